Context: an optimization exercise on an open-source flow, tuned for small area, a short achievable clock period and few clock cycles per item. The choices shown serve that exercise and are no tape-out recipe.
Where RTL was checked, it was by simulation tests only, not by an equivalence proof against the original.
Order is by start time. A run may have started before the one above it ended, and the first run may already hold edits.
Not every run is shown, and edits may drop behaviour that the tests do not exercise.
The RTL of runs 3 to 11, 16, 17, 25 and 28 was laid out without a check of its function.
The flow treats the clock pin as an ideal source, which a real chip does not have.
Power figures rest on the tool's default switching activity, not on a simulated workload.

==> flow/design.v <==
`timescale 1ns / 1ps
`timescale 1ns / 1ps
`timescale 1ns / 1ps
`timescale 1ns / 1ps
module systolic_array_controller (
	input clk,
	input rst_n,
	input [3:0] a11, a12, a21, a22,
	input [3:0] b11, b12, b21, b22,
	input in_valid,
	output logic [8:0] c11, c12, c21, c22,
	output logic out_valid
);
always_ff @(posedge clk or negedge rst_n) begin
	if (~rst_n) out_valid <= 1'b0;
	else        out_valid <= in_valid;
end
always_ff @(posedge clk) begin
	c11 <= 9'(a11 * b11) + 9'(a12 * b21);
	c12 <= 9'(a11 * b12) + 9'(a12 * b22);
	c21 <= 9'(a21 * b11) + 9'(a22 * b21);
	c22 <= 9'(a21 * b12) + 9'(a22 * b22);
end
endmodule
==> flow/run.sh <==
#!/bin/bash
# synth_recipe.tcl (not shown) runs the flow's synth.tcl, then flattens the netlist and writes it again
# the make line also repeats each setting of config.mk as NAME=value (left out here)
make -C /OpenROAD-flow-scripts/flow DESIGN_CONFIG=/design/flow/config.mk WORK_HOME=/design/flow/orfs CLKGATE_MAP_FILE= SYNTH_SCRIPT=/design/flow/synth_recipe.tcl finish
==> flow/config.mk <==
export PLATFORM = sky130hd
export DESIGN_NAME = systolic_array_controller
export DESIGN_NICKNAME = systolic_array_controller
export VERILOG_FILES = /design/flow/design.v
export SDC_FILE = /design/flow/constraint.sdc
export NUM_CORES = 4
export LEC_CHECK = 0
export CAP_MARGIN = 20
export CORE_MARGIN = 2
export CORE_UTILIZATION = 40
export SLEW_MARGIN = 20
==> flow/constraint.sdc <==
create_clock -name core_clock -period 5.0 [get_ports {clk}]
set_input_delay 1.0000 -clock core_clock [delete_from_list [all_inputs] [get_ports {clk}]]
set_output_delay 1.0000 -clock core_clock [all_outputs]
set_load 0.01 [all_outputs]
==> results of run 1 <==
-- layer usage --
layer / track usage / up-vias
li1: - / 1950
met1: 0.228 / 1908
met2: 0.272 / 82
met3: 0.0237 / 15
met4: 0.0494 / 0
met5: 0 / -
-- state kept, by name, summed over array words and instances, names as in the netlist --
name and count:
out_valid 1, c12 9, c22 9, c21 9
c11 9
-- worst max-delay path: stages --
cell and delay (ns):
sky130_fd_sc_hd__clkdlybuf4s50_1 0.60, sky130_fd_sc_hd__nand2_1 0.12, sky130_fd_sc_hd__fa_1 0.50, sky130_fd_sc_hd__fa_1 0.54
sky130_fd_sc_hd__inv_1 0.06, sky130_fd_sc_hd__fa_1 0.53, sky130_fd_sc_hd__inv_1 0.06, sky130_fd_sc_hd__fa_1 0.49
sky130_fd_sc_hd__buf_4 0.16, sky130_fd_sc_hd__fa_1 0.44, sky130_fd_sc_hd__nor2b_1 0.21, sky130_fd_sc_hd__o31a_1 0.18
sky130_fd_sc_hd__o311ai_1 0.11
-- power breakdown --
group          total, W  switching [W]  internal (W)
registers      0.000449      0.0000263      0.000423
logic           0.00142       0.000683      0.000734
clock network  0.000306       0.000120      0.000185
-- cells by family (layout without fill, tap and decap cells) --
| logic type | after synthesis | count (layout) | synth area share |
|---|---|---|---|
| xor+xnor | 9 | 9 | 0.0154 |
| compound gates | 55 | 55 | 0.0741 |
| fa+ha+maj | 156 | 156 | 0.485 |
| simple gates | 162 | 162 | 0.185 |
| flops | 37 | 37 | 0.145 |
| buf+inv | 130 | 242 | 0.0951 |
-- final cells by class --
type,count,area (um^2),share of cell area
multi-input cells,382,3910,0.605
repair buffers,104,968,0.150
flip-flops and latches,37,746,0.115
inverters,130,488,0.0756
well taps,172,215,0.0333
clock buffers,8,136,0.0211
-- timing repair --
action                                  CTS  global route
endpoints found under the setup margin    0             6
hold endpoints to repair                  0             0
resized for setup                         0             5
setup buffers                             0             0
-- stage by stage --
step / setup WS, ns / std cells
final: 0.163 / 833
after global routing: 0.0266 / 833
after CTS: 0.00814 / 833
after detailed placement: -0.274 / 825
after global placement: -0.174 / 825
after floorplan: 0.547 / 549
-- worst paths after layout --
| check | depth (start not counted) | startpoint | slack, ns | end |
|---|---|---|---|---|
| max | 13 | a12[1] | 0.16 | c11[8]$_DFF_P_ |
| min | 1 | rst_n | 0.85 | out_valid$_DFF_PN0_ |
| max in group asynchronous | 1 | rst_n | 4.05 | out_valid$_DFF_PN0_ |
| min in group core_clock | 1 | in_valid | 1.16 | out_valid$_DFF_PN0_ |
-- cells in the final DEF, fill, tap and decap left out, drive strengths merged --
cell | synthesis | layout
and3b | 2 | 2
nand2b | 2 | 2
dfxtp | 36 | 36
dlymetal6s2s | 0 | 4
clkdlybuf4s50 | 0 | 67
or4 | 1 | 1
a21o | 5 | 5
o21ai | 11 | 11
inv | 130 | 130
buf | 0 | 33
nor2 | 5 | 5
ha | 84 | 84
fa | 72 | 72
xor2 | 1 | 1
a211oi | 5 | 5
a21oi | 9 | 9
dfrtp | 1 | 1
nor3b | 9 | 9
or4b | 4 | 4
and2 | 96 | 96
o311ai | 6 | 6
clkbuf | 0 | 8
nand4 | 1 | 1
nor2b | 8 | 8
nand2 | 34 | 34
a31oi | 4 | 4
a311oi | 2 | 2
xnor2 | 8 | 8
o2111ai | 5 | 5
o211ai | 1 | 1
o21a | 3 | 3
o31a | 3 | 3
a221oi | 1 | 1
==> run notes, run 1 <==
The fraction of layout cells with a size suffix above 1 came out at 0.0605. The remaining global-route overflow was 0. The post-route worst hold slack is 0.855 ns, and the proportion of synthesized chip area in sequential cells is 0.145. The dominant register cell in the synthesized netlist was sky130_fd_sc_hd__dfxtp_1. The logs give 207 MHz for the highest clock frequency the design can meet and 1201 for the filler cell count in the final layout.

The path class of the tightest hold or removal check is input port to async pin. The area growth from synthesis to layout is 25.8%. The tools report the post-synthesis cell area as 0.00513 mm^2. The cell sitting at the root of the clock tree is a sky130_fd_sc_hd__clkbuf_16. The vertical die dimension was 117 um.

Critical path endpoint category: a flop. The slew of the pin with the lowest slew margin was 0.370 ns; the yosys synthesis warning count was 1. In this run, post-CTS hold repair placed 0 buffers. The total met3 wirelength after detailed routing came out at 447 um. The final route contains 3955 vias. In this run, distinct cell masters in the synthesized netlist total 32. The average via count per standard cell works out to 4.75.

For the number of top-level pins, the log shows 72. Sum of negative setup slack: 0 ns. The net count of the finished layout is 851.

Sorting the synthesized cells by how often they occur yields sky130_fd_sc_hd__inv_1 (130), sky130_fd_sc_hd__and2_1 (96), sky130_fd_sc_hd__ha_1 (84). For the sum of met2 wire segment lengths after detailed routing, the log shows 4.90 mm. Setup violations remaining at the end of the flow were counted as 0. The number of hold violations in the final report came out at 0.

The data required time of the critical path is 5.15 ns. The run finished with no timing, DRC or antenna violations. The leading cell type by number of instances after synthesis is sky130_fd_sc_hd__inv_1.

Starting density of the core: 0.408. The logs give 0 for the max-slew violation total from the final report and 0 for the DRC violation count after routing. The run gives 4 as the number of search-and-repair iterations in the first detailed-routing pass.

Clock-pin slew was measured on the worst setup and hold paths at 0.05 ns. The final weighted congestion of routability-driven global placement came out at 0.789. The number of enable-type register cells in the synthesized netlist came out at 0. In this run the worst path has a maximum fanout of 4. The total track usage was 0.166; the number of buffers between clock root and the deepest sink was 2. The placeable core area is 0.0126 mm^2. Element type at the critical path start: an input port. The H-tree was split into 2 levels. The portion of synthesized cell area occupied by the leading cell type was 0.281.

The critical path in this run is classified as input port to flop. The highest layer touched by signal routing is met4. The residual antenna-violating net count after detailed routing was 0; the routed wirelength normalized by instance count was 12.6 um.

The tools report the worst slew margin relative to its limit as 0.752. The fraction of the cycle the final worst path needs came out at 0.967. The tools report the final cell utilization of the core as 0.514.

The first global-routing pass estimated 17.8 mm of wire. Post-synthesis cell count: 549. The tools report the largest net degree at the start of global routing as 11. The reported leakage power was 3.26 nW; the number of storage elements in the synthesis netlist was 37. After routing the design area is 0.00646 mm^2. TritonCTS built the clock tree. The repair_antennas step left the layout with diodes totalling 0.

For the total power draw, the log shows 0.00217 W. The fraction of registers with async set or reset after synthesis is 0.0270. Across the VDD grid, the largest voltage drop is 162 uV.

The placement row count was 41. The die area came out at 0.0138 mm^2. The tool flagged a number of max-cap violations equal to 0. The run gives 9.02 mm as the detailed placer's ending HPWL. The detailed router put a total of 4.97 mm of wire on met1. The synthesized design spends more area on one cell type than any other, namely sky130_fd_sc_hd__fa_1. Input and output buffers added on the ports amount to 71. The average cell area after synthesis is 9.35 um^2, and the chip width is 117 um. The smallest clock period supported by the final layout is computed as 4.84 ns. The initial DRC count was 142.

Setup repair after global routing left no endpoint under its margin. The run gives 4.98 ns as the arrival time reported for the critical path endpoint. The logs give 37 for the clock sink count and 3954 for the via count of the first global-routing pass. In the post-synthesis netlist, the biggest area contributors are sky130_fd_sc_hd__fa_1 (28%), sky130_fd_sc_hd__ha_1 (20%), sky130_fd_sc_hd__dfxtp_1 (14%).

For the post-placement cell area, the log shows 0.00631 mm^2. The total power per unit cell area was 336 mW/mm^2; the CTS buffer count was 5. The logs give 10.5 mm for the total wire length and 0 for the initial antenna violation count.
Testbench counts, summed over its fixed seeds: cycles 1,208, items 1,200.
==> run 2: changes to the inputs <==
==> flow/design.v (replaced) <==
`timescale 1ns / 1ps
`timescale 1ns / 1ps
`timescale 1ns / 1ps
`timescale 1ns / 1ps
module systolic_array_controller (
	input clk,
	input rst_n,
	input [3:0] a11, a12, a21, a22,
	input [3:0] b11, b12, b21, b22,
	input in_valid,
	output logic [8:0] c11, c12, c21, c22,
	output logic out_valid
);
logic        v_q;
logic [3:0]  x11, x12, x21, x22, y11, y12, y21, y22;
always_ff @(posedge clk or negedge rst_n) begin
	if (~rst_n) {out_valid, v_q} <= 2'b00;
	else        {out_valid, v_q} <= {v_q, in_valid};
end
always_ff @(posedge clk) begin
	{x11, x12, x21, x22, y11, y12, y21, y22} <= {a11, a12, a21, a22, b11, b12, b21, b22};
	c11 <= 9'(x11 * y11) + 9'(x12 * y21);
	c12 <= 9'(x11 * y12) + 9'(x12 * y22);
	c21 <= 9'(x21 * y11) + 9'(x22 * y21);
	c22 <= 9'(x21 * y12) + 9'(x22 * y22);
end
endmodule
==> run 2 against run 1 <==
Against the previous run: still clean on timing, DRC and antenna; global-route usage about the same; non-clock buffer count is 33 lower; wire length is 12% higher; die area is 13% higher; critical endpoint is now c11[7]$_DFF_P_; largest power group unchanged; highest routed layer unchanged.
==> run notes, run 2 <==
The count of inserted antenna diode cells is 0 (unchanged), and the starting density of the core is 0.404 (-0.00468). Worst min-delay path startpoint: v_q$_DFF_PN0_. Fraction of layout cells with a size suffix above 1: 0.0269 (-0.0336). The worst reg2reg path startpoint is x12[1]$_DFF_P_. Die area: 0.0155 mm^2 (+13%). After synthesis, the cell types taking the most area are sky130_fd_sc_hd__fa_1 (25%), sky130_fd_sc_hd__dfxtp_1 (23%), sky130_fd_sc_hd__ha_1 (18%). The sum of negative setup slack was 0 ns (unchanged). The final non-filler cell total came out at 853 (+2.4%). The number of search-and-repair iterations in the first detailed-routing pass is 4 (unchanged), and the setup slack of the worst register-to-register path is 0.97 ns.

Number of buffers between clock root and the deepest sink: 2 (unchanged). The library cell used most frequently in the layout, excluding fill and tap cells, is sky130_fd_sc_hd__inv_1. The fraction of the cycle the final worst path needs came out at 0.807 (-0.161). The number of enable-type register cells in the synthesized netlist is 0 (unchanged). The routed wirelength normalized by instance count was 13.7 um (+9.0%); the residual antenna-violating net count after detailed routing was 0 (unchanged). The switching power is 0.000978 W (+18%). The tools report the DRC violation count after routing as 0 (unchanged). The fraction of registers with async set or reset after synthesis works out to 0.0286 (+0.00154).

The area of combinational cells with multiple inputs was 0.00390 mm^2 (about the same); the detailed placer's ending HPWL was 9.56 mm (+6.1%). The number of instances in the placed design was 837 (+1.5%). The critical path goes through nand2_1 -> fa_1 -> fa_1 -> inv_1 -> fa_1 -> inv_1 -> fa_1 -> inv_1 -> ha_1 -> a211oi_1 -> or4b_1 -> o2111ai_1. The count of buffers inserted at the top-level ports is 71 (unchanged), and the clock share of power is 0.230 (+0.089). The yosys synthesis warning count was 1 (unchanged).

Cell with the biggest individual delay on the critical path: sky130_fd_sc_hd__fa_1. The placement row count was 44 (+7.3%); the initial antenna violation count was 0 (unchanged). The critical path's largest stage delay is 0.59 ns (about the same), and the arrival time reported for the critical path endpoint is 4.30 ns (-0.68 ns). The shortest clock period the worst path allows after layout came out at 4.03 ns (-0.804 ns). The number of hold violations in the final report is 0 (unchanged), and the total non-filler cell area in the finished layout is 0.00703 mm^2 (+8.8%). The total power per unit cell area came out at 384 mW/mm^2 (+14%). The tools report the combinational share of power as 0.490 (-0.163). The slew of the pin with the lowest slew margin came out at 0.369 ns (-0.000680 ns).

Post-placement cell area: 0.00674 mm^2 (+6.9%). For the max-capacitance violation count, the log shows 0 (unchanged). The number of gates resized after CTS was 0 (unchanged). The path depth of the worst reg2reg path is 12, and the average via count per standard cell is 4.74 (-0.12%). The tools report the number of distinct library cells after synthesis as 31 (-3.1%). The critical path in this run is classified as flop to flop. Type of the most critical hold path: flop to flop. For the via count of the first global-routing pass, the log shows 4367 (+10%). The count of nets after finishing was 855 (+0.47%). The global routing usage on met3 was 0.0395 (+0.0158); the proportion of synthesized chip area in sequential cells was 0.243 (+0.0980). For the fraction of met2 tracks used by global routing, the log shows 0.280 (+0.00756). The CTS buffer count is 9 (+4), and the placeable core area is 0.0144 mm^2 (+14%). The total wire length was 11.7 mm (+12%); the number of top-level pins was 72 (unchanged). The run gives 20.5 mm (+15%) as the global-route wire length before repair. Largest fanout on the critical path: 8 (+4). The path with the worst hold slack has its endpoint at out_valid$_DFF_PN0_. The initial DRC count came out at 152 (+7.0%). The filler cell count in the final layout is 1382 (+15%). The tools report the largest net degree at the start of global routing as 14 (+3). For the power share of the sequential group, the log shows 0.281 (+0.074).

In this design, the critical path's most frequently occurring cell is sky130_fd_sc_hd__fa_1. The run gives 0.751 (-0.00118) as the worst slew margin relative to its limit. The area used by sequential logic in the layout was 0.00141 mm^2 (+89%); the switching portion of total power was 0.362 (-0.0197).

The element type at the critical path start was a flop. The max-slew violation total from the final report was 0 (unchanged); the number of storage elements in the synthesis netlist was 70 (+89%). Final-report setup violation count: 0 (unchanged). The run finished with no timing, DRC or antenna violations. The total vias in the final route was 4045 (+2.3%). Counting instances in the post-synthesis netlist gives the leading cell types as sky130_fd_sc_hd__inv_1 (130), sky130_fd_sc_hd__and2_1 (96), sky130_fd_sc_hd__ha_1 (84). The final weighted congestion of routability-driven global placement was 0.862 (+9.3%); the clock slew at the register clock pins of the worst setup and hold paths was 0.06 ns (about the same). The vertical die dimension works out to 124 um (+6.1%).

In the layout the commonest cells are sky130_fd_sc_hd__inv_1 (130), sky130_fd_sc_hd__and2_1 (96), sky130_fd_sc_hd__ha_1 (84). The synthesis-to-finish area growth was 21.1%; the total track usage was 0.166 (about the same). met2 is the most crowded layer. The remaining global-route overflow was 0 (unchanged). Leading cell type by number of instances after synthesis: sky130_fd_sc_hd__inv_1. For the clock sink count, the log shows 70 (+89%). The critical path endpoint category was a flop. The chip width came out at 124 um (+6.1%).

The worst hold path passes through 0 cells. The reported leakage power was 3.41 nW (+4.7%). Clock latency on the worst-skew pair, taken at its later pin, is 0.35 ns. In this run the critical register-to-register path is captured at c11[7]$_DFF_P_. The highest clock frequency the design can meet is 248 MHz (+20%), and the average cell area after synthesis is 9.97 um^2 (+6.6%).

The data required time of the critical path was 5.27 ns (+0.12 ns); the total power draw was 0.00270 W (+24%). The clock arrives with 0.00889 ns of skew. The portion of synthesized cell area occupied by the leading cell type was 0.248 (-0.0323); the global routing usage on met1 was 0.204 (-0.0236). Post-synthesis cell type with the largest combined area: sky130_fd_sc_hd__fa_1. In this run the worst setup path begins at x12[1]$_DFF_P_. Dominant register cell in the synthesized netlist: sky130_fd_sc_hd__dfxtp_1. The depth of the CTS H-tree came out at 3 (+1). The cell internal power dissipation is 0.00172 W (+28%).

Buffer cell driving the clock tree root: sky130_fd_sc_hd__clkbuf_16. For the number of buffers inserted by hold repair at cts, the log shows 0 (unchanged). Setup repair after global routing left no endpoint under its margin.

TritonCTS built the clock tree. The post-synthesis cell count is 582 (+6.0%), and the worst supply voltage drop on vdd is 242 uV (+49%). The tools report the post-synthesis cell area as 0.00580 mm^2 (+13%). The buffer count from post-CTS setup fixing was 0 (unchanged).
==> run 2: worst max path at each step <==
stage | end | slack, ns | cells past startpoint
after floorplan | c12[8]$_DFF_P_ | 1.19 | 13
after global placement | c12[8]$_DFF_P_ | 1.04 | 12
after detailed placement | c12[8]$_DFF_P_ | 0.95 | 12
after CTS | c12[8]$_DFF_P_ | 0.95 | 12
after global routing | c11[7]$_DFF_P_ | 0.75 | 12
final | c11[7]$_DFF_P_ | 0.97 | 12
==> run 2: per-layer routing <==
layer	vias up	part of all wire
li1	2003	-
met1	1956	0.45
met2	68	0.49
met3	18	0.036
met4	0	0.021
met5	-	0
==> run 2: metrics by stage <==
step	util	worst slack, ns	hold slack [ns]
6_report	0.489	0.967	0.355
5_1_grt	0.489	0.746	0.375
4_1_cts	0.489	0.947	0.363
3_5_place_dp	0.469	0.952	0.336
3_3_place_gp	0.469	1.04	0.343
2_1_floorplan	-	1.19	0.331
==> run 2: layout make-up <==
cell class,instances,share of cell area
inverter,130,0.0694
clock buffer,10,0.0340
tap,184,0.0328
multi-input combinational,382,0.555
timing repair buffer,71,0.101
sequential,70,0.201
clock inverter,6,0.00659
==> run 2: cells by family after synthesis <==
family / synth area share
compound gates: 0.0675
xor+xnor: 0.0136
fa+ha+maj: 0.430
buf+inv: 0.0841
flops: 0.243
simple gates: 0.162
==> run 2: power by group through the flow <==
stage	clock network, W	registers (W)	logic, W
floorplan	0	0.000819	0.000825
global placement	0	0.000768	0.00131
detailed placement	0	0.000772	0.00133
CTS	0.000650	0.000761	0.00135
global route	0.000663	0.000775	0.00152
finish	0.000620	0.000758	0.00132
==> run 2: critical path, delay by kind of cell, from the launching register on <==
family,cells,cell delay [ns]
flip-flops,1,0.46
AO/OA/AOI/OAI,2,0.18
AND/OR/NAND/NOR,2,0.63
adder cells (fa/ha/maj),5,2.51
buffers and inverters,3,0.18
Testbench counts for the RTL of run 2, summed over its fixed seeds: cycles 1,216, items 1,200.
==> run 3: changes to the inputs <==
--- a/flow/design.v
+++ b/flow/design.v
@@ -1,2 +1,44 @@
 `timescale 1ns / 1ps
+module fa3 (input a, b, c, output s, co);
+assign s  = a ^ b ^ c;
+assign co = (a & b) | (a & c) | (b & c);
+endmodule
+module ha2 (input a, b, output s, co);
+assign s  = a ^ b;
+assign co = a & b;
+endmodule
+module mac2 (
+	input  [3:0] x1, y1, x2, y2,
+	output [8:0] c
+);
+wire k0, s1, k1, k2, s3, k3, s4, k4, s5, k5, k6, s7, k7, s8, k8, s9, k9, s10, k10, s11, k11, k12, s13, k13, s14, k14, s15, k15, s16, k16, s17, k17, k18, s19, k19, s20, k20, s21, k21, s22, k22, k23, s24, k24, s25, k25, k26;
+ha2 u0 (.a((x1[0] & y1[0])), .b((x2[0] & y2[0])), .s(c[0]), .co(k0));
+fa3 u1 (.a((x1[0] & y1[1])), .b((x1[1] & y1[0])), .c((x2[0] & y2[1])), .s(s1), .co(k1));
+fa3 u2 (.a((x2[1] & y2[0])), .b(k0), .c(s1), .s(c[1]), .co(k2));
+fa3 u3 (.a((x1[0] & y1[2])), .b((x1[1] & y1[1])), .c((x1[2] & y1[0])), .s(s3), .co(k3));
+fa3 u4 (.a((x2[0] & y2[2])), .b((x2[1] & y2[1])), .c((x2[2] & y2[0])), .s(s4), .co(k4));
+fa3 u5 (.a(k1), .b(s3), .c(s4), .s(s5), .co(k5));
+ha2 u6 (.a(k2), .b(s5), .s(c[2]), .co(k6));
+fa3 u7 (.a((x1[0] & y1[3])), .b((x1[1] & y1[2])), .c((x1[2] & y1[1])), .s(s7), .co(k7));
+fa3 u8 (.a((x1[3] & y1[0])), .b((x2[0] & y2[3])), .c((x2[1] & y2[2])), .s(s8), .co(k8));
+fa3 u9 (.a((x2[2] & y2[1])), .b((x2[3] & y2[0])), .c(k3), .s(s9), .co(k9));
+fa3 u10 (.a(k4), .b(s7), .c(s8), .s(s10), .co(k10));
+fa3 u11 (.a(k5), .b(s9), .c(s10), .s(s11), .co(k11));
+ha2 u12 (.a(k6), .b(s11), .s(c[3]), .co(k12));
+fa3 u13 (.a((x1[1] & y1[3])), .b((x1[2] & y1[2])), .c((x1[3] & y1[1])), .s(s13), .co(k13));
+fa3 u14 (.a((x2[1] & y2[3])), .b((x2[2] & y2[2])), .c((x2[3] & y2[1])), .s(s14), .co(k14));
+fa3 u15 (.a(k7), .b(k8), .c(s13), .s(s15), .co(k15));
+fa3 u16 (.a(s14), .b(k9), .c(k10), .s(s16), .co(k16));
+fa3 u17 (.a(s15), .b(k11), .c(s16), .s(s17), .co(k17));
+ha2 u18 (.a(k12), .b(s17), .s(c[4]), .co(k18));
+fa3 u19 (.a((x1[2] & y1[3])), .b((x1[3] & y1[2])), .c((x2[2] & y2[3])), .s(s19), .co(k19));
+fa3 u20 (.a((x2[3] & y2[2])), .b(k13), .c(k14), .s(s20), .co(k20));
+fa3 u21 (.a(s19), .b(k15), .c(s20), .s(s21), .co(k21));
+fa3 u22 (.a(k16), .b(s21), .c(k17), .s(s22), .co(k22));
+ha2 u23 (.a(k18), .b(s22), .s(c[5]), .co(k23));
+fa3 u24 (.a((x1[3] & y1[3])), .b((x2[3] & y2[3])), .c(k19), .s(s24), .co(k24));
+fa3 u25 (.a(k20), .b(s24), .c(k21), .s(s25), .co(k25));
+fa3 u26 (.a(s25), .b(k22), .c(k23), .s(c[6]), .co(k26));
+fa3 u27 (.a(k24), .b(k25), .c(k26), .s(c[7]), .co(c[8]));
+endmodule
 `timescale 1ns / 1ps
@@ -15,2 +57,3 @@
 logic [3:0]  x11, x12, x21, x22, y11, y12, y21, y22;
+logic [8:0]  p11, p12, p21, p22;
 always_ff @(posedge clk or negedge rst_n) begin
@@ -19,8 +62,9 @@
 end
+mac2 i_mac11 (.x1(x11), .y1(y11), .x2(x12), .y2(y21), .c(p11));
+mac2 i_mac12 (.x1(x11), .y1(y12), .x2(x12), .y2(y22), .c(p12));
+mac2 i_mac21 (.x1(x21), .y1(y11), .x2(x22), .y2(y21), .c(p21));
+mac2 i_mac22 (.x1(x21), .y1(y12), .x2(x22), .y2(y22), .c(p22));
 always_ff @(posedge clk) begin
 	{x11, x12, x21, x22, y11, y12, y21, y22} <= {a11, a12, a21, a22, b11, b12, b21, b22};
-	c11 <= 9'(x11 * y11) + 9'(x12 * y21);
-	c12 <= 9'(x11 * y12) + 9'(x12 * y22);
-	c21 <= 9'(x21 * y11) + 9'(x22 * y21);
-	c22 <= 9'(x21 * y12) + 9'(x22 * y22);
+	{c11, c12, c21, c22} <= {p11, p12, p21, p22};
 end
--- a/flow/config.mk
+++ b/flow/config.mk
@@ -11 +11,3 @@
 export SLEW_MARGIN = 20
+export SYNTH_HIERARCHICAL = 1
+export SYNTH_MINIMUM_KEEP_SIZE = 0
==> run 3 against run 2 <==
Against the previous run: still clean; sequential power down 0.9%; wire length decreased by 30%; core utilization increased by 2.7 points; die area fell by 25%; synthesized area down 26%; non-clock buffer count unchanged; synthesized cell count fell by 47%; first-iteration DRC count shrank 60%; critical path depth shrank 3; worst setup slack got worse by 0.0056 ns; design area shrank 24%; critical endpoint unchanged; largest cell class unchanged.
==> run notes, run 3 <==
The flow ran to the end and the layout has no timing, DRC or antenna violations. The tools report the setup slack at placement as 0.941 ns (-0.0106 ns). The number of search-and-repair iterations in the first detailed-routing pass came out at 4 (unchanged).

For the yosys synthesis warning count, the log shows 7 (+6). The number of buffers between clock root and the deepest sink is 2 (unchanged), and the die area is 0.0116 mm^2 (-25%). The tools report the critical path endpoint category as a flop. Initial DRC count: 61 (-60%). Signal routing reaches up to met4.

The CTS buffer count is 9 (unchanged). The fraction of registers with async set or reset after synthesis is 0.0286 (unchanged). The reported leakage power was 2.32 nW (-32%); the average via count per standard cell was 4.69 (-1.1%).

sky130_fd_sc_hd__and2_1 is the most common cell in the netlist. The total track usage came out at 0.158 (-0.00787). The tools report the max-capacitance violation count as 0 (unchanged). The tools report the clock insertion delay at the later pin of the skew report as 0.35 ns (about the same). The area growth from synthesis to layout is 24.4%. The fraction of layout cells with a size suffix above 1 is 0.0353 (+0.00836), and the residual antenna-violating net count after detailed routing is 0 (unchanged). Max-slew violation total from the final report: 0 (unchanged). The remaining global-route overflow is 0 (unchanged), and the number of gates resized after CTS is 0 (unchanged).

The run gives 0.00766 ns (-0.00123 ns) as the final worst clock skew. The tools report the via count of the first global-routing pass as 2830 (-35%). The shortest clock period the worst path allows after layout came out at 4.04 ns (+0.00556 ns). The clock sink count came out at 70 (unchanged). Number of enable-type register cells in the synthesized netlist: 0 (unchanged). The average cell area after synthesis is 13.9 um^2 (+39%), and the initial antenna violation count is 0 (unchanged). The largest fanout on the critical path is 8 (unchanged), and the final-report setup violation count is 0 (unchanged). Setup repair after global routing left no endpoint under its margin. For the highest clock frequency the design can meet, the log shows 248 MHz (-0.14%). After synthesis, the cell types taking the most area are sky130_fd_sc_hd__fa_1 (43%), sky130_fd_sc_hd__dfxtp_1 (32%), sky130_fd_sc_hd__and2_1 (19%).

The fraction of the cycle the final worst path needs came out at 0.808 (+0.00111). Among the stages of the critical path, the cell type that occurs most often is sky130_fd_sc_hd__fa_1. The final non-filler cell total was 533 (-38%). The run gives 0.777 (-9.9%) as the final weighted congestion of routability-driven global placement.

The total met3 wirelength after detailed routing was 412 um (-2.4%). The total non-filler cell area in the finished layout was 0.00535 mm^2 (-24%); the routed wirelength normalized by instance count was 15.3 um (+12%). The largest delay contributor family on the critical path is adder cells. The area of combinational cells with multiple inputs was 0.00289 mm^2 (-26%); the worst slew margin relative to its limit was 0.777 (+0.0264).

Sorting the synthesized cells by how often they occur yields sky130_fd_sc_hd__and2_1 (128), sky130_fd_sc_hd__fa_1 (92), sky130_fd_sc_hd__dfxtp_1 (68). The number of instances in the placed design was 517 (-38%). The final setup slack of the worst path is 0.961 ns (-0.00556 ns). The DRC violation count after routing is 0 (unchanged).

On the critical path, the stage with the largest delay is an instance of sky130_fd_sc_hd__dfxtp_1. The count of inserted antenna diode cells is 0 (unchanged). The critical path goes through and2_1 -> fa_1 -> fa_1 -> fa_1 -> fa_1 -> fa_1 -> ha_1 -> fa_1 -> fa_1. The filler cell count in the final layout is 927 (-33%).

The number of hold violations in the final report was 0 (unchanged). Total vias in the final route: 2499 (-38%). The portion of synthesized cell area occupied by the leading cell type is 0.428 (+0.179), and the critical path's largest stage delay is 0.50 ns (-0.09 ns). The dominant register cell in the synthesized netlist is sky130_fd_sc_hd__dfxtp_1.

For the largest net degree at the start of global routing, the log shows 12 (-2). Routed length on met1: 3.46 mm (-34%). For the post-synthesis cell count, the log shows 310 (-47%). The count of buffers inserted at the top-level ports came out at 71 (unchanged). The tools report the placement row count as 37 (-16%). Detailed placer's ending HPWL: 6.36 mm (-33%).

The number of storage elements in the synthesis netlist was 70 (unchanged); the chip width was 108 um (-13%). The total power draw is 0.00189 W (-30%), and the count of buffer and inverter cells on the critical path is 0 (-3). The vertical die dimension works out to 108 um (-13%). The number of buffers inserted by hold repair at cts is 0 (unchanged).

For the starting density of the core, the log shows 0.415 (+0.0113). The placeable core area came out at 0.0104 mm^2 (-28%). The kind of critical path was flop to flop. The buffer count from post-CTS setup fixing came out at 0 (unchanged).

The number of top-level pins was 72 (unchanged). The run gives 4.19 mm (-27%) as the sum of met2 wire segment lengths after detailed routing. The type of the most critical hold path was flop to flop. The worst setup path is launched from a flop. TritonCTS built the clock tree. For the number of distinct library cells after synthesis, the log shows 5 (-84%). The clock slew at the register clock pins of the worst setup and hold paths works out to 0.07 ns (about the same). For the global-route wire length before repair, the log shows 13.8 mm (-33%).

The data required time of the critical path is 5.22 ns (-0.05 ns). The total wire length was 8.17 mm (-30%). The tools report the worst supply voltage drop on vdd as 140 uV (-42%). The tools report the post-placement cell area as 0.00518 mm^2 (-23%). The tools report the count of nets after finishing as 539 (-37%). The arrival time reported for the critical path endpoint is 4.26 ns (-0.04 ns). The logs give 0 ns (unchanged) for the sum of negative setup slack and 0.00430 mm^2 (-26%) for the post-synthesis cell area. In the layout the commonest cells are sky130_fd_sc_hd__and2_1 (128), sky130_fd_sc_hd__fa_1 (92), sky130_fd_sc_hd__clkdlybuf4s50_1 (71).

The run gives 3 (unchanged) as the depth of the CTS H-tree. Of all cell types, the one taking the most synthesized area is sky130_fd_sc_hd__fa_1. The run gives 0.328 (+0.0846) as the proportion of synthesized chip area in sequential cells.

The tools report the area used by sequential logic in the layout as 0.00141 mm^2 (unchanged). The slew of the pin with the lowest slew margin is 0.334 ns (-0.0354 ns). The total power per unit cell area came out at 353 mW/mm^2 (-8.2%). Most frequent standard cell in the layout excluding fill and tap cells: sky130_fd_sc_hd__and2_1. The root buffer cell chosen for the clock tree is sky130_fd_sc_hd__clkbuf_8.
## run 3: cell families (layout without fill, tap and decap cells)
| group | Yosys count | count (layout) | share of synthesized area |
|---|---|---|---|
| flip-flops | 70 | 70 | 0.328 |
| adder cells (fa/ha/maj) | 112 | 112 | 0.486 |
| buffers and inverters | 0 | 87 | 0 |
| AND/OR/NAND/NOR | 128 | 128 | 0.186 |
## run 3: report_power, final
part           total (W)  internal (W)  switching, W
combinational   0.000734      0.000421      0.000313
clock           0.000401      0.000191      0.000210
sequential      0.000751      0.000694     0.0000576
total            0.00189       0.00131      0.000580
## run 3: per-module statistics from Yosys, one instance, submodules excluded
module                     flip-flops and latches  area, um^2
fa3                                             0        20.0
ha2                                             0        12.5
systolic_array_controller                      70        1410
mac2                                            0         200
## run 3: layout make-up
cell class	count	share of cell area
Sequential cell	70	0.264
Clock buffer	12	0.0271
Tap cell	136	0.0318
Timing Repair Buffer	71	0.133
Multi-Input combinational cell	240	0.540
Clock inverter	4	0.00421
## run 3: per-layer routing
| metal | track usage | vias to the layer above |
|---|---|---|
| li1 | - | 1122 |
| met1 | 0.202 | 1300 |
| met2 | 0.263 | 65 |
| met3 | 0.0369 | 12 |
| met4 | 0.0559 | 0 |
| met5 | 0 | - |
## run 3: path summary, 6_finish.rpt
kind / start / to / slack (ns) / cells past startpoint
hold / removal: v_q$_DFF_PN0_ / out_valid$_DFF_PN0_ / 0.36 / 0
hold reg to reg: v_q$_DFF_PN0_ / out_valid$_DFF_PN0_ / 0.36 / 0
min in group asynchronous: rst_n / out_valid$_DFF_PN0_ / 0.81 / 1
setup reg to reg: x11[0]$_DFF_P_ / c11[7]$_DFF_P_ / 0.96 / 9
setup / recovery: x11[0]$_DFF_P_ / c11[7]$_DFF_P_ / 0.96 / 9
max in group asynchronous: rst_n / v_q$_DFF_PN0_ / 4.08 / 1
## run 3: through the flow
step,utilization,hold WS (ns)
final,0.516,0.364
after global routing,0.516,0.371
after CTS,0.516,0.366
after detailed placement,0.500,0.348
after global placement,0.500,0.343
after floorplan,-,0.331
## run 3: worst register-to-register path, delay by kind of cell (launching register included)
family | cells | cell delay (ns)
and+or+nand+nor | 1 | 0.21
DFF | 1 | 0.50
adders and majority gates | 8 | 3.21
==> run 4: changes to the inputs <==
--- a/flow/design.v
+++ b/flow/design.v
@@ -55,15 +55,12 @@
 );
-logic        v_q;
-logic [3:0]  x11, x12, x21, x22, y11, y12, y21, y22;
 logic [8:0]  p11, p12, p21, p22;
 always_ff @(posedge clk or negedge rst_n) begin
-	if (~rst_n) {out_valid, v_q} <= 2'b00;
-	else        {out_valid, v_q} <= {v_q, in_valid};
+	if (~rst_n) out_valid <= 1'b0;
+	else        out_valid <= in_valid;
 end
-mac2 i_mac11 (.x1(x11), .y1(y11), .x2(x12), .y2(y21), .c(p11));
-mac2 i_mac12 (.x1(x11), .y1(y12), .x2(x12), .y2(y22), .c(p12));
-mac2 i_mac21 (.x1(x21), .y1(y11), .x2(x22), .y2(y21), .c(p21));
-mac2 i_mac22 (.x1(x21), .y1(y12), .x2(x22), .y2(y22), .c(p22));
+mac2 i_mac11 (.x1(a11), .y1(b11), .x2(a12), .y2(b21), .c(p11));
+mac2 i_mac12 (.x1(a11), .y1(b12), .x2(a12), .y2(b22), .c(p12));
+mac2 i_mac21 (.x1(a21), .y1(b11), .x2(a22), .y2(b21), .c(p21));
+mac2 i_mac22 (.x1(a21), .y1(b12), .x2(a22), .y2(b22), .c(p22));
 always_ff @(posedge clk) begin
-	{x11, x12, x21, x22, y11, y12, y21, y22} <= {a11, a12, a21, a22, b11, b12, b21, b22};
 	{c11, c12, c21, c22} <= {p11, p12, p21, p22};
==> run 4 against run 3 <==
Against the previous run: still clean on timing, DRC and antenna; final cell count down 11%; synthesized cell count down 11%; first-iteration DRC count down 25%; global-route usage down 0.081 points; non-clock buffer count up 9; combinational power up 4.0%; sequential share of layout area down 10 points; core utilization up 1.5 points; largest power group is now combinational cells.
==> run notes, run 4 <==
STA classifies the critical path endpoint as a flop. The placement row count came out at 34 (-8.1%). The post-synthesis cell type with the largest combined area was sky130_fd_sc_hd__fa_1.

The number of distinct library cells after synthesis is 5 (unchanged). Most common cell type on the critical path: sky130_fd_sc_hd__fa_1. The clock sink count came out at 37 (-47%). The tools report the post-synthesis cell area as 0.00364 mm^2 (-15%). The reported leakage power came out at 2.12 nW (-8.7%).

The run gives 0 (unchanged) as the remaining global-route overflow. The placeable core area is 0.00876 mm^2 (-15%), and the final cell utilization of the core is 0.531 (+0.0150). The starting density of the core came out at 0.415 (about the same). The tree is rooted in a sky130_fd_sc_hd__clkbuf_8. The total track usage came out at 0.157 (-0.000813). The final weighted congestion of routability-driven global placement came out at 0.777 (about the same).

The run gives 12.1 mm (-12%) as the global-route wire length before repair. The depth of the CTS H-tree was 2 (-1). The signal on the critical path passes through clkdlybuf4s50_1 -> and2_1 -> fa_1 -> fa_1 -> fa_1 -> fa_1 -> fa_1 -> ha_1 -> fa_1 -> fa_1. The power share of the sequential group was 0.313 (-0.085). The count of buffers inserted at the top-level ports was 71 (unchanged). The total vias in the final route is 2262 (-9.5%). Counting instances in the post-synthesis netlist gives the leading cell types as sky130_fd_sc_hd__and2_1 (128), sky130_fd_sc_hd__fa_1 (92), sky130_fd_sc_hd__dfxtp_1 (36). The switching power is 0.000469 W (-19%), and the largest net degree at the start of global routing is 11 (-1). The run gives 781 (-16%) as the filler cell count in the final layout. TritonCTS built the clock tree. Setup repair after global routing left no endpoint under its margin. The data required time of the critical path was 5.17 ns (-0.05 ns). The initial DRC count is 46 (-25%). The combinational family with the most area after synthesis was adder cells. The CTS buffer count was 5 (-4). Total wire length: 6.88 mm (-16%).

The worst hold path belongs to the class input port to async pin. The run gives 0.849 ns (+0.484 ns) as the post-route worst hold slack. Proportion of synthesized chip area in sequential cells: 0.205 (-0.123).

Cell with the biggest individual delay on the critical path: sky130_fd_sc_hd__fa_1. The dominant register cell in the synthesized netlist is sky130_fd_sc_hd__dfxtp_1. For the total power draw, the log shows 0.00141 W (-25%).

The number of hold violations in the final report is 0 (unchanged). Post-synthesis cell count: 277 (-11%). The clock slew at the register clock pins of the worst setup and hold paths came out at 0.07 ns (about the same). The number of enable-type register cells in the synthesized netlist works out to 0 (unchanged). By startpoint and endpoint, the worst setup path is classified as input port to flop.

Via count of the first global-routing pass: 2603 (-8.0%). Sum of negative setup slack: 0 ns (unchanged). The count of inserted antenna diode cells is 0 (unchanged), and the adder-cell share of the synthesized area is 0.575 (+0.0889). Number of buffers inserted by hold repair at cts: 0 (unchanged). Switching portion of total power: 0.332 (+0.0246).

The logs give 0.146 (-0.067) for the clock share of power and 0.00289 mm^2 (unchanged) for the area of combinational cells with multiple inputs. The simple-gate share of the synthesized area is 0.220 (+0.0340), and the post-synthesis mux area share is 0 (unchanged). The count of nets after finishing is 511 (-5.2%).

Chip width: 99.4 um (-7.8%). The number of search-and-repair iterations in the first detailed-routing pass came out at 4 (unchanged). The run finished with no timing, DRC or antenna violations. The tools report the max-slew violation total from the final report as 0 (unchanged). The critical path's largest stage delay is 0.56 ns (+0.06 ns), and the fraction of layout cells with a size suffix above 1 is 0.0384 (+0.00309). Buffer count from post-CTS setup fixing: 0 (unchanged).

After synthesis, the cell types taking the most area are sky130_fd_sc_hd__fa_1 (51%), sky130_fd_sc_hd__and2_1 (22%), sky130_fd_sc_hd__dfxtp_1 (20%). The library cell used most frequently in the layout, excluding fill and tap cells, is sky130_fd_sc_hd__and2_1. Among all cell types in the netlist, the one instantiated most often is sky130_fd_sc_hd__and2_1. The worst supply voltage drop on vdd was 149 uV (+6.5%); the number of buffers between clock root and the deepest sink was 2 (unchanged).

The tools report the max-capacitance violation count as 0 (unchanged). The fraction of the cycle the final worst path needs was 0.975 (+0.167); the cell internal power dissipation was 0.000942 W (-28%). The tools report the yosys synthesis warning count as 7 (unchanged). The post-synthesis xor/xnor area fraction works out to 0 (unchanged).

The vertical die dimension came out at 99.4 um (-7.8%). In the layout the commonest cells are sky130_fd_sc_hd__and2_1 (128), sky130_fd_sc_hd__fa_1 (92), sky130_fd_sc_hd__clkdlybuf4s50_1 (62). For the area used by sequential logic in the layout, the log shows 746 um^2 (-47%). Average via count per standard cell: 4.78 (+2.0%). The element type at the critical path start is an input port. The run gives 0 (unchanged) as the initial antenna violation count. The shortest clock period the worst path allows after layout is 4.88 ns (+0.837 ns), and the detailed placer's ending HPWL is 5.80 mm (-8.8%). The DRC violation count after routing was 0 (unchanged); the complex-gate fraction of the synthesized area was 0 (unchanged).

The number of top-level pins is 72 (unchanged), and the number of storage elements in the synthesis netlist is 37 (-47%). The combinational share of power was 0.541 (+0.152). The fraction of registers with async set or reset after synthesis was 0.0270 (-0.00154); the portion of synthesized cell area occupied by the leading cell type was 0.506 (+0.0783). The area growth from synthesis to layout is 27.9%.

The slew of the pin with the lowest slew margin is 0.318 ns (-0.0155 ns). The die area is 0.00988 mm^2 (-15%), and the final-report setup violation count is 0 (unchanged). The residual antenna-violating net count after detailed routing came out at 0 (unchanged).

The arrival time reported for the critical path endpoint is 5.05 ns (+0.79 ns). The total power per unit cell area is 303 mW/mm^2 (-14%), and the worst slew margin relative to its limit is 0.787 (+0.00999). The routed wirelength normalized by instance count is 14.5 um (-5.1%).

The highest clock frequency the design can meet is 205 MHz (-17%). The largest fanout on the critical path was 8 (unchanged). The average cell area after synthesis works out to 13.1 um^2 (-5.4%).
## run 4: per-stage QoR
step	setup slack, ns	instances	instance area (um^2)
CTS	0.0735	473	4630
detailed placement	-0.233	465	4550
floorplan	0.516	277	3640
global route	0.000564	473	4650
finish	0.124	473	4650
global placement	-0.202	465	4550
## run 4: cells by family (layout without fill, tap and decap cells)
logic type               Yosys count  in the layout
AND/OR/NAND/NOR                  128            128
adder cells (fa/ha/maj)          112            112
flip-flops                        37             37
buffers and inverters              0             88
## run 4: per-module statistics from Yosys, one instance, submodules excluded
| module | copies in the design | cells | flip-flops and latches | area [um^2] |
|---|---|---|---|---|
| systolic_array_controller | 1 | 37 | 37 | 746 |
| mac2 | 4 | 32 | 0 | 200 |
| fa3 | 92 | 1 | 0 | 20.0 |
| ha2 | 20 | 1 | 0 | 12.5 |
## run 4: what timing repair did
| item | 4_1_cts | 5_1_grt |
|---|---|---|
| resized for setup | 0 | 9 |
| endpoints found under the hold margin | 0 | 0 |
| setup endpoints to repair | 0 | 4 |
## run 4: worst max-delay path by stage
stage | startpoint | end | cells past startpoint
finish | b11[3] | c11[7]$_DFF_P_ | 10
global route | b11[0] | c11[7]$_DFF_P_ | 10
CTS | b12[3] | c22[7]$_DFF_P_ | 10
detailed placement | b12[3] | c22[7]$_DFF_P_ | 10
global placement | a21[0] | c22[7]$_DFF_P_ | 10
floorplan | b11[3] | c11[7]$_DFF_P_ | 9
## run 4: power by group through the flow
stage	combinational (W)	clock [W]	sequential [W]
2_1_floorplan	0.000356	0	0.000512
3_3_place_gp	0.000777	0	0.000449
3_5_place_dp	0.000790	0	0.000450
4_1_cts	0.000794	0.000219	0.000443
5_1_grt	0.000890	0.000229	0.000454
6_report	0.000763	0.000206	0.000441
## run 4: worst max-delay path, delay by kind of cell
kind	cells	cell delay, ns
simple gates	1	0.24
buf+inv	1	0.53
fa+ha+maj	8	3.27
## run 4: final cells by class
class | count | area share
clock buffers | 8 | 0.0172
multi-input cells | 240 | 0.622
flip-flops and latches | 37 | 0.160
well taps | 108 | 0.0290
repair buffers | 80 | 0.172
## run 4: layer usage
metal,track usage,part of all wire
met1,0.214,0.44
met2,0.268,0.50
met3,0.0274,0.056
met4,0.0316,0.0084
met5,0,0
==> run 5: changes to the inputs <==
==> flow/design.v (replaced) <==
`timescale 1ns / 1ps
module fa3 (input a, b, c, output s, co);
assign s  = a ^ b ^ c;
assign co = (a & b) | (a & c) | (b & c);
endmodule
module ha2 (input a, b, output s, co);
assign s  = a ^ b;
assign co = a & b;
endmodule
`timescale 1ns / 1ps
`timescale 1ns / 1ps
`timescale 1ns / 1ps
module systolic_array_controller (
	input clk,
	input rst_n,
	input [3:0] a11, a12, a21, a22,
	input [3:0] b11, b12, b21, b22,
	input in_valid,
	output logic [8:0] c11, c12, c21, c22,
	output logic out_valid
);
logic v_q;
always_ff @(posedge clk or negedge rst_n) begin
	if (~rst_n) {out_valid, v_q} <= 2'b00;
	else        {out_valid, v_q} <= {v_q, in_valid};
end
wire [17:0] c11_m; logic [17:0] c11_q;
assign c11_m[0] = (a11[0] & b11[0]);
assign c11_m[1] = (a12[0] & b21[0]);
assign c11_m[2] = (a12[1] & b21[0]);
wire c11_k0, c11_s1, c11_k1, c11_s2, c11_k2, c11_s4, c11_k4, c11_s5, c11_k5, c11_s8, c11_k8, c11_k9, c11_k11;
fa3 c11_u0 (.a((a11[0] & b11[1])), .b((a11[1] & b11[0])), .c((a12[0] & b21[1])), .s(c11_m[3]), .co(c11_k0));
fa3 c11_u1 (.a((a11[0] & b11[2])), .b((a11[1] & b11[1])), .c((a11[2] & b11[0])), .s(c11_s1), .co(c11_k1));
fa3 c11_u2 (.a((a12[0] & b21[2])), .b((a12[1] & b21[1])), .c((a12[2] & b21[0])), .s(c11_s2), .co(c11_k2));
fa3 c11_u3 (.a(c11_k0), .b(c11_s1), .c(c11_s2), .s(c11_m[4]), .co(c11_m[5]));
fa3 c11_u4 (.a((a11[0] & b11[3])), .b((a11[1] & b11[2])), .c((a11[2] & b11[1])), .s(c11_s4), .co(c11_k4));
fa3 c11_u5 (.a((a11[3] & b11[0])), .b((a12[0] & b21[3])), .c((a12[1] & b21[2])), .s(c11_s5), .co(c11_k5));
fa3 c11_u6 (.a((a12[2] & b21[1])), .b((a12[3] & b21[0])), .c(c11_k1), .s(c11_m[6]), .co(c11_m[9]));
fa3 c11_u7 (.a(c11_k2), .b(c11_s4), .c(c11_s5), .s(c11_m[7]), .co(c11_m[10]));
fa3 c11_u8 (.a((a11[1] & b11[3])), .b((a11[2] & b11[2])), .c((a11[3] & b11[1])), .s(c11_s8), .co(c11_k8));
fa3 c11_u9 (.a((a12[1] & b21[3])), .b((a12[2] & b21[2])), .c((a12[3] & b21[1])), .s(c11_m[8]), .co(c11_k9));
fa3 c11_u10 (.a(c11_k4), .b(c11_k5), .c(c11_s8), .s(c11_m[11]), .co(c11_m[13]));
fa3 c11_u11 (.a((a11[2] & b11[3])), .b((a11[3] & b11[2])), .c((a12[2] & b21[3])), .s(c11_m[12]), .co(c11_k11));
fa3 c11_u12 (.a((a12[3] & b21[2])), .b(c11_k8), .c(c11_k9), .s(c11_m[14]), .co(c11_m[15]));
fa3 c11_u13 (.a((a11[3] & b11[3])), .b((a12[3] & b21[3])), .c(c11_k11), .s(c11_m[16]), .co(c11_m[17]));
wire c11_d0, c11_d1, c11_d2, c11_d3, c11_d4, c11_d5, c11_d6, c11_d7, c11_d8;
wire c11_2k0, c11_2k1, c11_2k2, c11_2s3, c11_2k3, c11_2k4, c11_2s5, c11_2k5, c11_2s6, c11_2k6, c11_2k7, c11_2s8, c11_2k8, c11_2s9, c11_2k9, c11_2k10, c11_2s11, c11_2k11, c11_2k12;
ha2 c11_2u0 (.a(c11_q[0]), .b(c11_q[1]), .s(c11_d0), .co(c11_2k0));
fa3 c11_2u1 (.a(c11_q[2]), .b(c11_q[3]), .c(c11_2k0), .s(c11_d1), .co(c11_2k1));
ha2 c11_2u2 (.a(c11_q[4]), .b(c11_2k1), .s(c11_d2), .co(c11_2k2));
fa3 c11_2u3 (.a(c11_q[5]), .b(c11_q[6]), .c(c11_q[7]), .s(c11_2s3), .co(c11_2k3));
ha2 c11_2u4 (.a(c11_2s3), .b(c11_2k2), .s(c11_d3), .co(c11_2k4));
fa3 c11_2u5 (.a(c11_q[8]), .b(c11_q[9]), .c(c11_q[10]), .s(c11_2s5), .co(c11_2k5));
fa3 c11_2u6 (.a(c11_q[11]), .b(c11_2k3), .c(c11_2s5), .s(c11_2s6), .co(c11_2k6));
ha2 c11_2u7 (.a(c11_2s6), .b(c11_2k4), .s(c11_d4), .co(c11_2k7));
fa3 c11_2u8 (.a(c11_q[12]), .b(c11_q[13]), .c(c11_q[14]), .s(c11_2s8), .co(c11_2k8));
fa3 c11_2u9 (.a(c11_2k5), .b(c11_2s8), .c(c11_2k6), .s(c11_2s9), .co(c11_2k9));
ha2 c11_2u10 (.a(c11_2k7), .b(c11_2s9), .s(c11_d5), .co(c11_2k10));
fa3 c11_2u11 (.a(c11_q[15]), .b(c11_q[16]), .c(c11_2k8), .s(c11_2s11), .co(c11_2k11));
fa3 c11_2u12 (.a(c11_2s11), .b(c11_2k9), .c(c11_2k10), .s(c11_d6), .co(c11_2k12));
fa3 c11_2u13 (.a(c11_q[17]), .b(c11_2k11), .c(c11_2k12), .s(c11_d7), .co(c11_d8));
wire [17:0] c12_m; logic [17:0] c12_q;
assign c12_m[0] = (a11[0] & b12[0]);
assign c12_m[1] = (a12[0] & b22[0]);
assign c12_m[2] = (a12[1] & b22[0]);
wire c12_k0, c12_s1, c12_k1, c12_s2, c12_k2, c12_s4, c12_k4, c12_s5, c12_k5, c12_s8, c12_k8, c12_k9, c12_k11;
fa3 c12_u0 (.a((a11[0] & b12[1])), .b((a11[1] & b12[0])), .c((a12[0] & b22[1])), .s(c12_m[3]), .co(c12_k0));
fa3 c12_u1 (.a((a11[0] & b12[2])), .b((a11[1] & b12[1])), .c((a11[2] & b12[0])), .s(c12_s1), .co(c12_k1));
fa3 c12_u2 (.a((a12[0] & b22[2])), .b((a12[1] & b22[1])), .c((a12[2] & b22[0])), .s(c12_s2), .co(c12_k2));
fa3 c12_u3 (.a(c12_k0), .b(c12_s1), .c(c12_s2), .s(c12_m[4]), .co(c12_m[5]));
fa3 c12_u4 (.a((a11[0] & b12[3])), .b((a11[1] & b12[2])), .c((a11[2] & b12[1])), .s(c12_s4), .co(c12_k4));
fa3 c12_u5 (.a((a11[3] & b12[0])), .b((a12[0] & b22[3])), .c((a12[1] & b22[2])), .s(c12_s5), .co(c12_k5));
fa3 c12_u6 (.a((a12[2] & b22[1])), .b((a12[3] & b22[0])), .c(c12_k1), .s(c12_m[6]), .co(c12_m[9]));
fa3 c12_u7 (.a(c12_k2), .b(c12_s4), .c(c12_s5), .s(c12_m[7]), .co(c12_m[10]));
fa3 c12_u8 (.a((a11[1] & b12[3])), .b((a11[2] & b12[2])), .c((a11[3] & b12[1])), .s(c12_s8), .co(c12_k8));
fa3 c12_u9 (.a((a12[1] & b22[3])), .b((a12[2] & b22[2])), .c((a12[3] & b22[1])), .s(c12_m[8]), .co(c12_k9));
fa3 c12_u10 (.a(c12_k4), .b(c12_k5), .c(c12_s8), .s(c12_m[11]), .co(c12_m[13]));
fa3 c12_u11 (.a((a11[2] & b12[3])), .b((a11[3] & b12[2])), .c((a12[2] & b22[3])), .s(c12_m[12]), .co(c12_k11));
fa3 c12_u12 (.a((a12[3] & b22[2])), .b(c12_k8), .c(c12_k9), .s(c12_m[14]), .co(c12_m[15]));
fa3 c12_u13 (.a((a11[3] & b12[3])), .b((a12[3] & b22[3])), .c(c12_k11), .s(c12_m[16]), .co(c12_m[17]));
wire c12_d0, c12_d1, c12_d2, c12_d3, c12_d4, c12_d5, c12_d6, c12_d7, c12_d8;
wire c12_2k0, c12_2k1, c12_2k2, c12_2s3, c12_2k3, c12_2k4, c12_2s5, c12_2k5, c12_2s6, c12_2k6, c12_2k7, c12_2s8, c12_2k8, c12_2s9, c12_2k9, c12_2k10, c12_2s11, c12_2k11, c12_2k12;
ha2 c12_2u0 (.a(c12_q[0]), .b(c12_q[1]), .s(c12_d0), .co(c12_2k0));
fa3 c12_2u1 (.a(c12_q[2]), .b(c12_q[3]), .c(c12_2k0), .s(c12_d1), .co(c12_2k1));
ha2 c12_2u2 (.a(c12_q[4]), .b(c12_2k1), .s(c12_d2), .co(c12_2k2));
fa3 c12_2u3 (.a(c12_q[5]), .b(c12_q[6]), .c(c12_q[7]), .s(c12_2s3), .co(c12_2k3));
ha2 c12_2u4 (.a(c12_2s3), .b(c12_2k2), .s(c12_d3), .co(c12_2k4));
fa3 c12_2u5 (.a(c12_q[8]), .b(c12_q[9]), .c(c12_q[10]), .s(c12_2s5), .co(c12_2k5));
fa3 c12_2u6 (.a(c12_q[11]), .b(c12_2k3), .c(c12_2s5), .s(c12_2s6), .co(c12_2k6));
ha2 c12_2u7 (.a(c12_2s6), .b(c12_2k4), .s(c12_d4), .co(c12_2k7));
fa3 c12_2u8 (.a(c12_q[12]), .b(c12_q[13]), .c(c12_q[14]), .s(c12_2s8), .co(c12_2k8));
fa3 c12_2u9 (.a(c12_2k5), .b(c12_2s8), .c(c12_2k6), .s(c12_2s9), .co(c12_2k9));
ha2 c12_2u10 (.a(c12_2k7), .b(c12_2s9), .s(c12_d5), .co(c12_2k10));
fa3 c12_2u11 (.a(c12_q[15]), .b(c12_q[16]), .c(c12_2k8), .s(c12_2s11), .co(c12_2k11));
fa3 c12_2u12 (.a(c12_2s11), .b(c12_2k9), .c(c12_2k10), .s(c12_d6), .co(c12_2k12));
fa3 c12_2u13 (.a(c12_q[17]), .b(c12_2k11), .c(c12_2k12), .s(c12_d7), .co(c12_d8));
wire [17:0] c21_m; logic [17:0] c21_q;
assign c21_m[0] = (a21[0] & b11[0]);
assign c21_m[1] = (a22[0] & b21[0]);
assign c21_m[2] = (a22[1] & b21[0]);
wire c21_k0, c21_s1, c21_k1, c21_s2, c21_k2, c21_s4, c21_k4, c21_s5, c21_k5, c21_s8, c21_k8, c21_k9, c21_k11;
fa3 c21_u0 (.a((a21[0] & b11[1])), .b((a21[1] & b11[0])), .c((a22[0] & b21[1])), .s(c21_m[3]), .co(c21_k0));
fa3 c21_u1 (.a((a21[0] & b11[2])), .b((a21[1] & b11[1])), .c((a21[2] & b11[0])), .s(c21_s1), .co(c21_k1));
fa3 c21_u2 (.a((a22[0] & b21[2])), .b((a22[1] & b21[1])), .c((a22[2] & b21[0])), .s(c21_s2), .co(c21_k2));
fa3 c21_u3 (.a(c21_k0), .b(c21_s1), .c(c21_s2), .s(c21_m[4]), .co(c21_m[5]));
fa3 c21_u4 (.a((a21[0] & b11[3])), .b((a21[1] & b11[2])), .c((a21[2] & b11[1])), .s(c21_s4), .co(c21_k4));
fa3 c21_u5 (.a((a21[3] & b11[0])), .b((a22[0] & b21[3])), .c((a22[1] & b21[2])), .s(c21_s5), .co(c21_k5));
fa3 c21_u6 (.a((a22[2] & b21[1])), .b((a22[3] & b21[0])), .c(c21_k1), .s(c21_m[6]), .co(c21_m[9]));
fa3 c21_u7 (.a(c21_k2), .b(c21_s4), .c(c21_s5), .s(c21_m[7]), .co(c21_m[10]));
fa3 c21_u8 (.a((a21[1] & b11[3])), .b((a21[2] & b11[2])), .c((a21[3] & b11[1])), .s(c21_s8), .co(c21_k8));
fa3 c21_u9 (.a((a22[1] & b21[3])), .b((a22[2] & b21[2])), .c((a22[3] & b21[1])), .s(c21_m[8]), .co(c21_k9));
fa3 c21_u10 (.a(c21_k4), .b(c21_k5), .c(c21_s8), .s(c21_m[11]), .co(c21_m[13]));
fa3 c21_u11 (.a((a21[2] & b11[3])), .b((a21[3] & b11[2])), .c((a22[2] & b21[3])), .s(c21_m[12]), .co(c21_k11));
fa3 c21_u12 (.a((a22[3] & b21[2])), .b(c21_k8), .c(c21_k9), .s(c21_m[14]), .co(c21_m[15]));
fa3 c21_u13 (.a((a21[3] & b11[3])), .b((a22[3] & b21[3])), .c(c21_k11), .s(c21_m[16]), .co(c21_m[17]));
wire c21_d0, c21_d1, c21_d2, c21_d3, c21_d4, c21_d5, c21_d6, c21_d7, c21_d8;
wire c21_2k0, c21_2k1, c21_2k2, c21_2s3, c21_2k3, c21_2k4, c21_2s5, c21_2k5, c21_2s6, c21_2k6, c21_2k7, c21_2s8, c21_2k8, c21_2s9, c21_2k9, c21_2k10, c21_2s11, c21_2k11, c21_2k12;
ha2 c21_2u0 (.a(c21_q[0]), .b(c21_q[1]), .s(c21_d0), .co(c21_2k0));
fa3 c21_2u1 (.a(c21_q[2]), .b(c21_q[3]), .c(c21_2k0), .s(c21_d1), .co(c21_2k1));
ha2 c21_2u2 (.a(c21_q[4]), .b(c21_2k1), .s(c21_d2), .co(c21_2k2));
fa3 c21_2u3 (.a(c21_q[5]), .b(c21_q[6]), .c(c21_q[7]), .s(c21_2s3), .co(c21_2k3));
ha2 c21_2u4 (.a(c21_2s3), .b(c21_2k2), .s(c21_d3), .co(c21_2k4));
fa3 c21_2u5 (.a(c21_q[8]), .b(c21_q[9]), .c(c21_q[10]), .s(c21_2s5), .co(c21_2k5));
fa3 c21_2u6 (.a(c21_q[11]), .b(c21_2k3), .c(c21_2s5), .s(c21_2s6), .co(c21_2k6));
ha2 c21_2u7 (.a(c21_2s6), .b(c21_2k4), .s(c21_d4), .co(c21_2k7));
fa3 c21_2u8 (.a(c21_q[12]), .b(c21_q[13]), .c(c21_q[14]), .s(c21_2s8), .co(c21_2k8));
fa3 c21_2u9 (.a(c21_2k5), .b(c21_2s8), .c(c21_2k6), .s(c21_2s9), .co(c21_2k9));
ha2 c21_2u10 (.a(c21_2k7), .b(c21_2s9), .s(c21_d5), .co(c21_2k10));
fa3 c21_2u11 (.a(c21_q[15]), .b(c21_q[16]), .c(c21_2k8), .s(c21_2s11), .co(c21_2k11));
fa3 c21_2u12 (.a(c21_2s11), .b(c21_2k9), .c(c21_2k10), .s(c21_d6), .co(c21_2k12));
fa3 c21_2u13 (.a(c21_q[17]), .b(c21_2k11), .c(c21_2k12), .s(c21_d7), .co(c21_d8));
wire [17:0] c22_m; logic [17:0] c22_q;
assign c22_m[0] = (a21[0] & b12[0]);
assign c22_m[1] = (a22[0] & b22[0]);
assign c22_m[2] = (a22[1] & b22[0]);
wire c22_k0, c22_s1, c22_k1, c22_s2, c22_k2, c22_s4, c22_k4, c22_s5, c22_k5, c22_s8, c22_k8, c22_k9, c22_k11;
fa3 c22_u0 (.a((a21[0] & b12[1])), .b((a21[1] & b12[0])), .c((a22[0] & b22[1])), .s(c22_m[3]), .co(c22_k0));
fa3 c22_u1 (.a((a21[0] & b12[2])), .b((a21[1] & b12[1])), .c((a21[2] & b12[0])), .s(c22_s1), .co(c22_k1));
fa3 c22_u2 (.a((a22[0] & b22[2])), .b((a22[1] & b22[1])), .c((a22[2] & b22[0])), .s(c22_s2), .co(c22_k2));
fa3 c22_u3 (.a(c22_k0), .b(c22_s1), .c(c22_s2), .s(c22_m[4]), .co(c22_m[5]));
fa3 c22_u4 (.a((a21[0] & b12[3])), .b((a21[1] & b12[2])), .c((a21[2] & b12[1])), .s(c22_s4), .co(c22_k4));
fa3 c22_u5 (.a((a21[3] & b12[0])), .b((a22[0] & b22[3])), .c((a22[1] & b22[2])), .s(c22_s5), .co(c22_k5));
fa3 c22_u6 (.a((a22[2] & b22[1])), .b((a22[3] & b22[0])), .c(c22_k1), .s(c22_m[6]), .co(c22_m[9]));
fa3 c22_u7 (.a(c22_k2), .b(c22_s4), .c(c22_s5), .s(c22_m[7]), .co(c22_m[10]));
fa3 c22_u8 (.a((a21[1] & b12[3])), .b((a21[2] & b12[2])), .c((a21[3] & b12[1])), .s(c22_s8), .co(c22_k8));
fa3 c22_u9 (.a((a22[1] & b22[3])), .b((a22[2] & b22[2])), .c((a22[3] & b22[1])), .s(c22_m[8]), .co(c22_k9));
fa3 c22_u10 (.a(c22_k4), .b(c22_k5), .c(c22_s8), .s(c22_m[11]), .co(c22_m[13]));
fa3 c22_u11 (.a((a21[2] & b12[3])), .b((a21[3] & b12[2])), .c((a22[2] & b22[3])), .s(c22_m[12]), .co(c22_k11));
fa3 c22_u12 (.a((a22[3] & b22[2])), .b(c22_k8), .c(c22_k9), .s(c22_m[14]), .co(c22_m[15]));
fa3 c22_u13 (.a((a21[3] & b12[3])), .b((a22[3] & b22[3])), .c(c22_k11), .s(c22_m[16]), .co(c22_m[17]));
wire c22_d0, c22_d1, c22_d2, c22_d3, c22_d4, c22_d5, c22_d6, c22_d7, c22_d8;
wire c22_2k0, c22_2k1, c22_2k2, c22_2s3, c22_2k3, c22_2k4, c22_2s5, c22_2k5, c22_2s6, c22_2k6, c22_2k7, c22_2s8, c22_2k8, c22_2s9, c22_2k9, c22_2k10, c22_2s11, c22_2k11, c22_2k12;
ha2 c22_2u0 (.a(c22_q[0]), .b(c22_q[1]), .s(c22_d0), .co(c22_2k0));
fa3 c22_2u1 (.a(c22_q[2]), .b(c22_q[3]), .c(c22_2k0), .s(c22_d1), .co(c22_2k1));
ha2 c22_2u2 (.a(c22_q[4]), .b(c22_2k1), .s(c22_d2), .co(c22_2k2));
fa3 c22_2u3 (.a(c22_q[5]), .b(c22_q[6]), .c(c22_q[7]), .s(c22_2s3), .co(c22_2k3));
ha2 c22_2u4 (.a(c22_2s3), .b(c22_2k2), .s(c22_d3), .co(c22_2k4));
fa3 c22_2u5 (.a(c22_q[8]), .b(c22_q[9]), .c(c22_q[10]), .s(c22_2s5), .co(c22_2k5));
fa3 c22_2u6 (.a(c22_q[11]), .b(c22_2k3), .c(c22_2s5), .s(c22_2s6), .co(c22_2k6));
ha2 c22_2u7 (.a(c22_2s6), .b(c22_2k4), .s(c22_d4), .co(c22_2k7));
fa3 c22_2u8 (.a(c22_q[12]), .b(c22_q[13]), .c(c22_q[14]), .s(c22_2s8), .co(c22_2k8));
fa3 c22_2u9 (.a(c22_2k5), .b(c22_2s8), .c(c22_2k6), .s(c22_2s9), .co(c22_2k9));
ha2 c22_2u10 (.a(c22_2k7), .b(c22_2s9), .s(c22_d5), .co(c22_2k10));
fa3 c22_2u11 (.a(c22_q[15]), .b(c22_q[16]), .c(c22_2k8), .s(c22_2s11), .co(c22_2k11));
fa3 c22_2u12 (.a(c22_2s11), .b(c22_2k9), .c(c22_2k10), .s(c22_d6), .co(c22_2k12));
fa3 c22_2u13 (.a(c22_q[17]), .b(c22_2k11), .c(c22_2k12), .s(c22_d7), .co(c22_d8));
always_ff @(posedge clk) begin
	c11_q <= c11_m;
	c11 <= {c11_d8, c11_d7, c11_d6, c11_d5, c11_d4, c11_d3, c11_d2, c11_d1, c11_d0};
	c12_q <= c12_m;
	c12 <= {c12_d8, c12_d7, c12_d6, c12_d5, c12_d4, c12_d3, c12_d2, c12_d1, c12_d0};
	c21_q <= c21_m;
	c21 <= {c21_d8, c21_d7, c21_d6, c21_d5, c21_d4, c21_d3, c21_d2, c21_d1, c21_d0};
	c22_q <= c22_m;
	c22 <= {c22_d8, c22_d7, c22_d6, c22_d5, c22_d4, c22_d3, c22_d2, c22_d1, c22_d0};
end
endmodule
==> run 5 against run 4 <==
Against the previous run: via count rose by 19%; sequential power rose to 2.6 times the previous value; core utilization is 2.7 points lower; largest cell class unchanged; largest power group is now sequential cells; highest routed layer unchanged.
==> run notes, run 5 <==
Average via count per standard cell: 4.43 (-7.4%). The number of buffers between clock root and the deepest sink was 2 (unchanged). For the depth of the CTS H-tree, the log shows 3 (+1). For the filler cell count in the final layout, the log shows 1139 (+46%). The most frequent standard cell in the layout excluding fill and tap cells was sky130_fd_sc_hd__and2_1.

The critical path's largest stage delay was 0.49 ns (-0.07 ns). TritonCTS built the clock tree. Cell with the biggest individual delay on the critical path: sky130_fd_sc_hd__fa_1. The total power per unit cell area was 403 mW/mm^2 (+33%).

Worst min-delay path endpoint: out_valid$_DFF_PN0_. The initial DRC count is 57 (+24%). For the highest clock frequency the design can meet, the log shows 357 MHz (+74%). The post-synthesis mux area share is 0 (unchanged), and the starting density of the core is 0.408 (-0.00735).

The final-report setup violation count was 0 (unchanged); the fraction of registers with async set or reset after synthesis was 0.0182 (-0.00885). The data required time of the critical path was 5.22 ns (+0.05 ns). Simple-gate share of the synthesized area: 0.157 (-0.0632). The average cell area after synthesis came out at 14.6 um^2 (+11%). Setup repair after global routing left no endpoint under its margin.

sky130_fd_sc_hd__dfxtp_1 takes more of the synthesized area than any other cell. The number of enable-type register cells in the synthesized netlist came out at 0 (unchanged). The total vias in the final route is 2693 (+19%).

The placement row count came out at 41 (+21%). Type of the most critical hold path: flop to flop. The number of cells on the worst hold path was 0. The adder-cell share of the synthesized area came out at 0.410 (-0.165).

The number of gates resized after CTS was 0 (unchanged). The complex-gate fraction of the synthesized area is 0 (unchanged). Walking the worst path, the cells encountered are fa_1 -> fa_1 -> fa_1 -> ha_1 -> fa_1 -> fa_1.

The cell that appears most often on the critical path is sky130_fd_sc_hd__fa_1. For the number of buffers inserted by hold repair at cts, the log shows 0 (unchanged). The portion of synthesized cell area occupied by the leading cell type was 0.424 (-0.0827). The worst supply voltage drop on vdd was 225 uV (+51%).

Worst slew margin relative to its limit: 0.783 (-0.00352). The tools report the number of search-and-repair iterations in the first detailed-routing pass as 4 (unchanged). The run gives 2.71 nW (+28%) as the reported leakage power. The chip width was 117 um (+18%).

The placeable core area is 0.0125 mm^2 (+43%), and the post-synthesis xor/xnor area fraction is 0 (unchanged). The residual antenna-violating net count after detailed routing is 0 (unchanged), and the post-synthesis cell count is 350 (+26%). After synthesis, the largest family of logic cells by area is adder cells.

The run gives 8.55 mm (+24%) as the total wire length. The endpoint identified for the worst register-to-register timing path is c21[7]$_DFF_P_. The tools report the die area as 0.0137 mm^2 (+39%). The final worst clock skew is 0.00691 ns.

Number of top-level pins: 72 (unchanged). Remaining global-route overflow: 0 (unchanged). The top cell types in the final layout, fill and taps aside, are sky130_fd_sc_hd__and2_1 (128), sky130_fd_sc_hd__dfxtp_1 (108), sky130_fd_sc_hd__fa_1 (92). The tools report the critical path endpoint category as a flop. The max-capacitance violation count was 0 (unchanged); the DRC violation count after routing was 0 (unchanged). The logs give 0 (unchanged) for the number of hold violations in the final report and 7.03 mm (+21%) for the detailed placer's ending HPWL. Total track usage: 0.146 (-0.0112). Routed wirelength normalized by instance count: 14.1 um (-3.3%). The tools report the clock insertion delay at the later pin of the skew report as 0.34 ns. Leading cell type by number of instances after synthesis: sky130_fd_sc_hd__and2_1. Proportion of synthesized chip area in sequential cells: 0.433 (+0.228). The setup path with the least slack is of type flop to flop. The yosys synthesis warning count is 7 (unchanged).

The CTS buffer count is 9 (+4). The flow ran to the end and the layout has no timing, DRC or antenna violations. The post-synthesis cell area is 0.00510 mm^2 (+40%). Sorting the synthesized cells by how often they occur yields sky130_fd_sc_hd__and2_1 (128), sky130_fd_sc_hd__dfxtp_1 (108), sky130_fd_sc_hd__fa_1 (92). The fraction of layout cells with a size suffix above 1 is 0.0298 (-0.00854), and the setup slack of the worst register-to-register path is 2.20 ns.

Path depth of the worst reg2reg path: 6. The sum of negative setup slack was 0 ns (unchanged); the count of inserted antenna diode cells was 0 (unchanged). For the final weighted congestion of routability-driven global placement, the log shows 0.756 (-2.7%). Sorting the synthesized cells by area gives the leading types as sky130_fd_sc_hd__dfxtp_1 (42%), sky130_fd_sc_hd__fa_1 (36%), sky130_fd_sc_hd__and2_1 (16%).

The fraction of the cycle the final worst path needs was 0.561 (-0.414). Largest fanout on the critical path: 1 (-7). The tools report the worst reg2reg path startpoint as c21_q[8]$_DFF_P_.

For the max-slew violation total from the final report, the log shows 0 (unchanged). The worst hold path begins at v_q$_DFF_PN0_. The count of buffers inserted at the top-level ports is 71 (unchanged), and the shortest clock period the worst path allows after layout is 2.80 ns (-2.07 ns).

The global-route wire length before repair came out at 14.8 mm (+22%). The buffer count from post-CTS setup fixing is 0 (unchanged), and the count of nets after finishing is 579 (+13%). The clock sink count was 110 (+200%). For this run, the leading register cell type out of synthesis is sky130_fd_sc_hd__dfxtp_1.

For the number of distinct library cells after synthesis, the log shows 5 (unchanged). The largest net degree at the start of global routing is 17 (+6), and the initial antenna violation count is 0 (unchanged). For the arrival time reported for the critical path endpoint, the log shows 3.02 ns (-2.03 ns). For the total power draw, the log shows 0.00254 W (+80%). The number of storage elements in the synthesis netlist came out at 110 (+200%). The clock slew at the register clock pins of the worst setup and hold paths is 0.06 ns (about the same), and the slew of the pin with the lowest slew margin is 0.324 ns (+0.00526 ns). The tools report the buffer cell driving the clock tree root as sky130_fd_sc_hd__clkbuf_16. The via count of the first global-routing pass was 3137 (+21%).

Vertical die dimension: 117 um (+18%). The element type at the critical path start was a flop. Compared with the post-synthesis result, the final layout area differs by 23.6%.
## run 5: cell count changes after synthesis
cell,delta
sky130_fd_sc_hd__dfxtp_1,+72
sky130_fd_sc_hd__dfrtp_1,+1
## run 5: layer usage
metal	wire, um	up-vias	track usage
li1	-	1240	-
met1	3640	1384	0.178
met2	4320	59	0.254
met3	487	10	0.0433
met4	93	0	0.0400
met5	0	-	0
## run 5: Yosys stat by module (local to each module, per instance)
module | cells inside | area, um^2
ha2 | 1 | 12.5
systolic_array_controller | 238 | 3010
fa3 | 1 | 20.0
## run 5: report_power, final
group	switching [W]	total, W	internal (W)	leakage [nW]
registers	0.0000732	0.00116	0.00109	0.927
clock network	0.000285	0.000660	0.000375	0.139
logic	0.000313	0.000718	0.000406	1.64
total	0.000671	0.00254	0.00187	2.71
## run 5: logic make-up after synthesis
group                      count (synthesis)
DFF                                      110
adders and majority gates                112
and+or+nand+nor                          128
## run 5: worst max-delay path by stage
| stage | start | end | slack (ns) | depth (start not counted) |
|---|---|---|---|---|
| after floorplan | c11_q[8]$_DFF_P_ | c11[7]$_DFF_P_ | 2.30 | 6 |
| after global placement | b22[2] | c22_q[4]$_DFF_P_ | 2.06 | 4 |
| after detailed placement | a12[0] | c12_q[4]$_DFF_P_ | 2.05 | 4 |
| after CTS | c21_q[8]$_DFF_P_ | c21[7]$_DFF_P_ | 2.16 | 6 |
| after global routing | c21_q[8]$_DFF_P_ | c21[7]$_DFF_P_ | 2.08 | 6 |
| final | c21_q[8]$_DFF_P_ | c21[7]$_DFF_P_ | 2.20 | 6 |
## run 5: worst max-delay path: cells and delay by family, from the launching register on
kind,cells,cell delay [ns]
flip-flops,1,0.32
adder cells (fa/ha/maj),6,2.36
## run 5: cell type report
cell class	count	area (um^2)	share of cell area
repair buffers	71	711	0.113
clock buffers	14	274	0.0434
flip-flops and latches	110	2210	0.351
well taps	172	215	0.0341
multi-input cells	240	2890	0.458
clock inverters	1	5.00	0.000793
## run 5: through the flow
| step | utilization | area, um^2 | worst slack [ns] | hold slack (ns) | std cells |
|---|---|---|---|---|---|
| 2_1_floorplan | - | 5100 | 2.30 | 0.331 | 350 |
| 3_3_place_gp | 0.482 | 6030 | 2.06 | 0.344 | 593 |
| 3_5_place_dp | 0.482 | 6030 | 2.05 | 0.350 | 593 |
| 4_1_cts | 0.504 | 6310 | 2.16 | 0.374 | 608 |
| 5_1_grt | 0.504 | 6310 | 2.08 | 0.375 | 608 |
| 6_report | 0.504 | 6310 | 2.20 | 0.364 | 608 |
==> run 6: changes to the inputs <==
==> flow/design.v: back to that of run 3 <==
--- a/flow/config.mk
+++ b/flow/config.mk
@@ -10,2 +10,3 @@
 export CORE_UTILIZATION = 40
+export SETUP_SLACK_MARGIN = 1.5
 export SLEW_MARGIN = 20
==> run 6 against run 5 <==
Against the previous run: register-to-register slack worse by 1.0 ns; hold slack worse by 0.0032 ns; non-clock buffer count is 9 higher; sequential cell count is 40 lower; maximum frequency is 27% lower; synthesized cell count is 11% lower; via count is 5.9% lower; critical path type unchanged.
==> run notes, run 6 <==
The flow ran to the end and the layout has no timing, DRC or antenna violations. The count of nets after finishing was 548 (-5.4%). The tools report the buffer cell driving the clock tree root as sky130_fd_sc_hd__clkbuf_8. The die area came out at 0.0116 mm^2 (-15%).

The number of enable-type register cells in the synthesized netlist came out at 0 (unchanged). The commonest cells after synthesis are sky130_fd_sc_hd__and2_1 (128), sky130_fd_sc_hd__fa_1 (92), sky130_fd_sc_hd__dfxtp_1 (68). The clock share of power was 0.261 (about the same); the switching power was 0.000603 W (-10%). For the count of inserted antenna diode cells, the log shows 0 (unchanged). The fraction of the cycle the final worst path needs was 0.766 (+0.205). The worst setup path is captured at a flop. The worst supply voltage drop on vdd was 215 uV (-4.3%). The total power per unit cell area was 367 mW/mm^2 (-8.9%); the starting density of the core was 0.415 (+0.00722).

For the reported leakage power, the log shows 2.38 nW (-12%). The cell internal power dissipation is 0.00147 W (-21%). Initial DRC count: 36 (-37%). The area growth from synthesis to layout is 31.4%. The post-synthesis cell count was 310 (-11%). Summed over all instances, the cell type with the most area after synthesis is sky130_fd_sc_hd__fa_1.

Element type at the critical path start: a flop. The final worst clock skew was 0.0113 ns (+0.00437 ns). The area of combinational cells with multiple inputs is 0.00299 mm^2 (+3.2%). The tools report the placement row count as 37 (-9.8%).

The depth of the CTS H-tree is 3 (unchanged), and the max-capacitance violation count is 0 (unchanged). The largest fanout on the critical path was 8 (+7). The final-report setup violation count was 0 (unchanged). By area the synthesized netlist is led by sky130_fd_sc_hd__fa_1 (43%), sky130_fd_sc_hd__dfxtp_1 (32%), sky130_fd_sc_hd__and2_1 (19%). TritonCTS built the clock tree. For the total wire length, the log shows 8.46 mm (-1.0%). The max-slew violation total from the final report was 0 (unchanged); the fraction of layout cells with a size suffix above 1 was 0.227 (+0.197). For the total track usage, the log shows 0.166 (+0.0200). The average cell area after synthesis was 13.9 um^2 (-4.8%); the post-route worst hold slack was 0.361 ns (-0.00323 ns).

The via count of the first global-routing pass was 2975 (-5.2%); the shortest clock period the worst path allows after layout was 3.83 ns (+1.03 ns). The final weighted congestion of routability-driven global placement is 0.828 (+9.6%), and the fraction of registers with async set or reset after synthesis is 0.0286 (+0.0104). The number of instances in the placed design came out at 517 (-13%). The routed wirelength normalized by instance count was 15.6 um (+11%); the largest net degree at the start of global routing was 13 (-4). The tools report the worst min-delay path startpoint as v_q$_DFF_PN0_. The run gives 1.17 ns (-1.03 ns) as the setup slack of the worst register-to-register path. The dominant register cell in the synthesized netlist is sky130_fd_sc_hd__dfxtp_1. The type of the most critical hold path is flop to flop. Portion of synthesized cell area occupied by the leading cell type: 0.428 (+0.00438). The total vias in the final route came out at 2534 (-5.9%).

The clock sink count is 70 (-36%), and the number of distinct library cells after synthesis is 5 (unchanged). The initial antenna violation count came out at 0 (unchanged). The library cell used most frequently in the layout, excluding fill and tap cells, is sky130_fd_sc_hd__and2_1.

The number of storage elements in the synthesis netlist was 70 (-36%); the combinational share of power was 0.378 (+0.095). The power share of the sequential group is 0.361 (-0.097), and the count of buffers inserted at the top-level ports is 71 (unchanged). For the detailed placer's ending HPWL, the log shows 6.60 mm (-6.1%). In this run the critical register-to-register path is captured at c21[7]$_DFF_P_. The tools report the number of search-and-repair iterations in the first detailed-routing pass as 4 (unchanged). Clock slew at the register clock pins of the worst setup and hold paths: 0.07 ns (about the same).

The logs give 72 (unchanged) for the number of top-level pins and 0 (unchanged) for the residual antenna-violating net count after detailed routing. For the clock insertion delay at the later pin of the skew report, the log shows 0.36 ns (+0.02 ns). In this run the critical register-to-register path is launched from x21[0]$_DFF_P_. The total power draw was 0.00208 W (-18%); the placeable core area was 0.0104 mm^2 (-17%). The chip width works out to 108 um (-7.9%). The final cell utilization of the core was 0.545 (+0.0414). The data required time of the critical path is 5.30 ns (+0.08 ns). The leading cell type by number of instances after synthesis is sky130_fd_sc_hd__and2_1. The tools report the post-synthesis cell area as 0.00430 mm^2 (-16%). The arrival time reported for the critical path endpoint is 4.13 ns (+1.11 ns), and the fraction of met2 tracks used by global routing is 0.280 (+0.0268).

The path depth of the worst reg2reg path was 9 (+3); the slew of the pin with the lowest slew margin was 0.296 ns (-0.0274 ns). The sum of negative setup slack is 0 ns (unchanged), and the global routing usage on met1 is 0.211 (+0.0321). Proportion of synthesized chip area in sequential cells: 0.328 (-0.105). For the yosys synthesis warning count, the log shows 7 (unchanged). The highest clock frequency the design can meet was 261 MHz (-27%). The number of hold violations in the final report came out at 0 (unchanged). The run gives 2 (unchanged) as the number of buffers between clock root and the deepest sink. For the area used by sequential logic in the layout, the log shows 0.00149 mm^2 (-33%). Kind of critical path: flop to flop. The average via count per standard cell works out to 4.68 (+5.6%). The tools report the worst slew margin relative to its limit as 0.802 (+0.0187). The final non-filler cell total was 542 (-11%); the number of cells on the worst hold path was 0 (unchanged). For hold timing, the worst endpoint is out_valid$_DFF_PN0_. The switching portion of total power was 0.290 (+0.0264). The DRC violation count after routing was 0 (unchanged); the CTS buffer count was 9 (unchanged).

The run gives 0.0412 (-0.00209) as the global routing usage on met3. Leaving out fill and tap cells, the most frequent cells in the layout are sky130_fd_sc_hd__and2_1 (119), sky130_fd_sc_hd__clkdlybuf4s50_1 (71), sky130_fd_sc_hd__fa_1 (68). The remaining global-route overflow is 0 (unchanged), and the global-route wire length before repair is 14.4 mm (-2.9%). Setup repair after global routing could not meet its margin everywhere. met2 is the most crowded layer. The vertical die dimension was 108 um (-7.9%); the filler cell count in the final layout was 914 (-20%).
[run 6: final cells by class]
| class | count | area share |
|---|---|---|
| clock inverters | 7 | 0.0199 |
| clock buffers | 9 | 0.0219 |
| flip-flops and latches | 70 | 0.263 |
| well taps | 136 | 0.0301 |
| multi-input cells | 240 | 0.528 |
| repair buffers | 80 | 0.138 |
[run 6: metrics by stage]
| stage | setup slack (ns) | area (um^2) |
|---|---|---|
| after CTS | 1.15 | 5620 |
| after global placement | 1.05 | 5240 |
| after global routing | 1.05 | 5660 |
| final | 1.17 | 5660 |
| after detailed placement | 1.01 | 5240 |
| after floorplan | 1.31 | 4360 |
[run 6: per-layer routing]
| layer | vias to the layer above | routed length [um] |
|---|---|---|
| met3 | 15 | 385 |
| met1 | 1321 | 3560 |
| met4 | 0 | 150 |
| li1 | 1141 | - |
| met5 | - | 0 |
| met2 | 57 | 4370 |
[run 6: repair_timing]
action                     4_1_cts  5_1_grt
hold buffers                     0        0
buffers inserted                 6        3
pin swaps                       17        3
setup endpoints to repair       12       12
hold endpoints to repair         0        0
gates resized for setup         51        7
[run 6: worst max-delay path, cell delays in order, from the launching register on]
cell	delay [ns]
sky130_fd_sc_hd__dfxtp_4	0.38
sky130_fd_sc_hd__and2_4	0.15
sky130_fd_sc_hd__fa_1	0.58
sky130_fd_sc_hd__fa_2	0.45
sky130_fd_sc_hd__fa_2	0.36
sky130_fd_sc_hd__fa_2	0.36
sky130_fd_sc_hd__fa_1	0.45
sky130_fd_sc_hd__ha_2	0.19
sky130_fd_sc_hd__fa_2	0.34
sky130_fd_sc_hd__fa_2	0.52
[run 6: power by group through the flow]
stage | logic (W) | clock network [W] | registers, W
floorplan | 0.000380 | 0 | 0.000809
global placement | 0.000789 | 0 | 0.000765
detailed placement | 0.000801 | 0 | 0.000766
CTS | 0.000813 | 0.000564 | 0.000752
global route | 0.000906 | 0.000587 | 0.000762
finish | 0.000785 | 0.000542 | 0.000749
[run 6: how the worst max path moves through the flow]
stage / cells after the start / to / slack [ns] / from
finish: 9 / c21[7]$_DFF_P_ / 1.17 / x21[0]$_DFF_P_
global route: 9 / c12[7]$_DFF_P_ / 1.05 / x11[2]$_DFF_P_
CTS: 9 / c21[7]$_DFF_P_ / 1.15 / x21[0]$_DFF_P_
detailed placement: 9 / c11[7]$_DFF_P_ / 1.01 / x12[0]$_DFF_P_
global placement: 9 / c12[7]$_DFF_P_ / 1.05 / x12[0]$_DFF_P_
floorplan: 9 / c11[7]$_DFF_P_ / 1.31 / y21[2]$_DFF_P_
[run 6: logic make-up (layout without fill, tap and decap cells)]
| family | Yosys count | after routing | synth area share |
|---|---|---|---|
| and+or+nand+nor | 128 | 128 | 0.186 |
| adders and majority gates | 112 | 112 | 0.486 |
| DFF | 70 | 70 | 0.328 |
| buffers and inverters | 0 | 96 | 0 |
[run 6: per-module statistics from Yosys (local to each module, per instance)]
module | copies in the design | flops+latches
mac2 | 4 | 0
systolic_array_controller | 1 | 70
fa3 | 92 | 0
ha2 | 20 | 0
==> run 7: changes to the inputs <==
==> flow/design.v (replaced) <==
`timescale 1ns / 1ps
module fa3 (input a, b, c, output s, co);
assign s  = a ^ b ^ c;
assign co = (a & b) | (a & c) | (b & c);
endmodule
module ha2 (input a, b, output s, co);
assign s  = a ^ b;
assign co = a & b;
endmodule
`timescale 1ns / 1ps
`timescale 1ns / 1ps
`timescale 1ns / 1ps
module systolic_array_controller (
	input clk,
	input rst_n,
	input [3:0] a11, a12, a21, a22,
	input [3:0] b11, b12, b21, b22,
	input in_valid,
	output logic [8:0] c11, c12, c21, c22,
	output logic out_valid
);
logic v_q;
always_ff @(posedge clk or negedge rst_n) begin
	if (~rst_n) {out_valid, v_q} <= 2'b00;
	else        {out_valid, v_q} <= {v_q, in_valid};
end
wire [17:0] c11_m; logic [17:0] c11_q;
assign c11_m[0] = (a11[0] & b11[0]);
assign c11_m[1] = (a12[0] & b21[0]);
assign c11_m[2] = (a12[1] & b21[0]);
wire c11_k0, c11_s1, c11_k1, c11_s2, c11_k2, c11_s4, c11_k4, c11_s5, c11_k5, c11_s8, c11_k8, c11_k9, c11_k11;
fa3 c11_u0 (.a((a11[0] & b11[1])), .b((a11[1] & b11[0])), .c((a12[0] & b21[1])), .s(c11_m[3]), .co(c11_k0));
fa3 c11_u1 (.a((a11[0] & b11[2])), .b((a11[1] & b11[1])), .c((a11[2] & b11[0])), .s(c11_s1), .co(c11_k1));
fa3 c11_u2 (.a((a12[0] & b21[2])), .b((a12[1] & b21[1])), .c((a12[2] & b21[0])), .s(c11_s2), .co(c11_k2));
fa3 c11_u3 (.a(c11_k0), .b(c11_s1), .c(c11_s2), .s(c11_m[4]), .co(c11_m[5]));
fa3 c11_u4 (.a((a11[0] & b11[3])), .b((a11[1] & b11[2])), .c((a11[2] & b11[1])), .s(c11_s4), .co(c11_k4));
fa3 c11_u5 (.a((a11[3] & b11[0])), .b((a12[0] & b21[3])), .c((a12[1] & b21[2])), .s(c11_s5), .co(c11_k5));
fa3 c11_u6 (.a((a12[2] & b21[1])), .b((a12[3] & b21[0])), .c(c11_k1), .s(c11_m[6]), .co(c11_m[9]));
fa3 c11_u7 (.a(c11_k2), .b(c11_s4), .c(c11_s5), .s(c11_m[7]), .co(c11_m[10]));
fa3 c11_u8 (.a((a11[1] & b11[3])), .b((a11[2] & b11[2])), .c((a11[3] & b11[1])), .s(c11_s8), .co(c11_k8));
fa3 c11_u9 (.a((a12[1] & b21[3])), .b((a12[2] & b21[2])), .c((a12[3] & b21[1])), .s(c11_m[8]), .co(c11_k9));
fa3 c11_u10 (.a(c11_k4), .b(c11_k5), .c(c11_s8), .s(c11_m[11]), .co(c11_m[13]));
fa3 c11_u11 (.a((a11[2] & b11[3])), .b((a11[3] & b11[2])), .c((a12[2] & b21[3])), .s(c11_m[12]), .co(c11_k11));
fa3 c11_u12 (.a((a12[3] & b21[2])), .b(c11_k8), .c(c11_k9), .s(c11_m[14]), .co(c11_m[15]));
fa3 c11_u13 (.a((a11[3] & b11[3])), .b((a12[3] & b21[3])), .c(c11_k11), .s(c11_m[16]), .co(c11_m[17]));
wire c11_2s0, c11_2k0, c11_2s1, c11_2k1, c11_2s2, c11_2k2, c11_2s3, c11_2k3, c11_2s4, c11_2k4, c11_2s5, c11_2k5;
fa3 c11_2u0 (.a(c11_q[5]), .b(c11_q[6]), .c(c11_q[7]), .s(c11_2s0), .co(c11_2k0));
fa3 c11_2u1 (.a(c11_q[8]), .b(c11_q[9]), .c(c11_q[10]), .s(c11_2s1), .co(c11_2k1));
fa3 c11_2u2 (.a(c11_q[11]), .b(c11_2k0), .c(c11_2s1), .s(c11_2s2), .co(c11_2k2));
fa3 c11_2u3 (.a(c11_q[12]), .b(c11_q[13]), .c(c11_q[14]), .s(c11_2s3), .co(c11_2k3));
fa3 c11_2u4 (.a(c11_2k1), .b(c11_2s3), .c(c11_2k2), .s(c11_2s4), .co(c11_2k4));
fa3 c11_2u5 (.a(c11_q[15]), .b(c11_q[16]), .c(c11_2k3), .s(c11_2s5), .co(c11_2k5));
wire [17:0] c12_m; logic [17:0] c12_q;
assign c12_m[0] = (a11[0] & b12[0]);
assign c12_m[1] = (a12[0] & b22[0]);
assign c12_m[2] = (a12[1] & b22[0]);
wire c12_k0, c12_s1, c12_k1, c12_s2, c12_k2, c12_s4, c12_k4, c12_s5, c12_k5, c12_s8, c12_k8, c12_k9, c12_k11;
fa3 c12_u0 (.a((a11[0] & b12[1])), .b((a11[1] & b12[0])), .c((a12[0] & b22[1])), .s(c12_m[3]), .co(c12_k0));
fa3 c12_u1 (.a((a11[0] & b12[2])), .b((a11[1] & b12[1])), .c((a11[2] & b12[0])), .s(c12_s1), .co(c12_k1));
fa3 c12_u2 (.a((a12[0] & b22[2])), .b((a12[1] & b22[1])), .c((a12[2] & b22[0])), .s(c12_s2), .co(c12_k2));
fa3 c12_u3 (.a(c12_k0), .b(c12_s1), .c(c12_s2), .s(c12_m[4]), .co(c12_m[5]));
fa3 c12_u4 (.a((a11[0] & b12[3])), .b((a11[1] & b12[2])), .c((a11[2] & b12[1])), .s(c12_s4), .co(c12_k4));
fa3 c12_u5 (.a((a11[3] & b12[0])), .b((a12[0] & b22[3])), .c((a12[1] & b22[2])), .s(c12_s5), .co(c12_k5));
fa3 c12_u6 (.a((a12[2] & b22[1])), .b((a12[3] & b22[0])), .c(c12_k1), .s(c12_m[6]), .co(c12_m[9]));
fa3 c12_u7 (.a(c12_k2), .b(c12_s4), .c(c12_s5), .s(c12_m[7]), .co(c12_m[10]));
fa3 c12_u8 (.a((a11[1] & b12[3])), .b((a11[2] & b12[2])), .c((a11[3] & b12[1])), .s(c12_s8), .co(c12_k8));
fa3 c12_u9 (.a((a12[1] & b22[3])), .b((a12[2] & b22[2])), .c((a12[3] & b22[1])), .s(c12_m[8]), .co(c12_k9));
fa3 c12_u10 (.a(c12_k4), .b(c12_k5), .c(c12_s8), .s(c12_m[11]), .co(c12_m[13]));
fa3 c12_u11 (.a((a11[2] & b12[3])), .b((a11[3] & b12[2])), .c((a12[2] & b22[3])), .s(c12_m[12]), .co(c12_k11));
fa3 c12_u12 (.a((a12[3] & b22[2])), .b(c12_k8), .c(c12_k9), .s(c12_m[14]), .co(c12_m[15]));
fa3 c12_u13 (.a((a11[3] & b12[3])), .b((a12[3] & b22[3])), .c(c12_k11), .s(c12_m[16]), .co(c12_m[17]));
wire c12_2s0, c12_2k0, c12_2s1, c12_2k1, c12_2s2, c12_2k2, c12_2s3, c12_2k3, c12_2s4, c12_2k4, c12_2s5, c12_2k5;
fa3 c12_2u0 (.a(c12_q[5]), .b(c12_q[6]), .c(c12_q[7]), .s(c12_2s0), .co(c12_2k0));
fa3 c12_2u1 (.a(c12_q[8]), .b(c12_q[9]), .c(c12_q[10]), .s(c12_2s1), .co(c12_2k1));
fa3 c12_2u2 (.a(c12_q[11]), .b(c12_2k0), .c(c12_2s1), .s(c12_2s2), .co(c12_2k2));
fa3 c12_2u3 (.a(c12_q[12]), .b(c12_q[13]), .c(c12_q[14]), .s(c12_2s3), .co(c12_2k3));
fa3 c12_2u4 (.a(c12_2k1), .b(c12_2s3), .c(c12_2k2), .s(c12_2s4), .co(c12_2k4));
fa3 c12_2u5 (.a(c12_q[15]), .b(c12_q[16]), .c(c12_2k3), .s(c12_2s5), .co(c12_2k5));
wire [17:0] c21_m; logic [17:0] c21_q;
assign c21_m[0] = (a21[0] & b11[0]);
assign c21_m[1] = (a22[0] & b21[0]);
assign c21_m[2] = (a22[1] & b21[0]);
wire c21_k0, c21_s1, c21_k1, c21_s2, c21_k2, c21_s4, c21_k4, c21_s5, c21_k5, c21_s8, c21_k8, c21_k9, c21_k11;
fa3 c21_u0 (.a((a21[0] & b11[1])), .b((a21[1] & b11[0])), .c((a22[0] & b21[1])), .s(c21_m[3]), .co(c21_k0));
fa3 c21_u1 (.a((a21[0] & b11[2])), .b((a21[1] & b11[1])), .c((a21[2] & b11[0])), .s(c21_s1), .co(c21_k1));
fa3 c21_u2 (.a((a22[0] & b21[2])), .b((a22[1] & b21[1])), .c((a22[2] & b21[0])), .s(c21_s2), .co(c21_k2));
fa3 c21_u3 (.a(c21_k0), .b(c21_s1), .c(c21_s2), .s(c21_m[4]), .co(c21_m[5]));
fa3 c21_u4 (.a((a21[0] & b11[3])), .b((a21[1] & b11[2])), .c((a21[2] & b11[1])), .s(c21_s4), .co(c21_k4));
fa3 c21_u5 (.a((a21[3] & b11[0])), .b((a22[0] & b21[3])), .c((a22[1] & b21[2])), .s(c21_s5), .co(c21_k5));
fa3 c21_u6 (.a((a22[2] & b21[1])), .b((a22[3] & b21[0])), .c(c21_k1), .s(c21_m[6]), .co(c21_m[9]));
fa3 c21_u7 (.a(c21_k2), .b(c21_s4), .c(c21_s5), .s(c21_m[7]), .co(c21_m[10]));
fa3 c21_u8 (.a((a21[1] & b11[3])), .b((a21[2] & b11[2])), .c((a21[3] & b11[1])), .s(c21_s8), .co(c21_k8));
fa3 c21_u9 (.a((a22[1] & b21[3])), .b((a22[2] & b21[2])), .c((a22[3] & b21[1])), .s(c21_m[8]), .co(c21_k9));
fa3 c21_u10 (.a(c21_k4), .b(c21_k5), .c(c21_s8), .s(c21_m[11]), .co(c21_m[13]));
fa3 c21_u11 (.a((a21[2] & b11[3])), .b((a21[3] & b11[2])), .c((a22[2] & b21[3])), .s(c21_m[12]), .co(c21_k11));
fa3 c21_u12 (.a((a22[3] & b21[2])), .b(c21_k8), .c(c21_k9), .s(c21_m[14]), .co(c21_m[15]));
fa3 c21_u13 (.a((a21[3] & b11[3])), .b((a22[3] & b21[3])), .c(c21_k11), .s(c21_m[16]), .co(c21_m[17]));
wire c21_2s0, c21_2k0, c21_2s1, c21_2k1, c21_2s2, c21_2k2, c21_2s3, c21_2k3, c21_2s4, c21_2k4, c21_2s5, c21_2k5;
fa3 c21_2u0 (.a(c21_q[5]), .b(c21_q[6]), .c(c21_q[7]), .s(c21_2s0), .co(c21_2k0));
fa3 c21_2u1 (.a(c21_q[8]), .b(c21_q[9]), .c(c21_q[10]), .s(c21_2s1), .co(c21_2k1));
fa3 c21_2u2 (.a(c21_q[11]), .b(c21_2k0), .c(c21_2s1), .s(c21_2s2), .co(c21_2k2));
fa3 c21_2u3 (.a(c21_q[12]), .b(c21_q[13]), .c(c21_q[14]), .s(c21_2s3), .co(c21_2k3));
fa3 c21_2u4 (.a(c21_2k1), .b(c21_2s3), .c(c21_2k2), .s(c21_2s4), .co(c21_2k4));
fa3 c21_2u5 (.a(c21_q[15]), .b(c21_q[16]), .c(c21_2k3), .s(c21_2s5), .co(c21_2k5));
wire [17:0] c22_m; logic [17:0] c22_q;
assign c22_m[0] = (a21[0] & b12[0]);
assign c22_m[1] = (a22[0] & b22[0]);
assign c22_m[2] = (a22[1] & b22[0]);
wire c22_k0, c22_s1, c22_k1, c22_s2, c22_k2, c22_s4, c22_k4, c22_s5, c22_k5, c22_s8, c22_k8, c22_k9, c22_k11;
fa3 c22_u0 (.a((a21[0] & b12[1])), .b((a21[1] & b12[0])), .c((a22[0] & b22[1])), .s(c22_m[3]), .co(c22_k0));
fa3 c22_u1 (.a((a21[0] & b12[2])), .b((a21[1] & b12[1])), .c((a21[2] & b12[0])), .s(c22_s1), .co(c22_k1));
fa3 c22_u2 (.a((a22[0] & b22[2])), .b((a22[1] & b22[1])), .c((a22[2] & b22[0])), .s(c22_s2), .co(c22_k2));
fa3 c22_u3 (.a(c22_k0), .b(c22_s1), .c(c22_s2), .s(c22_m[4]), .co(c22_m[5]));
fa3 c22_u4 (.a((a21[0] & b12[3])), .b((a21[1] & b12[2])), .c((a21[2] & b12[1])), .s(c22_s4), .co(c22_k4));
fa3 c22_u5 (.a((a21[3] & b12[0])), .b((a22[0] & b22[3])), .c((a22[1] & b22[2])), .s(c22_s5), .co(c22_k5));
fa3 c22_u6 (.a((a22[2] & b22[1])), .b((a22[3] & b22[0])), .c(c22_k1), .s(c22_m[6]), .co(c22_m[9]));
fa3 c22_u7 (.a(c22_k2), .b(c22_s4), .c(c22_s5), .s(c22_m[7]), .co(c22_m[10]));
fa3 c22_u8 (.a((a21[1] & b12[3])), .b((a21[2] & b12[2])), .c((a21[3] & b12[1])), .s(c22_s8), .co(c22_k8));
fa3 c22_u9 (.a((a22[1] & b22[3])), .b((a22[2] & b22[2])), .c((a22[3] & b22[1])), .s(c22_m[8]), .co(c22_k9));
fa3 c22_u10 (.a(c22_k4), .b(c22_k5), .c(c22_s8), .s(c22_m[11]), .co(c22_m[13]));
fa3 c22_u11 (.a((a21[2] & b12[3])), .b((a21[3] & b12[2])), .c((a22[2] & b22[3])), .s(c22_m[12]), .co(c22_k11));
fa3 c22_u12 (.a((a22[3] & b22[2])), .b(c22_k8), .c(c22_k9), .s(c22_m[14]), .co(c22_m[15]));
fa3 c22_u13 (.a((a21[3] & b12[3])), .b((a22[3] & b22[3])), .c(c22_k11), .s(c22_m[16]), .co(c22_m[17]));
wire c22_2s0, c22_2k0, c22_2s1, c22_2k1, c22_2s2, c22_2k2, c22_2s3, c22_2k3, c22_2s4, c22_2k4, c22_2s5, c22_2k5;
fa3 c22_2u0 (.a(c22_q[5]), .b(c22_q[6]), .c(c22_q[7]), .s(c22_2s0), .co(c22_2k0));
fa3 c22_2u1 (.a(c22_q[8]), .b(c22_q[9]), .c(c22_q[10]), .s(c22_2s1), .co(c22_2k1));
fa3 c22_2u2 (.a(c22_q[11]), .b(c22_2k0), .c(c22_2s1), .s(c22_2s2), .co(c22_2k2));
fa3 c22_2u3 (.a(c22_q[12]), .b(c22_q[13]), .c(c22_q[14]), .s(c22_2s3), .co(c22_2k3));
fa3 c22_2u4 (.a(c22_2k1), .b(c22_2s3), .c(c22_2k2), .s(c22_2s4), .co(c22_2k4));
fa3 c22_2u5 (.a(c22_q[15]), .b(c22_q[16]), .c(c22_2k3), .s(c22_2s5), .co(c22_2k5));
always_ff @(posedge clk) begin
	c11_q <= c11_m;
	c11 <= {1'b0, c11_q[17], c11_2s5, c11_2s4, c11_2s2, c11_2s0, c11_q[4], c11_q[2], c11_q[0]} + {1'b0, c11_2k5, c11_2k4, 1'b0, 1'b0, 1'b0, 1'b0, c11_q[3], c11_q[1]};
	c12_q <= c12_m;
	c12 <= {1'b0, c12_q[17], c12_2s5, c12_2s4, c12_2s2, c12_2s0, c12_q[4], c12_q[2], c12_q[0]} + {1'b0, c12_2k5, c12_2k4, 1'b0, 1'b0, 1'b0, 1'b0, c12_q[3], c12_q[1]};
	c21_q <= c21_m;
	c21 <= {1'b0, c21_q[17], c21_2s5, c21_2s4, c21_2s2, c21_2s0, c21_q[4], c21_q[2], c21_q[0]} + {1'b0, c21_2k5, c21_2k4, 1'b0, 1'b0, 1'b0, 1'b0, c21_q[3], c21_q[1]};
	c22_q <= c22_m;
	c22 <= {1'b0, c22_q[17], c22_2s5, c22_2s4, c22_2s2, c22_2s0, c22_q[4], c22_q[2], c22_q[0]} + {1'b0, c22_2k5, c22_2k4, 1'b0, 1'b0, 1'b0, 1'b0, c22_q[3], c22_q[1]};
end
endmodule
--- a/flow/config.mk
+++ b/flow/config.mk
@@ -10,3 +10,2 @@
 export CORE_UTILIZATION = 40
-export SETUP_SLACK_MARGIN = 1.5
 export SLEW_MARGIN = 20
==> run 7 against run 6 <==
Against the previous run: power grew 43%; synthesized cell count up 35%; largest cell class unchanged; core utilization shrank 3.9 points; via count up 26%; highest routed layer unchanged; worst setup slack improved by 1.2 ns; sequential power up 58%; critical endpoint is now c21_q[7]$_DFF_P_; sequential share of layout area grew 6.6 points; final cell count up 26%; non-clock buffer count down 9; hold slack lost 0.0087 ns; combinational power increased by 31%; sequential cell count up 40.
==> run notes, run 7 <==
Buffer cell driving the clock tree root: sky130_fd_sc_hd__clkbuf_16. The total wire length is 10.7 mm (+27%), and the max-slew violation total from the final report is 0 (unchanged). The number of gates resized after CTS is 0 (-100%), and the starting density of the core is 0.412 (-0.00296). Type of the most critical hold path: flop to flop. The highest clock frequency the design can meet came out at 378 MHz (+45%). The clock slew at the register clock pins of the worst setup and hold paths is 0.07 ns (about the same), and the placement row count is 42 (+14%). The tools report the yosys synthesis warning count as 7 (unchanged). The global routing's busiest layer is met2. The sum of negative setup slack is 0 ns (unchanged), and the synthesis-to-finish area growth is 22.9%.

The number of storage elements in the synthesis netlist was 110 (+57%); the DRC violation count after routing was 0 (unchanged). The data required time of the critical path was 5.23 ns (-0.07 ns). The library cells used most frequently in the layout, excluding fill and tap cells, are sky130_fd_sc_hd__and2_1 (128), sky130_fd_sc_hd__dfxtp_1 (108), sky130_fd_sc_hd__fa_1 (84).

For the depth of the CTS H-tree, the log shows 3 (unchanged). The startpoint identified for the worst hold timing path is v_q$_DFF_PN0_. The post-synthesis cell area is 0.00548 mm^2 (+27%), and the final weighted congestion of routability-driven global placement is 0.806 (-2.7%).

The number of search-and-repair iterations in the first detailed-routing pass is 4 (unchanged). The run gives 0.223 (+0.0123) as the global routing usage on met1. The final worst clock skew was 0.00641 ns (-0.00487 ns). The portion of synthesized cell area occupied by the leading cell type came out at 0.395 (-0.0333). The flow ran to the end and the layout has no timing, DRC or antenna violations.

The CTS buffer count is 9 (unchanged), and the post-route worst hold slack is 0.352 ns (-0.00870 ns). For the post-synthesis cell count, the log shows 419 (+35%). The vertical die dimension is 121 um (+12%), and the worst slew margin relative to its limit is 0.723 (-0.0794).

Fraction of the cycle the final worst path needs: 0.529 (-0.237). Number of distinct library cells after synthesis: 19 (+14). The number of buffers between clock root and the deepest sink is 2 (unchanged), and the total power per unit cell area is 442 mW/mm^2 (+21%). The startpoint identified for the worst register-to-register timing path is c22_q[8]$_DFF_P_. The routed wirelength normalized by instance count was 15.7 um (+0.85%); the total track usage was 0.163 (-0.00265). The run gives 2.87 ns (-1.26 ns) as the arrival time reported for the critical path endpoint. The number of enable-type register cells in the synthesized netlist is 0 (unchanged), and the placeable core area is 0.0133 mm^2 (+28%). Number of buffers inserted by hold repair at cts: 0 (unchanged).

The die area was 0.0146 mm^2 (+26%). The run gives 0 (-6) as the buffer count from post-CTS setup fixing. The logs give 0 (unchanged) for the max-capacitance violation count and 666 (+29%) for the number of instances in the placed design. The count of nets after finishing is 636 (+16%), and the global routing usage on met3 is 0.0376 (-0.00357).

The tools report the detailed placer's ending HPWL as 8.41 mm (+27%). The critical path is of the input port to flop type. The final-report setup violation count came out at 0 (unchanged). The total vias in the final route was 3187 (+26%); the final cell utilization of the core was 0.506 (-0.0390). The fraction of registers with async set or reset after synthesis was 0.0182 (-0.0104). Global-route wire length before repair: 17.7 mm (+23%). In the post-synthesis netlist, the biggest area contributors are sky130_fd_sc_hd__dfxtp_1 (39%), sky130_fd_sc_hd__fa_1 (31%), sky130_fd_sc_hd__and2_1 (15%).

The tools report the fraction of met2 tracks used by global routing as 0.253 (-0.0275). The run gives 0 (unchanged) as the remaining global-route overflow. The residual antenna-violating net count after detailed routing came out at 0 (unchanged). The average via count per standard cell is 4.68 (about the same), and the final non-filler cell total is 681 (+26%). The dominant register cell in the synthesized netlist was sky130_fd_sc_hd__dfxtp_1. The library cell used most frequently in the layout, excluding fill and tap cells, is sky130_fd_sc_hd__and2_1.

STA classifies the critical path endpoint as a flop. The clock insertion delay at the later pin of the skew report is 0.35 ns (about the same). The startpoint of the most critical setup path is b11[0]. The count of buffers inserted at the top-level ports is 71 (unchanged), and the chip width is 121 um (+12%). The shortest clock period the worst path allows after layout was 2.64 ns (-1.19 ns); the largest net degree at the start of global routing was 17 (+4). The filler cell count in the final layout is 1176 (+29%), and the largest fanout on the critical path is 8 (unchanged). The reported leakage power was 2.85 nW (+20%); the initial antenna violation count was 0 (unchanged). The initial DRC count was 111 (+210%). Slew of the pin with the lowest slew margin: 0.415 ns (+0.118 ns).

Setup repair after global routing left no endpoint under its margin. The tools report the number of hold violations in the final report as 0 (unchanged). TritonCTS built the clock tree. The post-synthesis cell type with the largest combined area was sky130_fd_sc_hd__dfxtp_1. The average cell area after synthesis is 13.1 um^2 (-5.8%), and the number of top-level pins is 72 (unchanged).

The count of inserted antenna diode cells came out at 0 (unchanged). sky130_fd_sc_hd__and2_1 is the most common cell in the netlist. By count the netlist is led by sky130_fd_sc_hd__and2_1 (128), sky130_fd_sc_hd__dfxtp_1 (108), sky130_fd_sc_hd__fa_1 (84). The tools report the element type at the critical path start as an input port.

The clock sink count was 110 (+57%). The total power draw was 0.00298 W (+43%); the proportion of synthesized chip area in sequential cells was 0.404 (+0.0758). The via count of the first global-routing pass was 3507 (+18%); the fraction of layout cells with a size suffix above 1 was 0.0455 (-0.181).

Worst supply voltage drop on vdd: 184 uV (-14%).
run 7: worst max-delay path, cell delays in order:
cell	delay [ns]
sky130_fd_sc_hd__clkdlybuf4s50_1	0.61
sky130_fd_sc_hd__and2_1	0.29
sky130_fd_sc_hd__fa_1	0.55
sky130_fd_sc_hd__fa_1	0.41
run 7: final timing paths:
| check | endpoint | slack (ns) | cells after the start |
|---|---|---|---|
| max in group asynchronous | v_q$_DFF_PN0_ | 4.06 | 1 |
| worst min register to register | out_valid$_DFF_PN0_ | 0.35 | 0 |
| min in group asynchronous | out_valid$_DFF_PN0_ | 0.81 | 1 |
| worst min-delay path | out_valid$_DFF_PN0_ | 0.35 | 0 |
| worst max-delay path | c21_q[7]$_DFF_P_ | 2.36 | 4 |
| worst max register to register | c22[7]$_DFF_P_ | 2.42 | 7 |
run 7: layout make-up:
class                      instances  area [um^2]  share of cell area
sequential                       110         2210               0.329
clock buffer                      12          256              0.0381
clock inverter                     3         67.6              0.0100
timing repair buffer              71          711               0.106
tap                              176          220              0.0327
inverter                          17         63.8             0.00948
multi-input combinational        292         3200               0.476
run 7: metal layers:
metal	wire length [um]	up-vias
met5	0	-
met4	206	0
met3	498	11
met2	4950	73
met1	5070	1631
li1	-	1472
run 7: modules after synthesis (local to each module, per instance):
module	cells	times used	cell area, um^2
systolic_array_controller	339	1	3880
fa3	1	80	20.0
run 7: logic make-up (layout without fill, tap and decap cells):
family                     Yosys count  after routing  synth area share
DFF                                110            110             0.404
buffers and inverters               17            103            0.0116
adders and majority gates          100            100             0.343
xor gates and xnor gates            24             24            0.0384
and+or+nand+nor                    152            152             0.176
AOI/OAI and AO/OA                   16             16            0.0267
run 7: stage by stage:
stage	cell area, um^2	setup WS, ns
after floorplan	5480	2.58
after global placement	6410	1.98
after detailed placement	6410	1.99
after CTS	6730	2.37
after global routing	6730	2.32
final	6730	2.36
run 7: power breakdown:
| part | switching, W | leakage (nW) | total (W) | internal [W] |
|---|---|---|---|---|
| Clock | 0.000306 | 0.155 | 0.000770 | 0.000464 |
| Combinational | 0.000455 | 1.77 | 0.00103 | 0.000572 |
| Sequential | 0.0000912 | 0.927 | 0.00118 | 0.00109 |
| Total | 0.000852 | 2.85 | 0.00298 | 0.00213 |
==> run 8: changes to the inputs <==
==> flow/flow/run.sh (new file) <==
#!/bin/bash
# Own layout flow: the standard layout (standard.sh), with the port buffers
# made from sky130_fd_sc_hd__buf_1 instead of the resizer's default choice.
# make's full output (yosys, openroad, ...) goes to make_finish.log here; ORFS
# keeps each step's own log under orfs/logs/.
set -euo pipefail
export BUFFER_PORTS_ARGS="-buffer_cell sky130_fd_sc_hd__buf_1"
bash standard.sh finish > make_finish.log 2>&1
==> flow/standard.sh (new file) <==
#!/bin/bash
# synth_recipe.tcl (not shown) runs the flow's synth.tcl, then flattens the netlist and writes it again
# the make line also repeats each setting of config.mk as NAME=value (left out here)
make -C /OpenROAD-flow-scripts/flow DESIGN_CONFIG=/design/flow/config.mk WORK_HOME=/design/flow/orfs CLKGATE_MAP_FILE= SYNTH_SCRIPT=/design/flow/synth_recipe.tcl "${@:-finish}"
removed: flow/run.sh
==> run 8 against run 7 <==
Against the previous run: combinational power decreased by 15%; maximum frequency increased by 3.7%; via count decreased by 1.4%; critical path depth increased by 3; worst setup slack improved by 0.095 ns; final cell count unchanged; sequential share of layout area increased by 2.6 points; clock skew decreased by 0.0014 ns.
==> run notes, run 8 <==
The slew of the pin with the lowest slew margin works out to 0.475 ns (+0.0602 ns). Clock insertion delay at the later pin of the skew report: 0.35 ns (about the same). STA classifies the critical path startpoint as a flop.

CTS placed an instance of sky130_fd_sc_hd__clkbuf_16 at the clock tree root. The run gives 0 (unchanged) as the residual antenna-violating net count after detailed routing. The total power per unit cell area works out to 435 mW/mm^2 (-1.8%).

The logs give 17 (unchanged) for the largest net degree at the start of global routing and 0 (unchanged) for the final-report setup violation count. The setup slack of the worst register-to-register path came out at 2.45 ns (+0.03 ns). The number of search-and-repair iterations in the first detailed-routing pass was 4 (unchanged); the final cell utilization of the core was 0.469 (-0.0376). Sorting the synthesized cells by how often they occur yields sky130_fd_sc_hd__and2_1 (128), sky130_fd_sc_hd__dfxtp_1 (108), sky130_fd_sc_hd__fa_1 (84).

The run gives 0 (unchanged) as the max-capacitance violation count. Leaving out fill and tap cells, the most frequent cell in the layout is sky130_fd_sc_hd__and2_1. The number of enable-type register cells in the synthesized netlist was 0 (unchanged). The post-synthesis cell type with the largest combined area is sky130_fd_sc_hd__dfxtp_1. Most common cell type on the critical path: sky130_fd_sc_hd__fa_1. For the total wire length, the log shows 10.4 mm (-3.0%). The tools report the yosys synthesis warning count as 7 (unchanged). The clock slew at the register clock pins of the worst setup and hold paths was 0.07 ns (about the same); the total vias in the final route was 3142 (-1.4%). The fraction of layout cells with a size suffix above 1 is 0.0436 (-0.00198). The tools report the worst supply voltage drop on vdd as 247 uV (+34%).

In the layout the commonest cells are sky130_fd_sc_hd__and2_1 (128), sky130_fd_sc_hd__dfxtp_1 (108), sky130_fd_sc_hd__fa_1 (84). DRC violation count after routing: 0 (unchanged). Sum of negative setup slack: 0 ns (unchanged). The global-route wire length before repair came out at 17.5 mm (-1.1%).

The final weighted congestion of routability-driven global placement came out at 0.839 (+4.2%). The critical path is of the flop to flop type. The critical path's largest stage delay is 0.49 ns (-0.12 ns).

For the post-synthesis cell count, the log shows 419 (unchanged). TritonCTS built the clock tree. The tools report the depth of the CTS H-tree as 3 (unchanged).

The min-delay analysis places its worst path in the category flop to flop. The number of top-level pins is 72 (unchanged). The logs give 0 (unchanged) for the max-slew violation total from the final report and 0 (unchanged) for the number of gates resized after CTS. The portion of synthesized cell area occupied by the leading cell type came out at 0.395 (unchanged). The total track usage is 0.159 (-0.00480). The number of distinct library cells after synthesis came out at 19 (unchanged). The number of buffers inserted by hold repair at cts was 0 (unchanged). The run gives 0 (unchanged) as the number of hold violations in the final report. The tools report the critical path endpoint category as a flop. The largest individual stage delay along the critical path comes from the cell sky130_fd_sc_hd__fa_1. The run gives 2 (unchanged) as the number of buffers between clock root and the deepest sink.

The largest fanout on the critical path is 2 (-6). Worst reg2reg path startpoint: c22_q[8]$_DFF_P_. The average cell area after synthesis came out at 13.1 um^2 (unchanged). The count of inserted antenna diode cells is 0 (unchanged), and the routed wirelength normalized by instance count is 15.3 um (-3.0%). The placeable core area was 0.0133 mm^2 (unchanged); the remaining global-route overflow was 0 (unchanged).

The tools report the worst slew margin relative to its limit as 0.683 (-0.0393). The run gives 9 (unchanged) as the CTS buffer count. The proportion of synthesized chip area in sequential cells came out at 0.404 (unchanged).

The flow ran to the end and the layout has no timing, DRC or antenna violations. The count of buffers inserted at the top-level ports was 71 (unchanged). Reported leakage power: 2.63 nW (-7.6%). The fraction of the cycle the final worst path needs was 0.510 (-0.0190).

The placement row count came out at 42 (unchanged). The shortest clock period the worst path allows after layout came out at 2.55 ns (-0.0951 ns). The fraction of registers with async set or reset after synthesis came out at 0.0182 (unchanged). For the data required time of the critical path, the log shows 5.28 ns (+0.05 ns). The average via count per standard cell was 4.61 (-1.4%). The vertical die dimension came out at 121 um (unchanged).

Setup repair after global routing left no endpoint under its margin. The synthesis-to-finish area growth was 13.8%; the via count of the first global-routing pass was 3460 (-1.3%). The worst min-delay path startpoint is v_q$_DFF_PN0_. The post-synthesis cell area came out at 0.00548 mm^2 (unchanged). The die area came out at 0.0146 mm^2 (unchanged). The clock sink count is 110 (unchanged), and the buffer count from post-CTS setup fixing is 0 (unchanged).

The chip width works out to 121 um (unchanged). The detailed placer's ending HPWL came out at 8.46 mm (+0.63%). The run gives 0.00500 ns (-0.00141 ns) as the final worst clock skew.

The logs give 392 MHz (+3.7%) for the highest clock frequency the design can meet and 0 (unchanged) for the initial antenna violation count. Dominant register cell in the synthesized netlist: sky130_fd_sc_hd__dfxtp_1. The starting density of the core is 0.412 (unchanged). Walking the worst path, the cells encountered are fa_1 -> fa_1 -> fa_1 -> ha_1 -> and4_1 -> a31oi_1 -> xnor2_1. Yosys attributes the largest share of cell area to sky130_fd_sc_hd__dfxtp_1 (39%), sky130_fd_sc_hd__fa_1 (31%), sky130_fd_sc_hd__and2_1 (15%). The run gives 127 (+14%) as the initial DRC count. The arrival time reported for the critical path endpoint came out at 2.83 ns (-0.04 ns).

The tools report the count of nets after finishing as 636 (unchanged). The most critical setup path has its startpoint at c22_q[8]$_DFF_P_. The number of storage elements in the synthesis netlist works out to 110 (unchanged).

Yosys instantiated no cell more often than sky130_fd_sc_hd__and2_1.
run 8: per-module statistics from Yosys, one instance, submodules excluded:
module	copies in the design	area (um^2)	flip-flops and latches
systolic_array_controller	1	3880	110
fa3	80	20.0	0
run 8: power by group:
| group | switching (W) | internal, W |
|---|---|---|
| Sequential | 0.0000892 | 0.00109 |
| Combinational | 0.000455 | 0.000419 |
| Clock | 0.000306 | 0.000349 |
run 8: worst max-delay path: cells and delay by family, from the launching register on:
family          cells  cell delay, ns
fa+ha+maj           4            1.58
compound gates      1            0.23
flops               1            0.32
xor+xnor            1            0.14
simple gates        1            0.22
run 8: final timing paths:
path | end | cells past startpoint
min reg2reg | out_valid$_DFF_PN0_ | 0
min | out_valid$_DFF_PN0_ | 0
min in group asynchronous | out_valid$_DFF_PN0_ | 1
max in group asynchronous | v_q$_DFF_PN0_ | 1
max reg2reg | c22[7]$_DFF_P_ | 7
max | c22[7]$_DFF_P_ | 7
run 8: area by class of cell:
cell class                      count  area, um^2
Clock inverter                      3        21.3
Clock buffer                       12         246
Inverter                           17        63.8
Tap cell                          176         220
Timing Repair Buffer               71         267
Sequential cell                   110        2210
Fill cell                        1222        7060
Multi-Input combinational cell    292        3200
run 8: logic make-up (layout without fill, tap and decap cells):
logic type / count (synthesis) / after routing / share of synthesized area
AO/OA/AOI/OAI: 16 / 16 / 0.0267
XOR/XNOR: 24 / 24 / 0.0384
adder cells (fa/ha/maj): 100 / 100 / 0.343
buffers and inverters: 17 / 103 / 0.0116
flip-flops: 110 / 110 / 0.404
AND/OR/NAND/NOR: 152 / 152 / 0.176
run 8: through the flow:
step                hold slack, ns  power [W]  instance area [um^2]  instances  worst slack [ns]
floorplan                    0.331    0.00183                  5480        419              2.58
global placement             0.343    0.00207                  5970        666              2.38
global route                 0.377    0.00291                  6230        681              2.29
finish                       0.361    0.00271                  6230        681              2.45
CTS                          0.367    0.00276                  6230        681              2.42
detailed placement           0.342    0.00210                  5970        666              2.37
run 8: per-layer routing:
layer  GRT usage  wire, um  share of wire  vias to the layer above
li1            -         -              -                     1469
met3      0.0357       541          0.052                       13
met5           0         0              0                        -
met1       0.220      4820           0.46                     1575
met2       0.248      4880           0.47                       85
met4      0.0509       153          0.015                        0
==> run 9: changes to the inputs <==
==> flow/design.v (replaced) <==
`timescale 1ns / 1ps
module fa3 (input a, b, c, output s, co);
assign s  = a ^ b ^ c;
assign co = (a & b) | (a & c) | (b & c);
endmodule
module ha2 (input a, b, output s, co);
assign s  = a ^ b;
assign co = a & b;
endmodule
`timescale 1ns / 1ps
`timescale 1ns / 1ps
`timescale 1ns / 1ps
module systolic_array_controller (
	input clk,
	input rst_n,
	input [3:0] a11, a12, a21, a22,
	input [3:0] b11, b12, b21, b22,
	input in_valid,
	output logic [8:0] c11, c12, c21, c22,
	output logic out_valid
);
logic v_q;
always_ff @(posedge clk or negedge rst_n) begin
	if (~rst_n) {out_valid, v_q} <= 2'b00;
	else        {out_valid, v_q} <= {v_q, in_valid};
end
wire [17:0] c11_m; logic [17:0] c11_q;
assign c11_m[0] = ~(a11[0] & b11[0]);
assign c11_m[1] = ~(a12[0] & b21[0]);
assign c11_m[2] = ~(a12[1] & b21[0]);
wire c11_k0, c11_s1, c11_k1, c11_s2, c11_k2, c11_s4, c11_k4, c11_s5, c11_k5, c11_s8, c11_k8, c11_k9, c11_k11;
fa3 c11_u0 (.a(~(a11[0] & b11[1])), .b(~(a11[1] & b11[0])), .c(~(a12[0] & b21[1])), .s(c11_m[3]), .co(c11_k0));
fa3 c11_u1 (.a(~(a11[0] & b11[2])), .b(~(a11[1] & b11[1])), .c(~(a11[2] & b11[0])), .s(c11_s1), .co(c11_k1));
fa3 c11_u2 (.a(~(a12[0] & b21[2])), .b(~(a12[1] & b21[1])), .c(~(a12[2] & b21[0])), .s(c11_s2), .co(c11_k2));
fa3 c11_u3 (.a(c11_k0), .b(c11_s1), .c(c11_s2), .s(c11_m[4]), .co(c11_m[5]));
fa3 c11_u4 (.a(~(a11[0] & b11[3])), .b(~(a11[1] & b11[2])), .c(~(a11[2] & b11[1])), .s(c11_s4), .co(c11_k4));
fa3 c11_u5 (.a(~(a11[3] & b11[0])), .b(~(a12[0] & b21[3])), .c(~(a12[1] & b21[2])), .s(c11_s5), .co(c11_k5));
fa3 c11_u6 (.a(~(a12[2] & b21[1])), .b(~(a12[3] & b21[0])), .c(c11_k1), .s(c11_m[6]), .co(c11_m[9]));
fa3 c11_u7 (.a(c11_k2), .b(c11_s4), .c(c11_s5), .s(c11_m[7]), .co(c11_m[10]));
fa3 c11_u8 (.a(~(a11[1] & b11[3])), .b(~(a11[2] & b11[2])), .c(~(a11[3] & b11[1])), .s(c11_s8), .co(c11_k8));
fa3 c11_u9 (.a(~(a12[1] & b21[3])), .b(~(a12[2] & b21[2])), .c(~(a12[3] & b21[1])), .s(c11_m[8]), .co(c11_k9));
fa3 c11_u10 (.a(c11_k4), .b(c11_k5), .c(c11_s8), .s(c11_m[11]), .co(c11_m[13]));
fa3 c11_u11 (.a(~(a11[2] & b11[3])), .b(~(a11[3] & b11[2])), .c(~(a12[2] & b21[3])), .s(c11_m[12]), .co(c11_k11));
fa3 c11_u12 (.a(~(a12[3] & b21[2])), .b(c11_k8), .c(c11_k9), .s(c11_m[14]), .co(c11_m[15]));
fa3 c11_u13 (.a(~(a11[3] & b11[3])), .b(~(a12[3] & b21[3])), .c(c11_k11), .s(c11_m[16]), .co(c11_m[17]));
wire c11_2s0, c11_2k0, c11_2s1, c11_2k1, c11_2s2, c11_2k2, c11_2s3, c11_2k3, c11_2s4, c11_2k4, c11_2s5, c11_2k5;
fa3 c11_2u0 (.a(c11_q[5]), .b(c11_q[6]), .c(c11_q[7]), .s(c11_2s0), .co(c11_2k0));
fa3 c11_2u1 (.a(c11_q[8]), .b(c11_q[9]), .c(c11_q[10]), .s(c11_2s1), .co(c11_2k1));
fa3 c11_2u2 (.a(c11_q[11]), .b(c11_2k0), .c(c11_2s1), .s(c11_2s2), .co(c11_2k2));
fa3 c11_2u3 (.a(c11_q[12]), .b(c11_q[13]), .c(c11_q[14]), .s(c11_2s3), .co(c11_2k3));
fa3 c11_2u4 (.a(c11_2k1), .b(c11_2s3), .c(c11_2k2), .s(c11_2s4), .co(c11_2k4));
fa3 c11_2u5 (.a(c11_q[15]), .b(c11_q[16]), .c(c11_2k3), .s(c11_2s5), .co(c11_2k5));
wire [8:0] c11_d;
wire c11_ak0, c11_ap0, c11_ak1, c11_ap1, c11_ak6, c11_ap6, c11_ak7, c11_ap7, c11_aK0_1, c11_aP0_1, c11_aK0_3, c11_aP0_3, c11_aK0_5, c11_aP0_5, c11_aK0_7, c11_aP0_7, c11_aK0_9, c11_aP0_9, c11_aK1_2, c11_aP1_2, c11_aK1_3, c11_aP1_3, c11_aK1_6, c11_aP1_6, c11_aK1_7, c11_aP1_7, c11_aK2_4, c11_aP2_4, c11_aK2_5, c11_aP2_5, c11_aK2_6, c11_aP2_6, c11_aK2_7, c11_aP2_7, c11_aK3_8, c11_aP3_8, c11_aK3_9, c11_aP3_9;
assign c11_ak0 = c11_q[0] & c11_q[1];
assign c11_ap0 = c11_q[0] ^ c11_q[1];
assign c11_ak1 = c11_q[2] & c11_q[3];
assign c11_ap1 = c11_q[2] ^ c11_q[3];
assign c11_ak6 = c11_2s5 & c11_2k4;
assign c11_ap6 = c11_2s5 ^ c11_2k4;
assign c11_ak7 = c11_q[17] & c11_2k5;
assign c11_ap7 = c11_q[17] ^ c11_2k5;
assign c11_aK0_1 = c11_ak0 | (c11_ap0 & 1'b1);
assign c11_aP0_1 = c11_ap0 & 1'b0;
assign c11_aK0_3 = c11_q[4] | (~c11_q[4] & c11_ak1);
assign c11_aP0_3 = ~c11_q[4] & c11_ap1;
assign c11_aK0_5 = c11_2s2 | (~c11_2s2 & c11_2s0);
assign c11_aP0_5 = ~c11_2s2 & ~c11_2s0;
assign c11_aK0_7 = c11_ak6 | (c11_ap6 & c11_2s4);
assign c11_aP0_7 = c11_ap6 & ~c11_2s4;
assign c11_aK0_9 = 1'b1 | (1'b0 & c11_ak7);
assign c11_aP0_9 = 1'b0 & c11_ap7;
assign c11_aK1_2 = c11_ak1 | (c11_ap1 & c11_aK0_1);
assign c11_aP1_2 = c11_ap1 & c11_aP0_1;
assign c11_aK1_3 = c11_aK0_3 | (c11_aP0_3 & c11_aK0_1);
assign c11_aP1_3 = c11_aP0_3 & c11_aP0_1;
assign c11_aK1_6 = c11_2s4 | (~c11_2s4 & c11_aK0_5);
assign c11_aP1_6 = ~c11_2s4 & c11_aP0_5;
assign c11_aK1_7 = c11_aK0_7 | (c11_aP0_7 & c11_aK0_5);
assign c11_aP1_7 = c11_aP0_7 & c11_aP0_5;
assign c11_aK2_4 = c11_2s0 | (~c11_2s0 & c11_aK1_3);
assign c11_aP2_4 = ~c11_2s0 & c11_aP1_3;
assign c11_aK2_5 = c11_aK0_5 | (c11_aP0_5 & c11_aK1_3);
assign c11_aP2_5 = c11_aP0_5 & c11_aP1_3;
assign c11_aK2_6 = c11_aK1_6 | (c11_aP1_6 & c11_aK1_3);
assign c11_aP2_6 = c11_aP1_6 & c11_aP1_3;
assign c11_aK2_7 = c11_aK1_7 | (c11_aP1_7 & c11_aK1_3);
assign c11_aP2_7 = c11_aP1_7 & c11_aP1_3;
assign c11_aK3_8 = c11_ak7 | (c11_ap7 & c11_aK2_7);
assign c11_aP3_8 = c11_ap7 & c11_aP2_7;
assign c11_aK3_9 = c11_aK0_9 | (c11_aP0_9 & c11_aK2_7);
assign c11_aP3_9 = c11_aP0_9 & c11_aP2_7;
assign c11_d[0] = ~(c11_ap0 ^ 1'b1);
assign c11_d[1] = ~(c11_ap1 ^ c11_aK0_1);
assign c11_d[2] = ~(~c11_q[4] ^ c11_aK1_2);
assign c11_d[3] = ~(~c11_2s0 ^ c11_aK1_3);
assign c11_d[4] = ~(~c11_2s2 ^ c11_aK2_4);
assign c11_d[5] = ~(~c11_2s4 ^ c11_aK2_5);
assign c11_d[6] = ~(c11_ap6 ^ c11_aK2_6);
assign c11_d[7] = ~(c11_ap7 ^ c11_aK2_7);
assign c11_d[8] = ~(1'b0 ^ c11_aK3_8);
wire [17:0] c12_m; logic [17:0] c12_q;
assign c12_m[0] = ~(a11[0] & b12[0]);
assign c12_m[1] = ~(a12[0] & b22[0]);
assign c12_m[2] = ~(a12[1] & b22[0]);
wire c12_k0, c12_s1, c12_k1, c12_s2, c12_k2, c12_s4, c12_k4, c12_s5, c12_k5, c12_s8, c12_k8, c12_k9, c12_k11;
fa3 c12_u0 (.a(~(a11[0] & b12[1])), .b(~(a11[1] & b12[0])), .c(~(a12[0] & b22[1])), .s(c12_m[3]), .co(c12_k0));
fa3 c12_u1 (.a(~(a11[0] & b12[2])), .b(~(a11[1] & b12[1])), .c(~(a11[2] & b12[0])), .s(c12_s1), .co(c12_k1));
fa3 c12_u2 (.a(~(a12[0] & b22[2])), .b(~(a12[1] & b22[1])), .c(~(a12[2] & b22[0])), .s(c12_s2), .co(c12_k2));
fa3 c12_u3 (.a(c12_k0), .b(c12_s1), .c(c12_s2), .s(c12_m[4]), .co(c12_m[5]));
fa3 c12_u4 (.a(~(a11[0] & b12[3])), .b(~(a11[1] & b12[2])), .c(~(a11[2] & b12[1])), .s(c12_s4), .co(c12_k4));
fa3 c12_u5 (.a(~(a11[3] & b12[0])), .b(~(a12[0] & b22[3])), .c(~(a12[1] & b22[2])), .s(c12_s5), .co(c12_k5));
fa3 c12_u6 (.a(~(a12[2] & b22[1])), .b(~(a12[3] & b22[0])), .c(c12_k1), .s(c12_m[6]), .co(c12_m[9]));
fa3 c12_u7 (.a(c12_k2), .b(c12_s4), .c(c12_s5), .s(c12_m[7]), .co(c12_m[10]));
fa3 c12_u8 (.a(~(a11[1] & b12[3])), .b(~(a11[2] & b12[2])), .c(~(a11[3] & b12[1])), .s(c12_s8), .co(c12_k8));
fa3 c12_u9 (.a(~(a12[1] & b22[3])), .b(~(a12[2] & b22[2])), .c(~(a12[3] & b22[1])), .s(c12_m[8]), .co(c12_k9));
fa3 c12_u10 (.a(c12_k4), .b(c12_k5), .c(c12_s8), .s(c12_m[11]), .co(c12_m[13]));
fa3 c12_u11 (.a(~(a11[2] & b12[3])), .b(~(a11[3] & b12[2])), .c(~(a12[2] & b22[3])), .s(c12_m[12]), .co(c12_k11));
fa3 c12_u12 (.a(~(a12[3] & b22[2])), .b(c12_k8), .c(c12_k9), .s(c12_m[14]), .co(c12_m[15]));
fa3 c12_u13 (.a(~(a11[3] & b12[3])), .b(~(a12[3] & b22[3])), .c(c12_k11), .s(c12_m[16]), .co(c12_m[17]));
wire c12_2s0, c12_2k0, c12_2s1, c12_2k1, c12_2s2, c12_2k2, c12_2s3, c12_2k3, c12_2s4, c12_2k4, c12_2s5, c12_2k5;
fa3 c12_2u0 (.a(c12_q[5]), .b(c12_q[6]), .c(c12_q[7]), .s(c12_2s0), .co(c12_2k0));
fa3 c12_2u1 (.a(c12_q[8]), .b(c12_q[9]), .c(c12_q[10]), .s(c12_2s1), .co(c12_2k1));
fa3 c12_2u2 (.a(c12_q[11]), .b(c12_2k0), .c(c12_2s1), .s(c12_2s2), .co(c12_2k2));
fa3 c12_2u3 (.a(c12_q[12]), .b(c12_q[13]), .c(c12_q[14]), .s(c12_2s3), .co(c12_2k3));
fa3 c12_2u4 (.a(c12_2k1), .b(c12_2s3), .c(c12_2k2), .s(c12_2s4), .co(c12_2k4));
fa3 c12_2u5 (.a(c12_q[15]), .b(c12_q[16]), .c(c12_2k3), .s(c12_2s5), .co(c12_2k5));
wire [8:0] c12_d;
wire c12_ak0, c12_ap0, c12_ak1, c12_ap1, c12_ak6, c12_ap6, c12_ak7, c12_ap7, c12_aK0_1, c12_aP0_1, c12_aK0_3, c12_aP0_3, c12_aK0_5, c12_aP0_5, c12_aK0_7, c12_aP0_7, c12_aK0_9, c12_aP0_9, c12_aK1_2, c12_aP1_2, c12_aK1_3, c12_aP1_3, c12_aK1_6, c12_aP1_6, c12_aK1_7, c12_aP1_7, c12_aK2_4, c12_aP2_4, c12_aK2_5, c12_aP2_5, c12_aK2_6, c12_aP2_6, c12_aK2_7, c12_aP2_7, c12_aK3_8, c12_aP3_8, c12_aK3_9, c12_aP3_9;
assign c12_ak0 = c12_q[0] & c12_q[1];
assign c12_ap0 = c12_q[0] ^ c12_q[1];
assign c12_ak1 = c12_q[2] & c12_q[3];
assign c12_ap1 = c12_q[2] ^ c12_q[3];
assign c12_ak6 = c12_2s5 & c12_2k4;
assign c12_ap6 = c12_2s5 ^ c12_2k4;
assign c12_ak7 = c12_q[17] & c12_2k5;
assign c12_ap7 = c12_q[17] ^ c12_2k5;
assign c12_aK0_1 = c12_ak0 | (c12_ap0 & 1'b1);
assign c12_aP0_1 = c12_ap0 & 1'b0;
assign c12_aK0_3 = c12_q[4] | (~c12_q[4] & c12_ak1);
assign c12_aP0_3 = ~c12_q[4] & c12_ap1;
assign c12_aK0_5 = c12_2s2 | (~c12_2s2 & c12_2s0);
assign c12_aP0_5 = ~c12_2s2 & ~c12_2s0;
assign c12_aK0_7 = c12_ak6 | (c12_ap6 & c12_2s4);
assign c12_aP0_7 = c12_ap6 & ~c12_2s4;
assign c12_aK0_9 = 1'b1 | (1'b0 & c12_ak7);
assign c12_aP0_9 = 1'b0 & c12_ap7;
assign c12_aK1_2 = c12_ak1 | (c12_ap1 & c12_aK0_1);
assign c12_aP1_2 = c12_ap1 & c12_aP0_1;
assign c12_aK1_3 = c12_aK0_3 | (c12_aP0_3 & c12_aK0_1);
assign c12_aP1_3 = c12_aP0_3 & c12_aP0_1;
assign c12_aK1_6 = c12_2s4 | (~c12_2s4 & c12_aK0_5);
assign c12_aP1_6 = ~c12_2s4 & c12_aP0_5;
assign c12_aK1_7 = c12_aK0_7 | (c12_aP0_7 & c12_aK0_5);
assign c12_aP1_7 = c12_aP0_7 & c12_aP0_5;
assign c12_aK2_4 = c12_2s0 | (~c12_2s0 & c12_aK1_3);
assign c12_aP2_4 = ~c12_2s0 & c12_aP1_3;
assign c12_aK2_5 = c12_aK0_5 | (c12_aP0_5 & c12_aK1_3);
assign c12_aP2_5 = c12_aP0_5 & c12_aP1_3;
assign c12_aK2_6 = c12_aK1_6 | (c12_aP1_6 & c12_aK1_3);
assign c12_aP2_6 = c12_aP1_6 & c12_aP1_3;
assign c12_aK2_7 = c12_aK1_7 | (c12_aP1_7 & c12_aK1_3);
assign c12_aP2_7 = c12_aP1_7 & c12_aP1_3;
assign c12_aK3_8 = c12_ak7 | (c12_ap7 & c12_aK2_7);
assign c12_aP3_8 = c12_ap7 & c12_aP2_7;
assign c12_aK3_9 = c12_aK0_9 | (c12_aP0_9 & c12_aK2_7);
assign c12_aP3_9 = c12_aP0_9 & c12_aP2_7;
assign c12_d[0] = ~(c12_ap0 ^ 1'b1);
assign c12_d[1] = ~(c12_ap1 ^ c12_aK0_1);
assign c12_d[2] = ~(~c12_q[4] ^ c12_aK1_2);
assign c12_d[3] = ~(~c12_2s0 ^ c12_aK1_3);
assign c12_d[4] = ~(~c12_2s2 ^ c12_aK2_4);
assign c12_d[5] = ~(~c12_2s4 ^ c12_aK2_5);
assign c12_d[6] = ~(c12_ap6 ^ c12_aK2_6);
assign c12_d[7] = ~(c12_ap7 ^ c12_aK2_7);
assign c12_d[8] = ~(1'b0 ^ c12_aK3_8);
wire [17:0] c21_m; logic [17:0] c21_q;
assign c21_m[0] = ~(a21[0] & b11[0]);
assign c21_m[1] = ~(a22[0] & b21[0]);
assign c21_m[2] = ~(a22[1] & b21[0]);
wire c21_k0, c21_s1, c21_k1, c21_s2, c21_k2, c21_s4, c21_k4, c21_s5, c21_k5, c21_s8, c21_k8, c21_k9, c21_k11;
fa3 c21_u0 (.a(~(a21[0] & b11[1])), .b(~(a21[1] & b11[0])), .c(~(a22[0] & b21[1])), .s(c21_m[3]), .co(c21_k0));
fa3 c21_u1 (.a(~(a21[0] & b11[2])), .b(~(a21[1] & b11[1])), .c(~(a21[2] & b11[0])), .s(c21_s1), .co(c21_k1));
fa3 c21_u2 (.a(~(a22[0] & b21[2])), .b(~(a22[1] & b21[1])), .c(~(a22[2] & b21[0])), .s(c21_s2), .co(c21_k2));
fa3 c21_u3 (.a(c21_k0), .b(c21_s1), .c(c21_s2), .s(c21_m[4]), .co(c21_m[5]));
fa3 c21_u4 (.a(~(a21[0] & b11[3])), .b(~(a21[1] & b11[2])), .c(~(a21[2] & b11[1])), .s(c21_s4), .co(c21_k4));
fa3 c21_u5 (.a(~(a21[3] & b11[0])), .b(~(a22[0] & b21[3])), .c(~(a22[1] & b21[2])), .s(c21_s5), .co(c21_k5));
fa3 c21_u6 (.a(~(a22[2] & b21[1])), .b(~(a22[3] & b21[0])), .c(c21_k1), .s(c21_m[6]), .co(c21_m[9]));
fa3 c21_u7 (.a(c21_k2), .b(c21_s4), .c(c21_s5), .s(c21_m[7]), .co(c21_m[10]));
fa3 c21_u8 (.a(~(a21[1] & b11[3])), .b(~(a21[2] & b11[2])), .c(~(a21[3] & b11[1])), .s(c21_s8), .co(c21_k8));
fa3 c21_u9 (.a(~(a22[1] & b21[3])), .b(~(a22[2] & b21[2])), .c(~(a22[3] & b21[1])), .s(c21_m[8]), .co(c21_k9));
fa3 c21_u10 (.a(c21_k4), .b(c21_k5), .c(c21_s8), .s(c21_m[11]), .co(c21_m[13]));
fa3 c21_u11 (.a(~(a21[2] & b11[3])), .b(~(a21[3] & b11[2])), .c(~(a22[2] & b21[3])), .s(c21_m[12]), .co(c21_k11));
fa3 c21_u12 (.a(~(a22[3] & b21[2])), .b(c21_k8), .c(c21_k9), .s(c21_m[14]), .co(c21_m[15]));
fa3 c21_u13 (.a(~(a21[3] & b11[3])), .b(~(a22[3] & b21[3])), .c(c21_k11), .s(c21_m[16]), .co(c21_m[17]));
wire c21_2s0, c21_2k0, c21_2s1, c21_2k1, c21_2s2, c21_2k2, c21_2s3, c21_2k3, c21_2s4, c21_2k4, c21_2s5, c21_2k5;
fa3 c21_2u0 (.a(c21_q[5]), .b(c21_q[6]), .c(c21_q[7]), .s(c21_2s0), .co(c21_2k0));
fa3 c21_2u1 (.a(c21_q[8]), .b(c21_q[9]), .c(c21_q[10]), .s(c21_2s1), .co(c21_2k1));
fa3 c21_2u2 (.a(c21_q[11]), .b(c21_2k0), .c(c21_2s1), .s(c21_2s2), .co(c21_2k2));
fa3 c21_2u3 (.a(c21_q[12]), .b(c21_q[13]), .c(c21_q[14]), .s(c21_2s3), .co(c21_2k3));
fa3 c21_2u4 (.a(c21_2k1), .b(c21_2s3), .c(c21_2k2), .s(c21_2s4), .co(c21_2k4));
fa3 c21_2u5 (.a(c21_q[15]), .b(c21_q[16]), .c(c21_2k3), .s(c21_2s5), .co(c21_2k5));
wire [8:0] c21_d;
wire c21_ak0, c21_ap0, c21_ak1, c21_ap1, c21_ak6, c21_ap6, c21_ak7, c21_ap7, c21_aK0_1, c21_aP0_1, c21_aK0_3, c21_aP0_3, c21_aK0_5, c21_aP0_5, c21_aK0_7, c21_aP0_7, c21_aK0_9, c21_aP0_9, c21_aK1_2, c21_aP1_2, c21_aK1_3, c21_aP1_3, c21_aK1_6, c21_aP1_6, c21_aK1_7, c21_aP1_7, c21_aK2_4, c21_aP2_4, c21_aK2_5, c21_aP2_5, c21_aK2_6, c21_aP2_6, c21_aK2_7, c21_aP2_7, c21_aK3_8, c21_aP3_8, c21_aK3_9, c21_aP3_9;
assign c21_ak0 = c21_q[0] & c21_q[1];
assign c21_ap0 = c21_q[0] ^ c21_q[1];
assign c21_ak1 = c21_q[2] & c21_q[3];
assign c21_ap1 = c21_q[2] ^ c21_q[3];
assign c21_ak6 = c21_2s5 & c21_2k4;
assign c21_ap6 = c21_2s5 ^ c21_2k4;
assign c21_ak7 = c21_q[17] & c21_2k5;
assign c21_ap7 = c21_q[17] ^ c21_2k5;
assign c21_aK0_1 = c21_ak0 | (c21_ap0 & 1'b1);
assign c21_aP0_1 = c21_ap0 & 1'b0;
assign c21_aK0_3 = c21_q[4] | (~c21_q[4] & c21_ak1);
assign c21_aP0_3 = ~c21_q[4] & c21_ap1;
assign c21_aK0_5 = c21_2s2 | (~c21_2s2 & c21_2s0);
assign c21_aP0_5 = ~c21_2s2 & ~c21_2s0;
assign c21_aK0_7 = c21_ak6 | (c21_ap6 & c21_2s4);
assign c21_aP0_7 = c21_ap6 & ~c21_2s4;
assign c21_aK0_9 = 1'b1 | (1'b0 & c21_ak7);
assign c21_aP0_9 = 1'b0 & c21_ap7;
assign c21_aK1_2 = c21_ak1 | (c21_ap1 & c21_aK0_1);
assign c21_aP1_2 = c21_ap1 & c21_aP0_1;
assign c21_aK1_3 = c21_aK0_3 | (c21_aP0_3 & c21_aK0_1);
assign c21_aP1_3 = c21_aP0_3 & c21_aP0_1;
assign c21_aK1_6 = c21_2s4 | (~c21_2s4 & c21_aK0_5);
assign c21_aP1_6 = ~c21_2s4 & c21_aP0_5;
assign c21_aK1_7 = c21_aK0_7 | (c21_aP0_7 & c21_aK0_5);
assign c21_aP1_7 = c21_aP0_7 & c21_aP0_5;
assign c21_aK2_4 = c21_2s0 | (~c21_2s0 & c21_aK1_3);
assign c21_aP2_4 = ~c21_2s0 & c21_aP1_3;
assign c21_aK2_5 = c21_aK0_5 | (c21_aP0_5 & c21_aK1_3);
assign c21_aP2_5 = c21_aP0_5 & c21_aP1_3;
assign c21_aK2_6 = c21_aK1_6 | (c21_aP1_6 & c21_aK1_3);
assign c21_aP2_6 = c21_aP1_6 & c21_aP1_3;
assign c21_aK2_7 = c21_aK1_7 | (c21_aP1_7 & c21_aK1_3);
assign c21_aP2_7 = c21_aP1_7 & c21_aP1_3;
assign c21_aK3_8 = c21_ak7 | (c21_ap7 & c21_aK2_7);
assign c21_aP3_8 = c21_ap7 & c21_aP2_7;
assign c21_aK3_9 = c21_aK0_9 | (c21_aP0_9 & c21_aK2_7);
assign c21_aP3_9 = c21_aP0_9 & c21_aP2_7;
assign c21_d[0] = ~(c21_ap0 ^ 1'b1);
assign c21_d[1] = ~(c21_ap1 ^ c21_aK0_1);
assign c21_d[2] = ~(~c21_q[4] ^ c21_aK1_2);
assign c21_d[3] = ~(~c21_2s0 ^ c21_aK1_3);
assign c21_d[4] = ~(~c21_2s2 ^ c21_aK2_4);
assign c21_d[5] = ~(~c21_2s4 ^ c21_aK2_5);
assign c21_d[6] = ~(c21_ap6 ^ c21_aK2_6);
assign c21_d[7] = ~(c21_ap7 ^ c21_aK2_7);
assign c21_d[8] = ~(1'b0 ^ c21_aK3_8);
wire [17:0] c22_m; logic [17:0] c22_q;
assign c22_m[0] = ~(a21[0] & b12[0]);
assign c22_m[1] = ~(a22[0] & b22[0]);
assign c22_m[2] = ~(a22[1] & b22[0]);
wire c22_k0, c22_s1, c22_k1, c22_s2, c22_k2, c22_s4, c22_k4, c22_s5, c22_k5, c22_s8, c22_k8, c22_k9, c22_k11;
fa3 c22_u0 (.a(~(a21[0] & b12[1])), .b(~(a21[1] & b12[0])), .c(~(a22[0] & b22[1])), .s(c22_m[3]), .co(c22_k0));
fa3 c22_u1 (.a(~(a21[0] & b12[2])), .b(~(a21[1] & b12[1])), .c(~(a21[2] & b12[0])), .s(c22_s1), .co(c22_k1));
fa3 c22_u2 (.a(~(a22[0] & b22[2])), .b(~(a22[1] & b22[1])), .c(~(a22[2] & b22[0])), .s(c22_s2), .co(c22_k2));
fa3 c22_u3 (.a(c22_k0), .b(c22_s1), .c(c22_s2), .s(c22_m[4]), .co(c22_m[5]));
fa3 c22_u4 (.a(~(a21[0] & b12[3])), .b(~(a21[1] & b12[2])), .c(~(a21[2] & b12[1])), .s(c22_s4), .co(c22_k4));
fa3 c22_u5 (.a(~(a21[3] & b12[0])), .b(~(a22[0] & b22[3])), .c(~(a22[1] & b22[2])), .s(c22_s5), .co(c22_k5));
fa3 c22_u6 (.a(~(a22[2] & b22[1])), .b(~(a22[3] & b22[0])), .c(c22_k1), .s(c22_m[6]), .co(c22_m[9]));
fa3 c22_u7 (.a(c22_k2), .b(c22_s4), .c(c22_s5), .s(c22_m[7]), .co(c22_m[10]));
fa3 c22_u8 (.a(~(a21[1] & b12[3])), .b(~(a21[2] & b12[2])), .c(~(a21[3] & b12[1])), .s(c22_s8), .co(c22_k8));
fa3 c22_u9 (.a(~(a22[1] & b22[3])), .b(~(a22[2] & b22[2])), .c(~(a22[3] & b22[1])), .s(c22_m[8]), .co(c22_k9));
fa3 c22_u10 (.a(c22_k4), .b(c22_k5), .c(c22_s8), .s(c22_m[11]), .co(c22_m[13]));
fa3 c22_u11 (.a(~(a21[2] & b12[3])), .b(~(a21[3] & b12[2])), .c(~(a22[2] & b22[3])), .s(c22_m[12]), .co(c22_k11));
fa3 c22_u12 (.a(~(a22[3] & b22[2])), .b(c22_k8), .c(c22_k9), .s(c22_m[14]), .co(c22_m[15]));
fa3 c22_u13 (.a(~(a21[3] & b12[3])), .b(~(a22[3] & b22[3])), .c(c22_k11), .s(c22_m[16]), .co(c22_m[17]));
wire c22_2s0, c22_2k0, c22_2s1, c22_2k1, c22_2s2, c22_2k2, c22_2s3, c22_2k3, c22_2s4, c22_2k4, c22_2s5, c22_2k5;
fa3 c22_2u0 (.a(c22_q[5]), .b(c22_q[6]), .c(c22_q[7]), .s(c22_2s0), .co(c22_2k0));
fa3 c22_2u1 (.a(c22_q[8]), .b(c22_q[9]), .c(c22_q[10]), .s(c22_2s1), .co(c22_2k1));
fa3 c22_2u2 (.a(c22_q[11]), .b(c22_2k0), .c(c22_2s1), .s(c22_2s2), .co(c22_2k2));
fa3 c22_2u3 (.a(c22_q[12]), .b(c22_q[13]), .c(c22_q[14]), .s(c22_2s3), .co(c22_2k3));
fa3 c22_2u4 (.a(c22_2k1), .b(c22_2s3), .c(c22_2k2), .s(c22_2s4), .co(c22_2k4));
fa3 c22_2u5 (.a(c22_q[15]), .b(c22_q[16]), .c(c22_2k3), .s(c22_2s5), .co(c22_2k5));
wire [8:0] c22_d;
wire c22_ak0, c22_ap0, c22_ak1, c22_ap1, c22_ak6, c22_ap6, c22_ak7, c22_ap7, c22_aK0_1, c22_aP0_1, c22_aK0_3, c22_aP0_3, c22_aK0_5, c22_aP0_5, c22_aK0_7, c22_aP0_7, c22_aK0_9, c22_aP0_9, c22_aK1_2, c22_aP1_2, c22_aK1_3, c22_aP1_3, c22_aK1_6, c22_aP1_6, c22_aK1_7, c22_aP1_7, c22_aK2_4, c22_aP2_4, c22_aK2_5, c22_aP2_5, c22_aK2_6, c22_aP2_6, c22_aK2_7, c22_aP2_7, c22_aK3_8, c22_aP3_8, c22_aK3_9, c22_aP3_9;
assign c22_ak0 = c22_q[0] & c22_q[1];
assign c22_ap0 = c22_q[0] ^ c22_q[1];
assign c22_ak1 = c22_q[2] & c22_q[3];
assign c22_ap1 = c22_q[2] ^ c22_q[3];
assign c22_ak6 = c22_2s5 & c22_2k4;
assign c22_ap6 = c22_2s5 ^ c22_2k4;
assign c22_ak7 = c22_q[17] & c22_2k5;
assign c22_ap7 = c22_q[17] ^ c22_2k5;
assign c22_aK0_1 = c22_ak0 | (c22_ap0 & 1'b1);
assign c22_aP0_1 = c22_ap0 & 1'b0;
assign c22_aK0_3 = c22_q[4] | (~c22_q[4] & c22_ak1);
assign c22_aP0_3 = ~c22_q[4] & c22_ap1;
assign c22_aK0_5 = c22_2s2 | (~c22_2s2 & c22_2s0);
assign c22_aP0_5 = ~c22_2s2 & ~c22_2s0;
assign c22_aK0_7 = c22_ak6 | (c22_ap6 & c22_2s4);
assign c22_aP0_7 = c22_ap6 & ~c22_2s4;
assign c22_aK0_9 = 1'b1 | (1'b0 & c22_ak7);
assign c22_aP0_9 = 1'b0 & c22_ap7;
assign c22_aK1_2 = c22_ak1 | (c22_ap1 & c22_aK0_1);
assign c22_aP1_2 = c22_ap1 & c22_aP0_1;
assign c22_aK1_3 = c22_aK0_3 | (c22_aP0_3 & c22_aK0_1);
assign c22_aP1_3 = c22_aP0_3 & c22_aP0_1;
assign c22_aK1_6 = c22_2s4 | (~c22_2s4 & c22_aK0_5);
assign c22_aP1_6 = ~c22_2s4 & c22_aP0_5;
assign c22_aK1_7 = c22_aK0_7 | (c22_aP0_7 & c22_aK0_5);
assign c22_aP1_7 = c22_aP0_7 & c22_aP0_5;
assign c22_aK2_4 = c22_2s0 | (~c22_2s0 & c22_aK1_3);
assign c22_aP2_4 = ~c22_2s0 & c22_aP1_3;
assign c22_aK2_5 = c22_aK0_5 | (c22_aP0_5 & c22_aK1_3);
assign c22_aP2_5 = c22_aP0_5 & c22_aP1_3;
assign c22_aK2_6 = c22_aK1_6 | (c22_aP1_6 & c22_aK1_3);
assign c22_aP2_6 = c22_aP1_6 & c22_aP1_3;
assign c22_aK2_7 = c22_aK1_7 | (c22_aP1_7 & c22_aK1_3);
assign c22_aP2_7 = c22_aP1_7 & c22_aP1_3;
assign c22_aK3_8 = c22_ak7 | (c22_ap7 & c22_aK2_7);
assign c22_aP3_8 = c22_ap7 & c22_aP2_7;
assign c22_aK3_9 = c22_aK0_9 | (c22_aP0_9 & c22_aK2_7);
assign c22_aP3_9 = c22_aP0_9 & c22_aP2_7;
assign c22_d[0] = ~(c22_ap0 ^ 1'b1);
assign c22_d[1] = ~(c22_ap1 ^ c22_aK0_1);
assign c22_d[2] = ~(~c22_q[4] ^ c22_aK1_2);
assign c22_d[3] = ~(~c22_2s0 ^ c22_aK1_3);
assign c22_d[4] = ~(~c22_2s2 ^ c22_aK2_4);
assign c22_d[5] = ~(~c22_2s4 ^ c22_aK2_5);
assign c22_d[6] = ~(c22_ap6 ^ c22_aK2_6);
assign c22_d[7] = ~(c22_ap7 ^ c22_aK2_7);
assign c22_d[8] = ~(1'b0 ^ c22_aK3_8);
always_ff @(posedge clk) begin
	c11_q <= c11_m;
	c11 <= c11_d;
	c12_q <= c12_m;
	c12 <= c12_d;
	c21_q <= c21_m;
	c21 <= c21_d;
	c22_q <= c22_m;
	c22 <= c22_d;
end
endmodule
==> run 9 against run 8 <==
Against the previous run: design area is 5.3% lower; first-iteration DRC count is 6.3% higher; synthesized cell count is 6.4% higher; maximum frequency is 4.1% lower; critical endpoint is now c11[7]$_DFF_P_; largest power group unchanged; highest routed layer unchanged.
==> run notes, run 9 <==
The run finished with no timing, DRC or antenna violations. Max-capacitance violation count: 0 (unchanged). The arrival time reported for the critical path endpoint was 2.89 ns (+0.06 ns); the detailed placer's ending HPWL was 7.59 mm (-10%). The tools report the global routing usage on met1 as 0.182 (-0.0373).

The capturing element of the worst setup path is c11[7]$_DFF_P_. For the area of combinational cells with multiple inputs, the log shows 0.00281 mm^2 (-12%). The number of buffers inserted by hold repair at cts was 0 (unchanged); the number of storage elements in the synthesis netlist was 110 (unchanged). For the starting density of the core, the log shows 0.412 (about the same).

Post-synthesis xor/xnor area fraction: 0.0267 (-0.0116). The number of gates resized after CTS is 0 (unchanged). The number of instances in the placed design was 657 (-1.4%). The shortest clock period the worst path allows after layout is 2.66 ns (+0.110 ns), and the placement row count is 41 (-2.4%).

The logs give 446 (+6.4%) for the post-synthesis cell count and 0.00221 mm^2 (unchanged) for the area used by sequential logic in the layout. Number of search-and-repair iterations in the first detailed-routing pass: 4 (unchanged). Setup repair after global routing left no endpoint under its margin.

The placeable core area is 0.0127 mm^2 (-4.3%), and the post-synthesis mux area share is 0 (unchanged). The most critical setup path has its startpoint at c11_q[8]$_DFF_P_. Largest fanout on the critical path: 2 (unchanged). The portion of synthesized cell area occupied by the leading cell type works out to 0.412 (+0.0177).

The CTS buffer count is 9 (unchanged). The number of enable-type register cells in the synthesized netlist is 0 (unchanged), and the setup slack of the worst register-to-register path is 2.34 ns (-0.11 ns). The global routing usage on met3 was 0.0487 (+0.0130); the global-route wire length before repair was 16.5 mm (-5.2%). Buffer cell driving the clock tree root: sky130_fd_sc_hd__clkbuf_16. The run gives 376 MHz (-4.1%) as the highest clock frequency the design can meet.

For the number of top-level pins, the log shows 72 (unchanged). The run gives 1202 (-1.6%) as the filler cell count in the final layout. The most frequent standard cell in the layout excluding fill and tap cells is sky130_fd_sc_hd__nand2_1.

The reported leakage power is 2.37 nW (-9.8%). Max-slew violation total from the final report: 0 (unchanged). After synthesis, the largest family of logic cells by area is adder cells. The slew of the pin with the lowest slew margin works out to 0.502 ns (+0.0270 ns).

The logs give 0 (unchanged) for the residual antenna-violating net count after detailed routing and 2.33 ns (-0.0453 ns) for the setup slack at placement. The post-synthesis cell area was 0.00524 mm^2 (-4.3%); the largest net degree at the start of global routing was 18 (+1). For the proportion of synthesized chip area in sequential cells, the log shows 0.422 (+0.0181).

Adder-cell share of the synthesized area: 0.374 (+0.0307). The total power per unit cell area was 456 mW/mm^2 (+4.9%); the average via count per standard cell was 4.60 (-0.23%). The run gives 0 (unchanged) as the count of inserted antenna diode cells.

For the final non-filler cell total, the log shows 673 (-1.2%). The tools report the worst reg2reg path startpoint as c11_q[8]$_DFF_P_. The DRC violation count after routing was 0 (unchanged). The chip width works out to 118 um (-2.1%).

Fraction of met2 tracks used by global routing: 0.259 (+0.0108). The tools report the depth of the CTS H-tree as 3 (unchanged). The tools report the post-placement cell area as 0.00561 mm^2 (-6.0%).

The run gives 2.34 ns (-0.110 ns) as the final setup slack of the worst path. The tools report the clock sink count as 110 (unchanged). The average cell area after synthesis is 11.8 um^2 (-10%).

The number of distinct library cells after synthesis is 17 (-2), and the fraction of registers with async set or reset after synthesis is 0.0182 (unchanged). For the worst supply voltage drop on vdd, the log shows 169 uV (-31%). The count of buffers inserted at the top-level ports came out at 71 (unchanged). The initial DRC count was 135 (+6.3%).

Yosys attributes the largest share of cell area to sky130_fd_sc_hd__dfxtp_1 (41%), sky130_fd_sc_hd__fa_1 (34%), sky130_fd_sc_hd__nand2_1 (9.2%). The routed wirelength normalized by instance count was 14.0 um (-8.0%). TritonCTS built the clock tree. The run gives 0.665 (-0.0180) as the worst slew margin relative to its limit. The clock slew at the register clock pins of the worst setup and hold paths is 0.07 ns (about the same), and the data required time of the critical path is 5.23 ns (-0.05 ns).

The commonest cells after synthesis are sky130_fd_sc_hd__nand2_1 (128), sky130_fd_sc_hd__dfxtp_1 (108), sky130_fd_sc_hd__fa_1 (88). Clock insertion delay at the later pin of the skew report: 0.35 ns (about the same). The leading cell type by number of instances after synthesis was sky130_fd_sc_hd__nand2_1. The endpoint of the lowest-slack register-to-register path was c11[7]$_DFF_P_.

The total non-filler cell area in the finished layout came out at 0.00590 mm^2 (-5.3%). The post-synthesis cell type with the largest combined area was sky130_fd_sc_hd__dfxtp_1. The worst setup path is of the flop to flop kind. The dominant register cell in the synthesized netlist is sky130_fd_sc_hd__dfxtp_1.

The tools report the critical path endpoint category as a flop. The initial antenna violation count was 0 (unchanged). The area growth from synthesis to layout is 12.5%.

The total wire length was 9.45 mm (-9.1%); the path depth of the worst reg2reg path was 6 (-1). The yosys synthesis warning count is 7 (unchanged), and the final-report setup violation count is 0 (unchanged). The simple-gate share of the synthesized area was 0.131 (-0.0455). For the remaining global-route overflow, the log shows 0 (unchanged). In the layout the commonest cells are sky130_fd_sc_hd__nand2_1 (128), sky130_fd_sc_hd__dfxtp_1 (108), sky130_fd_sc_hd__fa_1 (88).

The number of buffers between clock root and the deepest sink came out at 2 (unchanged). The total vias in the final route was 3098 (-1.4%). The die area is 0.0140 mm^2 (-4.2%). The sum of negative setup slack is 0 ns (unchanged), and the vertical die dimension is 118 um (-2.1%). The run gives 0.00558 ns (+0.000578 ns) as the final worst clock skew.

The worst hold path belongs to the class flop to flop. Total track usage: 0.153 (-0.00593). The number of hold violations in the final report is 0 (unchanged), and the fraction of layout cells with a size suffix above 1 is 0.0639 (+0.0203).

The buffer count from post-CTS setup fixing came out at 0 (unchanged). For the final weighted congestion of routability-driven global placement, the log shows 0.767 (-8.6%). STA classifies the critical path startpoint as a flop. The count of nets after finishing was 635 (-0.16%); the fraction of the cycle the final worst path needs was 0.532 (+0.0219). After global routing, the most crowded layer is met2. The via count of the first global-routing pass was 3432 (-0.81%); the complex-gate fraction of the synthesized area was 0.00382 (-0.0229).
[run 9: changes by cell type after synthesis, moves of 5 or more]
cell                       change
sky130_fd_sc_hd__xor2_1        +7
sky130_fd_sc_hd__and2_1      -125
sky130_fd_sc_hd__a21o_1        -7
sky130_fd_sc_hd__nand4_1       -5
sky130_fd_sc_hd__nor2_2        +8
sky130_fd_sc_hd__nand2_1     +117
sky130_fd_sc_hd__xnor2_1      -15
sky130_fd_sc_hd__clkbuf_1     +32
sky130_fd_sc_hd__inv_1        +11
[run 9: kinds of logic (layout without fill, tap and decap cells)]
kind of cell	count (synthesis)	count (layout)
AND/OR/NAND/NOR	152	152
flip-flops	110	110
adder cells (fa/ha/maj)	104	104
buffers and inverters	60	115
XOR/XNOR	16	16
AO/OA/AOI/OAI	4	4
[run 9: cell type report]
type,count,share of cell area
multi-input combinational,276,0.476
sequential,110,0.375
clock buffer,12,0.0452
timing repair buffer,71,0.0452
tap,172,0.0365
inverter,28,0.0178
clock inverter,4,0.00488
[run 9: metrics by stage]
stage                     hold WS (ns)  power, W   util
final                            0.364   0.00269  0.464
after detailed placement         0.351   0.00206  0.441
after CTS                        0.366   0.00275  0.464
after global placement           0.344   0.00203  0.441
after floorplan                  0.331   0.00182      -
after global routing             0.376   0.00292  0.464
[run 9: worst min path at each step]
stage	startpoint	to	slack (ns)	cells after the start
2_1_floorplan	v_q$_DFF_PN0_	out_valid$_DFF_PN0_	0.33	0
6_report	v_q$_DFF_PN0_	out_valid$_DFF_PN0_	0.36	0
3_5_place_dp	v_q$_DFF_PN0_	out_valid$_DFF_PN0_	0.35	0
4_1_cts	v_q$_DFF_PN0_	out_valid$_DFF_PN0_	0.37	0
3_3_place_gp	v_q$_DFF_PN0_	out_valid$_DFF_PN0_	0.34	0
5_1_grt	v_q$_DFF_PN0_	out_valid$_DFF_PN0_	0.38	0
[run 9: Yosys stat by module (local to each module, per instance)]
module	cells inside	flops+latches
systolic_array_controller	366	110
fa3	1	0
[run 9: report_power, final]
group          internal, W  switching (W)  leakage, nW
clock             0.000379       0.000307        0.141
sequential         0.00110      0.0000821        0.929
combinational     0.000374       0.000446         1.30
[run 9: critical path, stage by stage (launching register included)]
cell	delay (ns)
sky130_fd_sc_hd__dfxtp_1	0.31
sky130_fd_sc_hd__fa_1	0.49
sky130_fd_sc_hd__fa_1	0.39
sky130_fd_sc_hd__fa_1	0.48
sky130_fd_sc_hd__nand4b_2	0.24
sky130_fd_sc_hd__a21oi_1	0.21
sky130_fd_sc_hd__fa_1	0.42
[run 9: per-layer routing]
| layer | part of all wire | wire length [um] |
|---|---|---|
| met3 | 0.059 | 557 |
| met1 | 0.40 | 3760 |
| met5 | 0 | 0 |
| met4 | 0.022 | 204 |
| met2 | 0.52 | 4930 |
==> run 10: changes to the inputs <==
--- a/flow/config.mk
+++ b/flow/config.mk
@@ -9,3 +9,4 @@
 export CORE_MARGIN = 2
-export CORE_UTILIZATION = 40
+export CORE_UTILIZATION = 65
+export CTS_BUF_LIST = sky130_fd_sc_hd__clkbuf_8
 export SLEW_MARGIN = 20
==> run 10 against run 9 <==
Against the previous run: critical path depth is the same; final cell count down 10%; power fell by 7.4%; combinational power increased by 0.6%; worst setup slack lost 0.018 ns; die area shrank 37%; critical endpoint is now c12[7]$_DFF_P_; largest power group unchanged; highest routed layer unchanged.
==> run notes, run 10 <==
The count of nets after finishing was 635 (unchanged); the switching portion of total power was 0.335 (+0.0242). The post-placement cell area came out at 0.00552 mm^2 (-1.6%). The portion of synthesized cell area occupied by the leading cell type is 0.412 (unchanged), and the clock sink count is 110 (unchanged).

The buffer count from post-CTS setup fixing is 0 (unchanged), and the total power per unit cell area is 438 mW/mm^2 (-3.9%). Data required time of the critical path: 5.26 ns (+0.03 ns). The number of enable-type register cells in the synthesized netlist works out to 0 (unchanged).

Sorting the synthesized cells by how often they occur yields sky130_fd_sc_hd__nand2_1 (128), sky130_fd_sc_hd__dfxtp_1 (108), sky130_fd_sc_hd__fa_1 (88). The run gives 3 (unchanged) as the depth of the CTS H-tree. TritonCTS built the clock tree. The worst supply voltage drop on vdd is 257 uV (+52%), and the vertical die dimension is 93.8 um (-21%). The clock share of power came out at 0.195 (-0.060). Kind of critical path: flop to flop. Post-synthesis cell area: 0.00524 mm^2 (unchanged). The average via count per standard cell is 5.14 (+12%). The routed wirelength normalized by instance count works out to 14.9 um (+5.9%). sky130_fd_sc_hd__nand2_1 is the most common cell in the netlist.

The run gives 0.00569 mm^2 (-3.6%) as the total non-filler cell area in the finished layout. The average cell area after synthesis was 11.8 um^2 (unchanged); the total wire length was 8.97 mm (-5.1%). Yosys synthesis warning count: 7 (unchanged). In this design, the critical path's most frequently occurring cell is sky130_fd_sc_hd__fa_1. The tools report the number of gates resized after CTS as 0 (unchanged). For the highest clock frequency the design can meet, the log shows 374 MHz (-0.66%). The fraction of registers with async set or reset after synthesis was 0.0182 (unchanged). The slowest stage of the critical path belongs to the cell sky130_fd_sc_hd__fa_1. The tools report the final worst clock skew as 0.00830 ns (+0.00273 ns). The placeable core area came out at 0.00777 mm^2 (-39%). From synthesis to final layout, the design area changed by 8.52%.

Number of buffers between clock root and the deepest sink: 2 (unchanged). The switching power is 0.000834 W (-0.16%), and the critical path's largest stage delay is 0.50 ns (about the same). The post-synthesis mux area share was 0 (unchanged). For the clock insertion delay at the later pin of the skew report, the log shows 0.38 ns (+0.03 ns). The clock slew at the register clock pins of the worst setup and hold paths was 0.10 ns (+0.03 ns). The dominant register cell in the synthesized netlist was sky130_fd_sc_hd__dfxtp_1. The tools report the buffer cell driving the clock tree root as sky130_fd_sc_hd__clkbuf_8. For the remaining global-route overflow, the log shows 0 (unchanged).

The starting density of the core is 0.675 (+0.263), and the fraction of the cycle the final worst path needs is 0.535 (+0.00355). The total vias in the final route was 3099 (+0.032%). Fraction of layout cells with a size suffix above 1: 0.0639 (unchanged).

The tools report the post-synthesis cell count as 446 (unchanged). The count of buffers inserted at the top-level ports works out to 71 (unchanged). Chip width: 93.8 um (-21%). The path depth of the worst reg2reg path is 6 (unchanged).

For the number of buffers inserted by hold repair at cts, the log shows 0 (unchanged). The tools report the detailed placer's ending HPWL as 7.05 mm (-7.2%). The flow ran to the end and the layout has no timing, DRC or antenna violations. Die area: 0.00880 mm^2 (-37%).

Post-synthesis xor/xnor area fraction: 0.0267 (unchanged). Setup repair after global routing left no endpoint under its margin. Sum of negative setup slack: 0 ns (unchanged).

Total track usage: 0.234 (+0.0811). The logs give 0 (unchanged) for the number of hold violations in the final report and 0.00166 W (-11%) for the cell internal power dissipation. STA classifies the critical path endpoint as a flop. The post-route worst hold slack was 0.365 ns (+0.00122 ns); the worst slew margin relative to its limit was 0.695 (+0.0290). The number of distinct library cells after synthesis is 17 (unchanged), and the power share of the sequential group is 0.474 (+0.034). The area used by sequential logic in the layout is 0.00221 mm^2 (unchanged).

The arrival time reported for the critical path endpoint was 2.94 ns (+0.05 ns); the initial DRC count was 147 (+8.9%). The max-slew violation total from the final report was 0 (unchanged). Final cell utilization of the core: 0.733 (+0.269). The number of cells on the worst hold path is 0 (unchanged). The shortest clock period the worst path allows after layout works out to 2.68 ns (+0.0177 ns).

The combinational family with the most area after synthesis was adder cells. The run gives 0 (unchanged) as the final-report setup violation count. The largest net degree at the start of global routing was 19 (+1). The complex-gate fraction of the synthesized area is 0.00382 (unchanged), and the area of combinational cells with multiple inputs is 0.00281 mm^2 (unchanged). The adder-cell share of the synthesized area is 0.374 (unchanged), and the initial antenna violation count is 0 (unchanged). The run gives 0.754 (-1.7%) as the final weighted congestion of routability-driven global placement.

The element type at the critical path start was a flop. The library cells used most frequently in the layout, excluding fill and tap cells, are sky130_fd_sc_hd__nand2_1 (128), sky130_fd_sc_hd__dfxtp_1 (108), sky130_fd_sc_hd__fa_1 (88). The tools report the placement row count as 32 (-22%). Traced cell by cell, the critical path runs through fa_1 -> fa_1 -> fa_1 -> nand4b_2 -> a21oi_1 -> fa_1. The number of storage elements in the synthesis netlist works out to 110 (unchanged). The largest fanout on the critical path came out at 2 (unchanged). The run gives 0 (unchanged) as the max-capacitance violation count. The number of search-and-repair iterations in the first detailed-routing pass is 5 (+1). The count of inserted antenna diode cells is 0 (unchanged), and the simple-gate share of the synthesized area is 0.131 (unchanged). The run gives 15.3 mm (-7.5%) as the global-route wire length before repair. The run gives 563 (-53%) as the filler cell count in the final layout. The reported leakage power was 2.32 nW (-2.2%). DRC violation count after routing: 0 (unchanged). The slew of the pin with the lowest slew margin is 0.458 ns (-0.0436 ns). The tools report the proportion of synthesized chip area in sequential cells as 0.422 (unchanged). The tightest min-delay check is of the flop to flop type. The number of top-level pins came out at 72 (unchanged). The logs give 3263 (-4.9%) for the via count of the first global-routing pass and 9 (unchanged) for the CTS buffer count. The combinational share of power is 0.331 (+0.026). Yosys attributes the largest share of cell area to sky130_fd_sc_hd__dfxtp_1 (41%), sky130_fd_sc_hd__fa_1 (34%), sky130_fd_sc_hd__nand2_1 (9.2%). The most frequent standard cell in the layout excluding fill and tap cells was sky130_fd_sc_hd__nand2_1.

The residual antenna-violating net count after detailed routing is 0 (unchanged). The post-synthesis cell type with the largest combined area was sky130_fd_sc_hd__dfxtp_1.
[run 10: power groups by stage]
stage	Sequential, W	Combinational, W	Clock, W
3_3_place_gp	0.00120	0.000812	0
4_1_cts	0.00119	0.000850	0.000494
6_report	0.00118	0.000825	0.000485
3_5_place_dp	0.00121	0.000848	0
2_1_floorplan	0.00126	0.000563	0
5_1_grt	0.00121	0.000961	0.000532
[run 10: layout make-up]
type | instances | area share
multi-input combinational | 276 | 0.493
sequential | 110 | 0.389
timing repair buffer | 71 | 0.0468
tap | 102 | 0.0224
clock buffer | 9 | 0.0218
inverter | 28 | 0.0185
clock inverter | 7 | 0.00858
[run 10: Yosys stat by module, one instance, submodules excluded]
module	cells	times used
fa3	1	80
systolic_array_controller	366	1
[run 10: critical path: cells and delay by family (launching register included)]
kind                       cells  cell delay, ns
DFF                            1            0.33
and+or+nand+nor                1            0.24
adders and majority gates      4            1.81
AOI/OAI and AO/OA              1            0.19
[run 10: cells by family after synthesis]
family / Yosys count
simple gates: 152
compound gates: 4
flops: 110
fa+ha+maj: 104
buf+inv: 60
xor+xnor: 16
[run 10: stage by stage]
| step | worst slack, ns | std cells | power [W] |
|---|---|---|---|
| 6_report | 2.32 | 603 | 0.00249 |
| 5_1_grt | 2.22 | 603 | 0.00270 |
| 4_1_cts | 2.31 | 603 | 0.00253 |
| 3_5_place_dp | 2.32 | 587 | 0.00205 |
| 3_3_place_gp | 2.38 | 587 | 0.00201 |
| 2_1_floorplan | 2.44 | 446 | 0.00182 |
[run 10: final timing paths]
kind / startpoint / end / slack [ns]
worst max register to register: c12_q[8]$_DFF_P_ / c12[7]$_DFF_P_ / 2.32
min in group asynchronous: rst_n / out_valid$_DFF_PN0_ / 0.39
max in group asynchronous: rst_n / v_q$_DFF_PN0_ / 4.48
worst min-delay path: v_q$_DFF_PN0_ / out_valid$_DFF_PN0_ / 0.37
worst max-delay path: c12_q[8]$_DFF_P_ / c12[7]$_DFF_P_ / 2.32
worst min register to register: v_q$_DFF_PN0_ / out_valid$_DFF_PN0_ / 0.37
[run 10: per-layer routing]
metal	vias up	part of all wire	GRT usage
met1	1579	0.39	0.293
met5	-	0	0
met3	17	0.056	0.0554
li1	1419	-	-
met4	0	0.024	0.0773
met2	84	0.53	0.402
==> run 11: changes to the inputs <==
--- a/flow/config.mk
+++ b/flow/config.mk
@@ -9,4 +9,3 @@
 export CORE_MARGIN = 2
-export CORE_UTILIZATION = 65
-export CTS_BUF_LIST = sky130_fd_sc_hd__clkbuf_8
+export CORE_UTILIZATION = 80
 export SLEW_MARGIN = 20
==> run 11 against run 10 <==
Against the previous run: still clean; critical path depth unchanged; first-iteration DRC count grew 69%; clock power up 3%; global-route usage grew 11 points; maximum frequency is 4.0% lower; via count grew 8.3%; sequential share of layout area rose by 0.13 points; register-to-register slack got worse by 0.11 ns; highest routed layer unchanged.
==> run notes, run 11 <==
For the via count of the first global-routing pass, the log shows 3847 (+18%). The run gives 0.422 (unchanged) as the proportion of synthesized chip area in sequential cells. Data required time of the critical path: 5.25 ns (about the same). The total vias in the final route is 3357 (+8.3%). The worst hold path belongs to the class flop to flop. Cell with the biggest individual delay on the critical path: sky130_fd_sc_hd__fa_1. The total track usage was 0.339 (+0.105).

Clock insertion delay at the later pin of the skew report: 0.38 ns (about the same). By area the synthesized netlist is led by sky130_fd_sc_hd__dfxtp_1 (41%), sky130_fd_sc_hd__fa_1 (34%), sky130_fd_sc_hd__nand2_1 (9.2%). The tools report the max-slew violation total from the final report as 0 (unchanged). The count of buffer and inverter cells on the critical path is 0 (unchanged). The worst slew margin relative to its limit was 0.674 (-0.0206); the starting density of the core was 0.826 (+0.151). The area growth from synthesis to layout is 8.16%.

The number of instances in the placed design came out at 562 (-4.3%). Leaving out fill and tap cells, the most frequent cell in the layout is sky130_fd_sc_hd__nand2_1. The count of inserted antenna diode cells came out at 0 (unchanged). Walking the worst path, the cells encountered are fa_1 -> fa_1 -> fa_1 -> nand4b_2 -> a21oi_1 -> fa_1. Setup repair after global routing left no endpoint under its margin. The portion of synthesized cell area occupied by the leading cell type works out to 0.412 (unchanged). CTS placed an instance of sky130_fd_sc_hd__clkbuf_8 at the clock tree root. The number of top-level pins came out at 72 (unchanged). The shortest clock period the worst path allows after layout is 2.79 ns (+0.111 ns).

TritonCTS built the clock tree. The final cell utilization of the core came out at 0.893 (+0.161). For the buffer count from post-CTS setup fixing, the log shows 0 (unchanged).

The run gives 3.04 ns (+0.10 ns) as the arrival time reported for the critical path endpoint. The run gives 0 (unchanged) as the number of gates resized after CTS. The global routing's busiest layer was met2. Sorting the synthesized cells by how often they occur yields sky130_fd_sc_hd__nand2_1 (128), sky130_fd_sc_hd__dfxtp_1 (108), sky130_fd_sc_hd__fa_1 (88). The run gives 17 (unchanged) as the number of distinct library cells after synthesis. The run finished with no timing, DRC or antenna violations. The global-route wire length before repair was 17.9 mm (+17%). The reported leakage power is 2.32 nW (about the same), and the average cell area after synthesis is 11.8 um^2 (unchanged). The tools report the setup slack at placement as 2.31 ns (-0.0116 ns). The critical path's largest stage delay is 0.49 ns (about the same). The run gives 0.885 (+17%) as the final weighted congestion of routability-driven global placement. The cell family contributing the most delay on the critical path is adder cells. The CTS buffer count is 9 (unchanged), and the post-placement cell area is 0.00549 mm^2 (-0.57%). The path depth of the worst reg2reg path was 6 (unchanged); the final-report setup violation count was 0 (unchanged). The clock sink count was 110 (unchanged). The count of buffers inserted at the top-level ports is 71 (unchanged), and the worst supply voltage drop on vdd is 435 uV (+69%). Count of nets after finishing: 635 (unchanged).

The number of storage elements in the synthesis netlist is 110 (unchanged). The kind of critical path is flop to flop. The setup slack of the worst register-to-register path is 2.21 ns (-0.11 ns).

The chip width is 85.0 um (-9.4%). The critical path endpoint category is a flop. The number of enable-type register cells in the synthesized netlist was 0 (unchanged); the remaining global-route overflow was 0 (unchanged). The total power per unit cell area was 456 mW/mm^2 (+4.2%); the die area was 0.00722 mm^2 (-18%).

The slew of the pin with the lowest slew margin came out at 0.489 ns (+0.0309 ns). The synthesized design spends more area on one cell type than any other, namely sky130_fd_sc_hd__dfxtp_1. The fraction of registers with async set or reset after synthesis was 0.0182 (unchanged).

The initial antenna violation count came out at 0 (unchanged). The max-capacitance violation count is 0 (unchanged), and the fraction of layout cells with a size suffix above 1 is 0.0639 (unchanged). The tools report the final worst clock skew as 0.00924 ns (+0.000935 ns). The fraction of the cycle the final worst path needs was 0.557 (+0.0223). The vertical die dimension came out at 85.0 um (-9.4%). For the post-synthesis cell area, the log shows 0.00524 mm^2 (unchanged). The worst register-to-register path ends at c22[7]$_DFF_P_.

The yosys synthesis warning count was 7 (unchanged); the final setup slack of the worst path was 2.21 ns (-0.111 ns). The number of search-and-repair iterations in the first detailed-routing pass was 5 (unchanged); the largest fanout on the critical path was 2 (unchanged). Leaving out fill and tap cells, the most frequent cells in the layout are sky130_fd_sc_hd__nand2_1 (128), sky130_fd_sc_hd__dfxtp_1 (108), sky130_fd_sc_hd__fa_1 (88). The run gives 0.00635 mm^2 (-18%) as the placeable core area. Total non-filler cell area in the finished layout: 0.00567 mm^2 (-0.33%). The final non-filler cell total is 578 (-4.1%). The detailed placer's ending HPWL was 7.86 mm (+12%).

DRC violation count after routing: 0 (unchanged). The routed wirelength normalized by instance count works out to 19.2 um (+29%). For the depth of the CTS H-tree, the log shows 3 (unchanged). In the synthesized netlist the dominant register cell turns out to be sky130_fd_sc_hd__dfxtp_1.

The largest net degree at the start of global routing was 18 (-1). The clock slew at the register clock pins of the worst setup and hold paths works out to 0.10 ns (about the same). The run gives 0 (unchanged) as the residual antenna-violating net count after detailed routing. The element type at the critical path start is a flop. The number of cells on the worst hold path was 0 (unchanged). The run gives 0.619 (+0.217) as the fraction of met2 tracks used by global routing.

The highest clock frequency the design can meet was 359 MHz (-4.0%); the global routing usage on met3 was 0.0506 (-0.00479). The filler cell count in the final layout came out at 270 (-52%). The most common cell in the synthesized netlist is sky130_fd_sc_hd__nand2_1.

The average via count per standard cell works out to 5.81 (+13%). The run gives 29 (-9.4%) as the placement row count. Total wire length: 11.1 mm (+24%). The run gives 0 (unchanged) as the number of hold violations in the final report.

In this run the most critical hold path is launched from v_q$_DFF_PN0_. The worst min-delay path endpoint was out_valid$_DFF_PN0_. The worst register-to-register path begins at c22_q[8]$_DFF_P_. The post-synthesis cell count was 446 (unchanged); the number of buffers inserted by hold repair at cts was 0 (unchanged).

The most common cell type on the critical path was sky130_fd_sc_hd__fa_1. The run gives 0.354 (+0.0611) as the global routing usage on met1. The number of buffers between clock root and the deepest sink is 2 (unchanged), and the initial DRC count is 249 (+69%).

The sum of negative setup slack came out at 0 ns (unchanged).
[run 11: worst max path at each step]
| stage | startpoint | cells after the start | endpoint |
|---|---|---|---|
| 3_3_place_gp | c22_q[8]$_DFF_P_ | 6 | c22[7]$_DFF_P_ |
| 5_1_grt | c22_q[8]$_DFF_P_ | 6 | c22[7]$_DFF_P_ |
| 3_5_place_dp | c12_q[8]$_DFF_P_ | 6 | c12[7]$_DFF_P_ |
| 2_1_floorplan | c11_q[8]$_DFF_P_ | 6 | c11[7]$_DFF_P_ |
| 4_1_cts | c22_q[8]$_DFF_P_ | 6 | c22[7]$_DFF_P_ |
| 6_report | c22_q[8]$_DFF_P_ | 6 | c22[7]$_DFF_P_ |
[run 11: logic make-up after synthesis]
logic type,count (synthesis),share of synthesized area
simple gates,152,0.131
compound gates,4,0.00382
buf+inv,60,0.0429
flops,110,0.422
xor+xnor,16,0.0267
fa+ha+maj,104,0.374
[run 11: metrics by stage]
| stage | power [W] | hold WS, ns |
|---|---|---|
| detailed placement | 0.00208 | 0.347 |
| finish | 0.00259 | 0.367 |
| CTS | 0.00260 | 0.369 |
| global placement | 0.00200 | 0.337 |
| floorplan | 0.00182 | 0.331 |
| global route | 0.00273 | 0.376 |
[run 11: layout make-up]
type,instances,area (um^2),share of cell area
Sequential cell,110,2210,0.390
Timing Repair Buffer,71,267,0.0470
Tap cell,77,96.3,0.0170
Clock buffer,11,151,0.0267
Inverter,28,105,0.0185
Clock inverter,5,33.8,0.00596
Multi-Input combinational cell,276,2810,0.495
[run 11: per-layer routing]
metal / up-vias / part of all wire
li1: 1422 / -
met5: - / 0
met1: 1677 / 0.31
met3: 62 / 0.068
met4: 0 / 0.060
met2: 196 / 0.56
[run 11: modules after synthesis, one instance, submodules excluded]
module,flip-flops and latches,copies in the design,area [um^2],cells
fa3,0,80,20.0,1
systolic_array_controller,110,1,3640,366
[run 11: power breakdown]
part	internal, W	total [W]	switching [W]
Sequential	0.00110	0.00119	0.0000899
Clock	0.000208	0.000500	0.000293
Combinational	0.000392	0.000898	0.000506
Total	0.00170	0.00259	0.000888
==> run 12: changes to the inputs <==
--- a/flow/design.v
+++ b/flow/design.v
@@ -46,18 +46,17 @@
 wire c11_2s0, c11_2k0, c11_2s1, c11_2k1, c11_2s2, c11_2k2, c11_2s3, c11_2k3, c11_2s4, c11_2k4, c11_2s5, c11_2k5;
-fa3 c11_2u0 (.a(c11_q[5]), .b(c11_q[6]), .c(c11_q[7]), .s(c11_2s0), .co(c11_2k0));
-fa3 c11_2u1 (.a(c11_q[8]), .b(c11_q[9]), .c(c11_q[10]), .s(c11_2s1), .co(c11_2k1));
-fa3 c11_2u2 (.a(c11_q[11]), .b(c11_2k0), .c(c11_2s1), .s(c11_2s2), .co(c11_2k2));
-fa3 c11_2u3 (.a(c11_q[12]), .b(c11_q[13]), .c(c11_q[14]), .s(c11_2s3), .co(c11_2k3));
-fa3 c11_2u4 (.a(c11_2k1), .b(c11_2s3), .c(c11_2k2), .s(c11_2s4), .co(c11_2k4));
-fa3 c11_2u5 (.a(c11_q[15]), .b(c11_q[16]), .c(c11_2k3), .s(c11_2s5), .co(c11_2k5));
+fa3 c11_2u0 (.a(c11_q[8]), .b(c11_q[9]), .c(1'b1), .s(c11_2s0), .co(c11_2k0));
+fa3 c11_2u1 (.a(c11_q[12]), .b(c11_q[13]), .c(1'b1), .s(c11_2s1), .co(c11_2k1));
+fa3 c11_2u2 (.a(c11_q[5]), .b(c11_q[6]), .c(1'b1), .s(c11_2s2), .co(c11_2k2));
+fa3 c11_2u3 (.a(c11_q[10]), .b(c11_q[11]), .c(c11_2s0), .s(c11_2s3), .co(c11_2k3));
+fa3 c11_2u4 (.a(c11_q[14]), .b(c11_2k0), .c(c11_2s1), .s(c11_2s4), .co(c11_2k4));
+fa3 c11_2u5 (.a(c11_q[15]), .b(c11_q[16]), .c(c11_2k1), .s(c11_2s5), .co(c11_2k5));
 wire [8:0] c11_d;
-wire c11_ak0, c11_ap0, c11_ak1, c11_ap1, c11_ak6, c11_ap6, c11_ak7, c11_ap7, c11_aK0_1, c11_aP0_1, c11_aK0_3, c11_aP0_3, c11_aK0_5, c11_aP0_5, c11_aK0_7, c11_aP0_7, c11_aK0_9, c11_aP0_9, c11_aK1_2, c11_aP1_2, c11_aK1_3, c11_aP1_3, c11_aK1_6, c11_aP1_6, c11_aK1_7, c11_aP1_7, c11_aK2_4, c11_aP2_4, c11_aK2_5, c11_aP2_5, c11_aK2_6, c11_aP2_6, c11_aK2_7, c11_aP2_7, c11_aK3_8, c11_aP3_8, c11_aK3_9, c11_aP3_9;
-assign c11_ak0 = c11_q[0] & c11_q[1];
-assign c11_ap0 = c11_q[0] ^ c11_q[1];
-assign c11_ak1 = c11_q[2] & c11_q[3];
-assign c11_ap1 = c11_q[2] ^ c11_q[3];
-assign c11_ak6 = c11_2s5 & c11_2k4;
-assign c11_ap6 = c11_2s5 ^ c11_2k4;
-assign c11_ak7 = c11_q[17] & c11_2k5;
-assign c11_ap7 = c11_q[17] ^ c11_2k5;
+wire c11_ak0, c11_ap0, c11_ak1, c11_ap1, c11_ak3, c11_ap3, c11_ak4, c11_ap4, c11_ak5, c11_ap5, c11_ak6, c11_ap6, c11_ak7, c11_ap7, c11_aK0_1, c11_aP0_1, c11_aK0_3, c11_aP0_3, c11_aK0_5, c11_aP0_5, c11_aK0_7, c11_aP0_7, c11_aK0_9, c11_aP0_9, c11_aK1_2, c11_aP1_2, c11_aK1_3, c11_aP1_3, c11_aK1_6, c11_aP1_6, c11_aK1_7, c11_aP1_7, c11_aK2_4, c11_aP2_4, c11_aK2_5, c11_aP2_5, c11_aK2_6, c11_aP2_6, c11_aK2_7, c11_aP2_7, c11_aK3_8, c11_aP3_8, c11_aK3_9, c11_aP3_9;
+ha2 c11_ah0 (.a(c11_q[0]), .b(c11_q[1]), .s(c11_ap0), .co(c11_ak0));
+ha2 c11_ah1 (.a(c11_q[2]), .b(c11_q[3]), .s(c11_ap1), .co(c11_ak1));
+ha2 c11_ah3 (.a(c11_2s2), .b(c11_q[7]), .s(c11_ap3), .co(c11_ak3));
+ha2 c11_ah4 (.a(c11_2s3), .b(c11_2k2), .s(c11_ap4), .co(c11_ak4));
+ha2 c11_ah5 (.a(c11_2s4), .b(c11_2k3), .s(c11_ap5), .co(c11_ak5));
+ha2 c11_ah6 (.a(c11_2s5), .b(c11_2k4), .s(c11_ap6), .co(c11_ak6));
+ha2 c11_ah7 (.a(c11_q[17]), .b(c11_2k5), .s(c11_ap7), .co(c11_ak7));
 assign c11_aK0_1 = c11_ak0 | (c11_ap0 & 1'b1);
@@ -66,6 +65,6 @@
 assign c11_aP0_3 = ~c11_q[4] & c11_ap1;
-assign c11_aK0_5 = c11_2s2 | (~c11_2s2 & c11_2s0);
-assign c11_aP0_5 = ~c11_2s2 & ~c11_2s0;
-assign c11_aK0_7 = c11_ak6 | (c11_ap6 & c11_2s4);
-assign c11_aP0_7 = c11_ap6 & ~c11_2s4;
+assign c11_aK0_5 = c11_ak4 | (c11_ap4 & c11_ak3);
+assign c11_aP0_5 = c11_ap4 & c11_ap3;
+assign c11_aK0_7 = c11_ak6 | (c11_ap6 & c11_ak5);
+assign c11_aP0_7 = c11_ap6 & c11_ap5;
 assign c11_aK0_9 = 1'b1 | (1'b0 & c11_ak7);
@@ -76,8 +75,8 @@
 assign c11_aP1_3 = c11_aP0_3 & c11_aP0_1;
-assign c11_aK1_6 = c11_2s4 | (~c11_2s4 & c11_aK0_5);
-assign c11_aP1_6 = ~c11_2s4 & c11_aP0_5;
+assign c11_aK1_6 = c11_ak5 | (c11_ap5 & c11_aK0_5);
+assign c11_aP1_6 = c11_ap5 & c11_aP0_5;
 assign c11_aK1_7 = c11_aK0_7 | (c11_aP0_7 & c11_aK0_5);
 assign c11_aP1_7 = c11_aP0_7 & c11_aP0_5;
-assign c11_aK2_4 = c11_2s0 | (~c11_2s0 & c11_aK1_3);
-assign c11_aP2_4 = ~c11_2s0 & c11_aP1_3;
+assign c11_aK2_4 = c11_ak3 | (c11_ap3 & c11_aK1_3);
+assign c11_aP2_4 = c11_ap3 & c11_aP1_3;
 assign c11_aK2_5 = c11_aK0_5 | (c11_aP0_5 & c11_aK1_3);
@@ -95,5 +94,5 @@
 assign c11_d[2] = ~(~c11_q[4] ^ c11_aK1_2);
-assign c11_d[3] = ~(~c11_2s0 ^ c11_aK1_3);
-assign c11_d[4] = ~(~c11_2s2 ^ c11_aK2_4);
-assign c11_d[5] = ~(~c11_2s4 ^ c11_aK2_5);
+assign c11_d[3] = ~(c11_ap3 ^ c11_aK1_3);
+assign c11_d[4] = ~(c11_ap4 ^ c11_aK2_4);
+assign c11_d[5] = ~(c11_ap5 ^ c11_aK2_5);
 assign c11_d[6] = ~(c11_ap6 ^ c11_aK2_6);
@@ -121,18 +120,17 @@
 wire c12_2s0, c12_2k0, c12_2s1, c12_2k1, c12_2s2, c12_2k2, c12_2s3, c12_2k3, c12_2s4, c12_2k4, c12_2s5, c12_2k5;
-fa3 c12_2u0 (.a(c12_q[5]), .b(c12_q[6]), .c(c12_q[7]), .s(c12_2s0), .co(c12_2k0));
-fa3 c12_2u1 (.a(c12_q[8]), .b(c12_q[9]), .c(c12_q[10]), .s(c12_2s1), .co(c12_2k1));
-fa3 c12_2u2 (.a(c12_q[11]), .b(c12_2k0), .c(c12_2s1), .s(c12_2s2), .co(c12_2k2));
-fa3 c12_2u3 (.a(c12_q[12]), .b(c12_q[13]), .c(c12_q[14]), .s(c12_2s3), .co(c12_2k3));
-fa3 c12_2u4 (.a(c12_2k1), .b(c12_2s3), .c(c12_2k2), .s(c12_2s4), .co(c12_2k4));
-fa3 c12_2u5 (.a(c12_q[15]), .b(c12_q[16]), .c(c12_2k3), .s(c12_2s5), .co(c12_2k5));
+fa3 c12_2u0 (.a(c12_q[8]), .b(c12_q[9]), .c(1'b1), .s(c12_2s0), .co(c12_2k0));
+fa3 c12_2u1 (.a(c12_q[12]), .b(c12_q[13]), .c(1'b1), .s(c12_2s1), .co(c12_2k1));
+fa3 c12_2u2 (.a(c12_q[5]), .b(c12_q[6]), .c(1'b1), .s(c12_2s2), .co(c12_2k2));
+fa3 c12_2u3 (.a(c12_q[10]), .b(c12_q[11]), .c(c12_2s0), .s(c12_2s3), .co(c12_2k3));
+fa3 c12_2u4 (.a(c12_q[14]), .b(c12_2k0), .c(c12_2s1), .s(c12_2s4), .co(c12_2k4));
+fa3 c12_2u5 (.a(c12_q[15]), .b(c12_q[16]), .c(c12_2k1), .s(c12_2s5), .co(c12_2k5));
 wire [8:0] c12_d;
-wire c12_ak0, c12_ap0, c12_ak1, c12_ap1, c12_ak6, c12_ap6, c12_ak7, c12_ap7, c12_aK0_1, c12_aP0_1, c12_aK0_3, c12_aP0_3, c12_aK0_5, c12_aP0_5, c12_aK0_7, c12_aP0_7, c12_aK0_9, c12_aP0_9, c12_aK1_2, c12_aP1_2, c12_aK1_3, c12_aP1_3, c12_aK1_6, c12_aP1_6, c12_aK1_7, c12_aP1_7, c12_aK2_4, c12_aP2_4, c12_aK2_5, c12_aP2_5, c12_aK2_6, c12_aP2_6, c12_aK2_7, c12_aP2_7, c12_aK3_8, c12_aP3_8, c12_aK3_9, c12_aP3_9;
-assign c12_ak0 = c12_q[0] & c12_q[1];
-assign c12_ap0 = c12_q[0] ^ c12_q[1];
-assign c12_ak1 = c12_q[2] & c12_q[3];
-assign c12_ap1 = c12_q[2] ^ c12_q[3];
-assign c12_ak6 = c12_2s5 & c12_2k4;
-assign c12_ap6 = c12_2s5 ^ c12_2k4;
-assign c12_ak7 = c12_q[17] & c12_2k5;
-assign c12_ap7 = c12_q[17] ^ c12_2k5;
+wire c12_ak0, c12_ap0, c12_ak1, c12_ap1, c12_ak3, c12_ap3, c12_ak4, c12_ap4, c12_ak5, c12_ap5, c12_ak6, c12_ap6, c12_ak7, c12_ap7, c12_aK0_1, c12_aP0_1, c12_aK0_3, c12_aP0_3, c12_aK0_5, c12_aP0_5, c12_aK0_7, c12_aP0_7, c12_aK0_9, c12_aP0_9, c12_aK1_2, c12_aP1_2, c12_aK1_3, c12_aP1_3, c12_aK1_6, c12_aP1_6, c12_aK1_7, c12_aP1_7, c12_aK2_4, c12_aP2_4, c12_aK2_5, c12_aP2_5, c12_aK2_6, c12_aP2_6, c12_aK2_7, c12_aP2_7, c12_aK3_8, c12_aP3_8, c12_aK3_9, c12_aP3_9;
+ha2 c12_ah0 (.a(c12_q[0]), .b(c12_q[1]), .s(c12_ap0), .co(c12_ak0));
+ha2 c12_ah1 (.a(c12_q[2]), .b(c12_q[3]), .s(c12_ap1), .co(c12_ak1));
+ha2 c12_ah3 (.a(c12_2s2), .b(c12_q[7]), .s(c12_ap3), .co(c12_ak3));
+ha2 c12_ah4 (.a(c12_2s3), .b(c12_2k2), .s(c12_ap4), .co(c12_ak4));
+ha2 c12_ah5 (.a(c12_2s4), .b(c12_2k3), .s(c12_ap5), .co(c12_ak5));
+ha2 c12_ah6 (.a(c12_2s5), .b(c12_2k4), .s(c12_ap6), .co(c12_ak6));
+ha2 c12_ah7 (.a(c12_q[17]), .b(c12_2k5), .s(c12_ap7), .co(c12_ak7));
 assign c12_aK0_1 = c12_ak0 | (c12_ap0 & 1'b1);
@@ -141,6 +139,6 @@
 assign c12_aP0_3 = ~c12_q[4] & c12_ap1;
-assign c12_aK0_5 = c12_2s2 | (~c12_2s2 & c12_2s0);
-assign c12_aP0_5 = ~c12_2s2 & ~c12_2s0;
-assign c12_aK0_7 = c12_ak6 | (c12_ap6 & c12_2s4);
-assign c12_aP0_7 = c12_ap6 & ~c12_2s4;
+assign c12_aK0_5 = c12_ak4 | (c12_ap4 & c12_ak3);
+assign c12_aP0_5 = c12_ap4 & c12_ap3;
+assign c12_aK0_7 = c12_ak6 | (c12_ap6 & c12_ak5);
+assign c12_aP0_7 = c12_ap6 & c12_ap5;
 assign c12_aK0_9 = 1'b1 | (1'b0 & c12_ak7);
@@ -151,8 +149,8 @@
 assign c12_aP1_3 = c12_aP0_3 & c12_aP0_1;
-assign c12_aK1_6 = c12_2s4 | (~c12_2s4 & c12_aK0_5);
-assign c12_aP1_6 = ~c12_2s4 & c12_aP0_5;
+assign c12_aK1_6 = c12_ak5 | (c12_ap5 & c12_aK0_5);
+assign c12_aP1_6 = c12_ap5 & c12_aP0_5;
 assign c12_aK1_7 = c12_aK0_7 | (c12_aP0_7 & c12_aK0_5);
 assign c12_aP1_7 = c12_aP0_7 & c12_aP0_5;
-assign c12_aK2_4 = c12_2s0 | (~c12_2s0 & c12_aK1_3);
-assign c12_aP2_4 = ~c12_2s0 & c12_aP1_3;
+assign c12_aK2_4 = c12_ak3 | (c12_ap3 & c12_aK1_3);
+assign c12_aP2_4 = c12_ap3 & c12_aP1_3;
 assign c12_aK2_5 = c12_aK0_5 | (c12_aP0_5 & c12_aK1_3);
@@ -170,5 +168,5 @@
 assign c12_d[2] = ~(~c12_q[4] ^ c12_aK1_2);
-assign c12_d[3] = ~(~c12_2s0 ^ c12_aK1_3);
-assign c12_d[4] = ~(~c12_2s2 ^ c12_aK2_4);
-assign c12_d[5] = ~(~c12_2s4 ^ c12_aK2_5);
+assign c12_d[3] = ~(c12_ap3 ^ c12_aK1_3);
+assign c12_d[4] = ~(c12_ap4 ^ c12_aK2_4);
+assign c12_d[5] = ~(c12_ap5 ^ c12_aK2_5);
 assign c12_d[6] = ~(c12_ap6 ^ c12_aK2_6);
@@ -196,18 +194,17 @@
 wire c21_2s0, c21_2k0, c21_2s1, c21_2k1, c21_2s2, c21_2k2, c21_2s3, c21_2k3, c21_2s4, c21_2k4, c21_2s5, c21_2k5;
-fa3 c21_2u0 (.a(c21_q[5]), .b(c21_q[6]), .c(c21_q[7]), .s(c21_2s0), .co(c21_2k0));
-fa3 c21_2u1 (.a(c21_q[8]), .b(c21_q[9]), .c(c21_q[10]), .s(c21_2s1), .co(c21_2k1));
-fa3 c21_2u2 (.a(c21_q[11]), .b(c21_2k0), .c(c21_2s1), .s(c21_2s2), .co(c21_2k2));
-fa3 c21_2u3 (.a(c21_q[12]), .b(c21_q[13]), .c(c21_q[14]), .s(c21_2s3), .co(c21_2k3));
-fa3 c21_2u4 (.a(c21_2k1), .b(c21_2s3), .c(c21_2k2), .s(c21_2s4), .co(c21_2k4));
-fa3 c21_2u5 (.a(c21_q[15]), .b(c21_q[16]), .c(c21_2k3), .s(c21_2s5), .co(c21_2k5));
+fa3 c21_2u0 (.a(c21_q[8]), .b(c21_q[9]), .c(1'b1), .s(c21_2s0), .co(c21_2k0));
+fa3 c21_2u1 (.a(c21_q[12]), .b(c21_q[13]), .c(1'b1), .s(c21_2s1), .co(c21_2k1));
+fa3 c21_2u2 (.a(c21_q[5]), .b(c21_q[6]), .c(1'b1), .s(c21_2s2), .co(c21_2k2));
+fa3 c21_2u3 (.a(c21_q[10]), .b(c21_q[11]), .c(c21_2s0), .s(c21_2s3), .co(c21_2k3));
+fa3 c21_2u4 (.a(c21_q[14]), .b(c21_2k0), .c(c21_2s1), .s(c21_2s4), .co(c21_2k4));
+fa3 c21_2u5 (.a(c21_q[15]), .b(c21_q[16]), .c(c21_2k1), .s(c21_2s5), .co(c21_2k5));
 wire [8:0] c21_d;
-wire c21_ak0, c21_ap0, c21_ak1, c21_ap1, c21_ak6, c21_ap6, c21_ak7, c21_ap7, c21_aK0_1, c21_aP0_1, c21_aK0_3, c21_aP0_3, c21_aK0_5, c21_aP0_5, c21_aK0_7, c21_aP0_7, c21_aK0_9, c21_aP0_9, c21_aK1_2, c21_aP1_2, c21_aK1_3, c21_aP1_3, c21_aK1_6, c21_aP1_6, c21_aK1_7, c21_aP1_7, c21_aK2_4, c21_aP2_4, c21_aK2_5, c21_aP2_5, c21_aK2_6, c21_aP2_6, c21_aK2_7, c21_aP2_7, c21_aK3_8, c21_aP3_8, c21_aK3_9, c21_aP3_9;
-assign c21_ak0 = c21_q[0] & c21_q[1];
-assign c21_ap0 = c21_q[0] ^ c21_q[1];
-assign c21_ak1 = c21_q[2] & c21_q[3];
-assign c21_ap1 = c21_q[2] ^ c21_q[3];
-assign c21_ak6 = c21_2s5 & c21_2k4;
-assign c21_ap6 = c21_2s5 ^ c21_2k4;
-assign c21_ak7 = c21_q[17] & c21_2k5;
-assign c21_ap7 = c21_q[17] ^ c21_2k5;
+wire c21_ak0, c21_ap0, c21_ak1, c21_ap1, c21_ak3, c21_ap3, c21_ak4, c21_ap4, c21_ak5, c21_ap5, c21_ak6, c21_ap6, c21_ak7, c21_ap7, c21_aK0_1, c21_aP0_1, c21_aK0_3, c21_aP0_3, c21_aK0_5, c21_aP0_5, c21_aK0_7, c21_aP0_7, c21_aK0_9, c21_aP0_9, c21_aK1_2, c21_aP1_2, c21_aK1_3, c21_aP1_3, c21_aK1_6, c21_aP1_6, c21_aK1_7, c21_aP1_7, c21_aK2_4, c21_aP2_4, c21_aK2_5, c21_aP2_5, c21_aK2_6, c21_aP2_6, c21_aK2_7, c21_aP2_7, c21_aK3_8, c21_aP3_8, c21_aK3_9, c21_aP3_9;
+ha2 c21_ah0 (.a(c21_q[0]), .b(c21_q[1]), .s(c21_ap0), .co(c21_ak0));
+ha2 c21_ah1 (.a(c21_q[2]), .b(c21_q[3]), .s(c21_ap1), .co(c21_ak1));
+ha2 c21_ah3 (.a(c21_2s2), .b(c21_q[7]), .s(c21_ap3), .co(c21_ak3));
+ha2 c21_ah4 (.a(c21_2s3), .b(c21_2k2), .s(c21_ap4), .co(c21_ak4));
+ha2 c21_ah5 (.a(c21_2s4), .b(c21_2k3), .s(c21_ap5), .co(c21_ak5));
+ha2 c21_ah6 (.a(c21_2s5), .b(c21_2k4), .s(c21_ap6), .co(c21_ak6));
+ha2 c21_ah7 (.a(c21_q[17]), .b(c21_2k5), .s(c21_ap7), .co(c21_ak7));
 assign c21_aK0_1 = c21_ak0 | (c21_ap0 & 1'b1);
@@ -216,6 +213,6 @@
 assign c21_aP0_3 = ~c21_q[4] & c21_ap1;
-assign c21_aK0_5 = c21_2s2 | (~c21_2s2 & c21_2s0);
-assign c21_aP0_5 = ~c21_2s2 & ~c21_2s0;
-assign c21_aK0_7 = c21_ak6 | (c21_ap6 & c21_2s4);
-assign c21_aP0_7 = c21_ap6 & ~c21_2s4;
+assign c21_aK0_5 = c21_ak4 | (c21_ap4 & c21_ak3);
+assign c21_aP0_5 = c21_ap4 & c21_ap3;
+assign c21_aK0_7 = c21_ak6 | (c21_ap6 & c21_ak5);
+assign c21_aP0_7 = c21_ap6 & c21_ap5;
 assign c21_aK0_9 = 1'b1 | (1'b0 & c21_ak7);
@@ -226,8 +223,8 @@
 assign c21_aP1_3 = c21_aP0_3 & c21_aP0_1;
-assign c21_aK1_6 = c21_2s4 | (~c21_2s4 & c21_aK0_5);
-assign c21_aP1_6 = ~c21_2s4 & c21_aP0_5;
+assign c21_aK1_6 = c21_ak5 | (c21_ap5 & c21_aK0_5);
+assign c21_aP1_6 = c21_ap5 & c21_aP0_5;
 assign c21_aK1_7 = c21_aK0_7 | (c21_aP0_7 & c21_aK0_5);
 assign c21_aP1_7 = c21_aP0_7 & c21_aP0_5;
-assign c21_aK2_4 = c21_2s0 | (~c21_2s0 & c21_aK1_3);
-assign c21_aP2_4 = ~c21_2s0 & c21_aP1_3;
+assign c21_aK2_4 = c21_ak3 | (c21_ap3 & c21_aK1_3);
+assign c21_aP2_4 = c21_ap3 & c21_aP1_3;
 assign c21_aK2_5 = c21_aK0_5 | (c21_aP0_5 & c21_aK1_3);
@@ -245,5 +242,5 @@
 assign c21_d[2] = ~(~c21_q[4] ^ c21_aK1_2);
-assign c21_d[3] = ~(~c21_2s0 ^ c21_aK1_3);
-assign c21_d[4] = ~(~c21_2s2 ^ c21_aK2_4);
-assign c21_d[5] = ~(~c21_2s4 ^ c21_aK2_5);
+assign c21_d[3] = ~(c21_ap3 ^ c21_aK1_3);
+assign c21_d[4] = ~(c21_ap4 ^ c21_aK2_4);
+assign c21_d[5] = ~(c21_ap5 ^ c21_aK2_5);
 assign c21_d[6] = ~(c21_ap6 ^ c21_aK2_6);
@@ -271,18 +268,17 @@
 wire c22_2s0, c22_2k0, c22_2s1, c22_2k1, c22_2s2, c22_2k2, c22_2s3, c22_2k3, c22_2s4, c22_2k4, c22_2s5, c22_2k5;
-fa3 c22_2u0 (.a(c22_q[5]), .b(c22_q[6]), .c(c22_q[7]), .s(c22_2s0), .co(c22_2k0));
-fa3 c22_2u1 (.a(c22_q[8]), .b(c22_q[9]), .c(c22_q[10]), .s(c22_2s1), .co(c22_2k1));
-fa3 c22_2u2 (.a(c22_q[11]), .b(c22_2k0), .c(c22_2s1), .s(c22_2s2), .co(c22_2k2));
-fa3 c22_2u3 (.a(c22_q[12]), .b(c22_q[13]), .c(c22_q[14]), .s(c22_2s3), .co(c22_2k3));
-fa3 c22_2u4 (.a(c22_2k1), .b(c22_2s3), .c(c22_2k2), .s(c22_2s4), .co(c22_2k4));
-fa3 c22_2u5 (.a(c22_q[15]), .b(c22_q[16]), .c(c22_2k3), .s(c22_2s5), .co(c22_2k5));
+fa3 c22_2u0 (.a(c22_q[8]), .b(c22_q[9]), .c(1'b1), .s(c22_2s0), .co(c22_2k0));
+fa3 c22_2u1 (.a(c22_q[12]), .b(c22_q[13]), .c(1'b1), .s(c22_2s1), .co(c22_2k1));
+fa3 c22_2u2 (.a(c22_q[5]), .b(c22_q[6]), .c(1'b1), .s(c22_2s2), .co(c22_2k2));
+fa3 c22_2u3 (.a(c22_q[10]), .b(c22_q[11]), .c(c22_2s0), .s(c22_2s3), .co(c22_2k3));
+fa3 c22_2u4 (.a(c22_q[14]), .b(c22_2k0), .c(c22_2s1), .s(c22_2s4), .co(c22_2k4));
+fa3 c22_2u5 (.a(c22_q[15]), .b(c22_q[16]), .c(c22_2k1), .s(c22_2s5), .co(c22_2k5));
 wire [8:0] c22_d;
-wire c22_ak0, c22_ap0, c22_ak1, c22_ap1, c22_ak6, c22_ap6, c22_ak7, c22_ap7, c22_aK0_1, c22_aP0_1, c22_aK0_3, c22_aP0_3, c22_aK0_5, c22_aP0_5, c22_aK0_7, c22_aP0_7, c22_aK0_9, c22_aP0_9, c22_aK1_2, c22_aP1_2, c22_aK1_3, c22_aP1_3, c22_aK1_6, c22_aP1_6, c22_aK1_7, c22_aP1_7, c22_aK2_4, c22_aP2_4, c22_aK2_5, c22_aP2_5, c22_aK2_6, c22_aP2_6, c22_aK2_7, c22_aP2_7, c22_aK3_8, c22_aP3_8, c22_aK3_9, c22_aP3_9;
-assign c22_ak0 = c22_q[0] & c22_q[1];
-assign c22_ap0 = c22_q[0] ^ c22_q[1];
-assign c22_ak1 = c22_q[2] & c22_q[3];
-assign c22_ap1 = c22_q[2] ^ c22_q[3];
-assign c22_ak6 = c22_2s5 & c22_2k4;
-assign c22_ap6 = c22_2s5 ^ c22_2k4;
-assign c22_ak7 = c22_q[17] & c22_2k5;
-assign c22_ap7 = c22_q[17] ^ c22_2k5;
+wire c22_ak0, c22_ap0, c22_ak1, c22_ap1, c22_ak3, c22_ap3, c22_ak4, c22_ap4, c22_ak5, c22_ap5, c22_ak6, c22_ap6, c22_ak7, c22_ap7, c22_aK0_1, c22_aP0_1, c22_aK0_3, c22_aP0_3, c22_aK0_5, c22_aP0_5, c22_aK0_7, c22_aP0_7, c22_aK0_9, c22_aP0_9, c22_aK1_2, c22_aP1_2, c22_aK1_3, c22_aP1_3, c22_aK1_6, c22_aP1_6, c22_aK1_7, c22_aP1_7, c22_aK2_4, c22_aP2_4, c22_aK2_5, c22_aP2_5, c22_aK2_6, c22_aP2_6, c22_aK2_7, c22_aP2_7, c22_aK3_8, c22_aP3_8, c22_aK3_9, c22_aP3_9;
+ha2 c22_ah0 (.a(c22_q[0]), .b(c22_q[1]), .s(c22_ap0), .co(c22_ak0));
+ha2 c22_ah1 (.a(c22_q[2]), .b(c22_q[3]), .s(c22_ap1), .co(c22_ak1));
+ha2 c22_ah3 (.a(c22_2s2), .b(c22_q[7]), .s(c22_ap3), .co(c22_ak3));
+ha2 c22_ah4 (.a(c22_2s3), .b(c22_2k2), .s(c22_ap4), .co(c22_ak4));
+ha2 c22_ah5 (.a(c22_2s4), .b(c22_2k3), .s(c22_ap5), .co(c22_ak5));
+ha2 c22_ah6 (.a(c22_2s5), .b(c22_2k4), .s(c22_ap6), .co(c22_ak6));
+ha2 c22_ah7 (.a(c22_q[17]), .b(c22_2k5), .s(c22_ap7), .co(c22_ak7));
 assign c22_aK0_1 = c22_ak0 | (c22_ap0 & 1'b1);
@@ -291,6 +287,6 @@
 assign c22_aP0_3 = ~c22_q[4] & c22_ap1;
-assign c22_aK0_5 = c22_2s2 | (~c22_2s2 & c22_2s0);
-assign c22_aP0_5 = ~c22_2s2 & ~c22_2s0;
-assign c22_aK0_7 = c22_ak6 | (c22_ap6 & c22_2s4);
-assign c22_aP0_7 = c22_ap6 & ~c22_2s4;
+assign c22_aK0_5 = c22_ak4 | (c22_ap4 & c22_ak3);
+assign c22_aP0_5 = c22_ap4 & c22_ap3;
+assign c22_aK0_7 = c22_ak6 | (c22_ap6 & c22_ak5);
+assign c22_aP0_7 = c22_ap6 & c22_ap5;
 assign c22_aK0_9 = 1'b1 | (1'b0 & c22_ak7);
@@ -301,8 +297,8 @@
 assign c22_aP1_3 = c22_aP0_3 & c22_aP0_1;
-assign c22_aK1_6 = c22_2s4 | (~c22_2s4 & c22_aK0_5);
-assign c22_aP1_6 = ~c22_2s4 & c22_aP0_5;
+assign c22_aK1_6 = c22_ak5 | (c22_ap5 & c22_aK0_5);
+assign c22_aP1_6 = c22_ap5 & c22_aP0_5;
 assign c22_aK1_7 = c22_aK0_7 | (c22_aP0_7 & c22_aK0_5);
 assign c22_aP1_7 = c22_aP0_7 & c22_aP0_5;
-assign c22_aK2_4 = c22_2s0 | (~c22_2s0 & c22_aK1_3);
-assign c22_aP2_4 = ~c22_2s0 & c22_aP1_3;
+assign c22_aK2_4 = c22_ak3 | (c22_ap3 & c22_aK1_3);
+assign c22_aP2_4 = c22_ap3 & c22_aP1_3;
 assign c22_aK2_5 = c22_aK0_5 | (c22_aP0_5 & c22_aK1_3);
@@ -320,5 +316,5 @@
 assign c22_d[2] = ~(~c22_q[4] ^ c22_aK1_2);
-assign c22_d[3] = ~(~c22_2s0 ^ c22_aK1_3);
-assign c22_d[4] = ~(~c22_2s2 ^ c22_aK2_4);
-assign c22_d[5] = ~(~c22_2s4 ^ c22_aK2_5);
+assign c22_d[3] = ~(c22_ap3 ^ c22_aK1_3);
+assign c22_d[4] = ~(c22_ap4 ^ c22_aK2_4);
+assign c22_d[5] = ~(c22_ap5 ^ c22_aK2_5);
 assign c22_d[6] = ~(c22_ap6 ^ c22_aK2_6);
==> flow/flow/run.sh (replaced) <==
#!/bin/bash
# Own layout flow: the standard layout (standard.sh), with the port buffers
# made from sky130_fd_sc_hd__buf_2 instead of the resizer's default choice.
# make's full output (yosys, openroad, ...) goes to make_finish.log here; ORFS
# keeps each step's own log under orfs/logs/.
set -euo pipefail
export BUFFER_PORTS_ARGS="-buffer_cell sky130_fd_sc_hd__buf_2"
bash standard.sh finish > make_finish.log 2>&1
--- a/flow/config.mk
+++ b/flow/config.mk
@@ -9,3 +9,4 @@
 export CORE_MARGIN = 2
-export CORE_UTILIZATION = 80
+export CORE_UTILIZATION = 65
+export CTS_BUF_LIST = sky130_fd_sc_hd__clkbuf_8
 export SLEW_MARGIN = 20
==> run 12 against run 11 <==
Against the previous run: sequential power hardly changed; sequential cell count did not move; highest routed layer unchanged; via count rose by 0.98%; largest cell class unchanged; clock power shrank 4.2%; core utilization shrank 16 points; clock-buffer cell count is 1 lower.
==> run notes, run 12 <==
For the total vias in the final route, the log shows 3390 (+0.98%). Worst min-delay path startpoint: v_q$_DFF_PN0_. The worst hold path belongs to the class flop to flop.

The area growth from synthesis to layout is 10.7%. The max-capacitance violation count is 0 (unchanged), and the final worst clock skew is 0.0115 ns (+0.00226 ns). The DRC violation count after routing was 0 (unchanged).

The worst setup path is launched from a flop. The critical path's largest stage delay was 0.56 ns (+0.07 ns); the number of search-and-repair iterations in the first detailed-routing pass was 4 (-1). The clock slew at the register clock pins of the worst setup and hold paths came out at 0.10 ns (about the same). The logs give 0.00585 mm^2 (+6.6%) for the post-placement cell area and 649 (+12%) for the final non-filler cell total. The clock insertion delay at the later pin of the skew report came out at 0.37 ns (about the same). The worst supply voltage drop on vdd was 321 uV (-26%); the number of buffers inserted by hold repair at cts was 0 (unchanged). The largest fanout on the critical path works out to 3 (+1). Yosys instantiated no cell more often than sky130_fd_sc_hd__nand2_1.

The placement row count is 33 (+14%), and the max-slew violation total from the final report is 0 (unchanged). The number of enable-type register cells in the synthesized netlist is 0 (unchanged). The fraction of registers with async set or reset after synthesis works out to 0.0182 (unchanged). Total non-filler cell area in the finished layout: 0.00603 mm^2 (+6.3%). The run gives 0.666 (-0.160) as the starting density of the core. The startpoint identified for the worst register-to-register timing path is c22_q[8]$_DFF_P_. The worst setup path is of the flop to flop kind. The proportion of synthesized chip area in sequential cells came out at 0.406 (-0.0154). The logs give 110 (unchanged) for the clock sink count and 18 (unchanged) for the largest net degree at the start of global routing. The worst min-delay path endpoint was out_valid$_DFF_PN0_. For the total wire length, the log shows 9.48 mm (-15%).

The number of buffers between clock root and the deepest sink came out at 2 (unchanged). The portion of synthesized cell area occupied by the leading cell type was 0.397 (-0.0151). The fraction of layout cells with a size suffix above 1 was 0.182 (+0.118). The tree is rooted in a sky130_fd_sc_hd__clkbuf_8. The placeable core area was 0.00818 mm^2 (+29%); the routed wirelength normalized by instance count was 14.6 um (-24%). The buffer count from post-CTS setup fixing is 0 (unchanged). For the setup slack of the worst register-to-register path, the log shows 2.44 ns (+0.23 ns).

The cell with the biggest individual delay on the critical path was sky130_fd_sc_hd__fa_1. The path depth of the worst reg2reg path was 8 (+2); the data required time of the critical path was 5.28 ns (+0.03 ns). The post-synthesis cell area is 0.00544 mm^2 (+3.8%).

The total power per unit cell area is 462 mW/mm^2 (+1.4%), and the initial antenna violation count is 0 (unchanged). The chip width is 95.5 um (+12%), and the die area is 0.00912 mm^2 (+26%). The count of buffers inserted at the top-level ports came out at 71 (unchanged). Final weighted congestion of routability-driven global placement: 0.779 (-12%). The final-report setup violation count was 0 (unchanged); the arrival time reported for the critical path endpoint was 2.84 ns (-0.20 ns).

The dominant register cell in the synthesized netlist is sky130_fd_sc_hd__dfxtp_1. For the via count of the first global-routing pass, the log shows 3625 (-5.8%). The CTS buffer count was 9 (unchanged); the depth of the CTS H-tree was 3 (unchanged). The average via count per standard cell came out at 5.22 (-10%).

The post-synthesis cell count is 478 (+7.2%). The fraction of the cycle the final worst path needs is 0.512 (-0.0458), and the reported leakage power is 2.57 nW (+11%). The initial DRC count was 123 (-51%); the residual antenna-violating net count after detailed routing was 0 (unchanged). In the layout the commonest cells are sky130_fd_sc_hd__nand2_1 (134), sky130_fd_sc_hd__dfxtp_1 (108), sky130_fd_sc_hd__fa_1 (80). The remaining global-route overflow was 0 (unchanged); the shortest clock period the worst path allows after layout was 2.56 ns (-0.229 ns). The number of gates resized after CTS was 0 (unchanged); the count of inserted antenna diode cells was 0 (unchanged). The critical path endpoint category was a flop. The global-route wire length before repair was 16.2 mm (-9.4%). Setup repair after global routing left no endpoint under its margin. The detailed placer's ending HPWL is 7.68 mm (-2.4%).

The number of storage elements in the synthesis netlist was 110 (unchanged); the post-route worst hold slack was 0.375 ns (+0.00878 ns). The tools report the total track usage as 0.241 (-0.0984). The number of distinct library cells after synthesis was 25 (+8). The endpoint identified for the worst register-to-register timing path is c22[7]$_DFF_P_. Ranked by instance count, the synthesized netlist is headed by sky130_fd_sc_hd__nand2_1 (134), sky130_fd_sc_hd__dfxtp_1 (108), sky130_fd_sc_hd__fa_1 (80). The most frequent standard cell in the layout excluding fill and tap cells is sky130_fd_sc_hd__nand2_1. The count of nets after finishing came out at 694 (+9.3%).

The run finished with no timing, DRC or antenna violations. The number of cells on the worst hold path was 0 (unchanged). The logs give 72 (unchanged) for the number of top-level pins and 391 MHz (+8.9%) for the highest clock frequency the design can meet.

Post-synthesis cell type with the largest combined area: sky130_fd_sc_hd__dfxtp_1. Walking the worst path, the cells encountered are fa_1 -> fa_1 -> ha_1 -> o21a_1 -> a21oi_1 -> o21bai_1 -> ha_1 -> inv_1. The number of instances in the placed design came out at 633 (+13%). The average cell area after synthesis works out to 11.4 um^2 (-3.2%). Yosys attributes the largest share of cell area to sky130_fd_sc_hd__dfxtp_1 (40%), sky130_fd_sc_hd__fa_1 (29%), sky130_fd_sc_hd__nand2_1 (9.2%). Vertical die dimension: 95.5 um (+12%). TritonCTS built the clock tree. The number of hold violations in the final report is 0 (unchanged). The logs give 0 ns (unchanged) for the sum of negative setup slack and 7 (unchanged) for the yosys synthesis warning count.
-- run 12: cell types whose count changed after synthesis, moves of 4 or more --
| cell | before | now |
|---|---|---|
| sky130_fd_sc_hd__ha_1 | 16 | 40 |
| sky130_fd_sc_hd__nor2_1 | 0 | 19 |
| sky130_fd_sc_hd__inv_1 | 28 | 13 |
| sky130_fd_sc_hd__fa_1 | 88 | 80 |
| sky130_fd_sc_hd__nor2_2 | 8 | 0 |
| sky130_fd_sc_hd__nand2_1 | 128 | 134 |
| sky130_fd_sc_hd__nand4b_2 | 4 | 0 |
| sky130_fd_sc_hd__or2_2 | 0 | 4 |
-- run 12: power breakdown --
part           leakage (nW)  total, W  internal [W]  switching [W]
clock network        0.0875  0.000479      0.000193       0.000286
logic                  1.56   0.00112      0.000518       0.000602
registers             0.929   0.00119       0.00111      0.0000784
total                  2.57   0.00279       0.00182       0.000966
-- run 12: per-module statistics from Yosys (local to each module, per instance) --
module	area, um^2	flip-flops and latches
ha2	12.5	0
systolic_array_controller	3490	110
fa3	20.0	0
-- run 12: kinds of logic (layout without fill, tap and decap cells) --
| group | count (synthesis) | in the layout | share of synthesized area |
|---|---|---|---|
| fa+ha+maj | 120 | 120 | 0.386 |
| xor+xnor | 16 | 16 | 0.0257 |
| flops | 110 | 110 | 0.406 |
| buf+inv | 45 | 100 | 0.0310 |
| compound gates | 19 | 19 | 0.0264 |
| simple gates | 167 | 167 | 0.123 |
| other cells | 1 | 12 | 0.000689 |
-- run 12: through the flow --
step	power (W)	worst slack (ns)	util
6_report	0.00279	2.44	0.737
5_1_grt	0.00306	2.28	0.737
4_1_cts	0.00283	2.43	0.737
3_5_place_dp	0.00235	2.43	0.716
3_3_place_gp	0.00230	2.52	0.716
2_1_floorplan	0.00204	2.57	-
-- run 12: how the worst max path moves through the flow --
stage | cells past startpoint | slack, ns | endpoint | from
3_5_place_dp | 8 | 2.43 | c22[7]$_DFF_P_ | c22_q[8]$_DFF_P_
3_3_place_gp | 8 | 2.52 | c22[7]$_DFF_P_ | c22_q[8]$_DFF_P_
5_1_grt | 8 | 2.28 | c22[7]$_DFF_P_ | c22_q[8]$_DFF_P_
6_report | 8 | 2.44 | c22[7]$_DFF_P_ | c22_q[8]$_DFF_P_
4_1_cts | 8 | 2.43 | c22[7]$_DFF_P_ | c22_q[8]$_DFF_P_
2_1_floorplan | 8 | 2.57 | c22[7]$_DFF_P_ | c22_q[8]$_DFF_P_
-- run 12: area by class of cell --
cell class,instances,area (um^2)
multi-input combinational,334,3100
sequential,110,2210
fill,596,2150
timing repair buffer,71,355
clock buffer,10,138
tap,105,131
inverter,13,48.8
clock inverter,6,38.8
-- run 12: per-layer routing --
layer  global-route usage  wire length [um]  vias to the layer above
met5                    0                 0                        -
met4               0.0714               204                        0
met3               0.0530               498                       15
met2                0.436              5150                       97
met1                0.287              3620                     1693
li1                     -                 -                     1585
-- run 12: worst max-delay path, delay by kind of cell, from the launching register on --
family                     cells  cell delay, ns
DFF                            1            0.33
adders and majority gates      4            1.60
buffers and inverters          1            0.03
AOI/OAI and AO/OA              3            0.50
Testbench counts for the RTL of run 12, summed over its fixed seeds: cycles 1,216, items 1,200.
==> run 13: changes to the inputs <==
==> flow/flow/run.sh (replaced) <==
#!/bin/bash
# Own layout flow: the standard layout (standard.sh), with the port buffers
# made from sky130_fd_sc_hd__buf_1 instead of the resizer's default choice.
# make's full output (yosys, openroad, ...) goes to make_finish.log here; ORFS
# keeps each step's own log under orfs/logs/.
set -euo pipefail
export BUFFER_PORTS_ARGS="-buffer_cell sky130_fd_sc_hd__buf_1"
bash standard.sh finish > make_finish.log 2>&1
==> run 13 against run 12 <==
Against the previous run: sequential power hardly changed; clock skew grew 0.0017 ns; non-clock buffer count did not move; first-iteration DRC count rose by 19%; synthesized cell count is the same; maximum frequency up 1.2%; critical path depth is the same; register-to-register slack improved by 0.03 ns; critical path type unchanged; largest cell class unchanged; largest power group unchanged; highest routed layer unchanged.
==> run notes, run 13 <==
The max-slew violation total from the final report is 0 (unchanged). The tools report the number of top-level pins as 72 (unchanged). The tools report the final worst clock skew as 0.0132 ns (+0.00169 ns). The yosys synthesis warning count was 7 (unchanged). The arrival time reported for the critical path endpoint is 2.80 ns (-0.04 ns). The post-synthesis cell type with the largest combined area was sky130_fd_sc_hd__dfxtp_1. The worst slew margin relative to its limit is 0.646. The average via count per standard cell is 5.15 (-1.3%), and the final non-filler cell total is 649 (unchanged).

The buffer count from post-CTS setup fixing is 0 (unchanged). The commonest cells after synthesis are sky130_fd_sc_hd__nand2_1 (134), sky130_fd_sc_hd__dfxtp_1 (108), sky130_fd_sc_hd__fa_1 (80). The number of storage elements in the synthesis netlist was 110 (unchanged); the clock slew at the register clock pins of the worst setup and hold paths was 0.10 ns (about the same).

Leaving out fill and tap cells, the most frequent cell in the layout is sky130_fd_sc_hd__nand2_1. The logs give 7.68 mm (about the same) for the detailed placer's ending HPWL and 0.37 ns (about the same) for the clock insertion delay at the later pin of the skew report. For the count of inserted antenna diode cells, the log shows 0 (unchanged). The proportion of synthesized chip area in sequential cells is 0.406 (unchanged). The portion of synthesized cell area occupied by the leading cell type was 0.397 (unchanged).

STA classifies the critical path endpoint as a flop. The synthesis-to-finish area growth is 9.29%, and the data required time of the critical path is 5.28 ns (about the same). The type of the most critical hold path is flop to flop.

The total power per unit cell area works out to 466 mW/mm^2 (+0.77%). The run gives 18 (unchanged) as the largest net degree at the start of global routing. Setup repair after global routing left no endpoint under its margin.

The residual antenna-violating net count after detailed routing was 0 (unchanged). The reported leakage power was 2.38 nW (-7.8%); the highest clock frequency the design can meet was 396 MHz (+1.2%). For the total vias in the final route, the log shows 3345 (-1.3%). The tools report the depth of the CTS H-tree as 3 (unchanged). In the layout the commonest cells are sky130_fd_sc_hd__nand2_1 (134), sky130_fd_sc_hd__dfxtp_1 (108), sky130_fd_sc_hd__fa_1 (80). The fraction of the cycle the final worst path needs was 0.505 (-0.00618).

After synthesis, the cell types taking the most area are sky130_fd_sc_hd__dfxtp_1 (40%), sky130_fd_sc_hd__fa_1 (29%), sky130_fd_sc_hd__nand2_1 (9.2%). The placeable core area was 0.00818 mm^2 (unchanged). The die area came out at 0.00912 mm^2 (unchanged).

For the sum of negative setup slack, the log shows 0 ns (unchanged). The number of buffers between clock root and the deepest sink came out at 2 (unchanged). For this run, the leading register cell type out of synthesis is sky130_fd_sc_hd__dfxtp_1. For the global-route wire length before repair, the log shows 16.2 mm (-0.30%).

The final weighted congestion of routability-driven global placement is 0.831 (+6.7%). Largest fanout on the critical path: 3 (unchanged). The number of gates resized after CTS was 0 (unchanged); the max-capacitance violation count was 0 (unchanged). The total track usage is 0.240 (-0.000568). Starting density of the core: 0.666 (unchanged).

The chip width was 95.5 um (unchanged); the number of search-and-repair iterations in the first detailed-routing pass was 4 (unchanged). For the count of nets after finishing, the log shows 694 (unchanged). The fraction of registers with async set or reset after synthesis works out to 0.0182 (unchanged). At the pin with the least slew margin, the transition time is 0.531 ns. The number of hold violations in the final report was 0 (unchanged); the remaining global-route overflow was 0 (unchanged). The CTS buffer count was 9 (unchanged). For the post-synthesis cell count, the log shows 478 (unchanged). The worst supply voltage drop on vdd is 326 uV (+1.4%). TritonCTS built the clock tree. CTS placed an instance of sky130_fd_sc_hd__clkbuf_8 at the clock tree root. Total wire length: 9.44 mm (-0.36%). The routed wirelength normalized by instance count is 14.6 um (-0.36%), and the placement row count is 33 (unchanged). For the DRC violation count after routing, the log shows 0 (unchanged).

For the final-report setup violation count, the log shows 0 (unchanged). The clock sink count is 110 (unchanged). The run finished with no timing, DRC or antenna violations. The leading cell type by number of instances after synthesis was sky130_fd_sc_hd__nand2_1. The number of instances in the placed design was 633 (unchanged); the shortest clock period the worst path allows after layout was 2.53 ns (-0.0309 ns). The average cell area after synthesis came out at 11.4 um^2 (unchanged). The number of enable-type register cells in the synthesized netlist was 0 (unchanged); the number of buffers inserted by hold repair at cts was 0 (unchanged). The fraction of layout cells with a size suffix above 1 is 0.0533 (-0.129). The final cell utilization of the core is 0.728 (-0.00964). The critical path in this run is classified as flop to flop. The logs give 3553 (-2.0%) for the via count of the first global-routing pass and 0.00544 mm^2 (unchanged) for the post-synthesis cell area.

The run gives 0.00576 mm^2 (-1.5%) as the post-placement cell area. The vertical die dimension is 95.5 um (unchanged). The total non-filler cell area in the finished layout is 0.00595 mm^2 (-1.3%), and the number of distinct library cells after synthesis is 25 (unchanged). The total power draw was 0.00277 W (-0.54%); the count of buffers inserted at the top-level ports was 71 (unchanged). The initial DRC count came out at 146 (+19%).

Initial antenna violation count: 0 (unchanged). STA classifies the critical path startpoint as a flop.
-- run 13: path summary, 6_finish.rpt --
| path | start | to | slack [ns] | cells after the start |
|---|---|---|---|---|
| max reg2reg | c22_q[8]$_DFF_P_ | c22[7]$_DFF_P_ | 2.47 | 8 |
| min | v_q$_DFF_PN0_ | out_valid$_DFF_PN0_ | 0.38 | 0 |
| min reg2reg | v_q$_DFF_PN0_ | out_valid$_DFF_PN0_ | 0.38 | 0 |
| max in group asynchronous | rst_n | v_q$_DFF_PN0_ | 4.46 | 1 |
| max | c22_q[8]$_DFF_P_ | c22[7]$_DFF_P_ | 2.47 | 8 |
| min in group asynchronous | rst_n | out_valid$_DFF_PN0_ | 0.41 | 1 |
-- run 13: final cells by class --
cell class	instances	area (um^2)
Multi-Input combinational cell	334	3100
Clock buffer	11	151
Inverter	13	48.8
Clock inverter	5	35.0
Sequential cell	110	2210
Fill cell	627	2230
Tap cell	105	131
Timing Repair Buffer	71	267
-- run 13: cell families after synthesis --
kind of cell | share of synthesized area
AND/OR/NAND/NOR | 0.123
buffers and inverters | 0.0310
XOR/XNOR | 0.0257
AO/OA/AOI/OAI | 0.0264
other | 0.000689
flip-flops | 0.406
adder cells (fa/ha/maj) | 0.386
-- run 13: through the flow --
step	worst slack, ns	hold WS (ns)
after floorplan	2.57	0.331
after detailed placement	2.39	0.365
after global routing	2.33	0.398
after CTS	2.44	0.389
after global placement	2.45	0.342
final	2.47	0.381
-- run 13: Yosys stat by module, one instance, submodules excluded --
module,cells inside,area [um^2],copies in the design
systolic_array_controller,370,3490,1
ha2,1,12.5,28
fa3,1,20.0,80
-- run 13: worst max-delay path, cell delays in order (launching register included) --
cell	delay [ns]
sky130_fd_sc_hd__dfxtp_1	0.33
sky130_fd_sc_hd__fa_1	0.56
sky130_fd_sc_hd__fa_1	0.41
sky130_fd_sc_hd__ha_1	0.34
sky130_fd_sc_hd__o21a_1	0.19
sky130_fd_sc_hd__a21oi_1	0.21
sky130_fd_sc_hd__o21bai_1	0.09
sky130_fd_sc_hd__ha_1	0.27
sky130_fd_sc_hd__inv_1	0.03
-- run 13: power by group --
part	total [W]	leakage, nW	switching, W	internal, W
logic	0.00107	1.36	0.000594	0.000478
clock network	0.000504	0.0890	0.000296	0.000208
registers	0.00120	0.929	0.0000844	0.00111
total	0.00277	2.38	0.000975	0.00180
-- run 13: metal layers --
metal | part of all wire | vias up | wire, um | GRT usage
li1 | - | 1582 | - | -
met1 | 0.40 | 1654 | 3790 | 0.299
met2 | 0.52 | 89 | 4890 | 0.426
met3 | 0.057 | 20 | 537 | 0.0387
met4 | 0.023 | 0 | 218 | 0.0833
met5 | 0 | - | 0 | 0
==> run 14: changes to the inputs <==
--- a/flow/design.v
+++ b/flow/design.v
@@ -9,2 +9,5 @@
 endmodule
+module xn2 (input a, b, output y);
+assign y = ~(a ^ b);
+endmodule
 `timescale 1ns / 1ps
@@ -46,5 +49,5 @@
 wire c11_2s0, c11_2k0, c11_2s1, c11_2k1, c11_2s2, c11_2k2, c11_2s3, c11_2k3, c11_2s4, c11_2k4, c11_2s5, c11_2k5;
-fa3 c11_2u0 (.a(c11_q[8]), .b(c11_q[9]), .c(1'b1), .s(c11_2s0), .co(c11_2k0));
-fa3 c11_2u1 (.a(c11_q[12]), .b(c11_q[13]), .c(1'b1), .s(c11_2s1), .co(c11_2k1));
-fa3 c11_2u2 (.a(c11_q[5]), .b(c11_q[6]), .c(1'b1), .s(c11_2s2), .co(c11_2k2));
+fa3 c11_2u0 (.a(1'b1), .b(c11_q[8]), .c(c11_q[9]), .s(c11_2s0), .co(c11_2k0));
+fa3 c11_2u1 (.a(1'b1), .b(c11_q[12]), .c(c11_q[13]), .s(c11_2s1), .co(c11_2k1));
+fa3 c11_2u2 (.a(1'b1), .b(c11_q[5]), .c(c11_q[6]), .s(c11_2s2), .co(c11_2k2));
 fa3 c11_2u3 (.a(c11_q[10]), .b(c11_q[11]), .c(c11_2s0), .s(c11_2s3), .co(c11_2k3));
@@ -120,5 +123,5 @@
 wire c12_2s0, c12_2k0, c12_2s1, c12_2k1, c12_2s2, c12_2k2, c12_2s3, c12_2k3, c12_2s4, c12_2k4, c12_2s5, c12_2k5;
-fa3 c12_2u0 (.a(c12_q[8]), .b(c12_q[9]), .c(1'b1), .s(c12_2s0), .co(c12_2k0));
-fa3 c12_2u1 (.a(c12_q[12]), .b(c12_q[13]), .c(1'b1), .s(c12_2s1), .co(c12_2k1));
-fa3 c12_2u2 (.a(c12_q[5]), .b(c12_q[6]), .c(1'b1), .s(c12_2s2), .co(c12_2k2));
+fa3 c12_2u0 (.a(1'b1), .b(c12_q[8]), .c(c12_q[9]), .s(c12_2s0), .co(c12_2k0));
+fa3 c12_2u1 (.a(1'b1), .b(c12_q[12]), .c(c12_q[13]), .s(c12_2s1), .co(c12_2k1));
+fa3 c12_2u2 (.a(1'b1), .b(c12_q[5]), .c(c12_q[6]), .s(c12_2s2), .co(c12_2k2));
 fa3 c12_2u3 (.a(c12_q[10]), .b(c12_q[11]), .c(c12_2s0), .s(c12_2s3), .co(c12_2k3));
@@ -194,5 +197,5 @@
 wire c21_2s0, c21_2k0, c21_2s1, c21_2k1, c21_2s2, c21_2k2, c21_2s3, c21_2k3, c21_2s4, c21_2k4, c21_2s5, c21_2k5;
-fa3 c21_2u0 (.a(c21_q[8]), .b(c21_q[9]), .c(1'b1), .s(c21_2s0), .co(c21_2k0));
-fa3 c21_2u1 (.a(c21_q[12]), .b(c21_q[13]), .c(1'b1), .s(c21_2s1), .co(c21_2k1));
-fa3 c21_2u2 (.a(c21_q[5]), .b(c21_q[6]), .c(1'b1), .s(c21_2s2), .co(c21_2k2));
+fa3 c21_2u0 (.a(1'b1), .b(c21_q[8]), .c(c21_q[9]), .s(c21_2s0), .co(c21_2k0));
+fa3 c21_2u1 (.a(1'b1), .b(c21_q[12]), .c(c21_q[13]), .s(c21_2s1), .co(c21_2k1));
+fa3 c21_2u2 (.a(1'b1), .b(c21_q[5]), .c(c21_q[6]), .s(c21_2s2), .co(c21_2k2));
 fa3 c21_2u3 (.a(c21_q[10]), .b(c21_q[11]), .c(c21_2s0), .s(c21_2s3), .co(c21_2k3));
@@ -268,5 +271,5 @@
 wire c22_2s0, c22_2k0, c22_2s1, c22_2k1, c22_2s2, c22_2k2, c22_2s3, c22_2k3, c22_2s4, c22_2k4, c22_2s5, c22_2k5;
-fa3 c22_2u0 (.a(c22_q[8]), .b(c22_q[9]), .c(1'b1), .s(c22_2s0), .co(c22_2k0));
-fa3 c22_2u1 (.a(c22_q[12]), .b(c22_q[13]), .c(1'b1), .s(c22_2s1), .co(c22_2k1));
-fa3 c22_2u2 (.a(c22_q[5]), .b(c22_q[6]), .c(1'b1), .s(c22_2s2), .co(c22_2k2));
+fa3 c22_2u0 (.a(1'b1), .b(c22_q[8]), .c(c22_q[9]), .s(c22_2s0), .co(c22_2k0));
+fa3 c22_2u1 (.a(1'b1), .b(c22_q[12]), .c(c22_q[13]), .s(c22_2s1), .co(c22_2k1));
+fa3 c22_2u2 (.a(1'b1), .b(c22_q[5]), .c(c22_q[6]), .s(c22_2s2), .co(c22_2k2));
 fa3 c22_2u3 (.a(c22_q[10]), .b(c22_q[11]), .c(c22_2s0), .s(c22_2s3), .co(c22_2k3));
==> flow/flow/run.sh (replaced) <==
#!/bin/bash
# Own layout flow: the standard layout (standard.sh) with two changes:
# - the port buffers are sky130_fd_sc_hd__buf_1 instead of the resizer's default;
# - before CTS, flow/skew.tcl gives the output registers their own clock buffer,
#   so that their clock arrives later (useful skew for the stage-2 paths).
# make's full output (yosys, openroad, ...) goes to make_finish.log here; ORFS
# keeps each step's own log under orfs/logs/.
set -euo pipefail
export BUFFER_PORTS_ARGS="-buffer_cell sky130_fd_sc_hd__buf_1"
export PRE_CTS_TCL="$PWD/flow/skew.tcl"
bash standard.sh finish > make_finish.log 2>&1
==> flow/flow/skew.tcl (new file) <==
# Runs just before clock tree synthesis (PRE_CTS_TCL).  The output registers
# (c11..c22 and out_valid) get their clock through one extra clock buffer, so
# their clock arrives later than that of the stage-1 registers (useful skew
# for the register-to-register paths of stage 2).  CTS then builds the clock
# tree for both nets.
set block [ord::get_db_block]
set db [ord::get_db]
set master [$db findMaster sky130_fd_sc_hd__clkbuf_2]
set clk [$block findNet clk]
set regs {}
set sx 0
set sy 0
foreach inst [$block getInsts] {
  if {[regexp {^(c(11|12|21|22)\[[0-9]+\]|out_valid)\$_DFF} [$inst getName]]} {
    lappend regs $inst
    set b [$inst getBBox]
    set sx [expr {$sx + ([$b xMin] + [$b xMax]) / 2}]
    set sy [expr {$sy + ([$b yMin] + [$b yMax]) / 2}]
  }
}
set n [llength $regs]
puts "skew.tcl: $n output registers"
set buf [odb::dbInst_create $block $master clkskew_buf]
set net [odb::dbNet_create $block clk_out_regs]
$net setSigType CLOCK
[$buf findITerm A] connect $clk
[$buf findITerm X] connect $net
foreach inst $regs {
  set it [$inst findITerm CLK]
  $it disconnect
  $it connect $net
}
$buf setLocation [expr {$sx / $n}] [expr {$sy / $n}]
$buf setPlacementStatus PLACED
==> run 14 against run 13 <==
Against the previous run: synthesized area is 0.11% higher; critical endpoint unchanged; critical path depth rose by 1; still clean; clock power rose by 48%; largest cell class unchanged.
==> run notes, run 14 <==
The run gives 7.87 mm (+2.4%) as the detailed placer's ending HPWL. The largest fanout on the critical path is 3 (unchanged), and the die area is 0.00913 mm^2 (+0.12%). The proportion of synthesized chip area in sequential cells was 0.406 (-0.000467); the buffer count from post-CTS setup fixing was 0 (unchanged). The fraction of the cycle the final worst path needs was 0.493 (-0.0119); the synthesis-to-finish area growth was 11.5%. The largest delay contributor family on the critical path is adder cells.

Initial antenna violation count: 0 (unchanged). The number of hold violations in the final report was 0 (unchanged). The number of instances in the placed design came out at 634 (+0.16%). The initial DRC count was 138 (-5.5%). Post-synthesis cell count: 479 (+0.21%). The tools report the data required time of the critical path as 5.45 ns (+0.17 ns). The run finished with no timing, DRC or antenna violations. The placement row count was 33 (unchanged); the via count of the first global-routing pass was 3581 (+0.79%). The routed wirelength normalized by instance count works out to 15.3 um (+4.9%).

The total vias in the final route is 3420 (+2.2%), and the number of buffers inserted by hold repair at cts is 0 (unchanged). The complex-gate fraction of the synthesized area was 0.0230 (-0.00347); the remaining global-route overflow was 0 (unchanged). The critical path's largest stage delay works out to 0.52 ns (-0.04 ns). The chip width is 95.6 um (about the same). The final non-filler cell total was 655 (+0.92%); the count of buffers inserted at the top-level ports was 71 (unchanged). The total wire length was 10.0 mm (+5.9%). For the count of inserted antenna diode cells, the log shows 0 (unchanged). The clock slew at the register clock pins of the worst setup and hold paths is 0.11 ns (about the same), and the number of distinct library cells after synthesis is 19 (-24%).

The fraction of layout cells with a size suffix above 1 is 0.0582 (+0.00487). The cell with the biggest individual delay on the critical path is sky130_fd_sc_hd__fa_1. The run gives 2.91 ns (+0.11 ns) as the arrival time reported for the critical path endpoint.

The yosys synthesis warning count is 7 (unchanged), and the shortest clock period the worst path allows after layout is 2.47 ns (-0.0597 ns). The DRC violation count after routing was 0 (unchanged); the number of enable-type register cells in the synthesized netlist was 0 (unchanged). The run gives 405 MHz (+2.4%) as the highest clock frequency the design can meet. The count of buffer and inverter cells on the critical path works out to 1 (unchanged).

The average cell area after synthesis works out to 11.4 um^2 (about the same). In the synthesized netlist, the cells that appear most often are sky130_fd_sc_hd__nand2_1 (136), sky130_fd_sc_hd__dfxtp_1 (108), sky130_fd_sc_hd__fa_1 (80). The fraction of registers with async set or reset after synthesis was 0.0182 (unchanged). The run gives 304 uV (-6.8%) as the worst supply voltage drop on vdd. The filler cell count in the final layout is 597 (-4.8%), and the vertical die dimension is 95.6 um (about the same).

Post-synthesis cell area: 0.00545 mm^2 (+0.11%). The reported leakage power was 2.44 nW (+2.8%). The residual antenna-violating net count after detailed routing was 0 (unchanged); the average via count per standard cell was 5.22 (+1.3%).

The count of nets after finishing was 700 (+0.86%). The global-route wire length before repair came out at 16.6 mm (+2.6%). TritonCTS built the clock tree.

The simple-gate share of the synthesized area is 0.129 (+0.00514). The adder-cell share of the synthesized area was 0.386 (-0.000443). The post-synthesis xor/xnor area fraction is 0.0257 (-0.0000296), and the sum of negative setup slack is 0 ns (unchanged).

The logs give 0 (unchanged) for the final-report setup violation count and 0 (unchanged) for the max-slew violation total from the final report. Number of storage elements in the synthesis netlist: 110 (unchanged). The critical path in this run is classified as flop to flop. Leaving out fill and tap cells, the most frequent cell in the layout is sky130_fd_sc_hd__nand2_1. Among all flip-flop cells after synthesis, the most frequent one is sky130_fd_sc_hd__dfxtp_1. The library cells used most frequently in the layout, excluding fill and tap cells, are sky130_fd_sc_hd__nand2_1 (136), sky130_fd_sc_hd__dfxtp_1 (108), sky130_fd_sc_hd__fa_1 (80).

Post-synthesis cell type with the largest combined area: sky130_fd_sc_hd__dfxtp_1. Among all cell types in the netlist, the one instantiated most often is sky130_fd_sc_hd__nand2_1. The tools report the final weighted congestion of routability-driven global placement as 0.847 (+1.9%). Setup repair after global routing left no endpoint under its margin. The starting density of the core was 0.667 (+0.000765); the number of gates resized after CTS was 0 (unchanged). Element type at the critical path start: a flop. The post-synthesis mux area share was 0 (unchanged). After synthesis, the largest family of logic cells by area is adder cells. The max-capacitance violation count was 0 (unchanged). The critical path endpoint category is a flop. The number of search-and-repair iterations in the first detailed-routing pass came out at 4 (unchanged). For the clock insertion delay at the later pin of the skew report, the log shows 0.49 ns (+0.12 ns). The total power per unit cell area is 501 mW/mm^2 (+7.4%), and the number of top-level pins is 72 (unchanged). The signal on the critical path passes through fa_1 -> fa_1 -> ha_1 -> nor2_1 -> a211oi_2 -> nand3_1 -> nand2_1 -> ha_1 -> inv_1. The portion of synthesized cell area occupied by the leading cell type is 0.397 (-0.000456).

In the post-synthesis netlist, the biggest area contributors are sky130_fd_sc_hd__dfxtp_1 (40%), sky130_fd_sc_hd__fa_1 (29%), sky130_fd_sc_hd__nand2_1 (9.4%). The placeable core area is 0.00818 mm^2 (unchanged), and the total track usage is 0.250 (+0.00998). Largest net degree at the start of global routing: 19 (+1). The final worst clock skew came out at 0.0846 ns (+0.0714 ns).

Type of the most critical hold path: input port to async pin.
-- run 14: final cells by class, without the clock buffers --
class / count / area (um^2) / area share
Multi-Input combinational cell: 336 / 3110 / 0.512
Inverter: 12 / 45.0 / 0.00741
Tap cell: 105 / 131 / 0.0216
Timing Repair Buffer: 71 / 267 / 0.0439
Clock inverter: 6 / 111 / 0.0183
Buffer: 1 / 5.00 / 0.000824
Sequential cell: 110 / 2210 / 0.364
-- run 14: logic make-up (layout without fill, tap and decap cells) --
group | after synthesis | after routing
AND/OR/NAND/NOR | 172 | 172
adder cells (fa/ha/maj) | 120 | 120
flip-flops | 110 | 110
buffers and inverters | 44 | 104
AO/OA/AOI/OAI | 16 | 16
XOR/XNOR | 16 | 16
other | 1 | 12
-- run 14: power by group --
| group | internal (W) | total [W] | switching (W) | leakage (nW) |
|---|---|---|---|---|
| logic | 0.000486 | 0.00110 | 0.000619 | 1.35 |
| registers | 0.00111 | 0.00119 | 0.0000837 | 0.929 |
| clock network | 0.000421 | 0.000744 | 0.000323 | 0.161 |
-- run 14: metrics by stage --
stage	total power (W)	hold slack, ns	cell area [um^2]	util	setup slack [ns]
floorplan	0.00205	0.331	5490	-	2.59
global placement	0.00227	0.341	5770	0.706	2.42
detailed placement	0.00234	0.352	5770	0.706	2.34
CTS	0.00308	0.269	6080	0.743	2.51
global route	0.00328	0.269	6080	0.743	2.40
finish	0.00304	0.272	6080	0.743	2.53
-- run 14: worst register-to-register path, cell delays in order, from the launching register on --
cell                       delay (ns)
sky130_fd_sc_hd__dfxtp_1         0.34
sky130_fd_sc_hd__fa_1            0.52
sky130_fd_sc_hd__fa_1            0.42
sky130_fd_sc_hd__ha_1            0.33
sky130_fd_sc_hd__nor2_1          0.06
sky130_fd_sc_hd__a211oi_2        0.30
sky130_fd_sc_hd__nand3_1         0.12
sky130_fd_sc_hd__nand2_1         0.08
sky130_fd_sc_hd__ha_1            0.22
sky130_fd_sc_hd__inv_1           0.05
-- run 14: Yosys stat by module, one instance, submodules excluded --
module / times used / cells inside / flip-flops and latches
ha2: 28 / 1 / 0
fa3: 80 / 1 / 0
systolic_array_controller: 1 / 371 / 110
-- run 14: final timing paths --
kind,endpoint,slack [ns],startpoint,depth (start not counted)
max,c22[7]$_DFF_P_,2.53,c22_q[8]$_DFF_P_,9
min,v_q$_DFF_PN0_,0.27,rst_n,1
max reg2reg,c22[7]$_DFF_P_,2.53,c22_q[8]$_DFF_P_,9
min reg2reg,out_valid$_DFF_PN0_,0.47,v_q$_DFF_PN0_,0
max in group asynchronous,out_valid$_DFF_PN0_,4.49,rst_n,1
min in group core_clock,out_valid$_DFF_PN0_,0.47,v_q$_DFF_PN0_,0
-- run 14: metal layers --
metal | vias up | track usage | part of all wire
met5 | - | 0 | 0
met4 | 0 | 0.108 | 0.021
met3 | 18 | 0.0498 | 0.068
met2 | 109 | 0.426 | 0.52
met1 | 1695 | 0.310 | 0.39
li1 | 1598 | - | -
Testbench counts for the RTL of run 14, summed over its fixed seeds: cycles 1,216, items 1,200.
==> run 15: changes to the inputs <==
--- a/flow/flow/skew.tcl
+++ b/flow/flow/skew.tcl
@@ -13,3 +13,3 @@
 foreach inst [$block getInsts] {
-  if {[regexp {^(c(11|12|21|22)\[[0-9]+\]|out_valid)\$_DFF} [$inst getName]]} {
+  if {[regexp {^(c(11|12|21|22)\\?\[[0-9]+\\?\]|out_valid)\$_DFF} [$inst getName]]} {
     lappend regs $inst
==> run 15 against run 14 <==
Against the previous run: sequential power hardly changed; worst setup slack better by 0.035 ns; design area increased by 0.66%; core utilization up 0.49 points; critical path type unchanged; sequential share of layout area down 0.24 points; sequential cell count unchanged; register-to-register slack improved by 0.04 ns; power is 1.4% higher; maximum frequency up 1.5%; clock power is 5.5% higher; synthesized area stayed put; largest power group unchanged.
==> run notes, run 15 <==
Chip width: 95.6 um (unchanged). The run gives 0.406 (unchanged) as the proportion of synthesized chip area in sequential cells. The total vias in the final route is 3478 (+1.7%), and the number of gates resized after CTS is 0 (unchanged). The die area is 0.00913 mm^2 (unchanged).

The run gives 0 ns (unchanged) as the sum of negative setup slack. The final cell utilization of the core was 0.748 (+0.00490). The portion of synthesized cell area occupied by the leading cell type came out at 0.397 (unchanged). The most frequent standard cell in the layout excluding fill and tap cells was sky130_fd_sc_hd__nand2_1.

The max-slew violation total from the final report is 0 (unchanged). The largest net degree at the start of global routing is 13 (-6), and the total power per unit cell area is 504 mW/mm^2 (+0.72%). The highest clock frequency the design can meet was 411 MHz (+1.5%). The number of top-level pins was 72 (unchanged). Yosys attributes the largest share of cell area to sky130_fd_sc_hd__dfxtp_1 (40%), sky130_fd_sc_hd__fa_1 (29%), sky130_fd_sc_hd__nand2_1 (9.4%). The arrival time reported for the critical path endpoint was 2.99 ns (+0.08 ns). For this run, the leading register cell type out of synthesis is sky130_fd_sc_hd__dfxtp_1.

For the reported leakage power, the log shows 2.48 nW (+1.5%). The DRC violation count after routing is 0 (unchanged). The run gives 3688 (+3.0%) as the via count of the first global-routing pass. The number of buffers inserted by hold repair at cts is 0 (unchanged), and the number of distinct library cells after synthesis is 19 (unchanged). The average via count per standard cell came out at 5.25 (+0.47%). The fraction of registers with async set or reset after synthesis was 0.0182 (unchanged).

The buffer count from post-CTS setup fixing was 0 (unchanged); the synthesis-to-finish area growth was 12.3%. The placement row count is 33 (unchanged). Clock slew at the register clock pins of the worst setup and hold paths: 0.08 ns (-0.03 ns). TritonCTS built the clock tree. The critical path in this run is classified as flop to flop.

The run gives 0 (unchanged) as the number of hold violations in the final report. The tools report the clock insertion delay at the later pin of the skew report as 0.62 ns (+0.13 ns). Setup repair after global routing left no endpoint under its margin. The number of storage elements in the synthesis netlist came out at 110 (unchanged). The post-synthesis cell area was 0.00545 mm^2 (unchanged); the total wire length was 10.1 mm (+1.2%).

Fraction of the cycle the final worst path needs: 0.486 (-0.00709). The worst setup path is launched from a flop. Sorting the synthesized cells by how often they occur yields sky130_fd_sc_hd__nand2_1 (136), sky130_fd_sc_hd__dfxtp_1 (108), sky130_fd_sc_hd__fa_1 (80). The tools report the post-placement cell area as 0.00577 mm^2 (unchanged). The initial antenna violation count was 0 (unchanged). The logs give 7 (unchanged) for the yosys synthesis warning count and 0 (unchanged) for the final-report setup violation count.

In the layout the commonest cells are sky130_fd_sc_hd__nand2_1 (136), sky130_fd_sc_hd__dfxtp_1 (108), sky130_fd_sc_hd__fa_1 (80). The max-capacitance violation count is 0 (unchanged), and the data required time of the critical path is 5.56 ns (+0.11 ns). The fraction of layout cells with a size suffix above 1 works out to 0.0663 (+0.00813). The count of inserted antenna diode cells was 0 (unchanged); the average cell area after synthesis was 11.4 um^2 (unchanged). The flow ran to the end and the layout has no timing, DRC or antenna violations. Global-route wire length before repair: 17.0 mm (+2.0%). The detailed placer's ending HPWL was 7.87 mm (unchanged). The critical path endpoint category is a flop. The placeable core area was 0.00818 mm^2 (unchanged); the worst supply voltage drop on vdd was 311 uV (+2.3%).

The number of search-and-repair iterations in the first detailed-routing pass came out at 4 (unchanged). The run gives 2.34 ns (unchanged) as the setup slack at placement. Starting density of the core: 0.667 (unchanged). The run gives 0.259 (+0.00855) as the total track usage. The remaining global-route overflow was 0 (unchanged); the largest fanout on the critical path was 3 (unchanged). Total non-filler cell area in the finished layout: 0.00612 mm^2 (+0.66%).

Post-route worst hold slack: 0.152 ns (-0.121 ns). The worst hold path belongs to the class input port to async pin. The count of buffers inserted at the top-level ports came out at 71 (unchanged). Post-synthesis cell type with the largest combined area: sky130_fd_sc_hd__dfxtp_1.

The initial DRC count is 183 (+33%). The count of nets after finishing is 705 (+0.71%), and the shortest clock period the worst path allows after layout is 2.43 ns (-0.0354 ns). The tools report the final worst clock skew as 0.0471 ns (-0.0375 ns).

The final setup slack of the worst path is 2.57 ns (+0.0354 ns). The number of enable-type register cells in the synthesized netlist came out at 0 (unchanged). sky130_fd_sc_hd__nand2_1 is the most common cell in the netlist. The run gives 0.847 (unchanged) as the final weighted congestion of routability-driven global placement. The vertical die dimension is 95.6 um (unchanged), and the routed wirelength normalized by instance count is 15.3 um (about the same).

The post-synthesis cell count is 479 (unchanged). The run gives 0 (unchanged) as the residual antenna-violating net count after detailed routing.
[run 15: cell count changes in the layout (fill, tap and decap cells not counted), sizes merged]
cell,previous run,this run
inv,14,16
clkinv,1,2
bufinv,3,1
clkbuf,15,22
[run 15: per-stage QoR]
step	cells	power (W)
finish	663	0.00309
global route	663	0.00333
CTS	663	0.00312
detailed placement	634	0.00234
global placement	634	0.00227
floorplan	490	0.00205
[run 15: per-module statistics from Yosys, one instance, submodules excluded]
module                     flops+latches  cell area (um^2)  copies in the design  cells inside
fa3                                    0              20.0                    80             1
ha2                                    0              12.5                    28             1
systolic_array_controller            110              3500                     1           371
[run 15: metal layers]
metal  track usage  share of wire  wire [um]
met4         0.146          0.044        445
met3        0.0680          0.064        646
met2         0.424           0.50       5080
met5             0              0          0
met1         0.310           0.39       3950
[run 15: report_power, final]
part	internal [W]	total [W]	leakage, nW	switching (W)
combinational	0.000486	0.00110	1.35	0.000618
clock	0.000435	0.000785	0.198	0.000351
sequential	0.00111	0.00120	0.929	0.0000835
total	0.00203	0.00309	2.48	0.00105
[run 15: kinds of logic after synthesis]
group,Yosys count,synth area share
XOR/XNOR,16,0.0257
AND/OR/NAND/NOR,172,0.129
buffers and inverters,44,0.0303
flip-flops,110,0.406
adder cells (fa/ha/maj),120,0.386
other,1,0.000688
AO/OA/AOI/OAI,16,0.0230
[run 15: worst paths after layout]
path / start / slack (ns) / depth (start not counted) / endpoint
min: rst_n / 0.15 / 1 / out_valid$_DFF_PN0_
max in group asynchronous: rst_n / 4.68 / 1 / v_q$_DFF_PN0_
max reg2reg: c22_q[8]$_DFF_P_ / 2.57 / 9 / c22[7]$_DFF_P_
min reg2reg: v_q$_DFF_PN0_ / 0.33 / 0 / out_valid$_DFF_PN0_
max: c22_q[8]$_DFF_P_ / 2.57 / 9 / c22[7]$_DFF_P_
min in group core_clock: v_q$_DFF_PN0_ / 0.33 / 0 / out_valid$_DFF_PN0_
[run 15: worst max-delay path, cell delays in order, from the launching register on]
cell and delay [ns]:
sky130_fd_sc_hd__dfxtp_1 0.33, sky130_fd_sc_hd__fa_1 0.52, sky130_fd_sc_hd__fa_1 0.42, sky130_fd_sc_hd__ha_1 0.33
sky130_fd_sc_hd__nor2_1 0.06, sky130_fd_sc_hd__a211oi_2 0.29, sky130_fd_sc_hd__nand3_1 0.12, sky130_fd_sc_hd__nand2_1 0.08
sky130_fd_sc_hd__ha_1 0.22, sky130_fd_sc_hd__inv_1 0.05
[run 15: area by class of cell, without the clock buffers]
cell class                      instances  area, um^2
Multi-Input combinational cell        336        3110
Sequential cell                       110        2210
Fill cell                             597        2060
Timing Repair Buffer                   71         267
Tap cell                              105         131
Clock inverter                          7        55.1
Inverter                               12        45.0
Buffer                                  1        5.00
==> run 16: changes to the inputs <==
--- a/flow/design.v
+++ b/flow/design.v
@@ -49,13 +49,12 @@
 wire c11_2s0, c11_2k0, c11_2s1, c11_2k1, c11_2s2, c11_2k2, c11_2s3, c11_2k3, c11_2s4, c11_2k4, c11_2s5, c11_2k5;
-fa3 c11_2u0 (.a(1'b1), .b(c11_q[8]), .c(c11_q[9]), .s(c11_2s0), .co(c11_2k0));
-fa3 c11_2u1 (.a(1'b1), .b(c11_q[12]), .c(c11_q[13]), .s(c11_2s1), .co(c11_2k1));
-fa3 c11_2u2 (.a(1'b1), .b(c11_q[5]), .c(c11_q[6]), .s(c11_2s2), .co(c11_2k2));
-fa3 c11_2u3 (.a(c11_q[10]), .b(c11_q[11]), .c(c11_2s0), .s(c11_2s3), .co(c11_2k3));
-fa3 c11_2u4 (.a(c11_q[14]), .b(c11_2k0), .c(c11_2s1), .s(c11_2s4), .co(c11_2k4));
+fa3 c11_2u0 (.a(c11_q[8]), .b(c11_q[9]), .c(c11_q[10]), .s(c11_2s0), .co(c11_2k0));
+fa3 c11_2u1 (.a(c11_q[12]), .b(c11_q[13]), .c(c11_q[14]), .s(c11_2s1), .co(c11_2k1));
+fa3 c11_2u2 (.a(c11_q[5]), .b(c11_q[6]), .c(c11_q[7]), .s(c11_2s2), .co(c11_2k2));
+fa3 c11_2u3 (.a(1'b1), .b(c11_q[11]), .c(c11_2s0), .s(c11_2s3), .co(c11_2k3));
+fa3 c11_2u4 (.a(1'b1), .b(c11_2k0), .c(c11_2s1), .s(c11_2s4), .co(c11_2k4));
 fa3 c11_2u5 (.a(c11_q[15]), .b(c11_q[16]), .c(c11_2k1), .s(c11_2s5), .co(c11_2k5));
 wire [8:0] c11_d;
-wire c11_ak0, c11_ap0, c11_ak1, c11_ap1, c11_ak3, c11_ap3, c11_ak4, c11_ap4, c11_ak5, c11_ap5, c11_ak6, c11_ap6, c11_ak7, c11_ap7, c11_aK0_1, c11_aP0_1, c11_aK0_3, c11_aP0_3, c11_aK0_5, c11_aP0_5, c11_aK0_7, c11_aP0_7, c11_aK0_9, c11_aP0_9, c11_aK1_2, c11_aP1_2, c11_aK1_3, c11_aP1_3, c11_aK1_6, c11_aP1_6, c11_aK1_7, c11_aP1_7, c11_aK2_4, c11_aP2_4, c11_aK2_5, c11_aP2_5, c11_aK2_6, c11_aP2_6, c11_aK2_7, c11_aP2_7, c11_aK3_8, c11_aP3_8, c11_aK3_9, c11_aP3_9;
+wire c11_ak0, c11_ap0, c11_ak1, c11_ap1, c11_ak4, c11_ap4, c11_ak5, c11_ap5, c11_ak6, c11_ap6, c11_ak7, c11_ap7, c11_aK0_1, c11_aP0_1, c11_aK0_3, c11_aP0_3, c11_aK0_5, c11_aP0_5, c11_aK0_7, c11_aP0_7, c11_aK0_9, c11_aP0_9, c11_aK1_2, c11_aP1_2, c11_aK1_3, c11_aP1_3, c11_aK1_6, c11_aP1_6, c11_aK1_7, c11_aP1_7, c11_aK2_4, c11_aP2_4, c11_aK2_5, c11_aP2_5, c11_aK2_6, c11_aP2_6, c11_aK2_7, c11_aP2_7, c11_aK3_8, c11_aP3_8, c11_aK3_9, c11_aP3_9;
 ha2 c11_ah0 (.a(c11_q[0]), .b(c11_q[1]), .s(c11_ap0), .co(c11_ak0));
 ha2 c11_ah1 (.a(c11_q[2]), .b(c11_q[3]), .s(c11_ap1), .co(c11_ak1));
-ha2 c11_ah3 (.a(c11_2s2), .b(c11_q[7]), .s(c11_ap3), .co(c11_ak3));
 ha2 c11_ah4 (.a(c11_2s3), .b(c11_2k2), .s(c11_ap4), .co(c11_ak4));
@@ -68,4 +67,4 @@
 assign c11_aP0_3 = ~c11_q[4] & c11_ap1;
-assign c11_aK0_5 = c11_ak4 | (c11_ap4 & c11_ak3);
-assign c11_aP0_5 = c11_ap4 & c11_ap3;
+assign c11_aK0_5 = c11_ak4 | (c11_ap4 & c11_2s2);
+assign c11_aP0_5 = c11_ap4 & ~c11_2s2;
 assign c11_aK0_7 = c11_ak6 | (c11_ap6 & c11_ak5);
@@ -82,4 +81,4 @@
 assign c11_aP1_7 = c11_aP0_7 & c11_aP0_5;
-assign c11_aK2_4 = c11_ak3 | (c11_ap3 & c11_aK1_3);
-assign c11_aP2_4 = c11_ap3 & c11_aP1_3;
+assign c11_aK2_4 = c11_2s2 | (~c11_2s2 & c11_aK1_3);
+assign c11_aP2_4 = ~c11_2s2 & c11_aP1_3;
 assign c11_aK2_5 = c11_aK0_5 | (c11_aP0_5 & c11_aK1_3);
@@ -97,3 +96,3 @@
 assign c11_d[2] = ~(~c11_q[4] ^ c11_aK1_2);
-assign c11_d[3] = ~(c11_ap3 ^ c11_aK1_3);
+assign c11_d[3] = ~(~c11_2s2 ^ c11_aK1_3);
 assign c11_d[4] = ~(c11_ap4 ^ c11_aK2_4);
@@ -123,13 +122,12 @@
 wire c12_2s0, c12_2k0, c12_2s1, c12_2k1, c12_2s2, c12_2k2, c12_2s3, c12_2k3, c12_2s4, c12_2k4, c12_2s5, c12_2k5;
-fa3 c12_2u0 (.a(1'b1), .b(c12_q[8]), .c(c12_q[9]), .s(c12_2s0), .co(c12_2k0));
-fa3 c12_2u1 (.a(1'b1), .b(c12_q[12]), .c(c12_q[13]), .s(c12_2s1), .co(c12_2k1));
-fa3 c12_2u2 (.a(1'b1), .b(c12_q[5]), .c(c12_q[6]), .s(c12_2s2), .co(c12_2k2));
-fa3 c12_2u3 (.a(c12_q[10]), .b(c12_q[11]), .c(c12_2s0), .s(c12_2s3), .co(c12_2k3));
-fa3 c12_2u4 (.a(c12_q[14]), .b(c12_2k0), .c(c12_2s1), .s(c12_2s4), .co(c12_2k4));
+fa3 c12_2u0 (.a(c12_q[8]), .b(c12_q[9]), .c(c12_q[10]), .s(c12_2s0), .co(c12_2k0));
+fa3 c12_2u1 (.a(c12_q[12]), .b(c12_q[13]), .c(c12_q[14]), .s(c12_2s1), .co(c12_2k1));
+fa3 c12_2u2 (.a(c12_q[5]), .b(c12_q[6]), .c(c12_q[7]), .s(c12_2s2), .co(c12_2k2));
+fa3 c12_2u3 (.a(1'b1), .b(c12_q[11]), .c(c12_2s0), .s(c12_2s3), .co(c12_2k3));
+fa3 c12_2u4 (.a(1'b1), .b(c12_2k0), .c(c12_2s1), .s(c12_2s4), .co(c12_2k4));
 fa3 c12_2u5 (.a(c12_q[15]), .b(c12_q[16]), .c(c12_2k1), .s(c12_2s5), .co(c12_2k5));
 wire [8:0] c12_d;
-wire c12_ak0, c12_ap0, c12_ak1, c12_ap1, c12_ak3, c12_ap3, c12_ak4, c12_ap4, c12_ak5, c12_ap5, c12_ak6, c12_ap6, c12_ak7, c12_ap7, c12_aK0_1, c12_aP0_1, c12_aK0_3, c12_aP0_3, c12_aK0_5, c12_aP0_5, c12_aK0_7, c12_aP0_7, c12_aK0_9, c12_aP0_9, c12_aK1_2, c12_aP1_2, c12_aK1_3, c12_aP1_3, c12_aK1_6, c12_aP1_6, c12_aK1_7, c12_aP1_7, c12_aK2_4, c12_aP2_4, c12_aK2_5, c12_aP2_5, c12_aK2_6, c12_aP2_6, c12_aK2_7, c12_aP2_7, c12_aK3_8, c12_aP3_8, c12_aK3_9, c12_aP3_9;
+wire c12_ak0, c12_ap0, c12_ak1, c12_ap1, c12_ak4, c12_ap4, c12_ak5, c12_ap5, c12_ak6, c12_ap6, c12_ak7, c12_ap7, c12_aK0_1, c12_aP0_1, c12_aK0_3, c12_aP0_3, c12_aK0_5, c12_aP0_5, c12_aK0_7, c12_aP0_7, c12_aK0_9, c12_aP0_9, c12_aK1_2, c12_aP1_2, c12_aK1_3, c12_aP1_3, c12_aK1_6, c12_aP1_6, c12_aK1_7, c12_aP1_7, c12_aK2_4, c12_aP2_4, c12_aK2_5, c12_aP2_5, c12_aK2_6, c12_aP2_6, c12_aK2_7, c12_aP2_7, c12_aK3_8, c12_aP3_8, c12_aK3_9, c12_aP3_9;
 ha2 c12_ah0 (.a(c12_q[0]), .b(c12_q[1]), .s(c12_ap0), .co(c12_ak0));
 ha2 c12_ah1 (.a(c12_q[2]), .b(c12_q[3]), .s(c12_ap1), .co(c12_ak1));
-ha2 c12_ah3 (.a(c12_2s2), .b(c12_q[7]), .s(c12_ap3), .co(c12_ak3));
 ha2 c12_ah4 (.a(c12_2s3), .b(c12_2k2), .s(c12_ap4), .co(c12_ak4));
@@ -142,4 +140,4 @@
 assign c12_aP0_3 = ~c12_q[4] & c12_ap1;
-assign c12_aK0_5 = c12_ak4 | (c12_ap4 & c12_ak3);
-assign c12_aP0_5 = c12_ap4 & c12_ap3;
+assign c12_aK0_5 = c12_ak4 | (c12_ap4 & c12_2s2);
+assign c12_aP0_5 = c12_ap4 & ~c12_2s2;
 assign c12_aK0_7 = c12_ak6 | (c12_ap6 & c12_ak5);
@@ -156,4 +154,4 @@
 assign c12_aP1_7 = c12_aP0_7 & c12_aP0_5;
-assign c12_aK2_4 = c12_ak3 | (c12_ap3 & c12_aK1_3);
-assign c12_aP2_4 = c12_ap3 & c12_aP1_3;
+assign c12_aK2_4 = c12_2s2 | (~c12_2s2 & c12_aK1_3);
+assign c12_aP2_4 = ~c12_2s2 & c12_aP1_3;
 assign c12_aK2_5 = c12_aK0_5 | (c12_aP0_5 & c12_aK1_3);
@@ -171,3 +169,3 @@
 assign c12_d[2] = ~(~c12_q[4] ^ c12_aK1_2);
-assign c12_d[3] = ~(c12_ap3 ^ c12_aK1_3);
+assign c12_d[3] = ~(~c12_2s2 ^ c12_aK1_3);
 assign c12_d[4] = ~(c12_ap4 ^ c12_aK2_4);
@@ -197,13 +195,12 @@
 wire c21_2s0, c21_2k0, c21_2s1, c21_2k1, c21_2s2, c21_2k2, c21_2s3, c21_2k3, c21_2s4, c21_2k4, c21_2s5, c21_2k5;
-fa3 c21_2u0 (.a(1'b1), .b(c21_q[8]), .c(c21_q[9]), .s(c21_2s0), .co(c21_2k0));
-fa3 c21_2u1 (.a(1'b1), .b(c21_q[12]), .c(c21_q[13]), .s(c21_2s1), .co(c21_2k1));
-fa3 c21_2u2 (.a(1'b1), .b(c21_q[5]), .c(c21_q[6]), .s(c21_2s2), .co(c21_2k2));
-fa3 c21_2u3 (.a(c21_q[10]), .b(c21_q[11]), .c(c21_2s0), .s(c21_2s3), .co(c21_2k3));
-fa3 c21_2u4 (.a(c21_q[14]), .b(c21_2k0), .c(c21_2s1), .s(c21_2s4), .co(c21_2k4));
+fa3 c21_2u0 (.a(c21_q[8]), .b(c21_q[9]), .c(c21_q[10]), .s(c21_2s0), .co(c21_2k0));
+fa3 c21_2u1 (.a(c21_q[12]), .b(c21_q[13]), .c(c21_q[14]), .s(c21_2s1), .co(c21_2k1));
+fa3 c21_2u2 (.a(c21_q[5]), .b(c21_q[6]), .c(c21_q[7]), .s(c21_2s2), .co(c21_2k2));
+fa3 c21_2u3 (.a(1'b1), .b(c21_q[11]), .c(c21_2s0), .s(c21_2s3), .co(c21_2k3));
+fa3 c21_2u4 (.a(1'b1), .b(c21_2k0), .c(c21_2s1), .s(c21_2s4), .co(c21_2k4));
 fa3 c21_2u5 (.a(c21_q[15]), .b(c21_q[16]), .c(c21_2k1), .s(c21_2s5), .co(c21_2k5));
 wire [8:0] c21_d;
-wire c21_ak0, c21_ap0, c21_ak1, c21_ap1, c21_ak3, c21_ap3, c21_ak4, c21_ap4, c21_ak5, c21_ap5, c21_ak6, c21_ap6, c21_ak7, c21_ap7, c21_aK0_1, c21_aP0_1, c21_aK0_3, c21_aP0_3, c21_aK0_5, c21_aP0_5, c21_aK0_7, c21_aP0_7, c21_aK0_9, c21_aP0_9, c21_aK1_2, c21_aP1_2, c21_aK1_3, c21_aP1_3, c21_aK1_6, c21_aP1_6, c21_aK1_7, c21_aP1_7, c21_aK2_4, c21_aP2_4, c21_aK2_5, c21_aP2_5, c21_aK2_6, c21_aP2_6, c21_aK2_7, c21_aP2_7, c21_aK3_8, c21_aP3_8, c21_aK3_9, c21_aP3_9;
+wire c21_ak0, c21_ap0, c21_ak1, c21_ap1, c21_ak4, c21_ap4, c21_ak5, c21_ap5, c21_ak6, c21_ap6, c21_ak7, c21_ap7, c21_aK0_1, c21_aP0_1, c21_aK0_3, c21_aP0_3, c21_aK0_5, c21_aP0_5, c21_aK0_7, c21_aP0_7, c21_aK0_9, c21_aP0_9, c21_aK1_2, c21_aP1_2, c21_aK1_3, c21_aP1_3, c21_aK1_6, c21_aP1_6, c21_aK1_7, c21_aP1_7, c21_aK2_4, c21_aP2_4, c21_aK2_5, c21_aP2_5, c21_aK2_6, c21_aP2_6, c21_aK2_7, c21_aP2_7, c21_aK3_8, c21_aP3_8, c21_aK3_9, c21_aP3_9;
 ha2 c21_ah0 (.a(c21_q[0]), .b(c21_q[1]), .s(c21_ap0), .co(c21_ak0));
 ha2 c21_ah1 (.a(c21_q[2]), .b(c21_q[3]), .s(c21_ap1), .co(c21_ak1));
-ha2 c21_ah3 (.a(c21_2s2), .b(c21_q[7]), .s(c21_ap3), .co(c21_ak3));
 ha2 c21_ah4 (.a(c21_2s3), .b(c21_2k2), .s(c21_ap4), .co(c21_ak4));
@@ -216,4 +213,4 @@
 assign c21_aP0_3 = ~c21_q[4] & c21_ap1;
-assign c21_aK0_5 = c21_ak4 | (c21_ap4 & c21_ak3);
-assign c21_aP0_5 = c21_ap4 & c21_ap3;
+assign c21_aK0_5 = c21_ak4 | (c21_ap4 & c21_2s2);
+assign c21_aP0_5 = c21_ap4 & ~c21_2s2;
 assign c21_aK0_7 = c21_ak6 | (c21_ap6 & c21_ak5);
@@ -230,4 +227,4 @@
 assign c21_aP1_7 = c21_aP0_7 & c21_aP0_5;
-assign c21_aK2_4 = c21_ak3 | (c21_ap3 & c21_aK1_3);
-assign c21_aP2_4 = c21_ap3 & c21_aP1_3;
+assign c21_aK2_4 = c21_2s2 | (~c21_2s2 & c21_aK1_3);
+assign c21_aP2_4 = ~c21_2s2 & c21_aP1_3;
 assign c21_aK2_5 = c21_aK0_5 | (c21_aP0_5 & c21_aK1_3);
@@ -245,3 +242,3 @@
 assign c21_d[2] = ~(~c21_q[4] ^ c21_aK1_2);
-assign c21_d[3] = ~(c21_ap3 ^ c21_aK1_3);
+assign c21_d[3] = ~(~c21_2s2 ^ c21_aK1_3);
 assign c21_d[4] = ~(c21_ap4 ^ c21_aK2_4);
@@ -271,13 +268,12 @@
 wire c22_2s0, c22_2k0, c22_2s1, c22_2k1, c22_2s2, c22_2k2, c22_2s3, c22_2k3, c22_2s4, c22_2k4, c22_2s5, c22_2k5;
-fa3 c22_2u0 (.a(1'b1), .b(c22_q[8]), .c(c22_q[9]), .s(c22_2s0), .co(c22_2k0));
-fa3 c22_2u1 (.a(1'b1), .b(c22_q[12]), .c(c22_q[13]), .s(c22_2s1), .co(c22_2k1));
-fa3 c22_2u2 (.a(1'b1), .b(c22_q[5]), .c(c22_q[6]), .s(c22_2s2), .co(c22_2k2));
-fa3 c22_2u3 (.a(c22_q[10]), .b(c22_q[11]), .c(c22_2s0), .s(c22_2s3), .co(c22_2k3));
-fa3 c22_2u4 (.a(c22_q[14]), .b(c22_2k0), .c(c22_2s1), .s(c22_2s4), .co(c22_2k4));
+fa3 c22_2u0 (.a(c22_q[8]), .b(c22_q[9]), .c(c22_q[10]), .s(c22_2s0), .co(c22_2k0));
+fa3 c22_2u1 (.a(c22_q[12]), .b(c22_q[13]), .c(c22_q[14]), .s(c22_2s1), .co(c22_2k1));
+fa3 c22_2u2 (.a(c22_q[5]), .b(c22_q[6]), .c(c22_q[7]), .s(c22_2s2), .co(c22_2k2));
+fa3 c22_2u3 (.a(1'b1), .b(c22_q[11]), .c(c22_2s0), .s(c22_2s3), .co(c22_2k3));
+fa3 c22_2u4 (.a(1'b1), .b(c22_2k0), .c(c22_2s1), .s(c22_2s4), .co(c22_2k4));
 fa3 c22_2u5 (.a(c22_q[15]), .b(c22_q[16]), .c(c22_2k1), .s(c22_2s5), .co(c22_2k5));
 wire [8:0] c22_d;
-wire c22_ak0, c22_ap0, c22_ak1, c22_ap1, c22_ak3, c22_ap3, c22_ak4, c22_ap4, c22_ak5, c22_ap5, c22_ak6, c22_ap6, c22_ak7, c22_ap7, c22_aK0_1, c22_aP0_1, c22_aK0_3, c22_aP0_3, c22_aK0_5, c22_aP0_5, c22_aK0_7, c22_aP0_7, c22_aK0_9, c22_aP0_9, c22_aK1_2, c22_aP1_2, c22_aK1_3, c22_aP1_3, c22_aK1_6, c22_aP1_6, c22_aK1_7, c22_aP1_7, c22_aK2_4, c22_aP2_4, c22_aK2_5, c22_aP2_5, c22_aK2_6, c22_aP2_6, c22_aK2_7, c22_aP2_7, c22_aK3_8, c22_aP3_8, c22_aK3_9, c22_aP3_9;
+wire c22_ak0, c22_ap0, c22_ak1, c22_ap1, c22_ak4, c22_ap4, c22_ak5, c22_ap5, c22_ak6, c22_ap6, c22_ak7, c22_ap7, c22_aK0_1, c22_aP0_1, c22_aK0_3, c22_aP0_3, c22_aK0_5, c22_aP0_5, c22_aK0_7, c22_aP0_7, c22_aK0_9, c22_aP0_9, c22_aK1_2, c22_aP1_2, c22_aK1_3, c22_aP1_3, c22_aK1_6, c22_aP1_6, c22_aK1_7, c22_aP1_7, c22_aK2_4, c22_aP2_4, c22_aK2_5, c22_aP2_5, c22_aK2_6, c22_aP2_6, c22_aK2_7, c22_aP2_7, c22_aK3_8, c22_aP3_8, c22_aK3_9, c22_aP3_9;
 ha2 c22_ah0 (.a(c22_q[0]), .b(c22_q[1]), .s(c22_ap0), .co(c22_ak0));
 ha2 c22_ah1 (.a(c22_q[2]), .b(c22_q[3]), .s(c22_ap1), .co(c22_ak1));
-ha2 c22_ah3 (.a(c22_2s2), .b(c22_q[7]), .s(c22_ap3), .co(c22_ak3));
 ha2 c22_ah4 (.a(c22_2s3), .b(c22_2k2), .s(c22_ap4), .co(c22_ak4));
@@ -290,4 +286,4 @@
 assign c22_aP0_3 = ~c22_q[4] & c22_ap1;
-assign c22_aK0_5 = c22_ak4 | (c22_ap4 & c22_ak3);
-assign c22_aP0_5 = c22_ap4 & c22_ap3;
+assign c22_aK0_5 = c22_ak4 | (c22_ap4 & c22_2s2);
+assign c22_aP0_5 = c22_ap4 & ~c22_2s2;
 assign c22_aK0_7 = c22_ak6 | (c22_ap6 & c22_ak5);
@@ -304,4 +300,4 @@
 assign c22_aP1_7 = c22_aP0_7 & c22_aP0_5;
-assign c22_aK2_4 = c22_ak3 | (c22_ap3 & c22_aK1_3);
-assign c22_aP2_4 = c22_ap3 & c22_aP1_3;
+assign c22_aK2_4 = c22_2s2 | (~c22_2s2 & c22_aK1_3);
+assign c22_aP2_4 = ~c22_2s2 & c22_aP1_3;
 assign c22_aK2_5 = c22_aK0_5 | (c22_aP0_5 & c22_aK1_3);
@@ -319,3 +315,3 @@
 assign c22_d[2] = ~(~c22_q[4] ^ c22_aK1_2);
-assign c22_d[3] = ~(c22_ap3 ^ c22_aK1_3);
+assign c22_d[3] = ~(~c22_2s2 ^ c22_aK1_3);
 assign c22_d[4] = ~(c22_ap4 ^ c22_aK2_4);
==> flow/flow/run.sh (replaced) <==
#!/bin/bash
# Own layout flow: the standard layout (standard.sh), with the port buffers
# made from sky130_fd_sc_hd__buf_1 instead of the resizer's default choice.
# make's full output (yosys, openroad, ...) goes to make_finish.log here; ORFS
# keeps each step's own log under orfs/logs/.
set -euo pipefail
export BUFFER_PORTS_ARGS="-buffer_cell sky130_fd_sc_hd__buf_1"
bash standard.sh finish > make_finish.log 2>&1
removed: flow/flow/skew.tcl
==> run 16 against run 15 <==
Against the previous run: still clean; wire length down 2.5%; via count decreased by 1.1%; critical path depth is 1 lower; sequential share of layout area rose by 0.79 points; register-to-register slack worse by 0.05 ns; die area is essentially flat; design area down 2.1%; sequential cell count stayed put; synthesized area is essentially flat; power shrank 5.3%.
==> run notes, run 16 <==
The run finished with no timing, DRC or antenna violations. The fraction of registers with async set or reset after synthesis came out at 0.0182 (unchanged). In this run the worst hold path is classified as flop to flop.

The residual antenna-violating net count after detailed routing was 0 (unchanged); the switching portion of total power was 0.342 (+0.00136). TritonCTS created 9 clock buffers. sky130_fd_sc_hd__dfxtp_1 takes more of the synthesized area than any other cell.

The worst register-to-register path ends at c11[7]$_DFF_P_. The tools report the clock share of power as 0.207 (-0.048). TritonCTS built the clock tree. The run gives 0.36 ns (-0.26 ns) as the clock insertion delay at the later pin of the skew report. By area the synthesized netlist is led by sky130_fd_sc_hd__dfxtp_1 (40%), sky130_fd_sc_hd__fa_1 (29%), sky130_fd_sc_hd__nand2_1 (9.2%). By count the netlist is led by sky130_fd_sc_hd__nand2_1 (133), sky130_fd_sc_hd__dfxtp_1 (108), sky130_fd_sc_hd__fa_1 (80). The routed wirelength normalized by instance count came out at 15.2 um (-0.72%). The placeable core area was 0.00818 mm^2 (unchanged); the final weighted congestion of routability-driven global placement was 0.867 (+2.3%).

The count of inserted antenna diode cells was 0 (unchanged); the number of buffers between clock root and the deepest sink was 2. The initial antenna violation count is 0 (unchanged), and the die area is 0.00914 mm^2 (about the same). The largest fanout on the critical path works out to 4 (+1).

The tools report the max-slew violation total from the final report as 0 (unchanged). The logs give 635 (+0.16%) for the number of instances in the placed design and 2.52 ns (-0.0467 ns) for the final setup slack of the worst path. The arrival time reported for the critical path endpoint is 2.75 ns (-0.24 ns). The post-route worst hold slack was 0.385 ns (+0.234 ns); the path depth of the worst reg2reg path was 8 (-1). The number of cells on the worst hold path is 0. The tools report the setup slack of the worst register-to-register path as 2.52 ns (-0.05 ns).

The fraction of the cycle the final worst path needs was 0.496 (+0.00933). The worst hold path begins at v_q$_DFF_PN0_. The tools report the worst supply voltage drop on vdd as 305 uV (-1.9%).

The placement row count was 33 (unchanged). The tools report the critical path endpoint category as a flop. The number of enable-type register cells in the synthesized netlist came out at 0 (unchanged).

Largest net degree at the start of global routing: 19 (+6). The logs give 0.248 (-0.0110) for the total track usage and 0.408 (+0.021) for the power share of the sequential group. The logs give 0 (unchanged) for the max-capacitance violation count and 72 (unchanged) for the number of top-level pins. The global-route wire length before repair was 17.1 mm (+0.97%); the setup slack at placement was 2.37 ns (+0.0301 ns).

In the layout the commonest cells are sky130_fd_sc_hd__nand2_1 (133), sky130_fd_sc_hd__dfxtp_1 (108), sky130_fd_sc_hd__fa_1 (80). The starting density of the core is 0.667 (about the same). The tools report the highest clock frequency the design can meet as 403 MHz (-1.9%). The final worst clock skew is 0.0101 ns (-0.0369 ns), and the clock sink count is 110.

The number of search-and-repair iterations in the first detailed-routing pass was 4 (unchanged); the clock slew at the register clock pins of the worst setup and hold paths was 0.10 ns (+0.02 ns). Fraction of layout cells with a size suffix above 1: 0.0568 (-0.00953). The run gives 0.00100 W (-5.0%) as the switching power. Average cell area after synthesis: 11.3 um^2 (-0.96%). The cell internal power dissipation came out at 0.00192 W (-5.5%). Leaving out fill and tap cells, the most frequent cell in the layout is sky130_fd_sc_hd__nand2_1. The setup path with the least slack is of type flop to flop. The via count of the first global-routing pass was 3728 (+1.1%). Count of nets after finishing: 691 (-2.0%). Depth of the CTS H-tree: 3.

Clock tree synthesis selected as its root buffer the cell sky130_fd_sc_hd__clkbuf_8. By instance count, the leading cell after synthesis is sky130_fd_sc_hd__nand2_1. Vertical die dimension: 95.6 um (about the same). Total power per unit cell area: 488 mW/mm^2 (-3.3%). The chip width is 95.6 um (about the same), and the proportion of synthesized chip area in sequential cells is 0.406 (about the same). The tools report the number of hold violations in the final report as 0 (unchanged).

Element type at the critical path start: a flop. The tools report the final-report setup violation count as 0 (unchanged). Setup repair after global routing left no endpoint under its margin.

The DRC violation count after routing was 0 (unchanged); the total vias in the final route was 3439 (-1.1%). The portion of synthesized cell area occupied by the leading cell type was 0.397 (about the same); the post-synthesis cell area was 0.00545 mm^2 (about the same). The run gives 0 (unchanged) as the number of gates resized after CTS. The detailed placer's ending HPWL was 7.77 mm (-1.2%).

The tools report the worst reg2reg path startpoint as c11_q[12]$_DFF_P_. The tools report the final non-filler cell total as 651 (-1.8%). The combinational share of power is 0.385 (+0.027). The dominant register cell in the synthesized netlist is sky130_fd_sc_hd__dfxtp_1.

The tools report the number of buffers inserted by hold repair at cts as 0 (unchanged). The number of storage elements in the synthesis netlist came out at 110 (unchanged). The average via count per standard cell came out at 5.28 (+0.70%). The synthesis-to-finish area growth came out at 9.80%.

The tools report the number of distinct library cells after synthesis as 28 (+9). The worst hold path terminates at out_valid$_DFF_PN0_. For the reported leakage power, the log shows 2.38 nW (-3.9%). The logs give 5.27 ns (-0.29 ns) for the data required time of the critical path and 9.87 mm (-2.5%) for the total wire length.

The count of buffers inserted at the top-level ports was 71 (unchanged); the sum of negative setup slack was 0 ns (unchanged). The post-synthesis cell count was 484 (+1.0%); the total power draw was 0.00292 W (-5.3%). The yosys synthesis warning count is 7 (unchanged), and the remaining global-route overflow is 0 (unchanged).

The initial DRC count was 142 (-22%); the shortest clock period the worst path allows after layout was 2.48 ns (+0.0467 ns). Buffer count from post-CTS setup fixing: 0 (unchanged). The filler cell count in the final layout is 590 (-1.2%).
[run 16: through the flow]
step                utilization  area (um^2)
global placement          0.704         5760
floorplan                     -         5480
detailed placement        0.704         5760
global route              0.732         5990
CTS                       0.732         5990
finish                    0.732         5990
[run 16: layout make-up]
cell class                      count  area, um^2  area share
Clock inverter                      6        92.6      0.0155
Sequential cell                   110        2210       0.369
Clock buffer                       10         138      0.0230
Tap cell                          105         131      0.0219
Timing Repair Buffer               71         267      0.0445
Multi-Input combinational cell    338        3110       0.519
Inverter                           11        41.3     0.00690
[run 16: how the worst max path moves through the flow]
stage,cells past startpoint,to,startpoint
3_5_place_dp,4,c12_q[4]$_DFF_P_,b12[2]
4_1_cts,8,c11[7]$_DFF_P_,c11_q[12]$_DFF_P_
3_3_place_gp,4,c12_q[4]$_DFF_P_,b12[2]
2_1_floorplan,4,c21_q[7]$_DFF_P_,b11[3]
6_report,8,c11[7]$_DFF_P_,c11_q[12]$_DFF_P_
5_1_grt,8,c11[7]$_DFF_P_,c11_q[12]$_DFF_P_
[run 16: cells by family (layout without fill, tap and decap cells)]
group,Yosys count,after routing,share of synthesized area
XOR/XNOR,12,12,0.0193
AND/OR/NAND/NOR,171,171,0.129
adder cells (fa/ha/maj),115,115,0.374
other,1,8,0.000688
AO/OA/AOI/OAI,32,32,0.0418
buffers and inverters,43,98,0.0296
flip-flops,110,110,0.406
[run 16: per-module statistics from Yosys (local to each module, per instance)]
| module | times used | cells inside |
|---|---|---|
| fa3 | 80 | 1 |
| ha2 | 24 | 1 |
| systolic_array_controller | 1 | 380 |
[run 16: per-layer routing]
metal  share of wire  global-route usage
met5               0                   0
met3           0.059              0.0474
met2            0.52               0.431
met4           0.018              0.0857
met1            0.41               0.310
[run 16: power groups by stage]
stage	logic, W	registers, W	clock network [W]
5_1_grt	0.00132	0.00122	0.000650
3_3_place_gp	0.00109	0.00121	0
2_1_floorplan	0.000795	0.00127	0
3_5_place_dp	0.00114	0.00122	0
4_1_cts	0.00115	0.00119	0.000618
6_report	0.00113	0.00119	0.000603
[run 16: worst max-delay path, stage by stage, from the launching register on]
cell and delay [ns]:
sky130_fd_sc_hd__dfxtp_1 0.33, sky130_fd_sc_hd__fa_1 0.56, sky130_fd_sc_hd__fa_1 0.43, sky130_fd_sc_hd__ha_1 0.35, sky130_fd_sc_hd__and3_1 0.16, sky130_fd_sc_hd__a21oi_1 0.16
sky130_fd_sc_hd__nand3b_1 0.11, sky130_fd_sc_hd__ha_1 0.27, sky130_fd_sc_hd__inv_1 0.03
==> run 17: changes to the inputs <==
--- a/flow/config.mk
+++ b/flow/config.mk
@@ -11,2 +11,3 @@
 export CTS_BUF_LIST = sky130_fd_sc_hd__clkbuf_8
+export SETUP_SLACK_MARGIN = 2.8
 export SLEW_MARGIN = 20
==> run 17 against run 16 <==
Against the previous run: still clean on timing, DRC and antenna; synthesized cell count stayed put; core utilization is 5.9 points higher; design area is 8.1% higher; global-route usage is 1.6 points higher; wire length is 7.3% higher; clock skew is 0.0027 ns lower; maximum frequency is 2.5% higher; non-clock buffer count is 12 higher; sequential power hardly changed; hold slack worse by 0.022 ns; critical path type unchanged.
==> run notes, run 17 <==
The run gives 0.00818 mm^2 (unchanged) as the placeable core area. The number of hold violations in the final report came out at 0 (unchanged). The largest fanout on the critical path is 4 (unchanged), and the routed wirelength normalized by instance count is 16.0 um (+5.4%). The buffer cell driving the clock tree root is sky130_fd_sc_hd__clkbuf_8.

Post-placement cell area: 0.00596 mm^2 (+3.6%). The sum of negative setup slack was 0 ns (unchanged). The starting density of the core was 0.667 (unchanged).

The run gives 17.8 mm (+4.1%) as the global-route wire length before repair. The worst slew margin relative to its limit came out at 0.659. The largest net degree at the start of global routing came out at 19 (unchanged). The depth of the CTS H-tree is 3 (unchanged), and the fraction of the cycle the final worst path needs is 0.484 (-0.0122). The count of inserted antenna diode cells is 0 (unchanged). The cell that appears most often on the critical path is sky130_fd_sc_hd__fa_2.

The library cells used most frequently in the layout, excluding fill and tap cells, are sky130_fd_sc_hd__nand2_1 (112), sky130_fd_sc_hd__dfxtp_1 (97), sky130_fd_sc_hd__fa_1 (73). The area growth from synthesis to layout is 18.7%. The highest clock frequency the design can meet is 414 MHz (+2.5%), and the data required time of the critical path is 5.27 ns (about the same).

The number of cells on the worst hold path was 0 (unchanged). The worst setup path is captured at a flop. The residual antenna-violating net count after detailed routing was 0 (unchanged). On the critical path, the stage with the largest delay is an instance of sky130_fd_sc_hd__fa_2. The cell depth of the worst setup path was 8 (unchanged); the setup slack of the worst register-to-register path was 2.58 ns (+0.06 ns).

The total power per unit cell area was 527 mW/mm^2 (+8.1%). The clock sink count was 110 (unchanged). sky130_fd_sc_hd__dfxtp_1 takes more of the synthesized area than any other cell. The run gives 3596 (+4.6%) as the total vias in the final route. The fraction of registers with async set or reset after synthesis came out at 0.0182 (unchanged). Walking the worst path, the cells encountered are fa_2 -> fa_2 -> ha_4 -> and3_4 -> a21oi_4 -> nand3b_1 -> ha_1 -> inv_1. STA classifies the critical path startpoint as a flop. The run finished with no timing, DRC or antenna violations.

For the yosys synthesis warning count, the log shows 7 (unchanged). TritonCTS built the clock tree. The average via count per standard cell works out to 5.42 (+2.7%). The min-delay analysis places its worst path in the category flop to flop.

The number of storage elements in the synthesis netlist was 110 (unchanged). The tools report the number of top-level pins as 72 (unchanged). Number of buffers inserted by hold repair at cts: 0 (unchanged). The initial antenna violation count is 0 (unchanged), and the reported leakage power is 2.58 nW (+8.4%). Leaving out fill and tap cells, the most frequent cell in the layout is sky130_fd_sc_hd__nand2_1.

The remaining global-route overflow is 0 (unchanged), and the CTS buffer count is 9 (unchanged). The filler cell count in the final layout is 506 (-14%), and the total non-filler cell area in the finished layout is 0.00647 mm^2 (+8.1%). The chip width was 95.6 um (unchanged). Critical path's largest stage delay: 0.60 ns (+0.04 ns). The most used flip-flop cell after synthesis is sky130_fd_sc_hd__dfxtp_1. The initial DRC count was 184 (+30%). In this design, the largest share of critical-path delay is due to adder cells.

For the final-report setup violation count, the log shows 0 (unchanged). The proportion of synthesized chip area in sequential cells was 0.406 (unchanged); the final worst clock skew was 0.00749 ns (-0.00265 ns). The run gives 2 (unchanged) as the number of buffers between clock root and the deepest sink. The max-capacitance violation count was 0 (unchanged); the arrival time reported for the critical path endpoint was 2.69 ns (-0.06 ns).

Final cell utilization of the core: 0.792 (+0.0592). Setup repair after global routing could not meet its margin everywhere. The number of enable-type register cells in the synthesized netlist is 0 (unchanged). The run gives 3786 (+1.6%) as the via count of the first global-routing pass. The run gives 33 (unchanged) as the placement row count. The total power draw is 0.00341 W (+17%). The die area was 0.00914 mm^2 (unchanged); the clock slew at the register clock pins of the worst setup and hold paths was 0.10 ns (about the same). The portion of synthesized cell area occupied by the leading cell type is 0.397 (unchanged), and the path depth of the worst reg2reg path is 8 (unchanged).

The number of search-and-repair iterations in the first detailed-routing pass is 6 (+2). The count of nets after finishing was 703 (+1.7%). Kind of critical path: flop to flop.

The count of buffer and inverter cells on the critical path was 1 (unchanged); the post-synthesis cell count was 484 (unchanged). The shortest clock period the worst path allows after layout is 2.42 ns (-0.0609 ns), and the total wire length is 10.6 mm (+7.3%). The clock insertion delay at the later pin of the skew report was 0.36 ns (about the same); the detailed placer's ending HPWL was 8.34 mm (+7.2%).

For the final weighted congestion of routability-driven global placement, the log shows 0.900 (+3.8%). The worst supply voltage drop on vdd is 380 uV (+25%). The tools report the number of distinct library cells after synthesis as 28 (unchanged). Vertical die dimension: 95.6 um (unchanged). The commonest cells after synthesis are sky130_fd_sc_hd__nand2_1 (133), sky130_fd_sc_hd__dfxtp_1 (108), sky130_fd_sc_hd__fa_1 (80).

The slew of the pin with the lowest slew margin is 0.512 ns. The DRC violation count after routing was 0 (unchanged); the total track usage was 0.264 (+0.0164). For the post-synthesis cell area, the log shows 0.00545 mm^2 (unchanged). The count of buffers inserted at the top-level ports works out to 71 (unchanged). The average cell area after synthesis works out to 11.3 um^2 (unchanged).

The most common cell in the synthesized netlist is sky130_fd_sc_hd__nand2_1. The max-slew violation total from the final report came out at 0 (unchanged). The fraction of layout cells with a size suffix above 1 was 0.233 (+0.176). By area the synthesized netlist is led by sky130_fd_sc_hd__dfxtp_1 (40%), sky130_fd_sc_hd__fa_1 (29%), sky130_fd_sc_hd__nand2_1 (9.2%).
## run 17: kinds of logic (layout without fill, tap and decap cells)
group | count (synthesis) | in the layout | share of synthesized area
DFF | 110 | 110 | 0.406
adders and majority gates | 115 | 115 | 0.374
other | 1 | 8 | 0.000688
buffers and inverters | 43 | 110 | 0.0296
and+or+nand+nor | 171 | 171 | 0.129
AOI/OAI and AO/OA | 32 | 32 | 0.0418
xor gates and xnor gates | 12 | 12 | 0.0193
## run 17: metal layers
metal	vias up	part of all wire	GRT usage
li1	1649	-	-
met1	1783	0.39	0.340
met2	149	0.51	0.450
met3	15	0.080	0.0569
met4	0	0.014	0.0786
met5	-	0	0
## run 17: timing repair
action	4_1_cts	5_1_grt
endpoints found under the setup margin	37	42
setup buffers	12	0
pin swaps	21	11
gates cloned	0	0
resized for setup	30	34
## run 17: per-module statistics from Yosys, one instance, submodules excluded
module,area (um^2),times used,cells inside
systolic_array_controller,3550,1,380
ha2,12.5,24,1
fa3,20.0,80,1
## run 17: layout make-up
cell class / count / area, um^2 / share of cell area
clock buffers: 9 / 124 / 0.0191
clock inverters: 7 / 120 / 0.0186
inverters: 11 / 41.3 / 0.00638
multi-input cells: 338 / 3400 / 0.526
flip-flops and latches: 110 / 2230 / 0.344
well taps: 105 / 131 / 0.0203
repair buffers: 83 / 428 / 0.0661
## run 17: worst paths after layout
check,from,endpoint
max,c11_q[14]$_DFF_P_,c11[7]$_DFF_P_
min,v_q$_DFF_PN0_,out_valid$_DFF_PN0_
max reg2reg,c11_q[14]$_DFF_P_,c11[7]$_DFF_P_
min reg2reg,v_q$_DFF_PN0_,out_valid$_DFF_PN0_
max in group asynchronous,rst_n,v_q$_DFF_PN0_
min in group asynchronous,rst_n,out_valid$_DFF_PN0_
## run 17: where the power goes
| group | switching, W | internal (W) |
|---|---|---|
| registers | 0.0000858 | 0.00111 |
| clock network | 0.000300 | 0.000334 |
| logic | 0.000767 | 0.000812 |
## run 17: worst reg2reg max path: stages, from the launching register on
cell                       delay [ns]
sky130_fd_sc_hd__dfxtp_2         0.34
sky130_fd_sc_hd__fa_2            0.48
sky130_fd_sc_hd__fa_2            0.60
sky130_fd_sc_hd__ha_4            0.21
sky130_fd_sc_hd__and3_4          0.16
sky130_fd_sc_hd__a21oi_4         0.13
sky130_fd_sc_hd__nand3b_1        0.11
sky130_fd_sc_hd__ha_1            0.28
sky130_fd_sc_hd__inv_1           0.03
## run 17: stage by stage
stage | worst slack (ns) | cells | hold WS [ns]
floorplan | 2.75 | 491 | 0.331
detailed placement | 2.26 | 635 | 0.357
finish | 2.58 | 663 | 0.364
global route | 2.51 | 663 | 0.373
global placement | 2.33 | 635 | 0.340
CTS | 2.63 | 663 | 0.372
==> run 18: changes to the inputs <==
==> flow/design.v: back to that of run 14 <==
--- a/flow/config.mk
+++ b/flow/config.mk
@@ -11,3 +11,2 @@
 export CTS_BUF_LIST = sky130_fd_sc_hd__clkbuf_8
-export SETUP_SLACK_MARGIN = 2.8
 export SLEW_MARGIN = 20
==> run 18 against run 17 <==
Against the previous run: clock power shrank 23%; wire length shrank 8.2%; power shrank 18%; sequential share of layout area grew 2.8 points; synthesized area is essentially flat; global-route usage shrank 2.2 points.
==> run notes, run 18 <==
The fraction of registers with async set or reset after synthesis works out to 0.0182 (unchanged). The fraction of layout cells with a size suffix above 1 is 0.0495 (-0.183), and the number of buffers inserted by hold repair at cts is 0 (unchanged). The die area is 0.00913 mm^2 (about the same). The remaining global-route overflow is 0 (unchanged), and the max-capacitance violation count is 0 (unchanged). For the initial antenna violation count, the log shows 0 (unchanged). The data required time of the critical path is 5.33 ns (+0.06 ns), and the yosys synthesis warning count is 7 (unchanged). The buffer count from post-CTS setup fixing is 0 (-12), and the shortest clock period the worst path allows after layout is 2.47 ns (+0.0480 ns). Number of enable-type register cells in the synthesized netlist: 0 (unchanged).

The average via count per standard cell came out at 5.23 (-3.6%). The top cell types in the final layout, fill and taps aside, are sky130_fd_sc_hd__nand2_1 (136), sky130_fd_sc_hd__dfxtp_1 (108), sky130_fd_sc_hd__fa_1 (80). The largest delay contributor family on the critical path is adder cells.

The global-route wire length before repair was 16.2 mm (-9.2%); the synthesis-to-finish area growth was 9.02%. The highest clock frequency the design can meet is 406 MHz (-1.9%). Setup repair after global routing left no endpoint under its margin.

The post-synthesis cell area is 0.00545 mm^2 (about the same), and the post-synthesis cell count is 479 (-1.0%). After synthesis, the most frequently instantiated cells are sky130_fd_sc_hd__nand2_1 (136), sky130_fd_sc_hd__dfxtp_1 (108), sky130_fd_sc_hd__fa_1 (80). The vertical die dimension is 95.6 um (about the same), and the clock slew at the register clock pins of the worst setup and hold paths is 0.10 ns (about the same). The final worst clock skew was 0.0119 ns (+0.00439 ns). The reported leakage power was 2.36 nW (-8.4%). Element type at the critical path start: a flop. The largest fanout on the critical path works out to 3 (-1). The number of storage elements in the synthesis netlist is 110 (unchanged). The tools report the buffer cell driving the clock tree root as sky130_fd_sc_hd__clkbuf_8. The worst supply voltage drop on vdd came out at 304 uV (-20%). The average cell area after synthesis is 11.4 um^2 (+0.97%), and the residual antenna-violating net count after detailed routing is 0 (unchanged). The critical path is of the flop to flop type. The total wire length was 9.72 mm (-8.2%); the number of search-and-repair iterations in the first detailed-routing pass was 4 (-2). For the arrival time reported for the critical path endpoint, the log shows 2.80 ns (+0.11 ns). The via count of the first global-routing pass was 3513 (-7.2%). The logs give 0 (-100%) for the number of gates resized after CTS and 110 (unchanged) for the clock sink count. The count of nets after finishing was 695 (-1.1%). The flow ran to the end and the layout has no timing, DRC or antenna violations. The CTS buffer count was 9 (unchanged).

Leaving out fill and tap cells, the most frequent cell in the layout is sky130_fd_sc_hd__nand2_1. The number of top-level pins is 72 (unchanged), and the number of buffers between clock root and the deepest sink is 2 (unchanged). The setup slack of the worst register-to-register path is 2.53 ns (-0.05 ns), and the depth of the CTS H-tree is 3 (unchanged). The run gives 0.38 ns (+0.02 ns) as the clock insertion delay at the later pin of the skew report. The post-synthesis cell type with the largest combined area was sky130_fd_sc_hd__dfxtp_1. STA classifies the critical path endpoint as a flop.

Type of the most critical hold path: flop to flop. The placement row count is 33 (unchanged), and the final cell utilization of the core is 0.727 (-0.0649). Traced cell by cell, the critical path runs through fa_1 -> fa_1 -> ha_1 -> nor2_1 -> a211oi_2 -> nand3_1 -> nand2_1 -> ha_1 -> inv_1. The logs give 0.242 (-0.0217) for the total track usage and 3399 (-5.5%) for the total vias in the final route. The tools report the final weighted congestion of routability-driven global placement as 0.847 (-5.9%).

TritonCTS built the clock tree. The logs give 0.00818 mm^2 (unchanged) for the placeable core area and 0 (unchanged) for the count of inserted antenna diode cells. The routed wirelength normalized by instance count was 14.9 um (-6.4%). DRC violation count after routing: 0 (unchanged). The tools report the max-slew violation total from the final report as 0 (unchanged).

The fraction of the cycle the final worst path needs was 0.493 (+0.00959). For the starting density of the core, the log shows 0.667 (about the same). In the synthesized netlist the dominant register cell turns out to be sky130_fd_sc_hd__dfxtp_1.

The initial DRC count was 119 (-35%). The detailed placer's ending HPWL was 7.87 mm (-5.6%). Sorting the synthesized cells by area gives the leading types as sky130_fd_sc_hd__dfxtp_1 (40%), sky130_fd_sc_hd__fa_1 (29%), sky130_fd_sc_hd__nand2_1 (9.4%).

The number of hold violations in the final report was 0 (unchanged). The chip width was 95.6 um (about the same); the portion of synthesized cell area occupied by the leading cell type was 0.397 (about the same). The total power per unit cell area came out at 469 mW/mm^2 (-11%). Cell with the biggest individual delay on the critical path: sky130_fd_sc_hd__fa_1.

The proportion of synthesized chip area in sequential cells is 0.406 (about the same). The count of buffer and inverter cells on the critical path was 1 (unchanged); the largest net degree at the start of global routing was 19 (unchanged). The tools report the total power draw as 0.00279 W (-18%).

The final-report setup violation count is 0 (unchanged). The leading cell type by number of instances after synthesis was sky130_fd_sc_hd__nand2_1. The number of distinct library cells after synthesis was 19 (-32%). The count of buffers inserted at the top-level ports is 71 (unchanged). Critical path's largest stage delay: 0.52 ns (-0.08 ns).

The tools report the sum of negative setup slack as 0 ns (unchanged).
## run 18: cell count changes in the layout (fill, tap and decap cells not counted), moves of 13 or more
| cell | before | now |
|---|---|---|
| sky130_fd_sc_hd__buf_1 | 42 | 71 |
| sky130_fd_sc_hd__buf_2 | 13 | 0 |
| sky130_fd_sc_hd__clkbuf_2 | 16 | 0 |
| sky130_fd_sc_hd__ha_1 | 24 | 40 |
| sky130_fd_sc_hd__nand2_1 | 112 | 136 |
| sky130_fd_sc_hd__nand2_2 | 13 | 0 |
## run 18: layout make-up
cell class | count | area (um^2)
Clock buffer | 9 | 124
Sequential cell | 110 | 2210
Timing Repair Buffer | 71 | 267
Tap cell | 105 | 131
Inverter | 12 | 45.0
Fill cell | 618 | 2230
Clock inverter | 7 | 48.8
Multi-Input combinational cell | 336 | 3110
## run 18: power by group
| group | leakage, nW | internal [W] | switching [W] | total, W |
|---|---|---|---|---|
| sequential | 0.929 | 0.00111 | 0.0000828 | 0.00119 |
| combinational | 1.35 | 0.000485 | 0.000617 | 0.00110 |
| clock | 0.0834 | 0.000182 | 0.000308 | 0.000490 |
## run 18: routing by layer
metal | vias to the layer above | track usage | share of wire
li1 | 1589 | - | -
met1 | 1686 | 0.306 | 0.40
met2 | 99 | 0.403 | 0.51
met3 | 25 | 0.0466 | 0.050
met4 | 0 | 0.115 | 0.033
met5 | - | 0 | 0
## run 18: modules after synthesis (local to each module, per instance)
module,area (um^2),times used,flops+latches
fa3,20.0,80,0
systolic_array_controller,3500,1,110
ha2,12.5,28,0
## run 18: final timing paths
kind                                  start                  end  cells after the start
max in group asynchronous             rst_n        v_q$_DFF_PN0_                      1
setup reg to reg           c22_q[8]$_DFF_P_       c22[7]$_DFF_P_                      9
setup / recovery           c22_q[8]$_DFF_P_       c22[7]$_DFF_P_                      9
min in group asynchronous             rst_n  out_valid$_DFF_PN0_                      1
hold reg to reg               v_q$_DFF_PN0_  out_valid$_DFF_PN0_                      0
hold / removal                v_q$_DFF_PN0_  out_valid$_DFF_PN0_                      0
## run 18: through the flow
stage | setup slack [ns] | hold WS, ns | cell area, um^2 | instances
floorplan | 2.59 | 0.331 | 5490 | 490
global placement | 2.42 | 0.341 | 5770 | 634
detailed placement | 2.34 | 0.352 | 5770 | 634
CTS | 2.51 | 0.376 | 5940 | 650
global route | 2.40 | 0.371 | 5940 | 650
finish | 2.53 | 0.374 | 5940 | 650
## run 18: cell families (layout without fill, tap and decap cells)
logic type               Yosys count  after routing  synth area share
adder cells (fa/ha/maj)          120            120             0.386
buffers and inverters             44             99            0.0303
AO/OA/AOI/OAI                     16             16            0.0230
XOR/XNOR                          16             16            0.0257
other                              1             12          0.000688
flip-flops                       110            110             0.406
AND/OR/NAND/NOR                  172            172             0.129
Testbench counts for the RTL of run 18, summed over its fixed seeds: cycles 1,216, items 1,200.
==> run 19: changes to the inputs <==
==> flow/design.v (replaced) <==
`timescale 1ns / 1ps
module fa3 (input a, b, c, output s, co);
assign s  = a ^ b ^ c;
assign co = (a & b) | (a & c) | (b & c);
endmodule
module ha2 (input a, b, output s, co);
assign s  = a ^ b;
assign co = a & b;
endmodule
module xn2 (input a, b, output y);
assign y = ~(a ^ b);
endmodule
`timescale 1ns / 1ps
`timescale 1ns / 1ps
`timescale 1ns / 1ps
module systolic_array_controller (
	input clk,
	input rst_n,
	input [3:0] a11, a12, a21, a22,
	input [3:0] b11, b12, b21, b22,
	input in_valid,
	output logic [8:0] c11, c12, c21, c22,
	output logic out_valid
);
logic v_q;
always_ff @(posedge clk or negedge rst_n) begin
	if (~rst_n) {out_valid, v_q} <= 2'b00;
	else        {out_valid, v_q} <= {v_q, in_valid};
end
wire [14:0] c11_m; logic [14:0] c11_q;
assign c11_m[0] = ~(a11[0] & b11[0]);
assign c11_m[1] = ~(a12[0] & b21[0]);
assign c11_m[2] = ~(a12[1] & b21[0]);
wire c11_k0, c11_s1, c11_k1, c11_s2, c11_k2, c11_k3, c11_s4, c11_k4, c11_s5, c11_k5, c11_s6, c11_k6, c11_s7, c11_k7, c11_s9, c11_k9, c11_s10, c11_k10, c11_k11, c11_s13, c11_k13, c11_s14;
fa3 c11_u0 (.a(~(a11[0] & b11[1])), .b(~(a11[1] & b11[0])), .c(~(a12[0] & b21[1])), .s(c11_m[3]), .co(c11_k0));
fa3 c11_u1 (.a(~(a11[0] & b11[2])), .b(~(a11[1] & b11[1])), .c(~(a11[2] & b11[0])), .s(c11_s1), .co(c11_k1));
fa3 c11_u2 (.a(~(a12[0] & b21[2])), .b(~(a12[1] & b21[1])), .c(~(a12[2] & b21[0])), .s(c11_s2), .co(c11_k2));
fa3 c11_u3 (.a(c11_k0), .b(c11_s1), .c(c11_s2), .s(c11_m[4]), .co(c11_k3));
fa3 c11_u4 (.a(~(a11[0] & b11[3])), .b(~(a11[1] & b11[2])), .c(~(a11[2] & b11[1])), .s(c11_s4), .co(c11_k4));
fa3 c11_u5 (.a(~(a11[3] & b11[0])), .b(~(a12[0] & b21[3])), .c(~(a12[1] & b21[2])), .s(c11_s5), .co(c11_k5));
fa3 c11_u6 (.a(~(a12[2] & b21[1])), .b(~(a12[3] & b21[0])), .c(c11_k1), .s(c11_s6), .co(c11_k6));
fa3 c11_u7 (.a(c11_k2), .b(c11_s4), .c(c11_s5), .s(c11_s7), .co(c11_k7));
fa3 c11_u8 (.a(c11_k3), .b(c11_s6), .c(c11_s7), .s(c11_m[5]), .co(c11_m[7]));
fa3 c11_u9 (.a(~(a11[1] & b11[3])), .b(~(a11[2] & b11[2])), .c(~(a11[3] & b11[1])), .s(c11_s9), .co(c11_k9));
fa3 c11_u10 (.a(~(a12[1] & b21[3])), .b(~(a12[2] & b21[2])), .c(~(a12[3] & b21[1])), .s(c11_s10), .co(c11_k10));
fa3 c11_u11 (.a(c11_k4), .b(c11_k5), .c(c11_s9), .s(c11_m[6]), .co(c11_k11));
fa3 c11_u12 (.a(c11_s10), .b(c11_k6), .c(c11_k7), .s(c11_m[8]), .co(c11_m[9]));
fa3 c11_u13 (.a(~(a11[2] & b11[3])), .b(~(a11[3] & b11[2])), .c(~(a12[2] & b21[3])), .s(c11_s13), .co(c11_k13));
fa3 c11_u14 (.a(~(a12[3] & b21[2])), .b(c11_k9), .c(c11_k10), .s(c11_s14), .co(c11_m[11]));
fa3 c11_u15 (.a(c11_s13), .b(c11_k11), .c(c11_s14), .s(c11_m[10]), .co(c11_m[13]));
fa3 c11_u16 (.a(~(a11[3] & b11[3])), .b(~(a12[3] & b21[3])), .c(c11_k13), .s(c11_m[12]), .co(c11_m[14]));
wire c11_2s0, c11_2k0, c11_2s1, c11_2k1, c11_2s2, c11_2k2;
fa3 c11_2u0 (.a(c11_q[6]), .b(c11_q[7]), .c(c11_q[8]), .s(c11_2s0), .co(c11_2k0));
fa3 c11_2u1 (.a(1'b1), .b(c11_q[9]), .c(c11_q[10]), .s(c11_2s1), .co(c11_2k1));
fa3 c11_2u2 (.a(c11_q[11]), .b(c11_q[12]), .c(c11_q[13]), .s(c11_2s2), .co(c11_2k2));
wire [8:0] c11_d;
wire c11_ak0, c11_ap0, c11_ak1, c11_ap1, c11_ak5, c11_ap5, c11_ak6, c11_ap6, c11_ak7, c11_ap7, c11_aK0_1, c11_aP0_1, c11_aK0_3, c11_aP0_3, c11_aK0_5, c11_aP0_5, c11_aK0_7, c11_aP0_7, c11_aK0_9, c11_aP0_9, c11_aK1_2, c11_aP1_2, c11_aK1_3, c11_aP1_3, c11_aK1_6, c11_aP1_6, c11_aK1_7, c11_aP1_7, c11_aK2_4, c11_aP2_4, c11_aK2_5, c11_aP2_5, c11_aK2_6, c11_aP2_6, c11_aK2_7, c11_aP2_7, c11_aK3_8, c11_aP3_8, c11_aK3_9, c11_aP3_9;
ha2 c11_ah0 (.a(c11_q[0]), .b(c11_q[1]), .s(c11_ap0), .co(c11_ak0));
ha2 c11_ah1 (.a(c11_q[2]), .b(c11_q[3]), .s(c11_ap1), .co(c11_ak1));
ha2 c11_ah5 (.a(c11_2s1), .b(c11_2k0), .s(c11_ap5), .co(c11_ak5));
ha2 c11_ah6 (.a(c11_2s2), .b(c11_2k1), .s(c11_ap6), .co(c11_ak6));
ha2 c11_ah7 (.a(c11_q[14]), .b(c11_2k2), .s(c11_ap7), .co(c11_ak7));
assign c11_aK0_1 = c11_ak0 | (c11_ap0 & 1'b1);
assign c11_aP0_1 = c11_ap0 & 1'b0;
assign c11_aK0_3 = c11_q[4] | (~c11_q[4] & c11_ak1);
assign c11_aP0_3 = ~c11_q[4] & c11_ap1;
assign c11_aK0_5 = c11_2s0 | (~c11_2s0 & c11_q[5]);
assign c11_aP0_5 = ~c11_2s0 & ~c11_q[5];
assign c11_aK0_7 = c11_ak6 | (c11_ap6 & c11_ak5);
assign c11_aP0_7 = c11_ap6 & c11_ap5;
assign c11_aK0_9 = 1'b1 | (1'b0 & c11_ak7);
assign c11_aP0_9 = 1'b0 & c11_ap7;
assign c11_aK1_2 = c11_ak1 | (c11_ap1 & c11_aK0_1);
assign c11_aP1_2 = c11_ap1 & c11_aP0_1;
assign c11_aK1_3 = c11_aK0_3 | (c11_aP0_3 & c11_aK0_1);
assign c11_aP1_3 = c11_aP0_3 & c11_aP0_1;
assign c11_aK1_6 = c11_ak5 | (c11_ap5 & c11_aK0_5);
assign c11_aP1_6 = c11_ap5 & c11_aP0_5;
assign c11_aK1_7 = c11_aK0_7 | (c11_aP0_7 & c11_aK0_5);
assign c11_aP1_7 = c11_aP0_7 & c11_aP0_5;
assign c11_aK2_4 = c11_q[5] | (~c11_q[5] & c11_aK1_3);
assign c11_aP2_4 = ~c11_q[5] & c11_aP1_3;
assign c11_aK2_5 = c11_aK0_5 | (c11_aP0_5 & c11_aK1_3);
assign c11_aP2_5 = c11_aP0_5 & c11_aP1_3;
assign c11_aK2_6 = c11_aK1_6 | (c11_aP1_6 & c11_aK1_3);
assign c11_aP2_6 = c11_aP1_6 & c11_aP1_3;
assign c11_aK2_7 = c11_aK1_7 | (c11_aP1_7 & c11_aK1_3);
assign c11_aP2_7 = c11_aP1_7 & c11_aP1_3;
assign c11_aK3_8 = c11_ak7 | (c11_ap7 & c11_aK2_7);
assign c11_aP3_8 = c11_ap7 & c11_aP2_7;
assign c11_aK3_9 = c11_aK0_9 | (c11_aP0_9 & c11_aK2_7);
assign c11_aP3_9 = c11_aP0_9 & c11_aP2_7;
assign c11_d[0] = ~(c11_ap0 ^ 1'b1);
assign c11_d[1] = ~(c11_ap1 ^ c11_aK0_1);
assign c11_d[2] = ~(~c11_q[4] ^ c11_aK1_2);
assign c11_d[3] = ~(~c11_q[5] ^ c11_aK1_3);
assign c11_d[4] = ~(~c11_2s0 ^ c11_aK2_4);
assign c11_d[5] = ~(c11_ap5 ^ c11_aK2_5);
assign c11_d[6] = ~(c11_ap6 ^ c11_aK2_6);
assign c11_d[7] = ~(c11_ap7 ^ c11_aK2_7);
assign c11_d[8] = ~(1'b0 ^ c11_aK3_8);
wire [14:0] c12_m; logic [14:0] c12_q;
assign c12_m[0] = ~(a11[0] & b12[0]);
assign c12_m[1] = ~(a12[0] & b22[0]);
assign c12_m[2] = ~(a12[1] & b22[0]);
wire c12_k0, c12_s1, c12_k1, c12_s2, c12_k2, c12_k3, c12_s4, c12_k4, c12_s5, c12_k5, c12_s6, c12_k6, c12_s7, c12_k7, c12_s9, c12_k9, c12_s10, c12_k10, c12_k11, c12_s13, c12_k13, c12_s14;
fa3 c12_u0 (.a(~(a11[0] & b12[1])), .b(~(a11[1] & b12[0])), .c(~(a12[0] & b22[1])), .s(c12_m[3]), .co(c12_k0));
fa3 c12_u1 (.a(~(a11[0] & b12[2])), .b(~(a11[1] & b12[1])), .c(~(a11[2] & b12[0])), .s(c12_s1), .co(c12_k1));
fa3 c12_u2 (.a(~(a12[0] & b22[2])), .b(~(a12[1] & b22[1])), .c(~(a12[2] & b22[0])), .s(c12_s2), .co(c12_k2));
fa3 c12_u3 (.a(c12_k0), .b(c12_s1), .c(c12_s2), .s(c12_m[4]), .co(c12_k3));
fa3 c12_u4 (.a(~(a11[0] & b12[3])), .b(~(a11[1] & b12[2])), .c(~(a11[2] & b12[1])), .s(c12_s4), .co(c12_k4));
fa3 c12_u5 (.a(~(a11[3] & b12[0])), .b(~(a12[0] & b22[3])), .c(~(a12[1] & b22[2])), .s(c12_s5), .co(c12_k5));
fa3 c12_u6 (.a(~(a12[2] & b22[1])), .b(~(a12[3] & b22[0])), .c(c12_k1), .s(c12_s6), .co(c12_k6));
fa3 c12_u7 (.a(c12_k2), .b(c12_s4), .c(c12_s5), .s(c12_s7), .co(c12_k7));
fa3 c12_u8 (.a(c12_k3), .b(c12_s6), .c(c12_s7), .s(c12_m[5]), .co(c12_m[7]));
fa3 c12_u9 (.a(~(a11[1] & b12[3])), .b(~(a11[2] & b12[2])), .c(~(a11[3] & b12[1])), .s(c12_s9), .co(c12_k9));
fa3 c12_u10 (.a(~(a12[1] & b22[3])), .b(~(a12[2] & b22[2])), .c(~(a12[3] & b22[1])), .s(c12_s10), .co(c12_k10));
fa3 c12_u11 (.a(c12_k4), .b(c12_k5), .c(c12_s9), .s(c12_m[6]), .co(c12_k11));
fa3 c12_u12 (.a(c12_s10), .b(c12_k6), .c(c12_k7), .s(c12_m[8]), .co(c12_m[9]));
fa3 c12_u13 (.a(~(a11[2] & b12[3])), .b(~(a11[3] & b12[2])), .c(~(a12[2] & b22[3])), .s(c12_s13), .co(c12_k13));
fa3 c12_u14 (.a(~(a12[3] & b22[2])), .b(c12_k9), .c(c12_k10), .s(c12_s14), .co(c12_m[11]));
fa3 c12_u15 (.a(c12_s13), .b(c12_k11), .c(c12_s14), .s(c12_m[10]), .co(c12_m[13]));
fa3 c12_u16 (.a(~(a11[3] & b12[3])), .b(~(a12[3] & b22[3])), .c(c12_k13), .s(c12_m[12]), .co(c12_m[14]));
wire c12_2s0, c12_2k0, c12_2s1, c12_2k1, c12_2s2, c12_2k2;
fa3 c12_2u0 (.a(c12_q[6]), .b(c12_q[7]), .c(c12_q[8]), .s(c12_2s0), .co(c12_2k0));
fa3 c12_2u1 (.a(1'b1), .b(c12_q[9]), .c(c12_q[10]), .s(c12_2s1), .co(c12_2k1));
fa3 c12_2u2 (.a(c12_q[11]), .b(c12_q[12]), .c(c12_q[13]), .s(c12_2s2), .co(c12_2k2));
wire [8:0] c12_d;
wire c12_ak0, c12_ap0, c12_ak1, c12_ap1, c12_ak5, c12_ap5, c12_ak6, c12_ap6, c12_ak7, c12_ap7, c12_aK0_1, c12_aP0_1, c12_aK0_3, c12_aP0_3, c12_aK0_5, c12_aP0_5, c12_aK0_7, c12_aP0_7, c12_aK0_9, c12_aP0_9, c12_aK1_2, c12_aP1_2, c12_aK1_3, c12_aP1_3, c12_aK1_6, c12_aP1_6, c12_aK1_7, c12_aP1_7, c12_aK2_4, c12_aP2_4, c12_aK2_5, c12_aP2_5, c12_aK2_6, c12_aP2_6, c12_aK2_7, c12_aP2_7, c12_aK3_8, c12_aP3_8, c12_aK3_9, c12_aP3_9;
ha2 c12_ah0 (.a(c12_q[0]), .b(c12_q[1]), .s(c12_ap0), .co(c12_ak0));
ha2 c12_ah1 (.a(c12_q[2]), .b(c12_q[3]), .s(c12_ap1), .co(c12_ak1));
ha2 c12_ah5 (.a(c12_2s1), .b(c12_2k0), .s(c12_ap5), .co(c12_ak5));
ha2 c12_ah6 (.a(c12_2s2), .b(c12_2k1), .s(c12_ap6), .co(c12_ak6));
ha2 c12_ah7 (.a(c12_q[14]), .b(c12_2k2), .s(c12_ap7), .co(c12_ak7));
assign c12_aK0_1 = c12_ak0 | (c12_ap0 & 1'b1);
assign c12_aP0_1 = c12_ap0 & 1'b0;
assign c12_aK0_3 = c12_q[4] | (~c12_q[4] & c12_ak1);
assign c12_aP0_3 = ~c12_q[4] & c12_ap1;
assign c12_aK0_5 = c12_2s0 | (~c12_2s0 & c12_q[5]);
assign c12_aP0_5 = ~c12_2s0 & ~c12_q[5];
assign c12_aK0_7 = c12_ak6 | (c12_ap6 & c12_ak5);
assign c12_aP0_7 = c12_ap6 & c12_ap5;
assign c12_aK0_9 = 1'b1 | (1'b0 & c12_ak7);
assign c12_aP0_9 = 1'b0 & c12_ap7;
assign c12_aK1_2 = c12_ak1 | (c12_ap1 & c12_aK0_1);
assign c12_aP1_2 = c12_ap1 & c12_aP0_1;
assign c12_aK1_3 = c12_aK0_3 | (c12_aP0_3 & c12_aK0_1);
assign c12_aP1_3 = c12_aP0_3 & c12_aP0_1;
assign c12_aK1_6 = c12_ak5 | (c12_ap5 & c12_aK0_5);
assign c12_aP1_6 = c12_ap5 & c12_aP0_5;
assign c12_aK1_7 = c12_aK0_7 | (c12_aP0_7 & c12_aK0_5);
assign c12_aP1_7 = c12_aP0_7 & c12_aP0_5;
assign c12_aK2_4 = c12_q[5] | (~c12_q[5] & c12_aK1_3);
assign c12_aP2_4 = ~c12_q[5] & c12_aP1_3;
assign c12_aK2_5 = c12_aK0_5 | (c12_aP0_5 & c12_aK1_3);
assign c12_aP2_5 = c12_aP0_5 & c12_aP1_3;
assign c12_aK2_6 = c12_aK1_6 | (c12_aP1_6 & c12_aK1_3);
assign c12_aP2_6 = c12_aP1_6 & c12_aP1_3;
assign c12_aK2_7 = c12_aK1_7 | (c12_aP1_7 & c12_aK1_3);
assign c12_aP2_7 = c12_aP1_7 & c12_aP1_3;
assign c12_aK3_8 = c12_ak7 | (c12_ap7 & c12_aK2_7);
assign c12_aP3_8 = c12_ap7 & c12_aP2_7;
assign c12_aK3_9 = c12_aK0_9 | (c12_aP0_9 & c12_aK2_7);
assign c12_aP3_9 = c12_aP0_9 & c12_aP2_7;
assign c12_d[0] = ~(c12_ap0 ^ 1'b1);
assign c12_d[1] = ~(c12_ap1 ^ c12_aK0_1);
assign c12_d[2] = ~(~c12_q[4] ^ c12_aK1_2);
assign c12_d[3] = ~(~c12_q[5] ^ c12_aK1_3);
assign c12_d[4] = ~(~c12_2s0 ^ c12_aK2_4);
assign c12_d[5] = ~(c12_ap5 ^ c12_aK2_5);
assign c12_d[6] = ~(c12_ap6 ^ c12_aK2_6);
assign c12_d[7] = ~(c12_ap7 ^ c12_aK2_7);
assign c12_d[8] = ~(1'b0 ^ c12_aK3_8);
wire [14:0] c21_m; logic [14:0] c21_q;
assign c21_m[0] = ~(a21[0] & b11[0]);
assign c21_m[1] = ~(a22[0] & b21[0]);
assign c21_m[2] = ~(a22[1] & b21[0]);
wire c21_k0, c21_s1, c21_k1, c21_s2, c21_k2, c21_k3, c21_s4, c21_k4, c21_s5, c21_k5, c21_s6, c21_k6, c21_s7, c21_k7, c21_s9, c21_k9, c21_s10, c21_k10, c21_k11, c21_s13, c21_k13, c21_s14;
fa3 c21_u0 (.a(~(a21[0] & b11[1])), .b(~(a21[1] & b11[0])), .c(~(a22[0] & b21[1])), .s(c21_m[3]), .co(c21_k0));
fa3 c21_u1 (.a(~(a21[0] & b11[2])), .b(~(a21[1] & b11[1])), .c(~(a21[2] & b11[0])), .s(c21_s1), .co(c21_k1));
fa3 c21_u2 (.a(~(a22[0] & b21[2])), .b(~(a22[1] & b21[1])), .c(~(a22[2] & b21[0])), .s(c21_s2), .co(c21_k2));
fa3 c21_u3 (.a(c21_k0), .b(c21_s1), .c(c21_s2), .s(c21_m[4]), .co(c21_k3));
fa3 c21_u4 (.a(~(a21[0] & b11[3])), .b(~(a21[1] & b11[2])), .c(~(a21[2] & b11[1])), .s(c21_s4), .co(c21_k4));
fa3 c21_u5 (.a(~(a21[3] & b11[0])), .b(~(a22[0] & b21[3])), .c(~(a22[1] & b21[2])), .s(c21_s5), .co(c21_k5));
fa3 c21_u6 (.a(~(a22[2] & b21[1])), .b(~(a22[3] & b21[0])), .c(c21_k1), .s(c21_s6), .co(c21_k6));
fa3 c21_u7 (.a(c21_k2), .b(c21_s4), .c(c21_s5), .s(c21_s7), .co(c21_k7));
fa3 c21_u8 (.a(c21_k3), .b(c21_s6), .c(c21_s7), .s(c21_m[5]), .co(c21_m[7]));
fa3 c21_u9 (.a(~(a21[1] & b11[3])), .b(~(a21[2] & b11[2])), .c(~(a21[3] & b11[1])), .s(c21_s9), .co(c21_k9));
fa3 c21_u10 (.a(~(a22[1] & b21[3])), .b(~(a22[2] & b21[2])), .c(~(a22[3] & b21[1])), .s(c21_s10), .co(c21_k10));
fa3 c21_u11 (.a(c21_k4), .b(c21_k5), .c(c21_s9), .s(c21_m[6]), .co(c21_k11));
fa3 c21_u12 (.a(c21_s10), .b(c21_k6), .c(c21_k7), .s(c21_m[8]), .co(c21_m[9]));
fa3 c21_u13 (.a(~(a21[2] & b11[3])), .b(~(a21[3] & b11[2])), .c(~(a22[2] & b21[3])), .s(c21_s13), .co(c21_k13));
fa3 c21_u14 (.a(~(a22[3] & b21[2])), .b(c21_k9), .c(c21_k10), .s(c21_s14), .co(c21_m[11]));
fa3 c21_u15 (.a(c21_s13), .b(c21_k11), .c(c21_s14), .s(c21_m[10]), .co(c21_m[13]));
fa3 c21_u16 (.a(~(a21[3] & b11[3])), .b(~(a22[3] & b21[3])), .c(c21_k13), .s(c21_m[12]), .co(c21_m[14]));
wire c21_2s0, c21_2k0, c21_2s1, c21_2k1, c21_2s2, c21_2k2;
fa3 c21_2u0 (.a(c21_q[6]), .b(c21_q[7]), .c(c21_q[8]), .s(c21_2s0), .co(c21_2k0));
fa3 c21_2u1 (.a(1'b1), .b(c21_q[9]), .c(c21_q[10]), .s(c21_2s1), .co(c21_2k1));
fa3 c21_2u2 (.a(c21_q[11]), .b(c21_q[12]), .c(c21_q[13]), .s(c21_2s2), .co(c21_2k2));
wire [8:0] c21_d;
wire c21_ak0, c21_ap0, c21_ak1, c21_ap1, c21_ak5, c21_ap5, c21_ak6, c21_ap6, c21_ak7, c21_ap7, c21_aK0_1, c21_aP0_1, c21_aK0_3, c21_aP0_3, c21_aK0_5, c21_aP0_5, c21_aK0_7, c21_aP0_7, c21_aK0_9, c21_aP0_9, c21_aK1_2, c21_aP1_2, c21_aK1_3, c21_aP1_3, c21_aK1_6, c21_aP1_6, c21_aK1_7, c21_aP1_7, c21_aK2_4, c21_aP2_4, c21_aK2_5, c21_aP2_5, c21_aK2_6, c21_aP2_6, c21_aK2_7, c21_aP2_7, c21_aK3_8, c21_aP3_8, c21_aK3_9, c21_aP3_9;
ha2 c21_ah0 (.a(c21_q[0]), .b(c21_q[1]), .s(c21_ap0), .co(c21_ak0));
ha2 c21_ah1 (.a(c21_q[2]), .b(c21_q[3]), .s(c21_ap1), .co(c21_ak1));
ha2 c21_ah5 (.a(c21_2s1), .b(c21_2k0), .s(c21_ap5), .co(c21_ak5));
ha2 c21_ah6 (.a(c21_2s2), .b(c21_2k1), .s(c21_ap6), .co(c21_ak6));
ha2 c21_ah7 (.a(c21_q[14]), .b(c21_2k2), .s(c21_ap7), .co(c21_ak7));
assign c21_aK0_1 = c21_ak0 | (c21_ap0 & 1'b1);
assign c21_aP0_1 = c21_ap0 & 1'b0;
assign c21_aK0_3 = c21_q[4] | (~c21_q[4] & c21_ak1);
assign c21_aP0_3 = ~c21_q[4] & c21_ap1;
assign c21_aK0_5 = c21_2s0 | (~c21_2s0 & c21_q[5]);
assign c21_aP0_5 = ~c21_2s0 & ~c21_q[5];
assign c21_aK0_7 = c21_ak6 | (c21_ap6 & c21_ak5);
assign c21_aP0_7 = c21_ap6 & c21_ap5;
assign c21_aK0_9 = 1'b1 | (1'b0 & c21_ak7);
assign c21_aP0_9 = 1'b0 & c21_ap7;
assign c21_aK1_2 = c21_ak1 | (c21_ap1 & c21_aK0_1);
assign c21_aP1_2 = c21_ap1 & c21_aP0_1;
assign c21_aK1_3 = c21_aK0_3 | (c21_aP0_3 & c21_aK0_1);
assign c21_aP1_3 = c21_aP0_3 & c21_aP0_1;
assign c21_aK1_6 = c21_ak5 | (c21_ap5 & c21_aK0_5);
assign c21_aP1_6 = c21_ap5 & c21_aP0_5;
assign c21_aK1_7 = c21_aK0_7 | (c21_aP0_7 & c21_aK0_5);
assign c21_aP1_7 = c21_aP0_7 & c21_aP0_5;
assign c21_aK2_4 = c21_q[5] | (~c21_q[5] & c21_aK1_3);
assign c21_aP2_4 = ~c21_q[5] & c21_aP1_3;
assign c21_aK2_5 = c21_aK0_5 | (c21_aP0_5 & c21_aK1_3);
assign c21_aP2_5 = c21_aP0_5 & c21_aP1_3;
assign c21_aK2_6 = c21_aK1_6 | (c21_aP1_6 & c21_aK1_3);
assign c21_aP2_6 = c21_aP1_6 & c21_aP1_3;
assign c21_aK2_7 = c21_aK1_7 | (c21_aP1_7 & c21_aK1_3);
assign c21_aP2_7 = c21_aP1_7 & c21_aP1_3;
assign c21_aK3_8 = c21_ak7 | (c21_ap7 & c21_aK2_7);
assign c21_aP3_8 = c21_ap7 & c21_aP2_7;
assign c21_aK3_9 = c21_aK0_9 | (c21_aP0_9 & c21_aK2_7);
assign c21_aP3_9 = c21_aP0_9 & c21_aP2_7;
assign c21_d[0] = ~(c21_ap0 ^ 1'b1);
assign c21_d[1] = ~(c21_ap1 ^ c21_aK0_1);
assign c21_d[2] = ~(~c21_q[4] ^ c21_aK1_2);
assign c21_d[3] = ~(~c21_q[5] ^ c21_aK1_3);
assign c21_d[4] = ~(~c21_2s0 ^ c21_aK2_4);
assign c21_d[5] = ~(c21_ap5 ^ c21_aK2_5);
assign c21_d[6] = ~(c21_ap6 ^ c21_aK2_6);
assign c21_d[7] = ~(c21_ap7 ^ c21_aK2_7);
assign c21_d[8] = ~(1'b0 ^ c21_aK3_8);
wire [14:0] c22_m; logic [14:0] c22_q;
assign c22_m[0] = ~(a21[0] & b12[0]);
assign c22_m[1] = ~(a22[0] & b22[0]);
assign c22_m[2] = ~(a22[1] & b22[0]);
wire c22_k0, c22_s1, c22_k1, c22_s2, c22_k2, c22_k3, c22_s4, c22_k4, c22_s5, c22_k5, c22_s6, c22_k6, c22_s7, c22_k7, c22_s9, c22_k9, c22_s10, c22_k10, c22_k11, c22_s13, c22_k13, c22_s14;
fa3 c22_u0 (.a(~(a21[0] & b12[1])), .b(~(a21[1] & b12[0])), .c(~(a22[0] & b22[1])), .s(c22_m[3]), .co(c22_k0));
fa3 c22_u1 (.a(~(a21[0] & b12[2])), .b(~(a21[1] & b12[1])), .c(~(a21[2] & b12[0])), .s(c22_s1), .co(c22_k1));
fa3 c22_u2 (.a(~(a22[0] & b22[2])), .b(~(a22[1] & b22[1])), .c(~(a22[2] & b22[0])), .s(c22_s2), .co(c22_k2));
fa3 c22_u3 (.a(c22_k0), .b(c22_s1), .c(c22_s2), .s(c22_m[4]), .co(c22_k3));
fa3 c22_u4 (.a(~(a21[0] & b12[3])), .b(~(a21[1] & b12[2])), .c(~(a21[2] & b12[1])), .s(c22_s4), .co(c22_k4));
fa3 c22_u5 (.a(~(a21[3] & b12[0])), .b(~(a22[0] & b22[3])), .c(~(a22[1] & b22[2])), .s(c22_s5), .co(c22_k5));
fa3 c22_u6 (.a(~(a22[2] & b22[1])), .b(~(a22[3] & b22[0])), .c(c22_k1), .s(c22_s6), .co(c22_k6));
fa3 c22_u7 (.a(c22_k2), .b(c22_s4), .c(c22_s5), .s(c22_s7), .co(c22_k7));
fa3 c22_u8 (.a(c22_k3), .b(c22_s6), .c(c22_s7), .s(c22_m[5]), .co(c22_m[7]));
fa3 c22_u9 (.a(~(a21[1] & b12[3])), .b(~(a21[2] & b12[2])), .c(~(a21[3] & b12[1])), .s(c22_s9), .co(c22_k9));
fa3 c22_u10 (.a(~(a22[1] & b22[3])), .b(~(a22[2] & b22[2])), .c(~(a22[3] & b22[1])), .s(c22_s10), .co(c22_k10));
fa3 c22_u11 (.a(c22_k4), .b(c22_k5), .c(c22_s9), .s(c22_m[6]), .co(c22_k11));
fa3 c22_u12 (.a(c22_s10), .b(c22_k6), .c(c22_k7), .s(c22_m[8]), .co(c22_m[9]));
fa3 c22_u13 (.a(~(a21[2] & b12[3])), .b(~(a21[3] & b12[2])), .c(~(a22[2] & b22[3])), .s(c22_s13), .co(c22_k13));
fa3 c22_u14 (.a(~(a22[3] & b22[2])), .b(c22_k9), .c(c22_k10), .s(c22_s14), .co(c22_m[11]));
fa3 c22_u15 (.a(c22_s13), .b(c22_k11), .c(c22_s14), .s(c22_m[10]), .co(c22_m[13]));
fa3 c22_u16 (.a(~(a21[3] & b12[3])), .b(~(a22[3] & b22[3])), .c(c22_k13), .s(c22_m[12]), .co(c22_m[14]));
wire c22_2s0, c22_2k0, c22_2s1, c22_2k1, c22_2s2, c22_2k2;
fa3 c22_2u0 (.a(c22_q[6]), .b(c22_q[7]), .c(c22_q[8]), .s(c22_2s0), .co(c22_2k0));
fa3 c22_2u1 (.a(1'b1), .b(c22_q[9]), .c(c22_q[10]), .s(c22_2s1), .co(c22_2k1));
fa3 c22_2u2 (.a(c22_q[11]), .b(c22_q[12]), .c(c22_q[13]), .s(c22_2s2), .co(c22_2k2));
wire [8:0] c22_d;
wire c22_ak0, c22_ap0, c22_ak1, c22_ap1, c22_ak5, c22_ap5, c22_ak6, c22_ap6, c22_ak7, c22_ap7, c22_aK0_1, c22_aP0_1, c22_aK0_3, c22_aP0_3, c22_aK0_5, c22_aP0_5, c22_aK0_7, c22_aP0_7, c22_aK0_9, c22_aP0_9, c22_aK1_2, c22_aP1_2, c22_aK1_3, c22_aP1_3, c22_aK1_6, c22_aP1_6, c22_aK1_7, c22_aP1_7, c22_aK2_4, c22_aP2_4, c22_aK2_5, c22_aP2_5, c22_aK2_6, c22_aP2_6, c22_aK2_7, c22_aP2_7, c22_aK3_8, c22_aP3_8, c22_aK3_9, c22_aP3_9;
ha2 c22_ah0 (.a(c22_q[0]), .b(c22_q[1]), .s(c22_ap0), .co(c22_ak0));
ha2 c22_ah1 (.a(c22_q[2]), .b(c22_q[3]), .s(c22_ap1), .co(c22_ak1));
ha2 c22_ah5 (.a(c22_2s1), .b(c22_2k0), .s(c22_ap5), .co(c22_ak5));
ha2 c22_ah6 (.a(c22_2s2), .b(c22_2k1), .s(c22_ap6), .co(c22_ak6));
ha2 c22_ah7 (.a(c22_q[14]), .b(c22_2k2), .s(c22_ap7), .co(c22_ak7));
assign c22_aK0_1 = c22_ak0 | (c22_ap0 & 1'b1);
assign c22_aP0_1 = c22_ap0 & 1'b0;
assign c22_aK0_3 = c22_q[4] | (~c22_q[4] & c22_ak1);
assign c22_aP0_3 = ~c22_q[4] & c22_ap1;
assign c22_aK0_5 = c22_2s0 | (~c22_2s0 & c22_q[5]);
assign c22_aP0_5 = ~c22_2s0 & ~c22_q[5];
assign c22_aK0_7 = c22_ak6 | (c22_ap6 & c22_ak5);
assign c22_aP0_7 = c22_ap6 & c22_ap5;
assign c22_aK0_9 = 1'b1 | (1'b0 & c22_ak7);
assign c22_aP0_9 = 1'b0 & c22_ap7;
assign c22_aK1_2 = c22_ak1 | (c22_ap1 & c22_aK0_1);
assign c22_aP1_2 = c22_ap1 & c22_aP0_1;
assign c22_aK1_3 = c22_aK0_3 | (c22_aP0_3 & c22_aK0_1);
assign c22_aP1_3 = c22_aP0_3 & c22_aP0_1;
assign c22_aK1_6 = c22_ak5 | (c22_ap5 & c22_aK0_5);
assign c22_aP1_6 = c22_ap5 & c22_aP0_5;
assign c22_aK1_7 = c22_aK0_7 | (c22_aP0_7 & c22_aK0_5);
assign c22_aP1_7 = c22_aP0_7 & c22_aP0_5;
assign c22_aK2_4 = c22_q[5] | (~c22_q[5] & c22_aK1_3);
assign c22_aP2_4 = ~c22_q[5] & c22_aP1_3;
assign c22_aK2_5 = c22_aK0_5 | (c22_aP0_5 & c22_aK1_3);
assign c22_aP2_5 = c22_aP0_5 & c22_aP1_3;
assign c22_aK2_6 = c22_aK1_6 | (c22_aP1_6 & c22_aK1_3);
assign c22_aP2_6 = c22_aP1_6 & c22_aP1_3;
assign c22_aK2_7 = c22_aK1_7 | (c22_aP1_7 & c22_aK1_3);
assign c22_aP2_7 = c22_aP1_7 & c22_aP1_3;
assign c22_aK3_8 = c22_ak7 | (c22_ap7 & c22_aK2_7);
assign c22_aP3_8 = c22_ap7 & c22_aP2_7;
assign c22_aK3_9 = c22_aK0_9 | (c22_aP0_9 & c22_aK2_7);
assign c22_aP3_9 = c22_aP0_9 & c22_aP2_7;
assign c22_d[0] = ~(c22_ap0 ^ 1'b1);
assign c22_d[1] = ~(c22_ap1 ^ c22_aK0_1);
assign c22_d[2] = ~(~c22_q[4] ^ c22_aK1_2);
assign c22_d[3] = ~(~c22_q[5] ^ c22_aK1_3);
assign c22_d[4] = ~(~c22_2s0 ^ c22_aK2_4);
assign c22_d[5] = ~(c22_ap5 ^ c22_aK2_5);
assign c22_d[6] = ~(c22_ap6 ^ c22_aK2_6);
assign c22_d[7] = ~(c22_ap7 ^ c22_aK2_7);
assign c22_d[8] = ~(1'b0 ^ c22_aK3_8);
always_ff @(posedge clk) begin
	c11_q <= c11_m;
	c11 <= c11_d;
	c12_q <= c12_m;
	c12 <= c12_d;
	c21_q <= c21_m;
	c21 <= c21_d;
	c22_q <= c22_m;
	c22 <= c22_d;
end
endmodule
==> flow/flow/run.sh (replaced) <==
#!/bin/bash
# Own layout flow: the standard layout (standard.sh), with the port buffers
# made from sky130_fd_sc_hd__buf_2 instead of the resizer's default choice.
# make's full output (yosys, openroad, ...) goes to make_finish.log here; ORFS
# keeps each step's own log under orfs/logs/.
set -euo pipefail
export BUFFER_PORTS_ARGS="-buffer_cell sky130_fd_sc_hd__buf_2"
bash standard.sh finish > make_finish.log 2>&1
==> run 19 against run 18 <==
Against the previous run: still clean; global-route usage decreased by 0.20 points; wire length is 7.8% lower; design area shrank 4.0%; sequential power shrank 6%; hold slack got worse by 0.0018 ns; largest power group unchanged; die area decreased by 5.5%; synthesized cell count is 5.8% lower; sequential share of layout area is 2.7 points lower.
==> run notes, run 19 <==
The final-report setup violation count is 0 (unchanged), and the count of buffer and inverter cells on the critical path is 1 (unchanged). The number of enable-type register cells in the synthesized netlist works out to 0 (unchanged). The number of buffers between clock root and the deepest sink is 2 (unchanged), and the final setup slack of the worst path is 2.51 ns (-0.0243 ns).

The tools report the count of nets after finishing as 651 (-6.3%). The area growth from synthesis to layout is 11.0%. The sum of negative setup slack was 0 ns (unchanged); the count of inserted antenna diode cells was 0 (unchanged). The critical path endpoint category is a flop. The logs give 7 (unchanged) for the yosys synthesis warning count and 0.00884 ns (-0.00304 ns) for the final worst clock skew. The post-synthesis cell area is 0.00514 mm^2 (-5.7%), and the detailed placer's ending HPWL is 7.16 mm (-9.0%).

Setup repair after global routing left no endpoint under its margin. The initial DRC count is 164 (+38%). The logs give 72 (unchanged) for the number of top-level pins and 0 (unchanged) for the number of gates resized after CTS.

The fraction of registers with async set or reset after synthesis was 0.0204 (+0.00223); the placeable core area was 0.00769 mm^2 (-6.0%). The tools report the remaining global-route overflow as 0 (unchanged). The setup slack at placement is 2.12 ns (-0.220 ns). TritonCTS built the clock tree. The tools report the initial antenna violation count as 0 (unchanged).

Ranked by instance count, the synthesized netlist is headed by sky130_fd_sc_hd__nand2_1 (140), sky130_fd_sc_hd__dfxtp_1 (96), sky130_fd_sc_hd__fa_1 (80). The largest net degree at the start of global routing is 16 (-3), and the buffer count from post-CTS setup fixing is 0 (unchanged). The data required time of the critical path was 5.24 ns (-0.09 ns).

The routed wirelength normalized by instance count came out at 14.7 um (-1.9%). The clock insertion delay at the later pin of the skew report was 0.37 ns (about the same); the reported leakage power was 2.39 nW (+1.4%). The vertical die dimension is 92.9 um (-2.8%), and the critical path's largest stage delay is 0.57 ns (+0.05 ns). The run gives 0 (unchanged) as the max-slew violation total from the final report.

The average via count per standard cell is 5.23 (about the same), and the clock sink count is 98 (-11%). The number of buffers inserted by hold repair at cts was 0 (unchanged); the chip width was 92.9 um (-2.8%). The total power per unit cell area is 467 mW/mm^2 (-0.35%). The tightest min-delay check is of the flop to flop type.

The number of distinct library cells after synthesis was 20 (+1). The shortest clock period the worst path allows after layout came out at 2.49 ns (+0.0243 ns). Clock slew at the register clock pins of the worst setup and hold paths: 0.09 ns (about the same).

The total track usage was 0.240 (-0.00200); the number of instances in the placed design was 595 (-6.2%). The logs give 9 (unchanged) for the CTS buffer count and 402 MHz (-0.97%) for the highest clock frequency the design can meet. The most frequent standard cell in the layout excluding fill and tap cells was sky130_fd_sc_hd__nand2_1.

The fraction of layout cells with a size suffix above 1 came out at 0.196 (+0.147). The most common cell type on the critical path was sky130_fd_sc_hd__fa_1. The DRC violation count after routing is 0 (unchanged).

The largest delay contributor family on the critical path was adder cells. The total wire length came out at 8.96 mm (-7.8%). The depth of the CTS H-tree came out at 3 (unchanged). The global-route wire length before repair came out at 15.7 mm (-2.9%). The post-synthesis cell type with the largest combined area is sky130_fd_sc_hd__dfxtp_1. The final weighted congestion of routability-driven global placement is 0.816 (-3.7%). The count of buffers inserted at the top-level ports was 71 (unchanged). The dominant register cell in the synthesized netlist was sky130_fd_sc_hd__dfxtp_1. Leading cell type by number of instances after synthesis: sky130_fd_sc_hd__nand2_1.

In the layout the commonest cells are sky130_fd_sc_hd__nand2_1 (140), sky130_fd_sc_hd__dfxtp_1 (96), sky130_fd_sc_hd__fa_1 (80). For the via count of the first global-routing pass, the log shows 3465 (-1.4%). The arrival time reported for the critical path endpoint is 2.73 ns (-0.07 ns). Post-synthesis cell count: 451 (-5.8%). The run gives 3.11 ns (+0.58 ns) as the setup slack of the worst register-to-register path. The run gives 0.00863 mm^2 (-5.5%) as the die area.

The flow ran to the end and the layout has no timing, DRC or antenna violations. The average cell area after synthesis came out at 11.4 um^2 (+0.11%). Worst supply voltage drop on vdd: 315 uV (+3.6%). Traced cell by cell, the critical path runs through buf_2 -> nand2_1 -> fa_1 -> fa_1 -> fa_1. The proportion of synthesized chip area in sequential cells was 0.384 (-0.0220).

By area the synthesized netlist is led by sky130_fd_sc_hd__dfxtp_1 (37%), sky130_fd_sc_hd__fa_1 (31%), sky130_fd_sc_hd__nand2_1 (10%). The worst setup path is launched from an input port. The logs give 611 (-6.0%) for the final non-filler cell total and 3197 (-5.9%) for the total vias in the final route. The residual antenna-violating net count after detailed routing was 0 (unchanged).

The portion of synthesized cell area occupied by the leading cell type came out at 0.374 (-0.0226). The final cell utilization of the core was 0.742 (+0.0150). Placement row count: 32 (-3.0%).

Number of storage elements in the synthesis netlist: 98 (-11%). The fraction of the cycle the final worst path needs was 0.498 (+0.00486). Filler cell count in the final layout: 567 (-8.3%). The largest fanout on the critical path came out at 8 (+5).

The kind of critical path was input port to flop. The number of hold violations in the final report was 0 (unchanged). For this design, the slowest cell found on the critical path is sky130_fd_sc_hd__fa_1. Number of search-and-repair iterations in the first detailed-routing pass: 5 (+1). Buffer cell driving the clock tree root: sky130_fd_sc_hd__clkbuf_8. The starting density of the core came out at 0.668 (+0.00162). The tools report the max-capacitance violation count as 0 (unchanged).
==> run 19: layout make-up <==
cell class | count | area [um^2] | share of cell area
sequential | 98 | 1970 | 0.346
tap | 102 | 128 | 0.0224
multi-input combinational | 312 | 3010 | 0.528
timing repair buffer | 71 | 355 | 0.0623
clock buffer | 12 | 165 | 0.0290
inverter | 12 | 45.0 | 0.00790
clock inverter | 4 | 26.3 | 0.00461
==> run 19: worst paths after layout <==
check	end	startpoint	cells past startpoint
hold / removal	out_valid$_DFF_PN0_	v_q$_DFF_PN0_	0
min in group asynchronous	v_q$_DFF_PN0_	rst_n	1
setup reg to reg	c11[7]$_DFF_P_	c11_q[6]$_DFF_P_	6
setup / recovery	c22_q[5]$_DFF_P_	a22[0]	5
hold reg to reg	out_valid$_DFF_PN0_	v_q$_DFF_PN0_	0
max in group asynchronous	out_valid$_DFF_PN0_	rst_n	1
==> run 19: power by group <==
group	internal, W	switching, W	total, W	leakage (nW)
sequential	0.00103	0.0000964	0.00112	0.829
combinational	0.000511	0.000545	0.00106	1.47
clock	0.000220	0.000265	0.000485	0.0920
==> run 19: modules after synthesis, one instance, submodules excluded <==
module                     cell area, um^2  times used
fa3                                   20.0          80
systolic_array_controller             3280           1
ha2                                   12.5          20
==> run 19: per-stage QoR <==
step | hold WS (ns) | area [um^2] | power, W
after floorplan | 0.331 | 5150 | 0.00192
after global placement | 0.340 | 5510 | 0.00217
after detailed placement | 0.360 | 5510 | 0.00222
after CTS | 0.381 | 5700 | 0.00270
after global routing | 0.378 | 5700 | 0.00291
final | 0.372 | 5700 | 0.00266
==> run 19: per-layer routing <==
metal,GRT usage,wire (um)
met5,0,0
met4,0.0944,218
met3,0.0464,503
met2,0.417,4620
met1,0.297,3620
==> run 19: kinds of logic after synthesis <==
| family | synth area share |
|---|---|
| other | 0.000730 |
| adders and majority gates | 0.390 |
| DFF | 0.384 |
| AOI/OAI and AO/OA | 0.0268 |
| buffers and inverters | 0.0322 |
| and+or+nand+nor | 0.146 |
| xor gates and xnor gates | 0.0205 |
Testbench counts for the RTL of run 19, summed over its fixed seeds: cycles 1,216, items 1,200.
==> run 20: changes to the inputs <==
--- a/flow/config.mk
+++ b/flow/config.mk
@@ -11,2 +11,4 @@
 export CTS_BUF_LIST = sky130_fd_sc_hd__clkbuf_8
+export CTS_CLUSTER_DIAMETER = 60
+export CTS_CLUSTER_SIZE = 25
 export SLEW_MARGIN = 20
==> run 20 against run 19 <==
Against the previous run: sequential cell count is the same; design area is the same; maximum frequency is the same; register-to-register slack is essentially flat; wire length is the same; clock-buffer cell count is the same; critical path type unchanged; critical endpoint unchanged; largest cell class unchanged.
==> run notes, run 20 <==
The number of search-and-repair iterations in the first detailed-routing pass was 5 (unchanged). For the buffer count from post-CTS setup fixing, the log shows 0 (unchanged). The reported leakage power was 2.39 nW (unchanged); the final weighted congestion of routability-driven global placement was 0.816 (unchanged). The tools report the total vias in the final route as 3197 (unchanged). The CTS buffer count is 9 (unchanged), and the clock insertion delay at the later pin of the skew report is 0.37 ns (about the same). The buffer cell driving the clock tree root is sky130_fd_sc_hd__clkbuf_8.

The worst register-to-register path ends at c11[7]$_DFF_P_. The run gives 0.00176 W (unchanged) as the cell internal power dissipation. The largest fanout on the critical path is 8 (unchanged), and the number of hold violations in the final report is 0 (unchanged).

The via count of the first global-routing pass was 3465 (unchanged); the number of distinct library cells after synthesis was 20 (unchanged). The number of enable-type register cells in the synthesized netlist works out to 0 (unchanged). The placeable core area is 0.00769 mm^2 (unchanged), and the depth of the CTS H-tree is 3 (unchanged). The logs give 0.00514 mm^2 (unchanged) for the post-synthesis cell area and 567 (unchanged) for the filler cell count in the final layout. For the final worst clock skew, the log shows 0.00884 ns (unchanged). For the number of buffers between clock root and the deepest sink, the log shows 2 (unchanged).

The initial DRC count is 164 (unchanged), and the switching portion of total power is 0.340 (unchanged). The leading cell type by number of instances after synthesis was sky130_fd_sc_hd__nand2_1. The starting density of the core is 0.668 (unchanged).

The tools report the critical path endpoint category as a flop. The highest clock frequency the design can meet was 402 MHz (unchanged). The min-delay analysis places its worst path in the category flop to flop. The clock slew at the register clock pins of the worst setup and hold paths works out to 0.09 ns (about the same). The shortest clock period the worst path allows after layout works out to 2.49 ns (unchanged). Largest net degree at the start of global routing: 16 (unchanged). The number of cells on the worst hold path is 0 (unchanged). The total wire length is 8.96 mm (unchanged), and the residual antenna-violating net count after detailed routing is 0 (unchanged). The worst setup path is launched from an input port.

For hold timing, the worst endpoint is out_valid$_DFF_PN0_. The detailed placer's ending HPWL came out at 7.16 mm (unchanged). The average cell area after synthesis works out to 11.4 um^2 (unchanged). The total power per unit cell area is 467 mW/mm^2 (unchanged).

Fraction of the cycle the final worst path needs: 0.498 (unchanged). By area the synthesized netlist is led by sky130_fd_sc_hd__dfxtp_1 (37%), sky130_fd_sc_hd__fa_1 (31%), sky130_fd_sc_hd__nand2_1 (10%). The run gives 0 (unchanged) as the number of buffers inserted by hold repair at cts. The number of gates resized after CTS is 0 (unchanged), and the number of top-level pins is 72 (unchanged). The vertical die dimension was 92.9 um (unchanged); the worst supply voltage drop on vdd was 315 uV (unchanged). The run gives 651 (unchanged) as the count of nets after finishing. For the data required time of the critical path, the log shows 5.24 ns (about the same).

In this run the most critical hold path is launched from v_q$_DFF_PN0_. The routed wirelength normalized by instance count was 14.7 um (unchanged). Average via count per standard cell: 5.23 (unchanged). The run gives 0 (unchanged) as the final-report setup violation count. In this run the critical register-to-register path is launched from c11_q[6]$_DFF_P_.

The max-slew violation total from the final report is 0 (unchanged), and the count of inserted antenna diode cells is 0 (unchanged). The run finished with no timing, DRC or antenna violations. The synthesized design spends more area on one cell type than any other, namely sky130_fd_sc_hd__dfxtp_1. The tools report the placement row count as 32 (unchanged). The combinational share of power is 0.396 (about the same), and the fraction of registers with async set or reset after synthesis is 0.0204 (unchanged).

The tools report the proportion of synthesized chip area in sequential cells as 0.384 (unchanged). The global-route wire length before repair came out at 15.7 mm (unchanged). The total track usage was 0.240 (unchanged); the max-capacitance violation count was 0 (unchanged). The path depth of the worst reg2reg path was 6 (unchanged); the portion of synthesized cell area occupied by the leading cell type was 0.374 (unchanged). The number of storage elements in the synthesis netlist was 98 (unchanged); the switching power was 0.000907 W (unchanged). Setup repair after global routing left no endpoint under its margin. Leaving out fill and tap cells, the most frequent cells in the layout are sky130_fd_sc_hd__nand2_1 (140), sky130_fd_sc_hd__dfxtp_1 (96), sky130_fd_sc_hd__fa_1 (80).

The logs give 0 ns (unchanged) for the sum of negative setup slack and 2.73 ns (about the same) for the arrival time reported for the critical path endpoint. The fraction of layout cells with a size suffix above 1 is 0.196 (unchanged), and the synthesis-to-finish area growth is 11.0% (unchanged). For this run, the leading register cell type out of synthesis is sky130_fd_sc_hd__dfxtp_1. The clock share of power was 0.182 (about the same); the setup slack of the worst register-to-register path was 3.11 ns (about the same). The remaining global-route overflow is 0 (unchanged). The kind of critical path was input port to flop.

The count of buffers inserted at the top-level ports came out at 71 (unchanged). The die area came out at 0.00863 mm^2 (unchanged). The initial antenna violation count was 0 (unchanged); the yosys synthesis warning count was 7 (unchanged). The logs give 0.422 (about the same) for the power share of the sequential group and 451 (unchanged) for the post-synthesis cell count. The total power draw is 0.00266 W (unchanged). By count the netlist is led by sky130_fd_sc_hd__nand2_1 (140), sky130_fd_sc_hd__dfxtp_1 (96), sky130_fd_sc_hd__fa_1 (80). For the clock sink count, the log shows 98 (unchanged).

The chip width is 92.9 um (unchanged). The library cell used most frequently in the layout, excluding fill and tap cells, is sky130_fd_sc_hd__nand2_1. The run gives 0 (unchanged) as the DRC violation count after routing. TritonCTS built the clock tree.
run 20: cell counts after synthesis:
No cell type changed its count.
run 20: how the worst max path moves through the flow:
stage / from / end / slack (ns) / cells past startpoint
global placement: a21[0] / c21_q[5]$_DFF_P_ / 2.16 / 5
finish: a22[0] / c22_q[5]$_DFF_P_ / 2.51 / 5
global route: a21[0] / c22_q[5]$_DFF_P_ / 2.44 / 5
CTS: a21[0] / c22_q[5]$_DFF_P_ / 2.51 / 5
detailed placement: a21[0] / c22_q[5]$_DFF_P_ / 2.12 / 5
floorplan: b11[3] / c21_q[5]$_DFF_P_ / 2.13 / 5
run 20: per-layer routing:
layer | GRT usage | vias up | routed length, um
met5 | 0 | - | 0
met4 | 0.0944 | 0 | 218
met3 | 0.0464 | 17 | 503
met2 | 0.417 | 108 | 4620
met1 | 0.297 | 1585 | 3620
li1 | - | 1487 | -
run 20: logic make-up after synthesis:
| kind of cell | count (synthesis) | share of synthesized area |
|---|---|---|
| other cells | 1 | 0.000730 |
| buf+inv | 44 | 0.0322 |
| simple gates | 168 | 0.146 |
| fa+ha+maj | 112 | 0.390 |
| xor+xnor | 12 | 0.0205 |
| compound gates | 16 | 0.0268 |
| flops | 98 | 0.384 |
run 20: critical path: stages:
cell and delay (ns):
sky130_fd_sc_hd__buf_2 0.19, sky130_fd_sc_hd__nand2_1 0.11, sky130_fd_sc_hd__fa_1 0.45, sky130_fd_sc_hd__fa_1 0.57
sky130_fd_sc_hd__fa_1 0.42
run 20: per-module statistics from Yosys, one instance, submodules excluded:
module,cells,cell area (um^2)
fa3,1,20.0
ha2,1,12.5
systolic_array_controller,351,3280
run 20: layout make-up:
class	count	area (um^2)	share of cell area
multi-input cells	312	3010	0.528
inverters	12	45.0	0.00790
clock buffers	12	165	0.0290
clock inverters	4	26.3	0.00461
repair buffers	71	355	0.0623
flip-flops and latches	98	1970	0.346
well taps	102	128	0.0224
run 20: stage by stage:
| stage | cells | setup WS [ns] | hold slack, ns | cell area (um^2) | utilization |
|---|---|---|---|---|---|
| global placement | 595 | 2.16 | 0.340 | 5510 | 0.717 |
| detailed placement | 595 | 2.12 | 0.360 | 5510 | 0.717 |
| finish | 611 | 2.51 | 0.372 | 5700 | 0.742 |
| global route | 611 | 2.44 | 0.378 | 5700 | 0.742 |
| CTS | 611 | 2.51 | 0.381 | 5700 | 0.742 |
| floorplan | 454 | 2.13 | 0.331 | 5150 | - |
run 20: power groups by stage:
stage | combinational [W] | clock [W] | sequential (W)
finish | 0.00106 | 0.000485 | 0.00112
global route | 0.00123 | 0.000533 | 0.00115
CTS | 0.00108 | 0.000497 | 0.00113
detailed placement | 0.00107 | 0 | 0.00115
global placement | 0.00103 | 0 | 0.00114
floorplan | 0.000715 | 0 | 0.00120
==> run 21: changes to the inputs <==
--- a/flow/config.mk
+++ b/flow/config.mk
@@ -11,4 +11,4 @@
 export CTS_BUF_LIST = sky130_fd_sc_hd__clkbuf_8
-export CTS_CLUSTER_DIAMETER = 60
-export CTS_CLUSTER_SIZE = 25
+export CTS_CLUSTER_DIAMETER = 100
+export CTS_CLUSTER_SIZE = 35
 export SLEW_MARGIN = 20
==> run 21 against run 20 <==
Against the previous run: core utilization is the same; clock-buffer cell count unchanged; register-to-register slack barely moved; largest cell class unchanged.
==> run notes, run 21 <==
sky130_fd_sc_hd__nand2_1 is the most common cell in the netlist. By startpoint and endpoint, the worst setup path is classified as input port to flop. For the data required time of the critical path, the log shows 5.24 ns (about the same).

Via count of the first global-routing pass: 3465 (unchanged). The cell internal power dissipation is 0.00176 W (unchanged). The library cells used most frequently in the layout, excluding fill and tap cells, are sky130_fd_sc_hd__nand2_1 (140), sky130_fd_sc_hd__dfxtp_1 (96), sky130_fd_sc_hd__fa_1 (80).

For the power share of the sequential group, the log shows 0.422 (about the same). The tools report the capturing element of the worst setup path as c22_q[5]$_DFF_P_. The final weighted congestion of routability-driven global placement was 0.816 (unchanged). The run gives 402 MHz (unchanged) as the highest clock frequency the design can meet. The detailed placer's ending HPWL was 7.16 mm (unchanged). The run gives 0 (unchanged) as the number of hold violations in the final report. For the combinational share of power, the log shows 0.396 (about the same). The run gives 5 (unchanged) as the number of search-and-repair iterations in the first detailed-routing pass. The buffer cell driving the clock tree root was sky130_fd_sc_hd__clkbuf_8.

The post-synthesis cell count is 451 (unchanged), and the count of buffers inserted at the top-level ports is 71 (unchanged). The count of nets after finishing is 651 (unchanged), and the final-report setup violation count is 0 (unchanged). The tools report the switching power as 0.000907 W (unchanged).

Endpoint of the lowest-slack register-to-register path: c11[7]$_DFF_P_. The logs give 3197 (unchanged) for the total vias in the final route and 0.240 (unchanged) for the total track usage. The synthesis-to-finish area growth is 11.0% (unchanged), and the yosys synthesis warning count is 7 (unchanged). The critical path starts at a22[0].

The max-slew violation total from the final report is 0 (unchanged), and the average via count per standard cell is 5.23 (unchanged). The DRC violation count after routing is 0 (unchanged). The largest fanout on the critical path came out at 8 (unchanged). The min-delay analysis places its worst path in the category flop to flop.

Clock slew at the register clock pins of the worst setup and hold paths: 0.09 ns (about the same). The number of gates resized after CTS is 0 (unchanged). The clock share of power is 0.182 (about the same). The chip width was 92.9 um (unchanged). For the proportion of synthesized chip area in sequential cells, the log shows 0.384 (unchanged).

The residual antenna-violating net count after detailed routing is 0 (unchanged). Reported leakage power: 2.39 nW (unchanged). Most frequent standard cell in the layout excluding fill and tap cells: sky130_fd_sc_hd__nand2_1.

TritonCTS built the clock tree. Switching portion of total power: 0.340 (unchanged). The number of distinct library cells after synthesis was 20 (unchanged); the fraction of layout cells with a size suffix above 1 was 0.196 (unchanged). For the sum of negative setup slack, the log shows 0 ns (unchanged). The tools report the post-placement cell area as 0.00551 mm^2 (unchanged). For the remaining global-route overflow, the log shows 0 (unchanged).

The fraction of the cycle the final worst path needs was 0.498 (unchanged). The placement row count came out at 32 (unchanged). The worst reg2reg path startpoint was c11_q[6]$_DFF_P_.

The total non-filler cell area in the finished layout came out at 0.00570 mm^2 (unchanged). Number of enable-type register cells in the synthesized netlist: 0 (unchanged). The arrival time reported for the critical path endpoint is 2.73 ns (about the same), and the initial antenna violation count is 0 (unchanged). The logs give 0.742 (unchanged) for the final cell utilization of the core and 15.7 mm (unchanged) for the global-route wire length before repair. The logs give 72 (unchanged) for the number of top-level pins and 2 (unchanged) for the number of buffers between clock root and the deepest sink.

The CTS buffer count was 9 (unchanged). By count the netlist is led by sky130_fd_sc_hd__nand2_1 (140), sky130_fd_sc_hd__dfxtp_1 (96), sky130_fd_sc_hd__fa_1 (80). The buffer count from post-CTS setup fixing came out at 0 (unchanged).

The logs give 98 (unchanged) for the clock sink count and 315 uV (unchanged) for the worst supply voltage drop on vdd. The number of storage elements in the synthesis netlist was 98 (unchanged); the clock insertion delay at the later pin of the skew report was 0.37 ns (about the same). The vertical die dimension works out to 92.9 um (unchanged).

The run gives 0.00769 mm^2 (unchanged) as the placeable core area. STA classifies the critical path endpoint as a flop. Ranked by total cell area, the synthesized netlist is headed by sky130_fd_sc_hd__dfxtp_1 (37%), sky130_fd_sc_hd__fa_1 (31%), sky130_fd_sc_hd__nand2_1 (10%).

The run gives 3.11 ns (about the same) as the setup slack of the worst register-to-register path. The run gives 0.668 (unchanged) as the starting density of the core. The tools report the initial DRC count as 164 (unchanged). The fraction of registers with async set or reset after synthesis works out to 0.0204 (unchanged). The logs give 16 (unchanged) for the largest net degree at the start of global routing and 8.96 mm (unchanged) for the total wire length. The post-synthesis cell area came out at 0.00514 mm^2 (unchanged). Among all flip-flop cells after synthesis, the most frequent one is sky130_fd_sc_hd__dfxtp_1. Average cell area after synthesis: 11.4 um^2 (unchanged). The post-synthesis cell type with the largest combined area is sky130_fd_sc_hd__dfxtp_1.

The depth of the CTS H-tree came out at 3 (unchanged). The number of buffers inserted by hold repair at cts was 0 (unchanged). The tools report the element type at the critical path start as an input port.

The path depth of the worst reg2reg path was 6 (unchanged); the final worst clock skew was 0.00884 ns (unchanged). The run finished with no timing, DRC or antenna violations. Total power per unit cell area: 467 mW/mm^2 (unchanged). Setup repair after global routing left no endpoint under its margin. The portion of synthesized cell area occupied by the leading cell type works out to 0.374 (unchanged). The run gives 0.00863 mm^2 (unchanged) as the die area. The run gives 0 (unchanged) as the max-capacitance violation count. The count of inserted antenna diode cells came out at 0 (unchanged). The routed wirelength normalized by instance count was 14.7 um (unchanged); the shortest clock period the worst path allows after layout was 2.49 ns (unchanged).
## run 21: worst max-delay path, stage by stage
cell and delay (ns):
sky130_fd_sc_hd__buf_2 0.19, sky130_fd_sc_hd__nand2_1 0.11, sky130_fd_sc_hd__fa_1 0.45, sky130_fd_sc_hd__fa_1 0.57, sky130_fd_sc_hd__fa_1 0.42
## run 21: layout make-up
type | count | area, um^2
clock buffer | 12 | 165
clock inverter | 4 | 26.3
inverter | 12 | 45.0
timing repair buffer | 71 | 355
multi-input combinational | 312 | 3010
tap | 102 | 128
sequential | 98 | 1970
fill | 567 | 1990
## run 21: how the worst min path moves through the flow
stage | startpoint | endpoint | cells after the start
after floorplan | v_q$_DFF_PN0_ | out_valid$_DFF_PN0_ | 0
after global placement | v_q$_DFF_PN0_ | out_valid$_DFF_PN0_ | 0
after detailed placement | v_q$_DFF_PN0_ | out_valid$_DFF_PN0_ | 0
after CTS | v_q$_DFF_PN0_ | out_valid$_DFF_PN0_ | 0
after global routing | rst_n | v_q$_DFF_PN0_ | 1
final | v_q$_DFF_PN0_ | out_valid$_DFF_PN0_ | 0
## run 21: per-layer routing
layer  global-route usage  share of wire
met5                    0              0
met4               0.0944          0.024
met3               0.0464          0.056
met1                0.297           0.40
met2                0.417           0.52
## run 21: cells by family (layout without fill, tap and decap cells)
family                     Yosys count  after routing  share of synthesized area
buffers and inverters               44             99                     0.0322
xor gates and xnor gates            12             12                     0.0205
and+or+nand+nor                    168            168                      0.146
DFF                                 98             98                      0.384
other                                1              4                   0.000730
AOI/OAI and AO/OA                   16             16                     0.0268
adders and majority gates          112            112                      0.390
## run 21: power by group through the flow
stage / Sequential (W) / Clock (W) / Combinational, W
global route: 0.00115 / 0.000533 / 0.00123
detailed placement: 0.00115 / 0 / 0.00107
global placement: 0.00114 / 0 / 0.00103
finish: 0.00112 / 0.000485 / 0.00106
CTS: 0.00113 / 0.000497 / 0.00108
floorplan: 0.00120 / 0 / 0.000715
## run 21: per-module statistics from Yosys (local to each module, per instance)
module | times used | flip-flops and latches | cell area [um^2] | cells inside
ha2 | 20 | 0 | 12.5 | 1
fa3 | 80 | 0 | 20.0 | 1
systolic_array_controller | 1 | 98 | 3280 | 351
## run 21: stage by stage
step | cells | total power [W] | worst slack, ns | hold slack (ns)
after floorplan | 454 | 0.00192 | 2.13 | 0.331
after global placement | 595 | 0.00217 | 2.16 | 0.340
after detailed placement | 595 | 0.00222 | 2.12 | 0.360
after CTS | 611 | 0.00270 | 2.51 | 0.381
after global routing | 611 | 0.00291 | 2.44 | 0.378
final | 611 | 0.00266 | 2.51 | 0.372
==> run 22: changes to the inputs <==
==> flow/flow/run.sh (replaced) <==
#!/bin/bash
# Own layout flow: the standard layout (standard.sh), with smaller port
# buffers than the resizer's default choice: sky130_fd_sc_hd__buf_4 on the inputs
# (each drives eight gates) and, through flow/ports.tcl after global placement,
# sky130_fd_sc_hd__buf_1 on the outputs.
# make's full output (yosys, openroad, ...) goes to make_finish.log here; ORFS
# keeps each step's own log under orfs/logs/.
set -euo pipefail
export BUFFER_PORTS_ARGS="-buffer_cell sky130_fd_sc_hd__buf_4"
export POST_GLOBAL_PLACE_TCL="$PWD/flow/ports.tcl"
bash standard.sh finish > make_finish.log 2>&1
==> flow/flow/ports.tcl (new file) <==
# Runs after global placement (POST_GLOBAL_PLACE_TCL).  buffer_ports gave every
# port a sky130_fd_sc_hd__buf_4; the output ports' buffers only drive the pin
# load, so they become sky130_fd_sc_hd__buf_1 (detailed placement legalizes).
set n 0
foreach inst [[ord::get_db_block] getInsts] {
  if {[string match "output*" [$inst getName]] && [[$inst getMaster] getName] eq "sky130_fd_sc_hd__buf_4"} {
    replace_cell [$inst getName] sky130_fd_sc_hd__buf_1
    incr n
  }
}
puts "ports.tcl: $n output buffers are now sky130_fd_sc_hd__buf_1"
--- a/flow/config.mk
+++ b/flow/config.mk
@@ -11,4 +11,2 @@
 export CTS_BUF_LIST = sky130_fd_sc_hd__clkbuf_8
-export CTS_CLUSTER_DIAMETER = 100
-export CTS_CLUSTER_SIZE = 35
 export SLEW_MARGIN = 20
==> run 22 against run 21 <==
Against the previous run: still clean on timing, DRC and antenna; largest cell class unchanged; non-clock buffer count is the same; synthesized cell count is the same; register-to-register slack gained 0.03 ns; die area is the same; combinational power is essentially flat; highest routed layer unchanged; worst setup slack gained 0.061 ns; critical path depth is the same; clock power grew 14%; sequential cell count is the same; critical endpoint unchanged.
==> run notes, run 22 <==
The flow ran to the end and the layout has no timing, DRC or antenna violations. Initial antenna violation count: 0 (unchanged). For hold timing, the worst endpoint is out_valid$_DFF_PN0_. The number of buffers between clock root and the deepest sink was 2 (unchanged); the cell internal power dissipation was 0.00180 W (+2.6%). The tools report the final-report setup violation count as 0 (unchanged).

The run gives 0.751 (+0.00895) as the final cell utilization of the core. The post-synthesis cell type with the largest combined area is sky130_fd_sc_hd__dfxtp_1. The post-synthesis xor/xnor area fraction was 0.0205 (unchanged); the clock slew at the register clock pins of the worst setup and hold paths was 0.09 ns (about the same). The switching portion of total power is 0.334 (-0.00633), and the number of storage elements in the synthesis netlist is 98 (unchanged). Routed wirelength normalized by instance count: 14.8 um (+0.64%). The run gives 0 (unchanged) as the buffer count from post-CTS setup fixing. The number of cells on the worst hold path is 0 (unchanged), and the placement row count is 32 (unchanged). Leaving out fill and tap cells, the most frequent cell in the layout is sky130_fd_sc_hd__nand2_1. The detailed placer's ending HPWL came out at 7.30 mm (+1.9%).

The post-synthesis mux area share was 0 (unchanged). Number of top-level pins: 72 (unchanged). In the layout the commonest cells are sky130_fd_sc_hd__nand2_1 (140), sky130_fd_sc_hd__dfxtp_1 (96), sky130_fd_sc_hd__fa_1 (80).

The yosys synthesis warning count is 7 (unchanged), and the average via count per standard cell is 5.23 (-0.13%). By startpoint and endpoint, the worst setup path is classified as input port to flop. The global-route wire length before repair came out at 15.9 mm (+1.5%). The clock share of power was 0.204 (+0.022).

The worst supply voltage drop on vdd is 297 uV (-5.8%). Simple-gate share of the synthesized area: 0.146 (unchanged). The final worst clock skew was 0.00995 ns (+0.00111 ns). The CTS buffer count was 9 (unchanged); the number of search-and-repair iterations in the first detailed-routing pass was 5 (unchanged). The count of nets after finishing came out at 651 (unchanged). TritonCTS built the clock tree. In the post-synthesis netlist, the cell with the most instances is sky130_fd_sc_hd__nand2_1. The synthesis-to-finish area growth came out at 12.4%.

The count of inserted antenna diode cells is 0 (unchanged). The clock insertion delay at the later pin of the skew report was 0.36 ns (about the same); the average cell area after synthesis was 11.4 um^2 (unchanged). Complex-gate fraction of the synthesized area: 0.0268 (unchanged). The number of gates resized after CTS came out at 0 (unchanged). The total power per unit cell area is 469 mW/mm^2 (+0.45%).

Fraction of layout cells with a size suffix above 1: 0.122 (-0.0747). Arrival time reported for the critical path endpoint: 2.67 ns (-0.06 ns). The DRC violation count after routing came out at 0 (unchanged). The reported leakage power is 2.34 nW (-2.3%), and the initial DRC count is 128 (-22%). The element type at the critical path start was an input port. Number of buffers inserted by hold repair at cts: 0 (unchanged).

Setup repair after global routing left no endpoint under its margin. For the total track usage, the log shows 0.244 (+0.00380). The path depth of the worst reg2reg path is 6 (unchanged).

The power share of the sequential group is 0.417 (-0.005). The chip width works out to 92.9 um (unchanged). The residual antenna-violating net count after detailed routing is 0 (unchanged).

The tree is rooted in a sky130_fd_sc_hd__clkbuf_8. The worst setup path is captured at a flop. The tools report the post-synthesis cell area as 0.00514 mm^2 (unchanged). The tools report the number of distinct library cells after synthesis as 20 (unchanged). Worst min-delay path startpoint: v_q$_DFF_PN0_. The number of hold violations in the final report came out at 0 (unchanged). The shortest clock period the worst path allows after layout came out at 2.43 ns (-0.0608 ns). The tools report the post-synthesis cell count as 451 (unchanged). The dominant register cell in the synthesized netlist was sky130_fd_sc_hd__dfxtp_1. The commonest cells after synthesis are sky130_fd_sc_hd__nand2_1 (140), sky130_fd_sc_hd__dfxtp_1 (96), sky130_fd_sc_hd__fa_1 (80). The data required time of the critical path was 5.24 ns (about the same).

Fraction of registers with async set or reset after synthesis: 0.0204 (unchanged). For the placeable core area, the log shows 0.00769 mm^2 (unchanged). The logs give 0 (unchanged) for the remaining global-route overflow and 0.000905 W (-0.23%) for the switching power.

The tools report the proportion of synthesized chip area in sequential cells as 0.384 (unchanged). The die area was 0.00863 mm^2 (unchanged); the max-capacitance violation count was 0 (unchanged). The vertical die dimension works out to 92.9 um (unchanged).

The number of enable-type register cells in the synthesized netlist is 0 (unchanged), and the total vias in the final route is 3193 (-0.13%). Endpoint of the lowest-slack register-to-register path: c11[7]$_DFF_P_. The logs give 0.378 (-0.018) for the combinational share of power and 3.14 ns (+0.03 ns) for the setup slack of the worst register-to-register path. The combinational family with the most area after synthesis is adder cells. The depth of the CTS H-tree is 3 (unchanged).

The highest clock frequency the design can meet is 412 MHz (+2.5%), and the largest net degree at the start of global routing is 17 (+1). The largest fanout on the critical path was 8 (unchanged); the adder-cell share of the synthesized area was 0.390 (unchanged). The starting density of the core was 0.668 (unchanged). The count of buffers inserted at the top-level ports came out at 71 (unchanged). The tightest min-delay check is of the flop to flop type. The via count of the first global-routing pass came out at 3461 (-0.12%). For the total wire length, the log shows 9.02 mm (+0.64%). Portion of synthesized cell area occupied by the leading cell type: 0.374 (unchanged).

The clock sink count was 98 (unchanged). Ranked by total cell area, the synthesized netlist is headed by sky130_fd_sc_hd__dfxtp_1 (37%), sky130_fd_sc_hd__fa_1 (31%), sky130_fd_sc_hd__nand2_1 (10%). The max-slew violation total from the final report was 0 (unchanged). The run gives 0 ns (unchanged) as the sum of negative setup slack.

The fraction of the cycle the final worst path needs came out at 0.486 (-0.0122). Worst reg2reg path startpoint: c11_q[6]$_DFF_P_.
==> run 22: cell count changes in the layout (fill, tap and decap cells not counted) <==
cell                         change
sky130_fd_sc_hd__buf_2          -71
sky130_fd_sc_hd__clkinv_4        +1
sky130_fd_sc_hd__buf_4          +34
sky130_fd_sc_hd__clkbuf_8        -2
sky130_fd_sc_hd__bufinv_16       +2
sky130_fd_sc_hd__buf_1          +37
sky130_fd_sc_hd__inv_1           +1
sky130_fd_sc_hd__clkinvlp_4      -2
==> run 22: power groups by stage <==
stage	Combinational [W]	Clock, W	Sequential (W)
final	0.00103	0.000554	0.00113
after global placement	0.00110	0	0.00115
after CTS	0.00105	0.000570	0.00113
after floorplan	0.000715	0	0.00120
after global routing	0.00118	0.000605	0.00116
after detailed placement	0.00104	0	0.00115
==> run 22: per-module statistics from Yosys, one instance, submodules excluded <==
| module | times used | cells | cell area (um^2) |
|---|---|---|---|
| systolic_array_controller | 1 | 351 | 3280 |
| fa3 | 80 | 1 | 20.0 |
| ha2 | 20 | 1 | 12.5 |
==> run 22: layout make-up <==
cell class	count	area, um^2
repair buffers	71	394
flip-flops and latches	98	1970
well taps	102	128
clock inverters	6	83.8
multi-input cells	312	3010
fillers	563	1920
clock buffers	10	138
inverters	12	45.0
==> run 22: worst max path at each step <==
stage | startpoint | end | slack (ns) | cells past startpoint
3_5_place_dp | a21[0] | c22_q[5]$_DFF_P_ | 2.19 | 5
4_1_cts | b11[3] | c11_q[5]$_DFF_P_ | 2.59 | 5
5_1_grt | b11[0] | c11_q[5]$_DFF_P_ | 2.51 | 5
6_report | a21[0] | c22_q[5]$_DFF_P_ | 2.57 | 5
2_1_floorplan | b11[3] | c21_q[5]$_DFF_P_ | 2.13 | 5
3_3_place_gp | a21[0] | c22_q[5]$_DFF_P_ | 2.23 | 5
==> run 22: cell families (layout without fill, tap and decap cells) <==
family	Yosys count	in the layout
DFF	98	98
xor gates and xnor gates	12	12
other	1	4
buffers and inverters	44	99
AOI/OAI and AO/OA	16	16
adders and majority gates	112	112
and+or+nand+nor	168	168
==> run 22: worst max-delay path, cell delays in order <==
cell and delay, ns:
sky130_fd_sc_hd__buf_4 0.13, sky130_fd_sc_hd__nand2_1 0.08, sky130_fd_sc_hd__fa_1 0.51, sky130_fd_sc_hd__fa_1 0.54, sky130_fd_sc_hd__fa_1 0.40
==> run 22: per-stage QoR <==
step	hold WS, ns	area [um^2]	worst slack (ns)	instances	total power [W]
2_1_floorplan	0.331	5150	2.13	454	0.00192
3_3_place_gp	0.340	5690	2.23	595	0.00225
3_5_place_dp	0.360	5550	2.19	595	0.00219
4_1_cts	0.378	5770	2.59	611	0.00275
5_1_grt	0.370	5770	2.51	611	0.00294
6_report	0.373	5770	2.57	611	0.00271
==> run 22: routing by layer <==
metal | track usage | routed length, um | up-vias
met4 | 0.0882 | 164 | 0
met3 | 0.0521 | 563 | 13
met1 | 0.304 | 3500 | 1585
li1 | - | - | 1486
met5 | 0 | 0 | -
met2 | 0.421 | 4790 | 109
==> run 23: changes to the inputs <==
==> flow/flow/run.sh (replaced) <==
#!/bin/bash
# Own layout flow: the standard layout (standard.sh), with smaller port
# buffers than the resizer's default choice: sky130_fd_sc_hd__buf_2 on the inputs
# (each drives eight gates) and, through flow/ports.tcl after global placement,
# sky130_fd_sc_hd__buf_1 on the outputs.
# make's full output (yosys, openroad, ...) goes to make_finish.log here; ORFS
# keeps each step's own log under orfs/logs/.
set -euo pipefail
export BUFFER_PORTS_ARGS="-buffer_cell sky130_fd_sc_hd__buf_2"
export POST_GLOBAL_PLACE_TCL="$PWD/flow/ports.tcl"
bash standard.sh finish > make_finish.log 2>&1
==> flow/flow/ports.tcl (replaced) <==
# Runs after global placement (POST_GLOBAL_PLACE_TCL).  buffer_ports gave every
# port a sky130_fd_sc_hd__buf_2; the output ports' buffers only drive the pin
# load, so they become sky130_fd_sc_hd__buf_1 (detailed placement legalizes).
set n 0
foreach inst [[ord::get_db_block] getInsts] {
  if {[string match "output*" [$inst getName]] && [[$inst getMaster] getName] eq "sky130_fd_sc_hd__buf_2"} {
    replace_cell [$inst getName] sky130_fd_sc_hd__buf_1
    incr n
  }
}
puts "ports.tcl: $n output buffers are now sky130_fd_sc_hd__buf_1"
==> run 23 against run 22 <==
Against the previous run: global-route usage decreased by 0.76 points; combinational power about the same; first-iteration DRC count decreased by 6.3%; largest power group unchanged; non-clock buffer count unchanged; clock-buffer cell count decreased by 1; critical endpoint unchanged; power decreased by 4.7%; synthesized cell count unchanged.
==> run notes, run 23 <==
The run finished with no timing, DRC or antenna violations. The path depth of the worst reg2reg path was 6 (unchanged); the total wire length was 8.75 mm (-2.9%). The tools report the post-synthesis cell area as 0.00514 mm^2 (unchanged). The number of storage elements in the synthesis netlist is 98 (unchanged), and the largest net degree at the start of global routing is 17 (unchanged). The tools report the final cell utilization of the core as 0.732 (-0.0189).

The dominant register cell in the synthesized netlist is sky130_fd_sc_hd__dfxtp_1. The shortest clock period the worst path allows after layout was 2.50 ns (+0.0660 ns); the remaining global-route overflow was 0 (unchanged). The CTS buffer count is 9 (unchanged).

The largest fanout on the critical path came out at 8 (unchanged). The worst reg2reg path startpoint was c11_q[6]$_DFF_P_. For the initial DRC count, the log shows 120 (-6.3%). By area the synthesized netlist is led by sky130_fd_sc_hd__dfxtp_1 (37%), sky130_fd_sc_hd__fa_1 (31%), sky130_fd_sc_hd__nand2_1 (10%). The tools report the count of inserted antenna diode cells as 0 (unchanged). For the via count of the first global-routing pass, the log shows 3456 (-0.14%).

The logs give 2.73 ns (+0.06 ns) for the arrival time reported for the critical path endpoint and 32 (unchanged) for the placement row count. The chip width came out at 92.9 um (unchanged). Type of the most critical hold path: flop to flop. The vertical die dimension is 92.9 um (unchanged), and the count of nets after finishing is 651 (unchanged).

The tools report the switching power as 0.000902 W (-0.27%). The worst hold path begins at v_q$_DFF_PN0_. By instance count, the cell type seen most on the critical path is sky130_fd_sc_hd__fa_1. The post-synthesis cell count was 451 (unchanged). The fraction of the cycle the final worst path needs is 0.499 (+0.0132).

The worst supply voltage drop on vdd was 304 uV (+2.5%). The placeable core area is 0.00769 mm^2 (unchanged), and the total power per unit cell area is 459 mW/mm^2 (-2.3%). The proportion of synthesized chip area in sequential cells is 0.384 (unchanged), and the critical path's largest stage delay is 0.56 ns (+0.02 ns).

Cell internal power dissipation: 0.00168 W (-7.0%). The run gives 20 (unchanged) as the number of distinct library cells after synthesis. The average cell area after synthesis was 11.4 um^2 (unchanged). The final worst clock skew came out at 0.0127 ns (+0.00277 ns).

By startpoint and endpoint, the worst setup path is classified as input port to flop. The synthesis-to-finish area growth is 9.53%, and the buffer count from post-CTS setup fixing is 0 (unchanged). The routed wirelength normalized by instance count was 14.3 um (-2.8%). Final-report setup violation count: 0 (unchanged). The tools report the clock insertion delay at the later pin of the skew report as 0.36 ns (about the same). The tools report the element type at the critical path start as an input port.

The portion of synthesized cell area occupied by the leading cell type works out to 0.374 (unchanged). For the setup slack at placement, the log shows 2.13 ns (-0.0587 ns). The sum of negative setup slack is 0 ns (unchanged), and the setup slack of the worst register-to-register path is 3.08 ns (-0.06 ns). The max-slew violation total from the final report is 0 (unchanged), and the switching portion of total power is 0.350 (+0.0156). For the die area, the log shows 0.00863 mm^2 (unchanged). The tools report the total vias in the final route as 3166 (-0.85%). The worst min-delay path endpoint was out_valid$_DFF_PN0_. The fraction of registers with async set or reset after synthesis was 0.0204 (unchanged); the depth of the CTS H-tree was 3 (unchanged).

STA classifies the critical path endpoint as a flop. Number of search-and-repair iterations in the first detailed-routing pass: 5 (unchanged). The number of buffers between clock root and the deepest sink came out at 2 (unchanged). The endpoint of the lowest-slack register-to-register path was c11[7]$_DFF_P_. The critical path goes through buf_2 -> nand2_1 -> fa_1 -> fa_1 -> fa_1. The number of cells on the worst hold path works out to 0 (unchanged). The count of buffers inserted at the top-level ports works out to 71 (unchanged). The total power draw was 0.00258 W (-4.7%); the clock share of power was 0.169 (-0.035). The number of hold violations in the final report came out at 0 (unchanged). For the data required time of the critical path, the log shows 5.23 ns (about the same). The clock sink count came out at 98 (unchanged). For the number of buffers inserted by hold repair at cts, the log shows 0 (unchanged). The number of top-level pins is 72 (unchanged), and the combinational share of power is 0.394 (+0.016). The tools report the detailed placer's ending HPWL as 7.11 mm (-2.6%). The tools report the global-route wire length before repair as 15.7 mm (-1.8%). The cell sitting at the root of the clock tree is a sky130_fd_sc_hd__clkbuf_8.

The highest clock frequency the design can meet is 401 MHz (-2.6%). Number of enable-type register cells in the synthesized netlist: 0 (unchanged). The most frequent standard cell in the layout excluding fill and tap cells is sky130_fd_sc_hd__nand2_1. Clock slew at the register clock pins of the worst setup and hold paths: 0.09 ns (about the same).

The commonest cells after synthesis are sky130_fd_sc_hd__nand2_1 (140), sky130_fd_sc_hd__dfxtp_1 (96), sky130_fd_sc_hd__fa_1 (80). Setup repair after global routing left no endpoint under its margin. The cell with the biggest individual delay on the critical path is sky130_fd_sc_hd__fa_1. Leaving out fill and tap cells, the most frequent cells in the layout are sky130_fd_sc_hd__nand2_1 (140), sky130_fd_sc_hd__dfxtp_1 (96), sky130_fd_sc_hd__fa_1 (80). Initial antenna violation count: 0 (unchanged).

The DRC violation count after routing is 0 (unchanged), and the average via count per standard cell is 5.19 (-0.68%). The leading cell type by number of instances after synthesis was sky130_fd_sc_hd__nand2_1. The number of gates resized after CTS is 0 (unchanged), and the power share of the sequential group is 0.437 (+0.020).

Startpoint of the most critical setup path: b22[2]. The max-capacitance violation count was 0 (unchanged); the yosys synthesis warning count was 7 (unchanged). The fraction of layout cells with a size suffix above 1 was 0.122 (+0.000240); the residual antenna-violating net count after detailed routing was 0 (unchanged). For the starting density of the core, the log shows 0.668 (unchanged). The tools report the final setup slack of the worst path as 2.50 ns (-0.0660 ns). The reported leakage power came out at 2.28 nW (-2.7%). The logs give 0.236 (-0.00765) for the total track usage and 0.363 ns (-0.0101 ns) for the post-route worst hold slack. sky130_fd_sc_hd__dfxtp_1 takes more of the synthesized area than any other cell.

TritonCTS built the clock tree.
run 23: power groups by stage:
| stage | clock network, W | logic [W] | registers (W) |
|---|---|---|---|
| after global placement | 0 | 0.00103 | 0.00114 |
| after global routing | 0.000484 | 0.00119 | 0.00115 |
| after detailed placement | 0 | 0.00104 | 0.00115 |
| after floorplan | 0 | 0.000715 | 0.00120 |
| final | 0.000435 | 0.00102 | 0.00113 |
| after CTS | 0.000447 | 0.00104 | 0.00113 |
run 23: routing by layer:
metal | vias up | track usage | part of all wire
li1 | 1484 | - | -
met1 | 1581 | 0.303 | 0.41
met2 | 82 | 0.398 | 0.51
met3 | 19 | 0.0366 | 0.047
met4 | 0 | 0.109 | 0.029
met5 | - | 0 | 0
run 23: how the worst max path moves through the flow:
stage | end | slack, ns
2_1_floorplan | c21_q[5]$_DFF_P_ | 2.13
3_3_place_gp | c21_q[5]$_DFF_P_ | 2.16
3_5_place_dp | c21_q[5]$_DFF_P_ | 2.13
4_1_cts | c22_q[5]$_DFF_P_ | 2.51
5_1_grt | c11_q[5]$_DFF_P_ | 2.45
6_report | c22_q[5]$_DFF_P_ | 2.50
run 23: through the flow:
step           area, um^2  instances
2_1_floorplan        5150        454
3_3_place_gp         5510        595
3_5_place_dp         5460        595
4_1_cts              5630        610
5_1_grt              5630        610
6_report             5630        610
run 23: cell families (layout without fill, tap and decap cells):
kind of cell               after synthesis  after routing  synth area share
buffers and inverters                   44             98            0.0322
other                                    1              4          0.000730
DFF                                     98             98             0.384
adders and majority gates              112            112             0.390
AOI/OAI and AO/OA                       16             16            0.0268
and+or+nand+nor                        168            168             0.146
xor gates and xnor gates                12             12            0.0205
run 23: worst max-delay path: cells and delay by family:
| family | cells | cell delay (ns) |
|---|---|---|
| buffers and inverters | 1 | 0.19 |
| adder cells (fa/ha/maj) | 3 | 1.43 |
| AND/OR/NAND/NOR | 1 | 0.10 |
run 23: area by class of cell:
class | instances | area (um^2)
clock buffer | 9 | 124
clock inverter | 6 | 37.5
fill | 582 | 2060
inverter | 12 | 45.0
multi-input combinational | 312 | 3010
sequential | 98 | 1970
tap | 102 | 128
timing repair buffer | 71 | 309
run 23: per-module statistics from Yosys (local to each module, per instance):
module                     area [um^2]  flip-flops and latches  cells
systolic_array_controller         3280                      98    351
fa3                               20.0                       0      1
ha2                               12.5                       0      1
==> run 24: changes to the inputs <==
--- a/flow/config.mk
+++ b/flow/config.mk
@@ -9,4 +9,5 @@
 export CORE_MARGIN = 2
-export CORE_UTILIZATION = 65
+export CORE_UTILIZATION = 50
 export CTS_BUF_LIST = sky130_fd_sc_hd__clkbuf_8
+export PLACE_DENSITY = 0.75
 export SLEW_MARGIN = 20
==> run 24 against run 23 <==
Against the previous run: first-iteration DRC count is the same; sequential cell count did not move; maximum frequency barely moved; sequential power about the same; via count rose by 0.44%; combinational power hardly changed; largest power group unchanged.
==> run notes, run 24 <==
The tools report the remaining global-route overflow as 0 (unchanged). The vertical die dimension was 105 um (+13%); the number of hold violations in the final report was 0 (unchanged). The run gives 0 (unchanged) as the buffer count from post-CTS setup fixing. The kind of critical path is input port to flop.

The startpoint identified for the worst register-to-register timing path is c11_q[6]$_DFF_P_. The run finished with no timing, DRC or antenna violations. The tools report the post-route worst hold slack as 0.357 ns (-0.00628 ns). The tree is rooted in a sky130_fd_sc_hd__clkbuf_8. The portion of synthesized cell area occupied by the leading cell type came out at 0.374 (unchanged). The number of buffers inserted by hold repair at cts was 0 (unchanged); the number of storage elements in the synthesis netlist was 98 (unchanged). The shortest clock period the worst path allows after layout is 2.49 ns (-0.000430 ns). The tools report the critical path endpoint category as a flop. The startpoint identified for the worst hold timing path is v_q$_DFF_PN0_.

The routed length on met1 came out at 3.60 mm (-0.88%). For the count of inserted antenna diode cells, the log shows 0 (unchanged). The number of cells on the worst hold path is 0 (unchanged), and the fraction of the cycle the final worst path needs is 0.499 (about the same). TritonCTS built the clock tree.

The run gives 0.00986 mm^2 (+28%) as the placeable core area. The element type at the critical path start was an input port. The clock sink count was 98 (unchanged). For the number of distinct library cells after synthesis, the log shows 20 (unchanged).

For the total vias in the final route, the log shows 3180 (+0.44%). The post-synthesis cell type with the largest combined area is sky130_fd_sc_hd__dfxtp_1. The clock slew at the register clock pins of the worst setup and hold paths was 0.08 ns (about the same). The post-placement cell area is 0.00550 mm^2 (+0.71%), and the fraction of layout cells with a size suffix above 1 is 0.122 (unchanged). For the reported leakage power, the log shows 2.30 nW (+0.89%). The number of enable-type register cells in the synthesized netlist was 0 (unchanged); the largest fanout on the critical path was 8 (unchanged).

The count of nets after finishing was 651 (unchanged). The synthesis-to-finish area growth is 11.2%. By area the synthesized netlist is led by sky130_fd_sc_hd__dfxtp_1 (37%), sky130_fd_sc_hd__fa_1 (31%), sky130_fd_sc_hd__nand2_1 (10%). In the layout the commonest cells are sky130_fd_sc_hd__nand2_1 (140), sky130_fd_sc_hd__dfxtp_1 (96), sky130_fd_sc_hd__fa_1 (80).

Placement row count: 36 (+13%). The number of search-and-repair iterations in the first detailed-routing pass came out at 5 (unchanged). The chip width works out to 105 um (+13%).

The run gives 0 ns (unchanged) as the sum of negative setup slack. The library cell used most frequently in the layout, excluding fill and tap cells, is sky130_fd_sc_hd__nand2_1. The run gives 0.00657 ns (-0.00615 ns) as the final worst clock skew. For hold timing, the worst endpoint is out_valid$_DFF_PN0_. The total non-filler cell area in the finished layout is 0.00571 mm^2 (+1.5%). The total met3 wirelength after detailed routing is 485 um (+17%), and the total track usage is 0.185 (-0.0518). The total power per unit cell area was 470 mW/mm^2 (+2.5%); the setup slack of the worst register-to-register path was 3.09 ns (about the same).

The via count of the first global-routing pass is 3375 (-2.3%). For the highest clock frequency the design can meet, the log shows 401 MHz (about the same). Depth of the CTS H-tree: 3 (unchanged).

The tools report the proportion of synthesized chip area in sequential cells as 0.384 (unchanged). The largest net degree at the start of global routing is 16 (-1), and the DRC violation count after routing is 0 (unchanged). Fraction of registers with async set or reset after synthesis: 0.0204 (unchanged).

The logs give 4.76 mm (+6.9%) for the sum of met2 wire segment lengths after detailed routing and 0.521 (-0.147) for the starting density of the core. The tools report the die area as 0.0111 mm^2 (+29%). Setup repair after global routing left no endpoint under its margin. The arrival time reported for the critical path endpoint is 2.75 ns (+0.02 ns), and the global-route wire length before repair is 15.8 mm (+1.2%). The topmost layer with routed signal wires was met4. The run gives 0 (unchanged) as the number of gates resized after CTS. The tools report the clock insertion delay at the later pin of the skew report as 0.38 ns (+0.02 ns). The yosys synthesis warning count is 7 (unchanged). For the CTS buffer count, the log shows 9 (unchanged).

The tools report the number of buffers between clock root and the deepest sink as 2 (unchanged). The tools report the total wire length as 9.04 mm (+3.3%). The residual antenna-violating net count after detailed routing came out at 0 (unchanged).

The commonest cells after synthesis are sky130_fd_sc_hd__nand2_1 (140), sky130_fd_sc_hd__dfxtp_1 (96), sky130_fd_sc_hd__fa_1 (80). The initial antenna violation count was 0 (unchanged); the worst supply voltage drop on vdd was 229 uV (-25%). The path depth of the worst reg2reg path works out to 6 (unchanged). The routed wirelength normalized by instance count is 14.1 um (-1.7%). Among all flip-flop cells after synthesis, the most frequent one is sky130_fd_sc_hd__dfxtp_1. The count of buffers inserted at the top-level ports works out to 71 (unchanged). The run gives 5.25 ns (+0.02 ns) as the data required time of the critical path. The average via count per standard cell is 4.96 (-4.4%), and the post-synthesis cell count is 451 (unchanged). The tools report the final-report setup violation count as 0 (unchanged). The initial DRC count is 120 (unchanged).

The max-slew violation total from the final report was 0 (unchanged). The leading cell type by number of instances after synthesis is sky130_fd_sc_hd__nand2_1. The number of top-level pins was 72 (unchanged). The worst register-to-register path ends at c11[7]$_DFF_P_. The max-capacitance violation count is 0 (unchanged). The average cell area after synthesis was 11.4 um^2 (unchanged).

The tightest min-delay check is of the flop to flop type. The tools report the post-synthesis cell area as 0.00514 mm^2 (unchanged). Detailed placer's ending HPWL: 7.49 mm (+5.4%).
-- run 24: cell types whose count changed in the layout (fill, tap and decap cells not counted), sizes merged --
cell / before / now
bufinv: 0 / 2
clkinv: 3 / 1
-- run 24: worst max path at each step --
stage / start / end / slack (ns) / cells after the start
5_1_grt: b22[2] / c12_q[5]$_DFF_P_ / 2.45 / 5
4_1_cts: a11[1] / c12_q[10]$_DFF_P_ / 2.52 / 5
6_report: a11[1] / c12_q[10]$_DFF_P_ / 2.51 / 5
3_3_place_gp: a22[0] / c22_q[5]$_DFF_P_ / 2.17 / 5
3_5_place_dp: a11[1] / c12_q[10]$_DFF_P_ / 2.12 / 5
2_1_floorplan: b11[3] / c21_q[5]$_DFF_P_ / 2.13 / 5
-- run 24: cell type report --
| type | count | area [um^2] |
|---|---|---|
| fill | 831 | 4150 |
| tap | 133 | 166 |
| clock inverter | 6 | 83.8 |
| clock buffer | 9 | 124 |
| timing repair buffer | 71 | 309 |
| inverter | 12 | 45.0 |
| multi-input combinational | 312 | 3010 |
| sequential | 98 | 1970 |
-- run 24: power breakdown --
part	total, W	leakage [nW]	switching (W)	internal [W]
Combinational	0.00102	1.37	0.000539	0.000478
Clock	0.000540	0.103	0.000264	0.000276
Sequential	0.00113	0.829	0.000101	0.00103
Total	0.00269	2.30	0.000905	0.00178
-- run 24: cell families after synthesis --
group / after synthesis / synth area share
adder cells (fa/ha/maj): 112 / 0.390
buffers and inverters: 44 / 0.0322
AND/OR/NAND/NOR: 168 / 0.146
XOR/XNOR: 12 / 0.0205
flip-flops: 98 / 0.384
AO/OA/AOI/OAI: 16 / 0.0268
other: 1 / 0.000730
-- run 24: metrics by stage --
stage | setup WS (ns) | power [W] | util | std cells
final | 2.51 | 0.00269 | 0.579 | 641
after global routing | 2.45 | 0.00293 | 0.579 | 641
after CTS | 2.52 | 0.00274 | 0.579 | 641
after detailed placement | 2.12 | 0.00219 | 0.558 | 626
after global placement | 2.17 | 0.00217 | 0.563 | 626
after floorplan | 2.13 | 0.00192 | - | 454
-- run 24: Yosys stat by module, one instance, submodules excluded --
module	copies in the design	cells inside	flip-flops and latches	area [um^2]
fa3	80	1	0	20.0
ha2	20	1	0	12.5
systolic_array_controller	1	351	98	3280
-- run 24: worst max-delay path, cell delays in order --
cell,delay (ns)
sky130_fd_sc_hd__buf_2,0.18
sky130_fd_sc_hd__nand2_1,0.10
sky130_fd_sc_hd__fa_1,0.48
sky130_fd_sc_hd__fa_1,0.56
sky130_fd_sc_hd__fa_1,0.43
-- run 24: layer usage --
layer  vias to the layer above  GRT usage
li1                       1489          -
met1                      1578      0.226
met2                        96      0.312
met3                        17     0.0433
met4                         0     0.0810
met5                         -          0
==> run 25: too many edits to list; what changed since run 24 <==
flow/design.v: 328 -> 412 lines; modules unchanged: 3
  systolic_array_controller: edited, 313 -> 397 lines, shown in part
==> module systolic_array_controller as of run 25, first 30 of 397 lines <==
module systolic_array_controller (
	input clk,
	input rst_n,
	input [3:0] a11, a12, a21, a22,
	input [3:0] b11, b12, b21, b22,
	input in_valid,
	output logic [8:0] c11, c12, c21, c22,
	output logic out_valid
);
logic v_q;
always_ff @(posedge clk or negedge rst_n) begin
	if (~rst_n) {out_valid, v_q} <= 2'b00;
	else        {out_valid, v_q} <= {v_q, in_valid};
end
wire [17:0] c11_m; logic [17:0] c11_q;
assign c11_m[0] = ~(a11[0] & b11[0]);
assign c11_m[1] = ~(a12[0] & b21[0]);
assign c11_m[2] = ~(a12[1] & b21[0]);
wire c11_k0, c11_s1, c11_k1, c11_s2, c11_k2, c11_s4, c11_k4, c11_s5, c11_k5, c11_s8, c11_k8, c11_k9, c11_k11;
fa3 c11_u0 (.a(~(a11[0] & b11[1])), .b(~(a11[1] & b11[0])), .c(~(a12[0] & b21[1])), .s(c11_m[3]), .co(c11_k0));
fa3 c11_u1 (.a(~(a11[0] & b11[2])), .b(~(a11[1] & b11[1])), .c(~(a11[2] & b11[0])), .s(c11_s1), .co(c11_k1));
fa3 c11_u2 (.a(~(a12[0] & b21[2])), .b(~(a12[1] & b21[1])), .c(~(a12[2] & b21[0])), .s(c11_s2), .co(c11_k2));
fa3 c11_u3 (.a(c11_k0), .b(c11_s1), .c(c11_s2), .s(c11_m[4]), .co(c11_m[5]));
fa3 c11_u4 (.a(~(a11[0] & b11[3])), .b(~(a11[1] & b11[2])), .c(~(a11[2] & b11[1])), .s(c11_s4), .co(c11_k4));
fa3 c11_u5 (.a(~(a11[3] & b11[0])), .b(~(a12[0] & b21[3])), .c(~(a12[1] & b21[2])), .s(c11_s5), .co(c11_k5));
fa3 c11_u6 (.a(~(a12[2] & b21[1])), .b(~(a12[3] & b21[0])), .c(c11_k1), .s(c11_m[6]), .co(c11_m[9]));
fa3 c11_u7 (.a(c11_k2), .b(c11_s4), .c(c11_s5), .s(c11_m[7]), .co(c11_m[10]));
fa3 c11_u8 (.a(~(a11[1] & b11[3])), .b(~(a11[2] & b11[2])), .c(~(a11[3] & b11[1])), .s(c11_s8), .co(c11_k8));
fa3 c11_u9 (.a(~(a12[1] & b21[3])), .b(~(a12[2] & b21[2])), .c(~(a12[3] & b21[1])), .s(c11_m[8]), .co(c11_k9));
fa3 c11_u10 (.a(c11_k4), .b(c11_k5), .c(c11_s8), .s(c11_m[11]), .co(c11_m[13]));
--- a/flow/config.mk
+++ b/flow/config.mk
@@ -9,5 +9,4 @@
 export CORE_MARGIN = 2
-export CORE_UTILIZATION = 50
+export CORE_UTILIZATION = 65
 export CTS_BUF_LIST = sky130_fd_sc_hd__clkbuf_8
-export PLACE_DENSITY = 0.75
 export SLEW_MARGIN = 20
==> run 25 against run 24 <==
Against the previous run: clock skew up 0.0022 ns; combinational power about the same; largest cell class unchanged; synthesized cell count up 2.7%; sequential cell count up 12; via count up 6.0%; synthesized area up 3.2%.
==> run notes, run 25 <==
The clock slew at the register clock pins of the worst setup and hold paths came out at 0.10 ns (+0.02 ns). The final worst clock skew came out at 0.00874 ns (+0.00217 ns). Total track usage: 0.250 (+0.0659). The count of buffer and inverter cells on the critical path came out at 0 (-1). The synthesis-to-finish area growth came out at 10.3%. The tools report the residual antenna-violating net count after detailed routing as 0 (unchanged). Total power per unit cell area: 475 mW/mm^2 (+1.0%). The run gives 0 ns (unchanged) as the sum of negative setup slack. By area the synthesized netlist is led by sky130_fd_sc_hd__dfxtp_1 (41%), sky130_fd_sc_hd__fa_1 (30%), sky130_fd_sc_hd__nand2_1 (9.3%). The max-slew violation total from the final report was 0 (unchanged). The average via count per standard cell came out at 5.40 (+8.8%).

For the depth of the CTS H-tree, the log shows 3 (unchanged). The placement row count is 32 (-11%). The logs give 72 (unchanged) for the number of top-level pins and 9 (unchanged) for the CTS buffer count. The critical path's largest stage delay came out at 0.55 ns (about the same). Worst min-delay path startpoint: v_q$_DFF_PN0_. The simple-gate share of the synthesized area came out at 0.124 (-0.0222). The worst hold path belongs to the class flop to flop. The run gives 0.00221 mm^2 (+12%) as the area used by sequential logic in the layout. The reported leakage power was 2.31 nW (+0.77%). The average cell area after synthesis was 11.4 um^2 (+0.52%). The buffer count from post-CTS setup fixing is 0 (unchanged).

In the post-synthesis netlist, the cell with the most instances is sky130_fd_sc_hd__nand2_1. The post-synthesis xor/xnor area fraction is 0.0198 (-0.000633), and the fraction of the cycle the final worst path needs is 0.493 (-0.00557). Worst reg2reg path startpoint: c12_q[8]$_DFF_P_.

Setup repair after global routing left no endpoint under its margin. The count of nets after finishing is 659 (+1.2%), and the yosys synthesis warning count is 7 (unchanged). Post-synthesis cell type with the largest combined area: sky130_fd_sc_hd__dfxtp_1. For the remaining global-route overflow, the log shows 0 (unchanged).

The portion of synthesized cell area occupied by the leading cell type works out to 0.408 (+0.0338). The global-route wire length before repair is 16.7 mm (+5.4%), and the data required time of the critical path is 5.28 ns (+0.03 ns). The largest fanout on the critical path came out at 3 (-5). The fraction of layout cells with a size suffix above 1 is 0.107 (-0.0150).

The complex-gate fraction of the synthesized area was 0.0567 (+0.0299); the via count of the first global-routing pass was 3633 (+7.6%). Worst supply voltage drop on vdd: 252 uV (+10%). The shortest clock period the worst path allows after layout is 2.47 ns (-0.0278 ns), and the number of buffers between clock root and the deepest sink is 2 (unchanged).

The adder-cell share of the synthesized area was 0.359 (-0.0309). The flow ran to the end and the layout has no timing, DRC or antenna violations. The tools report the number of buffers inserted by hold repair at cts as 0 (unchanged). Post-synthesis cell count: 463 (+2.7%).

Number of enable-type register cells in the synthesized netlist: 0 (unchanged). The tools report the startpoint of the most critical setup path as c12_q[8]$_DFF_P_. Critical path endpoint category: a flop. Total wire length: 9.52 mm (+5.3%). Most frequent standard cell in the layout excluding fill and tap cells: sky130_fd_sc_hd__nand2_1. The library cells used most frequently in the layout, excluding fill and tap cells, are sky130_fd_sc_hd__nand2_1 (132), sky130_fd_sc_hd__dfxtp_1 (108), sky130_fd_sc_hd__fa_1 (80). The post-synthesis cell area was 0.00530 mm^2 (+3.2%). The run gives 0.37 ns (about the same) as the clock insertion delay at the later pin of the skew report. The kind of cell with the highest combined delay along the critical path is adder cells. The logs give 0 (unchanged) for the final-report setup violation count and 18 (+2) for the largest net degree at the start of global routing. The highest clock frequency the design can meet is 405 MHz (+1.1%). Vertical die dimension: 94.3 um (-10%). The initial antenna violation count is 0 (unchanged). The worst setup path is of the flop to flop kind.

Fraction of registers with async set or reset after synthesis: 0.0182 (-0.00223). The count of inserted antenna diode cells was 0 (unchanged); the filler cell count in the final layout was 558 (-33%). The commonest cells after synthesis are sky130_fd_sc_hd__nand2_1 (132), sky130_fd_sc_hd__dfxtp_1 (108), sky130_fd_sc_hd__fa_1 (80). The root buffer cell chosen for the clock tree is sky130_fd_sc_hd__clkbuf_8.

The die area is 0.00889 mm^2 (-20%), and the initial DRC count is 117 (-2.5%). The cell with the biggest individual delay on the critical path is sky130_fd_sc_hd__fa_1. The logs give 0 (unchanged) for the DRC violation count after routing and 110 (+12%) for the clock sink count.

Proportion of synthesized chip area in sequential cells: 0.417 (+0.0335). In the synthesized netlist the dominant register cell turns out to be sky130_fd_sc_hd__dfxtp_1. In this design, the critical path's most frequently occurring cell is sky130_fd_sc_hd__fa_1. The chip width was 94.3 um (-10%).

The number of storage elements in the synthesis netlist was 110 (+12%). Total vias in the final route: 3372 (+6.0%). The number of search-and-repair iterations in the first detailed-routing pass is 5 (unchanged). The tools report the number of gates resized after CTS as 0 (unchanged). For the number of hold violations in the final report, the log shows 0 (unchanged).

Arrival time reported for the critical path endpoint: 2.75 ns (about the same). The placeable core area was 0.00781 mm^2 (-21%). Traced cell by cell, the critical path runs through fa_1 -> fa_1 -> ha_1 -> nor4_1 -> a21oi_1 -> o31a_1 -> a21o_1. The area of combinational cells with multiple inputs is 0.00299 mm^2 (-0.54%). The number of distinct library cells after synthesis is 22 (+10%), and the routed wirelength normalized by instance count is 15.2 um (+7.9%). The combinational family with the most area after synthesis is adder cells. The total power draw was 0.00278 W (+3.4%). For the max-capacitance violation count, the log shows 0 (unchanged). Element type at the critical path start: a flop. The post-synthesis mux area share was 0 (unchanged); the count of buffers inserted at the top-level ports was 71 (unchanged). The starting density of the core is 0.679 (+0.158).

TritonCTS built the clock tree. The run gives 7.57 mm (+1.0%) as the detailed placer's ending HPWL.
## run 25: path summary, 6_finish.rpt
| check | endpoint | slack (ns) | cells after the start |
|---|---|---|---|
| max | c12[7]$_DFF_P_ | 2.53 | 7 |
| min | out_valid$_DFF_PN0_ | 0.36 | 0 |
| max reg2reg | c12[7]$_DFF_P_ | 2.53 | 7 |
| min reg2reg | out_valid$_DFF_PN0_ | 0.36 | 0 |
| max in group asynchronous | out_valid$_DFF_PN0_ | 4.52 | 1 |
| min in group asynchronous | v_q$_DFF_PN0_ | 0.38 | 1 |
## run 25: cells by family after synthesis
| logic type | Yosys count |
|---|---|
| other | 1 |
| adder cells (fa/ha/maj) | 104 |
| AND/OR/NAND/NOR | 160 |
| AO/OA/AOI/OAI | 44 |
| flip-flops | 110 |
| buffers and inverters | 32 |
| XOR/XNOR | 12 |
## run 25: layer usage
layer,global-route usage,up-vias,part of all wire
li1,-,1566,-
met4,0.104,0,0.018
met1,0.314,1693,0.41
met5,0,-,0
met3,0.0449,16,0.058
met2,0.431,97,0.52
## run 25: worst reg2reg max path, cell delays in order, from the launching register on
cell	delay (ns)
sky130_fd_sc_hd__dfxtp_1	0.33
sky130_fd_sc_hd__fa_1	0.55
sky130_fd_sc_hd__fa_1	0.41
sky130_fd_sc_hd__ha_1	0.25
sky130_fd_sc_hd__nor4_1	0.25
sky130_fd_sc_hd__a21oi_1	0.16
sky130_fd_sc_hd__o31a_1	0.28
sky130_fd_sc_hd__a21o_1	0.15
## run 25: metrics by stage
| step | cells | setup slack (ns) | instance area (um^2) | util | hold slack [ns] |
|---|---|---|---|---|---|
| finish | 625 | 2.53 | 5840 | 0.749 | 0.356 |
| global placement | 611 | 2.60 | 5690 | 0.729 | 0.340 |
| floorplan | 470 | 2.59 | 5330 | - | 0.331 |
| global route | 625 | 2.40 | 5840 | 0.749 | 0.361 |
| CTS | 625 | 2.52 | 5840 | 0.749 | 0.361 |
| detailed placement | 611 | 2.53 | 5640 | 0.723 | 0.337 |
## run 25: modules after synthesis (local to each module, per instance)
module	cell area, um^2	cells inside	flip-flops and latches	copies in the design
ha2	12.5	1	0	24
systolic_array_controller	3400	359	110	1
fa3	20.0	1	0	80
## run 25: power by group
part	leakage (nW)	total [W]	switching [W]	internal [W]
combinational	1.28	0.00103	0.000567	0.000463
sequential	0.929	0.00118	0.0000805	0.00110
clock	0.107	0.000564	0.000287	0.000276
## run 25: final cells by class
type | instances | area share
well taps | 102 | 0.0218
multi-input cells | 328 | 0.512
clock inverters | 5 | 0.0133
clock buffers | 9 | 0.0212
flip-flops and latches | 110 | 0.379
repair buffers | 71 | 0.0529
--- run 26: outline of the changes from run 25 ---
flow/design.v: 412 -> 408 lines; modules unchanged: 3
  systolic_array_controller: edited, 397 -> 393 lines, shown in part
==> module systolic_array_controller as of run 26, first 29 of 393 lines <==
module systolic_array_controller (
	input clk,
	input rst_n,
	input [3:0] a11, a12, a21, a22,
	input [3:0] b11, b12, b21, b22,
	input in_valid,
	output logic [8:0] c11, c12, c21, c22,
	output logic out_valid
);
logic v_q;
always_ff @(posedge clk or negedge rst_n) begin
	if (~rst_n) {out_valid, v_q} <= 2'b00;
	else        {out_valid, v_q} <= {v_q, in_valid};
end
wire [14:0] c11_m; logic [14:0] c11_q;
assign c11_m[0] = ~(a11[0] & b11[0]);
assign c11_m[1] = ~(a12[0] & b21[0]);
assign c11_m[2] = ~(a12[1] & b21[0]);
wire c11_k0, c11_s1, c11_k1, c11_s2, c11_k2, c11_k3, c11_s4, c11_k4, c11_s5, c11_k5, c11_s6, c11_k6, c11_s7, c11_k7, c11_s9, c11_k9, c11_s10, c11_k10, c11_k11, c11_s13, c11_k13, c11_s14;
fa3 c11_u0 (.a(~(a11[0] & b11[1])), .b(~(a11[1] & b11[0])), .c(~(a12[0] & b21[1])), .s(c11_m[3]), .co(c11_k0));
fa3 c11_u1 (.a(~(a11[0] & b11[2])), .b(~(a11[1] & b11[1])), .c(~(a11[2] & b11[0])), .s(c11_s1), .co(c11_k1));
fa3 c11_u2 (.a(~(a12[0] & b21[2])), .b(~(a12[1] & b21[1])), .c(~(a12[2] & b21[0])), .s(c11_s2), .co(c11_k2));
fa3 c11_u3 (.a(c11_k0), .b(c11_s1), .c(c11_s2), .s(c11_m[4]), .co(c11_k3));
fa3 c11_u4 (.a(~(a11[0] & b11[3])), .b(~(a11[1] & b11[2])), .c(~(a11[2] & b11[1])), .s(c11_s4), .co(c11_k4));
fa3 c11_u5 (.a(~(a11[3] & b11[0])), .b(~(a12[0] & b21[3])), .c(~(a12[1] & b21[2])), .s(c11_s5), .co(c11_k5));
fa3 c11_u6 (.a(~(a12[2] & b21[1])), .b(~(a12[3] & b21[0])), .c(c11_k1), .s(c11_s6), .co(c11_k6));
fa3 c11_u7 (.a(c11_k2), .b(c11_s4), .c(c11_s5), .s(c11_s7), .co(c11_k7));
fa3 c11_u8 (.a(c11_k3), .b(c11_s6), .c(c11_s7), .s(c11_m[5]), .co(c11_m[7]));
fa3 c11_u9 (.a(~(a11[1] & b11[3])), .b(~(a11[2] & b11[2])), .c(~(a11[3] & b11[1])), .s(c11_s9), .co(c11_k9));
==> run 26 against run 25 <==
Against the previous run: worst setup slack lost 0.045 ns; sequential share of layout area shrank 2.2 points; register-to-register slack better by 0.60 ns; hold slack better by 0.027 ns; die area down 5.3%; power shrank 7.7%; synthesized cell count down 5.2%; non-clock buffer count unchanged; core utilization fell by 2.2 points; global-route usage down 0.13 points; largest cell class unchanged.
==> run notes, run 26 <==
In this design, the critical path's most frequently occurring cell is sky130_fd_sc_hd__fa_1. Buffer count from post-CTS setup fixing: 0 (unchanged). The setup slack of the worst register-to-register path is 3.13 ns (+0.60 ns). The post-synthesis mux area share was 0 (unchanged). The element type at the critical path start is an input port.

The number of top-level pins was 72 (unchanged). STA classifies the critical path endpoint as a flop. The setup slack at placement is 2.10 ns (-0.431 ns), and the largest net degree at the start of global routing is 17 (-1). The die area was 0.00842 mm^2 (-5.3%). The adder-cell share of the synthesized area is 0.370 (+0.0109).

Of all cell types, the one taking the most synthesized area is sky130_fd_sc_hd__dfxtp_1. The number of search-and-repair iterations in the first detailed-routing pass came out at 4 (-1). For the final-report setup violation count, the log shows 0 (unchanged). The largest fanout on the critical path was 8 (+5).

The logs give 0 (unchanged) for the remaining global-route overflow and 0 ns (unchanged) for the sum of negative setup slack. The routed wirelength normalized by instance count was 14.9 um (-2.4%); the clock slew at the register clock pins of the worst setup and hold paths was 0.09 ns (about the same). The run gives 0.00501 mm^2 (-5.5%) as the post-synthesis cell area. The max-capacitance violation count was 0 (unchanged).

Among all flip-flop cells after synthesis, the most frequent one is sky130_fd_sc_hd__dfxtp_1. The fraction of layout cells with a size suffix above 1 came out at 0.119 (+0.0116). The CTS buffer count is 9 (unchanged). For the yosys synthesis warning count, the log shows 7 (unchanged). The final cell utilization of the core is 0.726 (-0.0222), and the initial DRC count is 139 (+19%). The total track usage was 0.249 (-0.00129). The complex-gate fraction of the synthesized area works out to 0.0400 (-0.0167). The tools report the proportion of synthesized chip area in sequential cells as 0.394 (-0.0237). The critical path goes through buf_2 -> nand2_1 -> fa_1 -> fa_1 -> fa_1.

The detailed placer's ending HPWL was 7.19 mm (-5.1%). For the reported leakage power, the log shows 2.13 nW (-8.0%). The chip width was 91.8 um (-2.7%); the average cell area after synthesis was 11.4 um^2 (-0.33%). The number of gates resized after CTS came out at 0 (unchanged).

The portion of synthesized cell area occupied by the leading cell type is 0.384 (-0.0242). Sorting the synthesized cells by how often they occur yields sky130_fd_sc_hd__nand2_1 (136), sky130_fd_sc_hd__dfxtp_1 (96), sky130_fd_sc_hd__fa_1 (80). Setup repair after global routing left no endpoint under its margin. The type of the most critical hold path is flop to flop. The placeable core area is 0.00761 mm^2 (-2.6%), and the total power draw is 0.00256 W (-7.7%). The tools report the starting density of the core as 0.658 (-0.0205). The top cell types in the final layout, fill and taps aside, are sky130_fd_sc_hd__nand2_1 (136), sky130_fd_sc_hd__dfxtp_1 (96), sky130_fd_sc_hd__fa_1 (80).

The tools report the total wire length as 8.91 mm (-6.4%). The post-synthesis xor/xnor area fraction was 0.0350 (+0.0151). Synthesis-to-finish area growth: 10.3% (about the same). The initial antenna violation count was 0 (unchanged). The shortest clock period the worst path allows after layout is 2.51 ns (+0.0448 ns), and the critical path's largest stage delay is 0.58 ns (+0.03 ns). The logs give 0 (unchanged) for the max-slew violation total from the final report and 21 (-4.5%) for the number of distinct library cells after synthesis. The depth of the CTS H-tree is 3 (unchanged), and the number of storage elements in the synthesis netlist is 98 (-11%).

The arrival time reported for the critical path endpoint was 2.76 ns (about the same). The number of buffers inserted by hold repair at cts was 0 (unchanged); the fraction of registers with async set or reset after synthesis was 0.0204 (+0.00223). The run gives 2 (unchanged) as the number of buffers between clock root and the deepest sink. The final setup slack of the worst path is 2.49 ns (-0.0448 ns), and the count of buffers inserted at the top-level ports is 71 (unchanged). The total power per unit cell area is 464 mW/mm^2 (-2.4%), and the count of buffer and inverter cells on the critical path is 1 (+1). The placement row count was 32 (unchanged).

The run gives 627 (-4.9%) as the count of nets after finishing. Leaving out fill and tap cells, the most frequent cell in the layout is sky130_fd_sc_hd__nand2_1. The highest clock frequency the design can meet came out at 398 MHz (-1.8%).

The tools report the via count of the first global-routing pass as 3474 (-4.4%). The vertical die dimension is 91.8 um (-2.7%). The kind of critical path is input port to flop. The residual antenna-violating net count after detailed routing was 0 (unchanged). The cell with the biggest individual delay on the critical path was sky130_fd_sc_hd__fa_1.

Leading cell type by number of instances after synthesis: sky130_fd_sc_hd__nand2_1. TritonCTS built the clock tree. The total vias in the final route is 3118 (-7.5%). The tools report the post-synthesis cell count as 439 (-5.2%).

The root buffer cell chosen for the clock tree is sky130_fd_sc_hd__clkbuf_8. The data required time of the critical path is 5.25 ns (-0.03 ns). After synthesis, the cell types taking the most area are sky130_fd_sc_hd__dfxtp_1 (38%), sky130_fd_sc_hd__fa_1 (32%), sky130_fd_sc_hd__nand2_1 (10%). The logs give 0 (unchanged) for the number of hold violations in the final report and 0 (unchanged) for the count of inserted antenna diode cells. The flow ran to the end and the layout has no timing, DRC or antenna violations.

The worst supply voltage drop on vdd was 324 uV (+29%). The clock insertion delay at the later pin of the skew report came out at 0.37 ns (about the same). The combinational family with the most area after synthesis was adder cells. The number of enable-type register cells in the synthesized netlist was 0 (unchanged); the fraction of the cycle the final worst path needs was 0.502 (+0.00897). The final worst clock skew was 0.00993 ns (+0.00119 ns). The DRC violation count after routing came out at 0 (unchanged). The global-route wire length before repair is 15.8 mm (-5.1%). Simple-gate share of the synthesized area: 0.134 (+0.00996).

The average via count per standard cell is 5.21 (-3.5%). The run gives 98 (-11%) as the clock sink count. The cell family contributing the most delay on the critical path is adder cells.
run 26: cell types whose count changed in the layout (fill, tap and decap cells not counted), moves of 6 or more:
cell / delta
sky130_fd_sc_hd__dfxtp_1: -12
sky130_fd_sc_hd__o21ai_0: -12
sky130_fd_sc_hd__nor2_1: -8
sky130_fd_sc_hd__xnor2_1: +8
sky130_fd_sc_hd__inv_1: +6
run 26: metal layers:
layer,routed length [um],vias up,GRT usage
met1,3420,1540,0.303
met2,4770,92,0.432
met3,498,17,0.0485
met5,0,-,0
met4,225,0,0.112
li1,-,1469,-
run 26: cells by family (layout without fill, tap and decap cells):
| kind of cell | after synthesis | after routing |
|---|---|---|
| and+or+nand+nor | 160 | 160 |
| other | 1 | 4 |
| AOI/OAI and AO/OA | 24 | 24 |
| buffers and inverters | 36 | 91 |
| adders and majority gates | 100 | 100 |
| xor gates and xnor gates | 20 | 20 |
| DFF | 98 | 98 |
run 26: per-stage QoR:
step	std cells	hold WS (ns)	instance area, um^2
3_3_place_gp	583	0.341	5380
5_1_grt	599	0.375	5530
3_5_place_dp	583	0.365	5340
4_1_cts	599	0.377	5530
6_report	599	0.383	5530
2_1_floorplan	442	0.331	5020
run 26: final timing paths:
path                                         from                   to  cells after the start
worst min-delay path                v_q$_DFF_PN0_  out_valid$_DFF_PN0_                      0
worst max register to register  c22_q[11]$_DFF_P_       c22[8]$_DFF_P_                      5
worst max-delay path                       a22[0]     c21_q[5]$_DFF_P_                      5
max in group asynchronous                   rst_n  out_valid$_DFF_PN0_                      1
worst min register to register      v_q$_DFF_PN0_  out_valid$_DFF_PN0_                      0
min in group asynchronous                   rst_n        v_q$_DFF_PN0_                      1
run 26: layout make-up:
| type | instances | area, um^2 |
|---|---|---|
| Multi-Input combinational cell | 308 | 2910 |
| Fill cell | 572 | 2080 |
| Sequential cell | 98 | 1970 |
| Timing Repair Buffer | 71 | 309 |
| Tap cell | 102 | 128 |
| Clock buffer | 9 | 124 |
| Clock inverter | 7 | 65.1 |
| Inverter | 4 | 15.0 |
run 26: worst register-to-register path, delay by kind of cell (launching register included):
family / cells / cell delay [ns]
flip-flops: 1 / 0.33
adder cells (fa/ha/maj): 2 / 0.83
AO/OA/AOI/OAI: 2 / 0.48
AND/OR/NAND/NOR: 1 / 0.18
run 26: Yosys stat by module, one instance, submodules excluded:
module | cells inside | flops+latches | times used
ha2 | 1 | 0 | 20
systolic_array_controller | 339 | 98 | 1
fa3 | 1 | 0 | 80
run 26: power by group:
group	leakage (nW)	switching [W]	total (W)	internal [W]
Sequential	0.829	0.0000968	0.00112	0.00102
Clock	0.0992	0.000266	0.000493	0.000227
Combinational	1.20	0.000502	0.000950	0.000448
Testbench counts for the RTL of run 26, summed over its fixed seeds: cycles 1,216, items 1,200.
==> run 27: changes to the inputs <==
==> flow/flow/run.sh (replaced) <==
#!/bin/bash
# Own layout flow: the standard layout (standard.sh), with smaller port
# buffers than the resizer's default choice: sky130_fd_sc_hd__buf_4 on the inputs
# (each drives eight gates) and, through flow/ports.tcl after global placement,
# sky130_fd_sc_hd__buf_1 on the outputs.
# make's full output (yosys, openroad, ...) goes to make_finish.log here; ORFS
# keeps each step's own log under orfs/logs/.
set -euo pipefail
export BUFFER_PORTS_ARGS="-buffer_cell sky130_fd_sc_hd__buf_4"
export POST_GLOBAL_PLACE_TCL="$PWD/flow/ports.tcl"
bash standard.sh finish > make_finish.log 2>&1
==> flow/flow/ports.tcl (replaced) <==
# Runs after global placement (POST_GLOBAL_PLACE_TCL).  buffer_ports gave every
# port a sky130_fd_sc_hd__buf_4; the output ports' buffers only drive the pin
# load, so they become sky130_fd_sc_hd__buf_1 (detailed placement legalizes).
set n 0
foreach inst [[ord::get_db_block] getInsts] {
  if {[string match "output*" [$inst getName]] && [[$inst getMaster] getName] eq "sky130_fd_sc_hd__buf_4"} {
    replace_cell [$inst getName] sky130_fd_sc_hd__buf_1
    incr n
  }
}
puts "ports.tcl: $n output buffers are now sky130_fd_sc_hd__buf_1"
==> run 27 against run 26 <==
Against the previous run: still clean; synthesized cell count unchanged; via count down 0.48%; worst setup slack better by 0.065 ns; largest cell class unchanged; largest power group unchanged.
==> run notes, run 27 <==
Filler cell count in the final layout: 601 (+5.1%). Critical path endpoint category: a flop. The number of distinct library cells after synthesis was 21 (unchanged); the average cell area after synthesis was 11.4 um^2 (unchanged).

For the worst supply voltage drop on vdd, the log shows 319 uV (-1.6%). The run gives 0.658 (unchanged) as the starting density of the core. The sum of negative setup slack was 0 ns (unchanged). For the total non-filler cell area in the finished layout, the log shows 0.00559 mm^2 (+1.2%). The clock share of power was 0.178 (-0.014). The total wire length is 8.53 mm (-4.2%). Count of inserted antenna diode cells: 0 (unchanged).

The fraction of registers with async set or reset after synthesis works out to 0.0204 (unchanged). The clock slew at the register clock pins of the worst setup and hold paths was 0.09 ns (about the same); the count of buffers inserted at the top-level ports was 71 (unchanged). The run gives 3103 (-0.48%) as the total vias in the final route. The chip width is 91.8 um (unchanged). The run finished with no timing, DRC or antenna violations.

The remaining global-route overflow came out at 0 (unchanged). The path class of the tightest hold or removal check is flop to flop. The tools report the area used by sequential logic in the layout as 0.00197 mm^2 (unchanged). The number of storage elements in the synthesis netlist works out to 98 (unchanged).

The largest delay contributor family on the critical path is adder cells. The placeable core area is 0.00761 mm^2 (unchanged). The logs give 0.394 (unchanged) for the proportion of synthesized chip area in sequential cells and 0 (unchanged) for the initial antenna violation count. The highest clock frequency the design can meet is 409 MHz (+2.7%). The arrival time reported for the critical path endpoint was 2.69 ns (-0.07 ns).

Leaving out fill and tap cells, the most frequent cell in the layout is sky130_fd_sc_hd__nand2_1. The total power per unit cell area came out at 449 mW/mm^2 (-3.2%). The vertical die dimension was 91.8 um (unchanged). The buffer cell driving the clock tree root was sky130_fd_sc_hd__clkbuf_8.

Area of combinational cells with multiple inputs: 0.00291 mm^2 (unchanged). The number of instances in the placed design is 583 (unchanged), and the routed wirelength normalized by instance count is 14.2 um (-4.2%). The critical path's largest stage delay was 0.54 ns (-0.04 ns); the number of buffers between clock root and the deepest sink was 2 (unchanged). The number of top-level pins was 72 (unchanged). Portion of synthesized cell area occupied by the leading cell type: 0.384 (unchanged). The number of hold violations in the final report is 0 (unchanged), and the CTS buffer count is 9 (unchanged). The final worst clock skew was 0.0147 ns (+0.00472 ns); the data required time of the critical path was 5.24 ns (about the same).

The dominant register cell in the synthesized netlist was sky130_fd_sc_hd__dfxtp_1. Topmost layer with routed signal wires: met4. TritonCTS built the clock tree.

Largest fanout on the critical path: 8 (unchanged). The run gives 3.36 mm (-1.6%) as the routed length on met1. The DRC violation count after routing was 0 (unchanged); the cell internal power dissipation was 0.00166 W (-2.5%). STA classifies the critical path startpoint as an input port. Yosys instantiated no cell more often than sky130_fd_sc_hd__nand2_1. The total track usage is 0.237 (-0.0120), and the reported leakage power is 2.16 nW (+1.2%).

The run gives 6.90 mm (-4.0%) as the detailed placer's ending HPWL. The post-placement cell area was 0.00542 mm^2 (+1.6%). The post-synthesis cell area was 0.00501 mm^2 (unchanged). The cell with the biggest individual delay on the critical path was sky130_fd_sc_hd__fa_1. Residual antenna-violating net count after detailed routing: 0 (unchanged).

The switching power is 0.000856 W (-0.99%). The total power draw is 0.00251 W (-2.0%), and the synthesis-to-finish area growth is 11.7%. The max-capacitance violation count is 0 (unchanged), and the final non-filler cell total is 599 (unchanged).

Largest net degree at the start of global routing: 17 (unchanged). The number of gates resized after CTS came out at 0 (unchanged). The signal on the critical path passes through buf_4 -> nand2_1 -> fa_1 -> fa_1 -> fa_1. The logs give 0 (unchanged) for the max-slew violation total from the final report and 439 (unchanged) for the post-synthesis cell count. The buffer count from post-CTS setup fixing is 0 (unchanged). The count of buffer and inverter cells on the critical path was 1 (unchanged); the number of search-and-repair iterations in the first detailed-routing pass was 4 (unchanged). The initial DRC count is 134 (-3.6%), and the fraction of the cycle the final worst path needs is 0.489 (-0.0131). The final setup slack of the worst path was 2.55 ns (+0.0654 ns). The global-route wire length before repair was 15.5 mm (-2.3%). The shortest clock period the worst path allows after layout came out at 2.45 ns (-0.0654 ns). The switching portion of total power is 0.341 (+0.00340), and the depth of the CTS H-tree is 3 (unchanged). Count of nets after finishing: 627 (unchanged). For the number of buffers inserted by hold repair at cts, the log shows 0 (unchanged). The setup path with the least slack is of type input port to flop. The combinational share of power is 0.377 (+0.006), and the average via count per standard cell is 5.18 (-0.48%). The startpoint of the most critical setup path was a21[0]. The run gives 4.51 mm (-5.4%) as the sum of met2 wire segment lengths after detailed routing. The startpoint identified for the worst register-to-register timing path is c21_q[11]$_DFF_P_. The post-synthesis cell type with the largest combined area is sky130_fd_sc_hd__dfxtp_1. The tools report the worst min-delay path startpoint as v_q$_DFF_PN0_. In the synthesized netlist, the cells that appear most often are sky130_fd_sc_hd__nand2_1 (136), sky130_fd_sc_hd__dfxtp_1 (96), sky130_fd_sc_hd__fa_1 (80). The fraction of layout cells with a size suffix above 1 is 0.121 (+0.00201), and the number of enable-type register cells in the synthesized netlist is 0 (unchanged). The placement row count came out at 32 (unchanged). The tools report the yosys synthesis warning count as 7 (unchanged). Setup repair after global routing left no endpoint under its margin. The run gives 2.18 ns (+0.0759 ns) as the setup slack at placement. Via count of the first global-routing pass: 3429 (-1.3%). The total met3 wirelength after detailed routing is 488 um (-2.0%).

Clock sink count: 98 (unchanged). The power share of the sequential group came out at 0.445 (+0.008). The run gives 0 (unchanged) as the final-report setup violation count. By area the synthesized netlist is led by sky130_fd_sc_hd__dfxtp_1 (38%), sky130_fd_sc_hd__fa_1 (32%), sky130_fd_sc_hd__nand2_1 (10%). Die area: 0.00842 mm^2 (unchanged). The most common cell type on the critical path was sky130_fd_sc_hd__fa_1. The tools report the clock insertion delay at the later pin of the skew report as 0.37 ns (about the same).

Leaving out fill and tap cells, the most frequent cells in the layout are sky130_fd_sc_hd__nand2_1 (136), sky130_fd_sc_hd__dfxtp_1 (96), sky130_fd_sc_hd__fa_1 (80).
[run 27: area by class of cell]
type / instances / area share
clock buffers: 9 / 0.0221
clock inverters: 7 / 0.00850
inverters: 4 / 0.00268
multi-input cells: 308 / 0.521
flip-flops and latches: 98 / 0.353
well taps: 102 / 0.0228
repair buffers: 71 / 0.0705
[run 27: routing by layer]
layer  vias to the layer above  track usage
li1                       1469            -
met1                      1519        0.300
met2                        99        0.408
met3                        16       0.0468
met4                         0       0.0858
met5                         -            0
[run 27: power by group through the flow]
| stage | combinational [W] | sequential (W) | clock [W] |
|---|---|---|---|
| finish | 0.000947 | 0.00112 | 0.000446 |
| floorplan | 0.000669 | 0.00119 | 0 |
| detailed placement | 0.000962 | 0.00114 | 0 |
| global route | 0.00110 | 0.00115 | 0.000492 |
| global placement | 0.00103 | 0.00114 | 0 |
| CTS | 0.000969 | 0.00112 | 0.000460 |
[run 27: metrics by stage]
step            util  hold slack, ns
2_1_floorplan      -           0.331
3_3_place_gp   0.731           0.340
3_5_place_dp   0.713           0.364
4_1_cts        0.735           0.394
5_1_grt        0.735           0.384
6_report       0.735           0.385
[run 27: logic make-up after synthesis]
kind of cell / after synthesis / synth area share
compound gates: 24 / 0.0400
xor+xnor: 20 / 0.0350
fa+ha+maj: 100 / 0.370
buf+inv: 36 / 0.0270
flops: 98 / 0.394
other cells: 1 / 0.000749
simple gates: 160 / 0.134
[run 27: path summary, 6_finish.rpt]
| path | end | cells past startpoint | slack (ns) |
|---|---|---|---|
| max in group asynchronous | out_valid$_DFF_PN0_ | 1 | 4.50 |
| max reg2reg | c21[7]$_DFF_P_ | 5 | 3.13 |
| min in group asynchronous | v_q$_DFF_PN0_ | 1 | 0.41 |
| min reg2reg | out_valid$_DFF_PN0_ | 0 | 0.39 |
| max | c21_q[5]$_DFF_P_ | 5 | 2.55 |
| min | out_valid$_DFF_PN0_ | 0 | 0.39 |
[run 27: Yosys stat by module, one instance, submodules excluded]
module	copies in the design	cell area (um^2)	flops+latches
fa3	80	20.0	0
ha2	20	12.5	0
systolic_array_controller	1	3160	98
==> run 28: changes to the inputs <==
--- a/flow/design.v
+++ b/flow/design.v
@@ -9,2 +9,11 @@
 endmodule
+module fa3f (input a, b, c, output s, co);
+wire t;
+xr2 u_ab (.a(a), .b(b), .y(t));
+xr2 u_s (.a(t), .b(c), .y(s));
+assign co = (a & b) | (a & c) | (b & c);
+endmodule
+module xr2 (input a, b, output y);
+assign y = a ^ b;
+endmodule
 module xn2 (input a, b, output y);
@@ -37,16 +46,16 @@
 fa3 c11_u2 (.a(~(a12[0] & b21[2])), .b(~(a12[1] & b21[1])), .c(~(a12[2] & b21[0])), .s(c11_s2), .co(c11_k2));
-fa3 c11_u3 (.a(c11_k0), .b(c11_s1), .c(c11_s2), .s(c11_m[4]), .co(c11_k3));
+fa3f c11_u3 (.a(c11_k0), .b(c11_s1), .c(c11_s2), .s(c11_m[4]), .co(c11_k3));
 fa3 c11_u4 (.a(~(a11[0] & b11[3])), .b(~(a11[1] & b11[2])), .c(~(a11[2] & b11[1])), .s(c11_s4), .co(c11_k4));
 fa3 c11_u5 (.a(~(a11[3] & b11[0])), .b(~(a12[0] & b21[3])), .c(~(a12[1] & b21[2])), .s(c11_s5), .co(c11_k5));
-fa3 c11_u6 (.a(~(a12[2] & b21[1])), .b(~(a12[3] & b21[0])), .c(c11_k1), .s(c11_s6), .co(c11_k6));
-fa3 c11_u7 (.a(c11_k2), .b(c11_s4), .c(c11_s5), .s(c11_s7), .co(c11_k7));
-fa3 c11_u8 (.a(c11_k3), .b(c11_s6), .c(c11_s7), .s(c11_m[5]), .co(c11_m[7]));
+fa3f c11_u6 (.a(~(a12[2] & b21[1])), .b(~(a12[3] & b21[0])), .c(c11_k1), .s(c11_s6), .co(c11_k6));
+fa3f c11_u7 (.a(c11_k2), .b(c11_s4), .c(c11_s5), .s(c11_s7), .co(c11_k7));
+fa3f c11_u8 (.a(c11_k3), .b(c11_s6), .c(c11_s7), .s(c11_m[5]), .co(c11_m[7]));
 fa3 c11_u9 (.a(~(a11[1] & b11[3])), .b(~(a11[2] & b11[2])), .c(~(a11[3] & b11[1])), .s(c11_s9), .co(c11_k9));
 fa3 c11_u10 (.a(~(a12[1] & b21[3])), .b(~(a12[2] & b21[2])), .c(~(a12[3] & b21[1])), .s(c11_s10), .co(c11_k10));
-fa3 c11_u11 (.a(c11_k4), .b(c11_k5), .c(c11_s9), .s(c11_m[6]), .co(c11_k11));
-fa3 c11_u12 (.a(c11_s10), .b(c11_k6), .c(c11_k7), .s(c11_m[8]), .co(c11_m[9]));
+fa3f c11_u11 (.a(c11_k4), .b(c11_k5), .c(c11_s9), .s(c11_m[6]), .co(c11_k11));
+fa3f c11_u12 (.a(c11_s10), .b(c11_k6), .c(c11_k7), .s(c11_m[8]), .co(c11_m[9]));
 fa3 c11_u13 (.a(~(a11[2] & b11[3])), .b(~(a11[3] & b11[2])), .c(~(a12[2] & b21[3])), .s(c11_s13), .co(c11_k13));
-fa3 c11_u14 (.a(~(a12[3] & b21[2])), .b(c11_k9), .c(c11_k10), .s(c11_s14), .co(c11_m[11]));
-fa3 c11_u15 (.a(c11_s13), .b(c11_k11), .c(c11_s14), .s(c11_m[10]), .co(c11_m[13]));
-fa3 c11_u16 (.a(~(a11[3] & b11[3])), .b(~(a12[3] & b21[3])), .c(c11_k13), .s(c11_m[12]), .co(c11_m[14]));
+fa3f c11_u14 (.a(~(a12[3] & b21[2])), .b(c11_k9), .c(c11_k10), .s(c11_s14), .co(c11_m[11]));
+fa3f c11_u15 (.a(c11_s13), .b(c11_k11), .c(c11_s14), .s(c11_m[10]), .co(c11_m[13]));
+fa3f c11_u16 (.a(~(a11[3] & b11[3])), .b(~(a12[3] & b21[3])), .c(c11_k13), .s(c11_m[12]), .co(c11_m[14]));
 wire c11_2s0, c11_2k0, c11_2s1, c11_2k1, c11_2s2, c11_2k2;
@@ -129,16 +138,16 @@
 fa3 c12_u2 (.a(~(a12[0] & b22[2])), .b(~(a12[1] & b22[1])), .c(~(a12[2] & b22[0])), .s(c12_s2), .co(c12_k2));
-fa3 c12_u3 (.a(c12_k0), .b(c12_s1), .c(c12_s2), .s(c12_m[4]), .co(c12_k3));
+fa3f c12_u3 (.a(c12_k0), .b(c12_s1), .c(c12_s2), .s(c12_m[4]), .co(c12_k3));
 fa3 c12_u4 (.a(~(a11[0] & b12[3])), .b(~(a11[1] & b12[2])), .c(~(a11[2] & b12[1])), .s(c12_s4), .co(c12_k4));
 fa3 c12_u5 (.a(~(a11[3] & b12[0])), .b(~(a12[0] & b22[3])), .c(~(a12[1] & b22[2])), .s(c12_s5), .co(c12_k5));
-fa3 c12_u6 (.a(~(a12[2] & b22[1])), .b(~(a12[3] & b22[0])), .c(c12_k1), .s(c12_s6), .co(c12_k6));
-fa3 c12_u7 (.a(c12_k2), .b(c12_s4), .c(c12_s5), .s(c12_s7), .co(c12_k7));
-fa3 c12_u8 (.a(c12_k3), .b(c12_s6), .c(c12_s7), .s(c12_m[5]), .co(c12_m[7]));
+fa3f c12_u6 (.a(~(a12[2] & b22[1])), .b(~(a12[3] & b22[0])), .c(c12_k1), .s(c12_s6), .co(c12_k6));
+fa3f c12_u7 (.a(c12_k2), .b(c12_s4), .c(c12_s5), .s(c12_s7), .co(c12_k7));
+fa3f c12_u8 (.a(c12_k3), .b(c12_s6), .c(c12_s7), .s(c12_m[5]), .co(c12_m[7]));
 fa3 c12_u9 (.a(~(a11[1] & b12[3])), .b(~(a11[2] & b12[2])), .c(~(a11[3] & b12[1])), .s(c12_s9), .co(c12_k9));
 fa3 c12_u10 (.a(~(a12[1] & b22[3])), .b(~(a12[2] & b22[2])), .c(~(a12[3] & b22[1])), .s(c12_s10), .co(c12_k10));
-fa3 c12_u11 (.a(c12_k4), .b(c12_k5), .c(c12_s9), .s(c12_m[6]), .co(c12_k11));
-fa3 c12_u12 (.a(c12_s10), .b(c12_k6), .c(c12_k7), .s(c12_m[8]), .co(c12_m[9]));
+fa3f c12_u11 (.a(c12_k4), .b(c12_k5), .c(c12_s9), .s(c12_m[6]), .co(c12_k11));
+fa3f c12_u12 (.a(c12_s10), .b(c12_k6), .c(c12_k7), .s(c12_m[8]), .co(c12_m[9]));
 fa3 c12_u13 (.a(~(a11[2] & b12[3])), .b(~(a11[3] & b12[2])), .c(~(a12[2] & b22[3])), .s(c12_s13), .co(c12_k13));
-fa3 c12_u14 (.a(~(a12[3] & b22[2])), .b(c12_k9), .c(c12_k10), .s(c12_s14), .co(c12_m[11]));
-fa3 c12_u15 (.a(c12_s13), .b(c12_k11), .c(c12_s14), .s(c12_m[10]), .co(c12_m[13]));
-fa3 c12_u16 (.a(~(a11[3] & b12[3])), .b(~(a12[3] & b22[3])), .c(c12_k13), .s(c12_m[12]), .co(c12_m[14]));
+fa3f c12_u14 (.a(~(a12[3] & b22[2])), .b(c12_k9), .c(c12_k10), .s(c12_s14), .co(c12_m[11]));
+fa3f c12_u15 (.a(c12_s13), .b(c12_k11), .c(c12_s14), .s(c12_m[10]), .co(c12_m[13]));
+fa3f c12_u16 (.a(~(a11[3] & b12[3])), .b(~(a12[3] & b22[3])), .c(c12_k13), .s(c12_m[12]), .co(c12_m[14]));
 wire c12_2s0, c12_2k0, c12_2s1, c12_2k1, c12_2s2, c12_2k2;
@@ -221,16 +230,16 @@
 fa3 c21_u2 (.a(~(a22[0] & b21[2])), .b(~(a22[1] & b21[1])), .c(~(a22[2] & b21[0])), .s(c21_s2), .co(c21_k2));
-fa3 c21_u3 (.a(c21_k0), .b(c21_s1), .c(c21_s2), .s(c21_m[4]), .co(c21_k3));
+fa3f c21_u3 (.a(c21_k0), .b(c21_s1), .c(c21_s2), .s(c21_m[4]), .co(c21_k3));
 fa3 c21_u4 (.a(~(a21[0] & b11[3])), .b(~(a21[1] & b11[2])), .c(~(a21[2] & b11[1])), .s(c21_s4), .co(c21_k4));
 fa3 c21_u5 (.a(~(a21[3] & b11[0])), .b(~(a22[0] & b21[3])), .c(~(a22[1] & b21[2])), .s(c21_s5), .co(c21_k5));
-fa3 c21_u6 (.a(~(a22[2] & b21[1])), .b(~(a22[3] & b21[0])), .c(c21_k1), .s(c21_s6), .co(c21_k6));
-fa3 c21_u7 (.a(c21_k2), .b(c21_s4), .c(c21_s5), .s(c21_s7), .co(c21_k7));
-fa3 c21_u8 (.a(c21_k3), .b(c21_s6), .c(c21_s7), .s(c21_m[5]), .co(c21_m[7]));
+fa3f c21_u6 (.a(~(a22[2] & b21[1])), .b(~(a22[3] & b21[0])), .c(c21_k1), .s(c21_s6), .co(c21_k6));
+fa3f c21_u7 (.a(c21_k2), .b(c21_s4), .c(c21_s5), .s(c21_s7), .co(c21_k7));
+fa3f c21_u8 (.a(c21_k3), .b(c21_s6), .c(c21_s7), .s(c21_m[5]), .co(c21_m[7]));
 fa3 c21_u9 (.a(~(a21[1] & b11[3])), .b(~(a21[2] & b11[2])), .c(~(a21[3] & b11[1])), .s(c21_s9), .co(c21_k9));
 fa3 c21_u10 (.a(~(a22[1] & b21[3])), .b(~(a22[2] & b21[2])), .c(~(a22[3] & b21[1])), .s(c21_s10), .co(c21_k10));
-fa3 c21_u11 (.a(c21_k4), .b(c21_k5), .c(c21_s9), .s(c21_m[6]), .co(c21_k11));
-fa3 c21_u12 (.a(c21_s10), .b(c21_k6), .c(c21_k7), .s(c21_m[8]), .co(c21_m[9]));
+fa3f c21_u11 (.a(c21_k4), .b(c21_k5), .c(c21_s9), .s(c21_m[6]), .co(c21_k11));
+fa3f c21_u12 (.a(c21_s10), .b(c21_k6), .c(c21_k7), .s(c21_m[8]), .co(c21_m[9]));
 fa3 c21_u13 (.a(~(a21[2] & b11[3])), .b(~(a21[3] & b11[2])), .c(~(a22[2] & b21[3])), .s(c21_s13), .co(c21_k13));
-fa3 c21_u14 (.a(~(a22[3] & b21[2])), .b(c21_k9), .c(c21_k10), .s(c21_s14), .co(c21_m[11]));
-fa3 c21_u15 (.a(c21_s13), .b(c21_k11), .c(c21_s14), .s(c21_m[10]), .co(c21_m[13]));
-fa3 c21_u16 (.a(~(a21[3] & b11[3])), .b(~(a22[3] & b21[3])), .c(c21_k13), .s(c21_m[12]), .co(c21_m[14]));
+fa3f c21_u14 (.a(~(a22[3] & b21[2])), .b(c21_k9), .c(c21_k10), .s(c21_s14), .co(c21_m[11]));
+fa3f c21_u15 (.a(c21_s13), .b(c21_k11), .c(c21_s14), .s(c21_m[10]), .co(c21_m[13]));
+fa3f c21_u16 (.a(~(a21[3] & b11[3])), .b(~(a22[3] & b21[3])), .c(c21_k13), .s(c21_m[12]), .co(c21_m[14]));
 wire c21_2s0, c21_2k0, c21_2s1, c21_2k1, c21_2s2, c21_2k2;
@@ -313,16 +322,16 @@
 fa3 c22_u2 (.a(~(a22[0] & b22[2])), .b(~(a22[1] & b22[1])), .c(~(a22[2] & b22[0])), .s(c22_s2), .co(c22_k2));
-fa3 c22_u3 (.a(c22_k0), .b(c22_s1), .c(c22_s2), .s(c22_m[4]), .co(c22_k3));
+fa3f c22_u3 (.a(c22_k0), .b(c22_s1), .c(c22_s2), .s(c22_m[4]), .co(c22_k3));
 fa3 c22_u4 (.a(~(a21[0] & b12[3])), .b(~(a21[1] & b12[2])), .c(~(a21[2] & b12[1])), .s(c22_s4), .co(c22_k4));
 fa3 c22_u5 (.a(~(a21[3] & b12[0])), .b(~(a22[0] & b22[3])), .c(~(a22[1] & b22[2])), .s(c22_s5), .co(c22_k5));
-fa3 c22_u6 (.a(~(a22[2] & b22[1])), .b(~(a22[3] & b22[0])), .c(c22_k1), .s(c22_s6), .co(c22_k6));
-fa3 c22_u7 (.a(c22_k2), .b(c22_s4), .c(c22_s5), .s(c22_s7), .co(c22_k7));
-fa3 c22_u8 (.a(c22_k3), .b(c22_s6), .c(c22_s7), .s(c22_m[5]), .co(c22_m[7]));
+fa3f c22_u6 (.a(~(a22[2] & b22[1])), .b(~(a22[3] & b22[0])), .c(c22_k1), .s(c22_s6), .co(c22_k6));
+fa3f c22_u7 (.a(c22_k2), .b(c22_s4), .c(c22_s5), .s(c22_s7), .co(c22_k7));
+fa3f c22_u8 (.a(c22_k3), .b(c22_s6), .c(c22_s7), .s(c22_m[5]), .co(c22_m[7]));
 fa3 c22_u9 (.a(~(a21[1] & b12[3])), .b(~(a21[2] & b12[2])), .c(~(a21[3] & b12[1])), .s(c22_s9), .co(c22_k9));
 fa3 c22_u10 (.a(~(a22[1] & b22[3])), .b(~(a22[2] & b22[2])), .c(~(a22[3] & b22[1])), .s(c22_s10), .co(c22_k10));
-fa3 c22_u11 (.a(c22_k4), .b(c22_k5), .c(c22_s9), .s(c22_m[6]), .co(c22_k11));
-fa3 c22_u12 (.a(c22_s10), .b(c22_k6), .c(c22_k7), .s(c22_m[8]), .co(c22_m[9]));
+fa3f c22_u11 (.a(c22_k4), .b(c22_k5), .c(c22_s9), .s(c22_m[6]), .co(c22_k11));
+fa3f c22_u12 (.a(c22_s10), .b(c22_k6), .c(c22_k7), .s(c22_m[8]), .co(c22_m[9]));
 fa3 c22_u13 (.a(~(a21[2] & b12[3])), .b(~(a21[3] & b12[2])), .c(~(a22[2] & b22[3])), .s(c22_s13), .co(c22_k13));
-fa3 c22_u14 (.a(~(a22[3] & b22[2])), .b(c22_k9), .c(c22_k10), .s(c22_s14), .co(c22_m[11]));
-fa3 c22_u15 (.a(c22_s13), .b(c22_k11), .c(c22_s14), .s(c22_m[10]), .co(c22_m[13]));
-fa3 c22_u16 (.a(~(a21[3] & b12[3])), .b(~(a22[3] & b22[3])), .c(c22_k13), .s(c22_m[12]), .co(c22_m[14]));
+fa3f c22_u14 (.a(~(a22[3] & b22[2])), .b(c22_k9), .c(c22_k10), .s(c22_s14), .co(c22_m[11]));
+fa3f c22_u15 (.a(c22_s13), .b(c22_k11), .c(c22_s14), .s(c22_m[10]), .co(c22_m[13]));
+fa3f c22_u16 (.a(~(a21[3] & b12[3])), .b(~(a22[3] & b22[3])), .c(c22_k13), .s(c22_m[12]), .co(c22_m[14]));
 wire c22_2s0, c22_2k0, c22_2s1, c22_2k1, c22_2s2, c22_2k2;
==> run 28 against run 27 <==
Against the previous run: sequential share of layout area down 2.3 points; core utilization is 0.35 points higher; combinational power increased by 13%; first-iteration DRC count shrank 19%; sequential cell count stayed put; clock power is about 30% higher; synthesized cell count is 16% higher; still clean on timing, DRC and antenna.
==> run notes, run 28 <==
The number of storage elements in the synthesis netlist works out to 98 (unchanged). The most used flip-flop cell after synthesis is sky130_fd_sc_hd__dfxtp_1. The buffer count from post-CTS setup fixing is 0 (unchanged), and the DRC violation count after routing is 0 (unchanged). The logs give 0.00809 mm^2 (+6.4%) for the placeable core area and 3.10 ns (-0.03 ns) for the setup slack of the worst register-to-register path. The logs give 17 (unchanged) for the largest net degree at the start of global routing and 0 (unchanged) for the final-report setup violation count. The vertical die dimension works out to 94.5 um (+3.0%). The tools report the worst reg2reg path startpoint as c12_q[11]$_DFF_P_. Remaining global-route overflow: 0 (unchanged). The run gives 17.0 mm (+9.8%) as the global-route wire length before repair. For the worst supply voltage drop on vdd, the log shows 265 uV (-17%). The arrival time reported for the critical path endpoint was 2.58 ns (-0.11 ns); the max-capacitance violation count was 0 (unchanged). The clock insertion delay at the later pin of the skew report is 0.36 ns (about the same), and the routed wirelength normalized by instance count is 14.9 um (+5.0%). Sorting the synthesized cells by area gives the leading types as sky130_fd_sc_hd__dfxtp_1 (36%), sky130_fd_sc_hd__fa_1 (17%), sky130_fd_sc_hd__xor2_1 (13%). The run finished with no timing, DRC or antenna violations. The worst setup path is launched from an input port.

The critical path is of the input port to flop type. The number of hold violations in the final report is 0 (unchanged). TritonCTS built the clock tree. The initial antenna violation count was 0 (unchanged).

Total track usage: 0.248 (+0.0109). The fraction of registers with async set or reset after synthesis works out to 0.0204 (unchanged). The number of gates resized after CTS came out at 0 (unchanged). For the initial DRC count, the log shows 108 (-19%). The synthesized design spends more area on one cell type than any other, namely sky130_fd_sc_hd__dfxtp_1. The clock slew at the register clock pins of the worst setup and hold paths is 0.09 ns (about the same). The tools report the reported leakage power as 2.30 nW (+6.4%).

STA classifies the critical path endpoint as a flop. Number of distinct library cells after synthesis: 22 (+4.8%). The logs give 72 (unchanged) for the number of top-level pins and 0.00277 W (+10%) for the total power draw.

The run gives 2 (unchanged) as the number of buffers between clock root and the deepest sink. Leaving out fill and tap cells, the most frequent cell in the layout is sky130_fd_sc_hd__nand2_1. The logs give 8.07 mm (+17%) for the detailed placer's ending HPWL and 5.31 ns (+0.07 ns) for the data required time of the critical path. Worst min-delay path endpoint: out_valid$_DFF_PN0_.

The portion of synthesized cell area occupied by the leading cell type came out at 0.361 (-0.0227). The via count of the first global-routing pass was 3845 (+12%); the final worst clock skew was 0.00857 ns (-0.00609 ns). The path depth of the worst reg2reg path came out at 5 (unchanged). The global routing's busiest layer is met2. The run gives 4 (unchanged) as the number of search-and-repair iterations in the first detailed-routing pass. The endpoint identified for the worst register-to-register timing path is c12[7]$_DFF_P_.

The count of buffers inserted at the top-level ports was 71 (unchanged); the sum of negative setup slack was 0 ns (unchanged). The worst hold path begins at v_q$_DFF_PN0_. The number of enable-type register cells in the synthesized netlist is 0 (unchanged). The tools report the clock sink count as 98 (unchanged).

The total power per unit cell area was 464 mW/mm^2 (+3.4%). The total wire length came out at 10.1 mm (+18%). The average cell area after synthesis works out to 10.4 um^2 (-8.7%). The run gives 0.430 (+0.0217) as the fraction of met2 tracks used by global routing. The post-synthesis cell area was 0.00532 mm^2 (+6.3%). The post-synthesis cell count is 511 (+16%), and the shortest clock period the worst path allows after layout is 2.28 ns (-0.169 ns).

For the number of buffers inserted by hold repair at cts, the log shows 0 (unchanged). Among all cell types in the netlist, the one instantiated most often is sky130_fd_sc_hd__nand2_1. The run gives 7 (unchanged) as the yosys synthesis warning count. The residual antenna-violating net count after detailed routing is 0 (unchanged). Total vias in the final route: 3655 (+18%). The area growth from synthesis to layout is 12.3%. Global routing usage on met1: 0.305 (+0.00413). For the CTS buffer count, the log shows 9 (unchanged).

The starting density of the core came out at 0.658 (about the same). The max-slew violation total from the final report was 0 (unchanged). Proportion of synthesized chip area in sequential cells: 0.370 (-0.0233). The depth of the CTS H-tree was 3 (unchanged); the highest clock frequency the design can meet was 439 MHz (+7.4%). The largest fanout on the critical path is 8 (unchanged). The run gives 33 (+3.1%) as the placement row count. The average via count per standard cell works out to 5.42 (+4.7%). The number of cells on the worst hold path was 0 (unchanged); the count of inserted antenna diode cells was 0 (unchanged).

Clock tree synthesis selected as its root buffer the cell sky130_fd_sc_hd__clkbuf_8. The library cells used most frequently in the layout, excluding fill and tap cells, are sky130_fd_sc_hd__nand2_1 (136), sky130_fd_sc_hd__dfxtp_1 (96), sky130_fd_sc_hd__xor2_1 (76). After synthesis, the most frequently instantiated cells are sky130_fd_sc_hd__nand2_1 (136), sky130_fd_sc_hd__dfxtp_1 (96), sky130_fd_sc_hd__xor2_1 (76). The die area is 0.00893 mm^2 (+6.0%), and the global routing usage on met3 is 0.0407 (-0.00613). Setup repair after global routing left no endpoint under its margin.

The path class of the tightest hold or removal check is flop to flop. Fraction of the cycle the final worst path needs: 0.455 (-0.0338). The count of nets after finishing is 663 (+5.7%).

The chip width is 94.5 um (+3.0%). Fraction of layout cells with a size suffix above 1: 0.172 (+0.0515).
run 28: changes by cell type in the layout (fill, tap and decap cells not counted):
cell,previous run,this run
sky130_fd_sc_hd__inv_1,6,4
sky130_fd_sc_hd__clkbuf_8,9,11
sky130_fd_sc_hd__maj3_2,0,36
sky130_fd_sc_hd__inv_6,1,0
sky130_fd_sc_hd__xor2_1,4,76
sky130_fd_sc_hd__fa_1,80,44
sky130_fd_sc_hd__bufinv_16,0,2
sky130_fd_sc_hd__clkinv_2,1,0
run 28: how the worst max path moves through the flow:
stage	end	startpoint	slack [ns]
3_3_place_gp	c11_q[7]$_DFF_P_	b11[3]	2.45
4_1_cts	c22_q[7]$_DFF_P_	b12[3]	2.75
5_1_grt	c22_q[5]$_DFF_P_	b12[2]	2.68
3_5_place_dp	c22_q[10]$_DFF_P_	b12[3]	2.40
6_report	c22_q[7]$_DFF_P_	b12[3]	2.72
2_1_floorplan	c21_q[10]$_DFF_P_	b11[3]	2.40
run 28: layout make-up:
cell class | instances | area (um^2)
tap | 105 | 131
sequential | 98 | 1970
timing repair buffer | 71 | 394
fill | 614 | 2110
inverter | 4 | 15.0
multi-input combinational | 380 | 3230
clock buffer | 11 | 151
clock inverter | 5 | 86.3
run 28: critical path: stages:
cell                      delay [ns]
sky130_fd_sc_hd__buf_4          0.15
sky130_fd_sc_hd__nand2_1        0.10
sky130_fd_sc_hd__fa_1           0.59
sky130_fd_sc_hd__xor2_1         0.20
sky130_fd_sc_hd__xor2_1         0.29
sky130_fd_sc_hd__maj3_2         0.26
run 28: report_power, final:
part           switching, W  total, W  leakage, nW  internal, W
Combinational      0.000567   0.00107         1.35     0.000505
Clock              0.000266  0.000578        0.120     0.000312
Sequential         0.000100   0.00112        0.829      0.00102
run 28: cells by family after synthesis:
| group | Yosys count | share of synthesized area |
|---|---|---|
| other cells | 1 | 0.000704 |
| buf+inv | 36 | 0.0254 |
| flops | 98 | 0.370 |
| compound gates | 24 | 0.0376 |
| xor+xnor | 92 | 0.151 |
| fa+ha+maj | 100 | 0.289 |
| simple gates | 160 | 0.126 |
run 28: stage by stage:
| step | instance area [um^2] | util | hold slack [ns] | setup slack, ns | instances |
|---|---|---|---|---|---|
| finish | 5980 | 0.739 | 0.372 | 2.72 | 674 |
| global route | 5980 | 0.739 | 0.386 | 2.68 | 674 |
| CTS | 5980 | 0.739 | 0.378 | 2.75 | 674 |
| detailed placement | 5740 | 0.709 | 0.358 | 2.40 | 658 |
| global placement | 5880 | 0.727 | 0.342 | 2.45 | 658 |
| floorplan | 5340 | - | 0.331 | 2.40 | 514 |
run 28: metal layers:
metal / vias to the layer above / routed length, um
li1: 1728 / -
met1: 1797 / 4220
met2: 111 / 5060
met3: 19 / 587
met5: - / 0
met4: 0 / 204
run 28: per-module statistics from Yosys (local to each module, per instance):
module | cells | copies in the design
fa3 | 1 | 44
fa3f | 1 | 36
ha2 | 1 | 20
systolic_array_controller | 339 | 1
xr2 | 1 | 72
==> run 29: changes to the inputs <==
--- a/flow/design.v
+++ b/flow/design.v
@@ -43,8 +43,8 @@
 wire c11_k0, c11_s1, c11_k1, c11_s2, c11_k2, c11_k3, c11_s4, c11_k4, c11_s5, c11_k5, c11_s6, c11_k6, c11_s7, c11_k7, c11_s9, c11_k9, c11_s10, c11_k10, c11_k11, c11_s13, c11_k13, c11_s14;
-fa3 c11_u0 (.a(~(a11[0] & b11[1])), .b(~(a11[1] & b11[0])), .c(~(a12[0] & b21[1])), .s(c11_m[3]), .co(c11_k0));
-fa3 c11_u1 (.a(~(a11[0] & b11[2])), .b(~(a11[1] & b11[1])), .c(~(a11[2] & b11[0])), .s(c11_s1), .co(c11_k1));
-fa3 c11_u2 (.a(~(a12[0] & b21[2])), .b(~(a12[1] & b21[1])), .c(~(a12[2] & b21[0])), .s(c11_s2), .co(c11_k2));
+fa3f c11_u0 (.a(~(a11[0] & b11[1])), .b(~(a11[1] & b11[0])), .c(~(a12[0] & b21[1])), .s(c11_m[3]), .co(c11_k0));
+fa3f c11_u1 (.a(~(a11[0] & b11[2])), .b(~(a11[1] & b11[1])), .c(~(a11[2] & b11[0])), .s(c11_s1), .co(c11_k1));
+fa3f c11_u2 (.a(~(a12[0] & b21[2])), .b(~(a12[1] & b21[1])), .c(~(a12[2] & b21[0])), .s(c11_s2), .co(c11_k2));
 fa3f c11_u3 (.a(c11_k0), .b(c11_s1), .c(c11_s2), .s(c11_m[4]), .co(c11_k3));
-fa3 c11_u4 (.a(~(a11[0] & b11[3])), .b(~(a11[1] & b11[2])), .c(~(a11[2] & b11[1])), .s(c11_s4), .co(c11_k4));
-fa3 c11_u5 (.a(~(a11[3] & b11[0])), .b(~(a12[0] & b21[3])), .c(~(a12[1] & b21[2])), .s(c11_s5), .co(c11_k5));
+fa3f c11_u4 (.a(~(a11[0] & b11[3])), .b(~(a11[1] & b11[2])), .c(~(a11[2] & b11[1])), .s(c11_s4), .co(c11_k4));
+fa3f c11_u5 (.a(~(a11[3] & b11[0])), .b(~(a12[0] & b21[3])), .c(~(a12[1] & b21[2])), .s(c11_s5), .co(c11_k5));
 fa3f c11_u6 (.a(~(a12[2] & b21[1])), .b(~(a12[3] & b21[0])), .c(c11_k1), .s(c11_s6), .co(c11_k6));
@@ -52,7 +52,7 @@
 fa3f c11_u8 (.a(c11_k3), .b(c11_s6), .c(c11_s7), .s(c11_m[5]), .co(c11_m[7]));
-fa3 c11_u9 (.a(~(a11[1] & b11[3])), .b(~(a11[2] & b11[2])), .c(~(a11[3] & b11[1])), .s(c11_s9), .co(c11_k9));
-fa3 c11_u10 (.a(~(a12[1] & b21[3])), .b(~(a12[2] & b21[2])), .c(~(a12[3] & b21[1])), .s(c11_s10), .co(c11_k10));
+fa3f c11_u9 (.a(~(a11[1] & b11[3])), .b(~(a11[2] & b11[2])), .c(~(a11[3] & b11[1])), .s(c11_s9), .co(c11_k9));
+fa3f c11_u10 (.a(~(a12[1] & b21[3])), .b(~(a12[2] & b21[2])), .c(~(a12[3] & b21[1])), .s(c11_s10), .co(c11_k10));
 fa3f c11_u11 (.a(c11_k4), .b(c11_k5), .c(c11_s9), .s(c11_m[6]), .co(c11_k11));
 fa3f c11_u12 (.a(c11_s10), .b(c11_k6), .c(c11_k7), .s(c11_m[8]), .co(c11_m[9]));
-fa3 c11_u13 (.a(~(a11[2] & b11[3])), .b(~(a11[3] & b11[2])), .c(~(a12[2] & b21[3])), .s(c11_s13), .co(c11_k13));
+fa3f c11_u13 (.a(~(a11[2] & b11[3])), .b(~(a11[3] & b11[2])), .c(~(a12[2] & b21[3])), .s(c11_s13), .co(c11_k13));
 fa3f c11_u14 (.a(~(a12[3] & b21[2])), .b(c11_k9), .c(c11_k10), .s(c11_s14), .co(c11_m[11]));
@@ -135,8 +135,8 @@
 wire c12_k0, c12_s1, c12_k1, c12_s2, c12_k2, c12_k3, c12_s4, c12_k4, c12_s5, c12_k5, c12_s6, c12_k6, c12_s7, c12_k7, c12_s9, c12_k9, c12_s10, c12_k10, c12_k11, c12_s13, c12_k13, c12_s14;
-fa3 c12_u0 (.a(~(a11[0] & b12[1])), .b(~(a11[1] & b12[0])), .c(~(a12[0] & b22[1])), .s(c12_m[3]), .co(c12_k0));
-fa3 c12_u1 (.a(~(a11[0] & b12[2])), .b(~(a11[1] & b12[1])), .c(~(a11[2] & b12[0])), .s(c12_s1), .co(c12_k1));
-fa3 c12_u2 (.a(~(a12[0] & b22[2])), .b(~(a12[1] & b22[1])), .c(~(a12[2] & b22[0])), .s(c12_s2), .co(c12_k2));
+fa3f c12_u0 (.a(~(a11[0] & b12[1])), .b(~(a11[1] & b12[0])), .c(~(a12[0] & b22[1])), .s(c12_m[3]), .co(c12_k0));
+fa3f c12_u1 (.a(~(a11[0] & b12[2])), .b(~(a11[1] & b12[1])), .c(~(a11[2] & b12[0])), .s(c12_s1), .co(c12_k1));
+fa3f c12_u2 (.a(~(a12[0] & b22[2])), .b(~(a12[1] & b22[1])), .c(~(a12[2] & b22[0])), .s(c12_s2), .co(c12_k2));
 fa3f c12_u3 (.a(c12_k0), .b(c12_s1), .c(c12_s2), .s(c12_m[4]), .co(c12_k3));
-fa3 c12_u4 (.a(~(a11[0] & b12[3])), .b(~(a11[1] & b12[2])), .c(~(a11[2] & b12[1])), .s(c12_s4), .co(c12_k4));
-fa3 c12_u5 (.a(~(a11[3] & b12[0])), .b(~(a12[0] & b22[3])), .c(~(a12[1] & b22[2])), .s(c12_s5), .co(c12_k5));
+fa3f c12_u4 (.a(~(a11[0] & b12[3])), .b(~(a11[1] & b12[2])), .c(~(a11[2] & b12[1])), .s(c12_s4), .co(c12_k4));
+fa3f c12_u5 (.a(~(a11[3] & b12[0])), .b(~(a12[0] & b22[3])), .c(~(a12[1] & b22[2])), .s(c12_s5), .co(c12_k5));
 fa3f c12_u6 (.a(~(a12[2] & b22[1])), .b(~(a12[3] & b22[0])), .c(c12_k1), .s(c12_s6), .co(c12_k6));
@@ -144,7 +144,7 @@
 fa3f c12_u8 (.a(c12_k3), .b(c12_s6), .c(c12_s7), .s(c12_m[5]), .co(c12_m[7]));
-fa3 c12_u9 (.a(~(a11[1] & b12[3])), .b(~(a11[2] & b12[2])), .c(~(a11[3] & b12[1])), .s(c12_s9), .co(c12_k9));
-fa3 c12_u10 (.a(~(a12[1] & b22[3])), .b(~(a12[2] & b22[2])), .c(~(a12[3] & b22[1])), .s(c12_s10), .co(c12_k10));
+fa3f c12_u9 (.a(~(a11[1] & b12[3])), .b(~(a11[2] & b12[2])), .c(~(a11[3] & b12[1])), .s(c12_s9), .co(c12_k9));
+fa3f c12_u10 (.a(~(a12[1] & b22[3])), .b(~(a12[2] & b22[2])), .c(~(a12[3] & b22[1])), .s(c12_s10), .co(c12_k10));
 fa3f c12_u11 (.a(c12_k4), .b(c12_k5), .c(c12_s9), .s(c12_m[6]), .co(c12_k11));
 fa3f c12_u12 (.a(c12_s10), .b(c12_k6), .c(c12_k7), .s(c12_m[8]), .co(c12_m[9]));
-fa3 c12_u13 (.a(~(a11[2] & b12[3])), .b(~(a11[3] & b12[2])), .c(~(a12[2] & b22[3])), .s(c12_s13), .co(c12_k13));
+fa3f c12_u13 (.a(~(a11[2] & b12[3])), .b(~(a11[3] & b12[2])), .c(~(a12[2] & b22[3])), .s(c12_s13), .co(c12_k13));
 fa3f c12_u14 (.a(~(a12[3] & b22[2])), .b(c12_k9), .c(c12_k10), .s(c12_s14), .co(c12_m[11]));
@@ -227,8 +227,8 @@
 wire c21_k0, c21_s1, c21_k1, c21_s2, c21_k2, c21_k3, c21_s4, c21_k4, c21_s5, c21_k5, c21_s6, c21_k6, c21_s7, c21_k7, c21_s9, c21_k9, c21_s10, c21_k10, c21_k11, c21_s13, c21_k13, c21_s14;
-fa3 c21_u0 (.a(~(a21[0] & b11[1])), .b(~(a21[1] & b11[0])), .c(~(a22[0] & b21[1])), .s(c21_m[3]), .co(c21_k0));
-fa3 c21_u1 (.a(~(a21[0] & b11[2])), .b(~(a21[1] & b11[1])), .c(~(a21[2] & b11[0])), .s(c21_s1), .co(c21_k1));
-fa3 c21_u2 (.a(~(a22[0] & b21[2])), .b(~(a22[1] & b21[1])), .c(~(a22[2] & b21[0])), .s(c21_s2), .co(c21_k2));
+fa3f c21_u0 (.a(~(a21[0] & b11[1])), .b(~(a21[1] & b11[0])), .c(~(a22[0] & b21[1])), .s(c21_m[3]), .co(c21_k0));
+fa3f c21_u1 (.a(~(a21[0] & b11[2])), .b(~(a21[1] & b11[1])), .c(~(a21[2] & b11[0])), .s(c21_s1), .co(c21_k1));
+fa3f c21_u2 (.a(~(a22[0] & b21[2])), .b(~(a22[1] & b21[1])), .c(~(a22[2] & b21[0])), .s(c21_s2), .co(c21_k2));
 fa3f c21_u3 (.a(c21_k0), .b(c21_s1), .c(c21_s2), .s(c21_m[4]), .co(c21_k3));
-fa3 c21_u4 (.a(~(a21[0] & b11[3])), .b(~(a21[1] & b11[2])), .c(~(a21[2] & b11[1])), .s(c21_s4), .co(c21_k4));
-fa3 c21_u5 (.a(~(a21[3] & b11[0])), .b(~(a22[0] & b21[3])), .c(~(a22[1] & b21[2])), .s(c21_s5), .co(c21_k5));
+fa3f c21_u4 (.a(~(a21[0] & b11[3])), .b(~(a21[1] & b11[2])), .c(~(a21[2] & b11[1])), .s(c21_s4), .co(c21_k4));
+fa3f c21_u5 (.a(~(a21[3] & b11[0])), .b(~(a22[0] & b21[3])), .c(~(a22[1] & b21[2])), .s(c21_s5), .co(c21_k5));
 fa3f c21_u6 (.a(~(a22[2] & b21[1])), .b(~(a22[3] & b21[0])), .c(c21_k1), .s(c21_s6), .co(c21_k6));
@@ -236,7 +236,7 @@
 fa3f c21_u8 (.a(c21_k3), .b(c21_s6), .c(c21_s7), .s(c21_m[5]), .co(c21_m[7]));
-fa3 c21_u9 (.a(~(a21[1] & b11[3])), .b(~(a21[2] & b11[2])), .c(~(a21[3] & b11[1])), .s(c21_s9), .co(c21_k9));
-fa3 c21_u10 (.a(~(a22[1] & b21[3])), .b(~(a22[2] & b21[2])), .c(~(a22[3] & b21[1])), .s(c21_s10), .co(c21_k10));
+fa3f c21_u9 (.a(~(a21[1] & b11[3])), .b(~(a21[2] & b11[2])), .c(~(a21[3] & b11[1])), .s(c21_s9), .co(c21_k9));
+fa3f c21_u10 (.a(~(a22[1] & b21[3])), .b(~(a22[2] & b21[2])), .c(~(a22[3] & b21[1])), .s(c21_s10), .co(c21_k10));
 fa3f c21_u11 (.a(c21_k4), .b(c21_k5), .c(c21_s9), .s(c21_m[6]), .co(c21_k11));
 fa3f c21_u12 (.a(c21_s10), .b(c21_k6), .c(c21_k7), .s(c21_m[8]), .co(c21_m[9]));
-fa3 c21_u13 (.a(~(a21[2] & b11[3])), .b(~(a21[3] & b11[2])), .c(~(a22[2] & b21[3])), .s(c21_s13), .co(c21_k13));
+fa3f c21_u13 (.a(~(a21[2] & b11[3])), .b(~(a21[3] & b11[2])), .c(~(a22[2] & b21[3])), .s(c21_s13), .co(c21_k13));
 fa3f c21_u14 (.a(~(a22[3] & b21[2])), .b(c21_k9), .c(c21_k10), .s(c21_s14), .co(c21_m[11]));
@@ -319,8 +319,8 @@
 wire c22_k0, c22_s1, c22_k1, c22_s2, c22_k2, c22_k3, c22_s4, c22_k4, c22_s5, c22_k5, c22_s6, c22_k6, c22_s7, c22_k7, c22_s9, c22_k9, c22_s10, c22_k10, c22_k11, c22_s13, c22_k13, c22_s14;
-fa3 c22_u0 (.a(~(a21[0] & b12[1])), .b(~(a21[1] & b12[0])), .c(~(a22[0] & b22[1])), .s(c22_m[3]), .co(c22_k0));
-fa3 c22_u1 (.a(~(a21[0] & b12[2])), .b(~(a21[1] & b12[1])), .c(~(a21[2] & b12[0])), .s(c22_s1), .co(c22_k1));
-fa3 c22_u2 (.a(~(a22[0] & b22[2])), .b(~(a22[1] & b22[1])), .c(~(a22[2] & b22[0])), .s(c22_s2), .co(c22_k2));
+fa3f c22_u0 (.a(~(a21[0] & b12[1])), .b(~(a21[1] & b12[0])), .c(~(a22[0] & b22[1])), .s(c22_m[3]), .co(c22_k0));
+fa3f c22_u1 (.a(~(a21[0] & b12[2])), .b(~(a21[1] & b12[1])), .c(~(a21[2] & b12[0])), .s(c22_s1), .co(c22_k1));
+fa3f c22_u2 (.a(~(a22[0] & b22[2])), .b(~(a22[1] & b22[1])), .c(~(a22[2] & b22[0])), .s(c22_s2), .co(c22_k2));
 fa3f c22_u3 (.a(c22_k0), .b(c22_s1), .c(c22_s2), .s(c22_m[4]), .co(c22_k3));
-fa3 c22_u4 (.a(~(a21[0] & b12[3])), .b(~(a21[1] & b12[2])), .c(~(a21[2] & b12[1])), .s(c22_s4), .co(c22_k4));
-fa3 c22_u5 (.a(~(a21[3] & b12[0])), .b(~(a22[0] & b22[3])), .c(~(a22[1] & b22[2])), .s(c22_s5), .co(c22_k5));
+fa3f c22_u4 (.a(~(a21[0] & b12[3])), .b(~(a21[1] & b12[2])), .c(~(a21[2] & b12[1])), .s(c22_s4), .co(c22_k4));
+fa3f c22_u5 (.a(~(a21[3] & b12[0])), .b(~(a22[0] & b22[3])), .c(~(a22[1] & b22[2])), .s(c22_s5), .co(c22_k5));
 fa3f c22_u6 (.a(~(a22[2] & b22[1])), .b(~(a22[3] & b22[0])), .c(c22_k1), .s(c22_s6), .co(c22_k6));
@@ -328,7 +328,7 @@
 fa3f c22_u8 (.a(c22_k3), .b(c22_s6), .c(c22_s7), .s(c22_m[5]), .co(c22_m[7]));
-fa3 c22_u9 (.a(~(a21[1] & b12[3])), .b(~(a21[2] & b12[2])), .c(~(a21[3] & b12[1])), .s(c22_s9), .co(c22_k9));
-fa3 c22_u10 (.a(~(a22[1] & b22[3])), .b(~(a22[2] & b22[2])), .c(~(a22[3] & b22[1])), .s(c22_s10), .co(c22_k10));
+fa3f c22_u9 (.a(~(a21[1] & b12[3])), .b(~(a21[2] & b12[2])), .c(~(a21[3] & b12[1])), .s(c22_s9), .co(c22_k9));
+fa3f c22_u10 (.a(~(a22[1] & b22[3])), .b(~(a22[2] & b22[2])), .c(~(a22[3] & b22[1])), .s(c22_s10), .co(c22_k10));
 fa3f c22_u11 (.a(c22_k4), .b(c22_k5), .c(c22_s9), .s(c22_m[6]), .co(c22_k11));
 fa3f c22_u12 (.a(c22_s10), .b(c22_k6), .c(c22_k7), .s(c22_m[8]), .co(c22_m[9]));
-fa3 c22_u13 (.a(~(a21[2] & b12[3])), .b(~(a21[3] & b12[2])), .c(~(a22[2] & b22[3])), .s(c22_s13), .co(c22_k13));
+fa3f c22_u13 (.a(~(a21[2] & b12[3])), .b(~(a21[3] & b12[2])), .c(~(a22[2] & b22[3])), .s(c22_s13), .co(c22_k13));
 fa3f c22_u14 (.a(~(a22[3] & b22[2])), .b(c22_k9), .c(c22_k10), .s(c22_s14), .co(c22_m[11]));
--- a/flow/flow/run.sh
+++ b/flow/flow/run.sh
@@ -4,3 +4,3 @@
 # (each drives eight gates) and, through flow/ports.tcl after global placement,
-# sky130_fd_sc_hd__buf_1 on the outputs.
+# sky130_fd_sc_hd__buf_1 on the outputs; and a clock tree of smaller buffers.
 # make's full output (yosys, openroad, ...) goes to make_finish.log here; ORFS
@@ -10,2 +10,5 @@
 export POST_GLOBAL_PLACE_TCL="$PWD/flow/ports.tcl"
+# clock tree: sky130_fd_sc_hd__clkbuf_8 at the root, sky130_fd_sc_hd__clkbuf_4 below,
+# with the leaf clusters kept small enough for the clock-pin slew limit
+export CTS_ARGS="-sink_clustering_enable -repair_clock_nets -root_buf sky130_fd_sc_hd__clkbuf_8 -buf_list sky130_fd_sc_hd__clkbuf_4 -sink_buffer_max_cap_derate 0.5"
 bash standard.sh finish > make_finish.log 2>&1
==> run 29 against run 28 <==
Against the previous run: core utilization rose by 1.1 points; synthesized cell count rose by 13%; sequential power is essentially flat; sequential share of layout area decreased by 1.3 points; wire length grew 7.1%; via count is 10% higher; critical path type unchanged; clock power is 11% lower; power fell by 0.74%; highest routed layer unchanged.
==> run notes, run 29 <==
The fraction of the cycle the final worst path needs works out to 0.433 (-0.0227). The buffer cell driving the clock tree root was sky130_fd_sc_hd__clkbuf_8. The run gives 0.0137 ns (+0.00514 ns) as the final worst clock skew. The tools report the element type at the critical path start as an input port. From synthesis to final layout, the design area changed by 11.0%. The kind of cell with the highest combined delay along the critical path is XOR/XNOR gates. The proportion of synthesized chip area in sequential cells is 0.352 (-0.0185), and the cell internal power dissipation is 0.00178 W (-3.5%).

The residual antenna-violating net count after detailed routing was 0 (unchanged). The global-route wire length before repair came out at 18.9 mm (+11%). The portion of synthesized cell area occupied by the leading cell type came out at 0.343 (-0.0181).

The count of buffer and inverter cells on the critical path works out to 1 (unchanged). Kind of critical path: input port to flop. For the combinational share of power, the log shows 0.406 (+0.019).

Number of enable-type register cells in the synthesized netlist: 0 (unchanged). The sum of negative setup slack was 0 ns (unchanged); the chip width was 96.9 um (+2.5%). Worst reg2reg path startpoint: c21_q[11]$_DFF_P_.

The routed wirelength normalized by instance count is 14.6 um (-2.2%). The run gives 0.186 (-0.022) as the clock share of power. The max-capacitance violation count was 0 (unchanged); the average cell area after synthesis was 9.75 um^2 (-6.5%). The logs give 0.36 ns (about the same) for the clock insertion delay at the later pin of the skew report and 7 (unchanged) for the yosys synthesis warning count.

The logs give 4 (unchanged) for the number of search-and-repair iterations in the first detailed-routing pass and 462 MHz (+5.2%) for the highest clock frequency the design can meet. The logs give 575 (+13%) for the post-synthesis cell count and 695 (+4.8%) for the count of nets after finishing. The endpoint of the lowest-slack register-to-register path is c21[8]$_DFF_P_. The total vias in the final route is 4019 (+10%), and the count of buffers inserted at the top-level ports is 71 (unchanged).

The number of storage elements in the synthesis netlist is 98 (unchanged). The worst supply voltage drop on vdd is 359 uV (+36%), and the die area is 0.00938 mm^2 (+5.0%). The clock sink count is 98 (unchanged).

The shortest clock period the worst path allows after layout is 2.16 ns (-0.114 ns). Cell with the biggest individual delay on the critical path: sky130_fd_sc_hd__maj3_2. The worst setup path is captured at a flop. The run gives 0.408 (+0.003) as the power share of the sequential group. For the number of buffers between clock root and the deepest sink, the log shows 2 (unchanged). The fraction of layout cells with a size suffix above 1 was 0.205 (+0.0331). Among all flip-flop cells after synthesis, the most frequent one is sky130_fd_sc_hd__dfxtp_1. The path with the worst hold slack has its endpoint at out_valid$_DFF_PN0_. The run finished with no timing, DRC or antenna violations. The run gives 9 (unchanged) as the CTS buffer count. The tools report the depth of the CTS H-tree as 3 (unchanged). The library cell used most frequently in the layout, excluding fill and tap cells, is sky130_fd_sc_hd__xor2_1.

The run gives 0.000978 W (+4.7%) as the switching power. In the synthesized netlist, the cells that appear most often are sky130_fd_sc_hd__xor2_1 (140), sky130_fd_sc_hd__nand2_1 (136), sky130_fd_sc_hd__dfxtp_1 (96). The largest fanout on the critical path was 8 (unchanged). The final cell utilization of the core came out at 0.749 (+0.0107). After synthesis, the cell types taking the most area are sky130_fd_sc_hd__dfxtp_1 (34%), sky130_fd_sc_hd__xor2_1 (22%), sky130_fd_sc_hd__maj3_2 (14%). The min-delay analysis places its worst path in the category flop to flop.

Total wire length: 10.8 mm (+7.1%). The signal on the critical path passes through buf_4 -> nand2_1 -> xor2_1 -> xor2_1 -> maj3_2 -> xor2_1 -> xor2_1. The count of inserted antenna diode cells was 0 (unchanged). The tools report the setup slack of the worst register-to-register path as 3.10 ns (about the same). Via count of the first global-routing pass: 4227 (+9.9%).

Setup repair after global routing left no endpoint under its margin. Post-route worst hold slack: 0.371 ns (-0.000490 ns). The path depth of the worst reg2reg path was 5 (unchanged); the initial antenna violation count was 0 (unchanged). Data required time of the critical path: 5.29 ns (-0.02 ns).

The critical path's largest stage delay came out at 0.31 ns (-0.28 ns). The number of buffers inserted by hold repair at cts came out at 0 (unchanged). The run gives 0 (unchanged) as the number of gates resized after CTS. The buffer count from post-CTS setup fixing was 0 (unchanged); the initial DRC count was 108 (unchanged).

The final-report setup violation count was 0 (unchanged). Among all cell types in the netlist, the one instantiated most often is sky130_fd_sc_hd__xor2_1. The detailed placer's ending HPWL was 8.73 mm (+8.1%). The average via count per standard cell works out to 5.45 (+0.42%). Post-synthesis cell type with the largest combined area: sky130_fd_sc_hd__dfxtp_1. The vertical die dimension was 96.9 um (+2.5%).

The tools report the number of hold violations in the final report as 0 (unchanged). The run gives 0 (unchanged) as the DRC violation count after routing. TritonCTS built the clock tree. For the reported leakage power, the log shows 2.37 nW (+3.3%). The number of cells on the worst hold path works out to 0 (unchanged).

The startpoint identified for the worst hold timing path is v_q$_DFF_PN0_. The largest net degree at the start of global routing is 18 (+1). The logs give 33 (unchanged) for the placement row count and 0 (unchanged) for the remaining global-route overflow. The tools report the number of distinct library cells after synthesis as 22 (unchanged).

The tools report the number of top-level pins as 72 (unchanged). The arrival time reported for the critical path endpoint was 2.46 ns (-0.12 ns). The run gives 0.675 (+0.0174) as the starting density of the core. The total power per unit cell area is 443 mW/mm^2 (-4.6%). The switching portion of total power was 0.355 (+0.0185); the placeable core area was 0.00830 mm^2 (+2.6%). Most common cell type on the critical path: sky130_fd_sc_hd__xor2_1. The top cell types in the final layout, fill and taps aside, are sky130_fd_sc_hd__xor2_1 (140), sky130_fd_sc_hd__nand2_1 (136), sky130_fd_sc_hd__dfxtp_1 (96). The total track usage is 0.247 (-0.00105).

The clock slew at the register clock pins of the worst setup and hold paths is 0.10 ns (about the same), and the post-synthesis cell area is 0.00560 mm^2 (+5.3%). The max-slew violation total from the final report was 0 (unchanged); the fraction of registers with async set or reset after synthesis was 0.0204 (unchanged).
[run 29: changes by cell type in the layout (fill, tap and decap cells not counted), sizes merged]
cell,before,now
maj3,36,68
clkbuf,11,10
bufinv,2,1
inv,4,5
fa,44,12
clkinv,3,2
xor2,76,140
clkinvlp,0,2
[run 29: logic make-up after synthesis]
kind of cell,after synthesis,share of synthesized area
and+or+nand+nor,160,0.120
xor gates and xnor gates,156,0.244
adders and majority gates,100,0.224
DFF,98,0.352
buffers and inverters,36,0.0241
other,1,0.000669
AOI/OAI and AO/OA,24,0.0357
[run 29: how the worst max path moves through the flow]
stage | from | to | cells after the start
after detailed placement | b22[1] | c12_q[5]$_DFF_P_ | 7
final | b22[2] | c12_q[5]$_DFF_P_ | 7
after global routing | b22[1] | c12_q[5]$_DFF_P_ | 7
after CTS | b22[2] | c12_q[5]$_DFF_P_ | 7
after floorplan | b11[2] | c21_q[7]$_DFF_P_ | 7
after global placement | a21[0] | c22_q[7]$_DFF_P_ | 7
[run 29: worst reg2reg max path, cell delays in order (launching register included)]
cell	delay, ns
sky130_fd_sc_hd__dfxtp_1	0.33
sky130_fd_sc_hd__fa_1	0.48
sky130_fd_sc_hd__ha_1	0.35
sky130_fd_sc_hd__and2_1	0.18
sky130_fd_sc_hd__a311oi_2	0.34
sky130_fd_sc_hd__o21ba_2	0.17
[run 29: cell type report]
cell class | count | area, um^2
tap | 105 | 131
sequential | 98 | 1970
clock buffer | 10 | 131
fill | 627 | 2080
inverter | 4 | 15.0
timing repair buffer | 71 | 394
multi-input combinational | 444 | 3510
clock inverter | 6 | 67.6
[run 29: per-stage QoR]
stage / power [W] / setup WS (ns) / area [um^2] / std cells
after floorplan: 0.00199 / 2.55 / 5620 / 578
after global placement: 0.00229 / 2.58 / 6160 / 722
after detailed placement: 0.00226 / 2.51 / 6020 / 722
after CTS: 0.00277 / 2.87 / 6220 / 738
after global routing: 0.00295 / 2.73 / 6220 / 738
final: 0.00275 / 2.84 / 6220 / 738
[run 29: power groups by stage]
stage / Sequential, W / Combinational (W) / Clock, W
detailed placement: 0.00114 / 0.00112 / 0
global route: 0.00115 / 0.00125 / 0.000552
finish: 0.00112 / 0.00112 / 0.000513
floorplan: 0.00119 / 0.000794 / 0
CTS: 0.00113 / 0.00113 / 0.000520
global placement: 0.00114 / 0.00115 / 0
[run 29: layer usage]
metal,wire length (um),vias up,global-route usage
met3,566,18,0.0470
met2,5410,114,0.427
li1,-,1964,-
met5,0,-,0
met1,4610,1923,0.308
met4,210,0,0.0856
[run 29: Yosys stat by module, one instance, submodules excluded]
module	times used	cell area [um^2]
fa3f	68	11.3
ha2	20	12.5
systolic_array_controller	1	3160
fa3	12	20.0
xr2	136	8.76
Testbench counts for the RTL of run 29, summed over its fixed seeds: cycles 1,216, items 1,200.
==> run 30: changes to the inputs <==
==> flow/flow/run.sh (replaced) <==
#!/bin/bash
# Own layout flow: the standard layout (standard.sh), with smaller port
# buffers than the resizer's default choice: sky130_fd_sc_hd__buf_4 on the inputs
# (each drives eight gates) and, through flow/ports.tcl after global placement,
# sky130_fd_sc_hd__buf_1 on the outputs.
# make's full output (yosys, openroad, ...) goes to make_finish.log here; ORFS
# keeps each step's own log under orfs/logs/.
set -euo pipefail
export BUFFER_PORTS_ARGS="-buffer_cell sky130_fd_sc_hd__buf_4"
export POST_GLOBAL_PLACE_TCL="$PWD/flow/ports.tcl"
bash standard.sh finish > make_finish.log 2>&1
==> run 30 against run 29 <==
Against the previous run: still clean on timing, DRC and antenna; design area about the same; sequential share of layout area barely moved; core utilization hardly changed; global-route usage grew 0.061 points; critical path depth is the same; non-clock buffer count is the same; maximum frequency about the same; critical endpoint unchanged; largest power group unchanged; highest routed layer unchanged.
==> run notes, run 30 <==
The largest net degree at the start of global routing was 18 (unchanged). Post-synthesis cell count: 575 (unchanged). The count of buffers inserted at the top-level ports came out at 71 (unchanged). The final worst clock skew was 0.0161 ns (+0.00240 ns); the sum of negative setup slack was 0 ns (unchanged). The portion of synthesized cell area occupied by the leading cell type works out to 0.343 (unchanged). Reported leakage power: 2.37 nW (about the same).

The run finished with no timing, DRC or antenna violations. The most critical setup path has its startpoint at b22[2]. The startpoint identified for the worst register-to-register timing path is c21_q[11]$_DFF_P_. The commonest cells after synthesis are sky130_fd_sc_hd__xor2_1 (140), sky130_fd_sc_hd__nand2_1 (136), sky130_fd_sc_hd__dfxtp_1 (96). The clock insertion delay at the later pin of the skew report was 0.36 ns (about the same).

The critical path endpoint category was a flop. For the number of buffers between clock root and the deepest sink, the log shows 2 (unchanged). The worst register-to-register path ends at c21[8]$_DFF_P_. Path depth of the worst reg2reg path: 5 (unchanged).

The clock sink count was 98 (unchanged); the global-route wire length before repair was 19.0 mm (+0.22%). The clock slew at the register clock pins of the worst setup and hold paths came out at 0.10 ns (about the same). The tools report the placeable core area as 0.00830 mm^2 (unchanged).

The routed length on met1 is 4.68 mm (+1.5%), and the fraction of layout cells with a size suffix above 1 is 0.204 (-0.00158). Setup repair after global routing left no endpoint under its margin. The tools report the post-synthesis cell area as 0.00560 mm^2 (unchanged). The depth of the CTS H-tree is 3 (unchanged), and the chip width is 96.9 um (unchanged). The tools report the max-capacitance violation count as 0 (unchanged).

The detailed placer's ending HPWL was 8.73 mm (unchanged); the total vias in the final route was 4022 (+0.075%). The total wire length was 10.9 mm (+0.69%). The sum of met2 wire segment lengths after detailed routing is 5.43 mm (+0.39%). DRC violation count after routing: 0 (unchanged). For the final cell utilization of the core, the log shows 0.749 (about the same). The count of nets after finishing was 695 (unchanged). The cell sitting at the root of the clock tree is a sky130_fd_sc_hd__clkbuf_8. Kind of critical path: input port to flop.

The element type at the critical path start was an input port. For the buffer count from post-CTS setup fixing, the log shows 0 (unchanged). For the count of inserted antenna diode cells, the log shows 0 (unchanged). The most critical setup path has its endpoint at c12_q[5]$_DFF_P_. The average via count per standard cell was 5.45 (about the same). The fraction of the cycle the final worst path needs is 0.432 (about the same), and the routed wirelength normalized by instance count is 14.7 um (+0.69%). The logs give 9 (unchanged) for the CTS buffer count and 0.00275 W (about the same) for the total power draw. The arrival time reported for the critical path endpoint came out at 2.46 ns (about the same).

The vertical die dimension was 96.9 um (unchanged). The logs give 5.30 ns (about the same) for the data required time of the critical path and 0 (unchanged) for the initial antenna violation count. Yosys synthesis warning count: 7 (unchanged). In the layout the commonest cells are sky130_fd_sc_hd__xor2_1 (140), sky130_fd_sc_hd__nand2_1 (136), sky130_fd_sc_hd__dfxtp_1 (96).

The number of top-level pins is 72 (unchanged), and the total track usage is 0.248 (+0.000611). The number of hold violations in the final report is 0 (unchanged). The run gives 0 (unchanged) as the remaining global-route overflow.

The tools report the final-report setup violation count as 0 (unchanged). The max-slew violation total from the final report was 0 (unchanged). The shortest clock period the worst path allows after layout was 2.16 ns (-0.00138 ns); the worst supply voltage drop on vdd was 359 uV (about the same). Of all cell types, the one taking the most synthesized area is sky130_fd_sc_hd__dfxtp_1.

The tools report the number of search-and-repair iterations in the first detailed-routing pass as 4 (unchanged). The tools report the die area as 0.00938 mm^2 (unchanged). The min-delay analysis places its worst path in the category flop to flop.

The number of storage elements in the synthesis netlist came out at 98 (unchanged). For the highest clock frequency the design can meet, the log shows 462 MHz (about the same). The largest fanout on the critical path is 8 (unchanged). In the post-synthesis netlist, the biggest area contributors are sky130_fd_sc_hd__dfxtp_1 (34%), sky130_fd_sc_hd__xor2_1 (22%), sky130_fd_sc_hd__maj3_2 (14%).

The fraction of registers with async set or reset after synthesis works out to 0.0204 (unchanged). Topmost layer with routed signal wires: met4. The number of gates resized after CTS is 0 (unchanged).

The starting density of the core is 0.675 (unchanged), and the setup slack of the worst register-to-register path is 3.10 ns (about the same). The number of enable-type register cells in the synthesized netlist was 0 (unchanged). TritonCTS built the clock tree. The residual antenna-violating net count after detailed routing came out at 0 (unchanged).

The dominant register cell in the synthesized netlist is sky130_fd_sc_hd__dfxtp_1. The total power per unit cell area was 443 mW/mm^2 (about the same). The synthesis-to-finish area growth works out to 10.9% (about the same). By instance count, the leading cell after synthesis is sky130_fd_sc_hd__xor2_1. Proportion of synthesized chip area in sequential cells: 0.352 (unchanged).

The filler cell count in the final layout was 629 (+0.32%); the via count of the first global-routing pass was 4236 (+0.21%). The total met3 wirelength after detailed routing came out at 554 um (-2.1%). Number of buffers inserted by hold repair at cts: 0 (unchanged). The tools report the placement row count as 33 (unchanged).

The most frequent standard cell in the layout excluding fill and tap cells was sky130_fd_sc_hd__xor2_1. The number of distinct library cells after synthesis is 22 (unchanged), and the initial DRC count is 115 (+6.5%). The average cell area after synthesis came out at 9.75 um^2 (unchanged).
[run 30: cell families after synthesis]
group / count (synthesis) / synth area share
AND/OR/NAND/NOR: 160 / 0.120
flip-flops: 98 / 0.352
XOR/XNOR: 156 / 0.244
buffers and inverters: 36 / 0.0241
AO/OA/AOI/OAI: 24 / 0.0357
other: 1 / 0.000669
adder cells (fa/ha/maj): 100 / 0.224
[run 30: layout make-up]
class | count | area [um^2] | area share
Clock buffer | 9 | 124 | 0.0199
Clock inverter | 7 | 71.3 | 0.0115
Inverter | 4 | 15.0 | 0.00242
Multi-Input combinational cell | 444 | 3510 | 0.564
Sequential cell | 98 | 1970 | 0.317
Tap cell | 105 | 131 | 0.0211
Timing Repair Buffer | 71 | 394 | 0.0634
[run 30: layer usage]
metal | GRT usage | vias to the layer above
met5 | 0 | -
met4 | 0.0856 | 0
met3 | 0.0470 | 18
met2 | 0.429 | 113
met1 | 0.308 | 1926
li1 | - | 1965
[run 30: worst min-delay path by stage]
| stage | startpoint | endpoint | depth (start not counted) |
|---|---|---|---|
| 2_1_floorplan | v_q$_DFF_PN0_ | out_valid$_DFF_PN0_ | 0 |
| 3_5_place_dp | v_q$_DFF_PN0_ | out_valid$_DFF_PN0_ | 0 |
| 4_1_cts | v_q$_DFF_PN0_ | out_valid$_DFF_PN0_ | 0 |
| 3_3_place_gp | v_q$_DFF_PN0_ | out_valid$_DFF_PN0_ | 0 |
| 5_1_grt | rst_n | v_q$_DFF_PN0_ | 1 |
| 6_report | v_q$_DFF_PN0_ | out_valid$_DFF_PN0_ | 0 |
[run 30: power breakdown]
part,internal [W],switching [W]
clock network,0.000231,0.000276
logic,0.000514,0.000607
registers,0.00102,0.0000999
[run 30: per-module statistics from Yosys (local to each module, per instance)]
module	times used	cells inside	flops+latches
systolic_array_controller	1	339	98
fa3	12	1	0
ha2	20	1	0
fa3f	68	1	0
xr2	136	1	0
[run 30: critical path, cell delays in order]
cell and delay, ns:
sky130_fd_sc_hd__buf_4 0.15, sky130_fd_sc_hd__nand2_1 0.11, sky130_fd_sc_hd__xor2_1 0.19, sky130_fd_sc_hd__xor2_1 0.29, sky130_fd_sc_hd__maj3_2 0.31, sky130_fd_sc_hd__xor2_1 0.23
sky130_fd_sc_hd__xor2_1 0.17
[run 30: stage by stage]
step | cell area (um^2) | instances | worst slack (ns) | hold slack (ns)
floorplan | 5620 | 578 | 2.55 | 0.331
global placement | 6160 | 722 | 2.58 | 0.343
detailed placement | 6020 | 722 | 2.51 | 0.352
CTS | 6220 | 738 | 2.87 | 0.375
global route | 6220 | 738 | 2.73 | 0.377
finish | 6220 | 738 | 2.84 | 0.372
==> run 31: changes to the inputs <==
--- a/flow/config.mk
+++ b/flow/config.mk
@@ -9,3 +9,3 @@
 export CORE_MARGIN = 2
-export CORE_UTILIZATION = 65
+export CORE_UTILIZATION = 75
 export CTS_BUF_LIST = sky130_fd_sc_hd__clkbuf_8
==> run 31 against run 30 <==
Against the previous run: still clean; design area about the same; sequential power about the same; hold slack better by 0.0089 ns; first-iteration DRC count up 97%; die area down 13%; combinational power about the same; clock skew down 0.0049 ns; synthesized area unchanged; global-route usage up 5.4 points; largest power group is now combinational cells.
==> run notes, run 31 <==
The run finished with no timing, DRC or antenna violations. Data required time of the critical path: 5.30 ns (about the same). Fraction of the cycle the final worst path needs: 0.434 (+0.00126).

The average via count per standard cell was 5.60 (+2.7%); the number of enable-type register cells in the synthesized netlist was 0 (unchanged). The tools report the total vias in the final route as 4097 (+1.9%). For the arrival time reported for the critical path endpoint, the log shows 2.47 ns (about the same). The critical path's largest stage delay works out to 0.28 ns (-0.03 ns). The most used flip-flop cell after synthesis is sky130_fd_sc_hd__dfxtp_1. The fraction of registers with async set or reset after synthesis came out at 0.0204 (unchanged). The tools report the count of inserted antenna diode cells as 0 (unchanged). For the initial antenna violation count, the log shows 0 (unchanged).

The placement row count was 31 (-6.1%); the clock share of power was 0.187 (+0.003). The total power per unit cell area was 449 mW/mm^2 (+1.4%). The type of the most critical hold path is flop to flop. The routed wirelength normalized by instance count was 16.0 um (+8.3%). The run gives 3.08 ns (-0.02 ns) as the setup slack of the worst register-to-register path.

The largest net degree at the start of global routing came out at 19 (+1). The critical path endpoint category was a flop. The shortest clock period the worst path allows after layout was 2.17 ns (+0.00629 ns). For the switching power, the log shows 0.00102 W (+3.3%). DRC violation count after routing: 0 (unchanged).

The number of storage elements in the synthesis netlist was 98 (unchanged). Count of nets after finishing: 695 (unchanged). The tools report the number of search-and-repair iterations in the first detailed-routing pass as 5 (+1). The path with the worst hold slack has its endpoint at out_valid$_DFF_PN0_. The most frequent standard cell in the layout excluding fill and tap cells is sky130_fd_sc_hd__xor2_1. The combinational share of power is 0.409 (+0.002).

The sum of negative setup slack came out at 0 ns (unchanged). In this run the critical register-to-register path is captured at c22[7]$_DFF_P_. The number of gates resized after CTS was 0 (unchanged); the count of buffers inserted at the top-level ports was 71 (unchanged). The vertical die dimension was 90.4 um (-6.6%).

The global-route wire length before repair came out at 19.9 mm (+4.9%). The number of hold violations in the final report is 0 (unchanged). Setup repair after global routing left no endpoint under its margin. The logs give 0 (unchanged) for the max-capacitance violation count and 0.36 ns (about the same) for the clock insertion delay at the later pin of the skew report. The path depth of the worst reg2reg path was 5 (unchanged). The starting density of the core was 0.773 (+0.0974). The post-synthesis cell area was 0.00560 mm^2 (unchanged). The logs give 0.0112 ns (-0.00493 ns) for the final worst clock skew and 4332 (+2.3%) for the via count of the first global-routing pass. The proportion of synthesized chip area in sequential cells was 0.352 (unchanged); the filler cell count in the final layout was 420 (-33%).

The cell with the biggest individual delay on the critical path is sky130_fd_sc_hd__xor2_1. The largest fanout on the critical path is 8 (unchanged), and the highest clock frequency the design can meet is 461 MHz (-0.29%). For the number of buffers inserted by hold repair at cts, the log shows 0 (unchanged). Number of distinct library cells after synthesis: 22 (unchanged). The average cell area after synthesis came out at 9.75 um^2 (unchanged). The number of top-level pins is 72 (unchanged).

Of all cell types, the one taking the most synthesized area is sky130_fd_sc_hd__dfxtp_1. Cell internal power dissipation: 0.00177 W (+0.29%). The remaining global-route overflow came out at 0 (unchanged). For the residual antenna-violating net count after detailed routing, the log shows 0 (unchanged). The worst min-delay path startpoint was v_q$_DFF_PN0_.

The number of cells on the worst hold path works out to 0 (unchanged). Most common cell type on the critical path: sky130_fd_sc_hd__xor2_1. The leading cell type by number of instances after synthesis was sky130_fd_sc_hd__xor2_1. The fraction of layout cells with a size suffix above 1 works out to 0.204 (unchanged).

The logs give 0.00818 mm^2 (-13%) for the die area and 575 (unchanged) for the post-synthesis cell count. The cell sitting at the root of the clock tree is a sky130_fd_sc_hd__clkbuf_8. In this run the critical register-to-register path is launched from c22_q[11]$_DFF_P_. The CTS buffer count was 9 (unchanged).

The logs give 388 uV (+7.9%) for the worst supply voltage drop on vdd and 0 (unchanged) for the final-report setup violation count. Portion of synthesized cell area occupied by the leading cell type: 0.343 (unchanged). The reported leakage power is 2.37 nW (+0.11%), and the clock sink count is 98 (unchanged). The chip width is 90.4 um (-6.6%).

By area the synthesized netlist is led by sky130_fd_sc_hd__dfxtp_1 (34%), sky130_fd_sc_hd__xor2_1 (22%), sky130_fd_sc_hd__maj3_2 (14%). The detailed placer's ending HPWL is 9.08 mm (+4.0%). By count the netlist is led by sky130_fd_sc_hd__xor2_1 (140), sky130_fd_sc_hd__nand2_1 (136), sky130_fd_sc_hd__dfxtp_1 (96).

The initial DRC count was 227 (+97%); the yosys synthesis warning count was 7 (unchanged). The synthesis-to-finish area growth is 10.9% (about the same). The total track usage came out at 0.302 (+0.0544). The top cell types in the final layout, fill and taps aside, are sky130_fd_sc_hd__xor2_1 (140), sky130_fd_sc_hd__nand2_1 (136), sky130_fd_sc_hd__dfxtp_1 (96). Total power draw: 0.00279 W (+1.4%). The total wire length came out at 11.7 mm (+7.4%). The max-slew violation total from the final report was 0 (unchanged); the clock slew at the register clock pins of the worst setup and hold paths was 0.10 ns (about the same). The logs give 0 (unchanged) for the buffer count from post-CTS setup fixing and 3 (unchanged) for the depth of the CTS H-tree.

STA classifies the critical path startpoint as an input port. TritonCTS built the clock tree. For the placeable core area, the log shows 0.00725 mm^2 (-13%). The signal on the critical path passes through buf_4 -> nand2_1 -> xor2_1 -> xor2_1 -> xor2_1 -> xor2_1 -> maj3_2. Largest delay contributor family on the critical path: XOR/XNOR gates. The critical path is of the input port to flop type. Count of buffer and inverter cells on the critical path: 1 (unchanged). The run gives 0.404 (-0.004) as the power share of the sequential group.

The switching portion of total power is 0.364 (+0.00686). The tools report the number of buffers between clock root and the deepest sink as 2 (unchanged).
run 31: cell counts after synthesis:
Identical to the previous run, type by type.
run 31: cells by family (layout without fill, tap and decap cells):
logic type	after synthesis	after routing	synth area share
buffers and inverters	36	91	0.0241
adders and majority gates	100	100	0.224
other	1	4	0.000669
AOI/OAI and AO/OA	24	24	0.0357
and+or+nand+nor	160	160	0.120
DFF	98	98	0.352
xor gates and xnor gates	156	156	0.244
run 31: modules after synthesis, one instance, submodules excluded:
module	times used	flip-flops and latches	area (um^2)	cells inside
xr2	136	0	8.76	1
fa3	12	0	20.0	1
ha2	20	0	12.5	1
systolic_array_controller	1	98	3160	339
fa3f	68	0	11.3	1
run 31: cell type report:
class                   instances  area [um^2]  area share
flip-flops and latches         98         1970       0.317
repair buffers                 71          394      0.0634
multi-input cells             444         3510       0.565
clock inverters                 7         77.6      0.0125
inverters                       4         15.0     0.00242
clock buffers                   9          124      0.0199
well taps                      99          124      0.0199
run 31: how the worst max path moves through the flow:
stage / from / endpoint / slack [ns] / depth (start not counted)
3_3_place_gp: a21[0] / c22_q[7]$_DFF_P_ / 2.59 / 7
3_5_place_dp: b11[2] / c11_q[7]$_DFF_P_ / 2.48 / 7
2_1_floorplan: b11[2] / c21_q[7]$_DFF_P_ / 2.55 / 7
4_1_cts: b11[2] / c11_q[7]$_DFF_P_ / 2.84 / 7
6_report: b11[3] / c11_q[7]$_DFF_P_ / 2.83 / 7
5_1_grt: b11[2] / c11_q[7]$_DFF_P_ / 2.73 / 7
run 31: worst reg2reg max path, stage by stage (launching register included):
cell                       delay, ns
sky130_fd_sc_hd__dfxtp_1        0.33
sky130_fd_sc_hd__fa_1           0.47
sky130_fd_sc_hd__ha_1           0.36
sky130_fd_sc_hd__and2_1         0.19
sky130_fd_sc_hd__a311oi_2       0.32
sky130_fd_sc_hd__xnor2_1        0.18
run 31: power groups by stage:
| stage | combinational [W] | sequential [W] | clock (W) |
|---|---|---|---|
| 2_1_floorplan | 0.000794 | 0.00119 | 0 |
| 3_3_place_gp | 0.00115 | 0.00114 | 0 |
| 3_5_place_dp | 0.00112 | 0.00115 | 0 |
| 4_1_cts | 0.00115 | 0.00113 | 0.000524 |
| 5_1_grt | 0.00127 | 0.00115 | 0.000551 |
| 6_report | 0.00114 | 0.00113 | 0.000520 |
run 31: per-stage QoR:
step	cells	setup slack (ns)	hold WS [ns]	util	instance area (um^2)
final	732	2.83	0.381	0.857	6210
after CTS	732	2.84	0.381	0.857	6210
after floorplan	578	2.55	0.331	-	5620
after global routing	732	2.73	0.380	0.857	6210
after global placement	716	2.59	0.342	0.848	6150
after detailed placement	716	2.48	0.358	0.829	6010
run 31: routing by layer:
metal | track usage | routed length [um] | vias up
met5 | 0 | 0 | -
met4 | 0.0872 | 157 | 0
met3 | 0.0593 | 641 | 16
met2 | 0.557 | 6050 | 142
met1 | 0.355 | 4830 | 1972
li1 | - | - | 1967
==> run 32: changes to the inputs <==
--- a/flow/config.mk
+++ b/flow/config.mk
@@ -9,4 +9,5 @@
 export CORE_MARGIN = 2
-export CORE_UTILIZATION = 75
+export CORE_UTILIZATION = 65
 export CTS_BUF_LIST = sky130_fd_sc_hd__clkbuf_8
+export PLACE_DENSITY = 0.85
 export SLEW_MARGIN = 20
==> run 32 against run 31 <==
Against the previous run: synthesized area is the same; largest power group is now sequential cells; clock power shrank 4%; via count shrank 2.8%; maximum frequency shrank 4.2%; power shrank 1.6%; register-to-register slack lost 0.10 ns; clock skew grew 0.0027 ns; synthesized cell count is the same; critical path type unchanged; highest routed layer unchanged.
==> run notes, run 32 <==
For the post-route worst hold slack, the log shows 0.357 ns (-0.0246 ns). The tools report the residual antenna-violating net count after detailed routing as 0 (unchanged). The run finished with no timing, DRC or antenna violations. For the clock share of power, the log shows 0.182 (-0.005). The tools report the total vias in the final route as 3981 (-2.8%). The placement row count is 33 (+6.5%). The number of gates resized after CTS came out at 0 (unchanged). The starting density of the core is 0.675 (-0.0974). Reported leakage power: 2.37 nW (about the same).

TritonCTS built the clock tree. The fraction of registers with async set or reset after synthesis was 0.0204 (unchanged). The shortest clock period the worst path allows after layout is 2.26 ns (+0.0952 ns). The tools report the filler cell count in the final layout as 606 (+44%). Largest net degree at the start of global routing: 19 (unchanged).

The clock sink count was 98 (unchanged). The run gives 19.1 mm (-4.1%) as the global-route wire length before repair. The number of enable-type register cells in the synthesized netlist works out to 0 (unchanged).

For the die area, the log shows 0.00938 mm^2 (+15%). The final setup slack of the worst path was 2.74 ns (-0.0952 ns). The clock slew at the register clock pins of the worst setup and hold paths was 0.10 ns (about the same); the average cell area after synthesis was 9.75 um^2 (unchanged).

Combinational share of power: 0.407 (-0.002). The tools report the number of buffers inserted by hold repair at cts as 0 (unchanged). sky130_fd_sc_hd__xor2_1 is the most common cell in the netlist.

For the via count of the first global-routing pass, the log shows 4089 (-5.6%). Leaving out fill and tap cells, the most frequent cells in the layout are sky130_fd_sc_hd__xor2_1 (140), sky130_fd_sc_hd__nand2_1 (136), sky130_fd_sc_hd__dfxtp_1 (96). Highest clock frequency the design can meet: 442 MHz (-4.2%).

The worst setup path is captured at a flop. The tools report the CTS buffer count as 9 (unchanged). The final cell utilization of the core is 0.749 (-0.108). The fraction of the cycle the final worst path needs is 0.453 (+0.0190), and the max-slew violation total from the final report is 0 (unchanged). The fraction of layout cells with a size suffix above 1 came out at 0.205 (+0.00158).

The run gives 330 uV (-15%) as the worst supply voltage drop on vdd. The yosys synthesis warning count is 7 (unchanged). For the initial DRC count, the log shows 97 (-57%). The final-report setup violation count came out at 0 (unchanged). Count of buffers inserted at the top-level ports: 71 (unchanged). The arrival time reported for the critical path endpoint is 2.58 ns (+0.11 ns), and the sum of negative setup slack is 0 ns (unchanged). The run gives 0 (unchanged) as the buffer count from post-CTS setup fixing. The largest total area in the synthesized netlist belongs to sky130_fd_sc_hd__dfxtp_1. Setup repair after global routing left no endpoint under its margin.

The run gives 0.254 (-0.0481) as the total track usage. The root buffer cell chosen for the clock tree is sky130_fd_sc_hd__clkbuf_8. The switching portion of total power was 0.365 (+0.00119); the placeable core area was 0.00830 mm^2 (+14%).

The worst setup path is of the input port to flop kind. The number of search-and-repair iterations in the first detailed-routing pass was 4 (-1). The power share of the sequential group was 0.411 (+0.007).

The tools report the depth of the CTS H-tree as 3 (unchanged). The number of buffers between clock root and the deepest sink came out at 2 (unchanged). The setup slack at placement came out at 2.50 ns (+0.0200 ns). The number of top-level pins was 72 (unchanged); the cell internal power dissipation was 0.00174 W (-1.8%). The synthesis-to-finish area growth works out to 10.9% (about the same). The tools report the element type at the critical path start as an input port. The number of distinct library cells after synthesis is 22 (unchanged), and the routed wirelength normalized by instance count is 15.7 um (-1.6%).

The chip width was 96.9 um (+7.1%). The DRC violation count after routing came out at 0 (unchanged). The average via count per standard cell is 5.39 (-3.6%), and the remaining global-route overflow is 0 (unchanged). Type of the most critical hold path: flop to flop. The proportion of synthesized chip area in sequential cells came out at 0.352 (unchanged). The tools report the initial antenna violation count as 0 (unchanged). Sorting the synthesized cells by how often they occur yields sky130_fd_sc_hd__xor2_1 (140), sky130_fd_sc_hd__nand2_1 (136), sky130_fd_sc_hd__dfxtp_1 (96).

The largest fanout on the critical path was 8 (unchanged). The post-synthesis cell count is 575 (unchanged). The vertical die dimension is 96.9 um (+7.1%), and the count of nets after finishing is 695 (unchanged).

By area the synthesized netlist is led by sky130_fd_sc_hd__dfxtp_1 (34%), sky130_fd_sc_hd__xor2_1 (22%), sky130_fd_sc_hd__maj3_2 (14%). The count of inserted antenna diode cells was 0 (unchanged). The total power per unit cell area is 442 mW/mm^2 (-1.6%). Among all flip-flop cells after synthesis, the most frequent one is sky130_fd_sc_hd__dfxtp_1. The run gives 0 (unchanged) as the max-capacitance violation count. Final worst clock skew: 0.0139 ns (+0.00269 ns). The tools report the clock insertion delay at the later pin of the skew report as 0.36 ns (about the same). Number of storage elements in the synthesis netlist: 98 (unchanged). The switching power was 0.00100 W (-1.3%); the number of hold violations in the final report was 0 (unchanged). The portion of synthesized cell area occupied by the leading cell type was 0.343 (unchanged).

Most frequent standard cell in the layout excluding fill and tap cells: sky130_fd_sc_hd__xor2_1. Detailed placer's ending HPWL: 9.05 mm (-0.32%). The post-synthesis cell area was 0.00560 mm^2 (unchanged). The total wire length is 11.6 mm (-0.78%). For the data required time of the critical path, the log shows 5.31 ns (about the same).
-- run 32: per-layer routing --
layer,global-route usage,part of all wire,up-vias
met1,0.307,0.43,1867
met5,0,0,-
met3,0.0412,0.054,22
met4,0.0953,0.024,0
li1,-,-,1964
met2,0.452,0.50,128
-- run 32: critical path, stage by stage --
cell	delay (ns)
sky130_fd_sc_hd__buf_4	0.15
sky130_fd_sc_hd__nand2_1	0.11
sky130_fd_sc_hd__xor2_1	0.22
sky130_fd_sc_hd__xor2_1	0.28
sky130_fd_sc_hd__xor2_1	0.26
sky130_fd_sc_hd__xor2_1	0.30
sky130_fd_sc_hd__maj3_2	0.26
-- run 32: Yosys stat by module (local to each module, per instance) --
| module | cells inside | area [um^2] | flops+latches | times used |
|---|---|---|---|---|
| fa3 | 1 | 20.0 | 0 | 12 |
| fa3f | 1 | 11.3 | 0 | 68 |
| ha2 | 1 | 12.5 | 0 | 20 |
| systolic_array_controller | 339 | 3160 | 98 | 1 |
| xr2 | 1 | 8.76 | 0 | 136 |
-- run 32: area by class of cell --
| type | count | area, um^2 | area share |
|---|---|---|---|
| multi-input cells | 444 | 3510 | 0.565 |
| flip-flops and latches | 98 | 1970 | 0.317 |
| repair buffers | 71 | 394 | 0.0634 |
| clock buffers | 10 | 138 | 0.0222 |
| well taps | 105 | 131 | 0.0211 |
| clock inverters | 6 | 55.1 | 0.00886 |
| inverters | 4 | 15.0 | 0.00242 |
-- run 32: final timing paths --
check	startpoint	endpoint	slack (ns)	cells past startpoint
worst max-delay path	b12[3]	c12_q[7]$_DFF_P_	2.74	7
worst min-delay path	v_q$_DFF_PN0_	out_valid$_DFF_PN0_	0.36	0
worst max register to register	c21_q[11]$_DFF_P_	c21[8]$_DFF_P_	2.98	5
worst min register to register	v_q$_DFF_PN0_	out_valid$_DFF_PN0_	0.36	0
max in group asynchronous	rst_n	v_q$_DFF_PN0_	4.51	1
min in group asynchronous	rst_n	out_valid$_DFF_PN0_	0.39	1
-- run 32: kinds of logic (layout without fill, tap and decap cells) --
group / count (synthesis) / count (layout) / synth area share
adders and majority gates: 100 / 100 / 0.224
other: 1 / 4 / 0.000669
and+or+nand+nor: 160 / 160 / 0.120
xor gates and xnor gates: 156 / 156 / 0.244
AOI/OAI and AO/OA: 24 / 24 / 0.0357
DFF: 98 / 98 / 0.352
buffers and inverters: 36 / 91 / 0.0241
-- run 32: per-stage QoR --
| step | power (W) | instance area, um^2 | std cells |
|---|---|---|---|
| 3_3_place_gp | 0.00230 | 6160 | 722 |
| 2_1_floorplan | 0.00199 | 5620 | 578 |
| 4_1_cts | 0.00277 | 6210 | 738 |
| 5_1_grt | 0.00292 | 6210 | 738 |
| 3_5_place_dp | 0.00227 | 6020 | 722 |
| 6_report | 0.00275 | 6210 | 738 |
-- run 32: power groups by stage --
stage	Combinational [W]	Sequential, W	Clock [W]
after global placement	0.00116	0.00114	0
final	0.00112	0.00113	0.000500
after detailed placement	0.00112	0.00115	0
after global routing	0.00123	0.00115	0.000541
after CTS	0.00113	0.00113	0.000506
after floorplan	0.000794	0.00119	0

==> afterwards: timing with drivers on the ports <==
The results above use ideal ports. As a check the final layouts listed here were re-extracted and re-timed, cells and wires unchanged.
Step 1 assumes that a clkbuf_16 drives the clock port and a buf_2 every other input.
Step 2 adds t to the input delays and takes it off the output delays; t is the mean of the earliest and latest rising clock arrival at the registers after step 1. Input paths then give back, and output paths get back, about the clock's delay inside the block.
Three values: no drivers, after step 1, after step 2; two values: the first two.
run	t, ns	slack for setup (ns)	latest minus earliest clock arrival (ns)	cell pins on the clock port's net
run 1	0.320	0.163 / 0.175 / -0.145	0.004 / 0.003	1
run 2	0.387	0.967 / 0.967 / 0.967	0.009 / 0.010	1
run 3	0.374	0.961 / 0.961 / 0.961	0.008 / 0.008	1
run 4	0.317	0.124 / 0.133 / -0.183	0.007 / 0.007	1
run 5	0.376	2.196 / 2.196 / 2.029	0.007 / 0.008	1
run 6	0.385	1.170 / 1.170 / 1.170	0.012 / 0.011	1
run 7	0.388	2.357 / 2.375 / 1.987	0.009 / 0.009	1
run 8	0.387	2.452 / 2.452 / 2.360	0.007 / 0.007	1
run 9	0.387	2.342 / 2.342 / 2.331	0.008 / 0.008	1
run 10	0.402	2.325 / 2.325 / 2.325	0.009 / 0.009	1
run 11	0.402	2.213 / 2.213 / 2.204	0.012 / 0.012	1
run 12	0.395	2.442 / 2.442 / 2.442	0.013 / 0.013	1
run 13	0.391	2.473 / 2.473 / 2.339	0.015 / 0.015	1
run 14	0.485	2.533 / 2.533 / 2.308	0.085 / 0.085	2
run 15	0.631	2.568 / 2.568 / 2.316	0.047 / 0.047	2
run 16	0.391	2.522 / 2.522 / 2.334	0.011 / 0.010	1
run 17	0.396	2.582 / 2.582 / 2.413	0.010 / 0.010	1
run 18	0.404	2.534 / 2.534 / 2.333	0.013 / 0.014	1
run 19	0.396	2.510 / 2.501 / 2.105	0.012 / 0.012	1
run 20	0.396	2.510 / 2.501 / 2.105	0.012 / 0.012	1
run 21	0.396	2.510 / 2.501 / 2.105	0.012 / 0.012	1
run 22	0.387	2.571 / 2.541 / 2.154	0.010 / 0.010	1
run 23	0.387	2.505 / 2.494 / 2.107	0.014 / 0.014	1
run 24	0.400	2.505 / 2.495 / 2.095	0.010 / 0.010	1
run 25	0.405	2.533 / 2.533 / 2.533	0.009 / 0.009	1
run 26	0.396	2.488 / 2.482 / 2.087	0.012 / 0.013	1
run 27	0.393	2.554 / 2.550 / 2.158	0.019 / 0.019	1
run 28	0.389	2.723 / 2.731 / 2.342	0.014 / 0.014	1
run 29	0.387	2.836 / 2.842 / 2.455	0.014 / 0.014	1
run 30	0.390	2.838 / 2.843 / 2.454	0.016 / 0.017	1
run 31	0.388	2.831 / 2.838 / 2.450	0.013 / 0.012	1
run 32	0.393	2.736 / 2.748 / 2.355	0.017 / 0.017	1
Met with ideal ports but missed after step 2: setup timing in run 1 and run 4. The setup slack of run 22, which loses most, moves by -0.030 ns with the drivers and by -0.417 ns with both steps.
